What follows belongs to an exercise in optimizing a design on an open flow for small area and a short achievable clock period; a production flow would make more cautious choices. At most, simulation tests tie the RTL to the original design; equivalence was not proved. The runs stand in the order in which they began. Some may have run side by side, so a run need not build on the results above it, and the first need not be the original design. Some runs may be left out. An edit can pass the tests and still lose a function that they never use. The RTL of runs 5, 6, 11, 12, 15 to 18 and 26 was laid out without a check of its function. Power and IR drop assume default switching activity.

==> flow/design.v <==
module mult_top(
    input clk,
    input  [15:0] x,
    input  [15:0] y,
    output reg [31:0] p_out
    );
    wire [31:0] P_vec;
    reg [15:0] X_vec;
    reg [15:0] Y_vec;
    LOBOq2_12bit_1C_v2 mult(X_vec,Y_vec,P_vec); 
    always @(posedge clk) 
    begin
        p_out <= P_vec;
        X_vec <= x;
        Y_vec <= y;
    end
endmodule 
module LOBOq2_12bit_1C_v2(
    input [15:0] x,
    input [15:0] y,
    output [31:0] p
    );
    wire [16:0] pp_rad4_0;
    wire [16:0] pp_rad4_1;
    wire [1:0] sign_factor;
    rad4_gen12 gen_rad4_pp( 
        .x1(x[15:11]), .y(y),
        .pp_rad4_0(pp_rad4_0),
        .pp_rad4_1(pp_rad4_1),
        .sign_factor(sign_factor));
    wire [14:0] PP_oa;
    wire [26:0] PP_ob;
    rad4096_gen_v1 gen_rad4096_pp( 
      .x2(x[11:0]),.y(y),
      .PP_oa(PP_oa),
      .PP_ob(PP_ob));
    pp_tree_red_v2_12bit wallace_tree(
        .pp_rad4_0(pp_rad4_0),
        .pp_rad4_1(pp_rad4_1),
        .PP_oa(PP_oa),
        .PP_ob(PP_ob),
        .sign_factor(sign_factor),
        .p(p));
endmodule
module rad4_gen12( x1,y,pp_rad4_0,pp_rad4_1,sign_factor);
input [15:0] y;
input [4:0] x1;
output [16:0] pp_rad4_0;
output [16:0] pp_rad4_1;
output [1:0] sign_factor;
wire [1:0] one,two,sign;
code code0(one[0],two[0],sign[0],x1[2],x1[1], x1[0]);
code code1(one[1],two[1],sign[1],x1[4],x1[3], x1[2]);
wire [16:0] tmp1_pp; 
assign tmp1_pp = {y[15],y};  
wire [17:0] out1;
assign out1[0] = sign[0];
genvar i;
generate
	for ( i = 0; i < 17; i = i+1 )
		begin : pp_rad4_first 
		product pp_pr(tmp1_pp[i],out1[i],one[0],two[0],sign[0],pp_rad4_0[i],out1[i+1]);
		end
endgenerate
wire[17:0] out2;
assign out2[0] = sign[1];
genvar i2;
generate
	for ( i2 = 0; i2 < 17; i2 = i2+1 )
		begin : pp_second 
		product pp_pr(tmp1_pp[i2],out2[i2],one[1],two[1],sign[1],pp_rad4_1[i2],out2[i2+1]);
		end
endgenerate
genvar i_sign;
generate
	for ( i_sign = 0; i_sign < 2; i_sign = i_sign+1 )
		begin : sgn_fac
		sgn_gen sgn_genXX(one[i_sign],two[i_sign],sign[i_sign],sign_factor[i_sign]);
		end
endgenerate
endmodule
module code(one,two,sign,y2,y1,y0);
	input y2,y1,y0;
	output one,two,sign;
	wire [1:0]k;
	xor x1(one,y0,y1);
	xor x2(k[1],y2,y1);
	not n1(k[0],one);
	and a1(two,k[0],k[1]);
	assign sign=y2;
endmodule
module product(x1,x0,one,two,sign,p,i);
	input x1,x0,sign,one,two;
	output p,i;
	wire [1:0] k;
	xor xo1(i,x1,sign);
	and a1(k[1],i,one);
	and a0(k[0],x0,two);
	or o1(p,k[1],k[0]);
endmodule
module sgn_gen(one,two,sign,sign_factor);
	input sign,one,two;
	output sign_factor;
	wire k;
	or o1(k,one,two);
	and a1(sign_factor,sign,k);
endmodule
module rad4096_gen_v1(x2,y,PP_oa,PP_ob);
input [15:0] y;
input [11:0] x2;
output [14:0] PP_oa;
output [26:0] PP_ob;
wire [11:0] abs_x2;
wire [4:0] k_x2;
wire [2:0] k_x2_enc;
wire zero_x2;
sec_complement_w12 x0_abs_gen
		(
            .data_in(x2), 
            .sign(x2[11]),
            .data_out(abs_x2) 
        );
LOD12_quant lod_x2(abs_x2,zero_x2,k_x2);
PriorityEncoder_5 PEx(k_x2,k_x2_enc);
wire [15:0] y_abs;
wire [3:0] k_y;
wire [1:0] k_y_enc;
wire zero_y;
sec_complement_w16 y_abs_gen 
		(
            .data_in(y), 
            .sign(y[15]),
            .data_out(y_abs) 
        );	
LOD16_quant lod16_y(y_abs[15:12],zero_y,k_y);
PriorityEncoder_4 PEy(k_y,k_y_enc);
wire [11:0] x20;  
assign x20[11:8] =  abs_x2[11:8] & (~k_x2[4:1]);
assign x20[7:1] = abs_x2[7:1];
assign x20[0] = abs_x2[0] & (~k_x2[0]);
wire prod_sign;
wire [11:0] tmp_out0;
wire [15:0] tmp_out1;
assign prod_sign = x2[11] ^ y[15];
wire [11:0] x20_signed;
wire [15:0] y_signed;
sec_complement_w12 x20_sign_gen 
		(
            .data_in(x20), 
            .sign(prod_sign),
            .data_out(tmp_out0) 
        );
sec_complement_w16 y_sign_gen 
		(
            .data_in(y_abs), 
            .sign(prod_sign),
            .data_out(tmp_out1) 
        );
assign y_signed = (!zero_x2) ? tmp_out1 : 16'b0;			
assign x20_signed = (!zero_y) ? tmp_out0 : 12'b0;
Barrel27L_12_quant gen_P0b(
			  .shift_i(k_x2_enc),
             .data_i(y_signed),
             .data_o(PP_ob));
Barrel15L_16 gen_P0a(
            .data_i(x20_signed),
            .shift_i(k_y_enc),
            .data_o(PP_oa));
endmodule 
module LOD16_quant(
    input [3:0] data_i,
    output zero_o,
    output [3:0] data_o
    );
	 wire [3:0] z;
	 assign zdet = data_i[3] | data_i[2] | data_i[1] | data_i[0];
	 assign zero_o = ~ zdet;
	 LOD4 lod4_1 (
		.data_i(data_i), 
		.data_o(data_o)
	 );
endmodule
module LOD12_quant(
    input [11:0] data_i,
    output zero_o,
    output [4:0] data_o
    );
	 wire [3:0] tmp_in;
	 assign tmp_in[3:1] = data_i[10:8];
	 assign tmp_in[0] =  |data_i[7:0];
	 assign zero_o = ~(data_i[11] | tmp_in[3] | tmp_in[2] | tmp_in[1] | tmp_in[0]);
	 LOD4 lod4_1 (
		.data_i(tmp_in), 
		.data_o(data_o[3:0])
	 );
	 assign data_o[4] = data_i[11];
endmodule
module LOD3(
    input [2:0] data_i,
    output [2:0] data_o
    );
	 wire mux0;
	 wire mux1;
	 assign mux1 = (data_i[2]==1) ? 1'b0 : 1'b1;
	 assign mux0 = (data_i[1]==1) ? 1'b0 : mux1;
	 assign data_o[2] = data_i[2];
	 assign data_o[1] =(mux1 & data_i[1]);
	 assign data_o[0] =(mux0 & data_i[0]);
endmodule
module LOD4(
    input [3:0] data_i,
    output [3:0] data_o
    );
	 wire mux0;
	 wire mux1;
	 wire mux2;
	 assign mux2 = (data_i[3]==1) ? 1'b0 : 1'b1;
	 assign mux1 = (data_i[2]==1) ? 1'b0 : mux2;
	 assign mux0 = (data_i[1]==1) ? 1'b0 : mux1;
	 assign data_o[3] = data_i[3];
	 assign data_o[2] =(mux2 & data_i[2]);
	 assign data_o[1] =(mux1 & data_i[1]);
	 assign data_o[0] =(mux0 & data_i[0]);
endmodule
module LOD2(
    input [1:0] data_i,
    output [1:0] data_o
    );
	 assign data_o[1] = data_i[1];
	 assign data_o[0] =(~data_i[1] & data_i[0]);
endmodule
module Muxes2in1Array4(
    input [3:0] data_i,
    input select_i,
    output [3:0] data_o
    );
	assign data_o[3] = select_i ? data_i[3] : 1'b0;
	assign data_o[2] = select_i ? data_i[2] : 1'b0;
	assign data_o[1] = select_i ? data_i[1] : 1'b0;
	assign data_o[0] = select_i ? data_i[0] : 1'b0;
endmodule
module PriorityEncoder_4(
    input [3:0] data_i,
    output reg [1:0] code_o
    );
	always @*
		case (data_i)
	     4'b0001 : code_o = 3'b00;
         4'b0010 : code_o = 3'b01;
         4'b0100 : code_o = 3'b10;
		 default  : code_o = 3'b11;
		endcase		
endmodule
module PriorityEncoder_5(
    input [4:0] data_i,
    output reg [2:0] code_o
    );
	  always @*
		case (data_i)
	       5'b00001 : code_o = 3'b000;
         5'b00010 : code_o = 3'b001;
         5'b00100 : code_o = 3'b010;
         5'b01000 : code_o = 3'b011;
		 default  : code_o = 3'b100;
		endcase		
	endmodule
module Barrel27L_12_quant(
    input [15:0] data_i,
    input [2:0] shift_i,
    output reg [26:0] data_o
    );
	wire [26:0] tmp;
   assign tmp = {{11{data_i[15]}},data_i};
  always @*
     case (shift_i)
        3'b000: data_o = tmp;
        3'b001: data_o = tmp << 8;
        3'b010: data_o = tmp << 9;
	    	3'b011: data_o = tmp << 10;		
        default: data_o = tmp << 11;
     endcase
endmodule
module Barrel15L_16(
    input [11:0] data_i,
    input [1:0] shift_i,
    output reg [14:0] data_o
    );
   wire [14:0] tmp;
   assign tmp = {{3{data_i[11]}},data_i};
   always @*
      case (shift_i)
         2'b00: data_o = tmp;
         2'b01: data_o = tmp << 1;
         2'b10: data_o = tmp << 2;
         default: data_o = tmp << 3;
      endcase
endmodule
module pp_tree_red_v2_12bit(pp_rad4_0,pp_rad4_1,PP_oa,PP_ob,sign_factor,p);
input [16:0] pp_rad4_0;
input [16:0] pp_rad4_1;
input [14:0] PP_oa;
input [26:0] PP_ob;
input [1:0] sign_factor;
output [31:0] p;
wire [3:0] E_MSB;
not n1(E_MSB[0],PP_ob[26]);
not n2(E_MSB[1],PP_oa[14]);
not n3(E_MSB[2],pp_rad4_0[16]);
not n4(E_MSB[3],pp_rad4_1[16]);
wire [15:0] sum00_FA;
wire [15:0] carry00_FA;
wire [15:0] tmp001_FA;
wire [15:0] tmp002_FA;
wire [15:0] tmp003_FA;
assign tmp001_FA = {E_MSB[0],PP_ob[26:12]};
assign tmp002_FA = {E_MSB[1],PP_oa[14:0]};
assign tmp003_FA = {pp_rad4_0[15:0]};
genvar i001;
generate
	for (i001 = 0; i001 < 16; i001 = i001 + 1)
		begin : pp_fad00
		FAd pp_fad(tmp001_FA[i001],tmp002_FA[i001], tmp003_FA[i001], carry00_FA[i001],sum00_FA[i001]);
		end
endgenerate
wire sum00_HA;
wire carry00_HA;
assign sum00_HA = E_MSB[2];
assign carry00_HA = pp_rad4_0[16];
wire [15:0] sum10_FA;
wire [15:0] carry10_FA;
wire[15:0] tmp100;
wire[15:0] tmp101;
wire[15:0] tmp102;
assign tmp100 = {E_MSB[2],sum00_HA,sum00_FA[15:2]};
assign tmp101 = {carry00_HA,carry00_FA[15:1]};
assign tmp102 = pp_rad4_1[15:0];
genvar i11;
generate
	for(i11 = 0; i11 < 16; i11 = i11 +1 )
		begin : pp_fad10
		FAd pp_fad(tmp100[i11],tmp101[i11],tmp102[i11],carry10_FA[i11],sum10_FA[i11]);
		end
endgenerate
wire sum10_HA;
wire carry10_HA;
assign sum10_HA = E_MSB[3];
assign carry10_HA = pp_rad4_1[16];
wire [31:0] tmp_ADD1;
wire [31:0] tmp_ADD2;
assign tmp_ADD1 = {E_MSB[3],sum10_HA, sum10_FA,sum00_FA[1:0],12'b0};
assign tmp_ADD2 = {carry10_HA, carry10_FA,sign_factor[1],carry00_FA[0],sign_factor[0],PP_ob[11:0]};
assign p = tmp_ADD1 + tmp_ADD2;
endmodule 
module HAd(a,b,c,s);
	input a,b;
	output c,s;
	xor x1(s,a,b);
	and a1(c,a,b);
endmodule
module FAd(a,b,c,cy,sm);
	input a,b,c;
	output cy,sm;
	wire x,y,z;
	xor x1(x,a,b);
	xor x2(sm,x,c);
	and a1(y,a,b);
	and a2(z,x,c);
	or o1(cy,y,z);
endmodule
module FA(a,b,c,cy,sm);
	input a,b,c;
	output cy,sm;
	wire x,y,z;
	xor x1(x,a,b);
	xor x2(sm,x,c);
	and a1(y,a,b);
	and a2(z,x,c);
	or o1(cy,y,z);
endmodule
module sec_complement_w12
  (
   input [11:0] data_in,
   input sign,
   output [11:0] data_out
   );
  genvar  ii;
  generate
    for (ii=0; ii<12; ii=ii+1) 
      begin: pc
           assign data_out[ii] = data_in[ii] ^ (sign);
      end
  endgenerate
endmodule  
module sec_complement_w16
  (
   input [15:0] data_in,
   input sign,
   output [15:0] data_out
   );
  genvar  ii;
  generate
    for (ii=0; ii<16; ii=ii+1) 
      begin: pc
	   assign data_out[ii] = data_in[ii] ^ (sign);
      end
  endgenerate
endmodule  
==> flow/run.sh <==
#!/bin/bash
# synth_recipe.tcl (not shown) runs the flow's synth.tcl, then flattens the netlist and writes it again
# the make line also repeats each setting of config.mk as NAME=value (left out here)
make -C /OpenROAD-flow-scripts/flow DESIGN_CONFIG=/design/flow/config.mk WORK_HOME=/design/flow/orfs CLKGATE_MAP_FILE= SYNTH_SCRIPT=/design/flow/synth_recipe.tcl finish
==> flow/config.mk <==
export PLATFORM = sky130hd
export DESIGN_NAME = mult_top
export DESIGN_NICKNAME = mult_top
export VERILOG_FILES = /design/flow/design.v
export SDC_FILE = /design/flow/constraint.sdc
export NUM_CORES = 4
export LEC_CHECK = 0
export CAP_MARGIN = 20
export CORE_MARGIN = 2
export CORE_UTILIZATION = 40
export SLEW_MARGIN = 20
==> flow/constraint.sdc <==
create_clock -name core_clock -period 5.2 [get_ports {clk}]
set_input_delay 1.0400 -clock core_clock [delete_from_list [all_inputs] [get_ports {clk}]]
set_output_delay 1.0400 -clock core_clock [all_outputs]
set_load 0.01 [all_outputs]
==> results of run 1 <==
## state kept, by name, indices dropped and copies added, names as in the netlist
register	cells
X_vec	16
Y_vec	16
p_out	32
## path summary, 6_finish.rpt
path / from / endpoint / slack (ns)
min reg2reg: X_vec[11] / p_out[2] / 0.64
max: X_vec[11] / p_out[29] / 0.24
min: X_vec[11] / p_out[2] / 0.64
max reg2reg: X_vec[11] / p_out[29] / 0.24
## power breakdown
group          internal, W  switching, W
sequential        0.000609     0.0000632
clock             0.000365      0.000213
combinational     0.000772      0.000884
## cell usage after synthesis, drive strengths merged, types with 6 or more instances
master and n:
nor2 76, dfxtp 64, nand2 53, inv 52
clkbuf 47, xnor2 45, a21oi 37, o21ai 34
fa 32, a211oi 31, buf 21, ha 20
xor2 19, nand2b 15, o221ai 15, mux2i 12
nand3 12, o22ai 12, nor2b 9, nor3 9
o31ai 8, a21o 7, a22oi 7, o2111ai 7
o21a 7, a31oi 6
## cell families after synthesis
family / Yosys count / synth area share, %
flops: 64 / 21.1
fa+ha+maj: 53 / 14.8
simple gates: 200 / 15.2
compound gates: 224 / 27.7
xor+xnor: 64 / 9.22
buf+inv: 122 / 9.14
mux: 14 / 2.82
## worst min-delay path: stages (launching register included)
cell and delay (ns):
dfxtp_4 0.41, nand2b_1 0.11, a21oi_1 0.07
## per-layer routing
metal | routed length, um | up-vias | GRT usage (%)
li1 | - | 2676 | -
met1 | 7220 | 2613 | 26.7
met2 | 7780 | 197 | 34.9
met3 | 1060 | 30 | 5.03
met4 | 384 | 0 | 6.79
met5 | 0 | - | 0
## repair_timing
item                                    CTS  global route
hold endpoints to repair                  0             0
endpoints found under the setup margin    0             6
resized for setup                         0             8
## cell type report
cell class | instances | share of cell area [%]
Multi-Input combinational cell | 555 | 60.2
Inverter | 52 | 2.74
Clock buffer | 9 | 3.17
Tap cell | 188 | 3.31
Timing Repair Buffer | 89 | 11.7
Clock inverter | 6 | 0.862
Sequential cell | 64 | 18.1
## per-stage QoR
step	std cells	setup TNS (ns)	power (W)	util (%)	worst slack (ns)
6_report	963	0	0.00291	47.3	0.245
5_1_grt	963	-0.0118	0.00315	47.3	-0.0118
4_1_cts	963	0	0.00290	47.0	0.124
3_5_place_dp	948	0	0.00230	45.1	0.199
3_3_place_gp	948	0	0.00227	45.1	0.251
2_1_floorplan	741	0	0.00183	-	0.662
==> metrics.csv, run 1 <==
stage,metric,value,unit
floorplan,Die ar.,0.0162,mm2
power_and_ir_drop,PD cells,409,mW/mm2
cells_and_area,fin area,0.00711,mm2
clocking,# clock sinks,64,
sta,final setup vio count,0,
logic_synthesis,mapped cell area,0.00608,mm2
clocking,Skew-Pair Late Insertion Delay,0.33,ns
clocking,H-Tree Depth,3,
critical_path,Critical Setup Path Class,register to register,
sta,Min Hold Slack,0.637,ns
logic_synthesis,asr flop ratio synth,0,%
place,Detailed Place HPWL,12.4,mm
critical_path,Worst EP required,5.41,ns
global_route,vias in the first global route,5322,
route,DR iter-0 viols,573,
logic_synthesis,Synth Flop Type,dfxtp_1,
logic_synthesis,"Distinct cells, synth",78,
critical_path,critical path arrival,5.16,ns
floorplan,Core Rows,45,
cells_and_area,Sequential cell area,0.00128,mm2
floorplan,die height,127,um
global_route,GRT Resource Usage Total,20.9,%
critical_path,CP peak stage delay,0.58,ns
cells_and_area,Layout Nets,856,
sta,fin crit share,95.3,%
critical_path,critical path depth,16,
floorplan,die width,127,um
route,vias per cell,5.73,
route,drt wl/cell,17.1,um
critical_path,worst-path fanout max,20,
logic_synthesis,share of the synthesized area in the top cell type,21.1,%
place,Placed Instance Area,0.00678,mm2
route,vias,5516,
outcome,status,"complete, no violations",
place,routability cong.,0.975,
floorplan,I/O pin cnt,65,
clocking,CTS clock-pin slew for the worst setup and hold paths,0.05,ns
critical_path,Startpoint Class,register,
cells_and_area,most frequent cells in the layout,"nor2_1, clkdlybuf4s50_1, dfxtp_1",
critical_path,critical path cell sequence,"or4_1, mux2i_4, a21boi_2, and2_1, buf_4, a211oi_1, fa_1, fa_1, inv_1, ha_1, a211oi_1, o21bai_1, a21o_1, a211o_1, nor4_2, a311oi_1",
critical_path,Slowest cell on crit path,or4_1,
cells_and_area,area of the multi-input gates,0.00428,mm2
route,DR pass1 iterations,5,
worst_hold_path,worst hold path stage count,2,
run,Max Cap Violations,0,
cells_and_area,number of fill cells,1412,
sta,max-slew violation count,0,
floorplan,Initial Util,40.4,%
power_and_ir_drop,Worst VDD drop,0.195,mV
clocking,Post-CTS Setup Inserts,0,
logic_synthesis,"Avg Cell Area, Syn",8.20,um2
floorplan,core area,0.0150,mm2
route,DRC viols,0,
sta,Worst slew margin,27.5,%
sta,Worst-Margin Slew,1.08,ns
logic_synthesis,post-synthesis sequential area ratio,21.1,%
sta,min Tclk post-route,4.96,ns
power_and_ir_drop,Lkg Pwr,2.82,nW
route,antenna-violating nets left,0,
clocking,worst-case clock buffer depth,2,
cells_and_area,n_diodes,0,
global_route,initial antenna violation count,0,
critical_path,Crit. End Element,register,
logic_synthesis,Synthesized Nets,826,
clocking,CTS tree,built,
critical_path,Worst Reg-to-Reg Cells,16,
cells_and_area,layout cells sized above 1,9.68,%
logic_synthesis,Synth Warn #,6,
place,port bufs,64,
global_route,first-pass GRT wire length,27.1,mm
logic_synthesis,Synth area leader,dfxtp_1,
logic_synthesis,number of enable flip-flop cells after synthesis,0,
logic_synthesis,register bit total from synthesis,64,
cells_and_area,"most common cell after layout, fill and taps aside",nor2_1,
global_route,largest net degree at the start of global routing,43,
clocking,# hold bufs at CTS,0,
clocking,clk root buf,clkbuf_16,
worst_hold_path,worst min path class,register to register,
sta,Setup Skew,0.00533,ns
cells_and_area,P&R area growth vs syn,17.0,%
clocking,TritonCTS Buffers,9,
logic_synthesis,synthesized instance count,741,
sta,f_max,202,MHz
sta,final hold violation count,0,
critical_path,Bufs and invs on worst path,2,
critical_path,"Largest delay share family, worst path",compound AO/OA/AOI/OAI gates,
global_route,GR Overflow Total,0,
route,DRT Wirelength,16.5,mm
logic_synthesis,ranking of synthesized cells by area,"dfxtp_1, fa_1, xnor2_1",
==> run 2: changes to the inputs <==
==> flow/design.v (replaced) <==
module mult_top(
    input clk,
    input  [15:0] x,
    input  [15:0] y,
    output reg [31:0] p_out
    );
    wire one0, two0, neg0, one1, two1, neg1, s10, s9, s8, s0, nzx;
    wire [12:0] oa;
    lobo_pre pre(.x(x), .y(y), .one0(one0), .two0(two0), .neg0(neg0),
        .one1(one1), .two1(two1), .neg1(neg1),
        .s10(s10), .s9(s9), .s8(s8), .s0(s0), .nzx(nzx), .oa(oa));
    reg [15:0] Y_vec;
    reg [5:0]  B_vec;    
    reg [4:0]  S_vec;    
    reg [12:0] A_vec;    
    always @(posedge clk)
    begin
        Y_vec <= y;
        B_vec <= {one0, two0, neg0, one1, two1, neg1};
        S_vec <= {s10, s9, s8, s0, nzx};
        A_vec <= oa;
    end
    wire [31:0] P_vec;
    lobo_sum sum(.y(Y_vec),
        .one0(B_vec[5]), .two0(B_vec[4]), .neg0(B_vec[3]),
        .one1(B_vec[2]), .two1(B_vec[1]), .neg1(B_vec[0]),
        .s10(S_vec[4]), .s9(S_vec[3]), .s8(S_vec[2]), .s0(S_vec[1]), .nzx(S_vec[0]),
        .oa(A_vec), .p(P_vec));
    always @(posedge clk)
        p_out <= P_vec;
endmodule
module lobo_pre(
    input  [15:0] x,
    input  [15:0] y,
    output one0, two0, neg0, one1, two1, neg1,
    output s10, s9, s8, s0, nzx,
    output [12:0] oa            
    );
    wire x11 = x[11];
    assign one0 = x[12] ^ x[11];
    assign two0 = ~one0 & (x[13] ^ x[12]);
    assign neg0 = x[13];
    assign one1 = x[14] ^ x[13];
    assign two1 = ~one1 & (x[15] ^ x[14]);
    assign neg1 = x[15];
    wire [10:0] a = x[10:0] ^ {11{x11}};
    assign s10 = a[10];
    assign s9  = ~a[10] & a[9];
    assign s8  = ~a[10] & ~a[9] & a[8];
    assign s0  = ~a[10] & ~a[9] & ~a[8] & (|a[7:0]);
    assign nzx = x11 & (|a);
    wire [9:0] x20 = {a[9] & a[10], a[8] & (a[10] | a[9]), a[7:1], a[0] & (a[10] | a[9] | a[8])};
    wire ps = x11 ^ y[15];
    wire [2:0] ya = y[14:12] ^ {3{y[15]}};
    wire k2 = ya[2];
    wire k1 = ~ya[2] & ya[1];
    wire k0 = ~ya[2] & ~ya[1] & ya[0];
    wire [12:0] ov = {{3{ps}}, x20 ^ {10{ps}}};
    wire [12:0] oas = ({13{k2}} & (ov << 2)) | ({13{k1}} & (ov << 1)) | ({13{k0}} & ov);
    assign oa = {~oas[12], oas[11:0]};
endmodule
module lobo_sum(
    input  [15:0] y,
    input  one0, two0, neg0, one1, two1, neg1,
    input  s10, s9, s8, s0, nzx,
    input  [12:0] oa,
    output [31:0] p
    );
    assign p[0] = ((s0 & y[0])) ^ (nzx & (s0));
    assign p[1] = ((s0 & y[1])) ^ (nzx & (s0));
    assign p[2] = ((s0 & y[2])) ^ (nzx & (s0));
    assign p[3] = ((s0 & y[3])) ^ (nzx & (s0));
    assign p[4] = ((s0 & y[4])) ^ (nzx & (s0));
    assign p[5] = ((s0 & y[5])) ^ (nzx & (s0));
    assign p[6] = ((s0 & y[6])) ^ (nzx & (s0));
    assign p[7] = ((s0 & y[7])) ^ (nzx & (s0));
    assign p[8] = ((s0 & y[8]) | (s8 & y[0])) ^ (nzx & (s0 | s8));
    assign p[9] = ((s0 & y[9]) | (s8 & y[1]) | (s9 & y[0])) ^ (nzx & (s0 | s8 | s9));
    assign p[10] = ((s0 & y[10]) | (s8 & y[2]) | (s9 & y[1]) | (s10 & y[0])) ^ nzx;
    assign p[11] = ((s0 & y[11]) | (s8 & y[3]) | (s9 & y[2]) | (s10 & y[1])) ^ nzx;
    wire c0 = neg0 ^ oa[0] ^ (((one0 & y[0])) ^ neg0);
    wire c1 = (neg0 & oa[0]) | ((((one0 & y[0])) ^ neg0) & (neg0 ^ oa[0]));
    wire c2 = oa[1] ^ (((one0 & y[1]) | (two0 & y[0])) ^ neg0) ^ (((s10 & y[3]) | (s9 & y[4]) | (s8 & y[5]) | (s0 & y[13])) ^ nzx);
    wire c3 = (oa[1] & (((one0 & y[1]) | (two0 & y[0])) ^ neg0)) | ((((s10 & y[3]) | (s9 & y[4]) | (s8 & y[5]) | (s0 & y[13])) ^ nzx) & (oa[1] ^ (((one0 & y[1]) | (two0 & y[0])) ^ neg0)));
    wire c4 = neg1 ^ oa[2] ^ (((one0 & y[2]) | (two0 & y[1])) ^ neg0);
    wire c5 = (neg1 & oa[2]) | ((((one0 & y[2]) | (two0 & y[1])) ^ neg0) & (neg1 ^ oa[2]));
    wire c6 = (((one1 & y[0])) ^ neg1) ^ (((s10 & y[4]) | (s9 & y[5]) | (s8 & y[6]) | (s0 & y[14])) ^ nzx) ^ c3;
    wire c7 = ((((one1 & y[0])) ^ neg1) & (((s10 & y[4]) | (s9 & y[5]) | (s8 & y[6]) | (s0 & y[14])) ^ nzx)) | (c3 & ((((one1 & y[0])) ^ neg1) ^ (((s10 & y[4]) | (s9 & y[5]) | (s8 & y[6]) | (s0 & y[14])) ^ nzx)));
    wire c8 = oa[3] ^ (((one0 & y[3]) | (two0 & y[2])) ^ neg0) ^ (((one1 & y[1]) | (two1 & y[0])) ^ neg1);
    wire c9 = (oa[3] & (((one0 & y[3]) | (two0 & y[2])) ^ neg0)) | ((((one1 & y[1]) | (two1 & y[0])) ^ neg1) & (oa[3] ^ (((one0 & y[3]) | (two0 & y[2])) ^ neg0)));
    wire c10 = (((s10 & y[5]) | (s9 & y[6]) | (s8 & y[7]) | (s0 & y[15])) ^ nzx) ^ c5 ^ c8;
    wire c11 = ((((s10 & y[5]) | (s9 & y[6]) | (s8 & y[7]) | (s0 & y[15])) ^ nzx) & c5) | (c8 & ((((s10 & y[5]) | (s9 & y[6]) | (s8 & y[7]) | (s0 & y[15])) ^ nzx) ^ c5));
    wire c12 = oa[4] ^ (((one0 & y[4]) | (two0 & y[3])) ^ neg0) ^ (((one1 & y[2]) | (two1 & y[1])) ^ neg1);
    wire c13 = (oa[4] & (((one0 & y[4]) | (two0 & y[3])) ^ neg0)) | ((((one1 & y[2]) | (two1 & y[1])) ^ neg1) & (oa[4] ^ (((one0 & y[4]) | (two0 & y[3])) ^ neg0)));
    wire c14 = (((s10 & y[6]) | (s9 & y[7]) | (s8 & y[8]) | (s0 & y[15])) ^ nzx) ^ c9 ^ c12;
    wire c15 = ((((s10 & y[6]) | (s9 & y[7]) | (s8 & y[8]) | (s0 & y[15])) ^ nzx) & c9) | (c12 & ((((s10 & y[6]) | (s9 & y[7]) | (s8 & y[8]) | (s0 & y[15])) ^ nzx) ^ c9));
    wire c16 = oa[5] ^ (((one0 & y[5]) | (two0 & y[4])) ^ neg0) ^ (((one1 & y[3]) | (two1 & y[2])) ^ neg1);
    wire c17 = (oa[5] & (((one0 & y[5]) | (two0 & y[4])) ^ neg0)) | ((((one1 & y[3]) | (two1 & y[2])) ^ neg1) & (oa[5] ^ (((one0 & y[5]) | (two0 & y[4])) ^ neg0)));
    wire c18 = (((s10 & y[7]) | (s9 & y[8]) | (s8 & y[9]) | (s0 & y[15])) ^ nzx) ^ c13 ^ c16;
    wire c19 = ((((s10 & y[7]) | (s9 & y[8]) | (s8 & y[9]) | (s0 & y[15])) ^ nzx) & c13) | (c16 & ((((s10 & y[7]) | (s9 & y[8]) | (s8 & y[9]) | (s0 & y[15])) ^ nzx) ^ c13));
    wire c20 = oa[6] ^ (((one0 & y[6]) | (two0 & y[5])) ^ neg0) ^ (((one1 & y[4]) | (two1 & y[3])) ^ neg1);
    wire c21 = (oa[6] & (((one0 & y[6]) | (two0 & y[5])) ^ neg0)) | ((((one1 & y[4]) | (two1 & y[3])) ^ neg1) & (oa[6] ^ (((one0 & y[6]) | (two0 & y[5])) ^ neg0)));
    wire c22 = (((s10 & y[8]) | (s9 & y[9]) | (s8 & y[10]) | (s0 & y[15])) ^ nzx) ^ c17 ^ c20;
    wire c23 = ((((s10 & y[8]) | (s9 & y[9]) | (s8 & y[10]) | (s0 & y[15])) ^ nzx) & c17) | (c20 & ((((s10 & y[8]) | (s9 & y[9]) | (s8 & y[10]) | (s0 & y[15])) ^ nzx) ^ c17));
    wire c24 = oa[7] ^ (((one0 & y[7]) | (two0 & y[6])) ^ neg0) ^ (((one1 & y[5]) | (two1 & y[4])) ^ neg1);
    wire c25 = (oa[7] & (((one0 & y[7]) | (two0 & y[6])) ^ neg0)) | ((((one1 & y[5]) | (two1 & y[4])) ^ neg1) & (oa[7] ^ (((one0 & y[7]) | (two0 & y[6])) ^ neg0)));
    wire c26 = (((s10 & y[9]) | (s9 & y[10]) | (s8 & y[11]) | (s0 & y[15])) ^ nzx) ^ c21 ^ c24;
    wire c27 = ((((s10 & y[9]) | (s9 & y[10]) | (s8 & y[11]) | (s0 & y[15])) ^ nzx) & c21) | (c24 & ((((s10 & y[9]) | (s9 & y[10]) | (s8 & y[11]) | (s0 & y[15])) ^ nzx) ^ c21));
    wire c28 = oa[8] ^ (((one0 & y[8]) | (two0 & y[7])) ^ neg0) ^ (((one1 & y[6]) | (two1 & y[5])) ^ neg1);
    wire c29 = (oa[8] & (((one0 & y[8]) | (two0 & y[7])) ^ neg0)) | ((((one1 & y[6]) | (two1 & y[5])) ^ neg1) & (oa[8] ^ (((one0 & y[8]) | (two0 & y[7])) ^ neg0)));
    wire c30 = (((s10 & y[10]) | (s9 & y[11]) | (s8 & y[12]) | (s0 & y[15])) ^ nzx) ^ c25 ^ c28;
    wire c31 = ((((s10 & y[10]) | (s9 & y[11]) | (s8 & y[12]) | (s0 & y[15])) ^ nzx) & c25) | (c28 & ((((s10 & y[10]) | (s9 & y[11]) | (s8 & y[12]) | (s0 & y[15])) ^ nzx) ^ c25));
    wire c32 = oa[9] ^ (((one0 & y[9]) | (two0 & y[8])) ^ neg0) ^ (((one1 & y[7]) | (two1 & y[6])) ^ neg1);
    wire c33 = (oa[9] & (((one0 & y[9]) | (two0 & y[8])) ^ neg0)) | ((((one1 & y[7]) | (two1 & y[6])) ^ neg1) & (oa[9] ^ (((one0 & y[9]) | (two0 & y[8])) ^ neg0)));
    wire c34 = (((s10 & y[11]) | (s9 & y[12]) | (s8 & y[13]) | (s0 & y[15])) ^ nzx) ^ c29 ^ c32;
    wire c35 = ((((s10 & y[11]) | (s9 & y[12]) | (s8 & y[13]) | (s0 & y[15])) ^ nzx) & c29) | (c32 & ((((s10 & y[11]) | (s9 & y[12]) | (s8 & y[13]) | (s0 & y[15])) ^ nzx) ^ c29));
    wire c36 = oa[10] ^ (((one0 & y[10]) | (two0 & y[9])) ^ neg0) ^ (((one1 & y[8]) | (two1 & y[7])) ^ neg1);
    wire c37 = (oa[10] & (((one0 & y[10]) | (two0 & y[9])) ^ neg0)) | ((((one1 & y[8]) | (two1 & y[7])) ^ neg1) & (oa[10] ^ (((one0 & y[10]) | (two0 & y[9])) ^ neg0)));
    wire c38 = (((s10 & y[12]) | (s9 & y[13]) | (s8 & y[14]) | (s0 & y[15])) ^ nzx) ^ c33 ^ c36;
    wire c39 = ((((s10 & y[12]) | (s9 & y[13]) | (s8 & y[14]) | (s0 & y[15])) ^ nzx) & c33) | (c36 & ((((s10 & y[12]) | (s9 & y[13]) | (s8 & y[14]) | (s0 & y[15])) ^ nzx) ^ c33));
    wire c40 = oa[11] ^ (((one0 & y[11]) | (two0 & y[10])) ^ neg0) ^ (((one1 & y[9]) | (two1 & y[8])) ^ neg1);
    wire c41 = (oa[11] & (((one0 & y[11]) | (two0 & y[10])) ^ neg0)) | ((((one1 & y[9]) | (two1 & y[8])) ^ neg1) & (oa[11] ^ (((one0 & y[11]) | (two0 & y[10])) ^ neg0)));
    wire c42 = (((s10 & y[13]) | (s9 & y[14]) | (s8 & y[15]) | (s0 & y[15])) ^ nzx) ^ c37 ^ c40;
    wire c43 = ((((s10 & y[13]) | (s9 & y[14]) | (s8 & y[15]) | (s0 & y[15])) ^ nzx) & c37) | (c40 & ((((s10 & y[13]) | (s9 & y[14]) | (s8 & y[15]) | (s0 & y[15])) ^ nzx) ^ c37));
    wire c44 = ~(oa[12] ^ (((one0 & y[12]) | (two0 & y[11])) ^ neg0));
    wire c45 = oa[12] | (((one0 & y[12]) | (two0 & y[11])) ^ neg0);
    wire c46 = (((one1 & y[10]) | (two1 & y[9])) ^ neg1) ^ (((s10 & y[14]) | (s9 & y[15]) | (s8 & y[15]) | (s0 & y[15])) ^ nzx) ^ c44;
    wire c47 = ((((one1 & y[10]) | (two1 & y[9])) ^ neg1) & (((s10 & y[14]) | (s9 & y[15]) | (s8 & y[15]) | (s0 & y[15])) ^ nzx)) | (c44 & ((((one1 & y[10]) | (two1 & y[9])) ^ neg1) ^ (((s10 & y[14]) | (s9 & y[15]) | (s8 & y[15]) | (s0 & y[15])) ^ nzx)));
    wire c48 = c41 ^ c46 ^ c43;
    wire c49 = (c41 & c46) | (c43 & (c41 ^ c46));
    wire c50 = (((one0 & y[13]) | (two0 & y[12])) ^ neg0) ^ (((one1 & y[11]) | (two1 & y[10])) ^ neg1) ^ ~(((s10 | s9 | s8 | s0) & y[15]) ^ nzx);
    wire c51 = ((((one0 & y[13]) | (two0 & y[12])) ^ neg0) & (((one1 & y[11]) | (two1 & y[10])) ^ neg1)) | (~(((s10 | s9 | s8 | s0) & y[15]) ^ nzx) & ((((one0 & y[13]) | (two0 & y[12])) ^ neg0) ^ (((one1 & y[11]) | (two1 & y[10])) ^ neg1)));
    wire c52 = c45 ^ c50 ^ c47;
    wire c53 = (c45 & c50) | (c47 & (c45 ^ c50));
    wire c54 = ~((((one0 & y[14]) | (two0 & y[13])) ^ neg0) ^ (((one1 & y[12]) | (two1 & y[11])) ^ neg1));
    wire c55 = (((one0 & y[14]) | (two0 & y[13])) ^ neg0) | (((one1 & y[12]) | (two1 & y[11])) ^ neg1);
    wire c56 = c54 ^ c51 ^ c53;
    wire c57 = (c54 & c51) | (c53 & (c54 ^ c51));
    wire c58 = ~((((one0 & y[15]) | (two0 & y[14])) ^ neg0) ^ (((one1 & y[13]) | (two1 & y[12])) ^ neg1));
    wire c59 = (((one0 & y[15]) | (two0 & y[14])) ^ neg0) | (((one1 & y[13]) | (two1 & y[12])) ^ neg1);
    wire c60 = c55 ^ c58 ^ c57;
    wire c61 = (c55 & c58) | (c57 & (c55 ^ c58));
    wire c62 = ~(((one0 & y[15]) | (two0 & y[15])) ^ neg0) ^ (((one1 & y[14]) | (two1 & y[13])) ^ neg1) ^ c59;
    wire c63 = (~(((one0 & y[15]) | (two0 & y[15])) ^ neg0) & (((one1 & y[14]) | (two1 & y[13])) ^ neg1)) | (c59 & (~(((one0 & y[15]) | (two0 & y[15])) ^ neg0) ^ (((one1 & y[14]) | (two1 & y[13])) ^ neg1)));
    wire c64 = ~((((one1 & y[15]) | (two1 & y[14])) ^ neg1) ^ c63);
    wire c65 = (((one1 & y[15]) | (two1 & y[14])) ^ neg1) | c63;
    wire [19:0] ra = {1'b1, ~(((one1 & y[15]) | (two1 & y[15])) ^ neg1), c64, c61, c60, c56, c49, c48, c39, c35, c31, c27, c23, c19, c15, c11, c7, c4, c1, (((s10 & y[2]) | (s9 & y[3]) | (s8 & y[4]) | (s0 & y[12])) ^ nzx)};
    wire [19:0] rb = {1'b0, c65, 1'b0, c62, 1'b0, 1'b0, c52, 1'b0, c42, c38, c34, c30, c26, c22, c18, c14, c10, c6, c2, c0};
    assign p[31:12] = ra + rb;
endmodule
module LOBOq2_12bit_1C_v2(
    input [15:0] x,
    input [15:0] y,
    output [31:0] p
    );
    wire one0, two0, neg0, one1, two1, neg1, s10, s9, s8, s0, nzx;
    wire [12:0] oa;
    lobo_pre pre(.x(x), .y(y), .one0(one0), .two0(two0), .neg0(neg0),
        .one1(one1), .two1(two1), .neg1(neg1),
        .s10(s10), .s9(s9), .s8(s8), .s0(s0), .nzx(nzx), .oa(oa));
    lobo_sum sum(.y(y), .one0(one0), .two0(two0), .neg0(neg0),
        .one1(one1), .two1(two1), .neg1(neg1),
        .s10(s10), .s9(s9), .s8(s8), .s0(s0), .nzx(nzx), .oa(oa), .p(p));
endmodule
--- a/flow/config.mk
+++ b/flow/config.mk
@@ -5,6 +5,7 @@
 export SDC_FILE = /design/flow/constraint.sdc
 export NUM_CORES = 4
 export LEC_CHECK = 0
+export ABC_AREA = 1
 export CAP_MARGIN = 20
 export CORE_MARGIN = 2
 export CORE_UTILIZATION = 40
==> run 2 against run 1 <==
Against the previous run: wire length decreased by 25%; fmax grew 23%; critical path depth is the same; synthesized area fell by 17%; clock skew increased by 0.0068 ns; clock power up 16%; count of clock-buffer cells in the layout up 1; first-iteration DRC count decreased by 62%; synthesized cell count shrank 12%; final cell count fell by 8.3%; sequential power grew 11%; critical endpoint unchanged.
==> metrics.csv, run 2 <==
stage,metric,value,unit,change
outcome,status,"complete, no violations",,
global_route,GR Overflow Total,0,,unchanged
sta,Worst-Margin Slew,0.973,ns,-0.111 ns
sta,Worst slew margin,34.9,%,+7.4 points
critical_path,worst-path fanout max,24,,+20%
logic_synthesis,multiplexer share of the synthesized area,0,%,-2.8 points
cells_and_area,"most common cell after layout, fill and taps aside",nand2_1,,
clocking,Post-CTS Setup Inserts,0,,unchanged
cells_and_area,Finished Layout Cells,883,,-8.3%
route,DRT met1 WL,5.60,mm,-22%
sta,setup TNS,0,ns,unchanged
route,DR pass1 iterations,5,,unchanged
logic_synthesis,"Distinct cells, synth",34,,-56%
logic_synthesis,register bit total from synthesis,72,,+13%
floorplan,Die ar.,0.0134,mm2,-17%
power_and_ir_drop,internal power,0.00199,W,+14%
sta,fin crit share,77.6,%,-18 points
floorplan,Initial Util,41.4,%,+0.98 points
place,Placed Cells incl. Taps,867,,-8.5%
power_and_ir_drop,Clk pwr share,18.9,%,-1.0 points
cells_and_area,Util after Layout,50.3,%,+3.0 points
run,Max Cap Violations,0,,unchanged
clocking,H-Tree Depth,3,,unchanged
logic_synthesis,Synth Flop Type,dfxtp_1,,
clocking,# clock sinks,72,,+13%
floorplan,core area,0.0121,mm2,-19%
global_route,largest net degree at the start of global routing,25,,-42%
sta,max-slew violation count,0,,unchanged
logic_synthesis,Post-synth top cells,"nand2_1, inv_1, dfxtp_1, xor2_1, o22ai_1",,
cells_and_area,most frequent cells in the layout,"nand2_1, inv_1, dfxtp_1",,
cells_and_area,layout cells sized above 1,2.66,%,-7.0 points
power_and_ir_drop,Pwr Total,0.00354,W,+22%
logic_synthesis,Synthesized Nets,735,,-11%
cells_and_area,Largest register FFs,32,,unchanged
clocking,# hold bufs at CTS,0,,unchanged
logic_synthesis,Synth Warn #,1,,-5
sta,final setup vio count,0,,unchanged
route,DRT Wirelength,12.3,mm,-25%
clocking,clk root buf,clkbuf_16,,
route,met3 WL,458,um,-57%
clocking,CTS clock-pin slew for the worst setup and hold paths,0.06,ns,about the same
power_and_ir_drop,Lkg Pwr,2.92,nW,+3.6%
global_route,GRT Resource Usage Total,19.2,%,-1.7 points
route,vias per cell,4.81,,-16%
logic_synthesis,Synth Area in XOR/XNOR,14.9,%,+5.6 points
floorplan,die width,116,um,-8.9%
logic_synthesis,post-synthesis sequential area ratio,28.7,%,+7.7 points
clocking,CTS tree,built,,
logic_synthesis,asr flop ratio synth,0,%,unchanged
logic_synthesis,most common cell in the netlist,nand2_1,,
logic_synthesis,mapped cell area,0.00501,mm2,-17%
logic_synthesis,Synth area leader,dfxtp_1,,
floorplan,die height,116,um,-8.9%
sta,RSZ-0062 raised after global routing,no,,
route,met2 routed WL,5.92,mm,-24%
route,antenna-violating nets left,0,,unchanged
critical_path,Startpoint Class,register,,
logic_synthesis,"Avg Cell Area, Syn",7.67,um2,-6.5%
cells_and_area,Reg with most FFs,p_out,,
critical_path,critical path arrival,4.27,ns,-0.89 ns
worst_hold_path,worst min path class,register to register,,
clocking,worst-case clock buffer depth,2,,unchanged
route,vias,4244,,-23%
logic_synthesis,share of the synthesized area in the top cell type,28.7,%,+7.7 points
cells_and_area,P&R area growth vs syn,21.4,%,
critical_path,Worst EP required,5.44,ns,+0.03 ns
clocking,Skew-Pair Late Insertion Delay,0.34,ns,about the same
global_route,initial antenna violation count,0,,unchanged
clocking,Post-CTS Resized,0,,unchanged
critical_path,Crit. End Element,register,,
cells_and_area,Layout Nets,791,,-7.6%
logic_synthesis,adder-cell share of the synthesized area,16.3,%,+1.5 points
logic_synthesis,largest family of logic cells by synthesized area,simple AND/OR/NAND/NOR gates,,
power_and_ir_drop,PD cells,581,mW/mm2,+42%
floorplan,Core Rows,40,,-11%
sta,final hold violation count,0,,unchanged
logic_synthesis,Post-Synth Simple-Gate Area,17.1,%,+1.9 points
route,DRC viols,0,,unchanged
critical_path,Critical Setup Path Class,register to register,,
place,routability cong.,0.934,,-4.1%
worst_hold_path,Min-Delay Startpoint,S_vec[1],,
route,Top Layer Used,met4,,
logic_synthesis,number of enable flip-flop cells after synthesis,0,,unchanged
route,DR iter-0 viols,217,,-62%
global_route,first-pass GRT wire length,19.7,mm,-28%
cells_and_area,n_diodes,0,,unchanged
logic_synthesis,ranking of synthesized cells by area,"dfxtp_1, xor2_1, fa_1",,
sta,Setup Skew,0.0121,ns,+0.00679 ns
place,Detailed Place HPWL,10.1,mm,-19%
cells_and_area,largest registers,"p_out x32, Y_vec x16, A_vec x13",,
power_and_ir_drop,Worst VDD drop,0.218,mV,+12%
route,drt wl/cell,14.0,um,-18%
power_and_ir_drop,combinational power share,59.9,%,+2.9 points
power_and_ir_drop,Sequential Power Share,21.2,%,-1.9 points
power_and_ir_drop,switch share,43.9,%,+3.9 points
logic_synthesis,Compound-Gate Fraction of Synth Area,12.3,%,-15 points
power_and_ir_drop,Sw Pwr,0.00155,W,+34%
global_route,vias in the first global route,4147,,-22%
sta,min Tclk post-route,4.03,ns,-0.921 ns
place,port bufs,64,,unchanged
critical_path,origin of the critical flop-to-flop path,S_vec[0],,
critical_path,CP Launch Point,S_vec[0],,
sta,f_max,248,MHz,+23%
floorplan,I/O pin cnt,65,,unchanged
logic_synthesis,synthesized instance count,654,,-12%
clocking,TritonCTS Buffers,9,,unchanged
run 2: changes by cell type after synthesis, moves of 31 or more:
cell / before / now
inv_1: 52 / 108
o22ai_1: 11 / 42
nor2_1: 76 / 28
clkbuf_1: 39 / 4
nand2_1: 52 / 138
xor2_1: 19 / 67
run 2: area by class of cell:
class,instances,area [um2]
clock buffers,10,229
flip-flops and latches,72,1440
clock inverters,6,91.3
inverters,115,432
well taps,168,210
repair buffers,65,648
fillers,1202,6020
multi-input cells,447,3040
run 2: metal layers:
| layer | up-vias | GRT usage [%] |
|---|---|---|
| met2 | 108 | 33.5 |
| li1 | 2183 | - |
| met1 | 1927 | 22.7 |
| met4 | 0 | 9.84 |
| met5 | - | 0 |
| met3 | 26 | 3.40 |
run 2: path summary, 6_finish.rpt:
path / end / slack (ns) / cells past startpoint
min reg2reg: p_out[4] / 0.58 / 2
max reg2reg: p_out[29] / 1.17 / 16
min: p_out[4] / 0.58 / 2
max: p_out[29] / 1.17 / 16
run 2: kinds of logic after synthesis:
family,count (synthesis)
fa+ha+maj,48
simple gates,211
compound gates,105
flops,72
xor+xnor,83
buf+inv,135
run 2: stage by stage:
step | cell area (um2) | setup WS, ns | hold slack (ns)
after CTS | 6090 | 1.20 | 0.571
after floorplan | 5010 | 1.62 | 0.513
after global placement | 5770 | 1.35 | 0.556
final | 6090 | 1.17 | 0.582
after detailed placement | 5770 | 1.21 | 0.558
after global routing | 6090 | 0.841 | 0.612
run 2: worst max-delay path: stages (launching register included):
cell and delay, ns:
dfxtp_1 0.64, inv_1 0.47, xor2_1 0.33, fa_1 0.47, fa_1 0.41, inv_1 0.08, fa_1 0.16, inv_1 0.05
fa_1 0.36, inv_1 0.07, ha_1 0.25, nand2_1 0.19, o21ai_0 0.11, a21oi_1 0.17, nand2_1 0.08, nand2_1 0.06
nand2_1 0.04
run 2: power by group through the flow:
| stage | clock, W | sequential (W) | combinational, W |
|---|---|---|---|
| 2_1_floorplan | 0 | 0.000800 | 0.00149 |
| 3_3_place_gp | 0 | 0.000761 | 0.00211 |
| 3_5_place_dp | 0 | 0.000763 | 0.00212 |
| 4_1_cts | 0.000690 | 0.000750 | 0.00213 |
| 5_1_grt | 0.000718 | 0.000761 | 0.00242 |
| 6_report | 0.000670 | 0.000749 | 0.00212 |
==> run 3: changes to the inputs <==
--- a/flow/config.mk
+++ b/flow/config.mk
@@ -9,4 +9,5 @@
 export CAP_MARGIN = 20
 export CORE_MARGIN = 2
 export CORE_UTILIZATION = 40
+export SETUP_SLACK_MARGIN = 1.5
 export SLEW_MARGIN = 20
==> run 3 against run 2 <==
Against the previous run: via count up 3.3%; utilization rose by 1.9 points; die area did not move; sequential power about the same; setup slack gained 0.53 ns; first-iteration DRC count increased by 25%.
==> metrics.csv, run 3 <==
stage,metric,value,unit,change
outcome,status,"complete, no violations",,
critical_path,CP dominant cell by count,nand2_1,,
route,vias per cell,4.85,,+0.85%
cells_and_area,largest registers,"p_out x32, Y_vec x16, A_vec x13",,
floorplan,die height,116,um,unchanged
sta,RSZ-0062 raised after global routing,no,,
logic_synthesis,Synthesized Nets,735,,unchanged
sta,Setup Skew,0.0113,ns,-0.000794 ns
cells_and_area,Largest register FFs,32,,unchanged
critical_path,Worst EP required,5.44,ns,about the same
route,DRT Wirelength,12.7,mm,+2.9%
logic_synthesis,Synth Warn #,1,,unchanged
global_route,first-pass GRT wire length,19.8,mm,+0.74%
critical_path,origin of the critical flop-to-flop path,B_vec[5],,
logic_synthesis,synthesized instance count,654,,unchanged
route,vias,4382,,+3.3%
logic_synthesis,mapped cell area,0.00501,mm2,unchanged
sta,min Tclk post-route,3.51,ns,-0.526 ns
critical_path,Startpoint Class,register,,
clocking,CTS clock-pin slew for the worst setup and hold paths,0.06,ns,about the same
route,DR pass1 iterations,5,,unchanged
power_and_ir_drop,Lkg Pwr,3.00,nW,+2.9%
critical_path,"Largest delay share family, worst path",adder cells,,
global_route,GR Overflow Total,0,,unchanged
sta,setup TNS,0,ns,unchanged
floorplan,die width,116,um,unchanged
logic_synthesis,register bit total from synthesis,72,,unchanged
route,DR iter-0 viols,272,,+25%
global_route,vias in the first global route,4202,,+1.3%
critical_path,worst-path fanout max,8,,-67%
place,Placement Setup Slack,1.21,ns,unchanged
critical_path,critical path cell sequence,"clkinvlp_4, buf_4, o22ai_2, xor2_1, fa_1, inv_1, fa_1, fa_1, inv_1, ha_1, nand2_1, o21ai_0, nor2_1, nand2_1, nand2_1, nand2_1",,
sta,fin crit share,67.5,%,-10 points
clocking,worst-case clock buffer depth,2,,unchanged
logic_synthesis,post-synthesis sequential area ratio,28.7,%,unchanged
logic_synthesis,share of the synthesized area in the top cell type,28.7,%,unchanged
clocking,clk root buf,clkbuf_16,,
cells_and_area,most frequent cells in the layout,"nand2_1, inv_1, xor2_1",,
critical_path,critical path arrival,3.74,ns,-0.53 ns
sta,Worst-Margin Slew,0.976,ns,+0.00385 ns
sta,f_max,285,MHz,+15%
cells_and_area,"most common cell after layout, fill and taps aside",nand2_1,,
cells_and_area,n_diodes,0,,unchanged
route,drt wl/cell,14.0,um,+0.52%
critical_path,CP peak stage delay,0.53,ns,-0.11 ns
sta,final worst slack,1.69,ns,+0.526 ns
logic_synthesis,Synth Flop Type,dfxtp_1,,
logic_synthesis,Post-synth top cells,"nand2_1, inv_1, dfxtp_1, xor2_1, o22ai_1",,
global_route,largest net degree at the start of global routing,16,,-36%
worst_hold_path,worst min path class,register to register,,
cells_and_area,layout cells sized above 1,8.83,%,+6.2 points
clocking,CTS tree,built,,
cells_and_area,P&R area growth vs syn,26.0,%,
logic_synthesis,"Distinct cells, synth",34,,unchanged
route,antenna-violating nets left,0,,unchanged
critical_path,Bufs and invs on worst path,4,,unchanged
logic_synthesis,asr flop ratio synth,0,%,unchanged
floorplan,Core Rows,40,,unchanged
cells_and_area,Reg with most FFs,p_out,,
clocking,H-Tree Depth,3,,unchanged
floorplan,I/O pin cnt,65,,unchanged
sta,max-slew violation count,0,,unchanged
logic_synthesis,most common cell in the netlist,nand2_1,,
run,Max Cap Violations,0,,unchanged
logic_synthesis,"Avg Cell Area, Syn",7.67,um2,unchanged
cells_and_area,Util after Layout,52.2,%,+1.9 points
logic_synthesis,Synth area leader,dfxtp_1,,
worst_hold_path,Min-Delay Startpoint,S_vec[1],,
sta,final setup vio count,0,,unchanged
cells_and_area,Layout Nets,812,,+2.7%
sta,final hold violation count,0,,unchanged
place,routability cong.,0.934,,unchanged
sta,Worst slew margin,34.7,%,-0.26 points
clocking,# clock sinks,72,,unchanged
clocking,# hold bufs at CTS,0,,unchanged
logic_synthesis,ranking of synthesized cells by area,"dfxtp_1, xor2_1, fa_1",,
floorplan,core area,0.0121,mm2,unchanged
floorplan,Die ar.,0.0134,mm2,unchanged
place,port bufs,64,,unchanged
critical_path,Slowest cell on crit path,fa_1,,
global_route,GRT Resource Usage Total,19.3,%,+0.14 points
critical_path,Critical Setup Path Class,register to register,,
clocking,Skew-Pair Late Insertion Delay,0.34,ns,about the same
place,Detailed Place HPWL,10.1,mm,unchanged
global_route,initial antenna violation count,0,,unchanged
route,DRC viols,0,,unchanged
clocking,TritonCTS Buffers,9,,unchanged
floorplan,Initial Util,41.4,%,unchanged
critical_path,Crit. End Element,register,,
power_and_ir_drop,PD cells,570,mW/mm2,-1.9%
critical_path,CP Launch Point,B_vec[5],,
logic_synthesis,number of enable flip-flop cells after synthesis,0,,unchanged
power_and_ir_drop,Worst VDD drop,0.219,mV,+0.44%
[run 3: cell types whose count changed in the layout (fill, tap and decap cells not counted), sizes merged]
cell | previous run | this run
inv | 111 | 107
clkinvlp | 0 | 5
buf | 1 | 21
[run 3: worst reg2reg max path: cells and delay by family (launching register included)]
kind	cells	cell delay, ns
xor gates and xnor gates	1	0.13
adders and majority gates	4	1.59
AOI/OAI and AO/OA	2	0.30
and+or+nand+nor	5	0.50
buffers and inverters	4	0.49
DFF	1	0.36
[run 3: per-stage QoR]
step	cell area (um2)	hold WS [ns]	instances	power [W]
after detailed placement	5770	0.558	867	0.00289
after floorplan	5010	0.513	654	0.00229
after global placement	5770	0.556	867	0.00287
final	6320	0.532	904	0.00361
after CTS	6120	0.582	886	0.00358
after global routing	6320	0.545	904	0.00397
[run 3: metal layers]
metal / vias to the layer above / global-route usage (%) / part of all wire [%]
met2: 152 / 33.5 / 49
met4: 0 / 10.5 / 3.0
met3: 31 / 3.56 / 4.9
met1: 1975 / 22.7 / 43
met5: - / 0 / 0
li1: 2224 / - / -
[run 3: path summary, 6_finish.rpt]
path | slack [ns] | depth (start not counted) | end
max reg2reg | 1.69 | 16 | p_out[27]
max | 1.69 | 16 | p_out[27]
min | 0.53 | 2 | p_out[4]
min reg2reg | 0.53 | 2 | p_out[4]
[run 3: report_power, final]
group          internal, W  switching, W  total [W]
logic             0.000898       0.00129    0.00218
clock network     0.000423      0.000247   0.000670
registers         0.000705     0.0000467   0.000752
total              0.00203       0.00158    0.00361
[run 3: cell type report]
cell class	instances	area [um2]
clock buffer	10	229
clock inverter	6	91.3
fill	1189	5790
inverter	115	450
multi-input combinational	447	3090
sequential	72	1450
tap	168	210
timing repair buffer	85	793
timing repair inverter	1	5.00
[run 3: cells by family (layout without fill, tap and decap cells)]
family          count (synthesis)  count (layout)  synth area share, %
simple gates                  211             211                 17.1
xor+xnor                       83              83                 14.9
buf+inv                       135             217                 10.7
flops                          72              72                 28.7
fa+ha+maj                      48              48                 16.3
compound gates                105             105                 12.3
[run 3: timing repair]
item                                    4_1_cts  5_1_grt
endpoints found under the setup margin        4        4
cloned                                        1        0
pin swaps                                     0        4
setup buffers                                 2       18
gates resized for setup                       9       21
==> run 4: changes to the inputs <==
--- a/flow/config.mk
+++ b/flow/config.mk
@@ -9,5 +9,5 @@
 export CAP_MARGIN = 20
 export CORE_MARGIN = 2
 export CORE_UTILIZATION = 40
-export SETUP_SLACK_MARGIN = 1.5
+export SETUP_SLACK_MARGIN = 2.5
 export SLEW_MARGIN = 20
==> run 4 against run 3 <==
Against the previous run: cell area grew 11%; sequential share of layout area fell by 1.9 points; wire length increased by 5.4%; global-route usage increased by 1.3 points; register-to-register slack better by 0.22 ns; largest power group unchanged; highest routed layer unchanged.
==> metrics.csv, run 4 <==
stage,metric,value,unit,change
outcome,status,"complete, no violations",,
logic_synthesis,number of enable flip-flop cells after synthesis,0,,unchanged
power_and_ir_drop,Sw Pwr,0.00201,W,+27%
route,vias per cell,5.02,,+3.6%
critical_path,critical path arrival,3.52,ns,-0.22 ns
route,met2 routed WL,6.47,mm,+4.7%
logic_synthesis,synthesized instance count,654,,unchanged
critical_path,Crit. End Element,register,,
logic_synthesis,Synthesized Nets,735,,unchanged
floorplan,core area,0.0121,mm2,unchanged
clocking,CTS clock-pin slew for the worst setup and hold paths,0.05,ns,about the same
worst_hold_path,worst min path class,register to register,,
power_and_ir_drop,combinational power share,70.3,%,+9.7 points
logic_synthesis,post-synthesis sequential area ratio,28.7,%,unchanged
power_and_ir_drop,switch share,45.2,%,+1.5 points
clocking,TritonCTS Buffers,9,,unchanged
place,Placed Cells incl. Taps,866,,-0.12%
route,antenna-violating nets left,0,,unchanged
logic_synthesis,"Avg Cell Area, Syn",7.67,um2,unchanged
global_route,initial antenna violation count,0,,unchanged
power_and_ir_drop,Sequential Power Share,17.1,%,-3.8 points
route,vias,4577,,+4.5%
cells_and_area,n_diodes,0,,unchanged
sta,RSZ-0062 raised after global routing,yes,,
logic_synthesis,"Distinct cells, synth",34,,unchanged
sta,final hold violation count,0,,unchanged
power_and_ir_drop,PD cells,634,mW/mm2,+11%
floorplan,die height,116,um,unchanged
logic_synthesis,mapped cell area,0.00501,mm2,unchanged
cells_and_area,"most common cell after layout, fill and taps aside",nand2_1,,
global_route,largest net degree at the start of global routing,16,,unchanged
power_and_ir_drop,Clk pwr share,12.6,%,-6.0 points
clocking,worst-case clock buffer depth,2,,unchanged
floorplan,I/O pin cnt,65,,unchanged
cells_and_area,Finished Layout Cells,911,,+0.77%
sta,max-slew violation count,0,,unchanged
route,DRT met1 WL,5.68,mm,+3.0%
route,DRT Wirelength,13.4,mm,+5.4%
cells_and_area,Reg with most FFs,p_out,,
sta,fin crit share,63.2,%,-4.3 points
place,port bufs,64,,unchanged
cells_and_area,most frequent cells in the layout,"nand2_1, inv_1, clkdlybuf4s50_1",,
cells_and_area,number of fill cells,1113,,-6.4%
route,DRC viols,0,,unchanged
cells_and_area,P&R area growth vs syn,39.9,%,
clocking,H-Tree Depth,3,,unchanged
place,Detailed Place HPWL,10.1,mm,+0.34%
run,Max Cap Violations,0,,unchanged
logic_synthesis,Post-synth top cells,"nand2_1, inv_1, dfxtp_1, xor2_1, o22ai_1",,
logic_synthesis,share of the synthesized area in the top cell type,28.7,%,unchanged
sta,final worst slack,1.91,ns,+0.222 ns
sta,setup TNS,0,ns,unchanged
cells_and_area,Largest register FFs,32,,unchanged
cells_and_area,layout cells sized above 1,24.8,%,+16 points
global_route,vias in the first global route,4478,,+6.6%
global_route,first-pass GRT wire length,21.4,mm,+8.1%
power_and_ir_drop,Lkg Pwr,3.14,nW,+4.7%
clocking,clk root buf,clkbuf_16,,
global_route,GR Overflow Total,0,,unchanged
floorplan,Core Rows,40,,unchanged
logic_synthesis,asr flop ratio synth,0,%,unchanged
critical_path,worst-path fanout max,6,,-2
place,routability cong.,0.912,,-2.3%
global_route,GRT Resource Usage Total,20.6,%,+1.3 points
sta,Worst-Margin Slew,0.806,ns,-0.171 ns
place,Placement Setup Slack,1.36,ns,+0.152 ns
logic_synthesis,Synth Warn #,1,,unchanged
floorplan,Die ar.,0.0134,mm2,unchanged
logic_synthesis,register bit total from synthesis,72,,unchanged
logic_synthesis,most common cell in the netlist,nand2_1,,
floorplan,Initial Util,41.4,%,unchanged
route,met3 WL,809,um,+30%
sta,min Tclk post-route,3.29,ns,-0.222 ns
clocking,# hold bufs at CTS,0,,unchanged
route,DR iter-0 viols,250,,-8.1%
power_and_ir_drop,internal power,0.00243,W,+20%
critical_path,Worst EP required,5.44,ns,about the same
route,drt wl/cell,14.7,um,+4.6%
route,Top Layer Used,met4,,
logic_synthesis,Synth area leader,dfxtp_1,,
power_and_ir_drop,Worst VDD drop,0.298,mV,+36%
sta,Worst slew margin,46.3,%,+12 points
logic_synthesis,ranking of synthesized cells by area,"dfxtp_1, xor2_1, fa_1",,
floorplan,die width,116,um,unchanged
critical_path,Startpoint Class,register,,
clocking,Skew-Pair Late Insertion Delay,0.34,ns,about the same
logic_synthesis,Synth Flop Type,dfxtp_1,,
sta,final setup vio count,0,,unchanged
sta,f_max,304,MHz,+6.7%
sta,Setup Skew,0.00474,ns,-0.00658 ns
clocking,CTS tree,built,,
power_and_ir_drop,Pwr Total,0.00445,W,+23%
cells_and_area,largest registers,"p_out x32, Y_vec x16, A_vec x13",,
clocking,# clock sinks,72,,unchanged
route,DR pass1 iterations,5,,unchanged
cells_and_area,Layout Nets,820,,+0.99%
critical_path,Critical Setup Path Class,register to register,,
[run 4: worst paths after layout]
check	start	to	slack, ns	cells past startpoint
hold reg to reg	Y_vec[4]	p_out[4]	0.57	2
setup reg to reg	Y_vec[11]	p_out[30]	1.91	18
setup / recovery	Y_vec[11]	p_out[30]	1.91	18
hold / removal	Y_vec[4]	p_out[4]	0.57	2
[run 4: repair_timing]
item / CTS / global route
gates cloned: 1 / 0
buffers inserted: 19 / 10
pin swaps: 24 / 37
gates resized for setup: 62 / 76
setup endpoints to repair: 33 / 30
[run 4: cells by family (layout without fill, tap and decap cells)]
family	count (synthesis)	after routing	synth area share (%)
AOI/OAI and AO/OA	105	105	12.3
xor gates and xnor gates	83	83	14.9
adders and majority gates	48	48	16.3
buffers and inverters	135	224	10.7
DFF	72	72	28.7
and+or+nand+nor	211	211	17.1
[run 4: cell type report]
| class | count | area [um2] | share of cell area [%] |
|---|---|---|---|
| multi-input combinational | 447 | 3670 | 52.3 |
| sequential | 72 | 1480 | 21.1 |
| timing repair buffer | 93 | 880 | 12.5 |
| inverter | 115 | 499 | 7.11 |
| clock buffer | 12 | 256 | 3.66 |
| tap | 168 | 210 | 3.00 |
| clock inverter | 3 | 17.5 | 0.250 |
| timing repair inverter | 1 | 5.00 | 0.0713 |
[run 4: power groups by stage]
stage / clock network [W] / logic [W] / registers (W)
floorplan: 0 / 0.00179 / 0.000801
global placement: 0 / 0.00246 / 0.000771
detailed placement: 0 / 0.00247 / 0.000774
CTS: 0.000572 / 0.00261 / 0.000764
global route: 0.000598 / 0.00345 / 0.000772
finish: 0.000558 / 0.00313 / 0.000761
[run 4: per-stage QoR]
step,utilization (%),instance area (um2),hold WS [ns]
global route,57.9,7020,0.602
global placement,49.8,6030,0.608
finish,57.9,7020,0.567
floorplan,-,5350,0.522
CTS,54.7,6620,0.556
detailed placement,49.8,6030,0.598
[run 4: worst max-delay path: stages, from the launching register on]
cell,delay [ns]
dfxtp_2,0.35
inv_4,0.06
o22ai_2,0.15
xor2_1,0.18
ha_1,0.29
fa_2,0.39
fa_2,0.34
inv_2,0.07
fa_2,0.18
inv_2,0.04
fa_2,0.58
inv_4,0.06
nand2_8,0.08
nor3_2,0.05
and2_1,0.14
nand2_1,0.08
nand2_1,0.05
nand2_1,0.06
nand2_1,0.04
[run 4: per-layer routing]
metal	track usage [%]	vias to the layer above
li1	-	2244
met1	25.7	2139
met2	34.6	158
met3	4.29	36
met4	9.05	0
met5	0	-
==> run 5: changes to the inputs <==
==> flow/design.v (replaced) <==
module mult_top(
    input clk,
    input  [15:0] x,
    input  [15:0] y,
    output [31:0] p_out
    );
    localparam M = 10;
    wire [15:0] yv;
    wire x11, one0, two0, neg0, negp0, one1, two1, neg1, negp1, s10, s9, s8, s0;
    wire [12:0] oa;
    lobo_pre pre(.x(x), .y(y), .yv(yv), .x11(x11),
        .one0(one0), .two0(two0), .neg0(neg0), .negp0(negp0),
        .one1(one1), .two1(two1), .neg1(neg1), .negp1(negp1),
        .s10(s10), .s9(s9), .s8(s8), .s0(s0), .oa(oa));
    reg [15:0] Y_vec;    
    reg [8:0]  B_vec;    
    reg [3:0]  S_vec;    
    reg [12:0] A_vec;    
    always @(posedge clk)
    begin
        Y_vec <= yv;
        B_vec <= {x11, one0, two0, neg0, negp0, one1, two1, neg1, negp1};
        S_vec <= {s10, s9, s8, s0};
        A_vec <= oa;
    end
    wire [11:0] pl;
    wire [M:0] lo;
    wire [19-M:0] hi;
    lobo_sum sum(.yv(Y_vec), .x11(B_vec[8]),
        .one0(B_vec[7]), .two0(B_vec[6]), .neg0(B_vec[5]), .negp0(B_vec[4]),
        .one1(B_vec[3]), .two1(B_vec[2]), .neg1(B_vec[1]), .negp1(B_vec[0]),
        .s10(S_vec[3]), .s9(S_vec[2]), .s8(S_vec[1]), .s0(S_vec[0]),
        .oa(A_vec), .pl(pl), .lo(lo), .hi(hi));
    reg [11+M:0] L_vec;   
    reg          C_vec;   
    reg [19-M:0] H_vec;   
    always @(posedge clk)
    begin
        L_vec <= {lo[M-1:0], pl};
        C_vec <= lo[M];
        H_vec <= hi;
    end
    assign p_out[11+M:0] = L_vec;
    lobo_inc inc(.hi(H_vec), .c(C_vec), .p(p_out[31:12+M]));
endmodule
module lobo_pre(
    input  [15:0] x,
    input  [15:0] y,
    output [15:0] yv,           
    output x11,
    output one0, two0, neg0, negp0, one1, two1, neg1, negp1,
    output s10, s9, s8, s0,
    output [12:0] oa            
    );
    assign x11 = x[11];
    assign yv = y ^ {16{x11}};
    assign one0 = x[12] ^ x[11];
    assign two0 = ~one0 & (x[13] ^ x[12]);
    assign neg0 = x[13];
    assign one1 = x[14] ^ x[13];
    assign two1 = ~one1 & (x[15] ^ x[14]);
    assign neg1 = x[15];
    assign negp0 = neg0 ^ (x11 & (one0 | two0));
    assign negp1 = neg1 ^ (x11 & (one1 | two1));
    wire [10:0] a = x[10:0] ^ {11{x11}};
    assign s10 = a[10];
    assign s9  = ~a[10] & a[9];
    assign s8  = ~a[10] & ~a[9] & a[8];
    assign s0  = ~a[10] & ~a[9] & ~a[8] & (|a[7:0]);
    wire [9:0] x20 = {a[9] & a[10], a[8] & (a[10] | a[9]), a[7:1], a[0] & (a[10] | a[9] | a[8])};
    wire ps = x11 ^ y[15];
    wire [2:0] ya = y[14:12] ^ {3{y[15]}};
    wire k2 = ya[2];
    wire k1 = ~ya[2] & ya[1];
    wire k0 = ~ya[2] & ~ya[1] & ya[0];
    wire [12:0] ov = {{3{ps}}, x20 ^ {10{ps}}};
    assign oa = ({13{k2}} & (ov << 2)) | ({13{k1}} & (ov << 1)) | ({13{k0}} & ov);
endmodule
module lobo_sum(
    input  [15:0] yv,
    input  x11,
    input  one0, two0, neg0, negp0, one1, two1, neg1, negp1,
    input  s10, s9, s8, s0,
    input  [12:0] oa,
    output [11:0] pl,           
    output [10:0] lo,           
    output [9:0] hi            
    );
    assign pl[0] = (s0 & yv[0]);
    assign pl[1] = (s0 & yv[1]);
    assign pl[2] = (s0 & yv[2]);
    assign pl[3] = (s0 & yv[3]);
    assign pl[4] = (s0 & yv[4]);
    assign pl[5] = (s0 & yv[5]);
    assign pl[6] = (s0 & yv[6]);
    assign pl[7] = (s0 & yv[7]);
    assign pl[8] = (s0 & yv[8]) | (s8 & yv[0]);
    assign pl[9] = (s0 & yv[9]) | (s8 & yv[1]) | (s9 & yv[0]);
    assign pl[10] = (s0 & yv[10]) | (s8 & yv[2]) | (s9 & yv[1]) | (s10 & yv[0]);
    assign pl[11] = (s0 & yv[11]) | (s8 & yv[3]) | (s9 & yv[2]) | (s10 & yv[1]);
    wire c0 = neg0 ^ oa[0] ^ ((s10 & yv[2]) | (s9 & yv[3]) | (s8 & yv[4]) | (s0 & yv[12]));
    wire c1 = (neg0 & oa[0]) | (((s10 & yv[2]) | (s9 & yv[3]) | (s8 & yv[4]) | (s0 & yv[12])) & (neg0 ^ oa[0]));
    wire c2 = oa[1] ^ ((s10 & yv[3]) | (s9 & yv[4]) | (s8 & yv[5]) | (s0 & yv[13])) ^ (((one0 & yv[1]) | (two0 & yv[0])) ^ negp0);
    wire c3 = (oa[1] & ((s10 & yv[3]) | (s9 & yv[4]) | (s8 & yv[5]) | (s0 & yv[13]))) | ((((one0 & yv[1]) | (two0 & yv[0])) ^ negp0) & (oa[1] ^ ((s10 & yv[3]) | (s9 & yv[4]) | (s8 & yv[5]) | (s0 & yv[13]))));
    wire c4 = neg1 ^ oa[2] ^ ((s10 & yv[4]) | (s9 & yv[5]) | (s8 & yv[6]) | (s0 & yv[14]));
    wire c5 = (neg1 & oa[2]) | (((s10 & yv[4]) | (s9 & yv[5]) | (s8 & yv[6]) | (s0 & yv[14])) & (neg1 ^ oa[2]));
    wire c6 = (((one0 & yv[2]) | (two0 & yv[1])) ^ negp0) ^ (((one1 & yv[0]) | (two1 & x11)) ^ negp1) ^ c4;
    wire c7 = ((((one0 & yv[2]) | (two0 & yv[1])) ^ negp0) & (((one1 & yv[0]) | (two1 & x11)) ^ negp1)) | (c4 & ((((one0 & yv[2]) | (two0 & yv[1])) ^ negp0) ^ (((one1 & yv[0]) | (two1 & x11)) ^ negp1)));
    wire c8 = oa[3] ^ ((s10 & yv[5]) | (s9 & yv[6]) | (s8 & yv[7]) | (s0 & yv[15])) ^ (((one0 & yv[3]) | (two0 & yv[2])) ^ negp0);
    wire c9 = (oa[3] & ((s10 & yv[5]) | (s9 & yv[6]) | (s8 & yv[7]) | (s0 & yv[15]))) | ((((one0 & yv[3]) | (two0 & yv[2])) ^ negp0) & (oa[3] ^ ((s10 & yv[5]) | (s9 & yv[6]) | (s8 & yv[7]) | (s0 & yv[15]))));
    wire c10 = (((one1 & yv[1]) | (two1 & yv[0])) ^ negp1) ^ c5 ^ c8;
    wire c11 = ((((one1 & yv[1]) | (two1 & yv[0])) ^ negp1) & c5) | (c8 & ((((one1 & yv[1]) | (two1 & yv[0])) ^ negp1) ^ c5));
    wire c12 = oa[4] ^ ((s10 & yv[6]) | (s9 & yv[7]) | (s8 & yv[8]) | (s0 & yv[15])) ^ (((one0 & yv[4]) | (two0 & yv[3])) ^ negp0);
    wire c13 = (oa[4] & ((s10 & yv[6]) | (s9 & yv[7]) | (s8 & yv[8]) | (s0 & yv[15]))) | ((((one0 & yv[4]) | (two0 & yv[3])) ^ negp0) & (oa[4] ^ ((s10 & yv[6]) | (s9 & yv[7]) | (s8 & yv[8]) | (s0 & yv[15]))));
    wire c14 = (((one1 & yv[2]) | (two1 & yv[1])) ^ negp1) ^ c9 ^ c12;
    wire c15 = ((((one1 & yv[2]) | (two1 & yv[1])) ^ negp1) & c9) | (c12 & ((((one1 & yv[2]) | (two1 & yv[1])) ^ negp1) ^ c9));
    wire c16 = oa[5] ^ ((s10 & yv[7]) | (s9 & yv[8]) | (s8 & yv[9]) | (s0 & yv[15])) ^ (((one0 & yv[5]) | (two0 & yv[4])) ^ negp0);
    wire c17 = (oa[5] & ((s10 & yv[7]) | (s9 & yv[8]) | (s8 & yv[9]) | (s0 & yv[15]))) | ((((one0 & yv[5]) | (two0 & yv[4])) ^ negp0) & (oa[5] ^ ((s10 & yv[7]) | (s9 & yv[8]) | (s8 & yv[9]) | (s0 & yv[15]))));
    wire c18 = (((one1 & yv[3]) | (two1 & yv[2])) ^ negp1) ^ c13 ^ c16;
    wire c19 = ((((one1 & yv[3]) | (two1 & yv[2])) ^ negp1) & c13) | (c16 & ((((one1 & yv[3]) | (two1 & yv[2])) ^ negp1) ^ c13));
    wire c20 = oa[6] ^ ((s10 & yv[8]) | (s9 & yv[9]) | (s8 & yv[10]) | (s0 & yv[15])) ^ (((one0 & yv[6]) | (two0 & yv[5])) ^ negp0);
    wire c21 = (oa[6] & ((s10 & yv[8]) | (s9 & yv[9]) | (s8 & yv[10]) | (s0 & yv[15]))) | ((((one0 & yv[6]) | (two0 & yv[5])) ^ negp0) & (oa[6] ^ ((s10 & yv[8]) | (s9 & yv[9]) | (s8 & yv[10]) | (s0 & yv[15]))));
    wire c22 = (((one1 & yv[4]) | (two1 & yv[3])) ^ negp1) ^ c17 ^ c20;
    wire c23 = ((((one1 & yv[4]) | (two1 & yv[3])) ^ negp1) & c17) | (c20 & ((((one1 & yv[4]) | (two1 & yv[3])) ^ negp1) ^ c17));
    wire c24 = oa[7] ^ ((s10 & yv[9]) | (s9 & yv[10]) | (s8 & yv[11]) | (s0 & yv[15])) ^ (((one0 & yv[7]) | (two0 & yv[6])) ^ negp0);
    wire c25 = (oa[7] & ((s10 & yv[9]) | (s9 & yv[10]) | (s8 & yv[11]) | (s0 & yv[15]))) | ((((one0 & yv[7]) | (two0 & yv[6])) ^ negp0) & (oa[7] ^ ((s10 & yv[9]) | (s9 & yv[10]) | (s8 & yv[11]) | (s0 & yv[15]))));
    wire c26 = (((one1 & yv[5]) | (two1 & yv[4])) ^ negp1) ^ c21 ^ c24;
    wire c27 = ((((one1 & yv[5]) | (two1 & yv[4])) ^ negp1) & c21) | (c24 & ((((one1 & yv[5]) | (two1 & yv[4])) ^ negp1) ^ c21));
    wire c28 = oa[8] ^ ((s10 & yv[10]) | (s9 & yv[11]) | (s8 & yv[12]) | (s0 & yv[15])) ^ (((one0 & yv[8]) | (two0 & yv[7])) ^ negp0);
    wire c29 = (oa[8] & ((s10 & yv[10]) | (s9 & yv[11]) | (s8 & yv[12]) | (s0 & yv[15]))) | ((((one0 & yv[8]) | (two0 & yv[7])) ^ negp0) & (oa[8] ^ ((s10 & yv[10]) | (s9 & yv[11]) | (s8 & yv[12]) | (s0 & yv[15]))));
    wire c30 = (((one1 & yv[6]) | (two1 & yv[5])) ^ negp1) ^ c25 ^ c28;
    wire c31 = ((((one1 & yv[6]) | (two1 & yv[5])) ^ negp1) & c25) | (c28 & ((((one1 & yv[6]) | (two1 & yv[5])) ^ negp1) ^ c25));
    wire c32 = oa[9] ^ ((s10 & yv[11]) | (s9 & yv[12]) | (s8 & yv[13]) | (s0 & yv[15])) ^ (((one0 & yv[9]) | (two0 & yv[8])) ^ negp0);
    wire c33 = (oa[9] & ((s10 & yv[11]) | (s9 & yv[12]) | (s8 & yv[13]) | (s0 & yv[15]))) | ((((one0 & yv[9]) | (two0 & yv[8])) ^ negp0) & (oa[9] ^ ((s10 & yv[11]) | (s9 & yv[12]) | (s8 & yv[13]) | (s0 & yv[15]))));
    wire c34 = (((one1 & yv[7]) | (two1 & yv[6])) ^ negp1) ^ c29 ^ c32;
    wire c35 = ((((one1 & yv[7]) | (two1 & yv[6])) ^ negp1) & c29) | (c32 & ((((one1 & yv[7]) | (two1 & yv[6])) ^ negp1) ^ c29));
    wire c36 = oa[10] ^ ((s10 & yv[12]) | (s9 & yv[13]) | (s8 & yv[14]) | (s0 & yv[15])) ^ (((one0 & yv[10]) | (two0 & yv[9])) ^ negp0);
    wire c37 = (oa[10] & ((s10 & yv[12]) | (s9 & yv[13]) | (s8 & yv[14]) | (s0 & yv[15]))) | ((((one0 & yv[10]) | (two0 & yv[9])) ^ negp0) & (oa[10] ^ ((s10 & yv[12]) | (s9 & yv[13]) | (s8 & yv[14]) | (s0 & yv[15]))));
    wire c38 = (((one1 & yv[8]) | (two1 & yv[7])) ^ negp1) ^ c33 ^ c36;
    wire c39 = ((((one1 & yv[8]) | (two1 & yv[7])) ^ negp1) & c33) | (c36 & ((((one1 & yv[8]) | (two1 & yv[7])) ^ negp1) ^ c33));
    wire c40 = oa[11] ^ ((s10 & yv[13]) | (s9 & yv[14]) | (s8 & yv[15]) | (s0 & yv[15])) ^ (((one0 & yv[11]) | (two0 & yv[10])) ^ negp0);
    wire c41 = (oa[11] & ((s10 & yv[13]) | (s9 & yv[14]) | (s8 & yv[15]) | (s0 & yv[15]))) | ((((one0 & yv[11]) | (two0 & yv[10])) ^ negp0) & (oa[11] ^ ((s10 & yv[13]) | (s9 & yv[14]) | (s8 & yv[15]) | (s0 & yv[15]))));
    wire c42 = (((one1 & yv[9]) | (two1 & yv[8])) ^ negp1) ^ c37 ^ c40;
    wire c43 = ((((one1 & yv[9]) | (two1 & yv[8])) ^ negp1) & c37) | (c40 & ((((one1 & yv[9]) | (two1 & yv[8])) ^ negp1) ^ c37));
    wire c44 = oa[12] ^ ((s10 & yv[14]) | (s9 & yv[15]) | (s8 & yv[15]) | (s0 & yv[15])) ^ (((one0 & yv[12]) | (two0 & yv[11])) ^ negp0);
    wire c45 = (oa[12] & ((s10 & yv[14]) | (s9 & yv[15]) | (s8 & yv[15]) | (s0 & yv[15]))) | ((((one0 & yv[12]) | (two0 & yv[11])) ^ negp0) & (oa[12] ^ ((s10 & yv[14]) | (s9 & yv[15]) | (s8 & yv[15]) | (s0 & yv[15]))));
    wire c46 = (((one1 & yv[10]) | (two1 & yv[9])) ^ negp1) ^ c41 ^ c44;
    wire c47 = ((((one1 & yv[10]) | (two1 & yv[9])) ^ negp1) & c41) | (c44 & ((((one1 & yv[10]) | (two1 & yv[9])) ^ negp1) ^ c41));
    wire c48 = ~oa[12] ^ ~((s10 | s9 | s8 | s0) & yv[15]) ^ (((one0 & yv[13]) | (two0 & yv[12])) ^ negp0);
    wire c49 = (~oa[12] & ~((s10 | s9 | s8 | s0) & yv[15])) | ((((one0 & yv[13]) | (two0 & yv[12])) ^ negp0) & (~oa[12] ^ ~((s10 | s9 | s8 | s0) & yv[15])));
    wire c50 = (((one1 & yv[11]) | (two1 & yv[10])) ^ negp1) ^ c45 ^ c48;
    wire c51 = ((((one1 & yv[11]) | (two1 & yv[10])) ^ negp1) & c45) | (c48 & ((((one1 & yv[11]) | (two1 & yv[10])) ^ negp1) ^ c45));
    wire c52 = ~((((one0 & yv[14]) | (two0 & yv[13])) ^ negp0) ^ (((one1 & yv[12]) | (two1 & yv[11])) ^ negp1));
    wire c53 = (((one0 & yv[14]) | (two0 & yv[13])) ^ negp0) | (((one1 & yv[12]) | (two1 & yv[11])) ^ negp1);
    wire c54 = c52 ^ c49 ^ c51;
    wire c55 = (c52 & c49) | (c51 & (c52 ^ c49));
    wire c56 = ~((((one0 & yv[15]) | (two0 & yv[14])) ^ negp0) ^ (((one1 & yv[13]) | (two1 & yv[12])) ^ negp1));
    wire c57 = (((one0 & yv[15]) | (two0 & yv[14])) ^ negp0) | (((one1 & yv[13]) | (two1 & yv[12])) ^ negp1);
    wire c58 = c53 ^ c56 ^ c55;
    wire c59 = (c53 & c56) | (c55 & (c53 ^ c56));
    wire c60 = ~(((one0 & yv[15]) | (two0 & yv[15])) ^ negp0) ^ (((one1 & yv[14]) | (two1 & yv[13])) ^ negp1) ^ c57;
    wire c61 = (~(((one0 & yv[15]) | (two0 & yv[15])) ^ negp0) & (((one1 & yv[14]) | (two1 & yv[13])) ^ negp1)) | (c57 & (~(((one0 & yv[15]) | (two0 & yv[15])) ^ negp0) ^ (((one1 & yv[14]) | (two1 & yv[13])) ^ negp1)));
    wire c62 = ~((((one1 & yv[15]) | (two1 & yv[14])) ^ negp1) ^ c61);
    wire c63 = (((one1 & yv[15]) | (two1 & yv[14])) ^ negp1) | c61;
    wire [19:0] ra = {1'b1, ~(((one1 & yv[15]) | (two1 & yv[15])) ^ negp1), c62, c59, c58, c54, c47, c43, c39, c35, c31, c27, c23, c19, c15, c11, c7, c3, c1, (((one0 & yv[0]) | (two0 & x11)) ^ negp0)};
    wire [19:0] rb = {1'b0, c63, 1'b0, c60, 1'b0, 1'b0, c50, c46, c42, c38, c34, c30, c26, c22, c18, c14, c10, c6, c2, c0};
    assign lo = {1'b0, ra[9:0]} + {1'b0, rb[9:0]};
    assign hi = ra[19:10] + rb[19:10];
endmodule
module lobo_inc(
    input  [9:0] hi,
    input  c,
    output [9:0] p
    );
    assign p = hi + c;
endmodule
module LOBOq2_12bit_1C_v2(
    input [15:0] x,
    input [15:0] y,
    output [31:0] p
    );
    wire [15:0] yv;
    wire x11, one0, two0, neg0, negp0, one1, two1, neg1, negp1, s10, s9, s8, s0;
    wire [12:0] oa;
    wire [10:0] lo;
    wire [9:0] hi;
    lobo_pre pre(.x(x), .y(y), .yv(yv), .x11(x11),
        .one0(one0), .two0(two0), .neg0(neg0), .negp0(negp0),
        .one1(one1), .two1(two1), .neg1(neg1), .negp1(negp1),
        .s10(s10), .s9(s9), .s8(s8), .s0(s0), .oa(oa));
    lobo_sum sum(.yv(yv), .x11(x11),
        .one0(one0), .two0(two0), .neg0(neg0), .negp0(negp0),
        .one1(one1), .two1(two1), .neg1(neg1), .negp1(negp1),
        .s10(s10), .s9(s9), .s8(s8), .s0(s0), .oa(oa),
        .pl(p[11:0]), .lo(lo), .hi(hi));
    assign p[21:12] = lo[9:0];
    lobo_inc inc(.hi(hi), .c(lo[10]), .p(p[31:22]));
endmodule
--- a/flow/config.mk
+++ b/flow/config.mk
@@ -9,5 +9,5 @@
 export CAP_MARGIN = 20
 export CORE_MARGIN = 2
 export CORE_UTILIZATION = 40
-export SETUP_SLACK_MARGIN = 2.5
+export SETUP_SLACK_MARGIN = 1.5
 export SLEW_MARGIN = 20
==> run 5 against run 4 <==
Against the previous run: synthesized cell count down 4.3%; setup slack worse by 0.22 ns; fmax shrank 6.2%; final cell count shrank 5.8%; still clean; largest cell class unchanged.
==> metrics.csv, run 5 <==
stage,metric,value,unit,change
place,port bufs,64,,unchanged
cells_and_area,Sequential cell area,0.00150,mm2,+1.4%
power_and_ir_drop,Sw Pwr,0.00137,W,-32%
logic_synthesis,ranking of synthesized cells by area,"dfxtp_1, fa_1, xor2_1",,
power_and_ir_drop,switch share,41.3,%,-3.9 points
logic_synthesis,Synth Warn #,1,,unchanged
logic_synthesis,"Distinct cells, synth",30,,-12%
logic_synthesis,register bit total from synthesis,75,,+4.2%
cells_and_area,area of the multi-input gates,0.00294,mm2,-20%
clocking,# hold bufs at CTS,0,,unchanged
floorplan,die height,115,um,-0.64%
cells_and_area,Util after Layout,50.0,%,-7.9 points
worst_hold_path,worst hold path stage count,2,,unchanged
clocking,CTS tree,built,,
sta,RSZ-0062 raised after global routing,no,,
route,vias per cell,4.81,,-4.3%
clocking,TritonCTS Buffers,9,,unchanged
outcome,status,"complete, no violations",,
logic_synthesis,mapped cell area,0.00495,mm2,-1.3%
power_and_ir_drop,Clk pwr share,19.4,%,+6.8 points
critical_path,Worst EP required,5.44,ns,about the same
cells_and_area,"most common cell after layout, fill and taps aside",nand2_1,,
cells_and_area,most frequent cells in the layout,"nand2_1, inv_1, dfxtp_1",,
route,antenna-violating nets left,0,,unchanged
critical_path,critical path cell sequence,"inv_2, xor2_1, fa_1, fa_1, fa_1, inv_1, fa_1, nand2_1, inv_1, a31oi_1, nand2_1, nand2_1, nand2_1",,
clocking,Post-CTS Resized,0,,-100%
clocking,Skew-Pair Late Insertion Delay,0.34,ns,about the same
route,DRT Wirelength,11.8,mm,-12%
logic_synthesis,synthesized instance count,626,,-4.3%
logic_synthesis,post-synthesis sequential area ratio,30.3,%,+1.6 points
global_route,GR Overflow Total,0,,unchanged
sta,Worst slew margin,47.2,%,+0.89 points
clocking,Post-CTS Setup Inserts,0,,-19
route,DR iter-0 viols,307,,+23%
power_and_ir_drop,Worst VDD drop,0.175,mV,-41%
power_and_ir_drop,PD cells,549,mW/mm2,-13%
cells_and_area,P&R area growth vs syn,21.9,%,
route,drt wl/cell,13.7,um,-6.5%
global_route,first-pass GRT wire length,19.1,mm,-11%
logic_synthesis,asr flop ratio synth,0,%,unchanged
floorplan,core area,0.0121,mm2,-0.41%
logic_synthesis,share of the synthesized area in the top cell type,30.3,%,+1.6 points
power_and_ir_drop,combinational power share,56.3,%,-14 points
cells_and_area,Layout Nets,770,,-6.1%
sta,setup TNS,0,ns,unchanged
logic_synthesis,number of enable flip-flop cells after synthesis,0,,unchanged
route,DRC viols,0,,unchanged
logic_synthesis,Synth area leader,dfxtp_1,,
logic_synthesis,"Avg Cell Area, Syn",7.90,um2,+3.1%
critical_path,Slowest cell on crit path,dfxtp_1,,
global_route,largest net degree at the start of global routing,23,,+7
floorplan,Core Rows,40,,unchanged
critical_path,critical path arrival,3.75,ns,+0.23 ns
power_and_ir_drop,internal power,0.00195,W,-20%
route,vias,4127,,-9.8%
place,Placed Cells incl. Taps,842,,-2.8%
critical_path,Critical Setup Path Class,register to register,,
place,routability cong.,0.902,,-1.2%
logic_synthesis,Post-synth top cells,"nand2_1, inv_1, dfxtp_1, xor2_1, o22ai_1",,
cells_and_area,number of fill cells,1186,,+6.6%
clocking,clk root buf,clkbuf_16,,
place,Placement Setup Slack,1.67,ns,+0.308 ns
critical_path,Crit. End Element,register,,
logic_synthesis,most common cell in the netlist,nand2_1,,
cells_and_area,Finished Layout Cells,858,,-5.8%
sta,final setup vio count,0,,unchanged
sta,Worst-Margin Slew,0.789,ns,-0.0162 ns
cells_and_area,layout cells sized above 1,3.48,%,-21 points
global_route,vias in the first global route,3957,,-12%
worst_hold_path,worst min path class,register to register,,
cells_and_area,Largest register FFs,22,,-31%
sta,fin crit share,67.4,%,+4.2 points
clocking,CTS clock-pin slew for the worst setup and hold paths,0.06,ns,about the same
floorplan,I/O pin cnt,65,,unchanged
global_route,GRT Resource Usage Total,18.6,%,-2.0 points
logic_synthesis,Synth Flop Type,dfxtp_1,,
floorplan,Initial Util,41.0,%,-0.38 points
global_route,initial antenna violation count,0,,unchanged
route,DR pass1 iterations,7,,+2
sta,f_max,285,MHz,-6.2%
power_and_ir_drop,Pwr Total,0.00332,W,-25%
power_and_ir_drop,Lkg Pwr,2.90,nW,-7.8%
sta,final hold violation count,0,,unchanged
place,Detailed Place HPWL,9.72,mm,-4.0%
floorplan,die width,115,um,-0.64%
cells_and_area,largest registers,"L_vec x22, Y_vec x16, A_vec x13",,
sta,final worst slack,1.69,ns,-0.219 ns
clocking,H-Tree Depth,3,,unchanged
critical_path,Startpoint Class,register,,
clocking,worst-case clock buffer depth,2,,unchanged
sta,min Tclk post-route,3.51,ns,+0.219 ns
sta,Setup Skew,0.00570,ns,+0.000952 ns
run,Max Cap Violations,0,,unchanged
logic_synthesis,Synthesized Nets,711,,-3.3%
clocking,# clock sinks,75,,+4.2%
critical_path,CP peak stage delay,0.64,ns,+0.06 ns
critical_path,Worst Reg-to-Reg Cells,13,,-5
floorplan,Die ar.,0.0133,mm2,-1.3%
cells_and_area,Reg with most FFs,L_vec,,
critical_path,worst-path fanout max,9,,+3
power_and_ir_drop,Sequential Power Share,24.3,%,+7.2 points
sta,max-slew violation count,0,,unchanged
cells_and_area,n_diodes,0,,unchanged
run 5: cell count changes after synthesis, moves of 4 or more:
| cell | change |
|---|---|
| xor2_1 | -6 |
| nor2_1 | -4 |
| buf_1 | -5 |
| nand2_1 | -10 |
| o22ai_1 | -4 |
| o211ai_1 | -5 |
| o21ai_1 | +6 |
| clkbuf_1 | +6 |
| o2111ai_1 | +5 |
| clkinv_1 | -5 |
| a221oi_1 | +5 |
| a21oi_1 | -12 |
run 5: layout make-up:
| class | instances | share of cell area, % |
|---|---|---|
| Multi-Input combinational cell | 421 | 48.7 |
| Sequential cell | 75 | 24.9 |
| Timing Repair Buffer | 66 | 10.9 |
| Inverter | 112 | 6.97 |
| Clock buffer | 9 | 3.73 |
| Tap cell | 168 | 3.48 |
| Clock inverter | 7 | 1.37 |
run 5: routing by layer:
layer  GRT usage [%]  vias to the layer above  routed length, um
li1                -                     2118                  -
met3            2.21                       18                390
met5               0                        -                  0
met1            24.1                     1893               5560
met4            9.72                        0                410
met2            30.5                       98               5430
run 5: logic make-up (layout without fill, tap and decap cells):
family / Yosys count / count (layout) / share of synthesized area, %
adder cells (fa/ha/maj): 52 / 52 / 17.9
flip-flops: 75 / 75 / 30.3
XOR/XNOR: 78 / 78 / 13.8
buffers and inverters: 130 / 194 / 10.3
AO/OA/AOI/OAI: 94 / 94 / 11.5
AND/OR/NAND/NOR: 197 / 197 / 16.2
run 5: critical path: cells and delay by family, from the launching register on:
family	cells	cell delay (ns)
AO/OA/AOI/OAI	1	0.16
buffers and inverters	3	0.37
flip-flops	1	0.64
XOR/XNOR	1	0.24
AND/OR/NAND/NOR	4	0.31
adder cells (fa/ha/maj)	4	1.70
run 5: per-stage QoR:
step           area [um2]  hold slack, ns
2_1_floorplan        4950           0.413
3_3_place_gp         5730           0.439
3_5_place_dp         5730           0.448
4_1_cts              6030           0.457
5_1_grt              6030           0.472
6_report             6030           0.454
run 5: worst paths after layout:
kind / from / endpoint / slack [ns]
max: B_vec[4] / H_vec[7] / 1.69
min: Y_vec[1] / L_vec[1] / 0.45
max reg2reg: B_vec[4] / H_vec[7] / 1.69
min reg2reg: Y_vec[1] / L_vec[1] / 0.45
run 5: power by group through the flow:
stage               logic (W)  registers, W  clock network [W]
detailed placement    0.00188      0.000820                  0
global route          0.00213      0.000821           0.000679
floorplan             0.00133      0.000821                  0
global placement      0.00185      0.000815                  0
finish                0.00187      0.000805           0.000645
CTS                   0.00189      0.000807           0.000659
==> run 6: changes to the inputs <==
==> flow/flow/run.sh (new file) <==
#!/bin/bash
# Standard layout, with the smallest buffer (buf_1) on every input and output port.
set -euo pipefail
export BUFFER_PORTS_ARGS="-buffer_cell sky130_fd_sc_hd__buf_1"
bash standard.sh > standard.log 2>&1
==> flow/standard.sh (new file) <==
#!/bin/bash
# synth_recipe.tcl (not shown) runs the flow's synth.tcl, then flattens the netlist and writes it again
# the make line also repeats each setting of config.mk as NAME=value (left out here)
make -C /OpenROAD-flow-scripts/flow DESIGN_CONFIG=/design/flow/config.mk WORK_HOME=/design/flow/orfs CLKGATE_MAP_FILE= SYNTH_SCRIPT=/design/flow/synth_recipe.tcl "${@:-finish}"
removed: flow/run.sh
==> run 6 against run 5 <==
Against the previous run: hold slack lost 0.0078 ns; via count fell by 1.3%; sequential cell count stayed put; utilization fell by 2.8 points; die area unchanged; critical path type unchanged; combinational power decreased by 7%; synthesized cell count unchanged; setup slack improved by 0.036 ns; final cell count increased by 0.82%; still clean on timing, DRC and antenna; first-iteration DRC count fell by 23%.
==> metrics.csv, run 6 <==
stage,metric,value,unit,change
critical_path,Startpoint Class,register,,
place,Placed Instance Area,0.00532,mm2,-7.1%
power_and_ir_drop,Worst VDD drop,0.199,mV,+14%
route,DRT Wirelength,11.5,mm,-2.6%
global_route,GRT Resource Usage Total,17.8,%,-0.75 points
place,Detailed Place HPWL,9.29,mm,-4.4%
power_and_ir_drop,Pwr Total,0.00317,W,-4.3%
route,drt wl/cell,13.3,um,-3.4%
critical_path,critical path arrival,3.70,ns,-0.05 ns
logic_synthesis,mapped cell area,0.00495,mm2,unchanged
logic_synthesis,Post-synth top cells,"nand2_1, inv_1, dfxtp_1, xor2_1, o22ai_1",,
floorplan,die height,115,um,unchanged
cells_and_area,"most common cell after layout, fill and taps aside",nand2_1,,
sta,final hold violation count,0,,unchanged
cells_and_area,most frequent cells in the layout,"nand2_1, inv_1, dfxtp_1",,
global_route,vias in the first global route,3736,,-5.6%
place,routability cong.,0.950,,+5.4%
power_and_ir_drop,PD cells,557,mW/mm2,+1.4%
cells_and_area,n_diodes,0,,unchanged
floorplan,Initial Util,41.0,%,unchanged
logic_synthesis,Synth Warn #,1,,unchanged
clocking,worst-case clock buffer depth,2,,unchanged
route,vias per cell,4.71,,-2.1%
sta,setup TNS,0,ns,unchanged
sta,Worst slew margin,44.8,%,-2.3 points
worst_hold_path,worst min path class,register to register,,
logic_synthesis,share of the synthesized area in the top cell type,30.3,%,unchanged
floorplan,I/O pin cnt,65,,unchanged
logic_synthesis,Synth Flop Type,dfxtp_1,,
global_route,GR peak layer,met2,,
power_and_ir_drop,Lkg Pwr,2.76,nW,-4.8%
critical_path,Worst EP required,5.44,ns,about the same
sta,max-slew violation count,0,,unchanged
sta,Setup Skew,0.0127,ns,+0.00699 ns
route,DR iter-0 viols,235,,-23%
logic_synthesis,ranking of synthesized cells by area,"dfxtp_1, fa_1, xor2_1",,
cells_and_area,number of fill cells,1233,,+4.0%
logic_synthesis,Synth area leader,dfxtp_1,,
sta,final setup vio count,0,,unchanged
route,antenna-violating nets left,0,,unchanged
critical_path,Slowest cell on crit path,dfxtp_1,,
clocking,TritonCTS Buffers,9,,unchanged
critical_path,worst-path fanout max,9,,unchanged
clocking,clk root buf,clkbuf_16,,
clocking,# clock sinks,75,,unchanged
sta,RSZ-0062 raised after global routing,no,,
global_route,largest net degree at the start of global routing,33,,+43%
cells_and_area,largest registers,"L_vec x22, Y_vec x16, A_vec x13",,
floorplan,Core Rows,40,,unchanged
place,port bufs,64,,unchanged
global_route,first-pass GRT wire length,18.5,mm,-3.1%
critical_path,Crit. End Element,register,,
floorplan,die width,115,um,unchanged
route,DR pass1 iterations,5,,-2
logic_synthesis,number of enable flip-flop cells after synthesis,0,,unchanged
sta,f_max,288,MHz,+1.0%
outcome,status,"complete, no violations",,
global_route,initial antenna violation count,0,,unchanged
route,vias,4074,,-1.3%
sta,fin crit share,66.7,%,-0.70 points
cells_and_area,Layout Nets,777,,+0.91%
clocking,H-Tree Depth,3,,unchanged
cells_and_area,P&R area growth vs syn,15.0,%,
cells_and_area,Util after Layout,47.2,%,-2.8 points
cells_and_area,Reg with most FFs,L_vec,,
global_route,M1 GR Usage,24.1,%,+0.050 points
global_route,met2 global-route usage,29.4,%,-1.1 points
logic_synthesis,"Avg Cell Area, Syn",7.90,um2,unchanged
logic_synthesis,synthesized instance count,626,,unchanged
run,Max Cap Violations,0,,unchanged
place,Placed Cells incl. Taps,841,,-0.12%
cells_and_area,layout cells sized above 1,4.73,%,+1.3 points
cells_and_area,fin area,0.00569,mm2,-5.7%
logic_synthesis,asr flop ratio synth,0,%,unchanged
clocking,CTS clock-pin slew for the worst setup and hold paths,0.06,ns,about the same
route,DRC viols,0,,unchanged
clocking,# hold bufs at CTS,0,,unchanged
logic_synthesis,post-synthesis sequential area ratio,30.3,%,unchanged
critical_path,CP peak stage delay,0.60,ns,-0.04 ns
critical_path,critical path cell sequence,"inv_2, xor2_1, fa_1, fa_1, fa_1, inv_1, fa_1, nand2_1, inv_1, a31oi_1, nand2_1, nand2_1, nand2_1",,
cells_and_area,Largest register FFs,22,,unchanged
logic_synthesis,most common cell in the netlist,nand2_1,,
logic_synthesis,register bit total from synthesis,75,,unchanged
critical_path,Critical Setup Path Class,register to register,,
global_route,grt met3 use,2.58,%,+0.37 points
cells_and_area,Finished Layout Cells,865,,+0.82%
sta,Worst-Margin Slew,0.827,ns,+0.0380 ns
clocking,CTS tree,built,,
floorplan,core area,0.0121,mm2,unchanged
clocking,Skew-Pair Late Insertion Delay,0.34,ns,about the same
global_route,GR Overflow Total,0,,unchanged
logic_synthesis,"Distinct cells, synth",30,,unchanged
sta,min Tclk post-route,3.47,ns,-0.0363 ns
floorplan,Die ar.,0.0133,mm2,unchanged
logic_synthesis,Synthesized Nets,711,,unchanged
[run 6: cell counts after synthesis]
Identical to the previous run, type by type.
[run 6: worst paths after layout]
check,from,endpoint,slack [ns],depth (start not counted)
worst max-delay path,B_vec[4],H_vec[7],1.73,13
worst min-delay path,Y_vec[1],L_vec[1],0.45,2
worst max register to register,B_vec[4],H_vec[7],1.73,13
worst min register to register,Y_vec[1],L_vec[1],0.45,2
[run 6: layout make-up]
class	count	area (um2)	area share, %
Tap cell	168	210	3.69
Inverter	112	424	7.45
Timing Repair Buffer	73	309	5.43
Sequential cell	75	1500	26.4
Multi-Input combinational cell	421	2940	51.6
Clock inverter	7	82.6	1.45
Clock buffer	9	225	3.96
[run 6: routing by layer]
layer / vias up / share of wire, %
li1: 2126 / -
met1: 1812 / 46
met2: 125 / 48
met3: 11 / 4.8
met4: 0 / 1.5
met5: - / 0
[run 6: report_power, final]
part           switching [W]  leakage, nW  total (W)  internal (W)
combinational        0.00103         1.99    0.00173      0.000699
sequential         0.0000695        0.629   0.000803      0.000733
clock               0.000260        0.145   0.000639      0.000379
total                0.00136         2.76    0.00317       0.00181
[run 6: timing repair]
action | in CTS | in global routing
gates resized for setup | 0 | 2
endpoints found under the setup margin | 0 | 4
endpoints found under the hold margin | 0 | 0
setup buffers | 0 | 8
[run 6: through the flow]
| stage | hold WS [ns] | worst slack [ns] |
|---|---|---|
| after floorplan | 0.413 | 1.91 |
| after global placement | 0.435 | 1.77 |
| after detailed placement | 0.445 | 1.70 |
| after CTS | 0.454 | 1.68 |
| after global routing | 0.472 | 1.51 |
| final | 0.446 | 1.73 |
[run 6: logic make-up after synthesis]
family          synth area share, %
flops                          30.3
compound gates                 11.5
simple gates                   16.2
xor+xnor                       13.8
buf+inv                        10.3
fa+ha+maj                      17.9
[run 6: worst max-delay path, delay by kind of cell, from the launching register on]
| kind | cells | cell delay [ns] |
|---|---|---|
| buf+inv | 3 | 0.36 |
| flops | 1 | 0.60 |
| fa+ha+maj | 4 | 1.69 |
| xor+xnor | 1 | 0.24 |
| compound gates | 1 | 0.16 |
| simple gates | 4 | 0.31 |
==> run 7: changes to the inputs <==
==> flow/design.v (replaced) <==
module mult_top(
    input clk,
    input  [15:0] x,
    input  [15:0] y,
    output [31:0] p_out
    );
    localparam M = 13;
    wire [15:0] yv;
    wire x11, one0, two0, neg0, negp0, one1, two1, neg1, negp1, s10, s9, s8, s0;
    wire [12:0] oa;
    lobo_pre pre(.x(x), .y(y), .yv(yv), .x11(x11),
        .one0(one0), .two0(two0), .neg0(neg0), .negp0(negp0),
        .one1(one1), .two1(two1), .neg1(neg1), .negp1(negp1),
        .s10(s10), .s9(s9), .s8(s8), .s0(s0), .oa(oa));
    reg [15:0] Y_vec;    
    reg [8:0]  B_vec;    
    reg [3:0]  S_vec;    
    reg [12:0] A_vec;    
    always @(posedge clk)
    begin
        Y_vec <= yv;
        B_vec <= {x11, one0, two0, neg0, negp0, one1, two1, neg1, negp1};
        S_vec <= {s10, s9, s8, s0};
        A_vec <= oa;
    end
    wire [11:0] pl;
    wire [M:0] lo;
    wire [19-M:0] hi;
    lobo_sum sum(.yv(Y_vec), .x11(B_vec[8]),
        .one0(B_vec[7]), .two0(B_vec[6]), .neg0(B_vec[5]), .negp0(B_vec[4]),
        .one1(B_vec[3]), .two1(B_vec[2]), .neg1(B_vec[1]), .negp1(B_vec[0]),
        .s10(S_vec[3]), .s9(S_vec[2]), .s8(S_vec[1]), .s0(S_vec[0]),
        .oa(A_vec), .pl(pl), .lo(lo), .hi(hi));
    reg [11+M:0] L_vec;   
    reg          C_vec;   
    reg [19-M:0] H_vec;   
    always @(posedge clk)
    begin
        L_vec <= {lo[M-1:0], pl};
        C_vec <= lo[M];
        H_vec <= hi;
    end
    assign p_out[11+M:0] = L_vec;
    lobo_inc inc(.hi(H_vec), .c(C_vec), .p(p_out[31:12+M]));
endmodule
module lobo_pre(
    input  [15:0] x,
    input  [15:0] y,
    output [15:0] yv,           
    output x11,
    output one0, two0, neg0, negp0, one1, two1, neg1, negp1,
    output s10, s9, s8, s0,
    output [12:0] oa            
    );
    assign x11 = x[11];
    assign yv = y ^ {16{x11}};
    assign one0 = x[12] ^ x[11];
    assign two0 = ~one0 & (x[13] ^ x[12]);
    assign neg0 = x[13];
    assign one1 = x[14] ^ x[13];
    assign two1 = ~one1 & (x[15] ^ x[14]);
    assign neg1 = x[15];
    assign negp0 = neg0 ^ (x11 & (one0 | two0));
    assign negp1 = neg1 ^ (x11 & (one1 | two1));
    wire [10:0] a = x[10:0] ^ {11{x11}};
    assign s10 = a[10];
    assign s9  = ~a[10] & a[9];
    assign s8  = ~a[10] & ~a[9] & a[8];
    assign s0  = ~a[10] & ~a[9] & ~a[8] & (|a[7:0]);
    wire [9:0] x20 = {a[9] & a[10], a[8] & (a[10] | a[9]), a[7:1], a[0] & (a[10] | a[9] | a[8])};
    wire ps = x11 ^ y[15];
    wire [2:0] ya = y[14:12] ^ {3{y[15]}};
    wire k2 = ya[2];
    wire k1 = ~ya[2] & ya[1];
    wire k0 = ~ya[2] & ~ya[1] & ya[0];
    wire [12:0] ov = {{3{ps}}, x20 ^ {10{ps}}};
    assign oa = ({13{k2}} & (ov << 2)) | ({13{k1}} & (ov << 1)) | ({13{k0}} & ov);
endmodule
module lobo_sum(
    input  [15:0] yv,
    input  x11,
    input  one0, two0, neg0, negp0, one1, two1, neg1, negp1,
    input  s10, s9, s8, s0,
    input  [12:0] oa,
    output [11:0] pl,           
    output [13:0] lo,           
    output [6:0] hi            
    );
    assign pl[0] = (s0 & yv[0]);
    assign pl[1] = (s0 & yv[1]);
    assign pl[2] = (s0 & yv[2]);
    assign pl[3] = (s0 & yv[3]);
    assign pl[4] = (s0 & yv[4]);
    assign pl[5] = (s0 & yv[5]);
    assign pl[6] = (s0 & yv[6]);
    assign pl[7] = (s0 & yv[7]);
    assign pl[8] = (s0 & yv[8]) | (s8 & yv[0]);
    assign pl[9] = (s0 & yv[9]) | (s8 & yv[1]) | (s9 & yv[0]);
    assign pl[10] = (s0 & yv[10]) | (s8 & yv[2]) | (s9 & yv[1]) | (s10 & yv[0]);
    assign pl[11] = (s0 & yv[11]) | (s8 & yv[3]) | (s9 & yv[2]) | (s10 & yv[1]);
    wire c0 = (((one0 & yv[0]) | (two0 & x11)) ^ negp0) ^ neg0 ^ ((s10 & yv[2]) | (s9 & yv[3]) | (s8 & yv[4]) | (s0 & yv[12]));
    wire c1 = ((((one0 & yv[0]) | (two0 & x11)) ^ negp0) & neg0) | (((s10 & yv[2]) | (s9 & yv[3]) | (s8 & yv[4]) | (s0 & yv[12])) & ((((one0 & yv[0]) | (two0 & x11)) ^ negp0) ^ neg0));
    wire c2 = (((one0 & yv[1]) | (two0 & yv[0])) ^ negp0) ^ ((s10 & yv[3]) | (s9 & yv[4]) | (s8 & yv[5]) | (s0 & yv[13])) ^ oa[1];
    wire c3 = ((((one0 & yv[1]) | (two0 & yv[0])) ^ negp0) & ((s10 & yv[3]) | (s9 & yv[4]) | (s8 & yv[5]) | (s0 & yv[13]))) | (oa[1] & ((((one0 & yv[1]) | (two0 & yv[0])) ^ negp0) ^ ((s10 & yv[3]) | (s9 & yv[4]) | (s8 & yv[5]) | (s0 & yv[13]))));
    wire c4 = (((one0 & yv[2]) | (two0 & yv[1])) ^ negp0) ^ (((one1 & yv[0]) | (two1 & x11)) ^ negp1) ^ neg1;
    wire c5 = ((((one0 & yv[2]) | (two0 & yv[1])) ^ negp0) & (((one1 & yv[0]) | (two1 & x11)) ^ negp1)) | (neg1 & ((((one0 & yv[2]) | (two0 & yv[1])) ^ negp0) ^ (((one1 & yv[0]) | (two1 & x11)) ^ negp1)));
    wire c6 = (((one0 & yv[3]) | (two0 & yv[2])) ^ negp0) ^ (((one1 & yv[1]) | (two1 & yv[0])) ^ negp1) ^ ((s10 & yv[5]) | (s9 & yv[6]) | (s8 & yv[7]) | (s0 & yv[15]));
    wire c7 = ((((one0 & yv[3]) | (two0 & yv[2])) ^ negp0) & (((one1 & yv[1]) | (two1 & yv[0])) ^ negp1)) | (((s10 & yv[5]) | (s9 & yv[6]) | (s8 & yv[7]) | (s0 & yv[15])) & ((((one0 & yv[3]) | (two0 & yv[2])) ^ negp0) ^ (((one1 & yv[1]) | (two1 & yv[0])) ^ negp1)));
    wire c8 = (((one0 & yv[4]) | (two0 & yv[3])) ^ negp0) ^ (((one1 & yv[2]) | (two1 & yv[1])) ^ negp1) ^ ((s10 & yv[6]) | (s9 & yv[7]) | (s8 & yv[8]) | (s0 & yv[15]));
    wire c9 = ((((one0 & yv[4]) | (two0 & yv[3])) ^ negp0) & (((one1 & yv[2]) | (two1 & yv[1])) ^ negp1)) | (((s10 & yv[6]) | (s9 & yv[7]) | (s8 & yv[8]) | (s0 & yv[15])) & ((((one0 & yv[4]) | (two0 & yv[3])) ^ negp0) ^ (((one1 & yv[2]) | (two1 & yv[1])) ^ negp1)));
    wire c10 = (((one0 & yv[5]) | (two0 & yv[4])) ^ negp0) ^ (((one1 & yv[3]) | (two1 & yv[2])) ^ negp1) ^ ((s10 & yv[7]) | (s9 & yv[8]) | (s8 & yv[9]) | (s0 & yv[15]));
    wire c11 = ((((one0 & yv[5]) | (two0 & yv[4])) ^ negp0) & (((one1 & yv[3]) | (two1 & yv[2])) ^ negp1)) | (((s10 & yv[7]) | (s9 & yv[8]) | (s8 & yv[9]) | (s0 & yv[15])) & ((((one0 & yv[5]) | (two0 & yv[4])) ^ negp0) ^ (((one1 & yv[3]) | (two1 & yv[2])) ^ negp1)));
    wire c12 = (((one0 & yv[6]) | (two0 & yv[5])) ^ negp0) ^ (((one1 & yv[4]) | (two1 & yv[3])) ^ negp1) ^ ((s10 & yv[8]) | (s9 & yv[9]) | (s8 & yv[10]) | (s0 & yv[15]));
    wire c13 = ((((one0 & yv[6]) | (two0 & yv[5])) ^ negp0) & (((one1 & yv[4]) | (two1 & yv[3])) ^ negp1)) | (((s10 & yv[8]) | (s9 & yv[9]) | (s8 & yv[10]) | (s0 & yv[15])) & ((((one0 & yv[6]) | (two0 & yv[5])) ^ negp0) ^ (((one1 & yv[4]) | (two1 & yv[3])) ^ negp1)));
    wire c14 = (((one0 & yv[7]) | (two0 & yv[6])) ^ negp0) ^ (((one1 & yv[5]) | (two1 & yv[4])) ^ negp1) ^ ((s10 & yv[9]) | (s9 & yv[10]) | (s8 & yv[11]) | (s0 & yv[15]));
    wire c15 = ((((one0 & yv[7]) | (two0 & yv[6])) ^ negp0) & (((one1 & yv[5]) | (two1 & yv[4])) ^ negp1)) | (((s10 & yv[9]) | (s9 & yv[10]) | (s8 & yv[11]) | (s0 & yv[15])) & ((((one0 & yv[7]) | (two0 & yv[6])) ^ negp0) ^ (((one1 & yv[5]) | (two1 & yv[4])) ^ negp1)));
    wire c16 = (((one0 & yv[8]) | (two0 & yv[7])) ^ negp0) ^ (((one1 & yv[6]) | (two1 & yv[5])) ^ negp1) ^ ((s10 & yv[10]) | (s9 & yv[11]) | (s8 & yv[12]) | (s0 & yv[15]));
    wire c17 = ((((one0 & yv[8]) | (two0 & yv[7])) ^ negp0) & (((one1 & yv[6]) | (two1 & yv[5])) ^ negp1)) | (((s10 & yv[10]) | (s9 & yv[11]) | (s8 & yv[12]) | (s0 & yv[15])) & ((((one0 & yv[8]) | (two0 & yv[7])) ^ negp0) ^ (((one1 & yv[6]) | (two1 & yv[5])) ^ negp1)));
    wire c18 = (((one0 & yv[9]) | (two0 & yv[8])) ^ negp0) ^ (((one1 & yv[7]) | (two1 & yv[6])) ^ negp1) ^ ((s10 & yv[11]) | (s9 & yv[12]) | (s8 & yv[13]) | (s0 & yv[15]));
    wire c19 = ((((one0 & yv[9]) | (two0 & yv[8])) ^ negp0) & (((one1 & yv[7]) | (two1 & yv[6])) ^ negp1)) | (((s10 & yv[11]) | (s9 & yv[12]) | (s8 & yv[13]) | (s0 & yv[15])) & ((((one0 & yv[9]) | (two0 & yv[8])) ^ negp0) ^ (((one1 & yv[7]) | (two1 & yv[6])) ^ negp1)));
    wire c20 = (((one0 & yv[10]) | (two0 & yv[9])) ^ negp0) ^ (((one1 & yv[8]) | (two1 & yv[7])) ^ negp1) ^ ((s10 & yv[12]) | (s9 & yv[13]) | (s8 & yv[14]) | (s0 & yv[15]));
    wire c21 = ((((one0 & yv[10]) | (two0 & yv[9])) ^ negp0) & (((one1 & yv[8]) | (two1 & yv[7])) ^ negp1)) | (((s10 & yv[12]) | (s9 & yv[13]) | (s8 & yv[14]) | (s0 & yv[15])) & ((((one0 & yv[10]) | (two0 & yv[9])) ^ negp0) ^ (((one1 & yv[8]) | (two1 & yv[7])) ^ negp1)));
    wire c22 = (((one0 & yv[11]) | (two0 & yv[10])) ^ negp0) ^ (((one1 & yv[9]) | (two1 & yv[8])) ^ negp1) ^ ((s10 & yv[13]) | (s9 & yv[14]) | (s8 & yv[15]) | (s0 & yv[15]));
    wire c23 = ((((one0 & yv[11]) | (two0 & yv[10])) ^ negp0) & (((one1 & yv[9]) | (two1 & yv[8])) ^ negp1)) | (((s10 & yv[13]) | (s9 & yv[14]) | (s8 & yv[15]) | (s0 & yv[15])) & ((((one0 & yv[11]) | (two0 & yv[10])) ^ negp0) ^ (((one1 & yv[9]) | (two1 & yv[8])) ^ negp1)));
    wire c24 = (((one0 & yv[12]) | (two0 & yv[11])) ^ negp0) ^ (((one1 & yv[10]) | (two1 & yv[9])) ^ negp1) ^ ((s10 & yv[14]) | (s9 & yv[15]) | (s8 & yv[15]) | (s0 & yv[15]));
    wire c25 = ((((one0 & yv[12]) | (two0 & yv[11])) ^ negp0) & (((one1 & yv[10]) | (two1 & yv[9])) ^ negp1)) | (((s10 & yv[14]) | (s9 & yv[15]) | (s8 & yv[15]) | (s0 & yv[15])) & ((((one0 & yv[12]) | (two0 & yv[11])) ^ negp0) ^ (((one1 & yv[10]) | (two1 & yv[9])) ^ negp1)));
    wire c26 = (((one0 & yv[13]) | (two0 & yv[12])) ^ negp0) ^ (((one1 & yv[11]) | (two1 & yv[10])) ^ negp1) ^ ~((s10 | s9 | s8 | s0) & yv[15]);
    wire c27 = ((((one0 & yv[13]) | (two0 & yv[12])) ^ negp0) & (((one1 & yv[11]) | (two1 & yv[10])) ^ negp1)) | (~((s10 | s9 | s8 | s0) & yv[15]) & ((((one0 & yv[13]) | (two0 & yv[12])) ^ negp0) ^ (((one1 & yv[11]) | (two1 & yv[10])) ^ negp1)));
    wire c28 = ~((((one0 & yv[14]) | (two0 & yv[13])) ^ negp0) ^ (((one1 & yv[12]) | (two1 & yv[11])) ^ negp1));
    wire c29 = (((one0 & yv[14]) | (two0 & yv[13])) ^ negp0) | (((one1 & yv[12]) | (two1 & yv[11])) ^ negp1);
    wire c30 = ~((((one0 & yv[15]) | (two0 & yv[14])) ^ negp0) ^ (((one1 & yv[13]) | (two1 & yv[12])) ^ negp1));
    wire c31 = (((one0 & yv[15]) | (two0 & yv[14])) ^ negp0) | (((one1 & yv[13]) | (two1 & yv[12])) ^ negp1);
    wire c32 = ~(((one0 & yv[15]) | (two0 & yv[15])) ^ negp0) ^ (((one1 & yv[14]) | (two1 & yv[13])) ^ negp1);
    wire c33 = ~(((one0 & yv[15]) | (two0 & yv[15])) ^ negp0) & (((one1 & yv[14]) | (two1 & yv[13])) ^ negp1);
    wire c34 = ~(((one1 & yv[15]) | (two1 & yv[14])) ^ negp1);
    wire c35 = ((s10 & yv[4]) | (s9 & yv[5]) | (s8 & yv[6]) | (s0 & yv[14])) ^ oa[2] ^ c3;
    wire c36 = (((s10 & yv[4]) | (s9 & yv[5]) | (s8 & yv[6]) | (s0 & yv[14])) & oa[2]) | (c3 & (((s10 & yv[4]) | (s9 & yv[5]) | (s8 & yv[6]) | (s0 & yv[14])) ^ oa[2]));
    wire c37 = oa[3] ^ c5 ^ c6;
    wire c38 = (oa[3] & c5) | (c6 & (oa[3] ^ c5));
    wire c39 = oa[4] ^ c7 ^ c8;
    wire c40 = (oa[4] & c7) | (c8 & (oa[4] ^ c7));
    wire c41 = oa[5] ^ c9 ^ c10;
    wire c42 = (oa[5] & c9) | (c10 & (oa[5] ^ c9));
    wire c43 = oa[6] ^ c11 ^ c12;
    wire c44 = (oa[6] & c11) | (c12 & (oa[6] ^ c11));
    wire c45 = oa[7] ^ c13 ^ c14;
    wire c46 = (oa[7] & c13) | (c14 & (oa[7] ^ c13));
    wire c47 = oa[8] ^ c15 ^ c16;
    wire c48 = (oa[8] & c15) | (c16 & (oa[8] ^ c15));
    wire c49 = oa[9] ^ c17 ^ c18;
    wire c50 = (oa[9] & c17) | (c18 & (oa[9] ^ c17));
    wire c51 = oa[10] ^ c19 ^ c20;
    wire c52 = (oa[10] & c19) | (c20 & (oa[10] ^ c19));
    wire c53 = oa[11] ^ c21 ^ c22;
    wire c54 = (oa[11] & c21) | (c22 & (oa[11] ^ c21));
    wire c55 = oa[12] ^ c23 ^ c24;
    wire c56 = (oa[12] & c23) | (c24 & (oa[12] ^ c23));
    wire c57 = ~oa[12] ^ c25 ^ c26;
    wire c58 = (~oa[12] & c25) | (c26 & (~oa[12] ^ c25));
    wire c59 = c27 ^ c28;
    wire c60 = c27 & c28;
    wire c61 = c29 ^ c30;
    wire c62 = c29 & c30;
    wire c63 = c31 ^ c32;
    wire c64 = c31 & c32;
    wire c65 = c33 ^ c34;
    wire c66 = c33 & c34;
    wire c67 = ~(((one1 & yv[15]) | (two1 & yv[15])) ^ negp1) ^ (((one1 & yv[15]) | (two1 & yv[14])) ^ negp1);
    wire c68 = ~(((one1 & yv[15]) | (two1 & yv[15])) ^ negp1) & (((one1 & yv[15]) | (two1 & yv[14])) ^ negp1);
    wire [19:0] ra = {1'b1, c66, c64, c62, c60, c58, c56, c54, c52, c50, c48, c46, c44, c42, c40, c38, c36, c4, c1, oa[0]};
    wire [19:0] rb = {c68, c67, c65, c63, c61, c59, c57, c55, c53, c51, c49, c47, c45, c43, c41, c39, c37, c35, c2, c0};
    assign lo = {1'b0, ra[12:0]} + {1'b0, rb[12:0]};
    assign hi = ra[19:13] + rb[19:13];
endmodule
module lobo_inc(
    input  [6:0] hi,
    input  c,
    output [6:0] p
    );
    assign p = hi + c;
endmodule
module LOBOq2_12bit_1C_v2(
    input [15:0] x,
    input [15:0] y,
    output [31:0] p
    );
    wire [15:0] yv;
    wire x11, one0, two0, neg0, negp0, one1, two1, neg1, negp1, s10, s9, s8, s0;
    wire [12:0] oa;
    wire [13:0] lo;
    wire [6:0] hi;
    lobo_pre pre(.x(x), .y(y), .yv(yv), .x11(x11),
        .one0(one0), .two0(two0), .neg0(neg0), .negp0(negp0),
        .one1(one1), .two1(two1), .neg1(neg1), .negp1(negp1),
        .s10(s10), .s9(s9), .s8(s8), .s0(s0), .oa(oa));
    lobo_sum sum(.yv(yv), .x11(x11),
        .one0(one0), .two0(two0), .neg0(neg0), .negp0(negp0),
        .one1(one1), .two1(two1), .neg1(neg1), .negp1(negp1),
        .s10(s10), .s9(s9), .s8(s8), .s0(s0), .oa(oa),
        .pl(p[11:0]), .lo(lo), .hi(hi));
    assign p[24:12] = lo[12:0];
    lobo_inc inc(.hi(hi), .c(lo[13]), .p(p[31:25]));
endmodule
==> flow/flow/run.sh (replaced) <==
#!/bin/bash
# Standard layout, with the smallest buffer (buf_1) on every input and output
# port, and a clock tree of clkbuf_8 without dummy loads.
set -euo pipefail
export BUFFER_PORTS_ARGS="-buffer_cell sky130_fd_sc_hd__buf_1"
export CTS_ARGS="-sink_clustering_enable -repair_clock_nets -dont_use_dummy_load -buf_list sky130_fd_sc_hd__clkbuf_8"
bash standard.sh > standard.log 2>&1
==> run 7 against run 6 <==
Against the previous run: hold slack lost 0.00066 ns; total power shrank 2.6%; global-route usage grew 0.36 points; combinational power grew 13%; synthesized area grew 3.1%; fmax grew 2.6%; highest routed layer unchanged.
==> metrics.csv, run 7 <==
stage,metric,value,unit,change
logic_synthesis,Synth area leader,dfxtp_1,,
logic_synthesis,"Avg Cell Area, Syn",7.74,um2,-2.1%
sta,max-slew violation count,0,,unchanged
logic_synthesis,Post-synth top cells,"nand2_1, inv_1, dfxtp_1, xor2_1, o22ai_1",,
critical_path,worst-path fanout max,11,,+2
route,DRT Wirelength,11.8,mm,+3.1%
route,DR pass1 iterations,6,,+1
logic_synthesis,Synth Flop Type,dfxtp_1,,
global_route,initial antenna violation count,0,,unchanged
logic_synthesis,mapped cell area,0.00510,mm2,+3.1%
cells_and_area,P&R area growth vs syn,9.52,%,
clocking,H-Tree Depth,3,,unchanged
global_route,first-pass GRT wire length,19.1,mm,+3.4%
place,port bufs,64,,unchanged
sta,final hold violation count,0,,unchanged
place,routability cong.,0.878,,-7.6%
clocking,# hold bufs at CTS,0,,unchanged
global_route,GR Overflow Total,0,,unchanged
cells_and_area,n_diodes,0,,unchanged
global_route,GRT Resource Usage Total,18.2,%,+0.36 points
sta,final setup vio count,0,,unchanged
cells_and_area,most frequent cells in the layout,"nand2_1, inv_1, dfxtp_1",,
logic_synthesis,Synth Warn #,1,,unchanged
critical_path,Startpoint Class,register,,
sta,Worst slew margin,45.9,%,+1.0 points
logic_synthesis,most common cell in the netlist,nand2_1,,
global_route,vias in the first global route,4041,,+8.2%
floorplan,die height,117,um,+1.5%
cells_and_area,largest registers,"L_vec x25, Y_vec x16, A_vec x13",,
logic_synthesis,synthesized instance count,659,,+5.3%
floorplan,die width,117,um,+1.5%
clocking,clk root buf,clkbuf_8,,
place,Detailed Place HPWL,9.59,mm,+3.2%
logic_synthesis,share of the synthesized area in the top cell type,29.4,%,-0.90 points
clocking,CTS tree,built,,
place,Placed Instance Area,0.00546,mm2,+2.7%
logic_synthesis,post-synthesis sequential area ratio,29.4,%,-0.90 points
critical_path,Crit. End Element,register,,
clocking,Post-CTS Setup Inserts,0,,unchanged
logic_synthesis,Synthesized Nets,749,,+5.3%
sta,fin crit share,65.0,%,-1.7 points
logic_synthesis,"Distinct cells, synth",29,,-3.3%
route,vias per cell,4.85,,+3.1%
sta,setup TNS,0,ns,unchanged
cells_and_area,Largest register FFs,25,,+14%
global_route,largest net degree at the start of global routing,33,,unchanged
critical_path,critical path arrival,3.61,ns,-0.09 ns
cells_and_area,fin area,0.00559,mm2,-1.9%
run,Max Cap Violations,0,,unchanged
sta,Worst-Margin Slew,0.812,ns,-0.0153 ns
route,DRC viols,0,,unchanged
critical_path,Critical Setup Path Class,register to register,,
power_and_ir_drop,Lkg Pwr,2.79,nW,+1.2%
clocking,worst-case clock buffer depth,2,,unchanged
sta,RSZ-0062 raised after global routing,no,,
clocking,Post-CTS Resized,0,,unchanged
floorplan,Die ar.,0.0137,mm2,+3.0%
critical_path,Worst EP required,5.43,ns,about the same
floorplan,Core Rows,41,,+2.5%
cells_and_area,Reg with most FFs,L_vec,,
critical_path,Worst Reg-to-Reg Cells,14,,+1
route,antenna-violating nets left,0,,unchanged
place,Placed Cells incl. Taps,876,,+4.2%
power_and_ir_drop,PD cells,553,mW/mm2,-0.73%
sta,f_max,296,MHz,+2.6%
power_and_ir_drop,Pwr Total,0.00309,W,-2.6%
worst_hold_path,worst min path class,register to register,,
logic_synthesis,number of enable flip-flop cells after synthesis,0,,unchanged
clocking,TritonCTS Buffers,9,,unchanged
logic_synthesis,register bit total from synthesis,75,,unchanged
floorplan,Initial Util,40.7,%,-0.28 points
sta,min Tclk post-route,3.38,ns,-0.0894 ns
logic_synthesis,asr flop ratio synth,0,%,unchanged
cells_and_area,area of the multi-input gates,0.00303,mm2,+3.3%
clocking,Skew-Pair Late Insertion Delay,0.36,ns,+0.02 ns
clocking,CTS clock-pin slew for the worst setup and hold paths,0.08,ns,+0.02 ns
cells_and_area,Sequential cell area,0.00150,mm2,about the same
route,vias,4296,,+5.4%
cells_and_area,number of fill cells,1338,,+8.5%
worst_hold_path,worst hold path stage count,2,,unchanged
route,DR iter-0 viols,242,,+3.0%
clocking,# clock sinks,75,,unchanged
power_and_ir_drop,Worst VDD drop,0.200,mV,+0.18%
cells_and_area,"most common cell after layout, fill and taps aside",nand2_1,,
cells_and_area,Layout Nets,805,,+3.6%
cells_and_area,Finished Layout Cells,885,,+2.3%
route,drt wl/cell,13.4,um,+0.76%
floorplan,core area,0.0125,mm2,+3.8%
logic_synthesis,ranking of synthesized cells by area,"dfxtp_1, fa_1, xor2_1",,
outcome,status,"complete, no violations",,
cells_and_area,layout cells sized above 1,1.96,%,-2.8 points
floorplan,I/O pin cnt,65,,unchanged
sta,Setup Skew,0.0326,ns,+0.0199 ns
## run 7: cell count changes after synthesis, sizes merged, moves of 5 or more
cell	previous run	this run
inv	111	125
o2111ai	5	0
o21ai	23	29
ha	21	29
nand2	129	134
## run 7: area by class of cell
type | instances | area share [%]
Clock buffer | 9 | 2.22
Inverter | 125 | 8.40
Multi-Input combinational cell | 440 | 54.3
Sequential cell | 75 | 26.9
Tap cell | 172 | 3.85
Timing Repair Buffer | 64 | 4.32
## run 7: where the power goes
| group | internal (W) | total [W] | switching, W |
|---|---|---|---|
| Sequential | 0.000734 | 0.000799 | 0.0000648 |
| Clock | 0.000154 | 0.000340 | 0.000186 |
| Combinational | 0.000769 | 0.00195 | 0.00118 |
## run 7: path summary, 6_finish.rpt
path / start / end / slack, ns
max: B_vec[4] / L_vec[21] / 1.82
min: Y_vec[2] / L_vec[2] / 0.45
max reg2reg: B_vec[4] / L_vec[21] / 1.82
min reg2reg: Y_vec[2] / L_vec[2] / 0.45
## run 7: kinds of logic after synthesis
kind of cell               share of synthesized area (%)
xor gates and xnor gates                            13.2
and+or+nand+nor                                     16.9
DFF                                                 29.4
adders and majority gates                           18.1
buffers and inverters                               11.1
AOI/OAI and AO/OA                                   11.3
## run 7: worst max-delay path, cell delays in order (launching register included)
cell and delay, ns:
dfxtp_1 0.58, inv_1 0.39, xor2_1 0.28, fa_1 0.56
inv_1 0.05, fa_1 0.43, ha_1 0.36, nand2_1 0.13
inv_1 0.06, nand2_1 0.07, nand2_1 0.04, nand2_1 0.08
nand3_1 0.10, nand2_1 0.08, nand2_1 0.05
## run 7: layer usage
metal,part of all wire [%],GRT usage [%],wire (um)
met1,46,23.1,5470
met2,47,30.9,5600
met3,4.0,3.81,470
met4,2.5,6.27,299
met5,0,0,0
## run 7: per-stage QoR
stage	util [%]	setup WS (ns)	hold slack, ns
after floorplan	-	2.17	0.413
after global placement	43.6	1.87	0.454
after detailed placement	43.6	1.88	0.437
after CTS	44.6	1.84	0.443
after global routing	44.6	1.58	0.474
final	44.6	1.82	0.445
==> run 8: changes to the inputs <==
==> flow/flow/run.sh (replaced) <==
#!/bin/bash
# Standard layout, with the smallest buffer (buf_1) on every input and output port.
set -euo pipefail
export BUFFER_PORTS_ARGS="-buffer_cell sky130_fd_sc_hd__buf_1"
bash standard.sh > standard.log 2>&1
==> run 8 against run 7 <==
Against the previous run: final cell count up 0.79%; critical path type unchanged; register-to-register slack about the same; highest routed layer unchanged; sequential share of layout area down 0.87 points; die area unchanged; non-clock buffer count unchanged; still clean; cell area up 3.3%; count of clock-buffer cells in the layout up 2; sequential power about the same.
==> metrics.csv, run 8 <==
stage,metric,value,unit,change
logic_synthesis,Synth area leader,dfxtp_1,,
cells_and_area,P&R area growth vs syn,13.2,%,
worst_hold_path,worst min path class,register to register,,
outcome,status,"complete, no violations",,
critical_path,internal reg-to-reg setup slack,1.82,ns,about the same
cells_and_area,largest registers,"L_vec x25, Y_vec x16, A_vec x13",,
logic_synthesis,"Avg Cell Area, Syn",7.74,um2,unchanged
power_and_ir_drop,Worst VDD drop,0.256,mV,+28%
cells_and_area,"most common cell after layout, fill and taps aside",nand2_1,,
clocking,CTS clock-pin slew for the worst setup and hold paths,0.06,ns,-0.02 ns
logic_synthesis,share of the synthesized area in the top cell type,29.4,%,unchanged
sta,max-slew violation count,0,,unchanged
place,port bufs,64,,unchanged
clocking,CTS tree,built,,
floorplan,core area,0.0125,mm2,unchanged
global_route,met2 global-route usage,31.4,%,+0.54 points
global_route,GR Overflow Total,0,,unchanged
place,routability cong.,0.878,,unchanged
critical_path,critical path cell sequence,"inv_1, xor2_1, fa_1, inv_1, fa_1, ha_1, nand2_1, inv_1, nand2_1, nand2_1, nand2_1, nand3_1, nand2_1, nand2_1",,
critical_path,critical path arrival,3.61,ns,about the same
floorplan,Die ar.,0.0137,mm2,unchanged
critical_path,"Largest delay share family, worst path",adder cells,,
floorplan,I/O pin cnt,65,,unchanged
sta,f_max,296,MHz,about the same
logic_synthesis,Synth Warn #,1,,unchanged
global_route,M1 GR Usage,23.4,%,+0.26 points
sta,setup TNS,0,ns,unchanged
logic_synthesis,"Distinct cells, synth",29,,unchanged
sta,final setup vio count,0,,unchanged
route,DRT Wirelength,12.0,mm,+1.4%
logic_synthesis,most common cell in the netlist,nand2_1,,
sta,Worst slew margin,46.1,%,+0.22 points
critical_path,Critical Setup Path Class,register to register,,
route,DR iter-0 viols,298,,+23%
sta,Worst-Margin Slew,0.809,ns,-0.00331 ns
cells_and_area,most frequent cells in the layout,"nand2_1, inv_1, dfxtp_1",,
clocking,Post-CTS Setup Inserts,0,,unchanged
cells_and_area,Reg with most FFs,L_vec,,
power_and_ir_drop,PD cells,589,mW/mm2,+6.5%
logic_synthesis,Synth Flop Type,dfxtp_1,,
global_route,first-pass GRT wire length,19.3,mm,+1.3%
critical_path,CP dominant cell by count,nand2_1,,
cells_and_area,Largest register FFs,25,,unchanged
sta,fin crit share,65.0,%,about the same
clocking,# clock sinks,75,,unchanged
cells_and_area,n_diodes,0,,unchanged
cells_and_area,Layout Nets,805,,unchanged
logic_synthesis,post-synthesis sequential area ratio,29.4,%,unchanged
clocking,Skew-Pair Late Insertion Delay,0.34,ns,-0.02 ns
sta,Setup Skew,0.00686,ns,-0.0257 ns
route,vias,4304,,+0.19%
run,Max Cap Violations,0,,unchanged
route,DRC viols,0,,unchanged
global_route,vias in the first global route,4111,,+1.7%
sta,RSZ-0062 raised after global routing,no,,
global_route,GRT Resource Usage Total,18.3,%,+0.14 points
critical_path,Worst EP required,5.43,ns,about the same
critical_path,Crit. End Element,register,,
route,antenna-violating nets left,0,,unchanged
logic_synthesis,mapped cell area,0.00510,mm2,unchanged
logic_synthesis,number of enable flip-flop cells after synthesis,0,,unchanged
clocking,Post-CTS Resized,0,,unchanged
global_route,initial antenna violation count,0,,unchanged
route,DR pass1 iterations,5,,-1
global_route,GR peak layer,met2,,
clocking,worst-case clock buffer depth,2,,unchanged
power_and_ir_drop,Lkg Pwr,2.88,nW,+3.1%
logic_synthesis,asr flop ratio synth,0,%,unchanged
logic_synthesis,ranking of synthesized cells by area,"dfxtp_1, fa_1, xor2_1",,
logic_synthesis,Post-synth top cells,"nand2_1, inv_1, dfxtp_1, xor2_1, o22ai_1",,
critical_path,CP peak stage delay,0.57,ns,about the same
floorplan,Core Rows,41,,unchanged
sta,min Tclk post-route,3.38,ns,+0.00195 ns
route,vias per cell,4.83,,-0.60%
cells_and_area,layout cells sized above 1,2.78,%,+0.81 points
floorplan,Initial Util,40.7,%,unchanged
place,Detailed Place HPWL,9.59,mm,unchanged
critical_path,worst-path fanout max,11,,unchanged
clocking,# hold bufs at CTS,0,,unchanged
critical_path,Bufs and invs on worst path,3,,unchanged
sta,final hold violation count,0,,unchanged
clocking,clk root buf,clkbuf_16,,
clocking,TritonCTS Buffers,9,,unchanged
critical_path,Startpoint Class,register,,
floorplan,die width,117,um,unchanged
global_route,grt met3 use,3.35,%,-0.46 points
floorplan,die height,117,um,unchanged
clocking,H-Tree Depth,3,,unchanged
logic_synthesis,register bit total from synthesis,75,,unchanged
critical_path,Slowest cell on crit path,dfxtp_1,,
global_route,largest net degree at the start of global routing,33,,unchanged
logic_synthesis,synthesized instance count,659,,unchanged
logic_synthesis,Synthesized Nets,749,,unchanged
cells_and_area,Util after Layout,46.1,%,+1.5 points
route,drt wl/cell,13.5,um,+0.56%
==> run 8: cell count changes in the layout (fill, tap and decap cells not counted), sizes merged <==
cell    change
clkinv      +1
clkbuf      +2
bufinv      +1
inv         +3
==> run 8: area by class of cell <==
type                       instances  area, um2
clock buffer                      11        243
clock inverter                     5       67.6
fill                            1316       6750
inverter                         125        469
multi-input combinational        440       3030
sequential                        75       1500
tap                              172        215
timing repair buffer              64        241
==> run 8: path summary, 6_finish.rpt <==
check             cells after the start      from        end
setup / recovery                     14  B_vec[4]  L_vec[21]
setup reg to reg                     14  B_vec[4]  L_vec[21]
hold reg to reg                       2  Y_vec[1]   L_vec[1]
hold / removal                        2  Y_vec[1]   L_vec[1]
==> run 8: power breakdown <==
| group | total (W) | internal, W | switching [W] |
|---|---|---|---|
| Clock | 0.000645 | 0.000392 | 0.000252 |
| Sequential | 0.000799 | 0.000735 | 0.0000646 |
| Combinational | 0.00196 | 0.000770 | 0.00119 |
| Total | 0.00340 | 0.00190 | 0.00150 |
==> run 8: cell families after synthesis <==
| group | Yosys count | share of synthesized area [%] |
|---|---|---|
| adders and majority gates | 57 | 18.1 |
| xor gates and xnor gates | 77 | 13.2 |
| DFF | 75 | 29.4 |
| and+or+nand+nor | 210 | 16.9 |
| AOI/OAI and AO/OA | 96 | 11.3 |
| buffers and inverters | 144 | 11.1 |
==> run 8: layer usage <==
layer  part of all wire [%]  up-vias  wire length, um
met5                      0        -                0
met4                    2.3        0              281
met3                    4.4       14              530
met2                     47      106             5690
met1                     46     1981             5500
li1                       -     2203                -
==> run 8: tightest hold or removal path, delay by kind of cell (launching register included) <==
kind          cells  cell delay [ns]
simple gates      1             0.06
flops             1             0.31
buf+inv           1             0.03
==> run 8: metrics by stage <==
| stage | setup slack, ns | hold WS (ns) | cells | cell area, um2 | power, W |
|---|---|---|---|---|---|
| final | 1.82 | 0.444 | 892 | 5770 | 0.00340 |
| after global routing | 1.60 | 0.470 | 892 | 5770 | 0.00376 |
| after CTS | 1.85 | 0.442 | 892 | 5770 | 0.00344 |
| after detailed placement | 1.88 | 0.437 | 876 | 5460 | 0.00277 |
| after global placement | 1.87 | 0.454 | 876 | 5460 | 0.00275 |
| after floorplan | 2.17 | 0.413 | 659 | 5100 | 0.00233 |
==> run 9: changes to the inputs <==
==> flow/flow/run.sh (replaced) <==
#!/bin/bash
# Standard layout, with the smallest buffer (buf_1) on every input and output
# port, and a clock tree of clkbuf_8 without dummy loads.
set -euo pipefail
export BUFFER_PORTS_ARGS="-buffer_cell sky130_fd_sc_hd__buf_1"
export CTS_ARGS="-sink_clustering_enable -repair_clock_nets -dont_use_dummy_load -buf_list sky130_fd_sc_hd__clkbuf_8"
bash standard.sh > standard.log 2>&1
--- a/flow/config.mk
+++ b/flow/config.mk
@@ -9,5 +9,5 @@
 export CAP_MARGIN = 20
 export CORE_MARGIN = 2
 export CORE_UTILIZATION = 40
-export SETUP_SLACK_MARGIN = 1.5
+export SETUP_SLACK_MARGIN = 2.4
 export SLEW_MARGIN = 20
==> run 9 against run 8 <==
Against the previous run: still clean; final cell count grew 2.7%; clock skew up 0.021 ns; utilization rose by 6.5 points; clock power is 48% lower; first-iteration DRC count shrank 8.1%; critical path depth shrank 3; count of clock-buffer cells in the layout shrank 2; cell area up 14%; sequential power rose by 1%; fmax increased by 8.4%; hold slack got worse by 0.0022 ns; register-to-register slack improved by 0.26 ns; largest cell class unchanged; largest power group unchanged.
==> metrics.csv, run 9 <==
stage,metric,value,unit,change
sta,Setup Skew,0.0282,ns,+0.0213 ns
cells_and_area,"most common cell after layout, fill and taps aside",nand2_1,,
cells_and_area,largest registers,"L_vec x25, Y_vec x16, A_vec x13",,
clocking,CTS tree,built,,
floorplan,I/O pin cnt,65,,unchanged
cells_and_area,Util after Layout,52.6,%,+6.5 points
outcome,status,"complete, no violations",,
cells_and_area,Largest register FFs,25,,unchanged
place,Placed Instance Area,0.00551,mm2,+0.92%
floorplan,core area,0.0125,mm2,unchanged
clocking,# clock sinks,75,,unchanged
critical_path,Startpoint Class,register,,
worst_hold_path,Min-Delay Startpoint,Y_vec[2],,
logic_synthesis,asr flop ratio synth,0,%,unchanged
logic_synthesis,Synth Flop Type,dfxtp_1,,
sta,RSZ-0062 raised after global routing,yes,,
place,port bufs,64,,unchanged
clocking,# hold bufs at CTS,0,,unchanged
sta,f_max,321,MHz,+8.4%
logic_synthesis,"Avg Cell Area, Syn",7.74,um2,unchanged
cells_and_area,P&R area growth vs syn,29.0,%,
critical_path,origin of the critical flop-to-flop path,B_vec[3],,
critical_path,CP dominant cell by count,fa_2,,
global_route,GR Overflow Total,0,,unchanged
worst_hold_path,worst min path class,register to register,,
clocking,CTS clock-pin slew for the worst setup and hold paths,0.07,ns,about the same
critical_path,Critical Setup Path Class,register to register,,
floorplan,die width,117,um,unchanged
sta,min Tclk post-route,3.12,ns,-0.262 ns
cells_and_area,n_diodes,0,,unchanged
floorplan,die height,117,um,unchanged
critical_path,critical path arrival,3.36,ns,-0.25 ns
sta,final worst slack,2.08,ns,+0.262 ns
route,DRC viols,0,,unchanged
route,DR pass1 iterations,4,,-1
critical_path,CP peak stage delay,0.57,ns,about the same
global_route,first-pass GRT wire length,21.1,mm,+8.9%
global_route,largest net degree at the start of global routing,33,,unchanged
power_and_ir_drop,Lkg Pwr,3.04,nW,+5.5%
clocking,H-Tree Depth,3,,unchanged
global_route,initial antenna violation count,0,,unchanged
logic_synthesis,"Distinct cells, synth",29,,unchanged
critical_path,CP Launch Point,B_vec[3],,
critical_path,Crit. End Element,register,,
logic_synthesis,synthesized instance count,659,,unchanged
clocking,worst-case clock buffer depth,2,,unchanged
route,vias per cell,4.92,,+2.0%
critical_path,Slowest cell on crit path,fa_1,,
global_route,vias in the first global route,4412,,+7.3%
critical_path,Worst EP required,5.44,ns,about the same
place,routability cong.,0.910,,+3.6%
logic_synthesis,Post-synth top cells,"nand2_1, inv_1, dfxtp_1, xor2_1, o22ai_1",,
floorplan,Initial Util,40.7,%,unchanged
route,drt wl/cell,14.3,um,+6.4%
logic_synthesis,number of enable flip-flop cells after synthesis,0,,unchanged
logic_synthesis,Synth Warn #,1,,unchanged
cells_and_area,Reg with most FFs,L_vec,,
run,Max Cap Violations,0,,unchanged
critical_path,worst-path fanout max,6,,-5
logic_synthesis,mapped cell area,0.00510,mm2,unchanged
logic_synthesis,ranking of synthesized cells by area,"dfxtp_1, fa_1, xor2_1",,
global_route,GRT Resource Usage Total,20.0,%,+1.7 points
critical_path,critical path cell sequence,"clkinvlp_4, buf_6, o22ai_4, xor2_2, fa_1, fa_2, ha_4, fa_2, nand4_1, nand3_1, xnor2_1",,
floorplan,Die ar.,0.0137,mm2,unchanged
clocking,Skew-Pair Late Insertion Delay,0.37,ns,+0.03 ns
floorplan,Core Rows,41,,unchanged
route,DRT Wirelength,13.1,mm,+9.2%
sta,final hold violation count,0,,unchanged
sta,Worst slew margin,44.1,%,-2.0 points
cells_and_area,Layout Nets,836,,+3.9%
cells_and_area,fin area,0.00658,mm2,+14%
place,Placement Setup Slack,1.80,ns,-0.0733 ns
logic_synthesis,Synthesized Nets,749,,unchanged
sta,final setup vio count,0,,unchanged
clocking,TritonCTS Buffers,9,,unchanged
logic_synthesis,Synth area leader,dfxtp_1,,
clocking,clk root buf,clkbuf_8,,
sta,Worst-Margin Slew,0.838,ns,+0.0294 ns
cells_and_area,most frequent cells in the layout,"nand2_1, inv_1, dfxtp_1",,
critical_path,internal reg-to-reg setup slack,2.08,ns,+0.26 ns
logic_synthesis,post-synthesis sequential area ratio,29.4,%,unchanged
route,vias,4510,,+4.8%
cells_and_area,layout cells sized above 1,23.3,%,+20 points
logic_synthesis,most common cell in the netlist,nand2_1,,
route,antenna-violating nets left,0,,unchanged
route,DR iter-0 viols,274,,-8.1%
place,Detailed Place HPWL,9.95,mm,+3.8%
power_and_ir_drop,PD cells,605,mW/mm2,+2.6%
logic_synthesis,register bit total from synthesis,75,,unchanged
sta,fin crit share,60.0,%,-5.0 points
sta,max-slew violation count,0,,unchanged
logic_synthesis,share of the synthesized area in the top cell type,29.4,%,unchanged
sta,setup TNS,0,ns,unchanged
power_and_ir_drop,Worst VDD drop,0.316,mV,+23%
-- run 9: cell count changes in the layout (fill, tap and decap cells not counted), moves of 16 or more --
cell,change
buf_4,+23
ha_1,-18
ha_4,+16
inv_1,-21
nand2_1,-16
o22ai_1,-17
-- run 9: where the power goes --
part / switching (W) / internal (W)
clock: 0.000181 / 0.000154
combinational: 0.00157 / 0.00127
sequential: 0.0000722 / 0.000735
total: 0.00182 / 0.00216
-- run 9: kinds of logic after synthesis --
family                     after synthesis  share of synthesized area [%]
AOI/OAI and AO/OA                       96                           11.3
xor gates and xnor gates                77                           13.2
adders and majority gates               57                           18.1
buffers and inverters                  144                           11.1
DFF                                     75                           29.4
and+or+nand+nor                        210                           16.9
-- run 9: worst paths after layout --
check / end / depth (start not counted)
min reg2reg: L_vec[2] / 2
max reg2reg: H_vec[6] / 11
max: H_vec[6] / 11
min: L_vec[2] / 2
-- run 9: critical path, delay by kind of cell, from the launching register on --
family | cells | cell delay [ns]
adders and majority gates | 4 | 1.60
buffers and inverters | 2 | 0.42
DFF | 1 | 0.38
xor gates and xnor gates | 2 | 0.24
and+or+nand+nor | 2 | 0.20
AOI/OAI and AO/OA | 1 | 0.15
-- run 9: layout make-up --
type | count | area, um2
fill | 1219 | 5940
multi-input combinational | 440 | 3690
sequential | 75 | 1530
timing repair buffer | 94 | 520
inverter | 125 | 492
tap | 172 | 215
clock buffer | 9 | 124
timing repair inverter | 1 | 7.51
-- run 9: what timing repair did --
item,CTS,global route
gates resized for setup,92,65
pin swaps,56,32
endpoints found under the setup margin,19,18
endpoints found under the hold margin,0,0
buffers inserted,21,9
gates cloned,1,0
-- run 9: metal layers --
metal  vias up  part of all wire (%)  GRT usage (%)
met4         0                   2.4           7.06
met2       103                    51           35.3
met1      2124                    42           24.1
met3        23                   4.4           4.43
met5         -                     0              0
li1       2260                     -              -
-- run 9: through the flow --
step / cells / hold WS, ns / power, W
floorplan: 659 / 0.413 / 0.00241
global placement: 876 / 0.446 / 0.00284
detailed placement: 876 / 0.434 / 0.00286
CTS: 907 / 0.445 / 0.00366
global route: 916 / 0.464 / 0.00438
finish: 916 / 0.442 / 0.00398
==> run 10: changes to the inputs <==
--- a/flow/config.mk
+++ b/flow/config.mk
@@ -9,5 +9,5 @@
 export CAP_MARGIN = 20
 export CORE_MARGIN = 2
 export CORE_UTILIZATION = 40
-export SETUP_SLACK_MARGIN = 2.4
+export SETUP_SLACK_MARGIN = 2.0
 export SLEW_MARGIN = 20
==> run 10 against run 9 <==
Against the previous run: critical path depth up 2; sequential share of layout area up 2.2 points; non-clock buffer count down 17; critical path type unchanged; critical endpoint is now L_vec[17].
==> metrics.csv, run 10 <==
stage,metric,value,unit,change
outcome,status,"complete, no violations",,
clocking,H-Tree Depth,3,,unchanged
critical_path,Crit. End Element,register,,
power_and_ir_drop,PD cells,562,mW/mm2,-7.0%
place,routability cong.,0.878,,-3.5%
global_route,GRT Resource Usage Total,18.4,%,-1.7 points
route,vias per cell,4.87,,-1.1%
logic_synthesis,synthesized instance count,659,,unchanged
logic_synthesis,Post-synth top cells,"nand2_1, inv_1, dfxtp_1, xor2_1, o22ai_1",,
logic_synthesis,"Distinct cells, synth",29,,unchanged
sta,min Tclk post-route,3.04,ns,-0.0801 ns
power_and_ir_drop,combinational power share,65.9,%,-5.4 points
global_route,initial antenna violation count,0,,unchanged
clocking,clk root buf,clkbuf_8,,
critical_path,Startpoint Class,register,,
cells_and_area,layout cells sized above 1,10.9,%,-12 points
power_and_ir_drop,Sequential Power Share,24.0,%,+3.7 points
global_route,vias in the first global route,4132,,-6.3%
clocking,TritonCTS Buffers,9,,unchanged
sta,Setup Skew,0.0321,ns,+0.00396 ns
sta,Min Hold Slack,0.450,ns,+0.00766 ns
floorplan,I/O pin cnt,65,,unchanged
logic_synthesis,number of enable flip-flop cells after synthesis,0,,unchanged
cells_and_area,Reg with most FFs,L_vec,,
floorplan,die height,117,um,unchanged
place,Placed Cells incl. Taps,876,,unchanged
clocking,CTS tree,built,,
logic_synthesis,"Avg Cell Area, Syn",7.74,um2,unchanged
power_and_ir_drop,Sw Pwr,0.00154,W,-16%
cells_and_area,most frequent cells in the layout,"nand2_1, inv_1, buf_1",,
cells_and_area,Finished Layout Cells,898,,-2.0%
global_route,GR Overflow Total,0,,unchanged
sta,final worst slack,2.16,ns,+0.0801 ns
sta,RSZ-0062 raised after global routing,yes,,
critical_path,Slowest cell on crit path,fa_1,,
route,DR iter-0 viols,305,,+11%
critical_path,Worst EP required,5.44,ns,about the same
logic_synthesis,Synth Warn #,1,,unchanged
clocking,CTS clock-pin slew for the worst setup and hold paths,0.08,ns,about the same
logic_synthesis,asr flop ratio synth,0,%,unchanged
route,DRT Wirelength,12.2,mm,-6.7%
critical_path,"Largest delay share family, worst path",adder cells,,
logic_synthesis,register bit total from synthesis,75,,unchanged
run,Max Cap Violations,0,,unchanged
sta,final setup vio count,0,,unchanged
logic_synthesis,share of the synthesized area in the top cell type,29.4,%,unchanged
global_route,largest net degree at the start of global routing,33,,unchanged
power_and_ir_drop,Clk pwr share,10.2,%,+1.8 points
place,Detailed Place HPWL,9.59,mm,-3.6%
critical_path,worst-path fanout max,13,,+7
power_and_ir_drop,internal power,0.00183,W,-15%
critical_path,Critical Setup Path Class,register to register,,
sta,final hold violation count,0,,unchanged
logic_synthesis,Synth area leader,dfxtp_1,,
logic_synthesis,Synth Flop Type,dfxtp_1,,
logic_synthesis,post-synthesis sequential area ratio,29.4,%,unchanged
clocking,worst-case clock buffer depth,2,,unchanged
power_and_ir_drop,Worst VDD drop,0.253,mV,-20%
clocking,# clock sinks,75,,unchanged
worst_hold_path,worst min path class,register to register,,
sta,Worst slew margin,46.0,%,+1.9 points
cells_and_area,n_diodes,0,,unchanged
cells_and_area,largest registers,"L_vec x25, Y_vec x16, A_vec x13",,
route,antenna-violating nets left,0,,unchanged
place,port bufs,64,,unchanged
critical_path,Bufs and invs on worst path,3,,+1
sta,Worst-Margin Slew,0.807,ns,-0.0309 ns
sta,fin crit share,58.4,%,-1.5 points
logic_synthesis,ranking of synthesized cells by area,"dfxtp_1, fa_1, xor2_1",,
cells_and_area,Layout Nets,818,,-2.2%
sta,f_max,329,MHz,+2.6%
place,Placement Setup Slack,1.88,ns,+0.0733 ns
global_route,first-pass GRT wire length,19.4,mm,-8.0%
critical_path,critical path arrival,3.28,ns,-0.08 ns
logic_synthesis,Synthesized Nets,749,,unchanged
route,vias,4371,,-3.1%
cells_and_area,P&R area growth vs syn,17.4,%,
route,DRC viols,0,,unchanged
route,drt wl/cell,13.6,um,-4.8%
logic_synthesis,most common cell in the netlist,nand2_1,,
floorplan,Core Rows,41,,unchanged
floorplan,core area,0.0125,mm2,unchanged
cells_and_area,"most common cell after layout, fill and taps aside",nand2_1,,
floorplan,Die ar.,0.0137,mm2,unchanged
cells_and_area,Largest register FFs,25,,unchanged
power_and_ir_drop,switch share,45.6,%,-0.17 points
clocking,Skew-Pair Late Insertion Delay,0.36,ns,about the same
critical_path,CP peak stage delay,0.47,ns,-0.10 ns
route,DR pass1 iterations,5,,+1
logic_synthesis,mapped cell area,0.00510,mm2,unchanged
floorplan,Initial Util,40.7,%,unchanged
sta,setup TNS,0,ns,unchanged
power_and_ir_drop,Lkg Pwr,2.87,nW,-5.5%
floorplan,die width,117,um,unchanged
sta,max-slew violation count,0,,unchanged
critical_path,critical path cell sequence,"clkinvlp_4, o22ai_1, a21oi_1, o21ai_1, fa_1, inv_1, fa_1, inv_1, ha_1, nand2_1, nand3_1, a21oi_1, xnor2_1",,
-- run 10: cell counts after synthesis --
No cell type changed its count.
-- run 10: cell families (layout without fill, tap and decap cells) --
kind of cell / count (synthesis) / in the layout / share of synthesized area [%]
fa+ha+maj: 57 / 57 / 18.1
xor+xnor: 77 / 77 / 13.2
buf+inv: 144 / 211 / 11.1
flops: 75 / 75 / 29.4
simple gates: 210 / 210 / 16.9
compound gates: 96 / 96 / 11.3
-- run 10: timing repair --
action / CTS / global route
buffers inserted: 12 / 1
pin swaps: 0 / 16
gates resized for setup: 9 / 52
gates cloned: 0 / 0
endpoints found under the setup margin: 12 / 13
hold buffers: 0 / 0
endpoints found under the hold margin: 0 / 0
-- run 10: metrics by stage --
step / total power (W) / util [%] / cell area, um2
finish: 0.00336 / 47.8 / 5990
global route: 0.00372 / 47.8 / 5990
CTS: 0.00315 / 45.9 / 5740
detailed placement: 0.00277 / 43.6 / 5460
global placement: 0.00275 / 43.6 / 5460
floorplan: 0.00233 / - / 5100
-- run 10: worst paths after layout --
path                 start   endpoint  slack (ns)  cells past startpoint
setup / recovery  S_vec[3]  L_vec[17]        2.16                     13
hold / removal    Y_vec[1]   L_vec[1]        0.45                      2
setup reg to reg  S_vec[3]  L_vec[17]        2.16                     13
hold reg to reg   Y_vec[1]   L_vec[1]        0.45                      2
-- run 10: layout make-up --
cell class                 count  area [um2]
fill                        1290        6530
multi-input combinational    440        3250
sequential                    75        1530
inverter                     125         495
timing repair buffer          77         377
tap                          172         215
clock buffer                   9         124
-- run 10: tightest hold or removal path: stages, from the launching register on --
cell and delay [ns]:
dfxtp_1 0.32, nand2_1 0.06, inv_1 0.03
-- run 10: metal layers --
layer	track usage, %	part of all wire, %	vias up
met1	23.4	45	2010
met2	31.2	48	117
met5	0	0	-
li1	-	-	2221
met4	6.82	2.6	0
met3	3.45	4.5	23
-- run 10: power by group through the flow --
stage | clock network [W] | logic (W) | registers (W)
2_1_floorplan | 0 | 0.00151 | 0.000820
3_3_place_gp | 0 | 0.00194 | 0.000810
3_5_place_dp | 0 | 0.00196 | 0.000814
4_1_cts | 0.000357 | 0.00199 | 0.000803
5_1_grt | 0.000377 | 0.00252 | 0.000821
6_report | 0.000342 | 0.00222 | 0.000807
==> run 11: changes to the inputs <==
==> flow/design.v (replaced) <==
module mult_top(
    input clk,
    input  [15:0] x,
    input  [15:0] y,
    output reg [31:0] p_out
    );
    wire [36:0] cs;
    wire [12:0] oa;
    wire [11:0] pl;
    lobo_pre pre(.x(x), .y(y), .cs(cs), .oa(oa), .pl(pl));
    reg [36:0] C_vec;    
    reg [12:0] A_vec;    
    reg [11:0] L_vec;    
    always @(posedge clk)
    begin
        C_vec <= cs;
        A_vec <= oa;
        L_vec <= pl;
    end
    wire [19:0] P_hi;
    lobo_sum sum(.cs(C_vec), .oa(A_vec), .p(P_hi));
    always @(posedge clk)
        p_out <= {P_hi, L_vec};
endmodule
module lobo_pre(
    input  [15:0] x,
    input  [15:0] y,
    output [36:0] cs,           
    output [12:0] oa,           
    output [11:0] pl            
    );
    wire x11 = x[11];
    wire [15:0] yv = y ^ {16{x11}};
    wire one0 = x[12] ^ x[11];
    wire two0 = ~one0 & (x[13] ^ x[12]);
    wire neg0 = x[13];
    wire one1 = x[14] ^ x[13];
    wire two1 = ~one1 & (x[15] ^ x[14]);
    wire neg1 = x[15];
    wire negp0 = neg0 ^ (x11 & (one0 | two0));
    wire negp1 = neg1 ^ (x11 & (one1 | two1));
    wire [10:0] a = x[10:0] ^ {11{x11}};
    wire s10 = a[10];
    wire s9  = ~a[10] & a[9];
    wire s8  = ~a[10] & ~a[9] & a[8];
    wire s0  = ~a[10] & ~a[9] & ~a[8] & (|a[7:0]);
    wire [9:0] x20 = {a[9] & a[10], a[8] & (a[10] | a[9]), a[7:1], a[0] & (a[10] | a[9] | a[8])};
    wire ps = x11 ^ y[15];
    wire [2:0] ya = y[14:12] ^ {3{y[15]}};
    wire k2 = ya[2];
    wire k1 = ~ya[2] & ya[1];
    wire k0 = ~ya[2] & ~ya[1] & ya[0];
    wire [12:0] ov = {{3{ps}}, x20 ^ {10{ps}}};
    assign oa = ({13{k2}} & (ov << 2)) | ({13{k1}} & (ov << 1)) | ({13{k0}} & ov);
    assign pl[0] = (s0 & yv[0]);
    assign pl[1] = (s0 & yv[1]);
    assign pl[2] = (s0 & yv[2]);
    assign pl[3] = (s0 & yv[3]);
    assign pl[4] = (s0 & yv[4]);
    assign pl[5] = (s0 & yv[5]);
    assign pl[6] = (s0 & yv[6]);
    assign pl[7] = (s0 & yv[7]);
    assign pl[8] = (s0 & yv[8]) | (s8 & yv[0]);
    assign pl[9] = (s0 & yv[9]) | (s8 & yv[1]) | (s9 & yv[0]);
    assign pl[10] = (s0 & yv[10]) | (s8 & yv[2]) | (s9 & yv[1]) | (s10 & yv[0]);
    assign pl[11] = (s0 & yv[11]) | (s8 & yv[3]) | (s9 & yv[2]) | (s10 & yv[1]);
    wire w0 = (((one0 & yv[0]) | (two0 & x11)) ^ negp0);
    wire w1 = (((one0 & yv[1]) | (two0 & yv[0])) ^ negp0);
    wire w2 = (((one0 & yv[2]) | (two0 & yv[1])) ^ negp0);
    wire w3 = (((one0 & yv[3]) | (two0 & yv[2])) ^ negp0);
    wire w4 = (((one0 & yv[4]) | (two0 & yv[3])) ^ negp0);
    wire w5 = (((one0 & yv[5]) | (two0 & yv[4])) ^ negp0);
    wire w6 = (((one0 & yv[6]) | (two0 & yv[5])) ^ negp0);
    wire w7 = (((one0 & yv[7]) | (two0 & yv[6])) ^ negp0);
    wire w8 = (((one0 & yv[8]) | (two0 & yv[7])) ^ negp0);
    wire w9 = (((one0 & yv[9]) | (two0 & yv[8])) ^ negp0);
    wire w10 = (((one0 & yv[10]) | (two0 & yv[9])) ^ negp0);
    wire w11 = (((one0 & yv[11]) | (two0 & yv[10])) ^ negp0);
    wire w12 = (((one0 & yv[12]) | (two0 & yv[11])) ^ negp0);
    wire w13 = (((one0 & yv[13]) | (two0 & yv[12])) ^ negp0);
    wire w14 = (((one0 & yv[14]) | (two0 & yv[13])) ^ negp0);
    wire w15 = (((one0 & yv[15]) | (two0 & yv[14])) ^ negp0);
    wire w16 = ~(((one0 & yv[15]) | (two0 & yv[15])) ^ negp0);
    wire w17 = (((one1 & yv[0]) | (two1 & x11)) ^ negp1);
    wire w18 = (((one1 & yv[1]) | (two1 & yv[0])) ^ negp1);
    wire w19 = (((one1 & yv[2]) | (two1 & yv[1])) ^ negp1);
    wire w20 = (((one1 & yv[3]) | (two1 & yv[2])) ^ negp1);
    wire w21 = (((one1 & yv[4]) | (two1 & yv[3])) ^ negp1);
    wire w22 = (((one1 & yv[5]) | (two1 & yv[4])) ^ negp1);
    wire w23 = (((one1 & yv[6]) | (two1 & yv[5])) ^ negp1);
    wire w24 = (((one1 & yv[7]) | (two1 & yv[6])) ^ negp1);
    wire w25 = (((one1 & yv[8]) | (two1 & yv[7])) ^ negp1);
    wire w26 = (((one1 & yv[9]) | (two1 & yv[8])) ^ negp1);
    wire w27 = (((one1 & yv[10]) | (two1 & yv[9])) ^ negp1);
    wire w28 = (((one1 & yv[11]) | (two1 & yv[10])) ^ negp1);
    wire w29 = (((one1 & yv[12]) | (two1 & yv[11])) ^ negp1);
    wire w30 = (((one1 & yv[13]) | (two1 & yv[12])) ^ negp1);
    wire w31 = (((one1 & yv[14]) | (two1 & yv[13])) ^ negp1);
    wire w32 = (((one1 & yv[15]) | (two1 & yv[14])) ^ negp1);
    wire w33 = ~(((one1 & yv[15]) | (two1 & yv[15])) ^ negp1);
    wire w34 = (s10 & yv[2]) | (s9 & yv[3]) | (s8 & yv[4]) | (s0 & yv[12]);
    wire w35 = (s10 & yv[3]) | (s9 & yv[4]) | (s8 & yv[5]) | (s0 & yv[13]);
    wire w36 = (s10 & yv[4]) | (s9 & yv[5]) | (s8 & yv[6]) | (s0 & yv[14]);
    wire w37 = (s10 & yv[5]) | (s9 & yv[6]) | (s8 & yv[7]) | (s0 & yv[15]);
    wire w38 = (s10 & yv[6]) | (s9 & yv[7]) | (s8 & yv[8]) | (s0 & yv[15]);
    wire w39 = (s10 & yv[7]) | (s9 & yv[8]) | (s8 & yv[9]) | (s0 & yv[15]);
    wire w40 = (s10 & yv[8]) | (s9 & yv[9]) | (s8 & yv[10]) | (s0 & yv[15]);
    wire w41 = (s10 & yv[9]) | (s9 & yv[10]) | (s8 & yv[11]) | (s0 & yv[15]);
    wire w42 = (s10 & yv[10]) | (s9 & yv[11]) | (s8 & yv[12]) | (s0 & yv[15]);
    wire w43 = (s10 & yv[11]) | (s9 & yv[12]) | (s8 & yv[13]) | (s0 & yv[15]);
    wire w44 = (s10 & yv[12]) | (s9 & yv[13]) | (s8 & yv[14]) | (s0 & yv[15]);
    wire w45 = (s10 & yv[13]) | (s9 & yv[14]) | (s8 & yv[15]) | (s0 & yv[15]);
    wire w46 = (s10 & yv[14]) | (s9 & yv[15]) | (s8 & yv[15]) | (s0 & yv[15]);
    wire w47 = ~((s10 | s9 | s8 | s0) & yv[15]);
    wire w48 = w0 ^ neg0 ^ w34;
    wire w49 = (w0 & neg0) | (w34 & (w0 ^ neg0));
    wire w50 = w2 ^ w17 ^ neg1;
    wire w51 = (w2 & w17) | (neg1 & (w2 ^ w17));
    wire w52 = w3 ^ w18 ^ w37;
    wire w53 = (w3 & w18) | (w37 & (w3 ^ w18));
    wire w54 = w4 ^ w19 ^ w38;
    wire w55 = (w4 & w19) | (w38 & (w4 ^ w19));
    wire w56 = w5 ^ w20 ^ w39;
    wire w57 = (w5 & w20) | (w39 & (w5 ^ w20));
    wire w58 = w6 ^ w21 ^ w40;
    wire w59 = (w6 & w21) | (w40 & (w6 ^ w21));
    wire w60 = w7 ^ w22 ^ w41;
    wire w61 = (w7 & w22) | (w41 & (w7 ^ w22));
    wire w62 = w8 ^ w23 ^ w42;
    wire w63 = (w8 & w23) | (w42 & (w8 ^ w23));
    wire w64 = w9 ^ w24 ^ w43;
    wire w65 = (w9 & w24) | (w43 & (w9 ^ w24));
    wire w66 = w10 ^ w25 ^ w44;
    wire w67 = (w10 & w25) | (w44 & (w10 ^ w25));
    wire w68 = w11 ^ w26 ^ w45;
    wire w69 = (w11 & w26) | (w45 & (w11 ^ w26));
    wire w70 = w12 ^ w27 ^ w46;
    wire w71 = (w12 & w27) | (w46 & (w12 ^ w27));
    wire w72 = w13 ^ w28 ^ w47;
    wire w73 = (w13 & w28) | (w47 & (w13 ^ w28));
    assign cs[0] = w48;    
    assign cs[1] = w1;    
    assign cs[2] = w35;    
    assign cs[3] = w49;    
    assign cs[4] = w36;    
    assign cs[5] = w50;    
    assign cs[6] = w51;    
    assign cs[7] = w52;    
    assign cs[8] = w53;    
    assign cs[9] = w54;    
    assign cs[10] = w55;    
    assign cs[11] = w56;    
    assign cs[12] = w57;    
    assign cs[13] = w58;    
    assign cs[14] = w59;    
    assign cs[15] = w60;    
    assign cs[16] = w61;    
    assign cs[17] = w62;    
    assign cs[18] = w63;    
    assign cs[19] = w64;    
    assign cs[20] = w65;    
    assign cs[21] = w66;    
    assign cs[22] = w67;    
    assign cs[23] = w68;    
    assign cs[24] = w69;    
    assign cs[25] = w70;    
    assign cs[26] = w71;    
    assign cs[27] = w72;    
    assign cs[28] = w14;    
    assign cs[29] = w29;    
    assign cs[30] = w73;    
    assign cs[31] = w15;    
    assign cs[32] = w30;    
    assign cs[33] = w16;    
    assign cs[34] = w31;    
    assign cs[35] = w32;    
    assign cs[36] = w33;    
endmodule
module lobo_sum(
    input  [36:0] cs,
    input  [12:0] oa,
    output [19:0] p             
    );
    wire w74 = cs[1] ^ cs[2] ^ cs[3];
    wire w75 = (cs[1] & cs[2]) | (cs[3] & (cs[1] ^ cs[2]));
    wire w76 = cs[4] ^ cs[5] ^ oa[2];
    wire w77 = (cs[4] & cs[5]) | (oa[2] & (cs[4] ^ cs[5]));
    wire w78 = cs[6] ^ cs[7] ^ oa[3];
    wire w79 = (cs[6] & cs[7]) | (oa[3] & (cs[6] ^ cs[7]));
    wire w80 = cs[8] ^ cs[9] ^ oa[4];
    wire w81 = (cs[8] & cs[9]) | (oa[4] & (cs[8] ^ cs[9]));
    wire w82 = cs[10] ^ cs[11] ^ oa[5];
    wire w83 = (cs[10] & cs[11]) | (oa[5] & (cs[10] ^ cs[11]));
    wire w84 = cs[12] ^ cs[13] ^ oa[6];
    wire w85 = (cs[12] & cs[13]) | (oa[6] & (cs[12] ^ cs[13]));
    wire w86 = cs[14] ^ cs[15] ^ oa[7];
    wire w87 = (cs[14] & cs[15]) | (oa[7] & (cs[14] ^ cs[15]));
    wire w88 = cs[16] ^ cs[17] ^ oa[8];
    wire w89 = (cs[16] & cs[17]) | (oa[8] & (cs[16] ^ cs[17]));
    wire w90 = cs[18] ^ cs[19] ^ oa[9];
    wire w91 = (cs[18] & cs[19]) | (oa[9] & (cs[18] ^ cs[19]));
    wire w92 = cs[20] ^ cs[21] ^ oa[10];
    wire w93 = (cs[20] & cs[21]) | (oa[10] & (cs[20] ^ cs[21]));
    wire w94 = cs[22] ^ cs[23] ^ oa[11];
    wire w95 = (cs[22] & cs[23]) | (oa[11] & (cs[22] ^ cs[23]));
    wire w96 = cs[24] ^ cs[25] ^ oa[12];
    wire w97 = (cs[24] & cs[25]) | (oa[12] & (cs[24] ^ cs[25]));
    wire w98 = cs[26] ^ cs[27] ^ ~oa[12];
    wire w99 = (cs[26] & cs[27]) | (~oa[12] & (cs[26] ^ cs[27]));
    wire w100 = ~(cs[28] ^ cs[29]);
    wire w101 = cs[28] | cs[29];
    wire w102 = ~(cs[31] ^ cs[32]);
    wire w103 = cs[31] | cs[32];
    wire w104 = cs[33] ^ cs[34];
    wire w105 = cs[33] & cs[34];
    wire w106 = cs[30] ^ w99 ^ w100;
    wire w107 = (cs[30] & w99) | (w100 & (cs[30] ^ w99));
    wire w108 = w101 ^ w102;
    wire w109 = w101 & w102;
    wire w110 = w103 ^ w104;
    wire w111 = w103 & w104;
    wire w112 = ~(cs[35] ^ w105);
    wire w113 = cs[35] | w105;
    wire [19:0] ra = {1'b1, cs[36], w111, w109, w107, w106, w97, w95, w93, w91, w89, w87, w85, w83, w81, w79, w77, w75, oa[1], cs[0]};
    wire [19:0] rb = {1'b0, w113, w112, w110, w108, 1'b0, w98, w96, w94, w92, w90, w88, w86, w84, w82, w80, w78, w76, w74, oa[0]};
    assign p = ra + rb;
endmodule
module LOBOq2_12bit_1C_v2(
    input [15:0] x,
    input [15:0] y,
    output [31:0] p
    );
    wire [36:0] cs;
    wire [12:0] oa;
    lobo_pre pre(.x(x), .y(y), .cs(cs), .oa(oa), .pl(p[11:0]));
    lobo_sum sum(.cs(cs), .oa(oa), .p(p[31:12]));
endmodule
--- a/flow/config.mk
+++ b/flow/config.mk
@@ -9,5 +9,5 @@
 export CAP_MARGIN = 20
 export CORE_MARGIN = 2
 export CORE_UTILIZATION = 40
-export SETUP_SLACK_MARGIN = 2.0
+export SETUP_SLACK_MARGIN = 2.6
 export SLEW_MARGIN = 20
==> run 11 against run 10 <==
Against the previous run: still clean; clock power is 11% higher; fmax rose by 19%; utilization increased by 0.63 points; synthesized cell count increased by 7.6%; global-route usage up 0.53 points; count of clock-buffer cells in the layout unchanged; sequential cell count is 19 higher; non-clock buffer count is 12 higher; register-to-register slack improved by 0.62 ns; wire length increased by 10%.
==> metrics.csv, run 11 <==
stage,metric,value,unit,change
outcome,status,"complete, no violations",,
critical_path,CP peak stage delay,0.51,ns,+0.04 ns
power_and_ir_drop,Lkg Pwr,3.18,nW,+11%
critical_path,critical path cell sequence,"clkbuf_8, buf_16, buf_12, xnor2_4, o22ai_1, nor2_1, nand2_1, fa_1",,
critical_path,worst-path fanout max,18,,+5
sta,min Tclk post-route,2.56,ns,-0.480 ns
clocking,TritonCTS Buffers,9,,unchanged
clocking,# clock sinks,94,,+25%
cells_and_area,Largest register FFs,37,,+48%
logic_synthesis,number of enable flip-flop cells after synthesis,0,,unchanged
critical_path,Crit. End Element,register,,
cells_and_area,layout cells sized above 1,10.9,%,+0.032 points
floorplan,die height,124,um,+5.9%
logic_synthesis,mapped cell area,0.00574,mm2,+13%
sta,final setup vio count,0,,unchanged
sta,final hold violation count,0,,unchanged
cells_and_area,n_diodes,0,,unchanged
sta,Worst-Margin Slew,0.710,ns,-0.0969 ns
route,drt wl/cell,13.9,um,+2.3%
sta,RSZ-0062 raised after global routing,yes,,
floorplan,core area,0.0139,mm2,+11%
place,port bufs,64,,unchanged
cells_and_area,Finished Layout Cells,968,,+7.8%
sta,setup TNS,0,ns,unchanged
cells_and_area,Reg with most FFs,C_vec,,
critical_path,Startpoint Class,input pin,,
global_route,largest net degree at the start of global routing,20,,-39%
logic_synthesis,"Avg Cell Area, Syn",8.10,um2,+4.7%
global_route,GR Overflow Total,0,,unchanged
critical_path,Bufs and invs on worst path,3,,unchanged
run,Max Cap Violations,0,,unchanged
route,DR pass1 iterations,4,,-1
cells_and_area,P&R area growth vs syn,17.5,%,
logic_synthesis,Synth Flop Type,dfxtp_1,,
route,vias,4688,,+7.3%
critical_path,Worst EP required,5.42,ns,-0.02 ns
clocking,Skew-Pair Late Insertion Delay,0.37,ns,about the same
cells_and_area,Util after Layout,48.5,%,+0.63 points
worst_hold_path,worst hold path stage count,0,,-2
logic_synthesis,register bit total from synthesis,94,,+25%
critical_path,critical path arrival,2.78,ns,-0.50 ns
critical_path,internal reg-to-reg setup slack,2.78,ns,+0.62 ns
sta,f_max,391,MHz,+19%
logic_synthesis,Post-synth top cells,"nand2_1, dfxtp_1, inv_1, nor2_1, o22ai_1",,
critical_path,"Largest delay share family, worst path",buffers and inverters,,
cells_and_area,Layout Nets,875,,+7.0%
cells_and_area,Sequential cell area,0.00188,mm2,+23%
floorplan,Die ar.,0.0153,mm2,+12%
critical_path,R2R Path End,p_out[29],,
route,antenna-violating nets left,0,,unchanged
critical_path,crit path to,C_vec[0],,
clocking,H-Tree Depth,3,,unchanged
clocking,clk root buf,clkbuf_8,,
logic_synthesis,post-synthesis sequential area ratio,32.8,%,+3.3 points
place,routability cong.,0.865,,-1.5%
cells_and_area,number of fill cells,1337,,+3.6%
critical_path,CP Launch Point,x[11],,
sta,fin crit share,49.2,%,-9.2 points
logic_synthesis,Synth area leader,dfxtp_1,,
critical_path,Worst Reg-to-Reg Cells,11,,-2
worst_hold_path,worst min path class,register to register,,
cells_and_area,"most common cell after layout, fill and taps aside",nand2_1,,
critical_path,Critical Setup Path Class,input pin to register,,
logic_synthesis,ranking of synthesized cells by area,"dfxtp_1, nand2_1, fa_1",,
route,vias per cell,4.84,,-0.50%
sta,max-slew violation count,0,,unchanged
critical_path,critical path depth,8,,-5
power_and_ir_drop,PD cells,536,mW/mm2,-4.6%
logic_synthesis,Synth Warn #,1,,unchanged
global_route,first-pass GRT wire length,21.8,mm,+13%
global_route,GRT Resource Usage Total,18.9,%,+0.53 points
route,DRC viols,0,,unchanged
floorplan,I/O pin cnt,65,,unchanged
sta,Setup Skew,0.0225,ns,-0.00961 ns
global_route,vias in the first global route,4436,,+7.4%
logic_synthesis,Synthesized Nets,794,,+6.0%
clocking,CTS tree,built,,
logic_synthesis,synthesized instance count,709,,+7.6%
cells_and_area,area of the multi-input gates,0.00364,mm2,+12%
global_route,initial antenna violation count,0,,unchanged
logic_synthesis,"Distinct cells, synth",38,,+31%
clocking,CTS clock-pin slew for the worst setup and hold paths,0.07,ns,about the same
floorplan,Core Rows,43,,+4.9%
place,Placed Cells incl. Taps,935,,+6.7%
logic_synthesis,share of the synthesized area in the top cell type,32.8,%,+3.3 points
floorplan,die width,124,um,+5.9%
critical_path,Slowest cell on crit path,fa_1,,
logic_synthesis,most common cell in the netlist,nand2_1,,
clocking,worst-case clock buffer depth,2,,unchanged
power_and_ir_drop,Worst VDD drop,0.212,mV,-16%
route,DR iter-0 viols,385,,+26%
floorplan,Initial Util,41.2,%,+0.48 points
sta,Worst slew margin,52.5,%,+6.5 points
route,DRT Wirelength,13.5,mm,+10%
critical_path,origin of the critical flop-to-flop path,A_vec[12],,
cells_and_area,largest registers,"C_vec x37, p_out x32, A_vec x13",,
place,Detailed Place HPWL,10.5,mm,+9.7%
logic_synthesis,asr flop ratio synth,0,%,unchanged
cells_and_area,most frequent cells in the layout,"nand2_1, dfxtp_1, inv_1",,
## run 11: cell count changes in the layout (fill, tap and decap cells not counted), moves of 7 or more
| cell | previous run | this run |
|---|---|---|
| dfxtp_1 | 62 | 94 |
| dfxtp_2 | 10 | 0 |
| inv_1 | 115 | 80 |
| xnor2_4 | 0 | 16 |
| xor2_1 | 58 | 25 |
| a221oi_2 | 7 | 0 |
| nand4_1 | 7 | 0 |
| ha_4 | 8 | 1 |
| o22ai_1 | 32 | 44 |
| o21ai_0 | 22 | 7 |
| nand2_1 | 130 | 195 |
| nor2_1 | 25 | 53 |
## run 11: how the worst min path moves through the flow
stage,startpoint,endpoint,slack (ns)
after floorplan,L_vec[0],p_out[0],0.31
after global placement,L_vec[4],p_out[4],0.31
after detailed placement,L_vec[3],p_out[3],0.31
after CTS,L_vec[4],p_out[4],0.33
after global routing,L_vec[2],p_out[2],0.34
final,L_vec[4],p_out[4],0.33
## run 11: layer usage
metal	routed length [um]	track usage (%)	vias up
li1	-	-	2406
met2	6510	31.4	113
met4	325	7.74	0
met3	583	4.95	23
met1	6070	23.3	2146
met5	0	0	-
## run 11: power breakdown
part	leakage [nW]	internal [W]	switching, W	total [W]
clock network	0.0647	0.000155	0.000225	0.000380
logic	2.33	0.000848	0.00133	0.00218
registers	0.787	0.000969	0.0000925	0.00106
total	3.18	0.00197	0.00165	0.00362
## run 11: layout make-up
cell class | instances | share of cell area [%]
sequential | 94 | 27.9
inverter | 83 | 4.73
multi-input combinational | 513 | 53.9
tap | 180 | 3.34
timing repair buffer | 89 | 8.32
clock buffer | 9 | 1.83
## run 11: kinds of logic after synthesis
logic type                 Yosys count  synth area share [%]
and+or+nand+nor                    314                  22.5
DFF                                 94                  32.8
xor gates and xnor gates            66                  13.1
AOI/OAI and AO/OA                   81                  8.60
buffers and inverters              102                  8.12
adders and majority gates           52                  15.0
## run 11: repair_timing
item | 4_1_cts | 5_1_grt
gates cloned | 0 | 0
hold buffers | 0 | 0
pin swaps | 3 | 5
gates resized for setup | 17 | 11
setup endpoints to repair | 26 | 15
setup buffers | 9 | 15
## run 11: metrics by stage
step | power, W | setup WS, ns | hold WS (ns) | cell area, um2
6_report | 0.00362 | 2.64 | 0.327 | 6750
5_1_grt | 0.00407 | 2.58 | 0.340 | 6750
4_1_cts | 0.00363 | 2.67 | 0.331 | 6520
2_1_floorplan | 0.00271 | 2.57 | 0.310 | 5910
3_5_place_dp | 0.00322 | 1.77 | 0.312 | 6200
3_3_place_gp | 0.00317 | 1.81 | 0.315 | 6200
==> run 12: changes to the inputs <==
--- a/flow/config.mk
+++ b/flow/config.mk
@@ -9,5 +9,5 @@
 export CAP_MARGIN = 20
 export CORE_MARGIN = 2
 export CORE_UTILIZATION = 40
-export SETUP_SLACK_MARGIN = 2.6
+export SETUP_SLACK_MARGIN = 2.0
 export SLEW_MARGIN = 20
==> run 12 against run 11 <==
Against the previous run: total power is 1.7% lower; still clean on timing, DRC and antenna; hold slack better by 0.0060 ns; final cell count is 2.4% lower; sequential cell count stayed put; setup slack worse by 0.49 ns; first-iteration DRC count is 21% lower; clock power hardly changed.
==> metrics.csv, run 12 <==
stage,metric,value,unit,change
outcome,status,"complete, no violations",,
logic_synthesis,"Distinct cells, synth",38,,unchanged
cells_and_area,most frequent cells in the layout,"nand2_1, dfxtp_1, inv_1",,
logic_synthesis,most common cell in the netlist,nand2_1,,
global_route,first-pass GRT wire length,22.5,mm,+3.2%
route,met2 routed WL,6.49,mm,-0.18%
critical_path,Crit. End Element,register,,
route,DRC viols,0,,unchanged
clocking,Skew-Pair Late Insertion Delay,0.37,ns,about the same
route,DR pass1 iterations,5,,+1
logic_synthesis,Compound-Gate Fraction of Synth Area,8.60,%,unchanged
floorplan,I/O pin cnt,65,,unchanged
cells_and_area,Largest register FFs,37,,unchanged
sta,setup TNS,0,ns,unchanged
route,drt wl/cell,14.5,um,+3.9%
clocking,# clock sinks,94,,unchanged
logic_synthesis,share of the synthesized area in the top cell type,32.8,%,unchanged
place,Detailed Place HPWL,10.9,mm,+3.4%
cells_and_area,Layout Nets,852,,-2.6%
sta,min Tclk post-route,3.05,ns,+0.487 ns
route,DRT met1 WL,6.21,mm,+2.3%
sta,max-slew violation count,0,,unchanged
cells_and_area,largest registers,"C_vec x37, p_out x32, A_vec x13",,
logic_synthesis,Synth Area in XOR/XNOR,13.1,%,unchanged
floorplan,core area,0.0139,mm2,unchanged
floorplan,die width,124,um,unchanged
sta,Worst slew margin,48.9,%,-3.6 points
cells_and_area,layout cells sized above 1,6.27,%,-4.6 points
power_and_ir_drop,Lkg Pwr,2.97,nW,-6.7%
logic_synthesis,"Avg Cell Area, Syn",8.10,um2,unchanged
logic_synthesis,Post-synth top cells,"nand2_1, dfxtp_1, inv_1, nor2_1, o22ai_1",,
logic_synthesis,ranking of synthesized cells by area,"dfxtp_1, nand2_1, fa_1",,
critical_path,Startpoint Class,input pin,,
sta,RSZ-0062 raised after global routing,no,,
global_route,initial antenna violation count,0,,unchanged
clocking,# hold bufs at CTS,0,,unchanged
cells_and_area,Reg with most FFs,C_vec,,
clocking,clk root buf,clkbuf_8,,
global_route,vias in the first global route,4389,,-1.1%
floorplan,die height,124,um,unchanged
clocking,TritonCTS Buffers,9,,unchanged
cells_and_area,n_diodes,0,,unchanged
sta,Worst-Margin Slew,0.766,ns,+0.0559 ns
place,Placed Instance Area,0.00606,mm2,-2.2%
logic_synthesis,Synth Warn #,1,,unchanged
route,DRT Wirelength,13.7,mm,+1.4%
route,vias per cell,4.85,,about the same
sta,final hold violation count,0,,unchanged
global_route,largest net degree at the start of global routing,20,,unchanged
sta,f_max,328,MHz,-16%
place,Placed Cells incl. Taps,935,,unchanged
clocking,worst-case clock buffer depth,2,,unchanged
logic_synthesis,largest family of logic cells by synthesized area,simple AND/OR/NAND/NOR gates,,
logic_synthesis,post-synthesis sequential area ratio,32.8,%,unchanged
sta,final setup vio count,0,,unchanged
route,vias,4580,,-2.3%
logic_synthesis,number of enable flip-flop cells after synthesis,0,,unchanged
logic_synthesis,Synth Flop Type,dfxtp_1,,
critical_path,Critical Setup Path Class,input pin to register,,
worst_hold_path,worst min path class,register to register,,
logic_synthesis,Synthesized Nets,794,,unchanged
global_route,GR Overflow Total,0,,unchanged
logic_synthesis,synthesized instance count,709,,unchanged
floorplan,Core Rows,43,,unchanged
run,Max Cap Violations,0,,unchanged
critical_path,critical path arrival,3.31,ns,+0.53 ns
logic_synthesis,adder-cell share of the synthesized area,15.0,%,unchanged
logic_synthesis,Post-Synth Simple-Gate Area,22.5,%,unchanged
cells_and_area,"most common cell after layout, fill and taps aside",nand2_1,,
cells_and_area,fin area,0.00620,mm2,-8.2%
power_and_ir_drop,PD cells,574,mW/mm2,+7.0%
floorplan,Initial Util,41.2,%,unchanged
logic_synthesis,Synth area leader,dfxtp_1,,
route,DR iter-0 viols,305,,-21%
clocking,CTS clock-pin slew for the worst setup and hold paths,0.07,ns,about the same
logic_synthesis,mapped cell area,0.00574,mm2,unchanged
route,antenna-violating nets left,0,,unchanged
critical_path,Worst EP required,5.46,ns,+0.04 ns
floorplan,Die ar.,0.0153,mm2,unchanged
clocking,CTS tree,built,,
global_route,GRT Resource Usage Total,19.4,%,+0.48 points
cells_and_area,Finished Layout Cells,945,,-2.4%
critical_path,worst-path fanout max,15,,-3
cells_and_area,P&R area growth vs syn,7.95,%,
route,met3 WL,646,um,+11%
clocking,H-Tree Depth,3,,unchanged
place,port bufs,64,,unchanged
sta,Setup Skew,0.0173,ns,-0.00528 ns
logic_synthesis,register bit total from synthesis,94,,unchanged
logic_synthesis,asr flop ratio synth,0,%,unchanged
logic_synthesis,multiplexer share of the synthesized area,0,%,unchanged
route,Top Layer Used,met4,,
place,routability cong.,0.918,,+6.2%
power_and_ir_drop,Worst VDD drop,0.203,mV,-4.4%
sta,fin crit share,58.6,%,+9.4 points
## run 12: changes by cell type in the layout (fill, tap and decap cells not counted), sizes merged
cell | before | now
buf | 87 | 66
clkbuf | 11 | 9
clkinvlp | 1 | 0
inv | 81 | 82
## run 12: area by class of cell
type | instances | area (um2)
clock buffers | 9 | 124
repair buffers | 66 | 260
fillers | 1416 | 7730
flip-flops and latches | 94 | 1880
well taps | 180 | 225
multi-input cells | 513 | 3400
inverters | 83 | 312
## run 12: power by group
group / leakage [nW] / total (W) / switching (W) / internal [W]
logic: 2.11 / 0.00211 / 0.00132 / 0.000794
registers: 0.787 / 0.00107 / 0.0000966 / 0.000969
clock network: 0.0647 / 0.000381 / 0.000226 / 0.000155
total: 2.97 / 0.00356 / 0.00164 / 0.00192
## run 12: cell families (layout without fill, tap and decap cells)
kind of cell,Yosys count,after routing
DFF,94,94
adders and majority gates,52,52
and+or+nand+nor,314,314
AOI/OAI and AO/OA,81,81
xor gates and xnor gates,66,66
buffers and inverters,102,158
## run 12: critical path: stages
cell,delay [ns]
buf_1,0.46
inv_1,0.28
nand2_1,0.13
nand2_1,0.35
o22ai_1,0.34
xnor2_1,0.14
fa_1,0.53
inv_1,0.03
## run 12: through the flow
stage                     util (%)  setup slack (ns)  hold slack, ns  total power [W]
final                         44.5              2.15           0.334          0.00356
after floorplan                  -              2.49           0.310          0.00269
after detailed placement      43.5              1.62           0.312          0.00321
after CTS                     44.4              2.02           0.337          0.00360
after global routing          44.5              2.01           0.341          0.00398
after global placement        43.5              1.67           0.317          0.00317
## run 12: what timing repair did
item / in CTS / in global routing
buffers inserted: 0 / 1
setup endpoints to repair: 0 / 14
resized for setup: 0 / 3
## run 12: worst paths after layout
kind / startpoint / endpoint / slack, ns / cells after the start
min: L_vec[6] / p_out[6] / 0.33 / 0
max reg2reg: A_vec[12] / p_out[29] / 2.78 / 11
min reg2reg: L_vec[6] / p_out[6] / 0.33 / 0
max: x[13] / C_vec[5] / 2.15 / 8
## run 12: layer usage
layer / vias up / global-route usage (%)
met3: 21 / 4.40
met2: 125 / 32.1
met1: 2086 / 24.8
met5: - / 0
li1: 2348 / -
met4: 0 / 7.03
==> run 13: changes to the inputs <==
--- a/flow/design.v
+++ b/flow/design.v
@@ -37,8 +37,6 @@
     wire one1 = x[14] ^ x[13];
     wire two1 = ~one1 & (x[15] ^ x[14]);
     wire neg1 = x[15];
-    wire negp0 = neg0 ^ (x11 & (one0 | two0));
-    wire negp1 = neg1 ^ (x11 & (one1 | two1));
     wire [10:0] a = x[10:0] ^ {11{x11}};
     wire s10 = a[10];
     wire s9  = ~a[10] & a[9];
@@ -64,40 +62,40 @@
     assign pl[9] = (s0 & yv[9]) | (s8 & yv[1]) | (s9 & yv[0]);
     assign pl[10] = (s0 & yv[10]) | (s8 & yv[2]) | (s9 & yv[1]) | (s10 & yv[0]);
     assign pl[11] = (s0 & yv[11]) | (s8 & yv[3]) | (s9 & yv[2]) | (s10 & yv[1]);
-    wire w0 = (((one0 & yv[0]) | (two0 & x11)) ^ negp0);
-    wire w1 = (((one0 & yv[1]) | (two0 & yv[0])) ^ negp0);
-    wire w2 = (((one0 & yv[2]) | (two0 & yv[1])) ^ negp0);
-    wire w3 = (((one0 & yv[3]) | (two0 & yv[2])) ^ negp0);
-    wire w4 = (((one0 & yv[4]) | (two0 & yv[3])) ^ negp0);
-    wire w5 = (((one0 & yv[5]) | (two0 & yv[4])) ^ negp0);
-    wire w6 = (((one0 & yv[6]) | (two0 & yv[5])) ^ negp0);
-    wire w7 = (((one0 & yv[7]) | (two0 & yv[6])) ^ negp0);
-    wire w8 = (((one0 & yv[8]) | (two0 & yv[7])) ^ negp0);
-    wire w9 = (((one0 & yv[9]) | (two0 & yv[8])) ^ negp0);
-    wire w10 = (((one0 & yv[10]) | (two0 & yv[9])) ^ negp0);
-    wire w11 = (((one0 & yv[11]) | (two0 & yv[10])) ^ negp0);
-    wire w12 = (((one0 & yv[12]) | (two0 & yv[11])) ^ negp0);
-    wire w13 = (((one0 & yv[13]) | (two0 & yv[12])) ^ negp0);
-    wire w14 = (((one0 & yv[14]) | (two0 & yv[13])) ^ negp0);
-    wire w15 = (((one0 & yv[15]) | (two0 & yv[14])) ^ negp0);
-    wire w16 = ~(((one0 & yv[15]) | (two0 & yv[15])) ^ negp0);
-    wire w17 = (((one1 & yv[0]) | (two1 & x11)) ^ negp1);
-    wire w18 = (((one1 & yv[1]) | (two1 & yv[0])) ^ negp1);
-    wire w19 = (((one1 & yv[2]) | (two1 & yv[1])) ^ negp1);
-    wire w20 = (((one1 & yv[3]) | (two1 & yv[2])) ^ negp1);
-    wire w21 = (((one1 & yv[4]) | (two1 & yv[3])) ^ negp1);
-    wire w22 = (((one1 & yv[5]) | (two1 & yv[4])) ^ negp1);
-    wire w23 = (((one1 & yv[6]) | (two1 & yv[5])) ^ negp1);
-    wire w24 = (((one1 & yv[7]) | (two1 & yv[6])) ^ negp1);
-    wire w25 = (((one1 & yv[8]) | (two1 & yv[7])) ^ negp1);
-    wire w26 = (((one1 & yv[9]) | (two1 & yv[8])) ^ negp1);
-    wire w27 = (((one1 & yv[10]) | (two1 & yv[9])) ^ negp1);
-    wire w28 = (((one1 & yv[11]) | (two1 & yv[10])) ^ negp1);
-    wire w29 = (((one1 & yv[12]) | (two1 & yv[11])) ^ negp1);
-    wire w30 = (((one1 & yv[13]) | (two1 & yv[12])) ^ negp1);
-    wire w31 = (((one1 & yv[14]) | (two1 & yv[13])) ^ negp1);
-    wire w32 = (((one1 & yv[15]) | (two1 & yv[14])) ^ negp1);
-    wire w33 = ~(((one1 & yv[15]) | (two1 & yv[15])) ^ negp1);
+    wire w0 = ((one0 & y[0]) ^ neg0);
+    wire w1 = (((one0 & y[1]) | (two0 & y[0])) ^ neg0);
+    wire w2 = (((one0 & y[2]) | (two0 & y[1])) ^ neg0);
+    wire w3 = (((one0 & y[3]) | (two0 & y[2])) ^ neg0);
+    wire w4 = (((one0 & y[4]) | (two0 & y[3])) ^ neg0);
+    wire w5 = (((one0 & y[5]) | (two0 & y[4])) ^ neg0);
+    wire w6 = (((one0 & y[6]) | (two0 & y[5])) ^ neg0);
+    wire w7 = (((one0 & y[7]) | (two0 & y[6])) ^ neg0);
+    wire w8 = (((one0 & y[8]) | (two0 & y[7])) ^ neg0);
+    wire w9 = (((one0 & y[9]) | (two0 & y[8])) ^ neg0);
+    wire w10 = (((one0 & y[10]) | (two0 & y[9])) ^ neg0);
+    wire w11 = (((one0 & y[11]) | (two0 & y[10])) ^ neg0);
+    wire w12 = (((one0 & y[12]) | (two0 & y[11])) ^ neg0);
+    wire w13 = (((one0 & y[13]) | (two0 & y[12])) ^ neg0);
+    wire w14 = (((one0 & y[14]) | (two0 & y[13])) ^ neg0);
+    wire w15 = (((one0 & y[15]) | (two0 & y[14])) ^ neg0);
+    wire w16 = ~(((one0 & y[15]) | (two0 & y[15])) ^ neg0);
+    wire w17 = ((one1 & y[0]) ^ neg1);
+    wire w18 = (((one1 & y[1]) | (two1 & y[0])) ^ neg1);
+    wire w19 = (((one1 & y[2]) | (two1 & y[1])) ^ neg1);
+    wire w20 = (((one1 & y[3]) | (two1 & y[2])) ^ neg1);
+    wire w21 = (((one1 & y[4]) | (two1 & y[3])) ^ neg1);
+    wire w22 = (((one1 & y[5]) | (two1 & y[4])) ^ neg1);
+    wire w23 = (((one1 & y[6]) | (two1 & y[5])) ^ neg1);
+    wire w24 = (((one1 & y[7]) | (two1 & y[6])) ^ neg1);
+    wire w25 = (((one1 & y[8]) | (two1 & y[7])) ^ neg1);
+    wire w26 = (((one1 & y[9]) | (two1 & y[8])) ^ neg1);
+    wire w27 = (((one1 & y[10]) | (two1 & y[9])) ^ neg1);
+    wire w28 = (((one1 & y[11]) | (two1 & y[10])) ^ neg1);
+    wire w29 = (((one1 & y[12]) | (two1 & y[11])) ^ neg1);
+    wire w30 = (((one1 & y[13]) | (two1 & y[12])) ^ neg1);
+    wire w31 = (((one1 & y[14]) | (two1 & y[13])) ^ neg1);
+    wire w32 = (((one1 & y[15]) | (two1 & y[14])) ^ neg1);
+    wire w33 = ~(((one1 & y[15]) | (two1 & y[15])) ^ neg1);
     wire w34 = (s10 & yv[2]) | (s9 & yv[3]) | (s8 & yv[4]) | (s0 & yv[12]);
     wire w35 = (s10 & yv[3]) | (s9 & yv[4]) | (s8 & yv[5]) | (s0 & yv[13]);
     wire w36 = (s10 & yv[4]) | (s9 & yv[5]) | (s8 & yv[6]) | (s0 & yv[14]);
--- a/flow/config.mk
+++ b/flow/config.mk
@@ -9,5 +9,5 @@
 export CAP_MARGIN = 20
 export CORE_MARGIN = 2
 export CORE_UTILIZATION = 40
-export SETUP_SLACK_MARGIN = 2.0
+export SETUP_SLACK_MARGIN = 2.9
 export SLEW_MARGIN = 20
==> run 13 against run 12 <==
Against the previous run: critical path depth increased by 4; sequential share of layout area decreased by 3.9 points; sequential cell count stayed put.
==> metrics.csv, run 13 <==
stage,metric,value,unit,change
power_and_ir_drop,PD cells,481,mW/mm2,-16%
power_and_ir_drop,Worst VDD drop,0.195,mV,-4.1%
sta,f_max,417,MHz,+27%
global_route,GRT Resource Usage Total,20.3,%,+0.92 points
clocking,H-Tree Depth,3,,unchanged
place,routability cong.,0.953,,+3.7%
cells_and_area,Util after Layout,51.4,%,+6.9 points
clocking,clk root buf,clkbuf_8,,
critical_path,Worst EP required,5.46,ns,about the same
global_route,initial antenna violation count,0,,unchanged
floorplan,Initial Util,40.8,%,-0.40 points
logic_synthesis,"Distinct cells, synth",45,,+18%
logic_synthesis,mapped cell area,0.00567,mm2,-1.4%
critical_path,critical path cell sequence,"clkbuf_16, buf_12, xnor2_1, buf_4, buf_6, nand2_8, inv_6, nand2_1, nand2_1, a21oi_2, nand2_2, fa_1",,
power_and_ir_drop,Lkg Pwr,3.35,nW,+13%
cells_and_area,Layout Nets,885,,+3.9%
global_route,GR Overflow Total,0,,unchanged
logic_synthesis,share of the synthesized area in the top cell type,33.2,%,+0.45 points
floorplan,die width,123,um,-0.65%
logic_synthesis,register bit total from synthesis,94,,unchanged
route,vias per cell,4.96,,+2.2%
sta,Worst slew margin,62.4,%,+14 points
cells_and_area,Largest register FFs,37,,unchanged
critical_path,"Largest delay share family, worst path",buffers and inverters,,
clocking,Skew-Pair Late Insertion Delay,0.38,ns,about the same
cells_and_area,P&R area growth vs syn,25.8,%,
place,Detailed Place HPWL,10.7,mm,-1.7%
global_route,first-pass GRT wire length,23.5,mm,+4.5%
critical_path,Slowest cell on crit path,fa_1,,
route,DRT Wirelength,14.8,mm,+8.3%
logic_synthesis,Synth area leader,dfxtp_1,,
logic_synthesis,synthesized instance count,703,,-0.85%
sta,fin crit share,46.2,%,-12 points
cells_and_area,Reg with most FFs,C_vec,,
logic_synthesis,"Avg Cell Area, Syn",8.06,um2,-0.51%
logic_synthesis,post-synthesis sequential area ratio,33.2,%,+0.45 points
floorplan,die height,123,um,-0.65%
critical_path,Crit. End Element,register,,
place,Placed Cells incl. Taps,933,,-0.21%
global_route,largest net degree at the start of global routing,22,,+10%
route,DR iter-0 viols,295,,-3.3%
critical_path,CP dominant cell by count,nand2_1,,
route,vias,4856,,+6.0%
critical_path,CP peak stage delay,0.43,ns,-0.10 ns
critical_path,Startpoint Class,input pin,,
cells_and_area,most frequent cells in the layout,"nand2_1, dfxtp_1, inv_1",,
logic_synthesis,most common cell in the netlist,nand2_1,,
route,antenna-violating nets left,0,,unchanged
logic_synthesis,asr flop ratio synth,0,%,unchanged
sta,setup TNS,0,ns,unchanged
sta,final setup vio count,0,,unchanged
logic_synthesis,Synthesized Nets,786,,-1.0%
critical_path,Critical Setup Path Class,input pin to register,,
cells_and_area,largest registers,"C_vec x37, p_out x32, A_vec x13",,
route,DRC viols,0,,unchanged
floorplan,Die ar.,0.0151,mm2,-1.3%
cells_and_area,layout cells sized above 1,20.1,%,+14 points
cells_and_area,Finished Layout Cells,980,,+3.7%
place,port bufs,64,,unchanged
cells_and_area,"most common cell after layout, fill and taps aside",nand2_1,,
critical_path,worst-path fanout max,7,,-8
cells_and_area,n_diodes,0,,unchanged
sta,RSZ-0062 raised after global routing,yes,,
floorplan,core area,0.0139,mm2,-0.39%
clocking,CTS clock-pin slew for the worst setup and hold paths,0.09,ns,+0.02 ns
logic_synthesis,Synth Flop Type,dfxtp_1,,
route,drt wl/cell,15.1,um,+4.4%
floorplan,Core Rows,43,,unchanged
critical_path,Bufs and invs on worst path,5,,+2
logic_synthesis,Post-synth top cells,"nand2_1, dfxtp_1, inv_1, xor2_1, nor2_1",,
outcome,status,"complete, no violations",,
worst_hold_path,worst min path class,register to register,,
run,Max Cap Violations,0,,unchanged
critical_path,critical path arrival,2.66,ns,-0.65 ns
sta,final hold violation count,0,,unchanged
sta,Worst-Margin Slew,0.559,ns,-0.208 ns
logic_synthesis,ranking of synthesized cells by area,"dfxtp_1, nand2_1, fa_1",,
sta,max-slew violation count,0,,unchanged
global_route,vias in the first global route,4704,,+7.2%
clocking,TritonCTS Buffers,9,,unchanged
clocking,CTS tree,built,,
logic_synthesis,number of enable flip-flop cells after synthesis,0,,unchanged
clocking,# clock sinks,94,,unchanged
clocking,worst-case clock buffer depth,2,,unchanged
logic_synthesis,Synth Warn #,1,,unchanged
route,DR pass1 iterations,4,,-1
sta,Setup Skew,0.0152,ns,-0.00204 ns
floorplan,I/O pin cnt,65,,unchanged
sta,min Tclk post-route,2.40,ns,-0.645 ns
[run 13: changes by cell type after synthesis, sizes merged, moves of 3 or more]
cell / before / now
nor2: 57 / 43
o22ai: 46 / 37
nand3: 42 / 38
inv: 82 / 87
nor4: 0 / 3
nand2: 204 / 209
clkbuf: 5 / 2
xor2: 27 / 54
xnor2: 39 / 14
a21oi: 20 / 27
[run 13: logic make-up after synthesis]
| kind of cell | synth area share, % |
|---|---|
| AO/OA/AOI/OAI | 8.68 |
| AND/OR/NAND/NOR | 22.5 |
| XOR/XNOR | 12.4 |
| adder cells (fa/ha/maj) | 14.5 |
| buffers and inverters | 8.66 |
| flip-flops | 33.2 |
[run 13: final timing paths]
path / from / endpoint / slack (ns) / cells past startpoint
worst min-delay path: L_vec[2] / p_out[2] / 0.33 / 0
worst max register to register: A_vec[12] / p_out[31] / 3.04 / 9
worst min register to register: L_vec[2] / p_out[2] / 0.33 / 0
worst max-delay path: x[11] / C_vec[19] / 2.80 / 12
[run 13: per-stage QoR]
step | hold slack, ns | setup WS [ns] | total power (W) | instance area [um2]
after floorplan | 0.310 | 2.64 | 0.00245 | 5750
after CTS | 0.335 | 2.86 | 0.00337 | 6780
after detailed placement | 0.312 | 1.75 | 0.00289 | 6070
after global routing | 0.342 | 2.78 | 0.00378 | 7130
after global placement | 0.311 | 1.82 | 0.00286 | 6070
final | 0.330 | 2.80 | 0.00343 | 7130
[run 13: per-layer routing]
layer | GRT usage, % | vias up | part of all wire, %
li1 | - | 2404 | -
met1 | 27.2 | 2226 | 46
met2 | 31.3 | 182 | 45
met3 | 3.55 | 44 | 5.2
met4 | 10.9 | 0 | 4.4
met5 | 0 | - | 0
[run 13: what timing repair did]
action	in CTS	in global routing
pin swaps	22	17
gates resized for setup	77	49
setup endpoints to repair	60	43
setup buffers	23	11
gates cloned	3	1
hold buffers	0	0
[run 13: power by group]
part / internal [W] / switching [W]
clock: 0.000155 / 0.000222
combinational: 0.000780 / 0.00125
sequential: 0.000943 / 0.0000829
total: 0.00188 / 0.00155
[run 13: cell type report]
type,instances,area [um2]
fillers,1292,6750
multi-input cells,505,3850
flip-flops and latches,94,1880
repair buffers,104,702
inverters,88,348
well taps,180,225
clock buffers,9,124
==> run 14: changes to the inputs <==
--- a/flow/config.mk
+++ b/flow/config.mk
@@ -9,5 +9,5 @@
 export CAP_MARGIN = 20
 export CORE_MARGIN = 2
 export CORE_UTILIZATION = 40
-export SETUP_SLACK_MARGIN = 2.9
+export SETUP_SLACK_MARGIN = 2.6
 export SLEW_MARGIN = 20
==> run 14 against run 13 <==
Against the previous run: sequential cell count did not move; wire length fell by 15%; cell area fell by 12%; register-to-register slack got worse by 0.25 ns; clock skew rose by 0.0092 ns; critical path type unchanged; utilization fell by 6.1 points; total power fell by 5.3%; count of clock-buffer cells in the layout did not move; still clean on timing, DRC and antenna; clock power fell by 2%.
==> metrics.csv, run 14 <==
stage,metric,value,unit,change
logic_synthesis,Compound-Gate Fraction of Synth Area,8.68,%,unchanged
worst_hold_path,worst min path class,register to register,,
floorplan,Core Rows,43,,unchanged
power_and_ir_drop,Lkg Pwr,3.02,nW,-9.9%
logic_synthesis,Synth area leader,dfxtp_1,,
sta,RSZ-0062 raised after global routing,yes,,
logic_synthesis,register bit total from synthesis,94,,unchanged
logic_synthesis,share of the synthesized area in the top cell type,33.2,%,unchanged
run,Max Cap Violations,0,,unchanged
floorplan,Initial Util,40.8,%,unchanged
global_route,initial antenna violation count,0,,unchanged
logic_synthesis,ranking of synthesized cells by area,"dfxtp_1, nand2_1, fa_1",,
clocking,# clock sinks,94,,unchanged
logic_synthesis,multiplexer share of the synthesized area,0,%,unchanged
critical_path,Slowest cell on crit path,fa_1,,
logic_synthesis,most common cell in the netlist,nand2_1,,
sta,final hold violation count,0,,unchanged
clocking,H-Tree Depth,3,,unchanged
sta,Min Hold Slack,0.322,ns,-0.00858 ns
logic_synthesis,adder-cell share of the synthesized area,14.5,%,unchanged
critical_path,"Largest delay share family, worst path",simple AND/OR/NAND/NOR gates,,
cells_and_area,number of fill cells,1405,,+8.7%
critical_path,worst-path fanout max,21,,+14
cells_and_area,Util after Layout,45.3,%,-6.1 points
logic_synthesis,Synth Area in XOR/XNOR,12.4,%,unchanged
cells_and_area,Largest register FFs,37,,unchanged
cells_and_area,layout cells sized above 1,7.43,%,-13 points
logic_synthesis,Post-synth top cells,"nand2_1, dfxtp_1, inv_1, xor2_1, nor2_1",,
cells_and_area,largest registers,"C_vec x37, p_out x32, A_vec x13",,
logic_synthesis,Synth Flop Type,dfxtp_1,,
clocking,TritonCTS Buffers,9,,unchanged
route,DR iter-0 viols,311,,+5.4%
logic_synthesis,post-synthesis sequential area ratio,33.2,%,unchanged
critical_path,Bufs and invs on worst path,2,,-3
global_route,largest net degree at the start of global routing,22,,unchanged
critical_path,Worst EP required,5.43,ns,-0.03 ns
sta,Setup Skew,0.0245,ns,+0.00924 ns
global_route,vias in the first global route,4219,,-10%
floorplan,core area,0.0139,mm2,unchanged
logic_synthesis,asr flop ratio synth,0,%,unchanged
clocking,worst-case clock buffer depth,2,,unchanged
logic_synthesis,largest family of logic cells by synthesized area,simple AND/OR/NAND/NOR gates,,
route,vias,4524,,-6.8%
logic_synthesis,Post-Synth Simple-Gate Area,22.5,%,unchanged
place,Placement Setup Slack,1.41,ns,-0.339 ns
cells_and_area,Layout Nets,852,,-3.7%
global_route,GRT Resource Usage Total,17.7,%,-2.6 points
critical_path,critical path cell sequence,"buf_1, buf_6, or2_2, nand2_2, o22ai_2, xor2_1, fa_1",,
sta,final setup vio count,0,,unchanged
sta,max-slew violation count,0,,unchanged
cells_and_area,P&R area growth vs syn,10.9,%,
clocking,Skew-Pair Late Insertion Delay,0.36,ns,-0.02 ns
cells_and_area,n_diodes,0,,unchanged
clocking,CTS clock-pin slew for the worst setup and hold paths,0.09,ns,about the same
clocking,CTS tree,built,,
sta,fin crit share,49.1,%,+2.9 points
global_route,GR Overflow Total,0,,unchanged
route,drt wl/cell,13.3,um,-12%
floorplan,die width,123,um,unchanged
sta,Worst slew margin,59.0,%,-3.5 points
sta,f_max,392,MHz,-6.0%
floorplan,I/O pin cnt,65,,unchanged
outcome,status,"complete, no violations",,
logic_synthesis,"Avg Cell Area, Syn",8.06,um2,unchanged
sta,setup TNS,0,ns,unchanged
logic_synthesis,number of enable flip-flop cells after synthesis,0,,unchanged
power_and_ir_drop,Worst VDD drop,0.190,mV,-2.5%
clocking,clk root buf,clkbuf_8,,
route,DRT Wirelength,12.6,mm,-15%
route,antenna-violating nets left,0,,unchanged
route,DR pass1 iterations,5,,+1
cells_and_area,"most common cell after layout, fill and taps aside",nand2_1,,
critical_path,CP peak stage delay,0.46,ns,+0.03 ns
place,Detailed Place HPWL,10.3,mm,-3.5%
critical_path,Crit. End Element,register,,
route,vias per cell,4.78,,-3.6%
logic_synthesis,"Distinct cells, synth",45,,unchanged
sta,min Tclk post-route,2.55,ns,+0.152 ns
critical_path,Startpoint Class,input pin,,
logic_synthesis,Synthesized Nets,786,,unchanged
sta,final worst slack,2.65,ns,-0.152 ns
global_route,first-pass GRT wire length,20.7,mm,-12%
cells_and_area,Reg with most FFs,C_vec,,
floorplan,die height,123,um,unchanged
logic_synthesis,Synth Warn #,1,,unchanged
floorplan,Die ar.,0.0151,mm2,unchanged
sta,Worst-Margin Slew,0.615,ns,+0.0568 ns
power_and_ir_drop,PD cells,517,mW/mm2,+7.5%
critical_path,Critical Setup Path Class,input pin to register,,
place,routability cong.,0.883,,-7.3%
cells_and_area,most frequent cells in the layout,"nand2_1, dfxtp_1, inv_1",,
logic_synthesis,synthesized instance count,703,,unchanged
logic_synthesis,mapped cell area,0.00567,mm2,unchanged
critical_path,critical path arrival,2.78,ns,+0.12 ns
route,DRC viols,0,,unchanged
place,port bufs,64,,unchanged
-- run 14: layout make-up --
class                           count  area, um2  area share, %
Multi-Input combinational cell    503       3380           53.8
Sequential cell                    94       1880           29.9
Inverter                           88        338           5.38
Timing Repair Buffer               73        334           5.32
Tap cell                          180        225           3.58
Clock buffer                        9        124           1.97
-- run 14: timing repair --
action,in CTS,in global routing
hold buffers,0,0
setup endpoints to repair,45,18
setup buffers,0,6
pin swaps,0,3
resized for setup,12,13
-- run 14: worst reg2reg max path: stages (launching register included) --
cell	delay, ns
dfxtp_1	0.36
inv_1	0.07
fa_1	0.45
fa_2	0.43
ha_4	0.31
nand2_1	0.11
nor2_2	0.16
nand4_1	0.13
a31oi_1	0.20
nor2_1	0.07
-- run 14: worst paths after layout --
check,start,end,slack [ns],cells past startpoint
worst min register to register,L_vec[1],p_out[1],0.32,0
worst max-delay path,x[13],C_vec[21],2.65,7
worst min-delay path,L_vec[1],p_out[1],0.32,0
worst max register to register,A_vec[12],p_out[31],2.79,9
-- run 14: per-layer routing --
metal,track usage [%],part of all wire [%]
met1,24.3,47
met2,28.4,46
met3,2.91,5.3
met4,6.18,1.8
met5,0,0
-- run 14: metrics by stage --
stage / std cells / area (um2) / total power, W
CTS: 941 / 6170 / 0.00326
detailed placement: 932 / 6000 / 0.00287
global route: 947 / 6280 / 0.00362
global placement: 932 / 6000 / 0.00285
floorplan: 703 / 5670 / 0.00244
finish: 947 / 6280 / 0.00325
-- run 14: logic make-up after synthesis --
logic type | count (synthesis)
AND/OR/NAND/NOR | 301
buffers and inverters | 106
XOR/XNOR | 68
AO/OA/AOI/OAI | 84
adder cells (fa/ha/maj) | 50
flip-flops | 94
-- run 14: power by group --
group	internal [W]	switching, W
clock network	0.000155	0.000216
registers	0.000943	0.0000755
logic	0.000698	0.00116
==> run 15: changes to the inputs <==
--- a/flow/design.v
+++ b/flow/design.v
@@ -2,8 +2,9 @@
     input clk,
     input  [15:0] x,
     input  [15:0] y,
-    output reg [31:0] p_out
-    );
+    output [31:0] p_out
+    );
+    localparam M = 14;
     wire [36:0] cs;
     wire [12:0] oa;
     wire [11:0] pl;
@@ -17,10 +18,20 @@
         A_vec <= oa;
         L_vec <= pl;
     end
-    wire [19:0] P_hi;
-    lobo_sum sum(.cs(C_vec), .oa(A_vec), .p(P_hi));
+    wire [M:0] lo;
+    wire [19-M:0] hi;
+    lobo_sum sum(.cs(C_vec), .oa(A_vec), .lo(lo), .hi(hi));
+    reg [11+M:0] P_vec;   
+    reg          K_vec;   
+    reg [19-M:0] H_vec;   
     always @(posedge clk)
-        p_out <= {P_hi, L_vec};
+    begin
+        P_vec <= {lo[M-1:0], L_vec};
+        K_vec <= lo[M];
+        H_vec <= hi;
+    end
+    assign p_out[11+M:0] = P_vec;
+    lobo_inc inc(.hi(H_vec), .c(K_vec), .p(p_out[31:12+M]));
 endmodule
 module lobo_pre(
     input  [15:0] x,
@@ -37,6 +48,10 @@
     wire one1 = x[14] ^ x[13];
     wire two1 = ~one1 & (x[15] ^ x[14]);
     wire neg1 = x[15];
+    wire [15:0] yn0 = y ^ {16{neg0}};
+    wire [15:0] yn1 = y ^ {16{neg1}};
+    wire sf0 = neg0 & (one0 | two0);
+    wire sf1 = neg1 & (one1 | two1);
     wire [10:0] a = x[10:0] ^ {11{x11}};
     wire s10 = a[10];
     wire s9  = ~a[10] & a[9];
@@ -62,40 +77,40 @@
     assign pl[9] = (s0 & yv[9]) | (s8 & yv[1]) | (s9 & yv[0]);
     assign pl[10] = (s0 & yv[10]) | (s8 & yv[2]) | (s9 & yv[1]) | (s10 & yv[0]);
     assign pl[11] = (s0 & yv[11]) | (s8 & yv[3]) | (s9 & yv[2]) | (s10 & yv[1]);
-    wire w0 = ((one0 & y[0]) ^ neg0);
-    wire w1 = (((one0 & y[1]) | (two0 & y[0])) ^ neg0);
-    wire w2 = (((one0 & y[2]) | (two0 & y[1])) ^ neg0);
-    wire w3 = (((one0 & y[3]) | (two0 & y[2])) ^ neg0);
-    wire w4 = (((one0 & y[4]) | (two0 & y[3])) ^ neg0);
-    wire w5 = (((one0 & y[5]) | (two0 & y[4])) ^ neg0);
-    wire w6 = (((one0 & y[6]) | (two0 & y[5])) ^ neg0);
-    wire w7 = (((one0 & y[7]) | (two0 & y[6])) ^ neg0);
-    wire w8 = (((one0 & y[8]) | (two0 & y[7])) ^ neg0);
-    wire w9 = (((one0 & y[9]) | (two0 & y[8])) ^ neg0);
-    wire w10 = (((one0 & y[10]) | (two0 & y[9])) ^ neg0);
-    wire w11 = (((one0 & y[11]) | (two0 & y[10])) ^ neg0);
-    wire w12 = (((one0 & y[12]) | (two0 & y[11])) ^ neg0);
-    wire w13 = (((one0 & y[13]) | (two0 & y[12])) ^ neg0);
-    wire w14 = (((one0 & y[14]) | (two0 & y[13])) ^ neg0);
-    wire w15 = (((one0 & y[15]) | (two0 & y[14])) ^ neg0);
-    wire w16 = ~(((one0 & y[15]) | (two0 & y[15])) ^ neg0);
-    wire w17 = ((one1 & y[0]) ^ neg1);
-    wire w18 = (((one1 & y[1]) | (two1 & y[0])) ^ neg1);
-    wire w19 = (((one1 & y[2]) | (two1 & y[1])) ^ neg1);
-    wire w20 = (((one1 & y[3]) | (two1 & y[2])) ^ neg1);
-    wire w21 = (((one1 & y[4]) | (two1 & y[3])) ^ neg1);
-    wire w22 = (((one1 & y[5]) | (two1 & y[4])) ^ neg1);
-    wire w23 = (((one1 & y[6]) | (two1 & y[5])) ^ neg1);
-    wire w24 = (((one1 & y[7]) | (two1 & y[6])) ^ neg1);
-    wire w25 = (((one1 & y[8]) | (two1 & y[7])) ^ neg1);
-    wire w26 = (((one1 & y[9]) | (two1 & y[8])) ^ neg1);
-    wire w27 = (((one1 & y[10]) | (two1 & y[9])) ^ neg1);
-    wire w28 = (((one1 & y[11]) | (two1 & y[10])) ^ neg1);
-    wire w29 = (((one1 & y[12]) | (two1 & y[11])) ^ neg1);
-    wire w30 = (((one1 & y[13]) | (two1 & y[12])) ^ neg1);
-    wire w31 = (((one1 & y[14]) | (two1 & y[13])) ^ neg1);
-    wire w32 = (((one1 & y[15]) | (two1 & y[14])) ^ neg1);
-    wire w33 = ~(((one1 & y[15]) | (two1 & y[15])) ^ neg1);
+    wire w0 = ((one0 & yn0[0]) | (two0 & neg0));
+    wire w1 = ((one0 & yn0[1]) | (two0 & yn0[0]));
+    wire w2 = ((one0 & yn0[2]) | (two0 & yn0[1]));
+    wire w3 = ((one0 & yn0[3]) | (two0 & yn0[2]));
+    wire w4 = ((one0 & yn0[4]) | (two0 & yn0[3]));
+    wire w5 = ((one0 & yn0[5]) | (two0 & yn0[4]));
+    wire w6 = ((one0 & yn0[6]) | (two0 & yn0[5]));
+    wire w7 = ((one0 & yn0[7]) | (two0 & yn0[6]));
+    wire w8 = ((one0 & yn0[8]) | (two0 & yn0[7]));
+    wire w9 = ((one0 & yn0[9]) | (two0 & yn0[8]));
+    wire w10 = ((one0 & yn0[10]) | (two0 & yn0[9]));
+    wire w11 = ((one0 & yn0[11]) | (two0 & yn0[10]));
+    wire w12 = ((one0 & yn0[12]) | (two0 & yn0[11]));
+    wire w13 = ((one0 & yn0[13]) | (two0 & yn0[12]));
+    wire w14 = ((one0 & yn0[14]) | (two0 & yn0[13]));
+    wire w15 = ((one0 & yn0[15]) | (two0 & yn0[14]));
+    wire w16 = ~((one0 & yn0[15]) | (two0 & yn0[15]));
+    wire w17 = ((one1 & yn1[0]) | (two1 & neg1));
+    wire w18 = ((one1 & yn1[1]) | (two1 & yn1[0]));
+    wire w19 = ((one1 & yn1[2]) | (two1 & yn1[1]));
+    wire w20 = ((one1 & yn1[3]) | (two1 & yn1[2]));
+    wire w21 = ((one1 & yn1[4]) | (two1 & yn1[3]));
+    wire w22 = ((one1 & yn1[5]) | (two1 & yn1[4]));
+    wire w23 = ((one1 & yn1[6]) | (two1 & yn1[5]));
+    wire w24 = ((one1 & yn1[7]) | (two1 & yn1[6]));
+    wire w25 = ((one1 & yn1[8]) | (two1 & yn1[7]));
+    wire w26 = ((one1 & yn1[9]) | (two1 & yn1[8]));
+    wire w27 = ((one1 & yn1[10]) | (two1 & yn1[9]));
+    wire w28 = ((one1 & yn1[11]) | (two1 & yn1[10]));
+    wire w29 = ((one1 & yn1[12]) | (two1 & yn1[11]));
+    wire w30 = ((one1 & yn1[13]) | (two1 & yn1[12]));
+    wire w31 = ((one1 & yn1[14]) | (two1 & yn1[13]));
+    wire w32 = ((one1 & yn1[15]) | (two1 & yn1[14]));
+    wire w33 = ~((one1 & yn1[15]) | (two1 & yn1[15]));
     wire w34 = (s10 & yv[2]) | (s9 & yv[3]) | (s8 & yv[4]) | (s0 & yv[12]);
     wire w35 = (s10 & yv[3]) | (s9 & yv[4]) | (s8 & yv[5]) | (s0 & yv[13]);
     wire w36 = (s10 & yv[4]) | (s9 & yv[5]) | (s8 & yv[6]) | (s0 & yv[14]);
@@ -110,10 +125,10 @@
     wire w45 = (s10 & yv[13]) | (s9 & yv[14]) | (s8 & yv[15]) | (s0 & yv[15]);
     wire w46 = (s10 & yv[14]) | (s9 & yv[15]) | (s8 & yv[15]) | (s0 & yv[15]);
     wire w47 = ~((s10 | s9 | s8 | s0) & yv[15]);
-    wire w48 = w0 ^ neg0 ^ w34;
-    wire w49 = (w0 & neg0) | (w34 & (w0 ^ neg0));
-    wire w50 = w2 ^ w17 ^ neg1;
-    wire w51 = (w2 & w17) | (neg1 & (w2 ^ w17));
+    wire w48 = w0 ^ sf0 ^ w34;
+    wire w49 = (w0 & sf0) | (w34 & (w0 ^ sf0));
+    wire w50 = w2 ^ w17 ^ sf1;
+    wire w51 = (w2 & w17) | (sf1 & (w2 ^ w17));
     wire w52 = w3 ^ w18 ^ w37;
     wire w53 = (w3 & w18) | (w37 & (w3 ^ w18));
     wire w54 = w4 ^ w19 ^ w38;
@@ -177,7 +192,8 @@
 module lobo_sum(
     input  [36:0] cs,
     input  [12:0] oa,
-    output [19:0] p             
+    output [14:0] lo,           
+    output [5:0] hi            
     );
     wire w74 = cs[1] ^ cs[2] ^ cs[3];
     wire w75 = (cs[1] & cs[2]) | (cs[3] & (cs[1] ^ cs[2]));
@@ -221,7 +237,15 @@
     wire w113 = cs[35] | w105;
     wire [19:0] ra = {1'b1, cs[36], w111, w109, w107, w106, w97, w95, w93, w91, w89, w87, w85, w83, w81, w79, w77, w75, oa[1], cs[0]};
     wire [19:0] rb = {1'b0, w113, w112, w110, w108, 1'b0, w98, w96, w94, w92, w90, w88, w86, w84, w82, w80, w78, w76, w74, oa[0]};
-    assign p = ra + rb;
+    assign lo = {1'b0, ra[13:0]} + {1'b0, rb[13:0]};
+    assign hi = ra[19:14] + rb[19:14];
+endmodule
+module lobo_inc(
+    input  [5:0] hi,
+    input  c,
+    output [5:0] p
+    );
+    assign p = hi + c;
 endmodule
 module LOBOq2_12bit_1C_v2(
     input [15:0] x,
@@ -230,6 +254,10 @@
     );
     wire [36:0] cs;
     wire [12:0] oa;
+    wire [14:0] lo;
+    wire [5:0] hi;
     lobo_pre pre(.x(x), .y(y), .cs(cs), .oa(oa), .pl(p[11:0]));
-    lobo_sum sum(.cs(cs), .oa(oa), .p(p[31:12]));
-endmodule
+    lobo_sum sum(.cs(cs), .oa(oa), .lo(lo), .hi(hi));
+    assign p[25:12] = lo[13:0];
+    lobo_inc inc(.hi(hi), .c(lo[14]), .p(p[31:26]));
+endmodule
--- a/flow/config.mk
+++ b/flow/config.mk
@@ -9,5 +9,5 @@
 export CAP_MARGIN = 20
 export CORE_MARGIN = 2
 export CORE_UTILIZATION = 40
-export SETUP_SLACK_MARGIN = 2.6
+export SETUP_SLACK_MARGIN = 2.7
 export SLEW_MARGIN = 20
==> run 15 against run 14 <==
Against the previous run: still clean on timing, DRC and antenna; sequential power is essentially flat; first-iteration DRC count is 19% lower; utilization increased by 1.5 points; highest routed layer unchanged.
==> metrics.csv, run 15 <==
stage,metric,value,unit,change
outcome,status,"complete, no violations",,
clocking,Skew-Pair Late Insertion Delay,0.37,ns,about the same
clocking,worst-case clock buffer depth,2,,unchanged
logic_synthesis,"Avg Cell Area, Syn",8.07,um2,+0.12%
global_route,GR Overflow Total,0,,unchanged
route,drt wl/cell,15.3,um,+15%
cells_and_area,largest registers,"C_vec x37, P_vec x26, A_vec x13",,
power_and_ir_drop,Worst VDD drop,0.151,mV,-20%
cells_and_area,P&R area growth vs syn,14.8,%,
critical_path,critical path arrival,1.43,ns,-1.35 ns
cells_and_area,layout cells sized above 1,11.1,%,+3.7 points
route,met2 routed WL,6.60,mm,+15%
sta,final worst slack,2.73,ns,+0.0854 ns
floorplan,die height,122,um,-0.49%
floorplan,I/O pin cnt,65,,unchanged
critical_path,Startpoint Class,register,,
logic_synthesis,Synth Warn #,1,,unchanged
logic_synthesis,synthesized instance count,695,,-1.1%
critical_path,Slowest cell on crit path,dfxtp_2,,
sta,f_max,405,MHz,+3.5%
global_route,first-pass GRT wire length,22.5,mm,+8.5%
critical_path,Worst EP required,4.16,ns,-1.27 ns
clocking,# clock sinks,95,,+1.1%
cells_and_area,Layout Nets,857,,+0.59%
critical_path,Critical Setup Path Class,register to output pin,,
cells_and_area,n_diodes,0,,unchanged
power_and_ir_drop,Lkg Pwr,3.02,nW,+0.16%
route,Top Layer Used,met4,,
clocking,TritonCTS Buffers,9,,unchanged
clocking,# hold bufs at CTS,0,,unchanged
logic_synthesis,number of enable flip-flop cells after synthesis,0,,unchanged
place,Placed Cells incl. Taps,925,,-0.75%
logic_synthesis,Synth Flop Type,dfxtp_1,,
logic_synthesis,mapped cell area,0.00561,mm2,-1.0%
logic_synthesis,Synth area leader,dfxtp_1,,
global_route,initial antenna violation count,0,,unchanged
floorplan,core area,0.0138,mm2,-0.78%
logic_synthesis,asr flop ratio synth,0,%,unchanged
critical_path,CP peak stage delay,0.35,ns,-0.11 ns
global_route,GRT Resource Usage Total,20.0,%,+2.3 points
logic_synthesis,"Distinct cells, synth",35,,-22%
place,routability cong.,0.905,,+2.4%
route,vias,4628,,+2.3%
route,DRT Wirelength,14.5,mm,+15%
floorplan,Die ar.,0.0150,mm2,-0.98%
logic_synthesis,ranking of synthesized cells by area,"dfxtp_1, nand2_1, fa_1",,
route,DR iter-0 viols,251,,-19%
cells_and_area,"most common cell after layout, fill and taps aside",nand2_1,,
worst_hold_path,worst min path class,register to register,,
sta,RSZ-0062 raised after global routing,yes,,
clocking,clk root buf,clkbuf_8,,
place,port bufs,64,,unchanged
worst_hold_path,worst hold path stage count,0,,unchanged
route,vias per cell,4.89,,+2.3%
global_route,largest net degree at the start of global routing,21,,-4.5%
sta,setup TNS,0,ns,unchanged
critical_path,worst-path fanout max,2,,-90%
place,Detailed Place HPWL,11.6,mm,+12%
place,Placement Setup Slack,1.74,ns,+0.331 ns
run,Max Cap Violations,0,,unchanged
sta,Worst slew margin,68.7,%,+9.8 points
clocking,H-Tree Depth,3,,unchanged
floorplan,Core Rows,43,,unchanged
route,antenna-violating nets left,0,,unchanged
sta,fin crit share,47.4,%,-1.6 points
critical_path,Crit. End Element,output pin,,
cells_and_area,Largest register FFs,37,,unchanged
sta,final hold violation count,0,,unchanged
critical_path,internal reg-to-reg setup slack,3.04,ns,+0.25 ns
cells_and_area,number of fill cells,1438,,+2.3%
critical_path,Worst Reg-to-Reg Cells,6,,-3
critical_path,critical path cell sequence,"ha_4, nand3_4, nor3_4, xor2_1, buf_2",,
route,DRT met1 WL,7.06,mm,+19%
logic_synthesis,most common cell in the netlist,nand2_1,,
cells_and_area,Reg with most FFs,C_vec,,
clocking,CTS clock-pin slew for the worst setup and hold paths,0.08,ns,about the same
sta,max-slew violation count,0,,unchanged
logic_synthesis,register bit total from synthesis,95,,+1.1%
power_and_ir_drop,PD cells,464,mW/mm2,-10%
sta,Setup Skew,0.0177,ns,-0.00674 ns
sta,min Tclk post-route,2.47,ns,-0.0854 ns
logic_synthesis,Synthesized Nets,783,,-0.38%
route,met3 WL,666,um,+0.15%
clocking,CTS tree,built,,
logic_synthesis,share of the synthesized area in the top cell type,33.9,%,+0.70 points
floorplan,Initial Util,40.7,%,-0.099 points
sta,final setup vio count,0,,unchanged
logic_synthesis,Post-synth top cells,"nand2_1, dfxtp_1, inv_1, nor2_1, nand3_1",,
global_route,vias in the first global route,4299,,+1.9%
route,DRC viols,0,,unchanged
route,DR pass1 iterations,5,,unchanged
logic_synthesis,post-synthesis sequential area ratio,33.9,%,+0.70 points
sta,Worst-Margin Slew,0.469,ns,-0.146 ns
cells_and_area,Finished Layout Cells,947,,unchanged
cells_and_area,most frequent cells in the layout,"nand2_1, dfxtp_1, inv_1",,
floorplan,die width,122,um,-0.49%
## run 15: changes by cell type in the layout (fill, tap and decap cells not counted), sizes merged, moves of 3 or more
| cell | before | now |
|---|---|---|
| inv | 87 | 81 |
| nand3 | 38 | 52 |
| xor2 | 54 | 21 |
| nor2 | 43 | 60 |
| or2 | 2 | 7 |
| a21oi | 27 | 11 |
| fa | 26 | 29 |
| o22ai | 37 | 28 |
| o21ai | 11 | 18 |
| buf | 72 | 80 |
| nor4 | 3 | 0 |
| nor3b | 0 | 3 |
| xnor2 | 14 | 52 |
| nand2 | 209 | 181 |
## run 15: area by class of cell
| class | instances | area (um2) | share of cell area, % |
|---|---|---|---|
| well taps | 180 | 225 | 3.50 |
| clock buffers | 9 | 124 | 1.92 |
| flip-flops and latches | 95 | 1900 | 29.6 |
| inverters | 86 | 335 | 5.21 |
| multi-input cells | 497 | 3450 | 53.5 |
| repair buffers | 80 | 404 | 6.28 |
## run 15: worst paths after layout
kind | startpoint | to
setup / recovery | H_vec[0] | p_out[31]
hold / removal | L_vec[6] | P_vec[6]
setup reg to reg | A_vec[12] | H_vec[3]
hold reg to reg | L_vec[6] | P_vec[6]
## run 15: report_power, final
| part | switching (W) | internal (W) | leakage (nW) |
|---|---|---|---|
| Sequential | 0.0000900 | 0.000938 | 0.794 |
| Combinational | 0.000958 | 0.000617 | 2.16 |
| Clock | 0.000229 | 0.000155 | 0.0647 |
## run 15: layer usage
layer	GRT usage, %	up-vias
met5	0	-
li1	-	2325
met2	31.3	120
met1	28.4	2168
met3	3.86	15
met4	5.17	0
## run 15: cells by family (layout without fill, tap and decap cells)
family,Yosys count,count (layout),share of synthesized area (%)
compound gates,59,59,5.98
xor+xnor,73,73,12.5
fa+ha+maj,55,55,16.1
buf+inv,104,175,8.25
flops,95,95,33.9
simple gates,309,310,23.2
## run 15: timing repair
item / CTS / global route
gates cloned: 0 / 1
setup buffers: 6 / 6
setup endpoints to repair: 41 / 26
pin swaps: 1 / 6
gates resized for setup: 28 / 22
## run 15: through the flow
stage	total power, W	util (%)	hold WS (ns)	area, um2
after floorplan	0.00218	-	0.310	5660
final	0.00299	46.8	0.328	6440
after CTS	0.00299	45.5	0.328	6270
after detailed placement	0.00255	43.5	0.313	5990
after global placement	0.00253	43.5	0.311	5990
after global routing	0.00330	46.8	0.333	6440
## run 15: worst max-delay path: cells and delay by family, from the launching register on
family | cells | cell delay [ns]
DFF | 1 | 0.35
and+or+nand+nor | 2 | 0.27
adders and majority gates | 1 | 0.17
xor gates and xnor gates | 1 | 0.14
buffers and inverters | 1 | 0.14
==> run 16: changes to the inputs <==
--- a/flow/config.mk
+++ b/flow/config.mk
@@ -9,5 +9,5 @@
 export CAP_MARGIN = 20
 export CORE_MARGIN = 2
 export CORE_UTILIZATION = 40
-export SETUP_SLACK_MARGIN = 2.7
+export SETUP_SLACK_MARGIN = 2.9
 export SLEW_MARGIN = 20
==> run 16 against run 15 <==
Against the previous run: clock skew hardly changed; highest routed layer unchanged; clock power is 2% lower; setup slack better by 0.027 ns; utilization is 5.2 points higher; synthesized area stayed put; sequential share of layout area is 3.0 points lower; largest cell class unchanged.
==> metrics.csv, run 16 <==
stage,metric,value,unit,change
outcome,status,"complete, no violations",,
logic_synthesis,share of the synthesized area in the top cell type,33.9,%,unchanged
clocking,CTS clock-pin slew for the worst setup and hold paths,0.07,ns,about the same
cells_and_area,"most common cell after layout, fill and taps aside",nand2_1,,
logic_synthesis,Post-synth top cells,"nand2_1, dfxtp_1, inv_1, nor2_1, nand3_1",,
sta,final hold violation count,0,,unchanged
critical_path,Worst EP required,4.16,ns,about the same
floorplan,I/O pin cnt,65,,unchanged
critical_path,critical path cell sequence,"ha_4, ha_4, nand3_2, xor2_1, buf_2",,
route,DR pass1 iterations,4,,-1
place,Detailed Place HPWL,11.1,mm,-3.8%
clocking,H-Tree Depth,3,,unchanged
cells_and_area,most frequent cells in the layout,"nand2_1, dfxtp_1, inv_1",,
critical_path,Worst Reg-to-Reg Cells,6,,unchanged
worst_hold_path,Min-Delay Startpoint,L_vec[4],,
critical_path,R2R Path End,H_vec[3],,
critical_path,CP peak stage delay,0.35,ns,about the same
logic_synthesis,register bit total from synthesis,95,,unchanged
clocking,clk root buf,clkbuf_8,,
logic_synthesis,mapped cell area,0.00561,mm2,unchanged
floorplan,Initial Util,40.7,%,unchanged
critical_path,Crit. End Element,output pin,,
logic_synthesis,most common cell in the netlist,nand2_1,,
floorplan,Core Rows,43,,unchanged
place,port bufs,64,,unchanged
clocking,worst-case clock buffer depth,2,,unchanged
sta,final setup vio count,0,,unchanged
critical_path,origin of the critical flop-to-flop path,A_vec[12],,
sta,setup TNS,0,ns,unchanged
critical_path,Bufs and invs on worst path,1,,unchanged
critical_path,critical path arrival,1.40,ns,-0.03 ns
logic_synthesis,number of enable flip-flop cells after synthesis,0,,unchanged
place,Placed Instance Area,0.00601,mm2,+0.19%
place,routability cong.,0.940,,+3.9%
power_and_ir_drop,Pwr Total,0.00309,W,+3.4%
run,Max Cap Violations,0,,unchanged
cells_and_area,fin area,0.00715,mm2,+11%
logic_synthesis,Synth Flop Type,dfxtp_1,,
sta,Worst slew margin,62.8,%,-6.0 points
logic_synthesis,ranking of synthesized cells by area,"dfxtp_1, nand2_1, fa_1",,
route,drt wl/cell,15.5,um,+0.92%
floorplan,Die ar.,0.0150,mm2,unchanged
clocking,# clock sinks,95,,unchanged
sta,max-slew violation count,0,,unchanged
clocking,Skew-Pair Late Insertion Delay,0.37,ns,about the same
logic_synthesis,asr flop ratio synth,0,%,unchanged
route,DR iter-0 viols,352,,+40%
global_route,first-pass GRT wire length,23.4,mm,+4.0%
logic_synthesis,Synth area leader,dfxtp_1,,
sta,Worst-Margin Slew,0.554,ns,+0.0855 ns
sta,Setup Skew,0.0173,ns,-0.000384 ns
logic_synthesis,synthesized instance count,695,,unchanged
place,Placement Setup Slack,1.70,ns,-0.0390 ns
floorplan,die width,122,um,unchanged
critical_path,critical path depth,5,,unchanged
sta,min Tclk post-route,2.44,ns,-0.0269 ns
route,DRT Wirelength,15.0,mm,+3.5%
cells_and_area,n_diodes,0,,unchanged
logic_synthesis,post-synthesis sequential area ratio,33.9,%,unchanged
global_route,GRT Resource Usage Total,20.6,%,+0.62 points
worst_hold_path,worst hold path stage count,0,,unchanged
clocking,CTS tree,built,,
sta,final worst slack,2.76,ns,+0.0269 ns
logic_synthesis,Synthesized Nets,783,,unchanged
global_route,GR Overflow Total,0,,unchanged
floorplan,core area,0.0138,mm2,unchanged
floorplan,die height,122,um,unchanged
cells_and_area,layout cells sized above 1,20.5,%,+9.4 points
sta,f_max,410,MHz,+1.1%
cells_and_area,Largest register FFs,37,,unchanged
power_and_ir_drop,Worst VDD drop,0.191,mV,+26%
cells_and_area,number of fill cells,1339,,-6.9%
critical_path,Startpoint Class,register,,
sta,fin crit share,46.9,%,-0.52 points
cells_and_area,P&R area growth vs syn,27.5,%,
global_route,vias in the first global route,4520,,+5.1%
critical_path,CP dominant cell by count,ha_4,,
worst_hold_path,worst min path class,register to register,,
clocking,TritonCTS Buffers,9,,unchanged
global_route,largest net degree at the start of global routing,20,,-4.8%
power_and_ir_drop,PD cells,432,mW/mm2,-6.8%
critical_path,"Largest delay share family, worst path",flip-flops,,
power_and_ir_drop,Lkg Pwr,3.30,nW,+9.1%
logic_synthesis,"Avg Cell Area, Syn",8.07,um2,unchanged
cells_and_area,Reg with most FFs,C_vec,,
route,vias,4751,,+2.7%
clocking,# hold bufs at CTS,0,,unchanged
route,vias per cell,4.89,,+0.12%
global_route,initial antenna violation count,0,,unchanged
logic_synthesis,"Distinct cells, synth",35,,unchanged
critical_path,worst-path fanout max,2,,unchanged
critical_path,Slowest cell on crit path,dfxtp_2,,
cells_and_area,largest registers,"C_vec x37, P_vec x26, A_vec x13",,
route,antenna-violating nets left,0,,unchanged
logic_synthesis,Synth Warn #,1,,unchanged
critical_path,Critical Setup Path Class,register to output pin,,
route,DRC viols,0,,unchanged
worst_hold_path,Hold EP,P_vec[4],,
cells_and_area,Layout Nets,881,,+2.8%
critical_path,internal reg-to-reg setup slack,3.07,ns,+0.03 ns
sta,RSZ-0062 raised after global routing,yes,,
==> run 16: changes by cell type in the layout (fill, tap and decap cells not counted), sizes merged <==
cell      previous run  this run
buf                 80        96
bufbuf               0         2
clkbuf               9        12
clkinvlp             2         1
inv                 81        82
nand2              181       184
==> run 16: logic make-up after synthesis <==
family / Yosys count / share of synthesized area, %
XOR/XNOR: 73 / 12.5
buffers and inverters: 104 / 8.25
flip-flops: 95 / 33.9
AO/OA/AOI/OAI: 59 / 5.98
AND/OR/NAND/NOR: 309 / 23.2
adder cells (fa/ha/maj): 55 / 16.1
==> run 16: layout make-up <==
cell class	instances	area [um2]	share of cell area (%)
flip-flops and latches	95	1900	26.6
clock buffers	9	124	1.73
repair buffers	101	689	9.64
multi-input cells	500	3870	54.1
inverters	86	342	4.78
well taps	180	225	3.15
==> run 16: repair_timing <==
| item | 4_1_cts | 5_1_grt |
|---|---|---|
| gates cloned | 6 | 2 |
| gates resized for setup | 76 | 65 |
| buffers inserted | 23 | 6 |
| pin swaps | 16 | 31 |
| endpoints found under the hold margin | 0 | 0 |
| endpoints found under the setup margin | 57 | 26 |
==> run 16: how the worst max path moves through the flow <==
stage          startpoint   endpoint  slack (ns)
2_1_floorplan       x[11]  C_vec[11]        2.60
3_3_place_gp        x[11]  C_vec[13]        1.80
3_5_place_dp        x[11]  C_vec[21]        1.70
4_1_cts             K_vec  p_out[30]        2.71
5_1_grt             K_vec  p_out[31]        2.68
6_report            K_vec  p_out[30]        2.76
==> run 16: power breakdown <==
group          leakage, nW  switching (W)  internal (W)
registers            0.794      0.0000833      0.000937
logic                 2.44        0.00101      0.000686
clock network       0.0647       0.000221      0.000155
==> run 16: routing by layer <==
layer	vias up	share of wire, %	GRT usage (%)
li1	2378	-	-
met1	2232	46	28.3
met2	127	48	33.0
met3	14	5.3	4.28
met4	0	1.4	5.68
met5	-	0	0
==> run 16: stage by stage <==
step,util (%),cells,hold WS (ns)
after global routing,51.9,971,0.336
after floorplan,-,695,0.310
final,51.9,971,0.330
after global placement,43.6,925,0.312
after detailed placement,43.6,925,0.312
after CTS,48.9,963,0.329
==> run 16: worst register-to-register path, stage by stage, from the launching register on <==
cell and delay, ns:
dfxtp_1 0.32, inv_1 0.07, fa_1 0.45, fa_1 0.43, ha_1 0.22, fa_2 0.35, xor2_1 0.16
==> run 17: changes to the inputs <==
--- a/flow/design.v
+++ b/flow/design.v
@@ -4,7 +4,7 @@
     input  [15:0] y,
     output [31:0] p_out
     );
-    localparam M = 14;
+    localparam M = 16;
     wire [36:0] cs;
     wire [12:0] oa;
     wire [11:0] pl;
@@ -192,8 +192,8 @@
 module lobo_sum(
     input  [36:0] cs,
     input  [12:0] oa,
-    output [14:0] lo,           
-    output [5:0] hi            
+    output [16:0] lo,           
+    output [3:0] hi            
     );
     wire w74 = cs[1] ^ cs[2] ^ cs[3];
     wire w75 = (cs[1] & cs[2]) | (cs[3] & (cs[1] ^ cs[2]));
@@ -237,13 +237,13 @@
     wire w113 = cs[35] | w105;
     wire [19:0] ra = {1'b1, cs[36], w111, w109, w107, w106, w97, w95, w93, w91, w89, w87, w85, w83, w81, w79, w77, w75, oa[1], cs[0]};
     wire [19:0] rb = {1'b0, w113, w112, w110, w108, 1'b0, w98, w96, w94, w92, w90, w88, w86, w84, w82, w80, w78, w76, w74, oa[0]};
-    assign lo = {1'b0, ra[13:0]} + {1'b0, rb[13:0]};
-    assign hi = ra[19:14] + rb[19:14];
+    assign lo = {1'b0, ra[15:0]} + {1'b0, rb[15:0]};
+    assign hi = ra[19:16] + rb[19:16];
 endmodule
 module lobo_inc(
-    input  [5:0] hi,
+    input  [3:0] hi,
     input  c,
-    output [5:0] p
+    output [3:0] p
     );
     assign p = hi + c;
 endmodule
@@ -254,10 +254,10 @@
     );
     wire [36:0] cs;
     wire [12:0] oa;
-    wire [14:0] lo;
-    wire [5:0] hi;
+    wire [16:0] lo;
+    wire [3:0] hi;
     lobo_pre pre(.x(x), .y(y), .cs(cs), .oa(oa), .pl(p[11:0]));
     lobo_sum sum(.cs(cs), .oa(oa), .lo(lo), .hi(hi));
-    assign p[25:12] = lo[13:0];
-    lobo_inc inc(.hi(hi), .c(lo[14]), .p(p[31:26]));
-endmodule
+    assign p[27:12] = lo[15:0];
+    lobo_inc inc(.hi(hi), .c(lo[16]), .p(p[31:28]));
+endmodule
--- a/flow/config.mk
+++ b/flow/config.mk
@@ -9,5 +9,5 @@
 export CAP_MARGIN = 20
 export CORE_MARGIN = 2
 export CORE_UTILIZATION = 40
-export SETUP_SLACK_MARGIN = 2.9
+export SETUP_SLACK_MARGIN = 2.7
 export SLEW_MARGIN = 20
==> run 17 against run 16 <==
Against the previous run: non-clock buffer count fell by 16; register-to-register slack improved by 0.02 ns; critical path depth increased by 7; largest power group unchanged; utilization fell by 4.6 points; cell area fell by 8.1%; setup slack lost 0.029 ns; wire length down 7.1%; die area up 1.4%; synthesized cell count grew 2.9%; clock skew grew 0.0051 ns; still clean on timing, DRC and antenna; count of clock-buffer cells in the layout is the same; critical endpoint is now C_vec[0]; sequential power hardly changed.
==> metrics.csv, run 17 <==
stage,metric,value,unit,change
cells_and_area,layout cells sized above 1,10.0,%,-10 points
sta,min Tclk post-route,2.47,ns,+0.0292 ns
logic_synthesis,Synth area leader,dfxtp_1,,
clocking,TritonCTS Buffers,9,,unchanged
power_and_ir_drop,internal power,0.00175,W,-1.8%
sta,setup TNS,0,ns,unchanged
route,antenna-violating nets left,0,,unchanged
logic_synthesis,ranking of synthesized cells by area,"dfxtp_1, nand2_1, fa_1",,
power_and_ir_drop,Worst VDD drop,0.162,mV,-15%
critical_path,R2R Path End,P_vec[27],,
critical_path,critical path arrival,2.71,ns,+1.31 ns
logic_synthesis,number of enable flip-flop cells after synthesis,0,,unchanged
critical_path,Critical Setup Path Class,input pin to register,,
clocking,# clock sinks,95,,unchanged
cells_and_area,"most common cell after layout, fill and taps aside",nand2_1,,
logic_synthesis,asr flop ratio synth,0,%,unchanged
clocking,CTS clock-pin slew for the worst setup and hold paths,0.10,ns,+0.03 ns
cells_and_area,n_diodes,0,,unchanged
outcome,status,"complete, no violations",,
floorplan,Core Rows,43,,unchanged
sta,max-slew violation count,0,,unchanged
floorplan,Initial Util,41.0,%,+0.28 points
route,DRC viols,0,,unchanged
sta,Setup Skew,0.0224,ns,+0.00511 ns
place,port bufs,64,,unchanged
route,drt wl/cell,14.4,um,-7.0%
floorplan,Die ar.,0.0152,mm2,+1.4%
power_and_ir_drop,combinational power share,55.0,%,+0.2 points
floorplan,I/O pin cnt,65,,unchanged
sta,RSZ-0062 raised after global routing,no,,
route,DR iter-0 viols,264,,-25%
logic_synthesis,Post-synth top cells,"nand2_1, dfxtp_1, inv_1, nor2_1, xnor2_1",,
sta,Worst-Margin Slew,0.469,ns,-0.0853 ns
critical_path,Crit. End Element,register,,
cells_and_area,fin area,0.00657,mm2,-8.1%
logic_synthesis,Synthesized Nets,803,,+2.6%
cells_and_area,most frequent cells in the layout,"nand2_1, dfxtp_1, inv_1",,
sta,fin crit share,47.5,%,+0.56 points
global_route,initial antenna violation count,1,,+1
global_route,GR Overflow Total,0,,unchanged
run,Max Cap Violations,0,,unchanged
critical_path,Worst Reg-to-Reg Cells,10,,+4
sta,f_max,405,MHz,-1.2%
cells_and_area,Largest register FFs,37,,unchanged
place,Detailed Place HPWL,10.5,mm,-5.7%
clocking,clk root buf,clkbuf_8,,
worst_hold_path,worst min path class,register to register,,
clocking,H-Tree Depth,3,,unchanged
clocking,CTS tree,built,,
global_route,grt met3 use,4.01,%,-0.26 points
floorplan,core area,0.0139,mm2,+0.78%
cells_and_area,P&R area growth vs syn,15.4,%,
place,Placement Setup Slack,1.61,ns,-0.0974 ns
power_and_ir_drop,switch share,44.2,%,+1.8 points
power_and_ir_drop,PD cells,477,mW/mm2,+10%
route,DRT Wirelength,14.0,mm,-7.1%
logic_synthesis,Synth Flop Type,dfxtp_1,,
route,vias per cell,4.80,,-1.9%
logic_synthesis,post-synthesis sequential area ratio,33.4,%,-0.49 points
clocking,worst-case clock buffer depth,2,,unchanged
sta,Worst slew margin,68.7,%,+6.0 points
critical_path,Worst EP required,5.44,ns,+1.28 ns
place,Placed Instance Area,0.00604,mm2,+0.58%
global_route,largest net degree at the start of global routing,23,,+15%
power_and_ir_drop,Sw Pwr,0.00138,W,+5.5%
cells_and_area,Layout Nets,880,,-0.11%
clocking,Skew-Pair Late Insertion Delay,0.38,ns,about the same
critical_path,internal reg-to-reg setup slack,3.09,ns,+0.02 ns
sta,final hold violation count,0,,unchanged
critical_path,Startpoint Class,input pin,,
logic_synthesis,most common cell in the netlist,nand2_1,,
logic_synthesis,Synth Warn #,1,,unchanged
global_route,first-pass GRT wire length,21.3,mm,-8.6%
power_and_ir_drop,Clk pwr share,12.4,%,+0.2 points
logic_synthesis,share of the synthesized area in the top cell type,33.4,%,-0.49 points
route,vias,4657,,-2.0%
power_and_ir_drop,Lkg Pwr,3.14,nW,-4.9%
critical_path,origin of the critical flop-to-flop path,A_vec[12],,
logic_synthesis,synthesized instance count,715,,+2.9%
logic_synthesis,"Avg Cell Area, Syn",7.96,um2,-1.4%
cells_and_area,Util after Layout,47.3,%,-4.6 points
global_route,GR peak layer,met2,,
global_route,M1 GR Usage,24.7,%,-3.6 points
global_route,vias in the first global route,4281,,-5.3%
power_and_ir_drop,Sequential Power Share,32.6,%,-0.4 points
worst_hold_path,Hold EP,P_vec[3],,
sta,final worst slack,2.73,ns,-0.0292 ns
logic_synthesis,"Distinct cells, synth",33,,-5.7%
cells_and_area,largest registers,"C_vec x37, P_vec x28, A_vec x13",,
global_route,GRT Resource Usage Total,18.6,%,-2.0 points
global_route,met2 global-route usage,29.6,%,-3.4 points
worst_hold_path,Min-Delay Startpoint,L_vec[3],,
route,DR pass1 iterations,7,,+3
logic_synthesis,register bit total from synthesis,95,,unchanged
worst_hold_path,worst hold path stage count,0,,unchanged
place,routability cong.,0.915,,-2.7%
logic_synthesis,mapped cell area,0.00569,mm2,+1.5%
floorplan,die width,123,um,+0.71%
power_and_ir_drop,Pwr Total,0.00313,W,+1.3%
critical_path,worst-path fanout max,11,,+9
sta,final setup vio count,0,,unchanged
cells_and_area,Reg with most FFs,C_vec,,
floorplan,die height,123,um,+0.71%
-- run 17: changes by cell type in the layout (fill, tap and decap cells not counted), moves of 5 or more --
cell	before	now
buf_1	54	61
buf_4	27	15
inv_1	72	90
nand2_1	160	180
nand2_2	15	4
nand2_4	9	3
nand3_1	45	40
nor2_1	50	60
o22ai_1	10	25
o22ai_2	8	3
o22ai_4	10	0
xnor2_1	36	49
xnor2_2	10	4
-- run 17: layout make-up --
cell class,instances,area [um2]
flip-flops and latches,95,1900
repair buffers,85,490
clock buffers,9,124
fillers,1395,7310
inverters,98,383
multi-input cells,503,3440
well taps,180,225
-- run 17: per-layer routing --
layer	share of wire (%)	vias to the layer above	routed length [um]
li1	-	2369	-
met1	45	2095	6280
met2	46	166	6470
met3	5.8	27	808
met4	2.9	0	408
met5	0	-	0
-- run 17: worst max-delay path, cell delays in order --
cell        delay, ns
clkbuf_16        0.17
buf_16           0.16
inv_4            0.06
nand2_4          0.07
nand2_8          0.11
clkinvlp_4       0.10
buf_4            0.16
nand2_1          0.07
o21ai_0          0.10
nor2_1           0.12
nand2_1          0.10
fa_1             0.43
-- run 17: how the worst max path moves through the flow --
stage / cells after the start / slack [ns] / start / end
after floorplan: 9 / 2.66 / x[11] / C_vec[11]
after global placement: 10 / 1.65 / x[11] / C_vec[15]
after detailed placement: 10 / 1.61 / x[11] / C_vec[15]
after CTS: 10 / 2.70 / x[11] / C_vec[15]
after global routing: 12 / 2.66 / x[11] / C_vec[0]
final: 12 / 2.73 / x[11] / C_vec[0]
-- run 17: cell families (layout without fill, tap and decap cells) --
kind of cell | count (synthesis) | in the layout | synth area share (%)
simple gates | 311 | 314 | 22.7
xor+xnor | 72 | 72 | 12.6
buf+inv | 120 | 192 | 9.23
compound gates | 62 | 62 | 6.16
flops | 95 | 95 | 33.4
fa+ha+maj | 55 | 55 | 15.9
-- run 17: power by group through the flow --
stage	Clock [W]	Sequential, W	Combinational [W]
after global routing	0.000426	0.00104	0.00199
after detailed placement	0	0.00104	0.00168
after floorplan	0	0.00106	0.00123
after global placement	0	0.00104	0.00167
final	0.000387	0.00102	0.00172
after CTS	0.000402	0.00103	0.00169
-- run 17: stage by stage --
step	cells	hold slack, ns
after floorplan	715	0.310
after global placement	940	0.312
after detailed placement	940	0.312
after CTS	949	0.319
after global routing	970	0.321
final	970	0.317
-- run 17: timing repair --
| action | in CTS | in global routing |
|---|---|---|
| resized for setup | 15 | 33 |
| setup buffers | 0 | 17 |
| gates cloned | 0 | 4 |
| setup endpoints to repair | 52 | 23 |
| pin swaps | 0 | 5 |
| endpoints found under the hold margin | 0 | 0 |
| hold buffers | 0 | 0 |
==> run 18: changes to the inputs <==
--- a/flow/design.v
+++ b/flow/design.v
@@ -48,10 +48,6 @@
     wire one1 = x[14] ^ x[13];
     wire two1 = ~one1 & (x[15] ^ x[14]);
     wire neg1 = x[15];
-    wire [15:0] yn0 = y ^ {16{neg0}};
-    wire [15:0] yn1 = y ^ {16{neg1}};
-    wire sf0 = neg0 & (one0 | two0);
-    wire sf1 = neg1 & (one1 | two1);
     wire [10:0] a = x[10:0] ^ {11{x11}};
     wire s10 = a[10];
     wire s9  = ~a[10] & a[9];
@@ -77,40 +73,40 @@
     assign pl[9] = (s0 & yv[9]) | (s8 & yv[1]) | (s9 & yv[0]);
     assign pl[10] = (s0 & yv[10]) | (s8 & yv[2]) | (s9 & yv[1]) | (s10 & yv[0]);
     assign pl[11] = (s0 & yv[11]) | (s8 & yv[3]) | (s9 & yv[2]) | (s10 & yv[1]);
-    wire w0 = ((one0 & yn0[0]) | (two0 & neg0));
-    wire w1 = ((one0 & yn0[1]) | (two0 & yn0[0]));
-    wire w2 = ((one0 & yn0[2]) | (two0 & yn0[1]));
-    wire w3 = ((one0 & yn0[3]) | (two0 & yn0[2]));
-    wire w4 = ((one0 & yn0[4]) | (two0 & yn0[3]));
-    wire w5 = ((one0 & yn0[5]) | (two0 & yn0[4]));
-    wire w6 = ((one0 & yn0[6]) | (two0 & yn0[5]));
-    wire w7 = ((one0 & yn0[7]) | (two0 & yn0[6]));
-    wire w8 = ((one0 & yn0[8]) | (two0 & yn0[7]));
-    wire w9 = ((one0 & yn0[9]) | (two0 & yn0[8]));
-    wire w10 = ((one0 & yn0[10]) | (two0 & yn0[9]));
-    wire w11 = ((one0 & yn0[11]) | (two0 & yn0[10]));
-    wire w12 = ((one0 & yn0[12]) | (two0 & yn0[11]));
-    wire w13 = ((one0 & yn0[13]) | (two0 & yn0[12]));
-    wire w14 = ((one0 & yn0[14]) | (two0 & yn0[13]));
-    wire w15 = ((one0 & yn0[15]) | (two0 & yn0[14]));
-    wire w16 = ~((one0 & yn0[15]) | (two0 & yn0[15]));
-    wire w17 = ((one1 & yn1[0]) | (two1 & neg1));
-    wire w18 = ((one1 & yn1[1]) | (two1 & yn1[0]));
-    wire w19 = ((one1 & yn1[2]) | (two1 & yn1[1]));
-    wire w20 = ((one1 & yn1[3]) | (two1 & yn1[2]));
-    wire w21 = ((one1 & yn1[4]) | (two1 & yn1[3]));
-    wire w22 = ((one1 & yn1[5]) | (two1 & yn1[4]));
-    wire w23 = ((one1 & yn1[6]) | (two1 & yn1[5]));
-    wire w24 = ((one1 & yn1[7]) | (two1 & yn1[6]));
-    wire w25 = ((one1 & yn1[8]) | (two1 & yn1[7]));
-    wire w26 = ((one1 & yn1[9]) | (two1 & yn1[8]));
-    wire w27 = ((one1 & yn1[10]) | (two1 & yn1[9]));
-    wire w28 = ((one1 & yn1[11]) | (two1 & yn1[10]));
-    wire w29 = ((one1 & yn1[12]) | (two1 & yn1[11]));
-    wire w30 = ((one1 & yn1[13]) | (two1 & yn1[12]));
-    wire w31 = ((one1 & yn1[14]) | (two1 & yn1[13]));
-    wire w32 = ((one1 & yn1[15]) | (two1 & yn1[14]));
-    wire w33 = ~((one1 & yn1[15]) | (two1 & yn1[15]));
+    wire w0 = ((one0 & y[0]) ^ neg0);
+    wire w1 = (((one0 & y[1]) | (two0 & y[0])) ^ neg0);
+    wire w2 = (((one0 & y[2]) | (two0 & y[1])) ^ neg0);
+    wire w3 = (((one0 & y[3]) | (two0 & y[2])) ^ neg0);
+    wire w4 = (((one0 & y[4]) | (two0 & y[3])) ^ neg0);
+    wire w5 = (((one0 & y[5]) | (two0 & y[4])) ^ neg0);
+    wire w6 = (((one0 & y[6]) | (two0 & y[5])) ^ neg0);
+    wire w7 = (((one0 & y[7]) | (two0 & y[6])) ^ neg0);
+    wire w8 = (((one0 & y[8]) | (two0 & y[7])) ^ neg0);
+    wire w9 = (((one0 & y[9]) | (two0 & y[8])) ^ neg0);
+    wire w10 = (((one0 & y[10]) | (two0 & y[9])) ^ neg0);
+    wire w11 = (((one0 & y[11]) | (two0 & y[10])) ^ neg0);
+    wire w12 = (((one0 & y[12]) | (two0 & y[11])) ^ neg0);
+    wire w13 = (((one0 & y[13]) | (two0 & y[12])) ^ neg0);
+    wire w14 = (((one0 & y[14]) | (two0 & y[13])) ^ neg0);
+    wire w15 = (((one0 & y[15]) | (two0 & y[14])) ^ neg0);
+    wire w16 = ~(((one0 & y[15]) | (two0 & y[15])) ^ neg0);
+    wire w17 = ((one1 & y[0]) ^ neg1);
+    wire w18 = (((one1 & y[1]) | (two1 & y[0])) ^ neg1);
+    wire w19 = (((one1 & y[2]) | (two1 & y[1])) ^ neg1);
+    wire w20 = (((one1 & y[3]) | (two1 & y[2])) ^ neg1);
+    wire w21 = (((one1 & y[4]) | (two1 & y[3])) ^ neg1);
+    wire w22 = (((one1 & y[5]) | (two1 & y[4])) ^ neg1);
+    wire w23 = (((one1 & y[6]) | (two1 & y[5])) ^ neg1);
+    wire w24 = (((one1 & y[7]) | (two1 & y[6])) ^ neg1);
+    wire w25 = (((one1 & y[8]) | (two1 & y[7])) ^ neg1);
+    wire w26 = (((one1 & y[9]) | (two1 & y[8])) ^ neg1);
+    wire w27 = (((one1 & y[10]) | (two1 & y[9])) ^ neg1);
+    wire w28 = (((one1 & y[11]) | (two1 & y[10])) ^ neg1);
+    wire w29 = (((one1 & y[12]) | (two1 & y[11])) ^ neg1);
+    wire w30 = (((one1 & y[13]) | (two1 & y[12])) ^ neg1);
+    wire w31 = (((one1 & y[14]) | (two1 & y[13])) ^ neg1);
+    wire w32 = (((one1 & y[15]) | (two1 & y[14])) ^ neg1);
+    wire w33 = ~(((one1 & y[15]) | (two1 & y[15])) ^ neg1);
     wire w34 = (s10 & yv[2]) | (s9 & yv[3]) | (s8 & yv[4]) | (s0 & yv[12]);
     wire w35 = (s10 & yv[3]) | (s9 & yv[4]) | (s8 & yv[5]) | (s0 & yv[13]);
     wire w36 = (s10 & yv[4]) | (s9 & yv[5]) | (s8 & yv[6]) | (s0 & yv[14]);
@@ -125,10 +121,10 @@
     wire w45 = (s10 & yv[13]) | (s9 & yv[14]) | (s8 & yv[15]) | (s0 & yv[15]);
     wire w46 = (s10 & yv[14]) | (s9 & yv[15]) | (s8 & yv[15]) | (s0 & yv[15]);
     wire w47 = ~((s10 | s9 | s8 | s0) & yv[15]);
-    wire w48 = w0 ^ sf0 ^ w34;
-    wire w49 = (w0 & sf0) | (w34 & (w0 ^ sf0));
-    wire w50 = w2 ^ w17 ^ sf1;
-    wire w51 = (w2 & w17) | (sf1 & (w2 ^ w17));
+    wire w48 = w0 ^ neg0 ^ w34;
+    wire w49 = (w0 & neg0) | (w34 & (w0 ^ neg0));
+    wire w50 = w2 ^ w17 ^ neg1;
+    wire w51 = (w2 & w17) | (neg1 & (w2 ^ w17));
     wire w52 = w3 ^ w18 ^ w37;
     wire w53 = (w3 & w18) | (w37 & (w3 ^ w18));
     wire w54 = w4 ^ w19 ^ w38;
==> run 18 against run 17 <==
Against the previous run: still clean; total power up 0.25%; sequential power hardly changed; first-iteration DRC count rose by 12%; synthesized area decreased by 4.3%; setup slack got worse by 0.033 ns; utilization is essentially flat; non-clock buffer count is 2 lower; fmax down 1.3%; global-route usage is 0.10 points higher; final cell count fell by 5.7%; clock skew down 0.0022 ns; sequential cell count unchanged.
==> metrics.csv, run 18 <==
stage,metric,value,unit,change
outcome,status,"complete, no violations",,
cells_and_area,fin area,0.00630,mm2,-4.2%
clocking,CTS clock-pin slew for the worst setup and hold paths,0.09,ns,about the same
clocking,H-Tree Depth,3,,unchanged
logic_synthesis,mapped cell area,0.00545,mm2,-4.3%
cells_and_area,Layout Nets,827,,-6.0%
logic_synthesis,post-synthesis sequential area ratio,34.9,%,+1.5 points
critical_path,Critical Setup Path Class,input pin to register,,
clocking,CTS tree,built,,
critical_path,critical path arrival,2.72,ns,about the same
global_route,initial antenna violation count,0,,-1
sta,final hold violation count,0,,unchanged
logic_synthesis,share of the synthesized area in the top cell type,34.9,%,+1.5 points
critical_path,Slowest cell on crit path,fa_1,,
cells_and_area,n_diodes,0,,unchanged
logic_synthesis,most common cell in the netlist,nand2_1,,
sta,min Tclk post-route,2.50,ns,+0.0326 ns
worst_hold_path,worst hold path stage count,0,,unchanged
route,vias,4487,,-3.7%
floorplan,Core Rows,42,,-2.3%
cells_and_area,Largest register FFs,37,,unchanged
sta,setup TNS,0,ns,unchanged
logic_synthesis,Synth Warn #,1,,unchanged
critical_path,"Largest delay share family, worst path",buffers and inverters,,
logic_synthesis,ranking of synthesized cells by area,"dfxtp_1, nand2_1, fa_1",,
critical_path,worst-path fanout max,21,,+10
logic_synthesis,register bit total from synthesis,95,,unchanged
route,DR pass1 iterations,5,,-2
logic_synthesis,Synth Flop Type,dfxtp_1,,
sta,Setup Skew,0.0203,ns,-0.00217 ns
logic_synthesis,number of enable flip-flop cells after synthesis,0,,unchanged
route,drt wl/cell,14.4,um,+0.17%
place,Detailed Place HPWL,10.4,mm,-1.0%
global_route,first-pass GRT wire length,21.2,mm,-0.48%
worst_hold_path,Min-Delay Startpoint,L_vec[1],,
critical_path,Worst EP required,5.42,ns,-0.02 ns
logic_synthesis,asr flop ratio synth,0,%,unchanged
sta,fin crit share,48.1,%,+0.63 points
place,port bufs,64,,unchanged
floorplan,die height,121,um,-2.1%
place,routability cong.,0.965,,+5.5%
sta,final setup vio count,0,,unchanged
cells_and_area,most frequent cells in the layout,"nand2_1, dfxtp_1, inv_1",,
critical_path,Bufs and invs on worst path,4,,-1
sta,Worst-Margin Slew,0.497,ns,+0.0275 ns
clocking,Skew-Pair Late Insertion Delay,0.35,ns,-0.03 ns
route,vias per cell,4.90,,+2.1%
floorplan,I/O pin cnt,65,,unchanged
clocking,# hold bufs at CTS,0,,unchanged
floorplan,core area,0.0133,mm2,-4.2%
route,DRC viols,0,,unchanged
route,DR iter-0 viols,296,,+12%
global_route,largest net degree at the start of global routing,22,,-4.3%
floorplan,Die ar.,0.0146,mm2,-4.1%
floorplan,Initial Util,41.0,%,about the same
worst_hold_path,Hold EP,P_vec[1],,
place,Placed Instance Area,0.00584,mm2,-3.3%
sta,Worst slew margin,66.9,%,-1.9 points
logic_synthesis,Synth area leader,dfxtp_1,,
route,DRT Wirelength,13.2,mm,-5.5%
critical_path,origin of the critical flop-to-flop path,C_vec[1],,
cells_and_area,P&R area growth vs syn,15.6,%,
power_and_ir_drop,Lkg Pwr,3.00,nW,-4.2%
cells_and_area,largest registers,"C_vec x37, P_vec x28, A_vec x13",,
global_route,GRT Resource Usage Total,18.7,%,+0.10 points
clocking,TritonCTS Buffers,9,,unchanged
floorplan,die width,121,um,-2.1%
logic_synthesis,Post-synth top cells,"nand2_1, dfxtp_1, inv_1, xor2_1, nor2_1",,
power_and_ir_drop,PD cells,499,mW/mm2,+4.6%
worst_hold_path,worst min path class,register to register,,
global_route,GR Overflow Total,0,,unchanged
critical_path,Startpoint Class,input pin,,
critical_path,R2R Path End,P_vec[26],,
run,Max Cap Violations,0,,unchanged
critical_path,Worst Reg-to-Reg Cells,10,,unchanged
logic_synthesis,"Avg Cell Area, Syn",8.19,um2,+2.9%
sta,RSZ-0062 raised after global routing,yes,,
clocking,worst-case clock buffer depth,2,,unchanged
cells_and_area,layout cells sized above 1,9.07,%,-0.93 points
logic_synthesis,synthesized instance count,665,,-7.0%
power_and_ir_drop,Worst VDD drop,0.181,mV,+12%
sta,max-slew violation count,0,,unchanged
clocking,clk root buf,clkbuf_8,,
global_route,vias in the first global route,4262,,-0.44%
logic_synthesis,"Distinct cells, synth",39,,+18%
critical_path,Crit. End Element,register,,
cells_and_area,Reg with most FFs,C_vec,,
critical_path,internal reg-to-reg setup slack,3.08,ns,about the same
logic_synthesis,Synthesized Nets,751,,-6.5%
route,antenna-violating nets left,0,,unchanged
critical_path,CP peak stage delay,0.45,ns,+0.02 ns
cells_and_area,"most common cell after layout, fill and taps aside",nand2_1,,
clocking,# clock sinks,95,,unchanged
critical_path,critical path cell sequence,"clkbuf_16, buf_12, xnor2_4, buf_4, nand3_2, clkinv_4, a21oi_1, nand2_1, fa_1",,
sta,f_max,400,MHz,-1.3%
run 18: cell types whose count changed after synthesis, sizes merged, moves of 4 or more:
cell and delta:
or2 -5, nor2 -29, xnor2 -38, nand3 -10, inv -14, xor2 +36, a21oi +17, o21ai -11
o211ai +7, clkbuf -4
run 18: worst max path at each step:
stage	startpoint	to	slack, ns	cells after the start
2_1_floorplan	x[11]	C_vec[23]	2.56	10
3_3_place_gp	x[11]	C_vec[25]	1.74	7
3_5_place_dp	x[11]	C_vec[23]	1.62	6
4_1_cts	x[11]	C_vec[23]	2.66	12
5_1_grt	x[11]	C_vec[23]	2.64	12
6_report	x[11]	C_vec[11]	2.70	9
run 18: what timing repair did:
action                                  in CTS  in global routing
gates resized for setup                     19                 23
gates cloned                                 0                  1
setup buffers                                5                 11
pin swaps                                    4                  8
endpoints found under the setup margin      37                 24
run 18: logic make-up (layout without fill, tap and decap cells):
logic type / Yosys count / in the layout / synth area share [%]
buffers and inverters: 102 / 175 / 7.95
adders and majority gates: 53 / 53 / 15.9
and+or+nand+nor: 263 / 264 / 19.9
AOI/OAI and AO/OA: 82 / 82 / 8.87
xor gates and xnor gates: 70 / 70 / 12.5
DFF: 95 / 95 / 34.9
run 18: routing by layer:
metal	vias to the layer above	part of all wire [%]	GRT usage [%]
met3	22	5.6	3.07
met2	166	45	28.7
met4	0	2.3	7.05
met5	-	0	0
li1	2242	-	-
met1	2057	47	26.4
run 18: where the power goes:
group          total, W  switching [W]  internal [W]  leakage, nW
logic           0.00173        0.00107      0.000660         2.14
clock network  0.000376       0.000220      0.000156       0.0647
registers       0.00103      0.0000806      0.000953        0.795
run 18: per-stage QoR:
step	util, %	power, W	hold WS, ns	instances	worst slack [ns]
2_1_floorplan	-	0.00232	0.310	665	2.56
3_3_place_gp	43.9	0.00270	0.311	889	1.74
6_report	47.4	0.00314	0.309	915	2.70
3_5_place_dp	43.9	0.00273	0.312	889	1.62
5_1_grt	47.4	0.00347	0.319	915	2.64
4_1_cts	45.9	0.00314	0.308	903	2.66
run 18: area by class of cell:
| type | instances | area, um2 |
|---|---|---|
| clock buffer | 9 | 124 |
| multi-input combinational | 469 | 3270 |
| tap | 176 | 220 |
| fill | 1301 | 7000 |
| timing repair buffer | 83 | 453 |
| inverter | 83 | 323 |
| sequential | 95 | 1900 |
run 18: worst register-to-register path, stage by stage (launching register included):
cell and delay (ns):
dfxtp_1 0.32, fa_1 0.53, fa_1 0.48, nand3_1 0.11, nand2_1 0.11, nand3_1 0.09, nand2_1 0.11, nand3_1 0.12
nand2_1 0.06, nand2_1 0.06, nand2_1 0.04
==> run 19: changes to the inputs <==
--- a/flow/design.v
+++ b/flow/design.v
@@ -4,7 +4,7 @@
     input  [15:0] y,
     output [31:0] p_out
     );
-    localparam M = 16;
+    localparam M = 14;
     wire [36:0] cs;
     wire [12:0] oa;
     wire [11:0] pl;
@@ -188,8 +188,8 @@
 module lobo_sum(
     input  [36:0] cs,
     input  [12:0] oa,
-    output [16:0] lo,           
-    output [3:0] hi            
+    output [14:0] lo,           
+    output [5:0] hi            
     );
     wire w74 = cs[1] ^ cs[2] ^ cs[3];
     wire w75 = (cs[1] & cs[2]) | (cs[3] & (cs[1] ^ cs[2]));
@@ -233,13 +233,13 @@
     wire w113 = cs[35] | w105;
     wire [19:0] ra = {1'b1, cs[36], w111, w109, w107, w106, w97, w95, w93, w91, w89, w87, w85, w83, w81, w79, w77, w75, oa[1], cs[0]};
     wire [19:0] rb = {1'b0, w113, w112, w110, w108, 1'b0, w98, w96, w94, w92, w90, w88, w86, w84, w82, w80, w78, w76, w74, oa[0]};
-    assign lo = {1'b0, ra[15:0]} + {1'b0, rb[15:0]};
-    assign hi = ra[19:16] + rb[19:16];
+    assign lo = {1'b0, ra[13:0]} + {1'b0, rb[13:0]};
+    assign hi = ra[19:14] + rb[19:14];
 endmodule
 module lobo_inc(
-    input  [3:0] hi,
+    input  [5:0] hi,
     input  c,
-    output [3:0] p
+    output [5:0] p
     );
     assign p = hi + c;
 endmodule
@@ -250,10 +250,10 @@
     );
     wire [36:0] cs;
     wire [12:0] oa;
-    wire [16:0] lo;
-    wire [3:0] hi;
+    wire [14:0] lo;
+    wire [5:0] hi;
     lobo_pre pre(.x(x), .y(y), .cs(cs), .oa(oa), .pl(p[11:0]));
     lobo_sum sum(.cs(cs), .oa(oa), .lo(lo), .hi(hi));
-    assign p[27:12] = lo[15:0];
-    lobo_inc inc(.hi(hi), .c(lo[16]), .p(p[31:28]));
-endmodule
+    assign p[25:12] = lo[13:0];
+    lobo_inc inc(.hi(hi), .c(lo[14]), .p(p[31:26]));
+endmodule
==> run 19 against run 18 <==
Against the previous run: clock skew down 0.0016 ns; via count decreased by 1.9%; non-clock buffer count shrank 3; synthesized area decreased by 0.18%; die area is 0.17% lower; count of clock-buffer cells in the layout unchanged; first-iteration DRC count is 29% higher; sequential share of layout area increased by 0.18 points; sequential cell count unchanged; synthesized cell count decreased by 2.9%; largest power group unchanged.
==> metrics.csv, run 19 <==
stage,metric,value,unit,change
sta,Worst-Margin Slew,0.491,ns,-0.00560 ns
logic_synthesis,mapped cell area,0.00544,mm2,-0.18%
cells_and_area,most frequent cells in the layout,"nand2_1, dfxtp_1, inv_1",,
route,DR iter-0 viols,382,,+29%
global_route,first-pass GRT wire length,21.3,mm,+0.16%
cells_and_area,layout cells sized above 1,10.6,%,+1.5 points
worst_hold_path,worst min path class,register to register,,
global_route,initial antenna violation count,0,,unchanged
sta,setup TNS,0,ns,unchanged
sta,min Tclk post-route,2.43,ns,-0.0700 ns
power_and_ir_drop,Lkg Pwr,2.96,nW,-1.4%
power_and_ir_drop,PD cells,491,mW/mm2,-1.5%
sta,Worst slew margin,67.2,%,+0.37 points
cells_and_area,Layout Nets,806,,-2.5%
logic_synthesis,register bit total from synthesis,95,,unchanged
floorplan,Die ar.,0.0145,mm2,-0.17%
clocking,H-Tree Depth,3,,unchanged
route,DR pass1 iterations,5,,unchanged
logic_synthesis,Post-synth top cells,"nand2_1, dfxtp_1, inv_1, xor2_1, nor2_1",,
place,Detailed Place HPWL,10.6,mm,+2.3%
clocking,clk root buf,clkbuf_8,,
sta,RSZ-0062 raised after global routing,yes,,
cells_and_area,Largest register FFs,37,,unchanged
global_route,largest net degree at the start of global routing,21,,-4.5%
floorplan,die height,121,um,about the same
global_route,vias in the first global route,4210,,-1.2%
clocking,TritonCTS Buffers,9,,unchanged
critical_path,critical path arrival,1.39,ns,-1.33 ns
cells_and_area,Finished Layout Cells,894,,-2.3%
critical_path,Worst EP required,4.16,ns,-1.26 ns
route,antenna-violating nets left,0,,unchanged
logic_synthesis,share of the synthesized area in the top cell type,35.0,%,+0.064 points
logic_synthesis,"Distinct cells, synth",40,,+2.6%
place,routability cong.,0.970,,+0.53%
sta,final hold violation count,0,,unchanged
floorplan,die width,121,um,about the same
logic_synthesis,Synth Warn #,1,,unchanged
sta,final worst slack,2.77,ns,+0.0700 ns
logic_synthesis,post-synthesis sequential area ratio,35.0,%,+0.064 points
logic_synthesis,Synth Flop Type,dfxtp_1,,
cells_and_area,number of fill cells,1336,,+2.7%
floorplan,core area,0.0132,mm2,-0.40%
logic_synthesis,most common cell in the netlist,nand2_1,,
logic_synthesis,asr flop ratio synth,0,%,unchanged
place,port bufs,64,,unchanged
outcome,status,"complete, no violations",,
route,vias,4402,,-1.9%
global_route,GRT Resource Usage Total,19.2,%,+0.45 points
route,DRT Wirelength,13.2,mm,+0.39%
critical_path,Crit. End Element,output pin,,
floorplan,Initial Util,41.1,%,+0.087 points
cells_and_area,largest registers,"C_vec x37, P_vec x26, A_vec x13",,
clocking,# clock sinks,95,,unchanged
place,Placed Cells incl. Taps,872,,-1.9%
clocking,CTS clock-pin slew for the worst setup and hold paths,0.09,ns,about the same
route,DRC viols,0,,unchanged
power_and_ir_drop,Worst VDD drop,0.191,mV,+5.7%
sta,Setup Skew,0.0187,ns,-0.00158 ns
floorplan,Core Rows,42,,unchanged
cells_and_area,"most common cell after layout, fill and taps aside",nand2_1,,
logic_synthesis,number of enable flip-flop cells after synthesis,0,,unchanged
place,Placement Setup Slack,1.64,ns,+0.0215 ns
logic_synthesis,synthesized instance count,646,,-2.9%
sta,f_max,411,MHz,+2.9%
cells_and_area,P&R area growth vs syn,15.2,%,
critical_path,worst-path fanout max,3,,-86%
route,drt wl/cell,14.8,um,+2.8%
logic_synthesis,ranking of synthesized cells by area,"dfxtp_1, nand2_1, fa_1",,
route,vias per cell,4.92,,+0.41%
logic_synthesis,Synthesized Nets,732,,-2.5%
sta,fin crit share,46.8,%,-1.3 points
clocking,worst-case clock buffer depth,2,,unchanged
logic_synthesis,"Avg Cell Area, Syn",8.42,um2,+2.8%
sta,max-slew violation count,0,,unchanged
critical_path,Critical Setup Path Class,register to output pin,,
cells_and_area,n_diodes,0,,unchanged
run,Max Cap Violations,0,,unchanged
clocking,CTS tree,built,,
cells_and_area,Reg with most FFs,C_vec,,
logic_synthesis,Synth area leader,dfxtp_1,,
floorplan,I/O pin cnt,65,,unchanged
clocking,Skew-Pair Late Insertion Delay,0.38,ns,+0.03 ns
sta,final setup vio count,0,,unchanged
global_route,GR Overflow Total,0,,unchanged
critical_path,Startpoint Class,register,,
[run 19: cell type report]
type / instances / area, um2 / area share (%)
well taps: 176 / 220 / 3.51
inverters: 75 / 289 / 4.61
multi-input cells: 459 / 3300 / 52.7
flip-flops and latches: 95 / 1900 / 30.4
repair buffers: 80 / 424 / 6.77
clock buffers: 9 / 124 / 1.98
[run 19: path summary, 6_finish.rpt]
check / start / to / slack [ns] / cells past startpoint
setup reg to reg: A_vec[12] / H_vec[5] / 3.03 / 8
hold / removal: L_vec[0] / P_vec[0] / 0.33 / 0
setup / recovery: H_vec[0] / p_out[30] / 2.77 / 5
hold reg to reg: L_vec[0] / P_vec[0] / 0.33 / 0
[run 19: timing repair]
action / in CTS / in global routing
hold buffers: 0 / 0
gates resized for setup: 19 / 13
setup endpoints to repair: 35 / 16
buffers inserted: 8 / 5
pin swaps: 5 / 5
[run 19: report_power, final]
part | leakage (nW) | switching [W] | internal [W]
combinational | 2.10 | 0.000994 | 0.000654
sequential | 0.796 | 0.0000957 | 0.000956
clock | 0.0647 | 0.000223 | 0.000155
total | 2.96 | 0.00131 | 0.00176
[run 19: kinds of logic (layout without fill, tap and decap cells)]
logic type	after synthesis	in the layout	share of synthesized area [%]
AND/OR/NAND/NOR	251	251	19.1
XOR/XNOR	74	74	13.5
buffers and inverters	92	164	7.62
AO/OA/AOI/OAI	81	81	8.93
flip-flops	95	95	35.0
adder cells (fa/ha/maj)	53	53	15.9
[run 19: critical path, stage by stage (launching register included)]
cell and delay (ns):
dfxtp_2 0.35, ha_4 0.16, ha_4 0.14, nand3_2 0.07, xnor2_1 0.15, buf_2 0.14
[run 19: stage by stage]
stage	hold WS, ns	cell area [um2]	total power, W	util (%)
5_1_grt	0.335	6270	0.00341	47.3
2_1_floorplan	0.310	5570	0.00229	-
6_report	0.328	6270	0.00308	47.3
3_5_place_dp	0.314	5890	0.00267	44.5
3_3_place_gp	0.310	5890	0.00265	44.5
4_1_cts	0.330	6150	0.00309	46.5
[run 19: layer usage]
layer  up-vias  share of wire, %  GRT usage [%]
li1       2196                 -              -
met1      2016                47           26.5
met2       164                44           29.1
met3        26               6.1           3.49
met4         0               3.1           8.65
met5         -                 0              0
==> run 20: changes to the inputs <==
--- a/flow/config.mk
+++ b/flow/config.mk
@@ -8,6 +8,6 @@
 export ABC_AREA = 1
 export CAP_MARGIN = 20
 export CORE_MARGIN = 2
-export CORE_UTILIZATION = 40
+export CORE_UTILIZATION = 55
 export SETUP_SLACK_MARGIN = 2.7
 export SLEW_MARGIN = 20
==> run 20 against run 19 <==
Against the previous run: via count shrank 1.7%; combinational power is essentially flat; synthesized cell count is the same; final cell count shrank 4.5%; sequential power is essentially flat; critical path depth grew 4; global-route usage grew 5.3 points; count of clock-buffer cells in the layout is the same; die area shrank 26%; non-clock buffer count grew 3; critical endpoint is now C_vec[7].
==> metrics.csv, run 20 <==
stage,metric,value,unit,change
logic_synthesis,Post-synth top cells,"nand2_1, dfxtp_1, inv_1, xor2_1, nor2_1",,
critical_path,worst-path fanout max,14,,+11
power_and_ir_drop,Lkg Pwr,3.01,nW,+1.6%
run,Max Cap Violations,0,,unchanged
cells_and_area,Largest register FFs,37,,unchanged
worst_hold_path,worst min path class,register to register,,
logic_synthesis,synthesized instance count,646,,unchanged
route,DRC viols,0,,unchanged
logic_synthesis,Synthesized Nets,732,,unchanged
logic_synthesis,Post-Synth Simple-Gate Area,19.1,%,unchanged
logic_synthesis,Synth Flop Type,dfxtp_1,,
critical_path,Critical Setup Path Class,input pin to register,,
cells_and_area,Util after Layout,66.1,%,+19 points
cells_and_area,largest registers,"C_vec x37, P_vec x26, A_vec x13",,
global_route,initial antenna violation count,0,,unchanged
logic_synthesis,asr flop ratio synth,0,%,unchanged
clocking,worst-case clock buffer depth,2,,unchanged
floorplan,Core Rows,36,,-14%
route,vias,4329,,-1.7%
cells_and_area,Reg with most FFs,C_vec,,
cells_and_area,most frequent cells in the layout,"nand2_1, dfxtp_1, inv_1",,
sta,RSZ-0062 raised after global routing,yes,,
logic_synthesis,ranking of synthesized cells by area,"dfxtp_1, nand2_1, fa_1",,
sta,final worst slack,2.74,ns,-0.0234 ns
floorplan,core area,0.00968,mm2,-27%
logic_synthesis,number of enable flip-flop cells after synthesis,0,,unchanged
logic_synthesis,adder-cell share of the synthesized area,15.9,%,unchanged
logic_synthesis,share of the synthesized area in the top cell type,35.0,%,unchanged
sta,Worst slew margin,65.8,%,-1.4 points
place,port bufs,64,,unchanged
cells_and_area,number of fill cells,857,,-36%
clocking,TritonCTS Buffers,9,,unchanged
sta,final setup vio count,0,,unchanged
logic_synthesis,"Avg Cell Area, Syn",8.42,um2,unchanged
global_route,vias in the first global route,4154,,-1.3%
clocking,clk root buf,clkbuf_8,,
logic_synthesis,largest family of logic cells by synthesized area,simple AND/OR/NAND/NOR gates,,
place,routability cong.,1.05,,+7.9%
logic_synthesis,mapped cell area,0.00544,mm2,unchanged
critical_path,Startpoint Class,input pin,,
critical_path,Crit. End Element,register,,
logic_synthesis,most common cell in the netlist,nand2_1,,
cells_and_area,layout cells sized above 1,13.9,%,+3.3 points
logic_synthesis,Compound-Gate Fraction of Synth Area,8.93,%,unchanged
sta,Setup Skew,0.0183,ns,-0.000430 ns
sta,min Tclk post-route,2.46,ns,+0.0234 ns
global_route,largest net degree at the start of global routing,22,,+4.8%
cells_and_area,P&R area growth vs syn,17.8,%,
floorplan,I/O pin cnt,65,,unchanged
global_route,GRT Resource Usage Total,24.5,%,+5.3 points
cells_and_area,area of the multi-input gates,0.00344,mm2,+4.1%
route,DR pass1 iterations,5,,unchanged
sta,f_max,407,MHz,-0.96%
cells_and_area,Layout Nets,809,,+0.37%
power_and_ir_drop,PD cells,483,mW/mm2,-1.7%
global_route,first-pass GRT wire length,20.0,mm,-6.2%
place,Placement Setup Slack,1.67,ns,+0.0300 ns
logic_synthesis,post-synthesis sequential area ratio,35.0,%,unchanged
global_route,GR Overflow Total,0,,unchanged
cells_and_area,"most common cell after layout, fill and taps aside",nand2_1,,
cells_and_area,Sequential cell area,0.00190,mm2,unchanged
logic_synthesis,Synth area leader,dfxtp_1,,
logic_synthesis,"Distinct cells, synth",40,,unchanged
clocking,CTS clock-pin slew for the worst setup and hold paths,0.09,ns,about the same
power_and_ir_drop,Worst VDD drop,0.255,mV,+33%
sta,final hold violation count,0,,unchanged
route,DRT Wirelength,12.1,mm,-8.3%
clocking,# clock sinks,95,,unchanged
clocking,H-Tree Depth,3,,unchanged
power_and_ir_drop,Pwr Total,0.00309,W,+0.52%
floorplan,die height,103,um,-14%
sta,setup TNS,0,ns,unchanged
route,vias per cell,5.07,,+2.9%
clocking,CTS tree,built,,
place,Detailed Place HPWL,9.34,mm,-12%
route,antenna-violating nets left,0,,unchanged
logic_synthesis,multiplexer share of the synthesized area,0,%,unchanged
sta,Worst-Margin Slew,0.513,ns,+0.0222 ns
floorplan,Initial Util,56.1,%,+15 points
sta,max-slew violation count,0,,unchanged
cells_and_area,n_diodes,0,,unchanged
route,drt wl/cell,14.2,um,-4.0%
route,DR iter-0 viols,301,,-21%
sta,fin crit share,47.2,%,+0.45 points
floorplan,Die ar.,0.0107,mm2,-26%
critical_path,Worst EP required,5.44,ns,+1.28 ns
clocking,Skew-Pair Late Insertion Delay,0.36,ns,-0.02 ns
outcome,status,"complete, no violations",,
logic_synthesis,register bit total from synthesis,95,,unchanged
logic_synthesis,Synth Area in XOR/XNOR,13.5,%,unchanged
critical_path,critical path arrival,2.70,ns,+1.31 ns
logic_synthesis,Synth Warn #,1,,unchanged
floorplan,die width,103,um,-14%
run 20: logic make-up (layout without fill, tap and decap cells):
family / count (synthesis) / in the layout
flip-flops: 95 / 95
XOR/XNOR: 74 / 74
adder cells (fa/ha/maj): 53 / 53
AO/OA/AOI/OAI: 81 / 81
AND/OR/NAND/NOR: 251 / 251
buffers and inverters: 92 / 167
run 20: through the flow:
stage | hold slack, ns | cell area (um2) | cells
6_report | 0.325 | 6410 | 854
4_1_cts | 0.327 | 6130 | 846
5_1_grt | 0.332 | 6410 | 854
3_5_place_dp | 0.312 | 5830 | 829
2_1_floorplan | 0.310 | 5570 | 646
3_3_place_gp | 0.310 | 5830 | 829
run 20: worst max-delay path: stages:
cell and delay (ns):
buf_8 0.15, buf_12 0.15, inv_4 0.06, nand2_1 0.12, nand2_4 0.12, buf_4 0.20
o22ai_2 0.18, xor2_1 0.25, fa_1 0.42
run 20: path summary, 6_finish.rpt:
path | start | end | slack, ns | cells past startpoint
max | x[11] | C_vec[7] | 2.74 | 9
min | L_vec[1] | P_vec[1] | 0.33 | 0
max reg2reg | A_vec[12] | H_vec[5] | 3.00 | 8
min reg2reg | L_vec[1] | P_vec[1] | 0.33 | 0
run 20: routing by layer:
layer	part of all wire, %	track usage [%]	vias up
met5	0	0	-
met4	2.5	9.92	0
met3	6.1	5.51	24
met2	49	40.6	137
met1	43	30.9	1966
li1	-	-	2202
run 20: report_power, final:
part | internal, W | total (W) | switching, W
sequential | 0.000956 | 0.00106 | 0.0000993
combinational | 0.000668 | 0.00166 | 0.000993
clock | 0.000155 | 0.000377 | 0.000221
total | 0.00178 | 0.00309 | 0.00131
run 20: area by class of cell:
cell class / count / area share (%)
multi-input combinational: 459 / 53.7
sequential: 95 / 29.7
timing repair buffer: 83 / 7.50
inverter: 75 / 4.55
tap: 133 / 2.60
clock buffer: 9 / 1.93
run 20: timing repair:
action,CTS,global route
buffers inserted,8,7
cloned,0,1
pin swaps,5,7
gates resized for setup,18,38
hold buffers,0,0
setup endpoints to repair,42,32
==> run 21: changes to the inputs <==
--- a/flow/config.mk
+++ b/flow/config.mk
@@ -8,6 +8,6 @@
 export ABC_AREA = 1
 export CAP_MARGIN = 20
 export CORE_MARGIN = 2
-export CORE_UTILIZATION = 55
-export SETUP_SLACK_MARGIN = 2.7
+export CORE_UTILIZATION = 40
+export SETUP_SLACK_MARGIN = 2.8
 export SLEW_MARGIN = 20
==> run 21 against run 20 <==
Against the previous run: global-route usage fell by 5.1 points; fmax rose by 0.62%; cell area rose by 4.4%; clock power rose by 3%; total power rose by 2.4%; utilization fell by 16 points; die area rose by 36%; largest power group unchanged; clock skew rose by 0.0040 ns.
==> metrics.csv, run 21 <==
stage,metric,value,unit,change
clocking,Skew-Pair Late Insertion Delay,0.38,ns,+0.02 ns
cells_and_area,layout cells sized above 1,16.2,%,+2.4 points
logic_synthesis,most common cell in the netlist,nand2_1,,
critical_path,critical path arrival,1.40,ns,-1.30 ns
floorplan,core area,0.0132,mm2,+37%
place,Placed Instance Area,0.00590,mm2,+1.1%
place,port bufs,64,,unchanged
floorplan,Initial Util,41.1,%,-15 points
logic_synthesis,Synthesized Nets,732,,unchanged
floorplan,die height,121,um,+17%
critical_path,"Largest delay share family, worst path",flip-flops,,
sta,RSZ-0062 raised after global routing,yes,,
cells_and_area,Reg with most FFs,C_vec,,
logic_synthesis,post-synthesis sequential area ratio,35.0,%,unchanged
logic_synthesis,ranking of synthesized cells by area,"dfxtp_1, nand2_1, fa_1",,
clocking,# clock sinks,95,,unchanged
logic_synthesis,"Distinct cells, synth",40,,unchanged
logic_synthesis,register bit total from synthesis,95,,unchanged
cells_and_area,Largest register FFs,37,,unchanged
logic_synthesis,synthesized instance count,646,,unchanged
power_and_ir_drop,Sequential Power Share,33.2,%,-0.9 points
sta,f_max,410,MHz,+0.62%
route,vias per cell,5.05,,-0.40%
critical_path,Slowest cell on crit path,dfxtp_2,,
floorplan,die width,121,um,+17%
power_and_ir_drop,combinational power share,54.6,%,+0.9 points
place,Detailed Place HPWL,10.6,mm,+13%
route,antenna-violating nets left,0,,unchanged
critical_path,Bufs and invs on worst path,1,,-3
logic_synthesis,mapped cell area,0.00544,mm2,unchanged
logic_synthesis,Synth area leader,dfxtp_1,,
clocking,H-Tree Depth,3,,unchanged
sta,final hold violation count,0,,unchanged
critical_path,Worst EP required,4.16,ns,-1.28 ns
logic_synthesis,Post-synth top cells,"nand2_1, dfxtp_1, inv_1, xor2_1, nor2_1",,
logic_synthesis,"Avg Cell Area, Syn",8.42,um2,unchanged
clocking,TritonCTS Buffers,9,,unchanged
sta,Worst-Margin Slew,0.563,ns,+0.0494 ns
critical_path,worst-path fanout max,3,,-11
clocking,worst-case clock buffer depth,2,,unchanged
sta,min Tclk post-route,2.44,ns,-0.0152 ns
power_and_ir_drop,Pwr Total,0.00317,W,+2.4%
critical_path,CP dominant cell by count,ha_4,,
global_route,GR Overflow Total,0,,unchanged
sta,Setup Skew,0.0222,ns,+0.00399 ns
route,drt wl/cell,15.6,um,+9.7%
sta,final setup vio count,0,,unchanged
power_and_ir_drop,switch share,43.1,%,+0.63 points
clocking,# hold bufs at CTS,0,,unchanged
cells_and_area,n_diodes,0,,unchanged
cells_and_area,Util after Layout,50.5,%,-16 points
critical_path,critical path cell sequence,"ha_4, ha_4, nand3_2, xnor2_1, buf_2",,
global_route,largest net degree at the start of global routing,22,,unchanged
cells_and_area,"most common cell after layout, fill and taps aside",nand2_1,,
place,routability cong.,1.02,,-2.8%
sta,Worst slew margin,62.4,%,-3.4 points
clocking,CTS tree,built,,
cells_and_area,P&R area growth vs syn,23.0,%,
power_and_ir_drop,PD cells,474,mW/mm2,-1.9%
route,DRC viols,0,,unchanged
global_route,first-pass GRT wire length,21.5,mm,+7.5%
power_and_ir_drop,Clk pwr share,12.2,%,about the same
logic_synthesis,number of enable flip-flop cells after synthesis,0,,unchanged
floorplan,Die ar.,0.0145,mm2,+36%
power_and_ir_drop,Sw Pwr,0.00137,W,+3.9%
cells_and_area,largest registers,"C_vec x37, P_vec x26, A_vec x13",,
logic_synthesis,Synth Flop Type,dfxtp_1,,
worst_hold_path,worst min path class,register to register,,
floorplan,Core Rows,42,,+17%
global_route,GRT Resource Usage Total,19.4,%,-5.1 points
sta,fin crit share,46.9,%,-0.29 points
route,DR pass1 iterations,5,,unchanged
route,DR iter-0 viols,378,,+26%
logic_synthesis,Synth Warn #,1,,unchanged
clocking,clk root buf,clkbuf_8,,
cells_and_area,fin area,0.00669,mm2,+4.4%
critical_path,Startpoint Class,register,,
power_and_ir_drop,Worst VDD drop,0.196,mV,-23%
sta,setup TNS,0,ns,unchanged
global_route,vias in the first global route,4211,,+1.4%
global_route,initial antenna violation count,0,,unchanged
cells_and_area,number of fill cells,1271,,+48%
logic_synthesis,asr flop ratio synth,0,%,unchanged
critical_path,Crit. End Element,output pin,,
cells_and_area,area of the multi-input gates,0.00357,mm2,+3.9%
power_and_ir_drop,internal power,0.00180,W,+1.3%
route,vias,4559,,+5.3%
critical_path,CP peak stage delay,0.34,ns,-0.08 ns
route,DRT Wirelength,14.1,mm,+16%
clocking,CTS clock-pin slew for the worst setup and hold paths,0.09,ns,about the same
floorplan,I/O pin cnt,65,,unchanged
run,Max Cap Violations,0,,unchanged
outcome,status,"complete, no violations",,
cells_and_area,Layout Nets,815,,+0.74%
logic_synthesis,share of the synthesized area in the top cell type,35.0,%,unchanged
cells_and_area,Sequential cell area,0.00190,mm2,unchanged
cells_and_area,most frequent cells in the layout,"nand2_1, dfxtp_1, inv_1",,
sta,max-slew violation count,0,,unchanged
power_and_ir_drop,Lkg Pwr,3.08,nW,+2.5%
critical_path,Critical Setup Path Class,register to output pin,,
[run 21: cell counts after synthesis]
Identical to the previous run, type by type.
[run 21: area by class of cell]
| class | instances | share of cell area, % |
|---|---|---|
| Clock buffer | 9 | 1.85 |
| Inverter | 75 | 4.32 |
| Multi-Input combinational cell | 460 | 53.4 |
| Sequential cell | 95 | 28.5 |
| Tap cell | 176 | 3.29 |
| Timing Repair Buffer | 88 | 8.63 |
[run 21: path summary, 6_finish.rpt]
| path | cells past startpoint | to | slack, ns | startpoint |
|---|---|---|---|---|
| hold reg to reg | 0 | P_vec[5] | 0.33 | L_vec[5] |
| hold / removal | 0 | P_vec[5] | 0.33 | L_vec[5] |
| setup reg to reg | 8 | H_vec[5] | 3.05 | A_vec[12] |
| setup / recovery | 5 | p_out[30] | 2.76 | H_vec[0] |
[run 21: cells by family after synthesis]
| kind of cell | after synthesis | share of synthesized area, % |
|---|---|---|
| adders and majority gates | 53 | 15.9 |
| DFF | 95 | 35.0 |
| xor gates and xnor gates | 74 | 13.5 |
| buffers and inverters | 92 | 7.62 |
| AOI/OAI and AO/OA | 81 | 8.93 |
| and+or+nand+nor | 251 | 19.1 |
[run 21: repair_timing]
action                                  in CTS  in global routing
gates resized for setup                     36                 41
pin swaps                                   10                 14
cloned                                       0                  5
setup buffers                                9                  8
endpoints found under the setup margin      48                 27
hold endpoints to repair                     0                  0
[run 21: metrics by stage]
stage,instances,hold slack (ns),worst slack [ns]
finish,903,0.331,2.76
global route,903,0.345,2.67
CTS,890,0.333,2.72
detailed placement,872,0.312,1.77
global placement,872,0.311,1.91
floorplan,646,0.310,2.64
[run 21: power by group through the flow]
| stage | registers [W] | logic, W | clock network (W) |
|---|---|---|---|
| finish | 0.00105 | 0.00173 | 0.000388 |
| global route | 0.00107 | 0.00198 | 0.000425 |
| CTS | 0.00105 | 0.00168 | 0.000400 |
| detailed placement | 0.00106 | 0.00162 | 0 |
| global placement | 0.00106 | 0.00159 | 0 |
| floorplan | 0.00108 | 0.00121 | 0 |
[run 21: worst register-to-register path, stage by stage, from the launching register on]
cell and delay [ns]:
dfxtp_1 0.31, inv_1 0.07, fa_1 0.46, fa_1 0.43, ha_1 0.22, fa_1 0.40
nand2_1 0.07, nand2_1 0.04, a21oi_1 0.10
[run 21: routing by layer]
| layer | up-vias | routed length (um) | GRT usage (%) |
|---|---|---|---|
| li1 | 2217 | - | - |
| met1 | 2124 | 6220 | 24.7 |
| met2 | 190 | 6520 | 32.2 |
| met3 | 28 | 965 | 4.76 |
| met4 | 0 | 379 | 6.61 |
| met5 | - | 0 | 0 |
==> run 22: changes to the inputs <==
--- a/flow/config.mk
+++ b/flow/config.mk
@@ -9,5 +9,5 @@
 export CAP_MARGIN = 20
 export CORE_MARGIN = 2
 export CORE_UTILIZATION = 40
-export SETUP_SLACK_MARGIN = 2.8
+export SETUP_SLACK_MARGIN = 2.5
 export SLEW_MARGIN = 20
==> run 22 against run 21 <==
Against the previous run: non-clock buffer count decreased by 20; wire length decreased by 9.2%; hold slack got worse by 0.0046 ns; final cell count decreased by 2.3%; global-route usage decreased by 0.56 points; die area unchanged; synthesized area unchanged; sequential cell count unchanged; setup slack got worse by 0.15 ns; largest cell class unchanged; largest power group unchanged.
==> metrics.csv, run 22 <==
stage,metric,value,unit,change
cells_and_area,n_diodes,0,,unchanged
critical_path,critical path cell sequence,"buf_1, buf_6, or2_1, nand2_4, nand2_4, o22ai_1, xor2_1, fa_1",,
sta,max-slew violation count,0,,unchanged
logic_synthesis,synthesized instance count,646,,unchanged
critical_path,worst-path fanout max,21,,+18
critical_path,"Largest delay share family, worst path",simple AND/OR/NAND/NOR gates,,
route,DR pass1 iterations,5,,unchanged
floorplan,I/O pin cnt,65,,unchanged
place,routability cong.,0.888,,-13%
route,antenna-violating nets left,0,,unchanged
cells_and_area,Reg with most FFs,C_vec,,
global_route,vias in the first global route,4266,,+1.3%
route,DRC viols,0,,unchanged
critical_path,Crit. End Element,register,,
logic_synthesis,"Avg Cell Area, Syn",8.42,um2,unchanged
cells_and_area,P&R area growth vs syn,9.94,%,
logic_synthesis,Synth area leader,dfxtp_1,,
logic_synthesis,Synth Warn #,1,,unchanged
cells_and_area,most frequent cells in the layout,"nand2_1, dfxtp_1, inv_1",,
clocking,Skew-Pair Late Insertion Delay,0.37,ns,about the same
critical_path,Worst EP required,5.46,ns,+1.30 ns
power_and_ir_drop,Worst VDD drop,0.177,mV,-9.5%
power_and_ir_drop,Lkg Pwr,2.84,nW,-7.9%
clocking,H-Tree Depth,3,,unchanged
cells_and_area,Largest register FFs,37,,unchanged
route,DRT Wirelength,12.8,mm,-9.2%
critical_path,CP dominant cell by count,nand2_4,,
floorplan,die height,121,um,unchanged
outcome,status,"complete, no violations",,
sta,RSZ-0062 raised after global routing,no,,
place,port bufs,64,,unchanged
route,vias,4311,,-5.4%
cells_and_area,largest registers,"C_vec x37, P_vec x26, A_vec x13",,
sta,final setup vio count,0,,unchanged
logic_synthesis,most common cell in the netlist,nand2_1,,
clocking,CTS clock-pin slew for the worst setup and hold paths,0.10,ns,about the same
logic_synthesis,asr flop ratio synth,0,%,unchanged
critical_path,CP peak stage delay,0.45,ns,+0.11 ns
sta,final hold violation count,0,,unchanged
clocking,CTS tree,built,,
run,Max Cap Violations,0,,unchanged
logic_synthesis,mapped cell area,0.00544,mm2,unchanged
logic_synthesis,Post-synth top cells,"nand2_1, dfxtp_1, inv_1, xor2_1, nor2_1",,
sta,setup TNS,0,ns,unchanged
logic_synthesis,Synthesized Nets,732,,unchanged
cells_and_area,layout cells sized above 1,5.52,%,-11 points
logic_synthesis,share of the synthesized area in the top cell type,35.0,%,unchanged
floorplan,Initial Util,41.1,%,unchanged
floorplan,Core Rows,42,,unchanged
floorplan,Die ar.,0.0145,mm2,unchanged
clocking,TritonCTS Buffers,9,,unchanged
sta,Setup Skew,0.0301,ns,+0.00785 ns
global_route,first-pass GRT wire length,21.2,mm,-1.3%
logic_synthesis,ranking of synthesized cells by area,"dfxtp_1, nand2_1, fa_1",,
sta,Worst slew margin,61.6,%,-0.74 points
critical_path,Slowest cell on crit path,fa_1,,
clocking,# clock sinks,95,,unchanged
sta,fin crit share,49.8,%,+2.8 points
global_route,GRT Resource Usage Total,18.8,%,-0.56 points
place,Detailed Place HPWL,10.4,mm,-2.3%
clocking,worst-case clock buffer depth,2,,unchanged
clocking,clk root buf,clkbuf_8,,
floorplan,core area,0.0132,mm2,unchanged
global_route,largest net degree at the start of global routing,32,,+45%
cells_and_area,Layout Nets,794,,-2.6%
logic_synthesis,number of enable flip-flop cells after synthesis,0,,unchanged
route,DR iter-0 viols,255,,-33%
logic_synthesis,"Distinct cells, synth",40,,unchanged
logic_synthesis,register bit total from synthesis,95,,unchanged
critical_path,Startpoint Class,input pin,,
global_route,GR Overflow Total,0,,unchanged
cells_and_area,"most common cell after layout, fill and taps aside",nand2_1,,
clocking,# hold bufs at CTS,0,,unchanged
power_and_ir_drop,PD cells,505,mW/mm2,+6.6%
logic_synthesis,Synth Flop Type,dfxtp_1,,
critical_path,Bufs and invs on worst path,2,,+1
critical_path,critical path arrival,2.85,ns,+1.45 ns
sta,f_max,387,MHz,-5.7%
route,drt wl/cell,14.5,um,-7.0%
cells_and_area,fin area,0.00598,mm2,-11%
sta,Worst-Margin Slew,0.576,ns,+0.0130 ns
cells_and_area,number of fill cells,1344,,+5.7%
critical_path,Critical Setup Path Class,input pin to register,,
floorplan,die width,121,um,unchanged
route,vias per cell,4.89,,-3.2%
place,Placed Instance Area,0.00578,mm2,-2.0%
sta,min Tclk post-route,2.59,ns,+0.147 ns
worst_hold_path,worst min path class,register to register,,
logic_synthesis,post-synthesis sequential area ratio,35.0,%,unchanged
global_route,initial antenna violation count,0,,unchanged
==> run 22: cell counts after synthesis <==
No cell type changed its count.
==> run 22: final timing paths <==
kind	startpoint	end	slack, ns	depth (start not counted)
max reg2reg	A_vec[12]	H_vec[5]	3.04	8
min reg2reg	L_vec[8]	P_vec[8]	0.33	0
min	L_vec[8]	P_vec[8]	0.33	0
max	x[13]	C_vec[11]	2.61	8
==> run 22: final cells by class <==
type                            instances  area (um2)  area share, %
Sequential cell                        95        1900           31.8
Clock buffer                            9         124           2.07
Inverter                               75         287           4.79
Multi-Input combinational cell        459        3160           52.9
Tap cell                              176         220           3.68
Timing Repair Buffer                   68         285           4.77
==> run 22: logic make-up (layout without fill, tap and decap cells) <==
group	after synthesis	after routing	share of synthesized area, %
flip-flops	95	95	35.0
AO/OA/AOI/OAI	81	81	8.93
XOR/XNOR	74	74	13.5
AND/OR/NAND/NOR	251	251	19.1
adder cells (fa/ha/maj)	53	53	15.9
buffers and inverters	92	152	7.62
==> run 22: per-layer routing <==
layer / wire (um) / track usage (%)
met5: 0 / 0
met4: 221 / 6.03
met3: 443 / 3.44
met2: 5770 / 30.1
met1: 6360 / 25.8
==> run 22: stage by stage <==
step	setup slack (ns)	total power, W	cells	hold slack (ns)	utilization (%)
3_5_place_dp	1.35	0.00266	871	0.312	43.7
4_1_cts	2.54	0.00306	880	0.323	45.0
3_3_place_gp	1.45	0.00263	871	0.311	43.7
6_report	2.61	0.00302	882	0.327	45.1
5_1_grt	2.51	0.00335	882	0.335	45.1
2_1_floorplan	2.58	0.00227	646	0.310	-
==> run 22: where the power goes <==
group	leakage, nW	switching [W]	internal, W
Clock	0.0647	0.000220	0.000155
Combinational	1.98	0.000987	0.000620
Sequential	0.795	0.0000846	0.000954
==> run 22: what timing repair did <==
item	in CTS	in global routing
gates resized for setup	9	4
pin swaps	0	1
setup endpoints to repair	49	21
gates cloned	0	0
setup buffers	0	2
==> run 23: changes to the inputs <==
--- a/flow/config.mk
+++ b/flow/config.mk
@@ -9,5 +9,6 @@
 export CAP_MARGIN = 20
 export CORE_MARGIN = 2
 export CORE_UTILIZATION = 40
-export SETUP_SLACK_MARGIN = 2.5
+export SETUP_SLACK_MARGIN = 2.7
 export SLEW_MARGIN = 20
+export TNS_END_PERCENT = 10
==> run 23 against run 22 <==
Against the previous run: sequential power is essentially flat; critical path type unchanged; via count grew 1.6%; sequential cell count is the same; clock skew shrank 0.012 ns; register-to-register slack lost 0.02 ns; combinational power grew 3%; die area is the same; still clean; fmax grew 3.9%.
==> metrics.csv, run 23 <==
stage,metric,value,unit,change
clocking,TritonCTS Buffers,9,,unchanged
clocking,H-Tree Depth,3,,unchanged
critical_path,Bufs and invs on worst path,2,,unchanged
sta,final hold violation count,0,,unchanged
logic_synthesis,Synth area leader,dfxtp_1,,
cells_and_area,Largest register FFs,37,,unchanged
logic_synthesis,"Avg Cell Area, Syn",8.42,um2,unchanged
logic_synthesis,"Distinct cells, synth",40,,unchanged
route,DRC viols,0,,unchanged
cells_and_area,layout cells sized above 1,10.4,%,+4.9 points
cells_and_area,largest registers,"C_vec x37, P_vec x26, A_vec x13",,
critical_path,Critical Setup Path Class,input pin to register,,
sta,f_max,402,MHz,+3.9%
logic_synthesis,multiplexer share of the synthesized area,0,%,unchanged
logic_synthesis,adder-cell share of the synthesized area,15.9,%,unchanged
floorplan,Die ar.,0.0145,mm2,unchanged
sta,Worst-Margin Slew,0.587,ns,+0.0112 ns
logic_synthesis,synthesized instance count,646,,unchanged
global_route,met2 global-route usage,33.3,%,+3.2 points
sta,Min Hold Slack,0.322,ns,-0.00487 ns
route,vias per cell,4.90,,+0.26%
critical_path,critical path arrival,2.74,ns,-0.11 ns
worst_hold_path,Min-Delay Startpoint,L_vec[6],,
logic_synthesis,asr flop ratio synth,0,%,unchanged
critical_path,Slowest cell on crit path,fa_1,,
global_route,M1 GR Usage,27.7,%,+1.9 points
critical_path,Crit. End Element,register,,
cells_and_area,most frequent cells in the layout,"nand2_1, dfxtp_1, inv_1",,
global_route,vias in the first global route,4256,,-0.23%
run,Max Cap Violations,0,,unchanged
clocking,CTS clock-pin slew for the worst setup and hold paths,0.08,ns,-0.02 ns
route,antenna-violating nets left,0,,unchanged
cells_and_area,Reg with most FFs,C_vec,,
critical_path,Worst EP required,5.45,ns,about the same
clocking,clk root buf,clkbuf_8,,
critical_path,CP peak stage delay,0.44,ns,about the same
cells_and_area,number of fill cells,1320,,-1.8%
global_route,first-pass GRT wire length,22.5,mm,+6.1%
clocking,# hold bufs at CTS,0,,unchanged
logic_synthesis,Post-synth top cells,"nand2_1, dfxtp_1, inv_1, xor2_1, nor2_1",,
critical_path,"Largest delay share family, worst path",simple AND/OR/NAND/NOR gates,,
logic_synthesis,number of enable flip-flop cells after synthesis,0,,unchanged
floorplan,die width,121,um,unchanged
clocking,worst-case clock buffer depth,2,,unchanged
route,DR iter-0 viols,252,,-1.2%
power_and_ir_drop,Lkg Pwr,2.96,nW,+4.3%
floorplan,I/O pin cnt,65,,unchanged
logic_synthesis,most common cell in the netlist,nand2_1,,
floorplan,core area,0.0132,mm2,unchanged
route,vias,4381,,+1.6%
logic_synthesis,Compound-Gate Fraction of Synth Area,8.93,%,unchanged
sta,RSZ-0062 raised after global routing,yes,,
sta,min Tclk post-route,2.49,ns,-0.0980 ns
critical_path,critical path cell sequence,"buf_1, buf_6, or2_1, nand2_4, nand2_4, o22ai_1, xor2_1, fa_1",,
sta,fin crit share,47.9,%,-1.9 points
critical_path,internal reg-to-reg setup slack,3.02,ns,-0.02 ns
route,drt wl/cell,15.7,um,+8.1%
clocking,Skew-Pair Late Insertion Delay,0.38,ns,about the same
logic_synthesis,Synth Area in XOR/XNOR,13.5,%,unchanged
logic_synthesis,post-synthesis sequential area ratio,35.0,%,unchanged
global_route,GRT Resource Usage Total,20.4,%,+1.6 points
clocking,# clock sinks,95,,unchanged
logic_synthesis,Synthesized Nets,732,,unchanged
sta,final setup vio count,0,,unchanged
route,DR pass1 iterations,5,,unchanged
critical_path,CP Launch Point,x[13],,
global_route,GR peak layer,met2,,
cells_and_area,P&R area growth vs syn,16.2,%,
cells_and_area,area of the multi-input gates,0.00334,mm2,+5.7%
place,Detailed Place HPWL,11.2,mm,+8.4%
cells_and_area,Sequential cell area,0.00190,mm2,+0.13%
sta,Worst slew margin,60.7,%,-0.88 points
critical_path,worst-path fanout max,21,,unchanged
logic_synthesis,share of the synthesized area in the top cell type,35.0,%,unchanged
cells_and_area,n_diodes,0,,unchanged
place,routability cong.,0.962,,+8.3%
floorplan,Initial Util,41.1,%,unchanged
logic_synthesis,largest family of logic cells by synthesized area,simple AND/OR/NAND/NOR gates,,
place,port bufs,64,,unchanged
floorplan,die height,121,um,unchanged
power_and_ir_drop,Worst VDD drop,0.189,mV,+6.8%
worst_hold_path,worst min path class,register to register,,
clocking,CTS tree,built,,
critical_path,origin of the critical flop-to-flop path,A_vec[12],,
logic_synthesis,ranking of synthesized cells by area,"dfxtp_1, nand2_1, fa_1",,
outcome,status,"complete, no violations",,
route,DRT Wirelength,14.0,mm,+9.6%
power_and_ir_drop,Pwr Total,0.00310,W,+2.7%
global_route,grt met3 use,3.73,%,+0.28 points
cells_and_area,Layout Nets,806,,+1.5%
critical_path,CP dominant cell by count,nand2_4,,
logic_synthesis,register bit total from synthesis,95,,unchanged
power_and_ir_drop,PD cells,491,mW/mm2,-2.8%
logic_synthesis,Synth Flop Type,dfxtp_1,,
floorplan,Core Rows,42,,unchanged
sta,Setup Skew,0.0183,ns,-0.0118 ns
critical_path,Startpoint Class,input pin,,
logic_synthesis,Post-Synth Simple-Gate Area,19.1,%,unchanged
sta,setup TNS,0,ns,unchanged
global_route,largest net degree at the start of global routing,22,,-31%
logic_synthesis,Synth Warn #,1,,unchanged
logic_synthesis,mapped cell area,0.00544,mm2,unchanged
sta,max-slew violation count,0,,unchanged
cells_and_area,"most common cell after layout, fill and taps aside",nand2_1,,
global_route,GR Overflow Total,0,,unchanged
global_route,initial antenna violation count,0,,unchanged
## run 23: cell count changes in the layout (fill, tap and decap cells not counted), sizes merged
cell  previous run  this run
buf             68        80
## run 23: cell type report
type | count | share of cell area [%]
well taps | 176 | 3.49
flip-flops and latches | 95 | 30.2
clock buffers | 9 | 1.96
inverters | 75 | 4.62
repair buffers | 80 | 6.89
multi-input cells | 459 | 52.9
## run 23: logic make-up after synthesis
family          after synthesis
simple gates                251
flops                        95
buf+inv                      92
compound gates               81
xor+xnor                     74
fa+ha+maj                    53
## run 23: stage by stage
step | cell area, um2 | instances | setup WS (ns) | util [%]
after floorplan | 5550 | 646 | 2.64 | -
after global placement | 5870 | 872 | 1.78 | 44.4
after detailed placement | 5870 | 872 | 1.72 | 44.4
after CTS | 6170 | 889 | 2.66 | 46.6
after global routing | 6320 | 894 | 2.65 | 47.7
final | 6320 | 894 | 2.71 | 47.7
## run 23: what timing repair did
| item | 4_1_cts | 5_1_grt |
|---|---|---|
| endpoints found under the setup margin | 39 | 26 |
| setup buffers | 8 | 5 |
| endpoints found under the hold margin | 0 | 0 |
| resized for setup | 16 | 20 |
| pin swaps | 4 | 3 |
## run 23: report_power, final
part           total, W  internal (W)  switching, W
Clock          0.000384      0.000155      0.000229
Sequential      0.00105      0.000956     0.0000991
Combinational   0.00166      0.000659       0.00101
## run 23: path summary, 6_finish.rpt
path	depth (start not counted)	end
worst max-delay path	8	C_vec[27]
worst min-delay path	0	P_vec[6]
worst max register to register	8	H_vec[5]
worst min register to register	0	P_vec[6]
## run 23: metal layers
layer,up-vias,part of all wire [%]
met4,0,1.8
li1,2200,-
met2,111,46
met3,17,4.1
met5,-,0
met1,2053,48
==> run 24: changes to the inputs <==
==> flow/flow/run.sh (replaced) <==
#!/bin/bash
# Standard layout, with the smallest buffer (buf_1) on every input and output
# port, and a clock tree of clkbuf_8 without dummy loads.
set -euo pipefail
export BUFFER_PORTS_ARGS="-buffer_cell sky130_fd_sc_hd__buf_1"
export CTS_ARGS="-sink_clustering_enable -repair_clock_nets -dont_use_dummy_load -buf_list {sky130_fd_sc_hd__clkbuf_4 sky130_fd_sc_hd__clkbuf_8}"
bash standard.sh > standard.log 2>&1
--- a/flow/config.mk
+++ b/flow/config.mk
@@ -11,4 +11,3 @@
 export CORE_UTILIZATION = 40
 export SETUP_SLACK_MARGIN = 2.7
 export SLEW_MARGIN = 20
-export TNS_END_PERCENT = 10
==> run 24 against run 23 <==
Against the previous run: still clean; global-route usage decreased by 1.3 points; critical path depth is 3 lower; clock power down 2%; utilization down 0.38 points; combinational power about the same; final cell count did not move; critical path type is now register to output pin; largest cell class unchanged; highest routed layer unchanged.
==> metrics.csv, run 24 <==
stage,metric,value,unit,change
run,Max Cap Violations,0,,unchanged
global_route,first-pass GRT wire length,21.3,mm,-5.3%
logic_synthesis,Synth Flop Type,dfxtp_1,,
sta,Worst slew margin,67.2,%,+6.5 points
floorplan,die width,121,um,unchanged
floorplan,core area,0.0132,mm2,unchanged
sta,setup TNS,0,ns,unchanged
power_and_ir_drop,Clk pwr share,12.3,%,about the same
cells_and_area,"most common cell after layout, fill and taps aside",nand2_1,,
logic_synthesis,Synth area leader,dfxtp_1,,
critical_path,Startpoint Class,register,,
logic_synthesis,asr flop ratio synth,0,%,unchanged
power_and_ir_drop,Worst VDD drop,0.191,mV,+1.3%
cells_and_area,largest registers,"C_vec x37, P_vec x26, A_vec x13",,
logic_synthesis,register bit total from synthesis,95,,unchanged
logic_synthesis,number of enable flip-flop cells after synthesis,0,,unchanged
route,DR pass1 iterations,5,,unchanged
outcome,status,"complete, no violations",,
cells_and_area,Largest register FFs,37,,unchanged
clocking,CTS tree,built,,
floorplan,I/O pin cnt,65,,unchanged
place,routability cong.,0.970,,+0.82%
power_and_ir_drop,Sw Pwr,0.00131,W,-1.5%
power_and_ir_drop,combinational power share,53.5,%,about the same
route,vias,4402,,+0.48%
sta,max-slew violation count,0,,unchanged
logic_synthesis,Synthesized Nets,732,,unchanged
clocking,worst-case clock buffer depth,2,,unchanged
place,Detailed Place HPWL,10.6,mm,-5.5%
logic_synthesis,share of the synthesized area in the top cell type,35.0,%,unchanged
cells_and_area,P&R area growth vs syn,15.2,%,
floorplan,die height,121,um,unchanged
cells_and_area,Finished Layout Cells,894,,unchanged
cells_and_area,Layout Nets,806,,unchanged
logic_synthesis,"Distinct cells, synth",40,,unchanged
floorplan,Core Rows,42,,unchanged
cells_and_area,number of fill cells,1336,,+1.2%
floorplan,Die ar.,0.0145,mm2,unchanged
critical_path,origin of the critical flop-to-flop path,A_vec[12],,
logic_synthesis,Synth Warn #,1,,unchanged
route,DRT Wirelength,13.2,mm,-5.5%
logic_synthesis,mapped cell area,0.00544,mm2,unchanged
clocking,TritonCTS Buffers,9,,unchanged
sta,RSZ-0062 raised after global routing,yes,,
clocking,clk root buf,clkbuf_8,,
route,antenna-violating nets left,0,,unchanged
logic_synthesis,"Avg Cell Area, Syn",8.42,um2,unchanged
clocking,# clock sinks,95,,unchanged
route,drt wl/cell,14.8,um,-5.5%
power_and_ir_drop,PD cells,491,mW/mm2,about the same
cells_and_area,layout cells sized above 1,10.6,%,+0.14 points
global_route,GR Overflow Total,0,,unchanged
logic_synthesis,post-synthesis sequential area ratio,35.0,%,unchanged
clocking,# hold bufs at CTS,0,,unchanged
sta,fin crit share,46.8,%,-1.1 points
place,Placed Cells incl. Taps,872,,unchanged
logic_synthesis,most common cell in the netlist,nand2_1,,
cells_and_area,Reg with most FFs,C_vec,,
power_and_ir_drop,switch share,42.7,%,-0.28 points
route,vias per cell,4.92,,+0.48%
route,DRC viols,0,,unchanged
clocking,CTS clock-pin slew for the worst setup and hold paths,0.09,ns,about the same
floorplan,Initial Util,41.1,%,unchanged
global_route,largest net degree at the start of global routing,21,,-4.5%
power_and_ir_drop,internal power,0.00176,W,-0.32%
sta,min Tclk post-route,2.43,ns,-0.0577 ns
route,DR iter-0 viols,382,,+52%
critical_path,Critical Setup Path Class,register to output pin,,
critical_path,CP Launch Point,H_vec[0],,
critical_path,critical path arrival,1.39,ns,-1.35 ns
logic_synthesis,synthesized instance count,646,,unchanged
logic_synthesis,Post-synth top cells,"nand2_1, dfxtp_1, inv_1, xor2_1, nor2_1",,
critical_path,worst-path fanout max,3,,-86%
logic_synthesis,ranking of synthesized cells by area,"dfxtp_1, nand2_1, fa_1",,
clocking,H-Tree Depth,3,,unchanged
sta,Worst-Margin Slew,0.491,ns,-0.0958 ns
power_and_ir_drop,Sequential Power Share,34.2,%,+0.2 points
global_route,vias in the first global route,4210,,-1.1%
critical_path,Worst EP required,4.16,ns,-1.29 ns
global_route,GRT Resource Usage Total,19.2,%,-1.3 points
critical_path,Crit. End Element,output pin,,
sta,final hold violation count,0,,unchanged
global_route,initial antenna violation count,0,,unchanged
power_and_ir_drop,Lkg Pwr,2.96,nW,-0.14%
place,port bufs,64,,unchanged
sta,f_max,411,MHz,+2.4%
worst_hold_path,Min-Delay Startpoint,L_vec[0],,
sta,Setup Skew,0.0187,ns,+0.000410 ns
clocking,Skew-Pair Late Insertion Delay,0.38,ns,about the same
worst_hold_path,worst min path class,register to register,,
cells_and_area,most frequent cells in the layout,"nand2_1, dfxtp_1, inv_1",,
cells_and_area,n_diodes,0,,unchanged
sta,final setup vio count,0,,unchanged
==> run 24: changes by cell type in the layout (fill, tap and decap cells not counted), moves of 2 or more <==
cell | before | now
buf_12 | 5 | 3
buf_1 | 62 | 59
nand2_8 | 2 | 0
clkbuf_2 | 0 | 2
==> run 24: kinds of logic after synthesis <==
kind of cell / synth area share [%]
fa+ha+maj: 15.9
flops: 35.0
simple gates: 19.1
compound gates: 8.93
buf+inv: 7.62
xor+xnor: 13.5
==> run 24: worst max-delay path, cell delays in order, from the launching register on <==
cell and delay, ns:
dfxtp_2 0.35, ha_4 0.16, ha_4 0.14, nand3_2 0.07, xnor2_1 0.15, buf_2 0.14
==> run 24: worst paths after layout <==
| check | to | slack (ns) | cells past startpoint |
|---|---|---|---|
| setup / recovery | p_out[30] | 2.77 | 5 |
| hold / removal | P_vec[0] | 0.33 | 0 |
| setup reg to reg | H_vec[5] | 3.03 | 8 |
| hold reg to reg | P_vec[0] | 0.33 | 0 |
==> run 24: timing repair <==
action	CTS	global route
gates resized for setup	19	13
gates cloned	0	0
setup endpoints to repair	35	16
setup buffers	8	5
pin swaps	5	5
==> run 24: final cells by class <==
type	count	area (um2)	area share, %
inverters	75	289	4.61
clock buffers	9	124	1.98
repair buffers	80	424	6.77
flip-flops and latches	95	1900	30.4
well taps	176	220	3.51
multi-input cells	459	3300	52.7
==> run 24: power groups by stage <==
stage	Clock (W)	Sequential, W	Combinational (W)
floorplan	0	0.00108	0.00121
global placement	0	0.00106	0.00158
detailed placement	0	0.00106	0.00161
CTS	0.000397	0.00105	0.00164
global route	0.000423	0.00108	0.00191
finish	0.000378	0.00105	0.00165
==> run 24: metrics by stage <==
step	area (um2)	total power, W	hold slack (ns)	util (%)	setup WS, ns
after floorplan	5570	0.00229	0.310	-	2.64
after global placement	5890	0.00265	0.310	44.5	1.83
after detailed placement	5890	0.00267	0.314	44.5	1.64
after CTS	6150	0.00309	0.330	46.5	2.70
after global routing	6270	0.00341	0.335	47.3	2.68
final	6270	0.00308	0.328	47.3	2.77
==> run 24: per-layer routing <==
layer	vias up	global-route usage, %	share of wire (%)
met2	164	29.1	44
met1	2016	26.5	47
met5	-	0	0
met4	0	8.65	3.1
met3	26	3.49	6.1
li1	2196	-	-
==> run 25: changes to the inputs <==
==> flow/flow/run.sh (replaced) <==
#!/bin/bash
# Standard layout, with the smallest buffer (buf_1) on every input and output
# port, and a clock tree of clkbuf_8 without dummy loads.
set -euo pipefail
export BUFFER_PORTS_ARGS="-buffer_cell sky130_fd_sc_hd__buf_1"
export CTS_ARGS="-sink_clustering_enable -repair_clock_nets -dont_use_dummy_load -buf_list sky130_fd_sc_hd__clkbuf_8 -sink_clustering_size 30 -sink_clustering_max_diameter 100"
bash standard.sh > standard.log 2>&1
==> run 25 against run 24 <==
Against the previous run: fmax did not move; via count did not move; first-iteration DRC count did not move; clock power barely moved; sequential share of layout area did not move; register-to-register slack barely moved; cell area did not move.
==> metrics.csv, run 25 <==
stage,metric,value,unit,change
critical_path,Slowest cell on crit path,dfxtp_2,,
worst_hold_path,worst min path class,register to register,,
place,routability cong.,0.970,,unchanged
critical_path,worst-path fanout max,3,,unchanged
clocking,CTS clock-pin slew for the worst setup and hold paths,0.09,ns,about the same
clocking,# hold bufs at CTS,0,,unchanged
cells_and_area,largest registers,"C_vec x37, P_vec x26, A_vec x13",,
logic_synthesis,asr flop ratio synth,0,%,unchanged
power_and_ir_drop,Lkg Pwr,2.96,nW,unchanged
global_route,vias in the first global route,4210,,unchanged
critical_path,CP dominant cell by count,ha_4,,
critical_path,Bufs and invs on worst path,1,,unchanged
sta,max-slew violation count,0,,unchanged
power_and_ir_drop,Worst VDD drop,0.191,mV,unchanged
sta,min Tclk post-route,2.43,ns,unchanged
logic_synthesis,Synthesized Nets,732,,unchanged
route,DRC viols,0,,unchanged
cells_and_area,Reg with most FFs,C_vec,,
sta,final worst slack,2.77,ns,unchanged
floorplan,Die ar.,0.0145,mm2,unchanged
global_route,GRT Resource Usage Total,19.2,%,unchanged
logic_synthesis,share of the synthesized area in the top cell type,35.0,%,unchanged
critical_path,Worst EP required,4.16,ns,about the same
logic_synthesis,register bit total from synthesis,95,,unchanged
clocking,worst-case clock buffer depth,2,,unchanged
cells_and_area,P&R area growth vs syn,15.2,%,unchanged
route,drt wl/cell,14.8,um,unchanged
global_route,first-pass GRT wire length,21.3,mm,unchanged
clocking,# clock sinks,95,,unchanged
sta,setup TNS,0,ns,unchanged
place,Detailed Place HPWL,10.6,mm,unchanged
logic_synthesis,Synth Flop Type,dfxtp_1,,
logic_synthesis,most common cell in the netlist,nand2_1,,
floorplan,core area,0.0132,mm2,unchanged
critical_path,Crit. End Element,output pin,,
critical_path,Worst Reg-to-Reg Cells,8,,unchanged
cells_and_area,Layout Nets,806,,unchanged
global_route,initial antenna violation count,0,,unchanged
floorplan,die height,121,um,unchanged
route,DR pass1 iterations,5,,unchanged
run,Max Cap Violations,0,,unchanged
sta,Worst-Margin Slew,0.491,ns,unchanged
route,vias per cell,4.92,,unchanged
floorplan,I/O pin cnt,65,,unchanged
cells_and_area,layout cells sized above 1,10.6,%,unchanged
clocking,clk root buf,clkbuf_8,,
route,DRT Wirelength,13.2,mm,unchanged
global_route,largest net degree at the start of global routing,21,,unchanged
route,vias,4402,,unchanged
cells_and_area,n_diodes,0,,unchanged
sta,Worst slew margin,67.2,%,unchanged
critical_path,Startpoint Class,register,,
worst_hold_path,worst hold path stage count,0,,unchanged
route,DR iter-0 viols,382,,unchanged
global_route,GR Overflow Total,0,,unchanged
sta,Setup Skew,0.0187,ns,unchanged
sta,fin crit share,46.8,%,unchanged
sta,final setup vio count,0,,unchanged
cells_and_area,"most common cell after layout, fill and taps aside",nand2_1,,
critical_path,critical path cell sequence,"ha_4, ha_4, nand3_2, xnor2_1, buf_2",,
clocking,H-Tree Depth,3,,unchanged
logic_synthesis,number of enable flip-flop cells after synthesis,0,,unchanged
logic_synthesis,"Avg Cell Area, Syn",8.42,um2,unchanged
power_and_ir_drop,PD cells,491,mW/mm2,unchanged
sta,final hold violation count,0,,unchanged
logic_synthesis,Post-synth top cells,"nand2_1, dfxtp_1, inv_1, xor2_1, nor2_1",,
route,antenna-violating nets left,0,,unchanged
logic_synthesis,"Distinct cells, synth",40,,unchanged
floorplan,Initial Util,41.1,%,unchanged
critical_path,CP peak stage delay,0.35,ns,about the same
floorplan,die width,121,um,unchanged
clocking,Skew-Pair Late Insertion Delay,0.38,ns,about the same
cells_and_area,Largest register FFs,37,,unchanged
outcome,status,"complete, no violations",,
critical_path,critical path depth,5,,unchanged
place,port bufs,64,,unchanged
logic_synthesis,mapped cell area,0.00544,mm2,unchanged
critical_path,Critical Setup Path Class,register to output pin,,
floorplan,Core Rows,42,,unchanged
sta,f_max,411,MHz,unchanged
cells_and_area,most frequent cells in the layout,"nand2_1, dfxtp_1, inv_1",,
logic_synthesis,Synth area leader,dfxtp_1,,
sta,RSZ-0062 raised after global routing,yes,,
clocking,TritonCTS Buffers,9,,unchanged
critical_path,critical path arrival,1.39,ns,about the same
logic_synthesis,synthesized instance count,646,,unchanged
logic_synthesis,post-synthesis sequential area ratio,35.0,%,unchanged
clocking,CTS tree,built,,
place,Placement Setup Slack,1.64,ns,unchanged
logic_synthesis,ranking of synthesized cells by area,"dfxtp_1, nand2_1, fa_1",,
logic_synthesis,Synth Warn #,1,,unchanged
critical_path,"Largest delay share family, worst path",flip-flops,,
==> run 25: cell counts after synthesis <==
No cell type changed its count.
==> run 25: per-layer routing <==
| layer | part of all wire, % | vias to the layer above | GRT usage, % | routed length (um) |
|---|---|---|---|---|
| met3 | 6.1 | 26 | 3.49 | 812 |
| li1 | - | 2196 | - | - |
| met2 | 44 | 164 | 29.1 | 5840 |
| met4 | 3.1 | 0 | 8.65 | 411 |
| met5 | 0 | - | 0 | 0 |
| met1 | 47 | 2016 | 26.5 | 6180 |
==> run 25: stage by stage <==
| stage | instance area (um2) | instances | total power [W] | util (%) | hold WS (ns) |
|---|---|---|---|---|---|
| 2_1_floorplan | 5570 | 646 | 0.00229 | - | 0.310 |
| 3_3_place_gp | 5890 | 872 | 0.00265 | 44.5 | 0.310 |
| 3_5_place_dp | 5890 | 872 | 0.00267 | 44.5 | 0.314 |
| 4_1_cts | 6150 | 889 | 0.00309 | 46.5 | 0.330 |
| 5_1_grt | 6270 | 894 | 0.00341 | 47.3 | 0.335 |
| 6_report | 6270 | 894 | 0.00308 | 47.3 | 0.328 |
==> run 25: area by class of cell <==
type | count | area, um2
sequential | 95 | 1900
timing repair buffer | 80 | 424
tap | 176 | 220
fill | 1336 | 6980
inverter | 75 | 289
clock buffer | 9 | 124
multi-input combinational | 459 | 3300
==> run 25: what timing repair did <==
| action | 4_1_cts | 5_1_grt |
|---|---|---|
| setup buffers | 8 | 5 |
| setup endpoints to repair | 35 | 16 |
| pin swaps | 5 | 5 |
| resized for setup | 19 | 13 |
==> run 25: path summary, 6_finish.rpt <==
| check | from | to | slack [ns] |
|---|---|---|---|
| worst max register to register | A_vec[12] | H_vec[5] | 3.03 |
| worst max-delay path | H_vec[0] | p_out[30] | 2.77 |
| worst min register to register | L_vec[0] | P_vec[0] | 0.33 |
| worst min-delay path | L_vec[0] | P_vec[0] | 0.33 |
==> run 25: power by group <==
part | switching, W | total (W) | internal (W)
Clock | 0.000223 | 0.000378 | 0.000155
Sequential | 0.0000957 | 0.00105 | 0.000956
Combinational | 0.000994 | 0.00165 | 0.000654
==> run 25: cells by family (layout without fill, tap and decap cells) <==
family,after synthesis,count (layout),share of synthesized area [%]
buf+inv,92,164,7.62
compound gates,81,81,8.93
fa+ha+maj,53,53,15.9
flops,95,95,35.0
xor+xnor,74,74,13.5
simple gates,251,251,19.1
==> run 26: changes to the inputs <==
--- a/flow/design.v
+++ b/flow/design.v
@@ -4,7 +4,7 @@
     input  [15:0] y,
     output [31:0] p_out
     );
-    localparam M = 14;
+    localparam M = 13;
     wire [36:0] cs;
     wire [12:0] oa;
     wire [11:0] pl;
@@ -188,8 +188,8 @@
 module lobo_sum(
     input  [36:0] cs,
     input  [12:0] oa,
-    output [14:0] lo,           
-    output [5:0] hi            
+    output [13:0] lo,           
+    output [6:0] hi            
     );
     wire w74 = cs[1] ^ cs[2] ^ cs[3];
     wire w75 = (cs[1] & cs[2]) | (cs[3] & (cs[1] ^ cs[2]));
@@ -233,13 +233,13 @@
     wire w113 = cs[35] | w105;
     wire [19:0] ra = {1'b1, cs[36], w111, w109, w107, w106, w97, w95, w93, w91, w89, w87, w85, w83, w81, w79, w77, w75, oa[1], cs[0]};
     wire [19:0] rb = {1'b0, w113, w112, w110, w108, 1'b0, w98, w96, w94, w92, w90, w88, w86, w84, w82, w80, w78, w76, w74, oa[0]};
-    assign lo = {1'b0, ra[13:0]} + {1'b0, rb[13:0]};
-    assign hi = ra[19:14] + rb[19:14];
+    assign lo = {1'b0, ra[12:0]} + {1'b0, rb[12:0]};
+    assign hi = ra[19:13] + rb[19:13];
 endmodule
 module lobo_inc(
-    input  [5:0] hi,
+    input  [6:0] hi,
     input  c,
-    output [5:0] p
+    output [6:0] p
     );
     assign p = hi + c;
 endmodule
@@ -250,10 +250,10 @@
     );
     wire [36:0] cs;
     wire [12:0] oa;
-    wire [14:0] lo;
-    wire [5:0] hi;
+    wire [13:0] lo;
+    wire [6:0] hi;
     lobo_pre pre(.x(x), .y(y), .cs(cs), .oa(oa), .pl(p[11:0]));
     lobo_sum sum(.cs(cs), .oa(oa), .lo(lo), .hi(hi));
-    assign p[25:12] = lo[13:0];
-    lobo_inc inc(.hi(hi), .c(lo[14]), .p(p[31:26]));
-endmodule
+    assign p[24:12] = lo[12:0];
+    lobo_inc inc(.hi(hi), .c(lo[13]), .p(p[31:25]));
+endmodule
==> flow/flow/run.sh (replaced) <==
#!/bin/bash
# Standard layout, with the smallest buffer (buf_1) on every input and output
# port, and a clock tree of clkbuf_8 without dummy loads.
set -euo pipefail
export BUFFER_PORTS_ARGS="-buffer_cell sky130_fd_sc_hd__buf_1"
export CTS_ARGS="-sink_clustering_enable -repair_clock_nets -dont_use_dummy_load -buf_list sky130_fd_sc_hd__clkbuf_8"
bash standard.sh > standard.log 2>&1
==> run 26 against run 25 <==
Against the previous run: sequential cell count stayed put; utilization is 1.5 points higher; register-to-register slack worse by 0.11 ns.
==> metrics.csv, run 26 <==
stage,metric,value,unit,change
sta,RSZ-0062 raised after global routing,yes,,
floorplan,I/O pin cnt,65,,unchanged
route,DR iter-0 viols,325,,-15%
route,DR pass1 iterations,5,,unchanged
worst_hold_path,Min-Delay Startpoint,L_vec[1],,
clocking,CTS clock-pin slew for the worst setup and hold paths,0.08,ns,about the same
cells_and_area,Util after Layout,48.8,%,+1.5 points
floorplan,die width,121,um,+0.46%
logic_synthesis,Synth Warn #,1,,unchanged
global_route,largest net degree at the start of global routing,22,,+4.8%
sta,final hold violation count,0,,unchanged
clocking,H-Tree Depth,3,,unchanged
sta,Worst slew margin,69.0,%,+1.8 points
logic_synthesis,Synth Area in XOR/XNOR,13.9,%,+0.35 points
logic_synthesis,synthesized instance count,648,,+0.31%
route,DRC viols,0,,unchanged
sta,Setup Skew,0.00942,ns,-0.00926 ns
cells_and_area,layout cells sized above 1,14.7,%,+4.1 points
logic_synthesis,share of the synthesized area in the top cell type,34.6,%,-0.33 points
logic_synthesis,number of enable flip-flop cells after synthesis,0,,unchanged
critical_path,Crit. End Element,output pin,,
power_and_ir_drop,Worst VDD drop,0.166,mV,-13%
logic_synthesis,adder-cell share of the synthesized area,15.6,%,-0.29 points
clocking,worst-case clock buffer depth,2,,unchanged
global_route,grt met3 use,3.95,%,+0.46 points
logic_synthesis,most common cell in the netlist,nand2_1,,
global_route,GR Overflow Total,0,,unchanged
clocking,clk root buf,clkbuf_8,,
clocking,Skew-Pair Late Insertion Delay,0.37,ns,about the same
critical_path,Critical Setup Path Class,register to output pin,,
sta,fin crit share,49.3,%,+2.6 points
sta,min Tclk post-route,2.56,ns,+0.133 ns
floorplan,Initial Util,41.1,%,+0.061 points
place,port bufs,64,,unchanged
power_and_ir_drop,PD cells,473,mW/mm2,-3.7%
global_route,met2 global-route usage,30.4,%,+1.3 points
place,Detailed Place HPWL,10.3,mm,-2.4%
sta,setup TNS,0,ns,unchanged
cells_and_area,n_diodes,0,,unchanged
logic_synthesis,"Avg Cell Area, Syn",8.47,um2,+0.63%
worst_hold_path,worst min path class,register to register,,
run,Max Cap Violations,0,,unchanged
critical_path,origin of the critical flop-to-flop path,C_vec[1],,
logic_synthesis,Synth Flop Type,dfxtp_1,,
logic_synthesis,mapped cell area,0.00549,mm2,+0.94%
logic_synthesis,largest family of logic cells by synthesized area,simple AND/OR/NAND/NOR gates,,
global_route,first-pass GRT wire length,21.4,mm,+0.39%
cells_and_area,Reg with most FFs,C_vec,,
route,vias per cell,4.92,,about the same
clocking,CTS tree,built,,
critical_path,Startpoint Class,register,,
route,drt wl/cell,14.5,um,-2.2%
route,vias,4447,,+1.0%
logic_synthesis,asr flop ratio synth,0,%,unchanged
route,DRT Wirelength,13.1,mm,-1.1%
floorplan,Core Rows,42,,unchanged
critical_path,CP Launch Point,H_vec[0],,
sta,final setup vio count,0,,unchanged
logic_synthesis,Synthesized Nets,734,,+0.27%
logic_synthesis,"Distinct cells, synth",41,,+2.5%
sta,Worst-Margin Slew,0.463,ns,-0.0282 ns
logic_synthesis,post-synthesis sequential area ratio,34.6,%,-0.33 points
sta,f_max,390,MHz,-5.2%
logic_synthesis,Post-synth top cells,"nand2_1, dfxtp_1, inv_1, xor2_1, o22ai_1",,
global_route,initial antenna violation count,0,,unchanged
critical_path,critical path arrival,1.52,ns,+0.13 ns
logic_synthesis,register bit total from synthesis,95,,unchanged
critical_path,worst-path fanout max,2,,-1
global_route,vias in the first global route,4344,,+3.2%
global_route,M1 GR Usage,25.3,%,-1.2 points
logic_synthesis,ranking of synthesized cells by area,"dfxtp_1, nand2_1, fa_1",,
cells_and_area,largest registers,"C_vec x37, P_vec x25, A_vec x13",,
floorplan,die height,121,um,+0.46%
sta,max-slew violation count,0,,unchanged
power_and_ir_drop,Lkg Pwr,3.07,nW,+3.9%
critical_path,Worst EP required,4.16,ns,about the same
place,routability cong.,0.988,,+1.9%
floorplan,core area,0.0133,mm2,+0.79%
outcome,status,"complete, no violations",,
cells_and_area,P&R area growth vs syn,18.6,%,
clocking,# clock sinks,95,,unchanged
logic_synthesis,Compound-Gate Fraction of Synth Area,10.1,%,+1.2 points
cells_and_area,Largest register FFs,37,,unchanged
cells_and_area,Layout Nets,816,,+1.2%
cells_and_area,most frequent cells in the layout,"nand2_1, dfxtp_1, inv_1",,
logic_synthesis,Post-Synth Simple-Gate Area,17.0,%,-2.1 points
logic_synthesis,multiplexer share of the synthesized area,0,%,unchanged
floorplan,Die ar.,0.0147,mm2,+0.91%
global_route,GRT Resource Usage Total,18.9,%,-0.29 points
global_route,GR peak layer,met2,,
logic_synthesis,Synth area leader,dfxtp_1,,
clocking,TritonCTS Buffers,9,,unchanged
route,antenna-violating nets left,0,,unchanged
cells_and_area,"most common cell after layout, fill and taps aside",nand2_1,,
clocking,# hold bufs at CTS,0,,unchanged
==> run 26: cell count changes in the layout (fill, tap and decap cells not counted), moves of 4 or more <==
cell and change:
buf_4 +4, inv_1 +18, nand2_1 -27, nand2_2 +8, nand3_1 -6, nor2_1 -7, o21ai_0 +7, o22ai_1 -4
o22ai_2 +5, xnor2_2 +5
==> run 26: what timing repair did <==
action,CTS,global route
pin swaps,8,4
gates resized for setup,23,32
cloned,1,1
buffers inserted,10,8
endpoints found under the hold margin,0,0
endpoints found under the setup margin,56,27
==> run 26: cell type report <==
| class | count | area (um2) |
|---|---|---|
| clock buffer | 9 | 124 |
| sequential | 95 | 1900 |
| fill | 1302 | 6840 |
| inverter | 93 | 354 |
| multi-input combinational | 445 | 3400 |
| tap | 176 | 220 |
| timing repair buffer | 86 | 514 |
==> run 26: metal layers <==
| metal | share of wire (%) | wire, um | up-vias |
|---|---|---|---|
| li1 | - | - | 2212 |
| met1 | 46 | 5990 | 2089 |
| met2 | 47 | 6130 | 127 |
| met3 | 5.8 | 764 | 19 |
| met4 | 1.6 | 209 | 0 |
| met5 | 0 | 0 | - |
==> run 26: through the flow <==
stage          instance area (um2)  setup WS (ns)  hold slack [ns]  std cells  power, W
2_1_floorplan                 5640           2.64            0.310        648   0.00227
3_3_place_gp                  5960           1.68            0.310        875   0.00261
3_5_place_dp                  5960           1.53            0.314        875   0.00264
4_1_cts                       6300           2.61            0.332        895   0.00307
5_1_grt                       6510           2.53            0.339        904   0.00342
6_report                      6510           2.64            0.329        904   0.00308
==> run 26: path summary, 6_finish.rpt <==
path / endpoint / slack (ns) / depth (start not counted)
max: p_out[27] / 2.64 / 6
min: P_vec[1] / 0.33 / 0
max reg2reg: P_vec[24] / 2.92 / 8
min reg2reg: P_vec[1] / 0.33 / 0
==> run 26: kinds of logic (layout without fill, tap and decap cells) <==
| group | after synthesis | in the layout |
|---|---|---|
| buffers and inverters | 109 | 188 |
| XOR/XNOR | 77 | 77 |
| AO/OA/AOI/OAI | 93 | 93 |
| adder cells (fa/ha/maj) | 53 | 53 |
| AND/OR/NAND/NOR | 221 | 222 |
| flip-flops | 95 | 95 |
==> run 26: report_power, final <==
part           internal [W]  total (W)  switching, W
clock network      0.000155   0.000371      0.000216
logic              0.000668    0.00166      0.000995
registers          0.000954    0.00104     0.0000905
total               0.00178    0.00308       0.00130
==> run 26: critical path: stages, from the launching register on <==
cell     delay, ns
dfxtp_2       0.33
ha_4          0.16
ha_4          0.15
buf_4         0.12
buf_4         0.12
xor2_1        0.12
buf_2         0.14
==> run 27: changes to the inputs <==
--- a/flow/design.v
+++ b/flow/design.v
@@ -4,7 +4,7 @@
     input  [15:0] y,
     output [31:0] p_out
     );
-    localparam M = 13;
+    localparam M = 14;
     wire [36:0] cs;
     wire [12:0] oa;
     wire [11:0] pl;
@@ -188,8 +188,8 @@
 module lobo_sum(
     input  [36:0] cs,
     input  [12:0] oa,
-    output [13:0] lo,           
-    output [6:0] hi            
+    output [14:0] lo,           
+    output [5:0] hi            
     );
     wire w74 = cs[1] ^ cs[2] ^ cs[3];
     wire w75 = (cs[1] & cs[2]) | (cs[3] & (cs[1] ^ cs[2]));
@@ -233,13 +233,13 @@
     wire w113 = cs[35] | w105;
     wire [19:0] ra = {1'b1, cs[36], w111, w109, w107, w106, w97, w95, w93, w91, w89, w87, w85, w83, w81, w79, w77, w75, oa[1], cs[0]};
     wire [19:0] rb = {1'b0, w113, w112, w110, w108, 1'b0, w98, w96, w94, w92, w90, w88, w86, w84, w82, w80, w78, w76, w74, oa[0]};
-    assign lo = {1'b0, ra[12:0]} + {1'b0, rb[12:0]};
-    assign hi = ra[19:13] + rb[19:13];
+    assign lo = {1'b0, ra[13:0]} + {1'b0, rb[13:0]};
+    assign hi = ra[19:14] + rb[19:14];
 endmodule
 module lobo_inc(
-    input  [6:0] hi,
+    input  [5:0] hi,
     input  c,
-    output [6:0] p
+    output [5:0] p
     );
     assign p = hi + c;
 endmodule
@@ -250,10 +250,10 @@
     );
     wire [36:0] cs;
     wire [12:0] oa;
-    wire [13:0] lo;
-    wire [6:0] hi;
+    wire [14:0] lo;
+    wire [5:0] hi;
     lobo_pre pre(.x(x), .y(y), .cs(cs), .oa(oa), .pl(p[11:0]));
     lobo_sum sum(.cs(cs), .oa(oa), .lo(lo), .hi(hi));
-    assign p[24:12] = lo[12:0];
-    lobo_inc inc(.hi(hi), .c(lo[13]), .p(p[31:25]));
-endmodule
+    assign p[25:12] = lo[13:0];
+    lobo_inc inc(.hi(hi), .c(lo[14]), .p(p[31:26]));
+endmodule
--- a/flow/config.mk
+++ b/flow/config.mk
@@ -5,7 +5,7 @@
 export SDC_FILE = /design/flow/constraint.sdc
 export NUM_CORES = 4
 export LEC_CHECK = 0
-export ABC_AREA = 1
+export ABC_AREA = 0
 export CAP_MARGIN = 20
 export CORE_MARGIN = 2
 export CORE_UTILIZATION = 40
==> run 27 against run 26 <==
Against the previous run: cell area grew 17%; sequential cell count is the same; synthesized cell count grew 19%; critical path type is now input pin to register; critical endpoint is now C_vec[21]; highest routed layer unchanged.
==> metrics.csv, run 27 <==
stage,metric,value,unit,change
floorplan,die width,132,um,+9.1%
logic_synthesis,Post-synth top cells,"dfxtp_1, clkbuf_1, nor2_1, nand2_1, a21oi_1",,
floorplan,Core Rows,46,,+9.5%
cells_and_area,P&R area growth vs syn,15.8,%,
logic_synthesis,ranking of synthesized cells by area,"dfxtp_1, fa_1, ha_1",,
global_route,vias in the first global route,5504,,+27%
floorplan,Die ar.,0.0175,mm2,+19%
route,DRT Wirelength,18.9,mm,+44%
power_and_ir_drop,Lkg Pwr,2.88,nW,-6.4%
critical_path,critical path arrival,2.81,ns,+1.29 ns
clocking,# hold bufs at CTS,0,,unchanged
logic_synthesis,Compound-Gate Fraction of Synth Area,28.0,%,+18 points
logic_synthesis,most common cell in the netlist,dfxtp_1,,
cells_and_area,area of the multi-input gates,0.00460,mm2,+36%
cells_and_area,Layout Nets,869,,+6.5%
critical_path,Critical Setup Path Class,input pin to register,,
power_and_ir_drop,PD cells,379,mW/mm2,-20%
route,vias,5959,,+34%
logic_synthesis,mapped cell area,0.00657,mm2,+20%
cells_and_area,fin area,0.00761,mm2,+17%
place,port bufs,64,,unchanged
sta,Setup Skew,0.0189,ns,+0.00948 ns
sta,min Tclk post-route,2.58,ns,+0.0118 ns
cells_and_area,layout cells sized above 1,17.3,%,+2.6 points
floorplan,I/O pin cnt,65,,unchanged
critical_path,origin of the critical flop-to-flop path,C_vec[1],,
cells_and_area,n_diodes,0,,unchanged
clocking,Skew-Pair Late Insertion Delay,0.37,ns,about the same
clocking,CTS clock-pin slew for the worst setup and hold paths,0.08,ns,about the same
route,drt wl/cell,18.9,um,+31%
logic_synthesis,synthesized instance count,772,,+19%
floorplan,Initial Util,41.2,%,+0.087 points
logic_synthesis,adder-cell share of the synthesized area,15.8,%,+0.13 points
worst_hold_path,worst min path class,register to register,,
sta,RSZ-0062 raised after global routing,yes,,
logic_synthesis,Synth Warn #,1,,unchanged
clocking,CTS tree,built,,
run,Max Cap Violations,0,,unchanged
critical_path,CP Launch Point,x[11],,
clocking,worst-case clock buffer depth,2,,unchanged
logic_synthesis,largest family of logic cells by synthesized area,compound AO/OA/AOI/OAI gates,,
place,Placed Instance Area,0.00686,mm2,+15%
logic_synthesis,post-synthesis sequential area ratio,28.9,%,-5.7 points
cells_and_area,Largest register FFs,37,,unchanged
sta,setup TNS,0,ns,unchanged
place,routability cong.,0.915,,-7.4%
logic_synthesis,asr flop ratio synth,0,%,unchanged
logic_synthesis,Synth area leader,dfxtp_1,,
route,DRC viols,0,,unchanged
global_route,initial antenna violation count,0,,unchanged
clocking,H-Tree Depth,3,,unchanged
cells_and_area,Reg with most FFs,C_vec,,
critical_path,crit path to,C_vec[21],,
route,antenna-violating nets left,0,,unchanged
logic_synthesis,"Distinct cells, synth",68,,+66%
global_route,largest net degree at the start of global routing,54,,+150%
sta,max-slew violation count,0,,unchanged
critical_path,Crit. End Element,register,,
route,DR iter-0 viols,644,,+98%
sta,Worst slew margin,49.2,%,-20 points
cells_and_area,"most common cell after layout, fill and taps aside",dfxtp_1,,
floorplan,core area,0.0159,mm2,+19%
outcome,status,"complete, no violations",,
logic_synthesis,Post-Synth Simple-Gate Area,13.2,%,-3.8 points
logic_synthesis,Synth Flop Type,dfxtp_1,,
clocking,clk root buf,clkbuf_8,,
floorplan,die height,132,um,+9.1%
global_route,GRT Resource Usage Total,21.7,%,+2.8 points
sta,fin crit share,49.6,%,+0.23 points
critical_path,Worst EP required,5.44,ns,+1.28 ns
clocking,TritonCTS Buffers,9,,unchanged
critical_path,Worst Reg-to-Reg Cells,7,,-1
logic_synthesis,Synth Area in XOR/XNOR,4.93,%,-8.9 points
sta,final setup vio count,0,,unchanged
logic_synthesis,share of the synthesized area in the top cell type,28.9,%,-5.7 points
critical_path,Startpoint Class,input pin,,
logic_synthesis,register bit total from synthesis,95,,unchanged
critical_path,internal reg-to-reg setup slack,2.78,ns,-0.14 ns
route,vias per cell,5.98,,+22%
sta,Worst-Margin Slew,0.762,ns,+0.299 ns
logic_synthesis,number of enable flip-flop cells after synthesis,0,,unchanged
sta,f_max,388,MHz,-0.46%
global_route,GR Overflow Total,0,,unchanged
place,Detailed Place HPWL,12.7,mm,+23%
sta,final hold violation count,0,,unchanged
route,DR pass1 iterations,5,,unchanged
clocking,# clock sinks,95,,unchanged
cells_and_area,Sequential cell area,0.00190,mm2,unchanged
critical_path,R2R Path End,P_vec[24],,
cells_and_area,largest registers,"C_vec x37, P_vec x26, A_vec x13",,
power_and_ir_drop,Worst VDD drop,0.184,mV,+11%
logic_synthesis,Synthesized Nets,858,,+17%
global_route,first-pass GRT wire length,30.3,mm,+42%
critical_path,worst-path fanout max,5,,+3
logic_synthesis,"Avg Cell Area, Syn",8.51,um2,+0.47%
logic_synthesis,multiplexer share of the synthesized area,2.02,%,+2.0 points
cells_and_area,most frequent cells in the layout,"dfxtp_1, nor2_1, nand2_1, a21oi_1, buf_1",,
cells_and_area,number of fill cells,1531,,+18%
==> run 27: cell types whose count changed in the layout (fill, tap and decap cells not counted), sizes merged, moves of 24 or more <==
cell   before  now
a21oi      24   57
nand2     151   59
nor2       36   66
inv        92   26
xor2       52   11
o21ai      14   38
==> run 27: worst min path at each step <==
stage	to	startpoint	slack, ns	cells after the start
floorplan	P_vec[0]	L_vec[0]	0.31	0
global placement	P_vec[9]	L_vec[9]	0.31	0
detailed placement	P_vec[0]	L_vec[0]	0.31	0
CTS	P_vec[0]	L_vec[0]	0.33	0
global route	P_vec[9]	L_vec[9]	0.35	0
finish	P_vec[7]	L_vec[7]	0.33	0
==> run 27: cell type report <==
type / instances / share of cell area, %
multi-input combinational: 563 / 60.5
tap: 216 / 3.55
timing repair buffer: 88 / 8.02
clock buffer: 9 / 1.63
sequential: 95 / 25.0
inverter: 26 / 1.28
==> run 27: cells by family (layout without fill, tap and decap cells) <==
logic type | after synthesis | after routing
xor gates and xnor gates | 37 | 37
AOI/OAI and AO/OA | 256 | 256
muxes | 13 | 13
and+or+nand+nor | 186 | 187
DFF | 95 | 95
adders and majority gates | 70 | 70
buffers and inverters | 115 | 123
==> run 27: critical path, cell delays in order <==
cell and delay [ns]:
clkbuf_16 0.13, buf_6 0.11, nor4_4 0.30, mux2i_4 0.13
o21a_4 0.25, a221oi_4 0.30, o21ai_2 0.10, fa_1 0.44
==> run 27: timing repair <==
| action | CTS | global route |
|---|---|---|
| pin swaps | 11 | 19 |
| cloned | 6 | 0 |
| setup buffers | 11 | 3 |
| setup endpoints to repair | 53 | 28 |
| gates resized for setup | 65 | 44 |
==> run 27: where the power goes <==
group          leakage [nW]  internal, W  switching [W]
sequential            0.796     0.000909      0.0000809
combinational          2.02     0.000664       0.000836
clock                0.0647     0.000156       0.000236
total                  2.88      0.00173        0.00115
==> run 27: per-stage QoR <==
stage          worst slack [ns]  util (%)  hold WS [ns]  power (W)  std cells
6_report                   2.62      47.7         0.332    0.00288        997
2_1_floorplan              2.45         -         0.310    0.00201        772
5_1_grt                    2.58      47.7         0.350    0.00311        997
3_5_place_dp               1.58      43.1         0.312    0.00233        968
4_1_cts                    2.68      46.4         0.333    0.00278        994
3_3_place_gp               1.67      43.1         0.314    0.00229        968
==> run 27: per-layer routing <==
| layer | share of wire, % | GRT usage, % |
|---|---|---|
| met1 | 44 | 29.6 |
| met2 | 46 | 34.1 |
| met3 | 7.0 | 3.31 |
| met4 | 3.2 | 9.24 |
| met5 | 0 | 0 |
==> run 28: changes to the inputs <==
--- a/flow/config.mk
+++ b/flow/config.mk
@@ -5,9 +5,9 @@
 export SDC_FILE = /design/flow/constraint.sdc
 export NUM_CORES = 4
 export LEC_CHECK = 0
-export ABC_AREA = 0
+export ABC_AREA = 1
 export CAP_MARGIN = 20
 export CORE_MARGIN = 2
 export CORE_UTILIZATION = 40
-export SETUP_SLACK_MARGIN = 2.7
+export SETUP_SLACK_MARGIN = 2.65
 export SLEW_MARGIN = 20
==> run 28 against run 27 <==
Against the previous run: sequential cell count did not move; die area fell by 17%; final cell count decreased by 10%; synthesized area fell by 17%.
==> metrics.csv, run 28 <==
stage,metric,value,unit,change
cells_and_area,largest registers,"C_vec x37, P_vec x26, A_vec x13",,
critical_path,Startpoint Class,input pin,,
critical_path,Worst EP required,5.44,ns,about the same
floorplan,core area,0.0132,mm2,-17%
cells_and_area,P&R area growth vs syn,15.3,%,
critical_path,internal reg-to-reg setup slack,3.01,ns,+0.23 ns
clocking,TritonCTS Buffers,9,,unchanged
global_route,vias in the first global route,4322,,-21%
sta,setup TNS,0,ns,unchanged
logic_synthesis,adder-cell share of the synthesized area,15.9,%,+0.15 points
logic_synthesis,register bit total from synthesis,95,,unchanged
sta,final hold violation count,0,,unchanged
power_and_ir_drop,Worst VDD drop,0.195,mV,+5.7%
critical_path,worst-path fanout max,21,,+16
floorplan,Initial Util,41.1,%,-0.15 points
sta,Worst-Margin Slew,0.713,ns,-0.0483 ns
critical_path,Critical Setup Path Class,input pin to register,,
global_route,largest net degree at the start of global routing,22,,-59%
critical_path,Crit. End Element,register,,
route,vias per cell,5.00,,-16%
sta,final setup vio count,0,,unchanged
logic_synthesis,Synth Warn #,1,,unchanged
logic_synthesis,"Avg Cell Area, Syn",8.42,um2,-1.1%
sta,Worst slew margin,52.4,%,+3.2 points
logic_synthesis,share of the synthesized area in the top cell type,35.0,%,+6.0 points
cells_and_area,"most common cell after layout, fill and taps aside",nand2_1,,
cells_and_area,Util after Layout,47.3,%,-0.41 points
cells_and_area,most frequent cells in the layout,"nand2_1, dfxtp_1, inv_1",,
global_route,GR Overflow Total,0,,unchanged
floorplan,die height,121,um,-8.8%
logic_synthesis,number of enable flip-flop cells after synthesis,0,,unchanged
place,Placed Instance Area,0.00587,mm2,-14%
clocking,worst-case clock buffer depth,2,,unchanged
logic_synthesis,Synth Area in XOR/XNOR,13.5,%,+8.6 points
logic_synthesis,Synth Flop Type,dfxtp_1,,
floorplan,I/O pin cnt,65,,unchanged
route,vias,4485,,-25%
critical_path,Slowest cell on crit path,fa_1,,
sta,min Tclk post-route,2.55,ns,-0.0285 ns
critical_path,Bufs and invs on worst path,2,,unchanged
critical_path,CP peak stage delay,0.48,ns,+0.04 ns
sta,Min Hold Slack,0.320,ns,-0.0124 ns
power_and_ir_drop,Lkg Pwr,2.96,nW,+2.7%
worst_hold_path,Min-Delay Startpoint,L_vec[10],,
logic_synthesis,most common cell in the netlist,nand2_1,,
route,DRC viols,0,,unchanged
cells_and_area,layout cells sized above 1,9.99,%,-7.3 points
critical_path,critical path cell sequence,"buf_1, buf_12, or2_1, nand2_4, nand2_4, o22ai_1, xor2_1, fa_1",,
sta,max-slew violation count,0,,unchanged
worst_hold_path,worst min path class,register to register,,
logic_synthesis,Post-Synth Simple-Gate Area,19.1,%,+5.9 points
logic_synthesis,synthesized instance count,646,,-16%
cells_and_area,Largest register FFs,37,,unchanged
critical_path,critical path depth,8,,unchanged
logic_synthesis,asr flop ratio synth,0,%,unchanged
critical_path,critical path arrival,2.79,ns,-0.02 ns
sta,Setup Skew,0.0131,ns,-0.00585 ns
floorplan,Core Rows,42,,-8.7%
global_route,first-pass GRT wire length,21.5,mm,-29%
logic_synthesis,mapped cell area,0.00544,mm2,-17%
place,routability cong.,0.939,,+2.6%
clocking,Skew-Pair Late Insertion Delay,0.37,ns,about the same
place,port bufs,64,,unchanged
route,DR pass1 iterations,5,,unchanged
sta,f_max,392,MHz,+1.1%
global_route,initial antenna violation count,0,,unchanged
outcome,status,"complete, no violations",,
global_route,GRT Resource Usage Total,19.4,%,-2.3 points
worst_hold_path,Hold EP,P_vec[10],,
worst_hold_path,worst hold path stage count,0,,unchanged
clocking,clk root buf,clkbuf_8,,
route,DRT Wirelength,13.7,mm,-27%
logic_synthesis,Synthesized Nets,732,,-15%
clocking,# clock sinks,95,,unchanged
floorplan,die width,121,um,-8.8%
route,DR iter-0 viols,548,,-15%
logic_synthesis,Compound-Gate Fraction of Synth Area,8.93,%,-19 points
cells_and_area,Reg with most FFs,C_vec,,
logic_synthesis,Synth area leader,dfxtp_1,,
logic_synthesis,"Distinct cells, synth",40,,-41%
clocking,H-Tree Depth,3,,unchanged
sta,fin crit share,49.0,%,-0.55 points
cells_and_area,fin area,0.00627,mm2,-18%
route,drt wl/cell,15.3,um,-19%
critical_path,R2R Path End,H_vec[5],,
route,antenna-violating nets left,0,,unchanged
cells_and_area,Layout Nets,809,,-6.9%
logic_synthesis,ranking of synthesized cells by area,"dfxtp_1, nand2_1, fa_1",,
logic_synthesis,Post-synth top cells,"nand2_1, dfxtp_1, inv_1, xor2_1, nor2_1",,
power_and_ir_drop,PD cells,493,mW/mm2,+30%
place,Detailed Place HPWL,10.7,mm,-16%
floorplan,Die ar.,0.0145,mm2,-17%
clocking,CTS tree,built,,
critical_path,Worst Reg-to-Reg Cells,8,,+1
logic_synthesis,largest family of logic cells by synthesized area,simple AND/OR/NAND/NOR gates,,
critical_path,"Largest delay share family, worst path",simple AND/OR/NAND/NOR gates,,
logic_synthesis,post-synthesis sequential area ratio,35.0,%,+6.0 points
critical_path,origin of the critical flop-to-flop path,A_vec[12],,
clocking,CTS clock-pin slew for the worst setup and hold paths,0.08,ns,about the same
cells_and_area,n_diodes,0,,unchanged
run,Max Cap Violations,0,,unchanged
logic_synthesis,multiplexer share of the synthesized area,0,%,-2.0 points
critical_path,CP dominant cell by count,nand2_4,,
sta,RSZ-0062 raised after global routing,yes,,
## run 28: kinds of logic after synthesis
kind of cell / count (synthesis)
XOR/XNOR: 74
buffers and inverters: 92
flip-flops: 95
AND/OR/NAND/NOR: 251
adder cells (fa/ha/maj): 53
AO/OA/AOI/OAI: 81
## run 28: how the worst max path moves through the flow
| stage | slack [ns] | from | to |
|---|---|---|---|
| 2_1_floorplan | 2.64 | x[11] | C_vec[11] |
| 3_5_place_dp | 1.82 | x[11] | C_vec[21] |
| 5_1_grt | 2.59 | x[13] | C_vec[11] |
| 3_3_place_gp | 1.90 | x[13] | C_vec[7] |
| 4_1_cts | 2.64 | x[13] | C_vec[11] |
| 6_report | 2.65 | x[13] | C_vec[11] |
## run 28: report_power, final
part / leakage [nW] / switching, W / internal, W
Clock: 0.0647 / 0.000227 / 0.000155
Sequential: 0.796 / 0.0000962 / 0.000955
Combinational: 2.10 / 0.00100 / 0.000656
## run 28: metal layers
layer	vias to the layer above	global-route usage [%]	wire, um
li1	2200	-	-
met1	2107	25.6	6110
met2	160	32.6	6650
met3	18	3.58	755
met4	0	5.09	216
met5	-	0	0
## run 28: layout make-up
class / instances / area [um2]
fill: 1316 / 6980
multi-input combinational: 459 / 3290
sequential: 95 / 1900
timing repair buffer: 83 / 437
inverter: 75 / 289
tap: 176 / 220
clock buffer: 9 / 124
## run 28: what timing repair did
action	in CTS	in global routing
pin swaps	2	5
hold buffers	0	0
setup buffers	2	14
resized for setup	17	11
endpoints found under the setup margin	28	24
## run 28: through the flow
step | total power (W) | setup WS (ns) | instances
2_1_floorplan | 0.00229 | 2.64 | 646
3_3_place_gp | 0.00265 | 1.90 | 872
3_5_place_dp | 0.00268 | 1.82 | 872
4_1_cts | 0.00309 | 2.64 | 883
5_1_grt | 0.00342 | 2.59 | 897
6_report | 0.00309 | 2.65 | 897
==> run 29: changes to the inputs <==
--- a/flow/config.mk
+++ b/flow/config.mk
@@ -9,5 +9,6 @@
 export CAP_MARGIN = 20
 export CORE_MARGIN = 2
 export CORE_UTILIZATION = 40
-export SETUP_SLACK_MARGIN = 2.65
+export PLACE_DENSITY = 0.45
+export SETUP_SLACK_MARGIN = 2.7
 export SLEW_MARGIN = 20
==> run 29 against run 28 <==
Against the previous run: still clean; sequential share of layout area decreased by 0.22 points; via count decreased by 3.7%; total power increased by 1.0%; die area unchanged; critical path type unchanged; largest power group unchanged.
==> metrics.csv, run 29 <==
stage,metric,value,unit,change
outcome,status,"complete, no violations",,
floorplan,core area,0.0132,mm2,unchanged
critical_path,Bufs and invs on worst path,3,,+1
power_and_ir_drop,Worst VDD drop,0.173,mV,-11%
route,DRT Wirelength,13.4,mm,-2.5%
place,Detailed Place HPWL,10.7,mm,-0.54%
cells_and_area,Largest register FFs,37,,unchanged
cells_and_area,layout cells sized above 1,11.0,%,+1.0 points
critical_path,CP dominant cell by count,nand2_1,,
power_and_ir_drop,PD cells,495,mW/mm2,+0.31%
logic_synthesis,"Avg Cell Area, Syn",8.42,um2,unchanged
floorplan,die width,121,um,unchanged
worst_hold_path,Hold EP,P_vec[11],,
sta,fin crit share,47.3,%,-1.7 points
route,Top Layer Used,met4,,
sta,min Tclk post-route,2.46,ns,-0.0887 ns
logic_synthesis,share of the synthesized area in the top cell type,35.0,%,unchanged
floorplan,die height,121,um,unchanged
logic_synthesis,asr flop ratio synth,0,%,unchanged
place,routability cong.,0.889,,-5.3%
critical_path,critical path arrival,2.67,ns,-0.12 ns
cells_and_area,Layout Nets,804,,-0.62%
critical_path,internal reg-to-reg setup slack,3.01,ns,about the same
critical_path,Critical Setup Path Class,input pin to register,,
global_route,first-pass GRT wire length,21.8,mm,+1.4%
critical_path,worst-path fanout max,21,,unchanged
logic_synthesis,Synthesized Nets,732,,unchanged
logic_synthesis,"Distinct cells, synth",40,,unchanged
clocking,worst-case clock buffer depth,2,,unchanged
clocking,Skew-Pair Late Insertion Delay,0.39,ns,+0.02 ns
sta,Setup Skew,0.0336,ns,+0.0206 ns
floorplan,I/O pin cnt,65,,unchanged
sta,RSZ-0062 raised after global routing,yes,,
logic_synthesis,Synth area leader,dfxtp_1,,
cells_and_area,most frequent cells in the layout,"nand2_1, dfxtp_1, inv_1",,
sta,final setup vio count,0,,unchanged
critical_path,R2R Path End,H_vec[5],,
sta,Worst slew margin,65.0,%,+13 points
floorplan,Die ar.,0.0145,mm2,unchanged
critical_path,Startpoint Class,input pin,,
cells_and_area,Reg with most FFs,C_vec,,
clocking,# clock sinks,95,,unchanged
global_route,vias in the first global route,4349,,+0.62%
run,Max Cap Violations,0,,unchanged
route,DR pass1 iterations,4,,-1
clocking,clk root buf,clkbuf_8,,
clocking,CTS tree,built,,
cells_and_area,"most common cell after layout, fill and taps aside",nand2_1,,
global_route,GR Overflow Total,0,,unchanged
logic_synthesis,register bit total from synthesis,95,,unchanged
cells_and_area,number of fill cells,1373,,+4.3%
logic_synthesis,ranking of synthesized cells by area,"dfxtp_1, nand2_1, fa_1",,
floorplan,Initial Util,41.1,%,unchanged
critical_path,origin of the critical flop-to-flop path,A_vec[12],,
critical_path,"Largest delay share family, worst path",adder cells,,
logic_synthesis,post-synthesis sequential area ratio,35.0,%,unchanged
logic_synthesis,synthesized instance count,646,,unchanged
cells_and_area,P&R area growth vs syn,16.1,%,
critical_path,critical path cell sequence,"buf_1, buf_12, inv_1, nand2_1, nand2_1, nand2_8, o22ai_2, xor2_1, fa_1",,
sta,Min Hold Slack,0.308,ns,-0.0124 ns
logic_synthesis,Synth Warn #,1,,unchanged
route,met2 routed WL,6.55,mm,-1.4%
route,DRC viols,0,,unchanged
route,vias per cell,4.84,,-3.1%
cells_and_area,largest registers,"C_vec x37, P_vec x26, A_vec x13",,
worst_hold_path,worst hold path stage count,0,,unchanged
place,Placement Setup Slack,1.56,ns,-0.265 ns
cells_and_area,n_diodes,0,,unchanged
global_route,GRT Resource Usage Total,19.7,%,+0.36 points
route,antenna-violating nets left,0,,unchanged
sta,final worst slack,2.74,ns,+0.0887 ns
sta,max-slew violation count,0,,unchanged
route,met3 WL,663,um,-12%
clocking,TritonCTS Buffers,9,,unchanged
sta,setup TNS,0,ns,unchanged
route,vias,4321,,-3.7%
logic_synthesis,Post-synth top cells,"nand2_1, dfxtp_1, inv_1, xor2_1, nor2_1",,
critical_path,Crit. End Element,register,,
clocking,CTS clock-pin slew for the worst setup and hold paths,0.09,ns,about the same
critical_path,Worst EP required,5.41,ns,-0.03 ns
logic_synthesis,number of enable flip-flop cells after synthesis,0,,unchanged
global_route,initial antenna violation count,0,,unchanged
power_and_ir_drop,Lkg Pwr,2.97,nW,+0.37%
global_route,largest net degree at the start of global routing,22,,unchanged
critical_path,Worst Reg-to-Reg Cells,8,,unchanged
critical_path,Slowest cell on crit path,fa_1,,
logic_synthesis,most common cell in the netlist,nand2_1,,
sta,Worst-Margin Slew,0.523,ns,-0.190 ns
worst_hold_path,worst min path class,register to register,,
sta,final hold violation count,0,,unchanged
floorplan,Core Rows,42,,unchanged
route,DRT met1 WL,5.89,mm,-3.6%
sta,f_max,407,MHz,+3.6%
worst_hold_path,Min-Delay Startpoint,L_vec[11],,
route,drt wl/cell,15.0,um,-2.0%
clocking,H-Tree Depth,3,,unchanged
logic_synthesis,mapped cell area,0.00544,mm2,unchanged
place,port bufs,64,,unchanged
route,DR iter-0 viols,141,,-74%
logic_synthesis,Synth Flop Type,dfxtp_1,,
critical_path,CP peak stage delay,0.50,ns,+0.02 ns
-- run 29: cell counts after synthesis --
Identical to the previous run, type by type.
-- run 29: power breakdown --
part           internal, W  switching [W]  leakage [nW]
clock network     0.000155       0.000230        0.0647
logic             0.000662        0.00102          2.11
registers         0.000956      0.0000965         0.796
-- run 29: final cells by class --
class | count | area (um2) | area share [%]
multi-input combinational | 459 | 3360 | 53.2
sequential | 95 | 1900 | 30.2
timing repair buffer | 78 | 415 | 6.58
inverter | 75 | 289 | 4.58
tap | 176 | 220 | 3.49
clock buffer | 9 | 124 | 1.96
-- run 29: kinds of logic (layout without fill, tap and decap cells) --
| family | Yosys count | count (layout) | synth area share, % |
|---|---|---|---|
| buf+inv | 92 | 162 | 7.62 |
| xor+xnor | 74 | 74 | 13.5 |
| simple gates | 251 | 251 | 19.1 |
| flops | 95 | 95 | 35.0 |
| fa+ha+maj | 53 | 53 | 15.9 |
| compound gates | 81 | 81 | 8.93 |
-- run 29: worst max path at each step --
stage / start / end / depth (start not counted)
after floorplan: x[11] / C_vec[11] / 10
after global placement: x[11] / C_vec[17] / 10
after detailed placement: x[11] / C_vec[9] / 10
after CTS: x[11] / C_vec[27] / 8
after global routing: x[13] / C_vec[15] / 8
final: x[13] / C_vec[30] / 9
-- run 29: what timing repair did --
item	in CTS	in global routing
hold buffers	0	0
gates resized for setup	20	20
pin swaps	3	5
endpoints found under the setup margin	49	32
setup buffers	5	6
-- run 29: metal layers --
layer | vias up | global-route usage, %
li1 | 2196 | -
met1 | 2018 | 24.7
met5 | - | 0
met4 | 0 | 7.99
met3 | 12 | 3.44
met2 | 95 | 33.5
-- run 29: per-stage QoR --
step / total power, W / cell area (um2) / std cells / utilization, %
2_1_floorplan: 0.00229 / 5570 / 646 / -
3_3_place_gp: 0.00269 / 5890 / 872 / 44.5
3_5_place_dp: 0.00271 / 5890 / 872 / 44.5
4_1_cts: 0.00315 / 6170 / 886 / 46.6
5_1_grt: 0.00344 / 6310 / 892 / 47.7
6_report: 0.00312 / 6310 / 892 / 47.7
==> run 30: changes to the inputs <==
--- a/flow/config.mk
+++ b/flow/config.mk
@@ -9,6 +9,6 @@
 export CAP_MARGIN = 20
 export CORE_MARGIN = 2
 export CORE_UTILIZATION = 40
-export PLACE_DENSITY = 0.45
+export PLACE_DENSITY = 0.75
 export SETUP_SLACK_MARGIN = 2.7
 export SLEW_MARGIN = 20
==> run 30 against run 29 <==
Against the previous run: still clean; total power is 1.0% lower; non-clock buffer count rose by 2; highest routed layer unchanged; synthesized area did not move.
==> metrics.csv, run 30 <==
stage,metric,value,unit,change
route,drt wl/cell,13.6,um,-9.5%
run,Max Cap Violations,0,,unchanged
critical_path,Startpoint Class,input pin,,
cells_and_area,Layout Nets,806,,+0.25%
clocking,worst-case clock buffer depth,2,,unchanged
cells_and_area,largest registers,"C_vec x37, P_vec x26, A_vec x13",,
logic_synthesis,share of the synthesized area in the top cell type,35.0,%,unchanged
global_route,vias in the first global route,4037,,-7.2%
clocking,CTS tree,built,,
sta,final worst slack,2.77,ns,+0.0325 ns
critical_path,Crit. End Element,register,,
sta,Setup Skew,0.0287,ns,-0.00490 ns
cells_and_area,Finished Layout Cells,894,,+0.22%
clocking,H-Tree Depth,3,,unchanged
critical_path,R2R Path End,H_vec[5],,
critical_path,CP peak stage delay,0.43,ns,-0.07 ns
critical_path,critical path cell sequence,"buf_1, buf_8, or2_1, nand2_4, buf_12, o22ai_1, xor2_1, fa_1",,
critical_path,Worst Reg-to-Reg Cells,8,,unchanged
place,port bufs,64,,unchanged
place,Placement Setup Slack,1.72,ns,+0.155 ns
logic_synthesis,number of enable flip-flop cells after synthesis,0,,unchanged
floorplan,die width,121,um,unchanged
cells_and_area,n_diodes,0,,unchanged
logic_synthesis,Synth Warn #,1,,unchanged
global_route,initial antenna violation count,0,,unchanged
power_and_ir_drop,Lkg Pwr,2.99,nW,+0.63%
clocking,Skew-Pair Late Insertion Delay,0.36,ns,-0.03 ns
place,Placed Instance Area,0.00589,mm2,unchanged
cells_and_area,"most common cell after layout, fill and taps aside",nand2_1,,
sta,max-slew violation count,0,,unchanged
logic_synthesis,register bit total from synthesis,95,,unchanged
worst_hold_path,worst min path class,register to register,,
critical_path,Worst EP required,5.43,ns,+0.02 ns
critical_path,internal reg-to-reg setup slack,3.02,ns,about the same
logic_synthesis,mapped cell area,0.00544,mm2,unchanged
worst_hold_path,Hold EP,P_vec[7],,
sta,final setup vio count,0,,unchanged
critical_path,worst-path fanout max,21,,unchanged
clocking,clk root buf,clkbuf_8,,
sta,f_max,412,MHz,+1.3%
global_route,GRT Resource Usage Total,17.4,%,-2.4 points
worst_hold_path,Min-Delay Startpoint,L_vec[7],,
logic_synthesis,Post-synth top cells,"nand2_1, dfxtp_1, inv_1, xor2_1, nor2_1",,
cells_and_area,Reg with most FFs,C_vec,,
clocking,CTS clock-pin slew for the worst setup and hold paths,0.08,ns,about the same
sta,min Tclk post-route,2.43,ns,-0.0325 ns
floorplan,Core Rows,42,,unchanged
route,DRC viols,0,,unchanged
sta,fin crit share,46.7,%,-0.62 points
global_route,first-pass GRT wire length,19.8,mm,-9.5%
place,routability cong.,0.937,,+5.4%
sta,Worst-Margin Slew,0.461,ns,-0.0620 ns
place,Placed Cells incl. Taps,872,,unchanged
sta,final hold violation count,0,,unchanged
global_route,GR Overflow Total,0,,unchanged
clocking,TritonCTS Buffers,9,,unchanged
logic_synthesis,asr flop ratio synth,0,%,unchanged
route,vias per cell,4.82,,-0.57%
route,vias,4306,,-0.35%
route,DR pass1 iterations,5,,+1
logic_synthesis,Synth area leader,dfxtp_1,,
cells_and_area,most frequent cells in the layout,"nand2_1, dfxtp_1, inv_1",,
worst_hold_path,worst hold path stage count,0,,unchanged
logic_synthesis,Synth Flop Type,dfxtp_1,,
clocking,# hold bufs at CTS,0,,unchanged
route,DR iter-0 viols,265,,+88%
logic_synthesis,"Avg Cell Area, Syn",8.42,um2,unchanged
logic_synthesis,Synthesized Nets,732,,unchanged
cells_and_area,Largest register FFs,37,,unchanged
critical_path,Slowest cell on crit path,fa_1,,
logic_synthesis,"Distinct cells, synth",40,,unchanged
logic_synthesis,post-synthesis sequential area ratio,35.0,%,unchanged
logic_synthesis,most common cell in the netlist,nand2_1,,
cells_and_area,P&R area growth vs syn,17.7,%,
floorplan,Initial Util,41.1,%,unchanged
sta,RSZ-0062 raised after global routing,yes,,
floorplan,core area,0.0132,mm2,unchanged
route,antenna-violating nets left,0,,unchanged
logic_synthesis,ranking of synthesized cells by area,"dfxtp_1, nand2_1, fa_1",,
route,DRT Wirelength,12.1,mm,-9.3%
place,Detailed Place HPWL,9.42,mm,-12%
global_route,largest net degree at the start of global routing,22,,unchanged
critical_path,critical path arrival,2.66,ns,about the same
outcome,status,"complete, no violations",,
sta,Worst slew margin,69.2,%,+4.2 points
power_and_ir_drop,Worst VDD drop,0.168,mV,-3.0%
sta,setup TNS,0,ns,unchanged
floorplan,I/O pin cnt,65,,unchanged
critical_path,origin of the critical flop-to-flop path,A_vec[12],,
floorplan,Die ar.,0.0145,mm2,unchanged
clocking,# clock sinks,95,,unchanged
floorplan,die height,121,um,unchanged
power_and_ir_drop,PD cells,483,mW/mm2,-2.4%
critical_path,Critical Setup Path Class,input pin to register,,
cells_and_area,layout cells sized above 1,13.0,%,+1.9 points
logic_synthesis,synthesized instance count,646,,unchanged
power_and_ir_drop,Pwr Total,0.00309,W,-1.0%
cells_and_area,fin area,0.00640,mm2,+1.4%
-- run 30: worst max-delay path by stage --
stage | from | end | slack (ns) | cells after the start
6_report | x[13] | C_vec[15] | 2.77 | 8
5_1_grt | x[11] | C_vec[27] | 2.69 | 9
4_1_cts | x[11] | C_vec[19] | 2.67 | 13
3_5_place_dp | x[11] | C_vec[19] | 1.72 | 12
3_3_place_gp | x[11] | C_vec[27] | 1.77 | 8
2_1_floorplan | x[11] | C_vec[11] | 2.64 | 10
-- run 30: layout make-up --
cell class	count	area [um2]
tap	176	220
clock buffer	9	124
inverter	75	292
fill	1290	6840
timing repair buffer	80	459
multi-input combinational	459	3400
sequential	95	1900
-- run 30: kinds of logic (layout without fill, tap and decap cells) --
kind of cell	Yosys count	in the layout	share of synthesized area, %
XOR/XNOR	74	74	13.5
AO/OA/AOI/OAI	81	81	8.93
adder cells (fa/ha/maj)	53	53	15.9
buffers and inverters	92	164	7.62
AND/OR/NAND/NOR	251	251	19.1
flip-flops	95	95	35.0
-- run 30: layer usage --
metal / up-vias / GRT usage (%) / wire length (um)
li1: 2188 / - / -
met1: 1972 / 23.1 / 5540
met2: 127 / 28.7 / 5730
met3: 19 / 3.07 / 656
met4: 0 / 5.52 / 210
met5: - / 0 / 0
-- run 30: timing repair --
| item | CTS | global route |
|---|---|---|
| gates cloned | 0 | 1 |
| resized for setup | 17 | 35 |
| buffers inserted | 7 | 5 |
| setup endpoints to repair | 43 | 37 |
| endpoints found under the hold margin | 0 | 0 |
| pin swaps | 4 | 1 |
-- run 30: through the flow --
step                      hold WS (ns)  util (%)
final                            0.320      48.3
after global routing             0.332      48.3
after CTS                        0.320      46.6
after detailed placement         0.313      44.5
after global placement           0.311      44.5
after floorplan                  0.310         -
-- run 30: power by group --
part | total (W) | internal (W) | switching [W]
combinational | 0.00167 | 0.000663 | 0.00101
clock | 0.000369 | 0.000155 | 0.000214
sequential | 0.00105 | 0.000955 | 0.0000943
total | 0.00309 | 0.00177 | 0.00132
-- run 30: critical path, delay by kind of cell --
| family | cells | cell delay [ns] |
|---|---|---|
| compound gates | 1 | 0.19 |
| simple gates | 2 | 0.29 |
| xor+xnor | 1 | 0.21 |
| fa+ha+maj | 1 | 0.43 |
| buf+inv | 3 | 0.48 |
==> run 31: changes to the inputs <==
==> flow/run.sh (new file) <==
#!/bin/bash
# synth_recipe.tcl (not shown) runs the flow's synth.tcl, then flattens the netlist and writes it again
# the make line also repeats each setting of config.mk as NAME=value (left out here)
make -C /OpenROAD-flow-scripts/flow DESIGN_CONFIG=/design/flow/config.mk WORK_HOME=/design/flow/orfs CLKGATE_MAP_FILE= SYNTH_SCRIPT=/design/flow/synth_recipe.tcl finish
--- a/flow/config.mk
+++ b/flow/config.mk
@@ -9,6 +9,5 @@
 export CAP_MARGIN = 20
 export CORE_MARGIN = 2
 export CORE_UTILIZATION = 40
-export PLACE_DENSITY = 0.75
 export SETUP_SLACK_MARGIN = 2.7
 export SLEW_MARGIN = 20
removed: flow/flow/run.sh
removed: flow/standard.sh
==> run 31 against run 30 <==
Against the previous run: utilization rose by 6.8 points; critical endpoint is now C_vec[19]; combinational power rose by 8%; via count rose by 3.1%; register-to-register slack got worse by 0.04 ns; synthesized area did not move; sequential power barely moved; fmax fell by 2.4%; sequential cell count did not move; clock skew fell by 0.024 ns; still clean; wire length rose by 8.0%; die area did not move; hold slack improved by 0.0044 ns.
==> metrics.csv, run 31 <==
stage,metric,value,unit,change
logic_synthesis,share of the synthesized area in the top cell type,35.0,%,unchanged
critical_path,CP dominant cell by count,nand2_1,,
sta,Worst-Margin Slew,0.484,ns,+0.0228 ns
global_route,GR Overflow Total,0,,unchanged
global_route,GRT Resource Usage Total,18.8,%,+1.4 points
power_and_ir_drop,Pwr Total,0.00349,W,+13%
critical_path,Crit. End Element,register,,
sta,final hold violation count,0,,unchanged
worst_hold_path,worst min path class,register to register,,
route,DR pass1 iterations,4,,-1
worst_hold_path,Hold EP,P_vec[0],,
sta,Setup Skew,0.00482,ns,-0.0239 ns
critical_path,CP peak stage delay,0.54,ns,+0.11 ns
cells_and_area,largest registers,"C_vec x37, P_vec x26, A_vec x13",,
logic_synthesis,"Avg Cell Area, Syn",8.42,um2,unchanged
clocking,# hold bufs at CTS,0,,unchanged
critical_path,Slowest cell on crit path,clkdlybuf4s50_1,,
route,drt wl/cell,14.3,um,+5.4%
logic_synthesis,most common cell in the netlist,nand2_1,,
cells_and_area,layout cells sized above 1,19.3,%,+6.4 points
global_route,vias in the first global route,4240,,+5.0%
clocking,Skew-Pair Late Insertion Delay,0.34,ns,-0.02 ns
outcome,status,"complete, no violations",,
run,Max Cap Violations,0,,unchanged
clocking,worst-case clock buffer depth,2,,unchanged
critical_path,critical path arrival,2.71,ns,+0.05 ns
sta,setup TNS,0,ns,unchanged
global_route,first-pass GRT wire length,21.1,mm,+6.7%
sta,final setup vio count,0,,unchanged
logic_synthesis,asr flop ratio synth,0,%,unchanged
critical_path,Critical Setup Path Class,input pin to register,,
power_and_ir_drop,Lkg Pwr,3.48,nW,+17%
critical_path,Bufs and invs on worst path,1,,-2
logic_synthesis,post-synthesis sequential area ratio,35.0,%,unchanged
logic_synthesis,Synth Warn #,1,,unchanged
power_and_ir_drop,PD cells,478,mW/mm2,-1.0%
cells_and_area,Util after Layout,55.1,%,+6.8 points
global_route,largest net degree at the start of global routing,21,,-4.5%
logic_synthesis,Post-synth top cells,"nand2_1, dfxtp_1, inv_1, xor2_1, nor2_1",,
cells_and_area,Largest register FFs,37,,unchanged
floorplan,die width,121,um,unchanged
clocking,TritonCTS Buffers,9,,unchanged
sta,max-slew violation count,0,,unchanged
logic_synthesis,Synthesized Nets,732,,unchanged
cells_and_area,P&R area growth vs syn,34.2,%,
clocking,# clock sinks,95,,unchanged
worst_hold_path,Min-Delay Startpoint,L_vec[0],,
sta,min Tclk post-route,2.49,ns,+0.0605 ns
critical_path,worst-path fanout max,4,,-81%
critical_path,internal reg-to-reg setup slack,2.98,ns,-0.04 ns
critical_path,Startpoint Class,input pin,,
place,routability cong.,1.03,,+9.4%
logic_synthesis,"Distinct cells, synth",40,,unchanged
clocking,H-Tree Depth,3,,unchanged
route,DRC viols,0,,unchanged
sta,Worst slew margin,67.5,%,-1.7 points
clocking,clk root buf,clkbuf_16,,
sta,Min Hold Slack,0.325,ns,+0.00439 ns
route,DR iter-0 viols,516,,+95%
critical_path,critical path cell sequence,"clkdlybuf4s50_1, xor2_1, nand2_1, nand2_1, a21oi_1, nand2_1, fa_1",,
logic_synthesis,register bit total from synthesis,95,,unchanged
cells_and_area,Reg with most FFs,C_vec,,
route,antenna-violating nets left,0,,unchanged
floorplan,Core Rows,42,,unchanged
logic_synthesis,mapped cell area,0.00544,mm2,unchanged
cells_and_area,n_diodes,0,,unchanged
critical_path,"Largest delay share family, worst path",buffers and inverters,,
route,DRT Wirelength,13.1,mm,+8.0%
logic_synthesis,synthesized instance count,646,,unchanged
clocking,CTS clock-pin slew for the worst setup and hold paths,0.06,ns,-0.02 ns
floorplan,Die ar.,0.0145,mm2,unchanged
critical_path,Worst EP required,5.42,ns,about the same
power_and_ir_drop,Worst VDD drop,0.215,mV,+28%
route,vias,4439,,+3.1%
cells_and_area,Layout Nets,823,,+2.1%
cells_and_area,"most common cell after layout, fill and taps aside",nand2_1,,
cells_and_area,most frequent cells in the layout,"nand2_1, dfxtp_1, inv_1",,
logic_synthesis,Synth Flop Type,dfxtp_1,,
worst_hold_path,worst hold path stage count,0,,unchanged
logic_synthesis,ranking of synthesized cells by area,"dfxtp_1, nand2_1, fa_1",,
route,vias per cell,4.85,,+0.61%
place,Detailed Place HPWL,10.0,mm,+6.4%
sta,RSZ-0062 raised after global routing,yes,,
floorplan,Initial Util,41.1,%,unchanged
critical_path,R2R Path End,H_vec[5],,
floorplan,core area,0.0132,mm2,unchanged
critical_path,origin of the critical flop-to-flop path,A_vec[12],,
floorplan,I/O pin cnt,65,,unchanged
place,port bufs,64,,unchanged
floorplan,die height,121,um,unchanged
clocking,CTS tree,built,,
logic_synthesis,Synth area leader,dfxtp_1,,
sta,f_max,402,MHz,-2.4%
global_route,initial antenna violation count,0,,unchanged
sta,fin crit share,47.8,%,+1.2 points
logic_synthesis,number of enable flip-flop cells after synthesis,0,,unchanged
critical_path,Worst Reg-to-Reg Cells,8,,unchanged
run 31: cell counts after synthesis:
Identical to the previous run, type by type.
run 31: cells by family after synthesis:
| kind of cell | share of synthesized area, % |
|---|---|
| xor gates and xnor gates | 13.5 |
| buffers and inverters | 7.62 |
| and+or+nand+nor | 19.1 |
| DFF | 35.0 |
| adders and majority gates | 15.9 |
| AOI/OAI and AO/OA | 8.93 |
run 31: layout make-up:
type,instances,area (um2)
Clock inverter,3,45.0
Tap cell,176,220
Sequential cell,95,1900
Timing Repair Buffer,95,985
Fill cell,1204,5940
Clock buffer,11,243
Multi-Input combinational cell,461,3610
Inverter,75,294
run 31: worst max path at each step:
| stage | end | start | slack (ns) | cells past startpoint |
|---|---|---|---|---|
| 2_1_floorplan | C_vec[11] | x[11] | 2.64 | 10 |
| 3_3_place_gp | C_vec[23] | x[13] | 1.77 | 8 |
| 3_5_place_dp | C_vec[7] | x[13] | 1.66 | 8 |
| 4_1_cts | C_vec[7] | x[13] | 2.67 | 8 |
| 5_1_grt | C_vec[17] | y[11] | 2.68 | 7 |
| 6_report | C_vec[19] | y[11] | 2.71 | 7 |
run 31: metal layers:
layer | up-vias | GRT usage (%) | part of all wire [%]
met3 | 31 | 4.20 | 6.6
met1 | 2037 | 25.6 | 45
li1 | 2228 | - | -
met2 | 143 | 28.6 | 45
met5 | - | 0 | 0
met4 | 0 | 7.99 | 3.0
run 31: report_power, final:
group,total [W],internal (W),switching (W)
combinational,0.00180,0.000790,0.00101
clock,0.000636,0.000380,0.000256
sequential,0.00105,0.000957,0.0000950
run 31: worst reg2reg max path, cell delays in order, from the launching register on:
cell	delay [ns]
dfxtp_1	0.30
inv_1	0.07
fa_1	0.46
fa_1	0.43
ha_1	0.23
fa_1	0.41
nand2_1	0.09
nand2_1	0.05
a21oi_1	0.12
run 31: what timing repair did:
action / CTS / global route
cloned: 2 / 1
setup buffers: 15 / 12
endpoints found under the setup margin: 50 / 24
pin swaps: 20 / 23
resized for setup: 86 / 46
run 31: stage by stage:
stage,setup WS [ns],cells,instance area (um2)
2_1_floorplan,2.64,646,5570
3_3_place_gp,1.77,872,6280
3_5_place_dp,1.66,872,6280
4_1_cts,2.67,903,7070
5_1_grt,2.68,916,7300
6_report,2.71,916,7300
==> run 32: changes to the inputs <==
--- a/flow/design.v
+++ b/flow/design.v
@@ -2,9 +2,8 @@
     input clk,
     input  [15:0] x,
     input  [15:0] y,
-    output [31:0] p_out
-    );
-    localparam M = 14;
+    output reg [31:0] p_out
+    );
     wire [36:0] cs;
     wire [12:0] oa;
     wire [11:0] pl;
@@ -18,20 +17,10 @@
         A_vec <= oa;
         L_vec <= pl;
     end
-    wire [M:0] lo;
-    wire [19-M:0] hi;
-    lobo_sum sum(.cs(C_vec), .oa(A_vec), .lo(lo), .hi(hi));
-    reg [11+M:0] P_vec;   
-    reg          K_vec;   
-    reg [19-M:0] H_vec;   
+    wire [19:0] P_hi;
+    lobo_sum sum(.cs(C_vec), .oa(A_vec), .p(P_hi));
     always @(posedge clk)
-    begin
-        P_vec <= {lo[M-1:0], L_vec};
-        K_vec <= lo[M];
-        H_vec <= hi;
-    end
-    assign p_out[11+M:0] = P_vec;
-    lobo_inc inc(.hi(H_vec), .c(K_vec), .p(p_out[31:12+M]));
+        p_out <= {P_hi, L_vec};
 endmodule
 module lobo_pre(
     input  [15:0] x,
@@ -188,8 +177,7 @@
 module lobo_sum(
     input  [36:0] cs,
     input  [12:0] oa,
-    output [14:0] lo,           
-    output [5:0] hi            
+    output [19:0] p             
     );
     wire w74 = cs[1] ^ cs[2] ^ cs[3];
     wire w75 = (cs[1] & cs[2]) | (cs[3] & (cs[1] ^ cs[2]));
@@ -233,15 +221,7 @@
     wire w113 = cs[35] | w105;
     wire [19:0] ra = {1'b1, cs[36], w111, w109, w107, w106, w97, w95, w93, w91, w89, w87, w85, w83, w81, w79, w77, w75, oa[1], cs[0]};
     wire [19:0] rb = {1'b0, w113, w112, w110, w108, 1'b0, w98, w96, w94, w92, w90, w88, w86, w84, w82, w80, w78, w76, w74, oa[0]};
-    assign lo = {1'b0, ra[13:0]} + {1'b0, rb[13:0]};
-    assign hi = ra[19:14] + rb[19:14];
-endmodule
-module lobo_inc(
-    input  [5:0] hi,
-    input  c,
-    output [5:0] p
-    );
-    assign p = hi + c;
+    assign p = ra + rb;
 endmodule
 module LOBOq2_12bit_1C_v2(
     input [15:0] x,
@@ -250,10 +230,6 @@
     );
     wire [36:0] cs;
     wire [12:0] oa;
-    wire [14:0] lo;
-    wire [5:0] hi;
     lobo_pre pre(.x(x), .y(y), .cs(cs), .oa(oa), .pl(p[11:0]));
-    lobo_sum sum(.cs(cs), .oa(oa), .lo(lo), .hi(hi));
-    assign p[25:12] = lo[13:0];
-    lobo_inc inc(.hi(hi), .c(lo[14]), .p(p[31:26]));
-endmodule
+    lobo_sum sum(.cs(cs), .oa(oa), .p(p[31:12]));
+endmodule
==> flow/flow/run.sh (new file) <==
#!/bin/bash
# Standard layout, with the smallest buffer (buf_1) on every input and output
# port, and a clock tree of clkbuf_8 without dummy loads.
set -euo pipefail
export BUFFER_PORTS_ARGS="-buffer_cell sky130_fd_sc_hd__buf_1"
export CTS_ARGS="-sink_clustering_enable -repair_clock_nets -dont_use_dummy_load -buf_list sky130_fd_sc_hd__clkbuf_8"
bash standard.sh > standard.log 2>&1
==> flow/standard.sh (new file) <==
#!/bin/bash
# synth_recipe.tcl (not shown) runs the flow's synth.tcl, then flattens the netlist and writes it again
# the make line also repeats each setting of config.mk as NAME=value (left out here)
make -C /OpenROAD-flow-scripts/flow DESIGN_CONFIG=/design/flow/config.mk WORK_HOME=/design/flow/orfs CLKGATE_MAP_FILE= SYNTH_SCRIPT=/design/flow/synth_recipe.tcl "${@:-finish}"
removed: flow/run.sh
==> run 32 against run 31 <==
Against the previous run: still clean on timing, DRC and antenna; first-iteration DRC count down 37%; wire length increased by 5.2%; utilization down 7.9 points; sequential power is essentially flat; total power is 4.4% lower; non-clock buffer count down 5; highest routed layer unchanged.
==> metrics.csv, run 32 <==
stage,metric,value,unit,change
outcome,status,"complete, no violations",,
clocking,Skew-Pair Late Insertion Delay,0.37,ns,+0.03 ns
cells_and_area,Util after Layout,47.2,%,-7.9 points
clocking,worst-case clock buffer depth,2,,unchanged
sta,f_max,398,MHz,-0.88%
logic_synthesis,number of enable flip-flop cells after synthesis,0,,unchanged
critical_path,Critical Setup Path Class,input pin to register,,
floorplan,Core Rows,43,,+2.4%
logic_synthesis,mapped cell area,0.00567,mm2,+4.2%
sta,fin crit share,48.3,%,+0.43 points
global_route,largest net degree at the start of global routing,22,,+4.8%
route,DR iter-0 viols,327,,-37%
clocking,CTS clock-pin slew for the worst setup and hold paths,0.08,ns,+0.02 ns
place,routability cong.,0.931,,-9.2%
route,DR pass1 iterations,5,,+1
logic_synthesis,asr flop ratio synth,0,%,unchanged
floorplan,Initial Util,40.8,%,-0.24 points
cells_and_area,"most common cell after layout, fill and taps aside",nand2_1,,
logic_synthesis,post-synthesis sequential area ratio,33.2,%,-1.8 points
critical_path,Startpoint Class,input pin,,
power_and_ir_drop,switch share,45.5,%,+6.4 points
logic_synthesis,Post-synth top cells,"nand2_1, dfxtp_1, inv_1, xor2_1, nor2_1",,
logic_synthesis,ranking of synthesized cells by area,"dfxtp_1, nand2_1, fa_1",,
run,Max Cap Violations,0,,unchanged
floorplan,die height,123,um,+2.0%
sta,RSZ-0062 raised after global routing,yes,,
sta,max-slew violation count,0,,unchanged
floorplan,die width,123,um,+2.0%
logic_synthesis,synthesized instance count,703,,+8.8%
sta,final hold violation count,0,,unchanged
cells_and_area,Reg with most FFs,C_vec,,
logic_synthesis,Synth Flop Type,dfxtp_1,,
cells_and_area,number of fill cells,1391,,+16%
logic_synthesis,"Distinct cells, synth",45,,+13%
floorplan,I/O pin cnt,65,,unchanged
logic_synthesis,most common cell in the netlist,nand2_1,,
logic_synthesis,Synth Warn #,1,,unchanged
global_route,GRT Resource Usage Total,19.0,%,+0.26 points
clocking,H-Tree Depth,3,,unchanged
cells_and_area,Layout Nets,869,,+5.6%
cells_and_area,most frequent cells in the layout,"nand2_1, dfxtp_1, inv_1",,
cells_and_area,layout cells sized above 1,11.2,%,-8.1 points
route,drt wl/cell,14.3,um,about the same
cells_and_area,area of the multi-input gates,0.00347,mm2,-3.7%
clocking,TritonCTS Buffers,9,,unchanged
place,port bufs,64,,unchanged
cells_and_area,P&R area growth vs syn,15.6,%,
power_and_ir_drop,PD cells,509,mW/mm2,+6.5%
floorplan,Die ar.,0.0151,mm2,+4.1%
place,Detailed Place HPWL,11.1,mm,+11%
power_and_ir_drop,internal power,0.00182,W,-15%
sta,Worst-Margin Slew,0.488,ns,+0.00421 ns
sta,final setup vio count,0,,unchanged
sta,Setup Skew,0.0227,ns,+0.0179 ns
power_and_ir_drop,Sw Pwr,0.00152,W,+11%
logic_synthesis,register bit total from synthesis,94,,-1.1%
cells_and_area,largest registers,"C_vec x37, p_out x32, A_vec x13",,
clocking,CTS tree,built,,
power_and_ir_drop,Clk pwr share,11.1,%,-7.1 points
global_route,GR Overflow Total,0,,unchanged
cells_and_area,Largest register FFs,37,,unchanged
cells_and_area,n_diodes,0,,unchanged
sta,Worst slew margin,67.3,%,-0.16 points
global_route,initial antenna violation count,0,,unchanged
route,vias per cell,4.91,,+1.4%
critical_path,Worst EP required,5.44,ns,+0.02 ns
critical_path,worst-path fanout max,21,,+17
route,DRC viols,0,,unchanged
global_route,vias in the first global route,4364,,+2.9%
critical_path,Crit. End Element,register,,
logic_synthesis,Synth area leader,dfxtp_1,,
sta,min Tclk post-route,2.51,ns,+0.0222 ns
power_and_ir_drop,Sequential Power Share,30.6,%,+0.5 points
route,DRT Wirelength,13.8,mm,+5.2%
floorplan,core area,0.0139,mm2,+4.8%
critical_path,critical path arrival,2.75,ns,+0.04 ns
route,antenna-violating nets left,0,,unchanged
clocking,# clock sinks,94,,-1.1%
global_route,first-pass GRT wire length,21.9,mm,+4.0%
logic_synthesis,"Avg Cell Area, Syn",8.06,um2,-4.2%
logic_synthesis,share of the synthesized area in the top cell type,33.2,%,-1.8 points
sta,setup TNS,0,ns,unchanged
power_and_ir_drop,Worst VDD drop,0.187,mV,-13%
logic_synthesis,Synthesized Nets,786,,+7.4%
power_and_ir_drop,combinational power share,58.2,%,+6.6 points
worst_hold_path,worst min path class,register to register,,
power_and_ir_drop,Lkg Pwr,3.14,nW,-9.9%
cells_and_area,Sequential cell area,0.00188,mm2,-1.2%
route,vias,4737,,+6.7%
clocking,clk root buf,clkbuf_8,,
clocking,# hold bufs at CTS,0,,unchanged
## run 32: final cells by class
cell class / count / share of cell area [%]
repair buffers: 90 / 7.68
multi-input cells: 503 / 53.0
well taps: 180 / 3.44
clock buffers: 9 / 1.89
inverters: 88 / 5.27
flip-flops and latches: 94 / 28.7
## run 32: kinds of logic (layout without fill, tap and decap cells)
kind of cell / after synthesis / in the layout / synth area share, %
AOI/OAI and AO/OA: 84 / 84 / 8.68
xor gates and xnor gates: 68 / 68 / 12.4
adders and majority gates: 50 / 50 / 14.5
buffers and inverters: 106 / 187 / 8.66
DFF: 94 / 94 / 33.2
and+or+nand+nor: 301 / 301 / 22.5
## run 32: final timing paths
kind / cells after the start / slack [ns] / end / start
worst max-delay path: 9 / 2.69 / C_vec[25] / x[13]
worst min-delay path: 0 / 0.33 / p_out[0] / L_vec[0]
worst max register to register: 9 / 2.80 / p_out[31] / A_vec[12]
worst min register to register: 0 / 0.33 / p_out[0] / L_vec[0]
## run 32: repair_timing
item	4_1_cts	5_1_grt
pin swaps	3	8
buffers inserted	9	13
gates resized for setup	18	30
setup endpoints to repair	40	22
## run 32: stage by stage
step,worst slack (ns),instance area (um2),hold slack (ns),total power (W),cells
global placement,1.73,6030,0.309,0.00288,933
global route,2.62,6550,0.339,0.00369,964
floorplan,2.64,5700,0.310,0.00244,703
finish,2.69,6550,0.330,0.00334,964
detailed placement,1.65,6030,0.312,0.00290,933
CTS,2.69,6320,0.331,0.00332,951
## run 32: power groups by stage
stage	clock, W	combinational (W)	sequential (W)
floorplan	0	0.00137	0.00107
global placement	0	0.00184	0.00104
detailed placement	0	0.00185	0.00104
CTS	0.000389	0.00190	0.00103
global route	0.000416	0.00223	0.00104
finish	0.000371	0.00194	0.00102
## run 32: critical path, cell delays in order
cell and delay [ns]:
buf_1 0.10, buf_12 0.17, or2_4 0.28, nand2_2 0.09
nand2_4 0.09, buf_4 0.20, o22ai_2 0.12, xor2_1 0.22
fa_1 0.44
## run 32: metal layers
layer / GRT usage [%] / wire (um) / vias to the layer above
li1: - / - / 2381
met1: 27.0 / 6670 / 2202
met2: 28.9 / 6090 / 137
met3: 3.74 / 745 / 17
met4: 6.61 / 269 / 0
met5: 0 / 0 / -

-- static timing again, ports no longer ideal --
The results above use ideal ports. As a check the final layouts listed here were re-extracted and re-timed, cells and wires unchanged. Step 1: set_driving_cell puts a clkbuf_16 on clk and a buf_2 on each other input, an assumption about the parent block. Step 2 times the ports against the registers' clock, not the clock port: input delays grow and output delays shrink by t, the midpoint of the rising clock arrivals with the driver on. a / b / c = ideal ports / drivers / drivers and shift; a / b = the first two.
run	t (ns)	setup WS [ns]	worst setup path after step 2	worst slew at a driven data input, ns
run 1	0.380	0.245 / 0.245 / 0.245	register to register	0.03
run 2	0.378	1.166 / 1.166 / 1.166	register to register	0.04
run 3	0.377	1.692 / 1.692 / 1.692	register to register	0.04
run 4	0.370	1.914 / 1.914 / 1.914	register to register	0.04
run 5	0.373	1.695 / 1.695 / 1.695	register to register	0.05
run 6	0.373	1.731 / 1.731 / 1.731	register to register	0.04
run 7	0.374	1.821 / 1.821 / 1.821	register to register	0.03
run 8	0.373	1.819 / 1.819 / 1.819	register to register	0.03
run 9	0.391	2.081 / 2.081 / 2.081	register to register	0.04
run 10	0.377	2.161 / 2.161 / 2.161	register to register	0.03
run 11	0.400	2.641 / 2.642 / 2.242	input to register	0.04
run 12	0.393	2.154 / 2.163 / 1.770	input to register	0.04
run 13	0.404	2.800 / 2.793 / 2.388	input to register	0.05
run 14	0.380	2.648 / 2.659 / 2.279	input to register	0.04
run 15	0.394	2.733 / 2.700 / 2.391	input to register	0.04
run 16	0.394	2.760 / 2.728 / 2.427	input to register	0.14
run 17	0.401	2.731 / 2.690 / 2.289	input to register	0.11
run 18	0.379	2.698 / 2.693 / 2.314	input to register	0.05
run 19	0.404	2.768 / 2.735 / 2.368	input to register	0.05
run 20	0.380	2.745 / 2.726 / 2.351	input to register	0.05
run 21	0.407	2.760 / 2.724 / 2.377	input to register	0.09
run 22	0.393	2.613 / 2.620 / 2.233	input to register	0.05
run 23	0.400	2.711 / 2.725 / 2.325	input to register	0.06
run 24	0.404	2.768 / 2.735 / 2.368	input to register	0.05
run 25	0.404	2.768 / 2.735 / 2.368	input to register	0.05
run 26	0.397	2.635 / 2.599 / 2.352	input to register	0.05
run 27	0.399	2.623 / 2.567 / 2.168	input to register	0.14
run 28	0.395	2.652 / 2.665 / 2.270	input to register	0.05
run 29	0.409	2.741 / 2.729 / 2.349	input to register	0.05
run 30	0.380	2.773 / 2.766 / 2.394	input to register	0.05
run 31	0.379	2.713 / 2.705 / 2.326	input to register	0.06
run 32	0.391	2.690 / 2.704 / 2.313	input to register	0.05
After both steps setup and hold are still met in every run listed. The setup slack of run 27, which loses most, moves by -0.056 ns with the drivers and by -0.455 ns with both steps.
